Source: an optimization exercise on an open RTL-to-GDS flow (aim: small area and few clock cycles per item). Production flows keep margins and buffers that such runs may drop. RTL that was checked went through simulation tests only; none was proved equivalent to the original. The runs stand in the order in which they began. Some may have run side by side, so a run need not build on the results above it, and the first need not be the original design. Some runs may be left out. An edit can pass the tests and still lose a function that they never use. Function not checked in runs 4 to 6, 10, 19 and 21: the RTL went through the layout flow alone.

### design/flow/run.sh
#!/bin/bash
# synth_recipe.tcl (not shown) runs the flow's synth.tcl, then flattens the netlist and writes it again
# the make line also repeats each setting of config.mk as NAME=value (left out here)
make -C /OpenROAD-flow-scripts/flow DESIGN_CONFIG=/design/flow/config.mk WORK_HOME=/design/flow/orfs CLKGATE_MAP_FILE= SYNTH_SCRIPT=/design/flow/synth_recipe.tcl finish
### design/flow/config.mk
export PLATFORM = sky130hd
export DESIGN_NAME = mul_op
export DESIGN_NICKNAME = mul_op
export VERILOG_FILES = /design/flow/design.v
export SDC_FILE = /design/flow/constraint.sdc
export NUM_CORES = 4
export LEC_CHECK = 0
export CAP_MARGIN = 20
export CORE_MARGIN = 2
export CORE_UTILIZATION = 40
export SLEW_MARGIN = 20
### design/flow/constraint.sdc
create_clock -name core_clock -period 8.0 [get_ports {clk}]
set_input_delay 1.6000 -clock core_clock [delete_from_list [all_inputs] [get_ports {clk}]]
set_output_delay 1.6000 -clock core_clock [all_outputs]
set_load 0.01 [all_outputs]
### design/flow/design.v
module joinC #(parameter N = 5)(
	input [N - 1 : 0] valid_in,
	output reg  [N - 1 : 0] ready_in,
	output valid_out,
	input ready_out
);
	assign valid_out = &valid_in; 
	reg[N - 1 : 0] singleValid;
	integer i, j;
	always @(*)begin
		for(i = 0; i < N; i = i + 1)begin
			singleValid[i] = 1;
			for(j = 0; j < N; j = j + 1)
				if(i != j)
					singleValid[i] = singleValid[i] & valid_in[j];
		end
		for(i = 0; i < N; i = i + 1)begin
			ready_in[i] = singleValid[i] & ready_out;
		end
	end
endmodule
module OEHB #(parameter INPUTS = 1,
		parameter OUTPUTS = 1,
		parameter DATA_IN_SIZE = 32,
		parameter DATA_OUT_SIZE = 32)
	(
		input clk,
		input rst,
		input [INPUTS * (DATA_IN_SIZE)- 1 : 0]data_in_bus,
		input [INPUTS - 1 : 0]valid_in_bus,
		output [INPUTS - 1 : 0] ready_in_bus,
		output [OUTPUTS * (DATA_OUT_SIZE) - 1 : 0]data_out_bus,
		output reg [OUTPUTS - 1 : 0]valid_out_bus,
		input 	[OUTPUTS - 1 : 0] ready_out_bus
);
	wire reg_en;
	reg [DATA_IN_SIZE - 1 : 0] data_reg;
	always@(posedge clk, posedge rst)
		if(rst)
			valid_out_bus[0] <= 0;
		else
			valid_out_bus[0] <= valid_in_bus[0] | ~ready_in_bus[0];
	always@(posedge clk, posedge rst)
		if(rst)
			data_reg <= 0;
		else if(reg_en)
			data_reg <= data_in_bus[0 * DATA_IN_SIZE +: DATA_IN_SIZE];
	assign data_out_bus[0 * DATA_OUT_SIZE +: DATA_OUT_SIZE] = data_reg;
	assign ready_in_bus[0] = ~valid_out_bus[0] | ready_out_bus[0];
	assign reg_en = ready_in_bus[0] & valid_in_bus[0];
endmodule
module delay_buffer #(parameter SIZE = 32) (
	input clk, rst,
	input valid_in, ready_in,
	output valid_out
);
	reg [SIZE - 1 : 0] shift_reg;
	always @(posedge clk)begin
		if(ready_in | rst)
			shift_reg[0] <= valid_in;
	end
	always @(posedge clk)begin
		if(rst)
			shift_reg[SIZE - 1 : 1] <= 0;
		else if(ready_in)
			shift_reg[SIZE - 1 : 1] <= shift_reg[SIZE - 2 : 0];
	end
	assign valid_out = shift_reg[SIZE - 1];
endmodule
module mul_4_stage (
	input clk, ce,
	input[31 : 0] a,
	input [31 : 0] b,
	output [31 : 0] p
);
	reg [31 : 0] a_reg, b_reg, q0, q1, q2;
	wire [63 : 0] mul_wire;
	assign mul_wire = a_reg * b_reg;
	wire [31 : 0] mul;
	assign mul = mul_wire[31 : 0];
	always @(posedge clk)
		if(ce)begin
			a_reg <= a;
			b_reg <= b;
			q0 <= mul;
			q1 <= q0;
			q2 <= q1;
		end
	assign p = q2;
endmodule
module mul_op #(parameter INPUTS = 2,
		parameter OUTPUTS = 1,
		parameter DATA_IN_SIZE = 32,
		parameter DATA_OUT_SIZE = 32)
		(
		input clk,
		input rst,
		input [INPUTS * (DATA_IN_SIZE)- 1 : 0]data_in_bus,
		input [INPUTS - 1 : 0]valid_in_bus,
		output [INPUTS - 1 : 0] ready_in_bus,
		output [OUTPUTS * (DATA_OUT_SIZE) - 1 : 0]data_out_bus,
		output [OUTPUTS - 1 : 0]valid_out_bus,
		input 	[OUTPUTS - 1 : 0] ready_out_bus
);
	localparam LATENCY = 4;
	wire [2 * DATA_OUT_SIZE - 1 : 0] temp_result;
	wire join_valid;
	wire buff_valid, oehb_valid, oehb_ready;
	wire oehb_dataOut, oehb_datain;
	joinC #(.N(INPUTS)) add_fork(.valid_in(valid_in_bus), .ready_in(ready_in_bus), .valid_out(join_valid), .ready_out(oehb_ready));
	mul_4_stage multiply_unit (.clk(clk), .ce(oehb_ready), .a(data_in_bus[0 * DATA_IN_SIZE +: DATA_IN_SIZE]), .b(data_in_bus[1 * DATA_IN_SIZE +: DATA_IN_SIZE]), .p(data_out_bus[0 * DATA_OUT_SIZE +: DATA_OUT_SIZE]));
	delay_buffer #(.SIZE(LATENCY - 1))delay_buff(.clk(clk), .rst(rst), .valid_in(join_valid), .ready_in(oehb_ready), .valid_out(buff_valid));
	OEHB #(.INPUTS(1), .OUTPUTS(1), .DATA_IN_SIZE(1), .DATA_OUT_SIZE(1)) oehb_buffer (.clk(clk), .rst(rst),
										 .data_in_bus(1'b0), .valid_in_bus(buff_valid), .ready_in_bus(oehb_ready),
										 .data_out_bus(oehb_dataOut), .valid_out_bus(valid_out_bus[0]), .ready_out_bus(ready_out_bus[0]));
endmodule
==> results.toml, run 1 <==
[cts]
cts-root-buf = "clkbuf_16"
cts_buffers = 17
ctsResizeCount = 0
clock-sinks = 164
cts_max_path_buffers = 2
cts_setup_buffers = 0
path_clk_slew_ps = 70
htree_levels = 4
ctsHoldBuffers = 0
clock_latency_ps = 490
cts_tree = "yes"

[yosys]
ys_seq_elements = 164
synth_top_area_cell = "fa_1"
synth_area_leaders = "fa_1 (39%), edfxtp_1 (23%), and2_1 (11%), ha_1 (7.4%), inv_1 (6.6%)"
synth_flop_cell = "edfxtp_1"
syn-cell-area_sq_mm = 0.0208
syn_nets = 2485
synthArstFlopShare = 0.00610
syn_avg_cell_area_sq_um = 11.0
synth.distinct_cells = 48
synth_top_family_by_area = "adder cells"
synth-edff-count = 161
ys_warn_count = 4
synth_adder_area_share = 0.467
synth_cells = 1885
synth_mux_area_frac = 0.000963
synth-simple-area-share = 0.152
seq_area_frac_synth = 0.236
synthXorXnorAreaFrac = 0.0354
synth_top_cell_area_share = 0.393
synth-compound-area-share = 0.0282

[critical_path]
endpoint_kind = "register"
slowest_delay_ps = 1010
cp_max_fo = 24
reg2reg_setup_slack_ps = 590
path_buf_inv = 3
path_delay_family = "adder cells"
worstSetupStartpointType = "register"
path_class = "reg -> reg"
cpMostUsedCell = "fa_1"
crit_required_ps = 8210
crit_chain = "nand2_1 -> fa_1 -> inv_1 -> fa_1 -> fa_1 -> inv_1 -> fa_1 -> inv_1 -> fa_1 -> fa_1 -> fa_1 -> fa_1 -> ha_1 -> a21o_1 -> a21oi_2 -> o21ai_1 -> a221o_1 -> a21oi_2 -> o31ai_4 -> a311oi_2 -> xnor2_1"
worstPathArrival_ps = 7630
cp_slowest_cell = "edfxtp_1"

[global_routing]
gr-usage-met2 = 0.313
grt_max_degree = 73
antenna_found_initial = 0
grt_use_met1 = 0.257
grt_pass1_wl_mm = 77.4
grt_use_met3 = 0.0338
grt_pass1_vias = 13900
gr-total-overflow = 0
top_usage_layer = "met2"
grt.total_usage = 0.191

[sta]
finalSetupViolCount = 0
fin_crit_ps = 7410
hold_viol_final = 0
clock_skew_ps = 13.8
fin_crit_sh = 0.927
rsz0062_at_grt = "false"
maxSlewViolCount = 0
worstMarginPinSlew_ps = 1130
max_freq_ghz = 0.135
setup_tns_ps = 0
slew_headroom = 0.244

[drt]
first_pass_iters = 7
vias = 12600
post_drt_wl_per_cell_microns = 17.9
wirelength_mm = 47.3
vias_per_cell = 4.79
drtAntennaViolNets = 0
drc = 0
drt-initial-drc-count = 621

[die]
start_util = 0.405
die_y_microns = 232
num_io_pins = 104
die_area_sq_mm = 0.0538
coreArea_sq_mm = 0.0514
die_w_microns = 232
rows = 83

[status]
status = "complete, no violations"

[finish]
final_cell_mix = "fa_1 (408), and2_1 (370), inv_1 (366), nand2_1 (163), edfxtp_1 (161)"
multi_input_area_sq_mm = 0.0142
layout_commonest_cell = "fa_1"
drive_gt1_frac = 0.0338
final-seq-area_sq_mm = 0.00490
layout.nets = 2542
fillers = 4740
area_growth_pct = 11.2
diodes = 0

[placement]
numPortBuffers = 103
dp_hpwl_mm = 37.9
gp_congestion = 0.844

[flow_run]
drv_cap = 0

[min_path]
hold_path_class = "reg -> reg"
[cell usage after synthesis (all sizes together), types with 3 or more instances]
cell type	instances
o31ai	4
o21ai	12
o21a	6
nor3	4
inv	366
ha	123
nor2	17
a21o	12
nand2b	5
xor2	20
edfxtp	161
clkbuf	82
and2	370
nand4	3
fa	408
nand3	5
and3	5
o21bai	5
xnor2	64
nand2	163
a21oi	23
[per-stage QoR]
step	util	setup slack, ps	hold slack [ps]	area [sq um]	std cells
CTS	0.449	565	421	23100	2632
floorplan	-	1250	400	20800	1885
global placement	0.437	741	403	22500	2600
global route	0.450	259	422	23100	2635
finish	0.450	585	419	23100	2635
detailed placement	0.437	582	405	22500	2600
[cell type report]
cell class,count,area share
well taps,680,0.0368
multi-input cells,1273,0.615
clock buffers,18,0.0186
inverters,366,0.0594
repair buffers,120,0.0511
flip-flops and latches,164,0.212
clock inverters,14,0.00730
[routing by layer]
layer	part of all wire	vias to the layer above
met5	0	-
met4	0.023	0
met3	0.037	48
met2	0.49	226
met1	0.45	6575
li1	-	5770
[path summary, 6_finish.rpt]
path	from	endpoint	depth (start not counted)
worst max-delay path	multiply_unit.b_reg[8]	multiply_unit.q0[31]	21
worst min-delay path	multiply_unit.q1[9]	multiply_unit.q2[9]	0
worst max register to register	multiply_unit.b_reg[8]	multiply_unit.q0[31]	21
worst min register to register	multiply_unit.q1[9]	multiply_unit.q2[9]	0
max in group asynchronous	rst	oehb_buffer.valid_out_bus	2
min in group asynchronous	rst	oehb_buffer.valid_out_bus	2
[logic make-up after synthesis]
family                     after synthesis
muxes                                    2
DFF                                    164
AOI/OAI and AO/OA                       78
and+or+nand+nor                        578
adders and majority gates              531
buffers and inverters                  448
xor gates and xnor gates                84
Testbench counts, summed over its fixed seeds: cycles 12,032, items 12,000.
Power of run 1 is not shown: default switching activity piles up to over one toggle a cycle in this logic, so the estimate is an artifact.
==> inputs of run 2 (changes only) <==
==> design/flow/design.v (replaced) <==
module joinC #(parameter N = 2)(
	input [N - 1 : 0] valid_in,
	output [N - 1 : 0] ready_in,
	output valid_out,
	input ready_out
);
	assign valid_out = &valid_in;
	genvar i;
	generate
		for (i = 0; i < N; i = i + 1) begin : g_ready
			wire [N - 1 : 0] others = valid_in | ({{(N-1){1'b0}}, 1'b1} << i);
			assign ready_in[i] = (&others) & ready_out;
		end
	endgenerate
endmodule
module OEHB #(parameter INPUTS = 1,
		parameter OUTPUTS = 1,
		parameter DATA_IN_SIZE = 32,
		parameter DATA_OUT_SIZE = 32)
	(
		input clk,
		input rst,
		input [INPUTS * (DATA_IN_SIZE)- 1 : 0]data_in_bus,
		input [INPUTS - 1 : 0]valid_in_bus,
		output [INPUTS - 1 : 0] ready_in_bus,
		output [OUTPUTS * (DATA_OUT_SIZE) - 1 : 0]data_out_bus,
		output reg [OUTPUTS - 1 : 0]valid_out_bus,
		input 	[OUTPUTS - 1 : 0] ready_out_bus
);
	reg [DATA_IN_SIZE - 1 : 0] data_reg;
	always@(posedge clk, posedge rst)
		if(rst)
			valid_out_bus[0] <= 0;
		else if(ready_in_bus[0])
			valid_out_bus[0] <= valid_in_bus[0];
	always@(posedge clk)
		if(ready_in_bus[0])
			data_reg <= data_in_bus[0 * DATA_IN_SIZE +: DATA_IN_SIZE];
	assign data_out_bus[0 * DATA_OUT_SIZE +: DATA_OUT_SIZE] = data_reg;
	assign ready_in_bus[0] = ~valid_out_bus[0] | ready_out_bus[0];
endmodule
module mul_comb (
  input [31:0] a,
  input [31:0] b,
  output [31:0] p
);
  wire [15:0] one, two, neg;
  wire [31:0] x, y;
  wire pp0_0, pn0, pp0_1, pp0_2, pp0_3, pp0_4, pp0_5, pp0_6, pp0_7, pp0_8, pp0_9, pp0_10;
  wire pp0_11, pp0_12, pp0_13, pp0_14, pp0_15, pp0_16, pp0_17, pp0_18, pp0_19, pp0_20, pp0_21, pp0_22;
  wire pp0_23, pp0_24, pp0_25, pp0_26, pp0_27, pp0_28, pp0_29, pp0_30, pp0_31, pp1_0, pn1, pp1_1;
  wire pp1_2, pp1_3, pp1_4, pp1_5, pp1_6, pp1_7, pp1_8, pp1_9, pp1_10, pp1_11, pp1_12, pp1_13;
  wire pp1_14, pp1_15, pp1_16, pp1_17, pp1_18, pp1_19, pp1_20, pp1_21, pp1_22, pp1_23, pp1_24, pp1_25;
  wire pp1_26, pp1_27, pp1_28, pp1_29, pp2_0, pn2, pp2_1, pp2_2, pp2_3, pp2_4, pp2_5, pp2_6;
  wire pp2_7, pp2_8, pp2_9, pp2_10, pp2_11, pp2_12, pp2_13, pp2_14, pp2_15, pp2_16, pp2_17, pp2_18;
  wire pp2_19, pp2_20, pp2_21, pp2_22, pp2_23, pp2_24, pp2_25, pp2_26, pp2_27, pp3_0, pn3, pp3_1;
  wire pp3_2, pp3_3, pp3_4, pp3_5, pp3_6, pp3_7, pp3_8, pp3_9, pp3_10, pp3_11, pp3_12, pp3_13;
  wire pp3_14, pp3_15, pp3_16, pp3_17, pp3_18, pp3_19, pp3_20, pp3_21, pp3_22, pp3_23, pp3_24, pp3_25;
  wire pp4_0, pn4, pp4_1, pp4_2, pp4_3, pp4_4, pp4_5, pp4_6, pp4_7, pp4_8, pp4_9, pp4_10;
  wire pp4_11, pp4_12, pp4_13, pp4_14, pp4_15, pp4_16, pp4_17, pp4_18, pp4_19, pp4_20, pp4_21, pp4_22;
  wire pp4_23, pp5_0, pn5, pp5_1, pp5_2, pp5_3, pp5_4, pp5_5, pp5_6, pp5_7, pp5_8, pp5_9;
  wire pp5_10, pp5_11, pp5_12, pp5_13, pp5_14, pp5_15, pp5_16, pp5_17, pp5_18, pp5_19, pp5_20, pp5_21;
  wire pp6_0, pn6, pp6_1, pp6_2, pp6_3, pp6_4, pp6_5, pp6_6, pp6_7, pp6_8, pp6_9, pp6_10;
  wire pp6_11, pp6_12, pp6_13, pp6_14, pp6_15, pp6_16, pp6_17, pp6_18, pp6_19, pp7_0, pn7, pp7_1;
  wire pp7_2, pp7_3, pp7_4, pp7_5, pp7_6, pp7_7, pp7_8, pp7_9, pp7_10, pp7_11, pp7_12, pp7_13;
  wire pp7_14, pp7_15, pp7_16, pp7_17, pp8_0, pn8, pp8_1, pp8_2, pp8_3, pp8_4, pp8_5, pp8_6;
  wire pp8_7, pp8_8, pp8_9, pp8_10, pp8_11, pp8_12, pp8_13, pp8_14, pp8_15, pp9_0, pn9, pp9_1;
  wire pp9_2, pp9_3, pp9_4, pp9_5, pp9_6, pp9_7, pp9_8, pp9_9, pp9_10, pp9_11, pp9_12, pp9_13;
  wire pp10_0, pn10, pp10_1, pp10_2, pp10_3, pp10_4, pp10_5, pp10_6, pp10_7, pp10_8, pp10_9, pp10_10;
  wire pp10_11, pp11_0, pn11, pp11_1, pp11_2, pp11_3, pp11_4, pp11_5, pp11_6, pp11_7, pp11_8, pp11_9;
  wire pp12_0, pn12, pp12_1, pp12_2, pp12_3, pp12_4, pp12_5, pp12_6, pp12_7, pp13_0, pn13, pp13_1;
  wire pp13_2, pp13_3, pp13_4, pp13_5, pp14_0, pn14, pp14_1, pp14_2, pp14_3, pp15_0, pn15, pp15_1;
  wire s1, c2, s3, c4, s5, c6, s7, c8, s9, c10, s11, c12;
  wire s13, c14, s15, c16, s17, c18, s19, c20, s21, c22, s23, c24;
  wire s25, s26, s27, s28, s29, c30, s31, c32, s33, c34, s35, c36;
  wire s37, c38, s39, c40, s41, c42, s43, c44, s45, c46, s47, c48;
  wire s49, c50, s51, c52, s53, c54, s55, c56, s57, c58, s59, c60;
  wire s61, c62, s63, c64, s65, c66, s67, c68, s69, c70, s71, c72;
  wire s73, c74, s75, c76, s77, c78, s79, c80, s81, c82, s83, c84;
  wire s85, c86, s87, c88, s89, c90, s91, c92, s93, c94, s95, c96;
  wire s97, c98, s99, c100, s101, c102, s103, c104, s105, c106, s107, c108;
  wire s109, c110, s111, c112, s113, c114, s115, c116, s117, s118, s119, s120;
  wire s121, c122, s123, c124, s125, c126, s127, c128, s129, c130, s131, c132;
  wire s133, c134, s135, c136, s137, c138, s139, c140, s141, c142, s143, c144;
  wire s145, c146, s147, c148, s149, c150, s151, c152, s153, c154, s155, c156;
  wire s157, c158, s159, c160, s161, c162, s163, c164, s165, c166, s167, c168;
  wire s169, c170, s171, c172, s173, c174, s175, c176, s177, c178, s179, c180;
  wire s181, c182, s183, c184, s185, c186, s187, c188, s189, c190, s191, c192;
  wire s193, c194, s195, c196, s197, c198, s199, c200, s201, c202, s203, c204;
  wire s205, c206, s207, c208, s209, c210, s211, c212, s213, c214, s215, c216;
  wire s217, c218, s219, c220, s221, c222, s223, c224, s225, c226, s227, c228;
  wire s229, s230, s231, s232, c233, s234, c235, s236, c237, s238, c239, s240;
  wire c241, s242, c243, s244, c245, s246, c247, s248, c249, s250, c251, s252;
  wire c253, s254, c255, s256, c257, s258, c259, s260, c261, s262, c263, s264;
  wire c265, s266, c267, s268, c269, s270, c271, s272, c273, s274, c275, s276;
  wire c277, s278, c279, s280, c281, s282, c283, s284, c285, s286, c287, s288;
  wire c289, s290, c291, s292, c293, s294, c295, s296, c297, s298, c299, s300;
  wire c301, s302, c303, s304, c305, s306, c307, s308, c309, s310, c311, s312;
  wire c313, s314, c315, s316, c317, s318, c319, s320, c321, s322, c323, s324;
  wire s325, s326, c327, s328, c329, s330, c331, s332, c333, s334, c335, s336;
  wire c337, s338, c339, s340, c341, s342, c343, s344, c345, s346, c347, s348;
  wire c349, s350, c351, s352, c353, s354, c355, s356, c357, s358, c359, s360;
  wire c361, s362, c363, s364, c365, s366, c367, s368, c369, s370, c371, s372;
  wire c373, s374, c375, s376, c377, s378, s379, c380, s381, c382, s383, c384;
  wire s385, c386, s387, c388, s389, c390, s391, c392, s393, c394, s395, c396;
  wire s397, c398, s399, c400, s401, c402, s403, c404, s405, c406, s407, c408;
  wire s409, c410, s411, c412, s413, c414, s415, c416, s417, c418, s419, c420;
  wire s421, c422, s423, c424, s425, c426, s427, c428, s429, c430, s431, c432;
  wire s433, c434, s435;
  assign one[0] = b[0] ^ 1'b0;
  assign two[0] = (b[1] & ~b[0] & ~1'b0) | (~b[1] & b[0] & 1'b0);
  assign neg[0] = b[1];
  assign one[1] = b[2] ^ b[1];
  assign two[1] = (b[3] & ~b[2] & ~b[1]) | (~b[3] & b[2] & b[1]);
  assign neg[1] = b[3];
  assign one[2] = b[4] ^ b[3];
  assign two[2] = (b[5] & ~b[4] & ~b[3]) | (~b[5] & b[4] & b[3]);
  assign neg[2] = b[5];
  assign one[3] = b[6] ^ b[5];
  assign two[3] = (b[7] & ~b[6] & ~b[5]) | (~b[7] & b[6] & b[5]);
  assign neg[3] = b[7];
  assign one[4] = b[8] ^ b[7];
  assign two[4] = (b[9] & ~b[8] & ~b[7]) | (~b[9] & b[8] & b[7]);
  assign neg[4] = b[9];
  assign one[5] = b[10] ^ b[9];
  assign two[5] = (b[11] & ~b[10] & ~b[9]) | (~b[11] & b[10] & b[9]);
  assign neg[5] = b[11];
  assign one[6] = b[12] ^ b[11];
  assign two[6] = (b[13] & ~b[12] & ~b[11]) | (~b[13] & b[12] & b[11]);
  assign neg[6] = b[13];
  assign one[7] = b[14] ^ b[13];
  assign two[7] = (b[15] & ~b[14] & ~b[13]) | (~b[15] & b[14] & b[13]);
  assign neg[7] = b[15];
  assign one[8] = b[16] ^ b[15];
  assign two[8] = (b[17] & ~b[16] & ~b[15]) | (~b[17] & b[16] & b[15]);
  assign neg[8] = b[17];
  assign one[9] = b[18] ^ b[17];
  assign two[9] = (b[19] & ~b[18] & ~b[17]) | (~b[19] & b[18] & b[17]);
  assign neg[9] = b[19];
  assign one[10] = b[20] ^ b[19];
  assign two[10] = (b[21] & ~b[20] & ~b[19]) | (~b[21] & b[20] & b[19]);
  assign neg[10] = b[21];
  assign one[11] = b[22] ^ b[21];
  assign two[11] = (b[23] & ~b[22] & ~b[21]) | (~b[23] & b[22] & b[21]);
  assign neg[11] = b[23];
  assign one[12] = b[24] ^ b[23];
  assign two[12] = (b[25] & ~b[24] & ~b[23]) | (~b[25] & b[24] & b[23]);
  assign neg[12] = b[25];
  assign one[13] = b[26] ^ b[25];
  assign two[13] = (b[27] & ~b[26] & ~b[25]) | (~b[27] & b[26] & b[25]);
  assign neg[13] = b[27];
  assign one[14] = b[28] ^ b[27];
  assign two[14] = (b[29] & ~b[28] & ~b[27]) | (~b[29] & b[28] & b[27]);
  assign neg[14] = b[29];
  assign one[15] = b[30] ^ b[29];
  assign two[15] = (b[31] & ~b[30] & ~b[29]) | (~b[31] & b[30] & b[29]);
  assign neg[15] = b[31];
  assign pp0_0 = one[0] & a[0];
  assign pn0 = neg[0] & ~(one[0] & a[0]);
  assign pp0_1 = ((one[0] & a[1]) | (two[0] & a[0])) ^ neg[0];
  assign pp0_2 = ((one[0] & a[2]) | (two[0] & a[1])) ^ neg[0];
  assign pp0_3 = ((one[0] & a[3]) | (two[0] & a[2])) ^ neg[0];
  assign pp0_4 = ((one[0] & a[4]) | (two[0] & a[3])) ^ neg[0];
  assign pp0_5 = ((one[0] & a[5]) | (two[0] & a[4])) ^ neg[0];
  assign pp0_6 = ((one[0] & a[6]) | (two[0] & a[5])) ^ neg[0];
  assign pp0_7 = ((one[0] & a[7]) | (two[0] & a[6])) ^ neg[0];
  assign pp0_8 = ((one[0] & a[8]) | (two[0] & a[7])) ^ neg[0];
  assign pp0_9 = ((one[0] & a[9]) | (two[0] & a[8])) ^ neg[0];
  assign pp0_10 = ((one[0] & a[10]) | (two[0] & a[9])) ^ neg[0];
  assign pp0_11 = ((one[0] & a[11]) | (two[0] & a[10])) ^ neg[0];
  assign pp0_12 = ((one[0] & a[12]) | (two[0] & a[11])) ^ neg[0];
  assign pp0_13 = ((one[0] & a[13]) | (two[0] & a[12])) ^ neg[0];
  assign pp0_14 = ((one[0] & a[14]) | (two[0] & a[13])) ^ neg[0];
  assign pp0_15 = ((one[0] & a[15]) | (two[0] & a[14])) ^ neg[0];
  assign pp0_16 = ((one[0] & a[16]) | (two[0] & a[15])) ^ neg[0];
  assign pp0_17 = ((one[0] & a[17]) | (two[0] & a[16])) ^ neg[0];
  assign pp0_18 = ((one[0] & a[18]) | (two[0] & a[17])) ^ neg[0];
  assign pp0_19 = ((one[0] & a[19]) | (two[0] & a[18])) ^ neg[0];
  assign pp0_20 = ((one[0] & a[20]) | (two[0] & a[19])) ^ neg[0];
  assign pp0_21 = ((one[0] & a[21]) | (two[0] & a[20])) ^ neg[0];
  assign pp0_22 = ((one[0] & a[22]) | (two[0] & a[21])) ^ neg[0];
  assign pp0_23 = ((one[0] & a[23]) | (two[0] & a[22])) ^ neg[0];
  assign pp0_24 = ((one[0] & a[24]) | (two[0] & a[23])) ^ neg[0];
  assign pp0_25 = ((one[0] & a[25]) | (two[0] & a[24])) ^ neg[0];
  assign pp0_26 = ((one[0] & a[26]) | (two[0] & a[25])) ^ neg[0];
  assign pp0_27 = ((one[0] & a[27]) | (two[0] & a[26])) ^ neg[0];
  assign pp0_28 = ((one[0] & a[28]) | (two[0] & a[27])) ^ neg[0];
  assign pp0_29 = ((one[0] & a[29]) | (two[0] & a[28])) ^ neg[0];
  assign pp0_30 = ((one[0] & a[30]) | (two[0] & a[29])) ^ neg[0];
  assign pp0_31 = ((one[0] & a[31]) | (two[0] & a[30])) ^ neg[0];
  assign pp1_0 = one[1] & a[0];
  assign pn1 = neg[1] & ~(one[1] & a[0]);
  assign pp1_1 = ((one[1] & a[1]) | (two[1] & a[0])) ^ neg[1];
  assign pp1_2 = ((one[1] & a[2]) | (two[1] & a[1])) ^ neg[1];
  assign pp1_3 = ((one[1] & a[3]) | (two[1] & a[2])) ^ neg[1];
  assign pp1_4 = ((one[1] & a[4]) | (two[1] & a[3])) ^ neg[1];
  assign pp1_5 = ((one[1] & a[5]) | (two[1] & a[4])) ^ neg[1];
  assign pp1_6 = ((one[1] & a[6]) | (two[1] & a[5])) ^ neg[1];
  assign pp1_7 = ((one[1] & a[7]) | (two[1] & a[6])) ^ neg[1];
  assign pp1_8 = ((one[1] & a[8]) | (two[1] & a[7])) ^ neg[1];
  assign pp1_9 = ((one[1] & a[9]) | (two[1] & a[8])) ^ neg[1];
  assign pp1_10 = ((one[1] & a[10]) | (two[1] & a[9])) ^ neg[1];
  assign pp1_11 = ((one[1] & a[11]) | (two[1] & a[10])) ^ neg[1];
  assign pp1_12 = ((one[1] & a[12]) | (two[1] & a[11])) ^ neg[1];
  assign pp1_13 = ((one[1] & a[13]) | (two[1] & a[12])) ^ neg[1];
  assign pp1_14 = ((one[1] & a[14]) | (two[1] & a[13])) ^ neg[1];
  assign pp1_15 = ((one[1] & a[15]) | (two[1] & a[14])) ^ neg[1];
  assign pp1_16 = ((one[1] & a[16]) | (two[1] & a[15])) ^ neg[1];
  assign pp1_17 = ((one[1] & a[17]) | (two[1] & a[16])) ^ neg[1];
  assign pp1_18 = ((one[1] & a[18]) | (two[1] & a[17])) ^ neg[1];
  assign pp1_19 = ((one[1] & a[19]) | (two[1] & a[18])) ^ neg[1];
  assign pp1_20 = ((one[1] & a[20]) | (two[1] & a[19])) ^ neg[1];
  assign pp1_21 = ((one[1] & a[21]) | (two[1] & a[20])) ^ neg[1];
  assign pp1_22 = ((one[1] & a[22]) | (two[1] & a[21])) ^ neg[1];
  assign pp1_23 = ((one[1] & a[23]) | (two[1] & a[22])) ^ neg[1];
  assign pp1_24 = ((one[1] & a[24]) | (two[1] & a[23])) ^ neg[1];
  assign pp1_25 = ((one[1] & a[25]) | (two[1] & a[24])) ^ neg[1];
  assign pp1_26 = ((one[1] & a[26]) | (two[1] & a[25])) ^ neg[1];
  assign pp1_27 = ((one[1] & a[27]) | (two[1] & a[26])) ^ neg[1];
  assign pp1_28 = ((one[1] & a[28]) | (two[1] & a[27])) ^ neg[1];
  assign pp1_29 = ((one[1] & a[29]) | (two[1] & a[28])) ^ neg[1];
  assign pp2_0 = one[2] & a[0];
  assign pn2 = neg[2] & ~(one[2] & a[0]);
  assign pp2_1 = ((one[2] & a[1]) | (two[2] & a[0])) ^ neg[2];
  assign pp2_2 = ((one[2] & a[2]) | (two[2] & a[1])) ^ neg[2];
  assign pp2_3 = ((one[2] & a[3]) | (two[2] & a[2])) ^ neg[2];
  assign pp2_4 = ((one[2] & a[4]) | (two[2] & a[3])) ^ neg[2];
  assign pp2_5 = ((one[2] & a[5]) | (two[2] & a[4])) ^ neg[2];
  assign pp2_6 = ((one[2] & a[6]) | (two[2] & a[5])) ^ neg[2];
  assign pp2_7 = ((one[2] & a[7]) | (two[2] & a[6])) ^ neg[2];
  assign pp2_8 = ((one[2] & a[8]) | (two[2] & a[7])) ^ neg[2];
  assign pp2_9 = ((one[2] & a[9]) | (two[2] & a[8])) ^ neg[2];
  assign pp2_10 = ((one[2] & a[10]) | (two[2] & a[9])) ^ neg[2];
  assign pp2_11 = ((one[2] & a[11]) | (two[2] & a[10])) ^ neg[2];
  assign pp2_12 = ((one[2] & a[12]) | (two[2] & a[11])) ^ neg[2];
  assign pp2_13 = ((one[2] & a[13]) | (two[2] & a[12])) ^ neg[2];
  assign pp2_14 = ((one[2] & a[14]) | (two[2] & a[13])) ^ neg[2];
  assign pp2_15 = ((one[2] & a[15]) | (two[2] & a[14])) ^ neg[2];
  assign pp2_16 = ((one[2] & a[16]) | (two[2] & a[15])) ^ neg[2];
  assign pp2_17 = ((one[2] & a[17]) | (two[2] & a[16])) ^ neg[2];
  assign pp2_18 = ((one[2] & a[18]) | (two[2] & a[17])) ^ neg[2];
  assign pp2_19 = ((one[2] & a[19]) | (two[2] & a[18])) ^ neg[2];
  assign pp2_20 = ((one[2] & a[20]) | (two[2] & a[19])) ^ neg[2];
  assign pp2_21 = ((one[2] & a[21]) | (two[2] & a[20])) ^ neg[2];
  assign pp2_22 = ((one[2] & a[22]) | (two[2] & a[21])) ^ neg[2];
  assign pp2_23 = ((one[2] & a[23]) | (two[2] & a[22])) ^ neg[2];
  assign pp2_24 = ((one[2] & a[24]) | (two[2] & a[23])) ^ neg[2];
  assign pp2_25 = ((one[2] & a[25]) | (two[2] & a[24])) ^ neg[2];
  assign pp2_26 = ((one[2] & a[26]) | (two[2] & a[25])) ^ neg[2];
  assign pp2_27 = ((one[2] & a[27]) | (two[2] & a[26])) ^ neg[2];
  assign pp3_0 = one[3] & a[0];
  assign pn3 = neg[3] & ~(one[3] & a[0]);
  assign pp3_1 = ((one[3] & a[1]) | (two[3] & a[0])) ^ neg[3];
  assign pp3_2 = ((one[3] & a[2]) | (two[3] & a[1])) ^ neg[3];
  assign pp3_3 = ((one[3] & a[3]) | (two[3] & a[2])) ^ neg[3];
  assign pp3_4 = ((one[3] & a[4]) | (two[3] & a[3])) ^ neg[3];
  assign pp3_5 = ((one[3] & a[5]) | (two[3] & a[4])) ^ neg[3];
  assign pp3_6 = ((one[3] & a[6]) | (two[3] & a[5])) ^ neg[3];
  assign pp3_7 = ((one[3] & a[7]) | (two[3] & a[6])) ^ neg[3];
  assign pp3_8 = ((one[3] & a[8]) | (two[3] & a[7])) ^ neg[3];
  assign pp3_9 = ((one[3] & a[9]) | (two[3] & a[8])) ^ neg[3];
  assign pp3_10 = ((one[3] & a[10]) | (two[3] & a[9])) ^ neg[3];
  assign pp3_11 = ((one[3] & a[11]) | (two[3] & a[10])) ^ neg[3];
  assign pp3_12 = ((one[3] & a[12]) | (two[3] & a[11])) ^ neg[3];
  assign pp3_13 = ((one[3] & a[13]) | (two[3] & a[12])) ^ neg[3];
  assign pp3_14 = ((one[3] & a[14]) | (two[3] & a[13])) ^ neg[3];
  assign pp3_15 = ((one[3] & a[15]) | (two[3] & a[14])) ^ neg[3];
  assign pp3_16 = ((one[3] & a[16]) | (two[3] & a[15])) ^ neg[3];
  assign pp3_17 = ((one[3] & a[17]) | (two[3] & a[16])) ^ neg[3];
  assign pp3_18 = ((one[3] & a[18]) | (two[3] & a[17])) ^ neg[3];
  assign pp3_19 = ((one[3] & a[19]) | (two[3] & a[18])) ^ neg[3];
  assign pp3_20 = ((one[3] & a[20]) | (two[3] & a[19])) ^ neg[3];
  assign pp3_21 = ((one[3] & a[21]) | (two[3] & a[20])) ^ neg[3];
  assign pp3_22 = ((one[3] & a[22]) | (two[3] & a[21])) ^ neg[3];
  assign pp3_23 = ((one[3] & a[23]) | (two[3] & a[22])) ^ neg[3];
  assign pp3_24 = ((one[3] & a[24]) | (two[3] & a[23])) ^ neg[3];
  assign pp3_25 = ((one[3] & a[25]) | (two[3] & a[24])) ^ neg[3];
  assign pp4_0 = one[4] & a[0];
  assign pn4 = neg[4] & ~(one[4] & a[0]);
  assign pp4_1 = ((one[4] & a[1]) | (two[4] & a[0])) ^ neg[4];
  assign pp4_2 = ((one[4] & a[2]) | (two[4] & a[1])) ^ neg[4];
  assign pp4_3 = ((one[4] & a[3]) | (two[4] & a[2])) ^ neg[4];
  assign pp4_4 = ((one[4] & a[4]) | (two[4] & a[3])) ^ neg[4];
  assign pp4_5 = ((one[4] & a[5]) | (two[4] & a[4])) ^ neg[4];
  assign pp4_6 = ((one[4] & a[6]) | (two[4] & a[5])) ^ neg[4];
  assign pp4_7 = ((one[4] & a[7]) | (two[4] & a[6])) ^ neg[4];
  assign pp4_8 = ((one[4] & a[8]) | (two[4] & a[7])) ^ neg[4];
  assign pp4_9 = ((one[4] & a[9]) | (two[4] & a[8])) ^ neg[4];
  assign pp4_10 = ((one[4] & a[10]) | (two[4] & a[9])) ^ neg[4];
  assign pp4_11 = ((one[4] & a[11]) | (two[4] & a[10])) ^ neg[4];
  assign pp4_12 = ((one[4] & a[12]) | (two[4] & a[11])) ^ neg[4];
  assign pp4_13 = ((one[4] & a[13]) | (two[4] & a[12])) ^ neg[4];
  assign pp4_14 = ((one[4] & a[14]) | (two[4] & a[13])) ^ neg[4];
  assign pp4_15 = ((one[4] & a[15]) | (two[4] & a[14])) ^ neg[4];
  assign pp4_16 = ((one[4] & a[16]) | (two[4] & a[15])) ^ neg[4];
  assign pp4_17 = ((one[4] & a[17]) | (two[4] & a[16])) ^ neg[4];
  assign pp4_18 = ((one[4] & a[18]) | (two[4] & a[17])) ^ neg[4];
  assign pp4_19 = ((one[4] & a[19]) | (two[4] & a[18])) ^ neg[4];
  assign pp4_20 = ((one[4] & a[20]) | (two[4] & a[19])) ^ neg[4];
  assign pp4_21 = ((one[4] & a[21]) | (two[4] & a[20])) ^ neg[4];
  assign pp4_22 = ((one[4] & a[22]) | (two[4] & a[21])) ^ neg[4];
  assign pp4_23 = ((one[4] & a[23]) | (two[4] & a[22])) ^ neg[4];
  assign pp5_0 = one[5] & a[0];
  assign pn5 = neg[5] & ~(one[5] & a[0]);
  assign pp5_1 = ((one[5] & a[1]) | (two[5] & a[0])) ^ neg[5];
  assign pp5_2 = ((one[5] & a[2]) | (two[5] & a[1])) ^ neg[5];
  assign pp5_3 = ((one[5] & a[3]) | (two[5] & a[2])) ^ neg[5];
  assign pp5_4 = ((one[5] & a[4]) | (two[5] & a[3])) ^ neg[5];
  assign pp5_5 = ((one[5] & a[5]) | (two[5] & a[4])) ^ neg[5];
  assign pp5_6 = ((one[5] & a[6]) | (two[5] & a[5])) ^ neg[5];
  assign pp5_7 = ((one[5] & a[7]) | (two[5] & a[6])) ^ neg[5];
  assign pp5_8 = ((one[5] & a[8]) | (two[5] & a[7])) ^ neg[5];
  assign pp5_9 = ((one[5] & a[9]) | (two[5] & a[8])) ^ neg[5];
  assign pp5_10 = ((one[5] & a[10]) | (two[5] & a[9])) ^ neg[5];
  assign pp5_11 = ((one[5] & a[11]) | (two[5] & a[10])) ^ neg[5];
  assign pp5_12 = ((one[5] & a[12]) | (two[5] & a[11])) ^ neg[5];
  assign pp5_13 = ((one[5] & a[13]) | (two[5] & a[12])) ^ neg[5];
  assign pp5_14 = ((one[5] & a[14]) | (two[5] & a[13])) ^ neg[5];
  assign pp5_15 = ((one[5] & a[15]) | (two[5] & a[14])) ^ neg[5];
  assign pp5_16 = ((one[5] & a[16]) | (two[5] & a[15])) ^ neg[5];
  assign pp5_17 = ((one[5] & a[17]) | (two[5] & a[16])) ^ neg[5];
  assign pp5_18 = ((one[5] & a[18]) | (two[5] & a[17])) ^ neg[5];
  assign pp5_19 = ((one[5] & a[19]) | (two[5] & a[18])) ^ neg[5];
  assign pp5_20 = ((one[5] & a[20]) | (two[5] & a[19])) ^ neg[5];
  assign pp5_21 = ((one[5] & a[21]) | (two[5] & a[20])) ^ neg[5];
  assign pp6_0 = one[6] & a[0];
  assign pn6 = neg[6] & ~(one[6] & a[0]);
  assign pp6_1 = ((one[6] & a[1]) | (two[6] & a[0])) ^ neg[6];
  assign pp6_2 = ((one[6] & a[2]) | (two[6] & a[1])) ^ neg[6];
  assign pp6_3 = ((one[6] & a[3]) | (two[6] & a[2])) ^ neg[6];
  assign pp6_4 = ((one[6] & a[4]) | (two[6] & a[3])) ^ neg[6];
  assign pp6_5 = ((one[6] & a[5]) | (two[6] & a[4])) ^ neg[6];
  assign pp6_6 = ((one[6] & a[6]) | (two[6] & a[5])) ^ neg[6];
  assign pp6_7 = ((one[6] & a[7]) | (two[6] & a[6])) ^ neg[6];
  assign pp6_8 = ((one[6] & a[8]) | (two[6] & a[7])) ^ neg[6];
  assign pp6_9 = ((one[6] & a[9]) | (two[6] & a[8])) ^ neg[6];
  assign pp6_10 = ((one[6] & a[10]) | (two[6] & a[9])) ^ neg[6];
  assign pp6_11 = ((one[6] & a[11]) | (two[6] & a[10])) ^ neg[6];
  assign pp6_12 = ((one[6] & a[12]) | (two[6] & a[11])) ^ neg[6];
  assign pp6_13 = ((one[6] & a[13]) | (two[6] & a[12])) ^ neg[6];
  assign pp6_14 = ((one[6] & a[14]) | (two[6] & a[13])) ^ neg[6];
  assign pp6_15 = ((one[6] & a[15]) | (two[6] & a[14])) ^ neg[6];
  assign pp6_16 = ((one[6] & a[16]) | (two[6] & a[15])) ^ neg[6];
  assign pp6_17 = ((one[6] & a[17]) | (two[6] & a[16])) ^ neg[6];
  assign pp6_18 = ((one[6] & a[18]) | (two[6] & a[17])) ^ neg[6];
  assign pp6_19 = ((one[6] & a[19]) | (two[6] & a[18])) ^ neg[6];
  assign pp7_0 = one[7] & a[0];
  assign pn7 = neg[7] & ~(one[7] & a[0]);
  assign pp7_1 = ((one[7] & a[1]) | (two[7] & a[0])) ^ neg[7];
  assign pp7_2 = ((one[7] & a[2]) | (two[7] & a[1])) ^ neg[7];
  assign pp7_3 = ((one[7] & a[3]) | (two[7] & a[2])) ^ neg[7];
  assign pp7_4 = ((one[7] & a[4]) | (two[7] & a[3])) ^ neg[7];
  assign pp7_5 = ((one[7] & a[5]) | (two[7] & a[4])) ^ neg[7];
  assign pp7_6 = ((one[7] & a[6]) | (two[7] & a[5])) ^ neg[7];
  assign pp7_7 = ((one[7] & a[7]) | (two[7] & a[6])) ^ neg[7];
  assign pp7_8 = ((one[7] & a[8]) | (two[7] & a[7])) ^ neg[7];
  assign pp7_9 = ((one[7] & a[9]) | (two[7] & a[8])) ^ neg[7];
  assign pp7_10 = ((one[7] & a[10]) | (two[7] & a[9])) ^ neg[7];
  assign pp7_11 = ((one[7] & a[11]) | (two[7] & a[10])) ^ neg[7];
  assign pp7_12 = ((one[7] & a[12]) | (two[7] & a[11])) ^ neg[7];
  assign pp7_13 = ((one[7] & a[13]) | (two[7] & a[12])) ^ neg[7];
  assign pp7_14 = ((one[7] & a[14]) | (two[7] & a[13])) ^ neg[7];
  assign pp7_15 = ((one[7] & a[15]) | (two[7] & a[14])) ^ neg[7];
  assign pp7_16 = ((one[7] & a[16]) | (two[7] & a[15])) ^ neg[7];
  assign pp7_17 = ((one[7] & a[17]) | (two[7] & a[16])) ^ neg[7];
  assign pp8_0 = one[8] & a[0];
  assign pn8 = neg[8] & ~(one[8] & a[0]);
  assign pp8_1 = ((one[8] & a[1]) | (two[8] & a[0])) ^ neg[8];
  assign pp8_2 = ((one[8] & a[2]) | (two[8] & a[1])) ^ neg[8];
  assign pp8_3 = ((one[8] & a[3]) | (two[8] & a[2])) ^ neg[8];
  assign pp8_4 = ((one[8] & a[4]) | (two[8] & a[3])) ^ neg[8];
  assign pp8_5 = ((one[8] & a[5]) | (two[8] & a[4])) ^ neg[8];
  assign pp8_6 = ((one[8] & a[6]) | (two[8] & a[5])) ^ neg[8];
  assign pp8_7 = ((one[8] & a[7]) | (two[8] & a[6])) ^ neg[8];
  assign pp8_8 = ((one[8] & a[8]) | (two[8] & a[7])) ^ neg[8];
  assign pp8_9 = ((one[8] & a[9]) | (two[8] & a[8])) ^ neg[8];
  assign pp8_10 = ((one[8] & a[10]) | (two[8] & a[9])) ^ neg[8];
  assign pp8_11 = ((one[8] & a[11]) | (two[8] & a[10])) ^ neg[8];
  assign pp8_12 = ((one[8] & a[12]) | (two[8] & a[11])) ^ neg[8];
  assign pp8_13 = ((one[8] & a[13]) | (two[8] & a[12])) ^ neg[8];
  assign pp8_14 = ((one[8] & a[14]) | (two[8] & a[13])) ^ neg[8];
  assign pp8_15 = ((one[8] & a[15]) | (two[8] & a[14])) ^ neg[8];
  assign pp9_0 = one[9] & a[0];
  assign pn9 = neg[9] & ~(one[9] & a[0]);
  assign pp9_1 = ((one[9] & a[1]) | (two[9] & a[0])) ^ neg[9];
  assign pp9_2 = ((one[9] & a[2]) | (two[9] & a[1])) ^ neg[9];
  assign pp9_3 = ((one[9] & a[3]) | (two[9] & a[2])) ^ neg[9];
  assign pp9_4 = ((one[9] & a[4]) | (two[9] & a[3])) ^ neg[9];
  assign pp9_5 = ((one[9] & a[5]) | (two[9] & a[4])) ^ neg[9];
  assign pp9_6 = ((one[9] & a[6]) | (two[9] & a[5])) ^ neg[9];
  assign pp9_7 = ((one[9] & a[7]) | (two[9] & a[6])) ^ neg[9];
  assign pp9_8 = ((one[9] & a[8]) | (two[9] & a[7])) ^ neg[9];
  assign pp9_9 = ((one[9] & a[9]) | (two[9] & a[8])) ^ neg[9];
  assign pp9_10 = ((one[9] & a[10]) | (two[9] & a[9])) ^ neg[9];
  assign pp9_11 = ((one[9] & a[11]) | (two[9] & a[10])) ^ neg[9];
  assign pp9_12 = ((one[9] & a[12]) | (two[9] & a[11])) ^ neg[9];
  assign pp9_13 = ((one[9] & a[13]) | (two[9] & a[12])) ^ neg[9];
  assign pp10_0 = one[10] & a[0];
  assign pn10 = neg[10] & ~(one[10] & a[0]);
  assign pp10_1 = ((one[10] & a[1]) | (two[10] & a[0])) ^ neg[10];
  assign pp10_2 = ((one[10] & a[2]) | (two[10] & a[1])) ^ neg[10];
  assign pp10_3 = ((one[10] & a[3]) | (two[10] & a[2])) ^ neg[10];
  assign pp10_4 = ((one[10] & a[4]) | (two[10] & a[3])) ^ neg[10];
  assign pp10_5 = ((one[10] & a[5]) | (two[10] & a[4])) ^ neg[10];
  assign pp10_6 = ((one[10] & a[6]) | (two[10] & a[5])) ^ neg[10];
  assign pp10_7 = ((one[10] & a[7]) | (two[10] & a[6])) ^ neg[10];
  assign pp10_8 = ((one[10] & a[8]) | (two[10] & a[7])) ^ neg[10];
  assign pp10_9 = ((one[10] & a[9]) | (two[10] & a[8])) ^ neg[10];
  assign pp10_10 = ((one[10] & a[10]) | (two[10] & a[9])) ^ neg[10];
  assign pp10_11 = ((one[10] & a[11]) | (two[10] & a[10])) ^ neg[10];
  assign pp11_0 = one[11] & a[0];
  assign pn11 = neg[11] & ~(one[11] & a[0]);
  assign pp11_1 = ((one[11] & a[1]) | (two[11] & a[0])) ^ neg[11];
  assign pp11_2 = ((one[11] & a[2]) | (two[11] & a[1])) ^ neg[11];
  assign pp11_3 = ((one[11] & a[3]) | (two[11] & a[2])) ^ neg[11];
  assign pp11_4 = ((one[11] & a[4]) | (two[11] & a[3])) ^ neg[11];
  assign pp11_5 = ((one[11] & a[5]) | (two[11] & a[4])) ^ neg[11];
  assign pp11_6 = ((one[11] & a[6]) | (two[11] & a[5])) ^ neg[11];
  assign pp11_7 = ((one[11] & a[7]) | (two[11] & a[6])) ^ neg[11];
  assign pp11_8 = ((one[11] & a[8]) | (two[11] & a[7])) ^ neg[11];
  assign pp11_9 = ((one[11] & a[9]) | (two[11] & a[8])) ^ neg[11];
  assign pp12_0 = one[12] & a[0];
  assign pn12 = neg[12] & ~(one[12] & a[0]);
  assign pp12_1 = ((one[12] & a[1]) | (two[12] & a[0])) ^ neg[12];
  assign pp12_2 = ((one[12] & a[2]) | (two[12] & a[1])) ^ neg[12];
  assign pp12_3 = ((one[12] & a[3]) | (two[12] & a[2])) ^ neg[12];
  assign pp12_4 = ((one[12] & a[4]) | (two[12] & a[3])) ^ neg[12];
  assign pp12_5 = ((one[12] & a[5]) | (two[12] & a[4])) ^ neg[12];
  assign pp12_6 = ((one[12] & a[6]) | (two[12] & a[5])) ^ neg[12];
  assign pp12_7 = ((one[12] & a[7]) | (two[12] & a[6])) ^ neg[12];
  assign pp13_0 = one[13] & a[0];
  assign pn13 = neg[13] & ~(one[13] & a[0]);
  assign pp13_1 = ((one[13] & a[1]) | (two[13] & a[0])) ^ neg[13];
  assign pp13_2 = ((one[13] & a[2]) | (two[13] & a[1])) ^ neg[13];
  assign pp13_3 = ((one[13] & a[3]) | (two[13] & a[2])) ^ neg[13];
  assign pp13_4 = ((one[13] & a[4]) | (two[13] & a[3])) ^ neg[13];
  assign pp13_5 = ((one[13] & a[5]) | (two[13] & a[4])) ^ neg[13];
  assign pp14_0 = one[14] & a[0];
  assign pn14 = neg[14] & ~(one[14] & a[0]);
  assign pp14_1 = ((one[14] & a[1]) | (two[14] & a[0])) ^ neg[14];
  assign pp14_2 = ((one[14] & a[2]) | (two[14] & a[1])) ^ neg[14];
  assign pp14_3 = ((one[14] & a[3]) | (two[14] & a[2])) ^ neg[14];
  assign pp15_0 = one[15] & a[0];
  assign pn15 = neg[15] & ~(one[15] & a[0]);
  assign pp15_1 = ((one[15] & a[1]) | (two[15] & a[0])) ^ neg[15];
  assign s1 = pp0_25 ^ pp1_23;
  assign c2 = pp0_25 & pp1_23;
  assign s3 = pp0_26 ^ pp1_24 ^ pp2_22;
  assign c4 = (pp0_26 & pp1_24) | (pp0_26 & pp2_22) | (pp1_24 & pp2_22);
  assign s5 = pp0_27 ^ pp1_25 ^ pp2_23;
  assign c6 = (pp0_27 & pp1_25) | (pp0_27 & pp2_23) | (pp1_25 & pp2_23);
  assign s7 = pp3_21 ^ pp4_19;
  assign c8 = pp3_21 & pp4_19;
  assign s9 = pp0_28 ^ pp1_26 ^ pp2_24;
  assign c10 = (pp0_28 & pp1_26) | (pp0_28 & pp2_24) | (pp1_26 & pp2_24);
  assign s11 = pp3_22 ^ pp4_20 ^ pp5_18;
  assign c12 = (pp3_22 & pp4_20) | (pp3_22 & pp5_18) | (pp4_20 & pp5_18);
  assign s13 = pp0_29 ^ pp1_27 ^ pp2_25;
  assign c14 = (pp0_29 & pp1_27) | (pp0_29 & pp2_25) | (pp1_27 & pp2_25);
  assign s15 = pp3_23 ^ pp4_21 ^ pp5_19;
  assign c16 = (pp3_23 & pp4_21) | (pp3_23 & pp5_19) | (pp4_21 & pp5_19);
  assign s17 = pp6_17 ^ pp7_15;
  assign c18 = pp6_17 & pp7_15;
  assign s19 = pp0_30 ^ pp1_28 ^ pp2_26;
  assign c20 = (pp0_30 & pp1_28) | (pp0_30 & pp2_26) | (pp1_28 & pp2_26);
  assign s21 = pp3_24 ^ pp4_22 ^ pp5_20;
  assign c22 = (pp3_24 & pp4_22) | (pp3_24 & pp5_20) | (pp4_22 & pp5_20);
  assign s23 = pp6_18 ^ pp7_16 ^ pp8_14;
  assign c24 = (pp6_18 & pp7_16) | (pp6_18 & pp8_14) | (pp7_16 & pp8_14);
  assign s25 = pp0_31 ^ pp1_29 ^ pp2_27;
  assign s26 = pp3_25 ^ pp4_23 ^ pp5_21;
  assign s27 = pp6_19 ^ pp7_17 ^ pp8_15;
  assign s28 = pp9_13 ^ pp10_11;
  assign s29 = pp0_17 ^ pp1_15;
  assign c30 = pp0_17 & pp1_15;
  assign s31 = pp0_18 ^ pp1_16 ^ pp2_14;
  assign c32 = (pp0_18 & pp1_16) | (pp0_18 & pp2_14) | (pp1_16 & pp2_14);
  assign s33 = pp0_19 ^ pp1_17 ^ pp2_15;
  assign c34 = (pp0_19 & pp1_17) | (pp0_19 & pp2_15) | (pp1_17 & pp2_15);
  assign s35 = pp3_13 ^ pp4_11;
  assign c36 = pp3_13 & pp4_11;
  assign s37 = pp0_20 ^ pp1_18 ^ pp2_16;
  assign c38 = (pp0_20 & pp1_18) | (pp0_20 & pp2_16) | (pp1_18 & pp2_16);
  assign s39 = pp3_14 ^ pp4_12 ^ pp5_10;
  assign c40 = (pp3_14 & pp4_12) | (pp3_14 & pp5_10) | (pp4_12 & pp5_10);
  assign s41 = pp0_21 ^ pp1_19 ^ pp2_17;
  assign c42 = (pp0_21 & pp1_19) | (pp0_21 & pp2_17) | (pp1_19 & pp2_17);
  assign s43 = pp3_15 ^ pp4_13 ^ pp5_11;
  assign c44 = (pp3_15 & pp4_13) | (pp3_15 & pp5_11) | (pp4_13 & pp5_11);
  assign s45 = pp6_9 ^ pp7_7;
  assign c46 = pp6_9 & pp7_7;
  assign s47 = pp0_22 ^ pp1_20 ^ pp2_18;
  assign c48 = (pp0_22 & pp1_20) | (pp0_22 & pp2_18) | (pp1_20 & pp2_18);
  assign s49 = pp3_16 ^ pp4_14 ^ pp5_12;
  assign c50 = (pp3_16 & pp4_14) | (pp3_16 & pp5_12) | (pp4_14 & pp5_12);
  assign s51 = pp6_10 ^ pp7_8 ^ pp8_6;
  assign c52 = (pp6_10 & pp7_8) | (pp6_10 & pp8_6) | (pp7_8 & pp8_6);
  assign s53 = pp0_23 ^ pp1_21 ^ pp2_19;
  assign c54 = (pp0_23 & pp1_21) | (pp0_23 & pp2_19) | (pp1_21 & pp2_19);
  assign s55 = pp3_17 ^ pp4_15 ^ pp5_13;
  assign c56 = (pp3_17 & pp4_15) | (pp3_17 & pp5_13) | (pp4_15 & pp5_13);
  assign s57 = pp6_11 ^ pp7_9 ^ pp8_7;
  assign c58 = (pp6_11 & pp7_9) | (pp6_11 & pp8_7) | (pp7_9 & pp8_7);
  assign s59 = pp9_5 ^ pp10_3;
  assign c60 = pp9_5 & pp10_3;
  assign s61 = pp0_24 ^ pp1_22 ^ pp2_20;
  assign c62 = (pp0_24 & pp1_22) | (pp0_24 & pp2_20) | (pp1_22 & pp2_20);
  assign s63 = pp3_18 ^ pp4_16 ^ pp5_14;
  assign c64 = (pp3_18 & pp4_16) | (pp3_18 & pp5_14) | (pp4_16 & pp5_14);
  assign s65 = pp6_12 ^ pp7_10 ^ pp8_8;
  assign c66 = (pp6_12 & pp7_10) | (pp6_12 & pp8_8) | (pp7_10 & pp8_8);
  assign s67 = pp9_6 ^ pp10_4 ^ pp11_2;
  assign c68 = (pp9_6 & pp10_4) | (pp9_6 & pp11_2) | (pp10_4 & pp11_2);
  assign s69 = s1 ^ pp2_21 ^ pp3_19;
  assign c70 = (s1 & pp2_21) | (s1 & pp3_19) | (pp2_21 & pp3_19);
  assign s71 = pp4_17 ^ pp5_15 ^ pp6_13;
  assign c72 = (pp4_17 & pp5_15) | (pp4_17 & pp6_13) | (pp5_15 & pp6_13);
  assign s73 = pp7_11 ^ pp8_9 ^ pp9_7;
  assign c74 = (pp7_11 & pp8_9) | (pp7_11 & pp9_7) | (pp8_9 & pp9_7);
  assign s75 = pp10_5 ^ pp11_3 ^ pn12;
  assign c76 = (pp10_5 & pp11_3) | (pp10_5 & pn12) | (pp11_3 & pn12);
  assign s77 = c2 ^ s3 ^ pp3_20;
  assign c78 = (c2 & s3) | (c2 & pp3_20) | (s3 & pp3_20);
  assign s79 = pp4_18 ^ pp5_16 ^ pp6_14;
  assign c80 = (pp4_18 & pp5_16) | (pp4_18 & pp6_14) | (pp5_16 & pp6_14);
  assign s81 = pp7_12 ^ pp8_10 ^ pp9_8;
  assign c82 = (pp7_12 & pp8_10) | (pp7_12 & pp9_8) | (pp8_10 & pp9_8);
  assign s83 = pp10_6 ^ pp11_4 ^ pp12_2;
  assign c84 = (pp10_6 & pp11_4) | (pp10_6 & pp12_2) | (pp11_4 & pp12_2);
  assign s85 = c4 ^ s5 ^ s7;
  assign c86 = (c4 & s5) | (c4 & s7) | (s5 & s7);
  assign s87 = pp5_17 ^ pp6_15 ^ pp7_13;
  assign c88 = (pp5_17 & pp6_15) | (pp5_17 & pp7_13) | (pp6_15 & pp7_13);
  assign s89 = pp8_11 ^ pp9_9 ^ pp10_7;
  assign c90 = (pp8_11 & pp9_9) | (pp8_11 & pp10_7) | (pp9_9 & pp10_7);
  assign s91 = pp11_5 ^ pp12_3 ^ pn13;
  assign c92 = (pp11_5 & pp12_3) | (pp11_5 & pn13) | (pp12_3 & pn13);
  assign s93 = c6 ^ c8 ^ s9;
  assign c94 = (c6 & c8) | (c6 & s9) | (c8 & s9);
  assign s95 = s11 ^ pp6_16 ^ pp7_14;
  assign c96 = (s11 & pp6_16) | (s11 & pp7_14) | (pp6_16 & pp7_14);
  assign s97 = pp8_12 ^ pp9_10 ^ pp10_8;
  assign c98 = (pp8_12 & pp9_10) | (pp8_12 & pp10_8) | (pp9_10 & pp10_8);
  assign s99 = pp11_6 ^ pp12_4 ^ pp13_2;
  assign c100 = (pp11_6 & pp12_4) | (pp11_6 & pp13_2) | (pp12_4 & pp13_2);
  assign s101 = c10 ^ c12 ^ s13;
  assign c102 = (c10 & c12) | (c10 & s13) | (c12 & s13);
  assign s103 = s15 ^ s17 ^ pp8_13;
  assign c104 = (s15 & s17) | (s15 & pp8_13) | (s17 & pp8_13);
  assign s105 = pp9_11 ^ pp10_9 ^ pp11_7;
  assign c106 = (pp9_11 & pp10_9) | (pp9_11 & pp11_7) | (pp10_9 & pp11_7);
  assign s107 = pp12_5 ^ pp13_3 ^ pn14;
  assign c108 = (pp12_5 & pp13_3) | (pp12_5 & pn14) | (pp13_3 & pn14);
  assign s109 = c14 ^ c16 ^ c18;
  assign c110 = (c14 & c16) | (c14 & c18) | (c16 & c18);
  assign s111 = s19 ^ s21 ^ s23;
  assign c112 = (s19 & s21) | (s19 & s23) | (s21 & s23);
  assign s113 = pp9_12 ^ pp10_10 ^ pp11_8;
  assign c114 = (pp9_12 & pp10_10) | (pp9_12 & pp11_8) | (pp10_10 & pp11_8);
  assign s115 = pp12_6 ^ pp13_4 ^ pp14_2;
  assign c116 = (pp12_6 & pp13_4) | (pp12_6 & pp14_2) | (pp13_4 & pp14_2);
  assign s117 = c20 ^ c22 ^ c24;
  assign s118 = s25 ^ s26 ^ s27;
  assign s119 = s28 ^ pp11_9 ^ pp12_7;
  assign s120 = pp13_5 ^ pp14_3 ^ pn15;
  assign s121 = pp0_11 ^ pp1_9;
  assign c122 = pp0_11 & pp1_9;
  assign s123 = pp0_12 ^ pp1_10 ^ pp2_8;
  assign c124 = (pp0_12 & pp1_10) | (pp0_12 & pp2_8) | (pp1_10 & pp2_8);
  assign s125 = pp0_13 ^ pp1_11 ^ pp2_9;
  assign c126 = (pp0_13 & pp1_11) | (pp0_13 & pp2_9) | (pp1_11 & pp2_9);
  assign s127 = pp3_7 ^ pp4_5;
  assign c128 = pp3_7 & pp4_5;
  assign s129 = pp0_14 ^ pp1_12 ^ pp2_10;
  assign c130 = (pp0_14 & pp1_12) | (pp0_14 & pp2_10) | (pp1_12 & pp2_10);
  assign s131 = pp3_8 ^ pp4_6 ^ pp5_4;
  assign c132 = (pp3_8 & pp4_6) | (pp3_8 & pp5_4) | (pp4_6 & pp5_4);
  assign s133 = pp0_15 ^ pp1_13 ^ pp2_11;
  assign c134 = (pp0_15 & pp1_13) | (pp0_15 & pp2_11) | (pp1_13 & pp2_11);
  assign s135 = pp3_9 ^ pp4_7 ^ pp5_5;
  assign c136 = (pp3_9 & pp4_7) | (pp3_9 & pp5_5) | (pp4_7 & pp5_5);
  assign s137 = pp6_3 ^ pn7;
  assign c138 = pp6_3 & pn7;
  assign s139 = pp0_16 ^ pp1_14 ^ pp2_12;
  assign c140 = (pp0_16 & pp1_14) | (pp0_16 & pp2_12) | (pp1_14 & pp2_12);
  assign s141 = pp3_10 ^ pp4_8 ^ pp5_6;
  assign c142 = (pp3_10 & pp4_8) | (pp3_10 & pp5_6) | (pp4_8 & pp5_6);
  assign s143 = pp6_4 ^ pp7_2 ^ pp8_0;
  assign c144 = (pp6_4 & pp7_2) | (pp6_4 & pp8_0) | (pp7_2 & pp8_0);
  assign s145 = s29 ^ pp2_13 ^ pp3_11;
  assign c146 = (s29 & pp2_13) | (s29 & pp3_11) | (pp2_13 & pp3_11);
  assign s147 = pp4_9 ^ pp5_7 ^ pp6_5;
  assign c148 = (pp4_9 & pp5_7) | (pp4_9 & pp6_5) | (pp5_7 & pp6_5);
  assign s149 = pp7_3 ^ pn8 ^ pp8_1;
  assign c150 = (pp7_3 & pn8) | (pp7_3 & pp8_1) | (pn8 & pp8_1);
  assign s151 = c30 ^ s31 ^ pp3_12;
  assign c152 = (c30 & s31) | (c30 & pp3_12) | (s31 & pp3_12);
  assign s153 = pp4_10 ^ pp5_8 ^ pp6_6;
  assign c154 = (pp4_10 & pp5_8) | (pp4_10 & pp6_6) | (pp5_8 & pp6_6);
  assign s155 = pp7_4 ^ pp8_2 ^ pp9_0;
  assign c156 = (pp7_4 & pp8_2) | (pp7_4 & pp9_0) | (pp8_2 & pp9_0);
  assign s157 = c32 ^ s33 ^ s35;
  assign c158 = (c32 & s33) | (c32 & s35) | (s33 & s35);
  assign s159 = pp5_9 ^ pp6_7 ^ pp7_5;
  assign c160 = (pp5_9 & pp6_7) | (pp5_9 & pp7_5) | (pp6_7 & pp7_5);
  assign s161 = pp8_3 ^ pn9 ^ pp9_1;
  assign c162 = (pp8_3 & pn9) | (pp8_3 & pp9_1) | (pn9 & pp9_1);
  assign s163 = c34 ^ c36 ^ s37;
  assign c164 = (c34 & c36) | (c34 & s37) | (c36 & s37);
  assign s165 = s39 ^ pp6_8 ^ pp7_6;
  assign c166 = (s39 & pp6_8) | (s39 & pp7_6) | (pp6_8 & pp7_6);
  assign s167 = pp8_4 ^ pp9_2 ^ pp10_0;
  assign c168 = (pp8_4 & pp9_2) | (pp8_4 & pp10_0) | (pp9_2 & pp10_0);
  assign s169 = c38 ^ c40 ^ s41;
  assign c170 = (c38 & c40) | (c38 & s41) | (c40 & s41);
  assign s171 = s43 ^ s45 ^ pp8_5;
  assign c172 = (s43 & s45) | (s43 & pp8_5) | (s45 & pp8_5);
  assign s173 = pp9_3 ^ pn10 ^ pp10_1;
  assign c174 = (pp9_3 & pn10) | (pp9_3 & pp10_1) | (pn10 & pp10_1);
  assign s175 = c42 ^ c44 ^ c46;
  assign c176 = (c42 & c44) | (c42 & c46) | (c44 & c46);
  assign s177 = s47 ^ s49 ^ s51;
  assign c178 = (s47 & s49) | (s47 & s51) | (s49 & s51);
  assign s179 = pp9_4 ^ pp10_2 ^ pp11_0;
  assign c180 = (pp9_4 & pp10_2) | (pp9_4 & pp11_0) | (pp10_2 & pp11_0);
  assign s181 = c48 ^ c50 ^ c52;
  assign c182 = (c48 & c50) | (c48 & c52) | (c50 & c52);
  assign s183 = s53 ^ s55 ^ s57;
  assign c184 = (s53 & s55) | (s53 & s57) | (s55 & s57);
  assign s185 = s59 ^ pn11 ^ pp11_1;
  assign c186 = (s59 & pn11) | (s59 & pp11_1) | (pn11 & pp11_1);
  assign s187 = c54 ^ c56 ^ c58;
  assign c188 = (c54 & c56) | (c54 & c58) | (c56 & c58);
  assign s189 = c60 ^ s61 ^ s63;
  assign c190 = (c60 & s61) | (c60 & s63) | (s61 & s63);
  assign s191 = s65 ^ s67 ^ pp12_0;
  assign c192 = (s65 & s67) | (s65 & pp12_0) | (s67 & pp12_0);
  assign s193 = c62 ^ c64 ^ c66;
  assign c194 = (c62 & c64) | (c62 & c66) | (c64 & c66);
  assign s195 = c68 ^ s69 ^ s71;
  assign c196 = (c68 & s69) | (c68 & s71) | (s69 & s71);
  assign s197 = s73 ^ s75 ^ pp12_1;
  assign c198 = (s73 & s75) | (s73 & pp12_1) | (s75 & pp12_1);
  assign s199 = c70 ^ c72 ^ c74;
  assign c200 = (c70 & c72) | (c70 & c74) | (c72 & c74);
  assign s201 = c76 ^ s77 ^ s79;
  assign c202 = (c76 & s77) | (c76 & s79) | (s77 & s79);
  assign s203 = s81 ^ s83 ^ pp13_0;
  assign c204 = (s81 & s83) | (s81 & pp13_0) | (s83 & pp13_0);
  assign s205 = c78 ^ c80 ^ c82;
  assign c206 = (c78 & c80) | (c78 & c82) | (c80 & c82);
  assign s207 = c84 ^ s85 ^ s87;
  assign c208 = (c84 & s85) | (c84 & s87) | (s85 & s87);
  assign s209 = s89 ^ s91 ^ pp13_1;
  assign c210 = (s89 & s91) | (s89 & pp13_1) | (s91 & pp13_1);
  assign s211 = c86 ^ c88 ^ c90;
  assign c212 = (c86 & c88) | (c86 & c90) | (c88 & c90);
  assign s213 = c92 ^ s93 ^ s95;
  assign c214 = (c92 & s93) | (c92 & s95) | (s93 & s95);
  assign s215 = s97 ^ s99 ^ pp14_0;
  assign c216 = (s97 & s99) | (s97 & pp14_0) | (s99 & pp14_0);
  assign s217 = c94 ^ c96 ^ c98;
  assign c218 = (c94 & c96) | (c94 & c98) | (c96 & c98);
  assign s219 = c100 ^ s101 ^ s103;
  assign c220 = (c100 & s101) | (c100 & s103) | (s101 & s103);
  assign s221 = s105 ^ s107 ^ pp14_1;
  assign c222 = (s105 & s107) | (s105 & pp14_1) | (s107 & pp14_1);
  assign s223 = c102 ^ c104 ^ c106;
  assign c224 = (c102 & c104) | (c102 & c106) | (c104 & c106);
  assign s225 = c108 ^ s109 ^ s111;
  assign c226 = (c108 & s109) | (c108 & s111) | (s109 & s111);
  assign s227 = s113 ^ s115 ^ pp15_0;
  assign c228 = (s113 & s115) | (s113 & pp15_0) | (s115 & pp15_0);
  assign s229 = c110 ^ c112 ^ c114;
  assign s230 = c116 ^ s117 ^ s118;
  assign s231 = s119 ^ s120 ^ pp15_1;
  assign s232 = pp0_7 ^ pp1_5;
  assign c233 = pp0_7 & pp1_5;
  assign s234 = pp0_8 ^ pp1_6 ^ pp2_4;
  assign c235 = (pp0_8 & pp1_6) | (pp0_8 & pp2_4) | (pp1_6 & pp2_4);
  assign s236 = pp0_9 ^ pp1_7 ^ pp2_5;
  assign c237 = (pp0_9 & pp1_7) | (pp0_9 & pp2_5) | (pp1_7 & pp2_5);
  assign s238 = pp3_3 ^ pn4;
  assign c239 = pp3_3 & pn4;
  assign s240 = pp0_10 ^ pp1_8 ^ pp2_6;
  assign c241 = (pp0_10 & pp1_8) | (pp0_10 & pp2_6) | (pp1_8 & pp2_6);
  assign s242 = pp3_4 ^ pp4_2 ^ pp5_0;
  assign c243 = (pp3_4 & pp4_2) | (pp3_4 & pp5_0) | (pp4_2 & pp5_0);
  assign s244 = s121 ^ pp2_7 ^ pp3_5;
  assign c245 = (s121 & pp2_7) | (s121 & pp3_5) | (pp2_7 & pp3_5);
  assign s246 = pp4_3 ^ pn5 ^ pp5_1;
  assign c247 = (pp4_3 & pn5) | (pp4_3 & pp5_1) | (pn5 & pp5_1);
  assign s248 = c122 ^ s123 ^ pp3_6;
  assign c249 = (c122 & s123) | (c122 & pp3_6) | (s123 & pp3_6);
  assign s250 = pp4_4 ^ pp5_2 ^ pp6_0;
  assign c251 = (pp4_4 & pp5_2) | (pp4_4 & pp6_0) | (pp5_2 & pp6_0);
  assign s252 = c124 ^ s125 ^ s127;
  assign c253 = (c124 & s125) | (c124 & s127) | (s125 & s127);
  assign s254 = pp5_3 ^ pn6 ^ pp6_1;
  assign c255 = (pp5_3 & pn6) | (pp5_3 & pp6_1) | (pn6 & pp6_1);
  assign s256 = c126 ^ c128 ^ s129;
  assign c257 = (c126 & c128) | (c126 & s129) | (c128 & s129);
  assign s258 = s131 ^ pp6_2 ^ pp7_0;
  assign c259 = (s131 & pp6_2) | (s131 & pp7_0) | (pp6_2 & pp7_0);
  assign s260 = c130 ^ c132 ^ s133;
  assign c261 = (c130 & c132) | (c130 & s133) | (c132 & s133);
  assign s262 = s135 ^ s137 ^ pp7_1;
  assign c263 = (s135 & s137) | (s135 & pp7_1) | (s137 & pp7_1);
  assign s264 = c134 ^ c136 ^ c138;
  assign c265 = (c134 & c136) | (c134 & c138) | (c136 & c138);
  assign s266 = s139 ^ s141 ^ s143;
  assign c267 = (s139 & s141) | (s139 & s143) | (s141 & s143);
  assign s268 = c140 ^ c142 ^ c144;
  assign c269 = (c140 & c142) | (c140 & c144) | (c142 & c144);
  assign s270 = s145 ^ s147 ^ s149;
  assign c271 = (s145 & s147) | (s145 & s149) | (s147 & s149);
  assign s272 = c146 ^ c148 ^ c150;
  assign c273 = (c146 & c148) | (c146 & c150) | (c148 & c150);
  assign s274 = s151 ^ s153 ^ s155;
  assign c275 = (s151 & s153) | (s151 & s155) | (s153 & s155);
  assign s276 = c152 ^ c154 ^ c156;
  assign c277 = (c152 & c154) | (c152 & c156) | (c154 & c156);
  assign s278 = s157 ^ s159 ^ s161;
  assign c279 = (s157 & s159) | (s157 & s161) | (s159 & s161);
  assign s280 = c158 ^ c160 ^ c162;
  assign c281 = (c158 & c160) | (c158 & c162) | (c160 & c162);
  assign s282 = s163 ^ s165 ^ s167;
  assign c283 = (s163 & s165) | (s163 & s167) | (s165 & s167);
  assign s284 = c164 ^ c166 ^ c168;
  assign c285 = (c164 & c166) | (c164 & c168) | (c166 & c168);
  assign s286 = s169 ^ s171 ^ s173;
  assign c287 = (s169 & s171) | (s169 & s173) | (s171 & s173);
  assign s288 = c170 ^ c172 ^ c174;
  assign c289 = (c170 & c172) | (c170 & c174) | (c172 & c174);
  assign s290 = s175 ^ s177 ^ s179;
  assign c291 = (s175 & s177) | (s175 & s179) | (s177 & s179);
  assign s292 = c176 ^ c178 ^ c180;
  assign c293 = (c176 & c178) | (c176 & c180) | (c178 & c180);
  assign s294 = s181 ^ s183 ^ s185;
  assign c295 = (s181 & s183) | (s181 & s185) | (s183 & s185);
  assign s296 = c182 ^ c184 ^ c186;
  assign c297 = (c182 & c184) | (c182 & c186) | (c184 & c186);
  assign s298 = s187 ^ s189 ^ s191;
  assign c299 = (s187 & s189) | (s187 & s191) | (s189 & s191);
  assign s300 = c188 ^ c190 ^ c192;
  assign c301 = (c188 & c190) | (c188 & c192) | (c190 & c192);
  assign s302 = s193 ^ s195 ^ s197;
  assign c303 = (s193 & s195) | (s193 & s197) | (s195 & s197);
  assign s304 = c194 ^ c196 ^ c198;
  assign c305 = (c194 & c196) | (c194 & c198) | (c196 & c198);
  assign s306 = s199 ^ s201 ^ s203;
  assign c307 = (s199 & s201) | (s199 & s203) | (s201 & s203);
  assign s308 = c200 ^ c202 ^ c204;
  assign c309 = (c200 & c202) | (c200 & c204) | (c202 & c204);
  assign s310 = s205 ^ s207 ^ s209;
  assign c311 = (s205 & s207) | (s205 & s209) | (s207 & s209);
  assign s312 = c206 ^ c208 ^ c210;
  assign c313 = (c206 & c208) | (c206 & c210) | (c208 & c210);
  assign s314 = s211 ^ s213 ^ s215;
  assign c315 = (s211 & s213) | (s211 & s215) | (s213 & s215);
  assign s316 = c212 ^ c214 ^ c216;
  assign c317 = (c212 & c214) | (c212 & c216) | (c214 & c216);
  assign s318 = s217 ^ s219 ^ s221;
  assign c319 = (s217 & s219) | (s217 & s221) | (s219 & s221);
  assign s320 = c218 ^ c220 ^ c222;
  assign c321 = (c218 & c220) | (c218 & c222) | (c220 & c222);
  assign s322 = s223 ^ s225 ^ s227;
  assign c323 = (s223 & s225) | (s223 & s227) | (s225 & s227);
  assign s324 = c224 ^ c226 ^ c228;
  assign s325 = s229 ^ s230 ^ s231;
  assign s326 = pp0_5 ^ pp1_3;
  assign c327 = pp0_5 & pp1_3;
  assign s328 = pp0_6 ^ pp1_4 ^ pp2_2;
  assign c329 = (pp0_6 & pp1_4) | (pp0_6 & pp2_2) | (pp1_4 & pp2_2);
  assign s330 = s232 ^ pp2_3 ^ pn3;
  assign c331 = (s232 & pp2_3) | (s232 & pn3) | (pp2_3 & pn3);
  assign s332 = c233 ^ s234 ^ pp3_2;
  assign c333 = (c233 & s234) | (c233 & pp3_2) | (s234 & pp3_2);
  assign s334 = c235 ^ s236 ^ s238;
  assign c335 = (c235 & s236) | (c235 & s238) | (s236 & s238);
  assign s336 = c237 ^ c239 ^ s240;
  assign c337 = (c237 & c239) | (c237 & s240) | (c239 & s240);
  assign s338 = c241 ^ c243 ^ s244;
  assign c339 = (c241 & c243) | (c241 & s244) | (c243 & s244);
  assign s340 = c245 ^ c247 ^ s248;
  assign c341 = (c245 & c247) | (c245 & s248) | (c247 & s248);
  assign s342 = c249 ^ c251 ^ s252;
  assign c343 = (c249 & c251) | (c249 & s252) | (c251 & s252);
  assign s344 = c253 ^ c255 ^ s256;
  assign c345 = (c253 & c255) | (c253 & s256) | (c255 & s256);
  assign s346 = c257 ^ c259 ^ s260;
  assign c347 = (c257 & c259) | (c257 & s260) | (c259 & s260);
  assign s348 = c261 ^ c263 ^ s264;
  assign c349 = (c261 & c263) | (c261 & s264) | (c263 & s264);
  assign s350 = c265 ^ c267 ^ s268;
  assign c351 = (c265 & c267) | (c265 & s268) | (c267 & s268);
  assign s352 = c269 ^ c271 ^ s272;
  assign c353 = (c269 & c271) | (c269 & s272) | (c271 & s272);
  assign s354 = c273 ^ c275 ^ s276;
  assign c355 = (c273 & c275) | (c273 & s276) | (c275 & s276);
  assign s356 = c277 ^ c279 ^ s280;
  assign c357 = (c277 & c279) | (c277 & s280) | (c279 & s280);
  assign s358 = c281 ^ c283 ^ s284;
  assign c359 = (c281 & c283) | (c281 & s284) | (c283 & s284);
  assign s360 = c285 ^ c287 ^ s288;
  assign c361 = (c285 & c287) | (c285 & s288) | (c287 & s288);
  assign s362 = c289 ^ c291 ^ s292;
  assign c363 = (c289 & c291) | (c289 & s292) | (c291 & s292);
  assign s364 = c293 ^ c295 ^ s296;
  assign c365 = (c293 & c295) | (c293 & s296) | (c295 & s296);
  assign s366 = c297 ^ c299 ^ s300;
  assign c367 = (c297 & c299) | (c297 & s300) | (c299 & s300);
  assign s368 = c301 ^ c303 ^ s304;
  assign c369 = (c301 & c303) | (c301 & s304) | (c303 & s304);
  assign s370 = c305 ^ c307 ^ s308;
  assign c371 = (c305 & c307) | (c305 & s308) | (c307 & s308);
  assign s372 = c309 ^ c311 ^ s312;
  assign c373 = (c309 & c311) | (c309 & s312) | (c311 & s312);
  assign s374 = c313 ^ c315 ^ s316;
  assign c375 = (c313 & c315) | (c313 & s316) | (c315 & s316);
  assign s376 = c317 ^ c319 ^ s320;
  assign c377 = (c317 & c319) | (c317 & s320) | (c319 & s320);
  assign s378 = c321 ^ c323 ^ s324;
  assign s379 = pp0_3 ^ pn1;
  assign c380 = pp0_3 & pn1;
  assign s381 = pp0_4 ^ pp1_2 ^ pp2_0;
  assign c382 = (pp0_4 & pp1_2) | (pp0_4 & pp2_0) | (pp1_2 & pp2_0);
  assign s383 = s326 ^ pn2 ^ pp2_1;
  assign c384 = (s326 & pn2) | (s326 & pp2_1) | (pn2 & pp2_1);
  assign s385 = c327 ^ s328 ^ pp3_0;
  assign c386 = (c327 & s328) | (c327 & pp3_0) | (s328 & pp3_0);
  assign s387 = c329 ^ s330 ^ pp3_1;
  assign c388 = (c329 & s330) | (c329 & pp3_1) | (s330 & pp3_1);
  assign s389 = c331 ^ s332 ^ pp4_0;
  assign c390 = (c331 & s332) | (c331 & pp4_0) | (s332 & pp4_0);
  assign s391 = c333 ^ s334 ^ pp4_1;
  assign c392 = (c333 & s334) | (c333 & pp4_1) | (s334 & pp4_1);
  assign s393 = c335 ^ s336 ^ s242;
  assign c394 = (c335 & s336) | (c335 & s242) | (s336 & s242);
  assign s395 = c337 ^ s338 ^ s246;
  assign c396 = (c337 & s338) | (c337 & s246) | (s338 & s246);
  assign s397 = c339 ^ s340 ^ s250;
  assign c398 = (c339 & s340) | (c339 & s250) | (s340 & s250);
  assign s399 = c341 ^ s342 ^ s254;
  assign c400 = (c341 & s342) | (c341 & s254) | (s342 & s254);
  assign s401 = c343 ^ s344 ^ s258;
  assign c402 = (c343 & s344) | (c343 & s258) | (s344 & s258);
  assign s403 = c345 ^ s346 ^ s262;
  assign c404 = (c345 & s346) | (c345 & s262) | (s346 & s262);
  assign s405 = c347 ^ s348 ^ s266;
  assign c406 = (c347 & s348) | (c347 & s266) | (s348 & s266);
  assign s407 = c349 ^ s350 ^ s270;
  assign c408 = (c349 & s350) | (c349 & s270) | (s350 & s270);
  assign s409 = c351 ^ s352 ^ s274;
  assign c410 = (c351 & s352) | (c351 & s274) | (s352 & s274);
  assign s411 = c353 ^ s354 ^ s278;
  assign c412 = (c353 & s354) | (c353 & s278) | (s354 & s278);
  assign s413 = c355 ^ s356 ^ s282;
  assign c414 = (c355 & s356) | (c355 & s282) | (s356 & s282);
  assign s415 = c357 ^ s358 ^ s286;
  assign c416 = (c357 & s358) | (c357 & s286) | (s358 & s286);
  assign s417 = c359 ^ s360 ^ s290;
  assign c418 = (c359 & s360) | (c359 & s290) | (s360 & s290);
  assign s419 = c361 ^ s362 ^ s294;
  assign c420 = (c361 & s362) | (c361 & s294) | (s362 & s294);
  assign s421 = c363 ^ s364 ^ s298;
  assign c422 = (c363 & s364) | (c363 & s298) | (s364 & s298);
  assign s423 = c365 ^ s366 ^ s302;
  assign c424 = (c365 & s366) | (c365 & s302) | (s366 & s302);
  assign s425 = c367 ^ s368 ^ s306;
  assign c426 = (c367 & s368) | (c367 & s306) | (s368 & s306);
  assign s427 = c369 ^ s370 ^ s310;
  assign c428 = (c369 & s370) | (c369 & s310) | (s370 & s310);
  assign s429 = c371 ^ s372 ^ s314;
  assign c430 = (c371 & s372) | (c371 & s314) | (s372 & s314);
  assign s431 = c373 ^ s374 ^ s318;
  assign c432 = (c373 & s374) | (c373 & s318) | (s374 & s318);
  assign s433 = c375 ^ s376 ^ s322;
  assign c434 = (c375 & s376) | (c375 & s322) | (s376 & s322);
  assign s435 = c377 ^ s378 ^ s325;
  assign x = {c434, c432, c430, c428, c426, c424, c422, c420, c418, c416, c414, c412, c410, c408, c406, c404, c402, c400, c398, c396, c394, c392, c390, c388, c386, c384, c382, c380, s379, pp0_2, pn0, pp0_0};
  assign y = {s435, s433, s431, s429, s427, s425, s423, s421, s419, s417, s415, s413, s411, s409, s407, s405, s403, s401, s399, s397, s395, s393, s391, s389, s387, s385, s383, s381, pp1_1, pp1_0, pp0_1, 1'b0};
  assign p = x + y;
endmodule
module mul_op #(parameter INPUTS = 2,
		parameter OUTPUTS = 1,
		parameter DATA_IN_SIZE = 32,
		parameter DATA_OUT_SIZE = 32)
		(
		input clk,
		input rst,
		input [INPUTS * (DATA_IN_SIZE)- 1 : 0]data_in_bus,
		input [INPUTS - 1 : 0]valid_in_bus,
		output [INPUTS - 1 : 0] ready_in_bus,
		output [OUTPUTS * (DATA_OUT_SIZE) - 1 : 0]data_out_bus,
		output [OUTPUTS - 1 : 0]valid_out_bus,
		input 	[OUTPUTS - 1 : 0] ready_out_bus
);
	wire join_valid, oehb_ready;
	wire [DATA_OUT_SIZE - 1 : 0] product;
	joinC #(.N(INPUTS)) add_fork(.valid_in(valid_in_bus), .ready_in(ready_in_bus), .valid_out(join_valid), .ready_out(oehb_ready));
	mul_comb multiply_unit (.a(data_in_bus[0 * DATA_IN_SIZE +: DATA_IN_SIZE]), .b(data_in_bus[1 * DATA_IN_SIZE +: DATA_IN_SIZE]), .p(product));
	OEHB #(.INPUTS(1), .OUTPUTS(1), .DATA_IN_SIZE(DATA_OUT_SIZE), .DATA_OUT_SIZE(DATA_OUT_SIZE)) oehb_buffer (.clk(clk), .rst(rst),
										 .data_in_bus(product), .valid_in_bus(join_valid), .ready_in_bus(oehb_ready),
										 .data_out_bus(data_out_bus), .valid_out_bus(valid_out_bus[0]), .ready_out_bus(ready_out_bus[0]));
endmodule
==> run 2 against run 1 <==
Net effect:
- critical path type is now in -> reg
- core utilization is 0.55 points higher
- register-to-register slack better by 6000 ps
- wire length is 28% higher
- clock skew is 7.2 ps lower
- sequential cell count is 131 lower
- highest routed layer unchanged
- synthesized cell count is 19% higher
- area after synthesis is 21% lower
==> results.toml, run 2 <==
[status]
status = "complete, no violations"

[finish]
fillers = 4112
drive_gt1_frac = 0.0929
layout.nets = 2548
layout_commonest_cell = "nor2_1"
final_cell_mix = "nor2_1 (233), inv_1 (221), fa_1 (197), a21oi_1 (177), buf_4 (163)"
largest_register_ff_count = 32
area_growth_pct = 13.1
diodes = 0
fin_area_sq_mm = 0.0185

[placement]
place_ws_ps = 14.0
dp_hpwl_mm = 47.7
dpl_cell_area_sq_mm = 0.0183
numPortBuffers = 103
gp_congestion = 0.963

[critical_path]
worst_r2r_endpoint = "oehb_buffer.data_reg[27]"
reg2reg_setup_slack_ps = 6570
endpoint_kind = "register"
path_class = "in -> reg"
r2r-start = "oehb_buffer.valid_out_bus"
worstSetupStartpointType = "input port"
worstPathArrival_ps = 7660
reg2regPathDepth = 1
cp_max_fo = 5
crit_required_ps = 8040

[yosys]
synth_cells = 2236
ys_warn_count = 1
synth_area_leaders = "fa_1 (24%), edfxtp_1 (5.9%), nor2_1 (5.4%), a21oi_1 (5.4%), a211oi_1 (5.2%)"
synthMostInstantiatedCell = "nor2_1"
synth_flop_cell = "edfxtp_1"
syn-cell-area_sq_mm = 0.0164
synth-edff-count = 32
seq_area_frac_synth = 0.0603
syn_avg_cell_area_sq_um = 7.32
syn_nets = 2546
synthArstFlopShare = 0.0303
ys_seq_elements = 33
synth.distinct_cells = 61
synth_top_area_cell = "fa_1"
synth_top_cell_area_share = 0.241
synth_common_cells = "nor2_1 (237), inv_1 (221), clkbuf_1 (215)"

[sta]
maxSlewViolCount = 0
fin_crit_ps = 7630
rsz0062_at_grt = "false"
clock_skew_ps = 6.59
slew_headroom = 0.402
fin_crit_sh = 0.953
fin_ws_ps = 375
hold_viol_final = 0
finalSetupViolCount = 0
max_freq_ghz = 0.131
worstMarginPinSlew_ps = 898
setup_tns_ps = 0

[global_routing]
top_usage_layer = "met2"
grt_pass1_vias = 15600
grt.total_usage = 0.287
grt_use_met1 = 0.413
antenna_found_initial = 0
grt_use_met3 = 0.0353
gr-usage-met2 = 0.458
grt_pass1_wl_mm = 94.7
gr-total-overflow = 0
grt_max_degree = 46

[cts]
path_clk_slew_ps = 60
clock_latency_ps = 290
htree_levels = 2
clock-sinks = 33
cts_tree = "yes"
cts-root-buf = "clkbuf_16"
cts_max_path_buffers = 2
cts_buffers = 5

[die]
rows = 74
die_area_sq_mm = 0.0425
die_w_microns = 206
coreArea_sq_mm = 0.0406
start_util = 0.403
num_io_pins = 104
die_y_microns = 206

[min_path]
min_to = "oehb_buffer.valid_out_bus"
min_path_cells = 2
worstHoldStart = "oehb_buffer.valid_out_bus"
hold_path_class = "reg -> reg"

[drt]
vias = 16800
post_drt_wl_per_cell_microns = 21.9
wirelength_mm = 60.7
first_pass_iters = 6
drtAntennaViolNets = 0
drt-initial-drc-count = 2006
vias_per_cell = 6.07
drc = 0

[flow_run]
drv_cap = 0
run 2: cell types whose count changed in the layout (fill, tap and decap cells not counted), moves of 100 or more:
cell	previous run	this run
and2_1	370	38
inv_1	366	221
o21ai_0	7	126
edfxtp_1	161	32
a21oi_1	20	177
nor2_1	17	233
a22oi_1	0	100
buf_4	14	163
a211oi_1	1	114
fa_1	408	197
run 2: how the worst max path moves through the flow:
stage                          from                        to  cells after the start
floorplan           data_in_bus[36]  oehb_buffer.data_reg[31]                     24
global placement    data_in_bus[34]  oehb_buffer.data_reg[31]                     21
detailed placement  data_in_bus[34]  oehb_buffer.data_reg[31]                     21
CTS                 data_in_bus[34]  oehb_buffer.data_reg[31]                     22
global route        data_in_bus[35]  oehb_buffer.data_reg[27]                     22
finish              data_in_bus[35]  oehb_buffer.data_reg[31]                     21
run 2: area by class of cell:
| cell class | count | area (sq um) | share of cell area |
|---|---|---|---|
| multi-input cells | 1699 | 13500 | 0.729 |
| repair buffers | 274 | 2360 | 0.128 |
| flip-flops and latches | 33 | 986 | 0.0533 |
| inverters | 225 | 845 | 0.0456 |
| well taps | 532 | 666 | 0.0360 |
| clock buffers | 6 | 129 | 0.00696 |
| clock inverters | 2 | 33.8 | 0.00182 |
run 2: critical path, cell delays in order:
cell             delay [ps]
clkdlybuf4s50_1         570
xor2_1                  250
and2_1                  210
buf_4                   150
a221oi_1                300
fa_1                    540
fa_1                    430
fa_1                    540
inv_1                    60
fa_1                    430
inv_1                    90
fa_1                    440
fa_1                    410
xnor2_1                 190
xnor2_1                 160
xnor2_1                 100
xnor2_1                 160
xnor2_1                 240
xnor2_2                 160
xnor3_1                 450
xnor2_1                 170
run 2: what timing repair did:
| action | in CTS | in global routing |
|---|---|---|
| hold buffers | 0 | 0 |
| resized for setup | 0 | 5 |
| endpoints found under the setup margin | 0 | 3 |
| buffers inserted | 0 | 0 |
run 2: per-layer routing:
metal | vias up | share of wire
met3 | 78 | 0.081
met4 | 0 | 0.026
li1 | 7745 | -
met1 | 8185 | 0.44
met2 | 808 | 0.46
met5 | - | 0
run 2: cells by family (layout without fill, tap and decap cells):
group	after synthesis	count (layout)	share of synthesized area
AO/OA/AOI/OAI	764	764	0.309
AND/OR/NAND/NOR	525	525	0.141
buffers and inverters	504	507	0.118
adder cells (fa/ha/maj)	285	285	0.302
XOR/XNOR	114	114	0.0632
flip-flops	33	33	0.0603
multiplexers	11	11	0.00711
run 2: per-stage QoR:
step / utilization / instances / hold WS, ps
finish: 0.455 / 2771 / 1090
global route: 0.455 / 2771 / 1240
CTS: 0.455 / 2771 / 1140
detailed placement: 0.451 / 2763 / 1120
global placement: 0.451 / 2763 / 1080
floorplan: - / 2236 / 1210
Testbench counts for the RTL of run 2, summed over its fixed seeds: cycles 12,008, items 12,000.
Power of run 2 is not shown: the default activity estimate is doubtful for this run.
==> inputs of run 3 (changes only) <==
--- a/design/flow/config.mk
+++ b/design/flow/config.mk
@@ -5,6 +5,7 @@
 export SDC_FILE = /design/flow/constraint.sdc
 export NUM_CORES = 4
 export LEC_CHECK = 0
+export ABC_AREA = 1
 export CAP_MARGIN = 20
 export CORE_MARGIN = 2
 export CORE_UTILIZATION = 40
==> run 3 against run 2 <==
Net effect:
- non-clock buffer count down 105
- sequential cell count unchanged
- critical path depth up 1
- maximum frequency up 2.9%
- register-to-register slack better by 140 ps
- clock skew down 1.7 ps
==> results.toml, run 3 <==
[status]
status = "complete, no violations"

[finish]
area_growth_pct = 13.3
layout.nets = 2050
diodes = 0
layout_commonest_cell = "inv_1"
fillers = 3229
largest_register_ff_count = 32
finalCoreUtilization = 0.460
drive_gt1_frac = 0.0752
final_cell_mix = "inv_1 (315), xor2_1 (271), o22ai_1 (238), nand2_1 (211), fa_1 (197)"

[yosys]
synthArstFlopShare = 0.0303
synth_top_cell_area_share = 0.299
seq_area_frac_synth = 0.0746
synth_area_leaders = "fa_1 (30%), xor2_1 (18%), o22ai_1 (11%), inv_1 (9.0%), edfxtp_1 (7.3%)"
syn_nets = 1978
syn_avg_cell_area_sq_um = 7.92
synth-edff-count = 32
ys_seq_elements = 33
synth.distinct_cells = 48
synth_cells = 1668
ys_warn_count = 1
synth_flop_cell = "edfxtp_1"
syn-cell-area_sq_mm = 0.0132
synth_common_cells = "inv_1 (315), xor2_1 (271), o22ai_1 (238)"
synth_top_area_cell = "fa_1"
synthMostInstantiatedCell = "inv_1"

[critical_path]
endpoint_kind = "register"
crit_required_ps = 8050
cp_max_fo = 13
worstPathArrival_ps = 7460
worstSetupStartpointType = "input port"
path_class = "in -> reg"

[global_routing]
grt.total_usage = 0.235
grt_pass1_wl_mm = 62.6
gr-total-overflow = 0
grt_pass1_vias = 11300
grt_max_degree = 33
antenna_found_initial = 0

[cts]
clock-sinks = 33
cts-root-buf = "clkbuf_16"
ctsResizeCount = 0
path_clk_slew_ps = 60
cts_buffers = 5
cts_max_path_buffers = 2
htree_levels = 2
ctsHoldBuffers = 0
cts_tree = "yes"
cts_setup_buffers = 0
clock_latency_ps = 290

[sta]
finalSetupViolCount = 0
clock_skew_ps = 4.85
fin_crit_ps = 7410
worstMarginPinSlew_ps = 577
hold_viol_final = 0
setup_tns_ps = 0
max_freq_ghz = 0.135
hold_slack_ps = 655
slew_headroom = 0.615
fin_crit_sh = 0.926
fin_ws_ps = 589
rsz0062_at_grt = "false"
maxSlewViolCount = 0

[placement]
gp_congestion = 0.938
numPortBuffers = 103
place_ws_ps = 326
dp_hpwl_mm = 33.1

[drt]
post_drt_wl_per_cell_microns = 18.3
wirelength_mm = 39.9
drt-initial-drc-count = 827
drc = 0
vias_per_cell = 5.26
drtAntennaViolNets = 0
first_pass_iters = 7
vias = 11500

[die]
die_w_microns = 186
num_io_pins = 104
die_area_sq_mm = 0.0345
coreArea_sq_mm = 0.0325
die_y_microns = 186
start_util = 0.406
rows = 66

[flow_run]
drv_cap = 0

[min_path]
hold_path_class = "reg -> reg"
## run 3: logic make-up (layout without fill, tap and decap cells)
| group | after synthesis | in the layout | synth area share |
|---|---|---|---|
| compound gates | 327 | 327 | 0.154 |
| buf+inv | 453 | 526 | 0.137 |
| fa+ha+maj | 241 | 241 | 0.340 |
| xor+xnor | 282 | 282 | 0.187 |
| flops | 33 | 33 | 0.0746 |
| simple gates | 332 | 332 | 0.107 |
## run 3: path summary, 6_finish.rpt
| check | startpoint | endpoint | slack (ps) | depth (start not counted) |
|---|---|---|---|---|
| setup reg to reg | oehb_buffer.valid_out_bus | oehb_buffer.data_reg[27] | 6710 | 4 |
| max in group asynchronous | rst | oehb_buffer.valid_out_bus | 6470 | 2 |
| min in group asynchronous | rst | oehb_buffer.valid_out_bus | 1440 | 2 |
| hold / removal | oehb_buffer.valid_out_bus | oehb_buffer.valid_out_bus | 660 | 4 |
| setup / recovery | data_in_bus[35] | oehb_buffer.data_reg[31] | 590 | 22 |
| hold reg to reg | oehb_buffer.valid_out_bus | oehb_buffer.valid_out_bus | 660 | 4 |
## run 3: metal layers
metal / vias to the layer above / global-route usage / share of wire
met2: 420 / 0.377 / 0.45
met4: 0 / 0.0573 / 0.022
li1: 5450 / - / -
met3: 52 / 0.0337 / 0.066
met1: 5558 / 0.333 / 0.46
met5: - / 0 / 0
## run 3: layout make-up
class / instances / area, sq um / area share
clock buffer: 6 / 129 / 0.00861
clock inverter: 2 / 33.8 / 0.00226
inverter: 349 / 1330 / 0.0889
multi-input combinational: 1182 / 10400 / 0.695
sequential: 33 / 986 / 0.0659
tap: 442 / 553 / 0.0369
timing repair buffer: 169 / 1530 / 0.102
## run 3: stage by stage
stage | area, sq um | instances
2_1_floorplan | 13200 | 1668
3_3_place_gp | 14800 | 2175
3_5_place_dp | 14800 | 2175
4_1_cts | 15000 | 2183
5_1_grt | 15000 | 2183
6_report | 15000 | 2183
## run 3: worst max-delay path, stage by stage
cell and delay (ps):
clkdlybuf4s50_1 540, or2_1 290, nand2_1 390, o22ai_1 160
xor2_1 170, fa_1 490, inv_1 50, fa_1 550
fa_1 460, fa_1 440, fa_1 520, inv_1 50
fa_1 520, ha_1 370, inv_1 110, o21bai_1 110
a31oi_1 140, o21ai_0 100, a21oi_1 220, inv_1 70
nand2_1 70, nand2_1 40
Power of run 3 is left out: the tool's default activity adds up to more than one toggle a clock period on the data nets, which glitch-free logic cannot reach.
==> inputs of run 4 (changes only) <==
--- a/design/flow/design.v
+++ b/design/flow/design.v
@@ -443,445 +443,243 @@
   assign pp15_0 = one[15] & a[0];
   assign pn15 = neg[15] & ~(one[15] & a[0]);
   assign pp15_1 = ((one[15] & a[1]) | (two[15] & a[0])) ^ neg[15];
-  assign s1 = pp0_25 ^ pp1_23;
-  assign c2 = pp0_25 & pp1_23;
-  assign s3 = pp0_26 ^ pp1_24 ^ pp2_22;
-  assign c4 = (pp0_26 & pp1_24) | (pp0_26 & pp2_22) | (pp1_24 & pp2_22);
-  assign s5 = pp0_27 ^ pp1_25 ^ pp2_23;
-  assign c6 = (pp0_27 & pp1_25) | (pp0_27 & pp2_23) | (pp1_25 & pp2_23);
-  assign s7 = pp3_21 ^ pp4_19;
-  assign c8 = pp3_21 & pp4_19;
-  assign s9 = pp0_28 ^ pp1_26 ^ pp2_24;
-  assign c10 = (pp0_28 & pp1_26) | (pp0_28 & pp2_24) | (pp1_26 & pp2_24);
-  assign s11 = pp3_22 ^ pp4_20 ^ pp5_18;
-  assign c12 = (pp3_22 & pp4_20) | (pp3_22 & pp5_18) | (pp4_20 & pp5_18);
-  assign s13 = pp0_29 ^ pp1_27 ^ pp2_25;
-  assign c14 = (pp0_29 & pp1_27) | (pp0_29 & pp2_25) | (pp1_27 & pp2_25);
-  assign s15 = pp3_23 ^ pp4_21 ^ pp5_19;
-  assign c16 = (pp3_23 & pp4_21) | (pp3_23 & pp5_19) | (pp4_21 & pp5_19);
-  assign s17 = pp6_17 ^ pp7_15;
-  assign c18 = pp6_17 & pp7_15;
-  assign s19 = pp0_30 ^ pp1_28 ^ pp2_26;
-  assign c20 = (pp0_30 & pp1_28) | (pp0_30 & pp2_26) | (pp1_28 & pp2_26);
-  assign s21 = pp3_24 ^ pp4_22 ^ pp5_20;
-  assign c22 = (pp3_24 & pp4_22) | (pp3_24 & pp5_20) | (pp4_22 & pp5_20);
-  assign s23 = pp6_18 ^ pp7_16 ^ pp8_14;
-  assign c24 = (pp6_18 & pp7_16) | (pp6_18 & pp8_14) | (pp7_16 & pp8_14);
+  ha_cell us1 (.a(pp0_25), .b(pp1_23), .s(s1), .co(c2));
+  fa_cell us3 (.a(pp0_26), .b(pp1_24), .ci(pp2_22), .s(s3), .co(c4));
+  fa_cell us5 (.a(pp0_27), .b(pp1_25), .ci(pp2_23), .s(s5), .co(c6));
+  ha_cell us7 (.a(pp3_21), .b(pp4_19), .s(s7), .co(c8));
+  fa_cell us9 (.a(pp0_28), .b(pp1_26), .ci(pp2_24), .s(s9), .co(c10));
+  fa_cell us11 (.a(pp3_22), .b(pp4_20), .ci(pp5_18), .s(s11), .co(c12));
+  fa_cell us13 (.a(pp0_29), .b(pp1_27), .ci(pp2_25), .s(s13), .co(c14));
+  fa_cell us15 (.a(pp3_23), .b(pp4_21), .ci(pp5_19), .s(s15), .co(c16));
+  ha_cell us17 (.a(pp6_17), .b(pp7_15), .s(s17), .co(c18));
+  fa_cell us19 (.a(pp0_30), .b(pp1_28), .ci(pp2_26), .s(s19), .co(c20));
+  fa_cell us21 (.a(pp3_24), .b(pp4_22), .ci(pp5_20), .s(s21), .co(c22));
+  fa_cell us23 (.a(pp6_18), .b(pp7_16), .ci(pp8_14), .s(s23), .co(c24));
   assign s25 = pp0_31 ^ pp1_29 ^ pp2_27;
   assign s26 = pp3_25 ^ pp4_23 ^ pp5_21;
   assign s27 = pp6_19 ^ pp7_17 ^ pp8_15;
   assign s28 = pp9_13 ^ pp10_11;
-  assign s29 = pp0_17 ^ pp1_15;
-  assign c30 = pp0_17 & pp1_15;
-  assign s31 = pp0_18 ^ pp1_16 ^ pp2_14;
-  assign c32 = (pp0_18 & pp1_16) | (pp0_18 & pp2_14) | (pp1_16 & pp2_14);
-  assign s33 = pp0_19 ^ pp1_17 ^ pp2_15;
-  assign c34 = (pp0_19 & pp1_17) | (pp0_19 & pp2_15) | (pp1_17 & pp2_15);
-  assign s35 = pp3_13 ^ pp4_11;
-  assign c36 = pp3_13 & pp4_11;
-  assign s37 = pp0_20 ^ pp1_18 ^ pp2_16;
-  assign c38 = (pp0_20 & pp1_18) | (pp0_20 & pp2_16) | (pp1_18 & pp2_16);
-  assign s39 = pp3_14 ^ pp4_12 ^ pp5_10;
-  assign c40 = (pp3_14 & pp4_12) | (pp3_14 & pp5_10) | (pp4_12 & pp5_10);
-  assign s41 = pp0_21 ^ pp1_19 ^ pp2_17;
-  assign c42 = (pp0_21 & pp1_19) | (pp0_21 & pp2_17) | (pp1_19 & pp2_17);
-  assign s43 = pp3_15 ^ pp4_13 ^ pp5_11;
-  assign c44 = (pp3_15 & pp4_13) | (pp3_15 & pp5_11) | (pp4_13 & pp5_11);
-  assign s45 = pp6_9 ^ pp7_7;
-  assign c46 = pp6_9 & pp7_7;
-  assign s47 = pp0_22 ^ pp1_20 ^ pp2_18;
-  assign c48 = (pp0_22 & pp1_20) | (pp0_22 & pp2_18) | (pp1_20 & pp2_18);
-  assign s49 = pp3_16 ^ pp4_14 ^ pp5_12;
-  assign c50 = (pp3_16 & pp4_14) | (pp3_16 & pp5_12) | (pp4_14 & pp5_12);
-  assign s51 = pp6_10 ^ pp7_8 ^ pp8_6;
-  assign c52 = (pp6_10 & pp7_8) | (pp6_10 & pp8_6) | (pp7_8 & pp8_6);
-  assign s53 = pp0_23 ^ pp1_21 ^ pp2_19;
-  assign c54 = (pp0_23 & pp1_21) | (pp0_23 & pp2_19) | (pp1_21 & pp2_19);
-  assign s55 = pp3_17 ^ pp4_15 ^ pp5_13;
-  assign c56 = (pp3_17 & pp4_15) | (pp3_17 & pp5_13) | (pp4_15 & pp5_13);
-  assign s57 = pp6_11 ^ pp7_9 ^ pp8_7;
-  assign c58 = (pp6_11 & pp7_9) | (pp6_11 & pp8_7) | (pp7_9 & pp8_7);
-  assign s59 = pp9_5 ^ pp10_3;
-  assign c60 = pp9_5 & pp10_3;
-  assign s61 = pp0_24 ^ pp1_22 ^ pp2_20;
-  assign c62 = (pp0_24 & pp1_22) | (pp0_24 & pp2_20) | (pp1_22 & pp2_20);
-  assign s63 = pp3_18 ^ pp4_16 ^ pp5_14;
-  assign c64 = (pp3_18 & pp4_16) | (pp3_18 & pp5_14) | (pp4_16 & pp5_14);
-  assign s65 = pp6_12 ^ pp7_10 ^ pp8_8;
-  assign c66 = (pp6_12 & pp7_10) | (pp6_12 & pp8_8) | (pp7_10 & pp8_8);
-  assign s67 = pp9_6 ^ pp10_4 ^ pp11_2;
-  assign c68 = (pp9_6 & pp10_4) | (pp9_6 & pp11_2) | (pp10_4 & pp11_2);
-  assign s69 = s1 ^ pp2_21 ^ pp3_19;
-  assign c70 = (s1 & pp2_21) | (s1 & pp3_19) | (pp2_21 & pp3_19);
-  assign s71 = pp4_17 ^ pp5_15 ^ pp6_13;
-  assign c72 = (pp4_17 & pp5_15) | (pp4_17 & pp6_13) | (pp5_15 & pp6_13);
-  assign s73 = pp7_11 ^ pp8_9 ^ pp9_7;
-  assign c74 = (pp7_11 & pp8_9) | (pp7_11 & pp9_7) | (pp8_9 & pp9_7);
-  assign s75 = pp10_5 ^ pp11_3 ^ pn12;
-  assign c76 = (pp10_5 & pp11_3) | (pp10_5 & pn12) | (pp11_3 & pn12);
-  assign s77 = c2 ^ s3 ^ pp3_20;
-  assign c78 = (c2 & s3) | (c2 & pp3_20) | (s3 & pp3_20);
-  assign s79 = pp4_18 ^ pp5_16 ^ pp6_14;
-  assign c80 = (pp4_18 & pp5_16) | (pp4_18 & pp6_14) | (pp5_16 & pp6_14);
-  assign s81 = pp7_12 ^ pp8_10 ^ pp9_8;
-  assign c82 = (pp7_12 & pp8_10) | (pp7_12 & pp9_8) | (pp8_10 & pp9_8);
-  assign s83 = pp10_6 ^ pp11_4 ^ pp12_2;
-  assign c84 = (pp10_6 & pp11_4) | (pp10_6 & pp12_2) | (pp11_4 & pp12_2);
-  assign s85 = c4 ^ s5 ^ s7;
-  assign c86 = (c4 & s5) | (c4 & s7) | (s5 & s7);
-  assign s87 = pp5_17 ^ pp6_15 ^ pp7_13;
-  assign c88 = (pp5_17 & pp6_15) | (pp5_17 & pp7_13) | (pp6_15 & pp7_13);
-  assign s89 = pp8_11 ^ pp9_9 ^ pp10_7;
-  assign c90 = (pp8_11 & pp9_9) | (pp8_11 & pp10_7) | (pp9_9 & pp10_7);
-  assign s91 = pp11_5 ^ pp12_3 ^ pn13;
-  assign c92 = (pp11_5 & pp12_3) | (pp11_5 & pn13) | (pp12_3 & pn13);
-  assign s93 = c6 ^ c8 ^ s9;
-  assign c94 = (c6 & c8) | (c6 & s9) | (c8 & s9);
-  assign s95 = s11 ^ pp6_16 ^ pp7_14;
-  assign c96 = (s11 & pp6_16) | (s11 & pp7_14) | (pp6_16 & pp7_14);
-  assign s97 = pp8_12 ^ pp9_10 ^ pp10_8;
-  assign c98 = (pp8_12 & pp9_10) | (pp8_12 & pp10_8) | (pp9_10 & pp10_8);
-  assign s99 = pp11_6 ^ pp12_4 ^ pp13_2;
-  assign c100 = (pp11_6 & pp12_4) | (pp11_6 & pp13_2) | (pp12_4 & pp13_2);
-  assign s101 = c10 ^ c12 ^ s13;
-  assign c102 = (c10 & c12) | (c10 & s13) | (c12 & s13);
-  assign s103 = s15 ^ s17 ^ pp8_13;
-  assign c104 = (s15 & s17) | (s15 & pp8_13) | (s17 & pp8_13);
-  assign s105 = pp9_11 ^ pp10_9 ^ pp11_7;
-  assign c106 = (pp9_11 & pp10_9) | (pp9_11 & pp11_7) | (pp10_9 & pp11_7);
-  assign s107 = pp12_5 ^ pp13_3 ^ pn14;
-  assign c108 = (pp12_5 & pp13_3) | (pp12_5 & pn14) | (pp13_3 & pn14);
-  assign s109 = c14 ^ c16 ^ c18;
-  assign c110 = (c14 & c16) | (c14 & c18) | (c16 & c18);
-  assign s111 = s19 ^ s21 ^ s23;
-  assign c112 = (s19 & s21) | (s19 & s23) | (s21 & s23);
-  assign s113 = pp9_12 ^ pp10_10 ^ pp11_8;
-  assign c114 = (pp9_12 & pp10_10) | (pp9_12 & pp11_8) | (pp10_10 & pp11_8);
-  assign s115 = pp12_6 ^ pp13_4 ^ pp14_2;
-  assign c116 = (pp12_6 & pp13_4) | (pp12_6 & pp14_2) | (pp13_4 & pp14_2);
+  ha_cell us29 (.a(pp0_17), .b(pp1_15), .s(s29), .co(c30));
+  fa_cell us31 (.a(pp0_18), .b(pp1_16), .ci(pp2_14), .s(s31), .co(c32));
+  fa_cell us33 (.a(pp0_19), .b(pp1_17), .ci(pp2_15), .s(s33), .co(c34));
+  ha_cell us35 (.a(pp3_13), .b(pp4_11), .s(s35), .co(c36));
+  fa_cell us37 (.a(pp0_20), .b(pp1_18), .ci(pp2_16), .s(s37), .co(c38));
+  fa_cell us39 (.a(pp3_14), .b(pp4_12), .ci(pp5_10), .s(s39), .co(c40));
+  fa_cell us41 (.a(pp0_21), .b(pp1_19), .ci(pp2_17), .s(s41), .co(c42));
+  fa_cell us43 (.a(pp3_15), .b(pp4_13), .ci(pp5_11), .s(s43), .co(c44));
+  ha_cell us45 (.a(pp6_9), .b(pp7_7), .s(s45), .co(c46));
+  fa_cell us47 (.a(pp0_22), .b(pp1_20), .ci(pp2_18), .s(s47), .co(c48));
+  fa_cell us49 (.a(pp3_16), .b(pp4_14), .ci(pp5_12), .s(s49), .co(c50));
+  fa_cell us51 (.a(pp6_10), .b(pp7_8), .ci(pp8_6), .s(s51), .co(c52));
+  fa_cell us53 (.a(pp0_23), .b(pp1_21), .ci(pp2_19), .s(s53), .co(c54));
+  fa_cell us55 (.a(pp3_17), .b(pp4_15), .ci(pp5_13), .s(s55), .co(c56));
+  fa_cell us57 (.a(pp6_11), .b(pp7_9), .ci(pp8_7), .s(s57), .co(c58));
+  ha_cell us59 (.a(pp9_5), .b(pp10_3), .s(s59), .co(c60));
+  fa_cell us61 (.a(pp0_24), .b(pp1_22), .ci(pp2_20), .s(s61), .co(c62));
+  fa_cell us63 (.a(pp3_18), .b(pp4_16), .ci(pp5_14), .s(s63), .co(c64));
+  fa_cell us65 (.a(pp6_12), .b(pp7_10), .ci(pp8_8), .s(s65), .co(c66));
+  fa_cell us67 (.a(pp9_6), .b(pp10_4), .ci(pp11_2), .s(s67), .co(c68));
+  fa_cell us69 (.a(s1), .b(pp2_21), .ci(pp3_19), .s(s69), .co(c70));
+  fa_cell us71 (.a(pp4_17), .b(pp5_15), .ci(pp6_13), .s(s71), .co(c72));
+  fa_cell us73 (.a(pp7_11), .b(pp8_9), .ci(pp9_7), .s(s73), .co(c74));
+  fa_cell us75 (.a(pp10_5), .b(pp11_3), .ci(pn12), .s(s75), .co(c76));
+  fa_cell us77 (.a(c2), .b(s3), .ci(pp3_20), .s(s77), .co(c78));
+  fa_cell us79 (.a(pp4_18), .b(pp5_16), .ci(pp6_14), .s(s79), .co(c80));
+  fa_cell us81 (.a(pp7_12), .b(pp8_10), .ci(pp9_8), .s(s81), .co(c82));
+  fa_cell us83 (.a(pp10_6), .b(pp11_4), .ci(pp12_2), .s(s83), .co(c84));
+  fa_cell us85 (.a(c4), .b(s5), .ci(s7), .s(s85), .co(c86));
+  fa_cell us87 (.a(pp5_17), .b(pp6_15), .ci(pp7_13), .s(s87), .co(c88));
+  fa_cell us89 (.a(pp8_11), .b(pp9_9), .ci(pp10_7), .s(s89), .co(c90));
+  fa_cell us91 (.a(pp11_5), .b(pp12_3), .ci(pn13), .s(s91), .co(c92));
+  fa_cell us93 (.a(c6), .b(c8), .ci(s9), .s(s93), .co(c94));
+  fa_cell us95 (.a(s11), .b(pp6_16), .ci(pp7_14), .s(s95), .co(c96));
+  fa_cell us97 (.a(pp8_12), .b(pp9_10), .ci(pp10_8), .s(s97), .co(c98));
+  fa_cell us99 (.a(pp11_6), .b(pp12_4), .ci(pp13_2), .s(s99), .co(c100));
+  fa_cell us101 (.a(c10), .b(c12), .ci(s13), .s(s101), .co(c102));
+  fa_cell us103 (.a(s15), .b(s17), .ci(pp8_13), .s(s103), .co(c104));
+  fa_cell us105 (.a(pp9_11), .b(pp10_9), .ci(pp11_7), .s(s105), .co(c106));
+  fa_cell us107 (.a(pp12_5), .b(pp13_3), .ci(pn14), .s(s107), .co(c108));
+  fa_cell us109 (.a(c14), .b(c16), .ci(c18), .s(s109), .co(c110));
+  fa_cell us111 (.a(s19), .b(s21), .ci(s23), .s(s111), .co(c112));
+  fa_cell us113 (.a(pp9_12), .b(pp10_10), .ci(pp11_8), .s(s113), .co(c114));
+  fa_cell us115 (.a(pp12_6), .b(pp13_4), .ci(pp14_2), .s(s115), .co(c116));
   assign s117 = c20 ^ c22 ^ c24;
   assign s118 = s25 ^ s26 ^ s27;
   assign s119 = s28 ^ pp11_9 ^ pp12_7;
   assign s120 = pp13_5 ^ pp14_3 ^ pn15;
-  assign s121 = pp0_11 ^ pp1_9;
-  assign c122 = pp0_11 & pp1_9;
-  assign s123 = pp0_12 ^ pp1_10 ^ pp2_8;
-  assign c124 = (pp0_12 & pp1_10) | (pp0_12 & pp2_8) | (pp1_10 & pp2_8);
-  assign s125 = pp0_13 ^ pp1_11 ^ pp2_9;
-  assign c126 = (pp0_13 & pp1_11) | (pp0_13 & pp2_9) | (pp1_11 & pp2_9);
-  assign s127 = pp3_7 ^ pp4_5;
-  assign c128 = pp3_7 & pp4_5;
-  assign s129 = pp0_14 ^ pp1_12 ^ pp2_10;
-  assign c130 = (pp0_14 & pp1_12) | (pp0_14 & pp2_10) | (pp1_12 & pp2_10);
-  assign s131 = pp3_8 ^ pp4_6 ^ pp5_4;
-  assign c132 = (pp3_8 & pp4_6) | (pp3_8 & pp5_4) | (pp4_6 & pp5_4);
-  assign s133 = pp0_15 ^ pp1_13 ^ pp2_11;
-  assign c134 = (pp0_15 & pp1_13) | (pp0_15 & pp2_11) | (pp1_13 & pp2_11);
-  assign s135 = pp3_9 ^ pp4_7 ^ pp5_5;
-  assign c136 = (pp3_9 & pp4_7) | (pp3_9 & pp5_5) | (pp4_7 & pp5_5);
-  assign s137 = pp6_3 ^ pn7;
-  assign c138 = pp6_3 & pn7;
-  assign s139 = pp0_16 ^ pp1_14 ^ pp2_12;
-  assign c140 = (pp0_16 & pp1_14) | (pp0_16 & pp2_12) | (pp1_14 & pp2_12);
-  assign s141 = pp3_10 ^ pp4_8 ^ pp5_6;
-  assign c142 = (pp3_10 & pp4_8) | (pp3_10 & pp5_6) | (pp4_8 & pp5_6);
-  assign s143 = pp6_4 ^ pp7_2 ^ pp8_0;
-  assign c144 = (pp6_4 & pp7_2) | (pp6_4 & pp8_0) | (pp7_2 & pp8_0);
-  assign s145 = s29 ^ pp2_13 ^ pp3_11;
-  assign c146 = (s29 & pp2_13) | (s29 & pp3_11) | (pp2_13 & pp3_11);
-  assign s147 = pp4_9 ^ pp5_7 ^ pp6_5;
-  assign c148 = (pp4_9 & pp5_7) | (pp4_9 & pp6_5) | (pp5_7 & pp6_5);
-  assign s149 = pp7_3 ^ pn8 ^ pp8_1;
-  assign c150 = (pp7_3 & pn8) | (pp7_3 & pp8_1) | (pn8 & pp8_1);
-  assign s151 = c30 ^ s31 ^ pp3_12;
-  assign c152 = (c30 & s31) | (c30 & pp3_12) | (s31 & pp3_12);
-  assign s153 = pp4_10 ^ pp5_8 ^ pp6_6;
-  assign c154 = (pp4_10 & pp5_8) | (pp4_10 & pp6_6) | (pp5_8 & pp6_6);
-  assign s155 = pp7_4 ^ pp8_2 ^ pp9_0;
-  assign c156 = (pp7_4 & pp8_2) | (pp7_4 & pp9_0) | (pp8_2 & pp9_0);
-  assign s157 = c32 ^ s33 ^ s35;
-  assign c158 = (c32 & s33) | (c32 & s35) | (s33 & s35);
-  assign s159 = pp5_9 ^ pp6_7 ^ pp7_5;
-  assign c160 = (pp5_9 & pp6_7) | (pp5_9 & pp7_5) | (pp6_7 & pp7_5);
-  assign s161 = pp8_3 ^ pn9 ^ pp9_1;
-  assign c162 = (pp8_3 & pn9) | (pp8_3 & pp9_1) | (pn9 & pp9_1);
-  assign s163 = c34 ^ c36 ^ s37;
-  assign c164 = (c34 & c36) | (c34 & s37) | (c36 & s37);
-  assign s165 = s39 ^ pp6_8 ^ pp7_6;
-  assign c166 = (s39 & pp6_8) | (s39 & pp7_6) | (pp6_8 & pp7_6);
-  assign s167 = pp8_4 ^ pp9_2 ^ pp10_0;
-  assign c168 = (pp8_4 & pp9_2) | (pp8_4 & pp10_0) | (pp9_2 & pp10_0);
-  assign s169 = c38 ^ c40 ^ s41;
-  assign c170 = (c38 & c40) | (c38 & s41) | (c40 & s41);
-  assign s171 = s43 ^ s45 ^ pp8_5;
-  assign c172 = (s43 & s45) | (s43 & pp8_5) | (s45 & pp8_5);
-  assign s173 = pp9_3 ^ pn10 ^ pp10_1;
-  assign c174 = (pp9_3 & pn10) | (pp9_3 & pp10_1) | (pn10 & pp10_1);
-  assign s175 = c42 ^ c44 ^ c46;
-  assign c176 = (c42 & c44) | (c42 & c46) | (c44 & c46);
-  assign s177 = s47 ^ s49 ^ s51;
-  assign c178 = (s47 & s49) | (s47 & s51) | (s49 & s51);
-  assign s179 = pp9_4 ^ pp10_2 ^ pp11_0;
-  assign c180 = (pp9_4 & pp10_2) | (pp9_4 & pp11_0) | (pp10_2 & pp11_0);
-  assign s181 = c48 ^ c50 ^ c52;
-  assign c182 = (c48 & c50) | (c48 & c52) | (c50 & c52);
-  assign s183 = s53 ^ s55 ^ s57;
-  assign c184 = (s53 & s55) | (s53 & s57) | (s55 & s57);
-  assign s185 = s59 ^ pn11 ^ pp11_1;
-  assign c186 = (s59 & pn11) | (s59 & pp11_1) | (pn11 & pp11_1);
-  assign s187 = c54 ^ c56 ^ c58;
-  assign c188 = (c54 & c56) | (c54 & c58) | (c56 & c58);
-  assign s189 = c60 ^ s61 ^ s63;
-  assign c190 = (c60 & s61) | (c60 & s63) | (s61 & s63);
-  assign s191 = s65 ^ s67 ^ pp12_0;
-  assign c192 = (s65 & s67) | (s65 & pp12_0) | (s67 & pp12_0);
-  assign s193 = c62 ^ c64 ^ c66;
-  assign c194 = (c62 & c64) | (c62 & c66) | (c64 & c66);
-  assign s195 = c68 ^ s69 ^ s71;
-  assign c196 = (c68 & s69) | (c68 & s71) | (s69 & s71);
-  assign s197 = s73 ^ s75 ^ pp12_1;
-  assign c198 = (s73 & s75) | (s73 & pp12_1) | (s75 & pp12_1);
-  assign s199 = c70 ^ c72 ^ c74;
-  assign c200 = (c70 & c72) | (c70 & c74) | (c72 & c74);
-  assign s201 = c76 ^ s77 ^ s79;
-  assign c202 = (c76 & s77) | (c76 & s79) | (s77 & s79);
-  assign s203 = s81 ^ s83 ^ pp13_0;
-  assign c204 = (s81 & s83) | (s81 & pp13_0) | (s83 & pp13_0);
-  assign s205 = c78 ^ c80 ^ c82;
-  assign c206 = (c78 & c80) | (c78 & c82) | (c80 & c82);
-  assign s207 = c84 ^ s85 ^ s87;
-  assign c208 = (c84 & s85) | (c84 & s87) | (s85 & s87);
-  assign s209 = s89 ^ s91 ^ pp13_1;
-  assign c210 = (s89 & s91) | (s89 & pp13_1) | (s91 & pp13_1);
-  assign s211 = c86 ^ c88 ^ c90;
-  assign c212 = (c86 & c88) | (c86 & c90) | (c88 & c90);
-  assign s213 = c92 ^ s93 ^ s95;
-  assign c214 = (c92 & s93) | (c92 & s95) | (s93 & s95);
-  assign s215 = s97 ^ s99 ^ pp14_0;
-  assign c216 = (s97 & s99) | (s97 & pp14_0) | (s99 & pp14_0);
-  assign s217 = c94 ^ c96 ^ c98;
-  assign c218 = (c94 & c96) | (c94 & c98) | (c96 & c98);
-  assign s219 = c100 ^ s101 ^ s103;
-  assign c220 = (c100 & s101) | (c100 & s103) | (s101 & s103);
-  assign s221 = s105 ^ s107 ^ pp14_1;
-  assign c222 = (s105 & s107) | (s105 & pp14_1) | (s107 & pp14_1);
-  assign s223 = c102 ^ c104 ^ c106;
-  assign c224 = (c102 & c104) | (c102 & c106) | (c104 & c106);
-  assign s225 = c108 ^ s109 ^ s111;
-  assign c226 = (c108 & s109) | (c108 & s111) | (s109 & s111);
-  assign s227 = s113 ^ s115 ^ pp15_0;
-  assign c228 = (s113 & s115) | (s113 & pp15_0) | (s115 & pp15_0);
+  ha_cell us121 (.a(pp0_11), .b(pp1_9), .s(s121), .co(c122));
+  fa_cell us123 (.a(pp0_12), .b(pp1_10), .ci(pp2_8), .s(s123), .co(c124));
+  fa_cell us125 (.a(pp0_13), .b(pp1_11), .ci(pp2_9), .s(s125), .co(c126));
+  ha_cell us127 (.a(pp3_7), .b(pp4_5), .s(s127), .co(c128));
+  fa_cell us129 (.a(pp0_14), .b(pp1_12), .ci(pp2_10), .s(s129), .co(c130));
+  fa_cell us131 (.a(pp3_8), .b(pp4_6), .ci(pp5_4), .s(s131), .co(c132));
+  fa_cell us133 (.a(pp0_15), .b(pp1_13), .ci(pp2_11), .s(s133), .co(c134));
+  fa_cell us135 (.a(pp3_9), .b(pp4_7), .ci(pp5_5), .s(s135), .co(c136));
+  ha_cell us137 (.a(pp6_3), .b(pn7), .s(s137), .co(c138));
+  fa_cell us139 (.a(pp0_16), .b(pp1_14), .ci(pp2_12), .s(s139), .co(c140));
+  fa_cell us141 (.a(pp3_10), .b(pp4_8), .ci(pp5_6), .s(s141), .co(c142));
+  fa_cell us143 (.a(pp6_4), .b(pp7_2), .ci(pp8_0), .s(s143), .co(c144));
+  fa_cell us145 (.a(s29), .b(pp2_13), .ci(pp3_11), .s(s145), .co(c146));
+  fa_cell us147 (.a(pp4_9), .b(pp5_7), .ci(pp6_5), .s(s147), .co(c148));
+  fa_cell us149 (.a(pp7_3), .b(pn8), .ci(pp8_1), .s(s149), .co(c150));
+  fa_cell us151 (.a(c30), .b(s31), .ci(pp3_12), .s(s151), .co(c152));
+  fa_cell us153 (.a(pp4_10), .b(pp5_8), .ci(pp6_6), .s(s153), .co(c154));
+  fa_cell us155 (.a(pp7_4), .b(pp8_2), .ci(pp9_0), .s(s155), .co(c156));
+  fa_cell us157 (.a(c32), .b(s33), .ci(s35), .s(s157), .co(c158));
+  fa_cell us159 (.a(pp5_9), .b(pp6_7), .ci(pp7_5), .s(s159), .co(c160));
+  fa_cell us161 (.a(pp8_3), .b(pn9), .ci(pp9_1), .s(s161), .co(c162));
+  fa_cell us163 (.a(c34), .b(c36), .ci(s37), .s(s163), .co(c164));
+  fa_cell us165 (.a(s39), .b(pp6_8), .ci(pp7_6), .s(s165), .co(c166));
+  fa_cell us167 (.a(pp8_4), .b(pp9_2), .ci(pp10_0), .s(s167), .co(c168));
+  fa_cell us169 (.a(c38), .b(c40), .ci(s41), .s(s169), .co(c170));
+  fa_cell us171 (.a(s43), .b(s45), .ci(pp8_5), .s(s171), .co(c172));
+  fa_cell us173 (.a(pp9_3), .b(pn10), .ci(pp10_1), .s(s173), .co(c174));
+  fa_cell us175 (.a(c42), .b(c44), .ci(c46), .s(s175), .co(c176));
+  fa_cell us177 (.a(s47), .b(s49), .ci(s51), .s(s177), .co(c178));
+  fa_cell us179 (.a(pp9_4), .b(pp10_2), .ci(pp11_0), .s(s179), .co(c180));
+  fa_cell us181 (.a(c48), .b(c50), .ci(c52), .s(s181), .co(c182));
+  fa_cell us183 (.a(s53), .b(s55), .ci(s57), .s(s183), .co(c184));
+  fa_cell us185 (.a(s59), .b(pn11), .ci(pp11_1), .s(s185), .co(c186));
+  fa_cell us187 (.a(c54), .b(c56), .ci(c58), .s(s187), .co(c188));
+  fa_cell us189 (.a(c60), .b(s61), .ci(s63), .s(s189), .co(c190));
+  fa_cell us191 (.a(s65), .b(s67), .ci(pp12_0), .s(s191), .co(c192));
+  fa_cell us193 (.a(c62), .b(c64), .ci(c66), .s(s193), .co(c194));
+  fa_cell us195 (.a(c68), .b(s69), .ci(s71), .s(s195), .co(c196));
+  fa_cell us197 (.a(s73), .b(s75), .ci(pp12_1), .s(s197), .co(c198));
+  fa_cell us199 (.a(c70), .b(c72), .ci(c74), .s(s199), .co(c200));
+  fa_cell us201 (.a(c76), .b(s77), .ci(s79), .s(s201), .co(c202));
+  fa_cell us203 (.a(s81), .b(s83), .ci(pp13_0), .s(s203), .co(c204));
+  fa_cell us205 (.a(c78), .b(c80), .ci(c82), .s(s205), .co(c206));
+  fa_cell us207 (.a(c84), .b(s85), .ci(s87), .s(s207), .co(c208));
+  fa_cell us209 (.a(s89), .b(s91), .ci(pp13_1), .s(s209), .co(c210));
+  fa_cell us211 (.a(c86), .b(c88), .ci(c90), .s(s211), .co(c212));
+  fa_cell us213 (.a(c92), .b(s93), .ci(s95), .s(s213), .co(c214));
+  fa_cell us215 (.a(s97), .b(s99), .ci(pp14_0), .s(s215), .co(c216));
+  fa_cell us217 (.a(c94), .b(c96), .ci(c98), .s(s217), .co(c218));
+  fa_cell us219 (.a(c100), .b(s101), .ci(s103), .s(s219), .co(c220));
+  fa_cell us221 (.a(s105), .b(s107), .ci(pp14_1), .s(s221), .co(c222));
+  fa_cell us223 (.a(c102), .b(c104), .ci(c106), .s(s223), .co(c224));
+  fa_cell us225 (.a(c108), .b(s109), .ci(s111), .s(s225), .co(c226));
+  fa_cell us227 (.a(s113), .b(s115), .ci(pp15_0), .s(s227), .co(c228));
   assign s229 = c110 ^ c112 ^ c114;
   assign s230 = c116 ^ s117 ^ s118;
   assign s231 = s119 ^ s120 ^ pp15_1;
-  assign s232 = pp0_7 ^ pp1_5;
-  assign c233 = pp0_7 & pp1_5;
-  assign s234 = pp0_8 ^ pp1_6 ^ pp2_4;
-  assign c235 = (pp0_8 & pp1_6) | (pp0_8 & pp2_4) | (pp1_6 & pp2_4);
-  assign s236 = pp0_9 ^ pp1_7 ^ pp2_5;
-  assign c237 = (pp0_9 & pp1_7) | (pp0_9 & pp2_5) | (pp1_7 & pp2_5);
-  assign s238 = pp3_3 ^ pn4;
-  assign c239 = pp3_3 & pn4;
-  assign s240 = pp0_10 ^ pp1_8 ^ pp2_6;
-  assign c241 = (pp0_10 & pp1_8) | (pp0_10 & pp2_6) | (pp1_8 & pp2_6);
-  assign s242 = pp3_4 ^ pp4_2 ^ pp5_0;
-  assign c243 = (pp3_4 & pp4_2) | (pp3_4 & pp5_0) | (pp4_2 & pp5_0);
-  assign s244 = s121 ^ pp2_7 ^ pp3_5;
-  assign c245 = (s121 & pp2_7) | (s121 & pp3_5) | (pp2_7 & pp3_5);
-  assign s246 = pp4_3 ^ pn5 ^ pp5_1;
-  assign c247 = (pp4_3 & pn5) | (pp4_3 & pp5_1) | (pn5 & pp5_1);
-  assign s248 = c122 ^ s123 ^ pp3_6;
-  assign c249 = (c122 & s123) | (c122 & pp3_6) | (s123 & pp3_6);
-  assign s250 = pp4_4 ^ pp5_2 ^ pp6_0;
-  assign c251 = (pp4_4 & pp5_2) | (pp4_4 & pp6_0) | (pp5_2 & pp6_0);
-  assign s252 = c124 ^ s125 ^ s127;
-  assign c253 = (c124 & s125) | (c124 & s127) | (s125 & s127);
-  assign s254 = pp5_3 ^ pn6 ^ pp6_1;
-  assign c255 = (pp5_3 & pn6) | (pp5_3 & pp6_1) | (pn6 & pp6_1);
-  assign s256 = c126 ^ c128 ^ s129;
-  assign c257 = (c126 & c128) | (c126 & s129) | (c128 & s129);
-  assign s258 = s131 ^ pp6_2 ^ pp7_0;
-  assign c259 = (s131 & pp6_2) | (s131 & pp7_0) | (pp6_2 & pp7_0);
-  assign s260 = c130 ^ c132 ^ s133;
-  assign c261 = (c130 & c132) | (c130 & s133) | (c132 & s133);
-  assign s262 = s135 ^ s137 ^ pp7_1;
-  assign c263 = (s135 & s137) | (s135 & pp7_1) | (s137 & pp7_1);
-  assign s264 = c134 ^ c136 ^ c138;
-  assign c265 = (c134 & c136) | (c134 & c138) | (c136 & c138);
-  assign s266 = s139 ^ s141 ^ s143;
-  assign c267 = (s139 & s141) | (s139 & s143) | (s141 & s143);
-  assign s268 = c140 ^ c142 ^ c144;
-  assign c269 = (c140 & c142) | (c140 & c144) | (c142 & c144);
-  assign s270 = s145 ^ s147 ^ s149;
-  assign c271 = (s145 & s147) | (s145 & s149) | (s147 & s149);
-  assign s272 = c146 ^ c148 ^ c150;
-  assign c273 = (c146 & c148) | (c146 & c150) | (c148 & c150);
-  assign s274 = s151 ^ s153 ^ s155;
-  assign c275 = (s151 & s153) | (s151 & s155) | (s153 & s155);
-  assign s276 = c152 ^ c154 ^ c156;
-  assign c277 = (c152 & c154) | (c152 & c156) | (c154 & c156);
-  assign s278 = s157 ^ s159 ^ s161;
-  assign c279 = (s157 & s159) | (s157 & s161) | (s159 & s161);
-  assign s280 = c158 ^ c160 ^ c162;
-  assign c281 = (c158 & c160) | (c158 & c162) | (c160 & c162);
-  assign s282 = s163 ^ s165 ^ s167;
-  assign c283 = (s163 & s165) | (s163 & s167) | (s165 & s167);
-  assign s284 = c164 ^ c166 ^ c168;
-  assign c285 = (c164 & c166) | (c164 & c168) | (c166 & c168);
-  assign s286 = s169 ^ s171 ^ s173;
-  assign c287 = (s169 & s171) | (s169 & s173) | (s171 & s173);
-  assign s288 = c170 ^ c172 ^ c174;
-  assign c289 = (c170 & c172) | (c170 & c174) | (c172 & c174);
-  assign s290 = s175 ^ s177 ^ s179;
-  assign c291 = (s175 & s177) | (s175 & s179) | (s177 & s179);
-  assign s292 = c176 ^ c178 ^ c180;
-  assign c293 = (c176 & c178) | (c176 & c180) | (c178 & c180);
-  assign s294 = s181 ^ s183 ^ s185;
-  assign c295 = (s181 & s183) | (s181 & s185) | (s183 & s185);
-  assign s296 = c182 ^ c184 ^ c186;
-  assign c297 = (c182 & c184) | (c182 & c186) | (c184 & c186);
-  assign s298 = s187 ^ s189 ^ s191;
-  assign c299 = (s187 & s189) | (s187 & s191) | (s189 & s191);
-  assign s300 = c188 ^ c190 ^ c192;
-  assign c301 = (c188 & c190) | (c188 & c192) | (c190 & c192);
-  assign s302 = s193 ^ s195 ^ s197;
-  assign c303 = (s193 & s195) | (s193 & s197) | (s195 & s197);
-  assign s304 = c194 ^ c196 ^ c198;
-  assign c305 = (c194 & c196) | (c194 & c198) | (c196 & c198);
-  assign s306 = s199 ^ s201 ^ s203;
-  assign c307 = (s199 & s201) | (s199 & s203) | (s201 & s203);
-  assign s308 = c200 ^ c202 ^ c204;
-  assign c309 = (c200 & c202) | (c200 & c204) | (c202 & c204);
-  assign s310 = s205 ^ s207 ^ s209;
-  assign c311 = (s205 & s207) | (s205 & s209) | (s207 & s209);
-  assign s312 = c206 ^ c208 ^ c210;
-  assign c313 = (c206 & c208) | (c206 & c210) | (c208 & c210);
-  assign s314 = s211 ^ s213 ^ s215;
-  assign c315 = (s211 & s213) | (s211 & s215) | (s213 & s215);
-  assign s316 = c212 ^ c214 ^ c216;
-  assign c317 = (c212 & c214) | (c212 & c216) | (c214 & c216);
-  assign s318 = s217 ^ s219 ^ s221;
-  assign c319 = (s217 & s219) | (s217 & s221) | (s219 & s221);
-  assign s320 = c218 ^ c220 ^ c222;
-  assign c321 = (c218 & c220) | (c218 & c222) | (c220 & c222);
-  assign s322 = s223 ^ s225 ^ s227;
-  assign c323 = (s223 & s225) | (s223 & s227) | (s225 & s227);
+  ha_cell us232 (.a(pp0_7), .b(pp1_5), .s(s232), .co(c233));
+  fa_cell us234 (.a(pp0_8), .b(pp1_6), .ci(pp2_4), .s(s234), .co(c235));
+  fa_cell us236 (.a(pp0_9), .b(pp1_7), .ci(pp2_5), .s(s236), .co(c237));
+  ha_cell us238 (.a(pp3_3), .b(pn4), .s(s238), .co(c239));
+  fa_cell us240 (.a(pp0_10), .b(pp1_8), .ci(pp2_6), .s(s240), .co(c241));
+  fa_cell us242 (.a(pp3_4), .b(pp4_2), .ci(pp5_0), .s(s242), .co(c243));
+  fa_cell us244 (.a(s121), .b(pp2_7), .ci(pp3_5), .s(s244), .co(c245));
+  fa_cell us246 (.a(pp4_3), .b(pn5), .ci(pp5_1), .s(s246), .co(c247));
+  fa_cell us248 (.a(c122), .b(s123), .ci(pp3_6), .s(s248), .co(c249));
+  fa_cell us250 (.a(pp4_4), .b(pp5_2), .ci(pp6_0), .s(s250), .co(c251));
+  fa_cell us252 (.a(c124), .b(s125), .ci(s127), .s(s252), .co(c253));
+  fa_cell us254 (.a(pp5_3), .b(pn6), .ci(pp6_1), .s(s254), .co(c255));
+  fa_cell us256 (.a(c126), .b(c128), .ci(s129), .s(s256), .co(c257));
+  fa_cell us258 (.a(s131), .b(pp6_2), .ci(pp7_0), .s(s258), .co(c259));
+  fa_cell us260 (.a(c130), .b(c132), .ci(s133), .s(s260), .co(c261));
+  fa_cell us262 (.a(s135), .b(s137), .ci(pp7_1), .s(s262), .co(c263));
+  fa_cell us264 (.a(c134), .b(c136), .ci(c138), .s(s264), .co(c265));
+  fa_cell us266 (.a(s139), .b(s141), .ci(s143), .s(s266), .co(c267));
+  fa_cell us268 (.a(c140), .b(c142), .ci(c144), .s(s268), .co(c269));
+  fa_cell us270 (.a(s145), .b(s147), .ci(s149), .s(s270), .co(c271));
+  fa_cell us272 (.a(c146), .b(c148), .ci(c150), .s(s272), .co(c273));
+  fa_cell us274 (.a(s151), .b(s153), .ci(s155), .s(s274), .co(c275));
+  fa_cell us276 (.a(c152), .b(c154), .ci(c156), .s(s276), .co(c277));
+  fa_cell us278 (.a(s157), .b(s159), .ci(s161), .s(s278), .co(c279));
+  fa_cell us280 (.a(c158), .b(c160), .ci(c162), .s(s280), .co(c281));
+  fa_cell us282 (.a(s163), .b(s165), .ci(s167), .s(s282), .co(c283));
+  fa_cell us284 (.a(c164), .b(c166), .ci(c168), .s(s284), .co(c285));
+  fa_cell us286 (.a(s169), .b(s171), .ci(s173), .s(s286), .co(c287));
+  fa_cell us288 (.a(c170), .b(c172), .ci(c174), .s(s288), .co(c289));
+  fa_cell us290 (.a(s175), .b(s177), .ci(s179), .s(s290), .co(c291));
+  fa_cell us292 (.a(c176), .b(c178), .ci(c180), .s(s292), .co(c293));
+  fa_cell us294 (.a(s181), .b(s183), .ci(s185), .s(s294), .co(c295));
+  fa_cell us296 (.a(c182), .b(c184), .ci(c186), .s(s296), .co(c297));
+  fa_cell us298 (.a(s187), .b(s189), .ci(s191), .s(s298), .co(c299));
+  fa_cell us300 (.a(c188), .b(c190), .ci(c192), .s(s300), .co(c301));
+  fa_cell us302 (.a(s193), .b(s195), .ci(s197), .s(s302), .co(c303));
+  fa_cell us304 (.a(c194), .b(c196), .ci(c198), .s(s304), .co(c305));
+  fa_cell us306 (.a(s199), .b(s201), .ci(s203), .s(s306), .co(c307));
+  fa_cell us308 (.a(c200), .b(c202), .ci(c204), .s(s308), .co(c309));
+  fa_cell us310 (.a(s205), .b(s207), .ci(s209), .s(s310), .co(c311));
+  fa_cell us312 (.a(c206), .b(c208), .ci(c210), .s(s312), .co(c313));
+  fa_cell us314 (.a(s211), .b(s213), .ci(s215), .s(s314), .co(c315));
+  fa_cell us316 (.a(c212), .b(c214), .ci(c216), .s(s316), .co(c317));
+  fa_cell us318 (.a(s217), .b(s219), .ci(s221), .s(s318), .co(c319));
+  fa_cell us320 (.a(c218), .b(c220), .ci(c222), .s(s320), .co(c321));
+  fa_cell us322 (.a(s223), .b(s225), .ci(s227), .s(s322), .co(c323));
   assign s324 = c224 ^ c226 ^ c228;
   assign s325 = s229 ^ s230 ^ s231;
-  assign s326 = pp0_5 ^ pp1_3;
-  assign c327 = pp0_5 & pp1_3;
-  assign s328 = pp0_6 ^ pp1_4 ^ pp2_2;
-  assign c329 = (pp0_6 & pp1_4) | (pp0_6 & pp2_2) | (pp1_4 & pp2_2);
-  assign s330 = s232 ^ pp2_3 ^ pn3;
-  assign c331 = (s232 & pp2_3) | (s232 & pn3) | (pp2_3 & pn3);
-  assign s332 = c233 ^ s234 ^ pp3_2;
-  assign c333 = (c233 & s234) | (c233 & pp3_2) | (s234 & pp3_2);
-  assign s334 = c235 ^ s236 ^ s238;
-  assign c335 = (c235 & s236) | (c235 & s238) | (s236 & s238);
-  assign s336 = c237 ^ c239 ^ s240;
-  assign c337 = (c237 & c239) | (c237 & s240) | (c239 & s240);
-  assign s338 = c241 ^ c243 ^ s244;
-  assign c339 = (c241 & c243) | (c241 & s244) | (c243 & s244);
-  assign s340 = c245 ^ c247 ^ s248;
-  assign c341 = (c245 & c247) | (c245 & s248) | (c247 & s248);
-  assign s342 = c249 ^ c251 ^ s252;
-  assign c343 = (c249 & c251) | (c249 & s252) | (c251 & s252);
-  assign s344 = c253 ^ c255 ^ s256;
-  assign c345 = (c253 & c255) | (c253 & s256) | (c255 & s256);
-  assign s346 = c257 ^ c259 ^ s260;
-  assign c347 = (c257 & c259) | (c257 & s260) | (c259 & s260);
-  assign s348 = c261 ^ c263 ^ s264;
-  assign c349 = (c261 & c263) | (c261 & s264) | (c263 & s264);
-  assign s350 = c265 ^ c267 ^ s268;
-  assign c351 = (c265 & c267) | (c265 & s268) | (c267 & s268);
-  assign s352 = c269 ^ c271 ^ s272;
-  assign c353 = (c269 & c271) | (c269 & s272) | (c271 & s272);
-  assign s354 = c273 ^ c275 ^ s276;
-  assign c355 = (c273 & c275) | (c273 & s276) | (c275 & s276);
-  assign s356 = c277 ^ c279 ^ s280;
-  assign c357 = (c277 & c279) | (c277 & s280) | (c279 & s280);
-  assign s358 = c281 ^ c283 ^ s284;
-  assign c359 = (c281 & c283) | (c281 & s284) | (c283 & s284);
-  assign s360 = c285 ^ c287 ^ s288;
-  assign c361 = (c285 & c287) | (c285 & s288) | (c287 & s288);
-  assign s362 = c289 ^ c291 ^ s292;
-  assign c363 = (c289 & c291) | (c289 & s292) | (c291 & s292);
-  assign s364 = c293 ^ c295 ^ s296;
-  assign c365 = (c293 & c295) | (c293 & s296) | (c295 & s296);
-  assign s366 = c297 ^ c299 ^ s300;
-  assign c367 = (c297 & c299) | (c297 & s300) | (c299 & s300);
-  assign s368 = c301 ^ c303 ^ s304;
-  assign c369 = (c301 & c303) | (c301 & s304) | (c303 & s304);
-  assign s370 = c305 ^ c307 ^ s308;
-  assign c371 = (c305 & c307) | (c305 & s308) | (c307 & s308);
-  assign s372 = c309 ^ c311 ^ s312;
-  assign c373 = (c309 & c311) | (c309 & s312) | (c311 & s312);
-  assign s374 = c313 ^ c315 ^ s316;
-  assign c375 = (c313 & c315) | (c313 & s316) | (c315 & s316);
-  assign s376 = c317 ^ c319 ^ s320;
-  assign c377 = (c317 & c319) | (c317 & s320) | (c319 & s320);
+  ha_cell us326 (.a(pp0_5), .b(pp1_3), .s(s326), .co(c327));
+  fa_cell us328 (.a(pp0_6), .b(pp1_4), .ci(pp2_2), .s(s328), .co(c329));
+  fa_cell us330 (.a(s232), .b(pp2_3), .ci(pn3), .s(s330), .co(c331));
+  fa_cell us332 (.a(c233), .b(s234), .ci(pp3_2), .s(s332), .co(c333));
+  fa_cell us334 (.a(c235), .b(s236), .ci(s238), .s(s334), .co(c335));
+  fa_cell us336 (.a(c237), .b(c239), .ci(s240), .s(s336), .co(c337));
+  fa_cell us338 (.a(c241), .b(c243), .ci(s244), .s(s338), .co(c339));
+  fa_cell us340 (.a(c245), .b(c247), .ci(s248), .s(s340), .co(c341));
+  fa_cell us342 (.a(c249), .b(c251), .ci(s252), .s(s342), .co(c343));
+  fa_cell us344 (.a(c253), .b(c255), .ci(s256), .s(s344), .co(c345));
+  fa_cell us346 (.a(c257), .b(c259), .ci(s260), .s(s346), .co(c347));
+  fa_cell us348 (.a(c261), .b(c263), .ci(s264), .s(s348), .co(c349));
+  fa_cell us350 (.a(c265), .b(c267), .ci(s268), .s(s350), .co(c351));
+  fa_cell us352 (.a(c269), .b(c271), .ci(s272), .s(s352), .co(c353));
+  fa_cell us354 (.a(c273), .b(c275), .ci(s276), .s(s354), .co(c355));
+  fa_cell us356 (.a(c277), .b(c279), .ci(s280), .s(s356), .co(c357));
+  fa_cell us358 (.a(c281), .b(c283), .ci(s284), .s(s358), .co(c359));
+  fa_cell us360 (.a(c285), .b(c287), .ci(s288), .s(s360), .co(c361));
+  fa_cell us362 (.a(c289), .b(c291), .ci(s292), .s(s362), .co(c363));
+  fa_cell us364 (.a(c293), .b(c295), .ci(s296), .s(s364), .co(c365));
+  fa_cell us366 (.a(c297), .b(c299), .ci(s300), .s(s366), .co(c367));
+  fa_cell us368 (.a(c301), .b(c303), .ci(s304), .s(s368), .co(c369));
+  fa_cell us370 (.a(c305), .b(c307), .ci(s308), .s(s370), .co(c371));
+  fa_cell us372 (.a(c309), .b(c311), .ci(s312), .s(s372), .co(c373));
+  fa_cell us374 (.a(c313), .b(c315), .ci(s316), .s(s374), .co(c375));
+  fa_cell us376 (.a(c317), .b(c319), .ci(s320), .s(s376), .co(c377));
   assign s378 = c321 ^ c323 ^ s324;
-  assign s379 = pp0_3 ^ pn1;
-  assign c380 = pp0_3 & pn1;
-  assign s381 = pp0_4 ^ pp1_2 ^ pp2_0;
-  assign c382 = (pp0_4 & pp1_2) | (pp0_4 & pp2_0) | (pp1_2 & pp2_0);
-  assign s383 = s326 ^ pn2 ^ pp2_1;
-  assign c384 = (s326 & pn2) | (s326 & pp2_1) | (pn2 & pp2_1);
-  assign s385 = c327 ^ s328 ^ pp3_0;
-  assign c386 = (c327 & s328) | (c327 & pp3_0) | (s328 & pp3_0);
-  assign s387 = c329 ^ s330 ^ pp3_1;
-  assign c388 = (c329 & s330) | (c329 & pp3_1) | (s330 & pp3_1);
-  assign s389 = c331 ^ s332 ^ pp4_0;
-  assign c390 = (c331 & s332) | (c331 & pp4_0) | (s332 & pp4_0);
-  assign s391 = c333 ^ s334 ^ pp4_1;
-  assign c392 = (c333 & s334) | (c333 & pp4_1) | (s334 & pp4_1);
-  assign s393 = c335 ^ s336 ^ s242;
-  assign c394 = (c335 & s336) | (c335 & s242) | (s336 & s242);
-  assign s395 = c337 ^ s338 ^ s246;
-  assign c396 = (c337 & s338) | (c337 & s246) | (s338 & s246);
-  assign s397 = c339 ^ s340 ^ s250;
-  assign c398 = (c339 & s340) | (c339 & s250) | (s340 & s250);
-  assign s399 = c341 ^ s342 ^ s254;
-  assign c400 = (c341 & s342) | (c341 & s254) | (s342 & s254);
-  assign s401 = c343 ^ s344 ^ s258;
-  assign c402 = (c343 & s344) | (c343 & s258) | (s344 & s258);
-  assign s403 = c345 ^ s346 ^ s262;
-  assign c404 = (c345 & s346) | (c345 & s262) | (s346 & s262);
-  assign s405 = c347 ^ s348 ^ s266;
-  assign c406 = (c347 & s348) | (c347 & s266) | (s348 & s266);
-  assign s407 = c349 ^ s350 ^ s270;
-  assign c408 = (c349 & s350) | (c349 & s270) | (s350 & s270);
-  assign s409 = c351 ^ s352 ^ s274;
-  assign c410 = (c351 & s352) | (c351 & s274) | (s352 & s274);
-  assign s411 = c353 ^ s354 ^ s278;
-  assign c412 = (c353 & s354) | (c353 & s278) | (s354 & s278);
-  assign s413 = c355 ^ s356 ^ s282;
-  assign c414 = (c355 & s356) | (c355 & s282) | (s356 & s282);
-  assign s415 = c357 ^ s358 ^ s286;
-  assign c416 = (c357 & s358) | (c357 & s286) | (s358 & s286);
-  assign s417 = c359 ^ s360 ^ s290;
-  assign c418 = (c359 & s360) | (c359 & s290) | (s360 & s290);
-  assign s419 = c361 ^ s362 ^ s294;
-  assign c420 = (c361 & s362) | (c361 & s294) | (s362 & s294);
-  assign s421 = c363 ^ s364 ^ s298;
-  assign c422 = (c363 & s364) | (c363 & s298) | (s364 & s298);
-  assign s423 = c365 ^ s366 ^ s302;
-  assign c424 = (c365 & s366) | (c365 & s302) | (s366 & s302);
-  assign s425 = c367 ^ s368 ^ s306;
-  assign c426 = (c367 & s368) | (c367 & s306) | (s368 & s306);
-  assign s427 = c369 ^ s370 ^ s310;
-  assign c428 = (c369 & s370) | (c369 & s310) | (s370 & s310);
-  assign s429 = c371 ^ s372 ^ s314;
-  assign c430 = (c371 & s372) | (c371 & s314) | (s372 & s314);
-  assign s431 = c373 ^ s374 ^ s318;
-  assign c432 = (c373 & s374) | (c373 & s318) | (s374 & s318);
-  assign s433 = c375 ^ s376 ^ s322;
-  assign c434 = (c375 & s376) | (c375 & s322) | (s376 & s322);
+  ha_cell us379 (.a(pp0_3), .b(pn1), .s(s379), .co(c380));
+  fa_cell us381 (.a(pp0_4), .b(pp1_2), .ci(pp2_0), .s(s381), .co(c382));
+  fa_cell us383 (.a(s326), .b(pn2), .ci(pp2_1), .s(s383), .co(c384));
+  fa_cell us385 (.a(c327), .b(s328), .ci(pp3_0), .s(s385), .co(c386));
+  fa_cell us387 (.a(c329), .b(s330), .ci(pp3_1), .s(s387), .co(c388));
+  fa_cell us389 (.a(c331), .b(s332), .ci(pp4_0), .s(s389), .co(c390));
+  fa_cell us391 (.a(c333), .b(s334), .ci(pp4_1), .s(s391), .co(c392));
+  fa_cell us393 (.a(c335), .b(s336), .ci(s242), .s(s393), .co(c394));
+  fa_cell us395 (.a(c337), .b(s338), .ci(s246), .s(s395), .co(c396));
+  fa_cell us397 (.a(c339), .b(s340), .ci(s250), .s(s397), .co(c398));
+  fa_cell us399 (.a(c341), .b(s342), .ci(s254), .s(s399), .co(c400));
+  fa_cell us401 (.a(c343), .b(s344), .ci(s258), .s(s401), .co(c402));
+  fa_cell us403 (.a(c345), .b(s346), .ci(s262), .s(s403), .co(c404));
+  fa_cell us405 (.a(c347), .b(s348), .ci(s266), .s(s405), .co(c406));
+  fa_cell us407 (.a(c349), .b(s350), .ci(s270), .s(s407), .co(c408));
+  fa_cell us409 (.a(c351), .b(s352), .ci(s274), .s(s409), .co(c410));
+  fa_cell us411 (.a(c353), .b(s354), .ci(s278), .s(s411), .co(c412));
+  fa_cell us413 (.a(c355), .b(s356), .ci(s282), .s(s413), .co(c414));
+  fa_cell us415 (.a(c357), .b(s358), .ci(s286), .s(s415), .co(c416));
+  fa_cell us417 (.a(c359), .b(s360), .ci(s290), .s(s417), .co(c418));
+  fa_cell us419 (.a(c361), .b(s362), .ci(s294), .s(s419), .co(c420));
+  fa_cell us421 (.a(c363), .b(s364), .ci(s298), .s(s421), .co(c422));
+  fa_cell us423 (.a(c365), .b(s366), .ci(s302), .s(s423), .co(c424));
+  fa_cell us425 (.a(c367), .b(s368), .ci(s306), .s(s425), .co(c426));
+  fa_cell us427 (.a(c369), .b(s370), .ci(s310), .s(s427), .co(c428));
+  fa_cell us429 (.a(c371), .b(s372), .ci(s314), .s(s429), .co(c430));
+  fa_cell us431 (.a(c373), .b(s374), .ci(s318), .s(s431), .co(c432));
+  fa_cell us433 (.a(c375), .b(s376), .ci(s322), .s(s433), .co(c434));
   assign s435 = c377 ^ s378 ^ s325;
   assign x = {c434, c432, c430, c428, c426, c424, c422, c420, c418, c416, c414, c412, c410, c408, c406, c404, c402, c400, c398, c396, c394, c392, c390, c388, c386, c384, c382, c380, s379, pp0_2, pn0, pp0_0};
   assign y = {s435, s433, s431, s429, s427, s425, s423, s421, s419, s417, s415, s413, s411, s409, s407, s405, s403, s401, s399, s397, s395, s393, s391, s389, s387, s385, s383, s381, pp1_1, pp1_0, pp0_1, 1'b0};
   assign p = x + y;
 endmodule
+module fa_cell (input a, input b, input ci, output s, output co);
+  assign s = a ^ b ^ ci;
+  assign co = (a & b) | (a & ci) | (b & ci);
+endmodule
+module ha_cell (input a, input b, output s, output co);
+  assign s = a ^ b;
+  assign co = a & b;
+endmodule
 module mul_op #(parameter INPUTS = 2,
 		parameter OUTPUTS = 1,
 		parameter DATA_IN_SIZE = 32,
--- a/design/flow/config.mk
+++ b/design/flow/config.mk
@@ -10,3 +10,4 @@
 export CORE_MARGIN = 2
 export CORE_UTILIZATION = 40
 export SLEW_MARGIN = 20
+export SYNTH_HIERARCHICAL = 1
==> run 4 against run 3 <==
Net effect:
- first-iteration DRC count is 15% higher
- area after synthesis down 5.2%
- register-to-register slack got worse by 70 ps
- critical path depth stayed put
- wire length decreased by 2.0%
- clock skew shrank 0.84 ps
- still clean on timing, DRC and antenna
- critical path type unchanged
- largest cell class unchanged
- critical endpoint is now oehb_buffer.data_reg[31]
==> results.toml, run 4 <==
[critical_path]
path_class = "in -> reg"
endpoint_kind = "register"
worstSetupStartpointType = "input port"
r2r-start = "oehb_buffer.valid_out_bus"
slowest_delay_ps = 620
crit_required_ps = 8030
cp_max_fo = 15
path_buf_inv = 5
worst_r2r_endpoint = "oehb_buffer.data_reg[17]"
reg2regPathDepth = 1
worstPathArrival_ps = 7400
cpMostUsedCell = "fa_1"
reg2reg_setup_slack_ps = 6640
crit_chain = "clkdlybuf4s50_1 -> nor2_1 -> nor2_1 -> inv_1 -> o22ai_1 -> xor2_1 -> fa_1 -> fa_1 -> fa_1 -> fa_1 -> fa_1 -> fa_1 -> ha_1 -> inv_1 -> nor3_1 -> nand2_1 -> inv_1 -> nand4_1 -> nand2_1 -> inv_1 -> nand3_1 -> nand2_1"
path_delay_family = "adder cells"
cp_slowest_cell = "clkdlybuf4s50_1"

[placement]
dp_hpwl_mm = 31.9
place_ws_ps = 405
gp_congestion = 0.929
numPortBuffers = 103

[finish]
drive_gt1_frac = 0.0629
final_cell_mix = "xor2_1 (266), o22ai_1 (239), nand2_1 (214), fa_1 (197), inv_1 (136)"
multi_input_area_sq_mm = 0.0104
fillers = 3066
area_growth_pct = 13.0
diodes = 0
layout_commonest_cell = "xor2_1"
largest_register_ff_count = 32
final-seq-area_sq_um = 986
layout.nets = 1883

[yosys]
ys_seq_elements = 33
syn_avg_cell_area_sq_um = 8.29
ys_warn_count = 7
synth_mux_area_frac = 0
synthMostInstantiatedCell = "xor2_1"
synth_area_leaders = "fa_1 (31%), xor2_1 (19%), o22ai_1 (12%), edfxtp_1 (7.7%), nand2_1 (6.4%)"
synth_adder_area_share = 0.359
synth_common_cells = "xor2_1 (266), o22ai_1 (239), nand2_1 (214)"
synth_cells = 1512
synth_top_area_cell = "fa_1"
synthArstFlopShare = 0.0303
synth-simple-area-share = 0.115
synth-compound-area-share = 0.162
syn-cell-area_sq_mm = 0.0125
synth.distinct_cells = 41
synth_top_family_by_area = "adder cells"
seq_area_frac_synth = 0.0787
syn_nets = 1822
synth-edff-count = 32
synth_flop_cell = "edfxtp_1"
synth_top_cell_area_share = 0.315
synthXorXnorAreaFrac = 0.198

[sta]
worstMarginPinSlew_ps = 792
clock_skew_ps = 4.01
max_freq_ghz = 0.136
maxSlewViolCount = 0
rsz0062_at_grt = "false"
fin_ws_ps = 628
hold_viol_final = 0
fin_crit_ps = 7370
fin_crit_sh = 0.922
slew_headroom = 0.470
finalSetupViolCount = 0
setup_tns_ps = 0

[min_path]
min_to = "oehb_buffer.valid_out_bus"
hold_path_class = "reg -> reg"
worstHoldStart = "oehb_buffer.valid_out_bus"
min_path_cells = 2

[global_routing]
grt_pass1_vias = 11200
gr-total-overflow = 0
grt.total_usage = 0.235
grt_pass1_wl_mm = 61.3
antenna_found_initial = 0
grt_max_degree = 36

[drt]
vias_per_cell = 5.72
wirelength_mm = 39.0
drtAntennaViolNets = 0
post_drt_wl_per_cell_microns = 19.8
drt-initial-drc-count = 950
vias = 11300
drc = 0
first_pass_iters = 9

[die]
die_area_sq_mm = 0.0328
die_y_microns = 181
num_io_pins = 104
die_w_microns = 181
rows = 64
coreArea_sq_mm = 0.0307
start_util = 0.407

[cts]
clock_latency_ps = 280
path_clk_slew_ps = 50
cts_max_path_buffers = 2
htree_levels = 2
cts_buffers = 5
clock-sinks = 33
ctsHoldBuffers = 0
cts_setup_buffers = 0
ctsResizeCount = 0
cts-root-buf = "clkbuf_16"
cts_tree = "yes"

[flow_run]
drv_cap = 0

[status]
status = "complete, no violations"
## run 4: changes by cell type in the layout (fill, tap and decap cells not counted), moves of 4 or more
cell,change
buf_4,-5
inv_1,-179
nand2_2,-9
nand3_1,+14
nor2_1,+13
o21ai_1,+6
o22ai_2,-4
xnor2_1,+6
xor2_1,-5
## run 4: worst min-delay path: stages (launching register included)
cell and delay [ps]:
dfrtp_1 350, nand2_2 450, nand2_2 170
## run 4: cell type report
cell class | instances | share of cell area
well taps | 396 | 0.0350
multi-input cells | 1206 | 0.738
repair buffers | 164 | 0.104
clock buffers | 8 | 0.0103
inverters | 163 | 0.0432
flip-flops and latches | 33 | 0.0696
## run 4: how the worst max path moves through the flow
stage                                from                        to  slack, ps  cells past startpoint
after floorplan           data_in_bus[33]  oehb_buffer.data_reg[28]       1300                     24
after global placement    data_in_bus[39]  oehb_buffer.data_reg[31]        470                     22
after detailed placement  data_in_bus[39]  oehb_buffer.data_reg[31]        410                     22
after CTS                 data_in_bus[39]  oehb_buffer.data_reg[31]        680                     22
after global routing      data_in_bus[39]  oehb_buffer.data_reg[31]        330                     22
final                     data_in_bus[39]  oehb_buffer.data_reg[31]        630                     22
## run 4: cell families after synthesis
family | after synthesis
buffers and inverters | 273
xor gates and xnor gates | 283
AOI/OAI and AO/OA | 333
adders and majority gates | 241
DFF | 33
and+or+nand+nor | 349
## run 4: routing by layer
metal	up-vias	global-route usage	wire, microns
li1	5166	-	-
met2	589	0.376	17700
met5	-	0	0
met4	0	0.0611	872
met1	5465	0.332	16900
met3	58	0.0349	3540
## run 4: modules after synthesis, one instance, submodules excluded, a selection
module	flops+latches	cell area (sq um)	cells inside
mul_comb	0	7400	1258
fa_cell	0	20.0	1
ha_cell	0	12.5	1
## run 4: metrics by stage
stage	instance area [sq um]	hold slack [ps]	instances	util
2_1_floorplan	12500	922	1512	-
3_3_place_gp	14000	1010	1962	0.456
3_5_place_dp	14000	1050	1962	0.456
4_1_cts	14200	1060	1970	0.460
5_1_grt	14200	1160	1970	0.460
6_report	14200	1010	1970	0.460
Power of run 4 is left out for the same reason.
==> inputs of run 5 (changes only) <==
--- a/design/flow/config.mk
+++ b/design/flow/config.mk
@@ -6,8 +6,8 @@
 export NUM_CORES = 4
 export LEC_CHECK = 0
 export ABC_AREA = 1
-export CAP_MARGIN = 20
+export CAP_MARGIN = 0
 export CORE_MARGIN = 2
-export CORE_UTILIZATION = 40
-export SLEW_MARGIN = 20
+export CORE_UTILIZATION = 65
+export SLEW_MARGIN = 0
 export SYNTH_HIERARCHICAL = 1
==> run 5 against run 4 <==
Net effect:
- critical path type unchanged
- sequential share of layout area is 0.052 points higher
- worst hold slack better by 3.0 ps
- register-to-register slack about the same
==> results.toml, run 5 <==
[finish]
multi_input_area_sq_mm = 0.0104
layout_commonest_cell = "xor2_1"
final_cell_mix = "xor2_1 (266), o22ai_1 (239), nand2_1 (214), fa_1 (197), inv_1 (136)"
fillers = 1509
drive_gt1_frac = 0.0671
area_growth_pct = 12.2
diodes = 0
layout.nets = 1889
final-seq-area_sq_um = 986
largest_register_ff_count = 32

[die]
die_w_microns = 143
num_io_pins = 104
die_y_microns = 143
die_area_sq_mm = 0.0204
start_util = 0.665
rows = 50
coreArea_sq_mm = 0.0188

[sta]
finalSetupViolCount = 0
clock_skew_ps = 5.05
worstMarginPinSlew_ps = 842
maxSlewViolCount = 0
slew_headroom = 0.435
max_freq_ghz = 0.135
rsz0062_at_grt = "false"
fin_crit_sh = 0.925
hold_viol_final = 0
setup_tns_ps = 0
fin_crit_ps = 7400

[yosys]
syn_avg_cell_area_sq_um = 8.29
synth_common_cells = "xor2_1 (266), o22ai_1 (239), nand2_1 (214)"
synth.distinct_cells = 41
synth_area_leaders = "fa_1 (31%), xor2_1 (19%), o22ai_1 (12%), edfxtp_1 (7.7%), nand2_1 (6.4%)"
synth_flop_cell = "edfxtp_1"
ys_warn_count = 7
synth_top_cell_area_share = 0.315
synth-edff-count = 32
synth_top_area_cell = "fa_1"
ys_seq_elements = 33
syn-cell-area_sq_mm = 0.0125
synth_cells = 1512
syn_nets = 1822
seq_area_frac_synth = 0.0787
synthMostInstantiatedCell = "xor2_1"
synthArstFlopShare = 0.0303

[drt]
drc = 0
vias = 11800
drt-initial-drc-count = 1313
post_drt_wl_per_cell_microns = 20.7
drtAntennaViolNets = 0
vias_per_cell = 6.43
first_pass_iters = 6
wirelength_mm = 38.2

[cts]
htree_levels = 2
clock_latency_ps = 280
cts-root-buf = "clkbuf_16"
ctsResizeCount = 0
clock-sinks = 33
cts_max_path_buffers = 2
cts_setup_buffers = 0
cts_buffers = 5
cts_tree = "yes"
ctsHoldBuffers = 0
path_clk_slew_ps = 50

[min_path]
worstHoldStart = "oehb_buffer.valid_out_bus"
hold_path_class = "reg -> reg"

[critical_path]
crit_required_ps = 8040
endpoint_kind = "register"
worstSetupStartpointType = "input port"
cp-startpoint = "data_in_bus[43]"
path_class = "in -> reg"
worstPathArrival_ps = 7440
cp_max_fo = 12
r2r-start = "oehb_buffer.valid_out_bus"

[placement]
dp_hpwl_mm = 30.7
gp_congestion = 1.01
numPortBuffers = 103

[status]
status = "complete, no violations"

[global_routing]
grt.total_usage = 0.382
grt_pass1_vias = 11500
gr-total-overflow = 0
grt_max_degree = 36
antenna_found_initial = 0
grt_pass1_wl_mm = 60.4

[flow_run]
drv_cap = 0
[run 5: cell count changes in the layout (fill, tap and decap cells not counted), sizes merged]
cell      before  now
buf           64   70
clkbuf         8    5
bufinv         0    1
clkinv        12   13
clkinvlp       0    1
[run 5: cells by family (layout without fill, tap and decap cells)]
family,count (synthesis),in the layout,share of synthesized area
AOI/OAI and AO/OA,333,333,0.162
buffers and inverters,273,341,0.0876
xor gates and xnor gates,283,283,0.198
DFF,33,33,0.0787
and+or+nand+nor,349,349,0.115
adders and majority gates,241,241,0.359
[run 5: final cells by class]
| type | instances | share of cell area |
|---|---|---|
| multi-input combinational | 1206 | 0.743 |
| clock buffer | 5 | 0.00890 |
| sequential | 33 | 0.0702 |
| inverter | 163 | 0.0435 |
| tap | 260 | 0.0231 |
| clock inverter | 3 | 0.00294 |
| timing repair buffer | 170 | 0.108 |
[run 5: worst paths after layout]
check / cells after the start / slack, ps / end
setup / recovery: 22 / 600 / oehb_buffer.data_reg[31]
hold / removal: 2 / 1020 / oehb_buffer.valid_out_bus
setup reg to reg: 1 / 6640 / oehb_buffer.data_reg[12]
hold reg to reg: 2 / 1020 / oehb_buffer.valid_out_bus
max in group asynchronous: 2 / 6450 / oehb_buffer.valid_out_bus
min in group asynchronous: 2 / 1460 / oehb_buffer.valid_out_bus
[run 5: stage by stage]
step	cell area (sq um)	setup slack, ps	hold WS, ps	util	instances
after floorplan	12500	1300	922	-	1512
after global routing	14100	340	1100	0.746	1840
after global placement	13900	580	979	0.737	1832
after detailed placement	13900	407	1020	0.737	1832
after CTS	14100	718	1030	0.746	1840
final	14100	598	1020	0.746	1840
[run 5: modules after synthesis (local to each module, per instance), excerpt]
module | area (sq um) | cells inside
fa_cell | 20.0 | 1
ha_cell | 12.5 | 1
mul_comb | 7400 | 1258
[run 5: worst max-delay path, cell delays in order]
cell and delay (ps):
clkdlybuf4s50_1 690, inv_2 100, nand2_1 100, nand2_1 280
o22ai_1 250, xor2_1 230, fa_1 490, fa_1 580
fa_1 450, fa_1 430, fa_1 560, fa_1 420
ha_1 330, inv_1 90, nor3_1 270, nand2_1 100
inv_1 80, nand4_1 90, nand2_1 100, inv_1 50
nand3_1 80, nand2_1 50
[run 5: layer usage]
metal,vias up,track usage,routed length (microns)
met5,-,0,0
li1,5171,-,-
met1,5649,0.517,14500
met3,148,0.0701,4620
met4,0,0.161,1610
met2,858,0.608,17400
Power of run 5 is left out for the same reason.
==> inputs of run 6 (changes only) <==
--- a/design/flow/design.v
+++ b/design/flow/design.v
@@ -670,7 +670,145 @@
   assign s435 = c377 ^ s378 ^ s325;
   assign x = {c434, c432, c430, c428, c426, c424, c422, c420, c418, c416, c414, c412, c410, c408, c406, c404, c402, c400, c398, c396, c394, c392, c390, c388, c386, c384, c382, c380, s379, pp0_2, pn0, pp0_0};
   assign y = {s435, s433, s431, s429, s427, s425, s423, s421, s419, s417, s415, s413, s411, s409, s407, s405, s403, s401, s399, s397, s395, s393, s391, s389, s387, s385, s383, s381, pp1_1, pp1_0, pp0_1, 1'b0};
-  assign p = x + y;
+  wire [31:0] g, t, cg, cp;
+  assign g = x & y;
+  assign t = x ^ y;
+  wire pg1 = g[1] | (t[1] & g[0]);
+  wire pp1 = t[1] & t[0];
+  wire pg2 = g[3] | (t[3] & g[2]);
+  wire pp2 = t[3] & t[2];
+  wire pg3 = g[5] | (t[5] & g[4]);
+  wire pp3 = t[5] & t[4];
+  wire pg4 = g[7] | (t[7] & g[6]);
+  wire pp4 = t[7] & t[6];
+  wire pg5 = g[9] | (t[9] & g[8]);
+  wire pp5 = t[9] & t[8];
+  wire pg6 = g[11] | (t[11] & g[10]);
+  wire pp6 = t[11] & t[10];
+  wire pg7 = g[13] | (t[13] & g[12]);
+  wire pp7 = t[13] & t[12];
+  wire pg8 = g[15] | (t[15] & g[14]);
+  wire pp8 = t[15] & t[14];
+  wire pg9 = g[17] | (t[17] & g[16]);
+  wire pp9 = t[17] & t[16];
+  wire pg10 = g[19] | (t[19] & g[18]);
+  wire pp10 = t[19] & t[18];
+  wire pg11 = g[21] | (t[21] & g[20]);
+  wire pp11 = t[21] & t[20];
+  wire pg12 = g[23] | (t[23] & g[22]);
+  wire pp12 = t[23] & t[22];
+  wire pg13 = g[25] | (t[25] & g[24]);
+  wire pp13 = t[25] & t[24];
+  wire pg14 = g[27] | (t[27] & g[26]);
+  wire pp14 = t[27] & t[26];
+  wire pg15 = g[29] | (t[29] & g[28]);
+  wire pp15 = t[29] & t[28];
+  wire pg16 = pg2 | (pp2 & pg1);
+  wire pp16 = pp2 & pp1;
+  wire pg17 = pg4 | (pp4 & pg3);
+  wire pp17 = pp4 & pp3;
+  wire pg18 = pg6 | (pp6 & pg5);
+  wire pp18 = pp6 & pp5;
+  wire pg19 = pg8 | (pp8 & pg7);
+  wire pp19 = pp8 & pp7;
+  wire pg20 = pg10 | (pp10 & pg9);
+  wire pp20 = pp10 & pp9;
+  wire pg21 = pg12 | (pp12 & pg11);
+  wire pp21 = pp12 & pp11;
+  wire pg22 = pg14 | (pp14 & pg13);
+  wire pp22 = pp14 & pp13;
+  wire pg23 = pg17 | (pp17 & pg16);
+  wire pp23 = pp17 & pp16;
+  wire pg24 = pg19 | (pp19 & pg18);
+  wire pp24 = pp19 & pp18;
+  wire pg25 = pg21 | (pp21 & pg20);
+  wire pp25 = pp21 & pp20;
+  wire pg26 = pg24 | (pp24 & pg23);
+  wire pp26 = pp24 & pp23;
+  wire pg27 = pg25 | (pp25 & pg26);
+  wire pp27 = pp25 & pp26;
+  wire pg28 = pg18 | (pp18 & pg23);
+  wire pp28 = pp18 & pp23;
+  wire pg29 = pg20 | (pp20 & pg26);
+  wire pp29 = pp20 & pp26;
+  wire pg30 = pg22 | (pp22 & pg27);
+  wire pp30 = pp22 & pp27;
+  wire pg31 = pg3 | (pp3 & pg16);
+  wire pp31 = pp3 & pp16;
+  wire pg32 = pg5 | (pp5 & pg23);
+  wire pp32 = pp5 & pp23;
+  wire pg33 = pg7 | (pp7 & pg28);
+  wire pp33 = pp7 & pp28;
+  wire pg34 = pg9 | (pp9 & pg26);
+  wire pp34 = pp9 & pp26;
+  wire pg35 = pg11 | (pp11 & pg29);
+  wire pp35 = pp11 & pp29;
+  wire pg36 = pg13 | (pp13 & pg27);
+  wire pp36 = pp13 & pp27;
+  wire pg37 = pg15 | (pp15 & pg30);
+  wire pp37 = pp15 & pp30;
+  wire pg38 = g[2] | (t[2] & pg1);
+  wire pp38 = t[2] & pp1;
+  wire pg39 = g[4] | (t[4] & pg16);
+  wire pp39 = t[4] & pp16;
+  wire pg40 = g[6] | (t[6] & pg31);
+  wire pp40 = t[6] & pp31;
+  wire pg41 = g[8] | (t[8] & pg23);
+  wire pp41 = t[8] & pp23;
+  wire pg42 = g[10] | (t[10] & pg32);
+  wire pp42 = t[10] & pp32;
+  wire pg43 = g[12] | (t[12] & pg28);
+  wire pp43 = t[12] & pp28;
+  wire pg44 = g[14] | (t[14] & pg33);
+  wire pp44 = t[14] & pp33;
+  wire pg45 = g[16] | (t[16] & pg26);
+  wire pp45 = t[16] & pp26;
+  wire pg46 = g[18] | (t[18] & pg34);
+  wire pp46 = t[18] & pp34;
+  wire pg47 = g[20] | (t[20] & pg29);
+  wire pp47 = t[20] & pp29;
+  wire pg48 = g[22] | (t[22] & pg35);
+  wire pp48 = t[22] & pp35;
+  wire pg49 = g[24] | (t[24] & pg27);
+  wire pp49 = t[24] & pp27;
+  wire pg50 = g[26] | (t[26] & pg36);
+  wire pp50 = t[26] & pp36;
+  wire pg51 = g[28] | (t[28] & pg30);
+  wire pp51 = t[28] & pp30;
+  wire pg52 = g[30] | (t[30] & pg37);
+  wire pp52 = t[30] & pp37;
+  assign p[0] = t[0];
+  assign p[1] = t[1] ^ g[0];
+  assign p[2] = t[2] ^ pg1;
+  assign p[3] = t[3] ^ pg38;
+  assign p[4] = t[4] ^ pg16;
+  assign p[5] = t[5] ^ pg39;
+  assign p[6] = t[6] ^ pg31;
+  assign p[7] = t[7] ^ pg40;
+  assign p[8] = t[8] ^ pg23;
+  assign p[9] = t[9] ^ pg41;
+  assign p[10] = t[10] ^ pg32;
+  assign p[11] = t[11] ^ pg42;
+  assign p[12] = t[12] ^ pg28;
+  assign p[13] = t[13] ^ pg43;
+  assign p[14] = t[14] ^ pg33;
+  assign p[15] = t[15] ^ pg44;
+  assign p[16] = t[16] ^ pg26;
+  assign p[17] = t[17] ^ pg45;
+  assign p[18] = t[18] ^ pg34;
+  assign p[19] = t[19] ^ pg46;
+  assign p[20] = t[20] ^ pg29;
+  assign p[21] = t[21] ^ pg47;
+  assign p[22] = t[22] ^ pg35;
+  assign p[23] = t[23] ^ pg48;
+  assign p[24] = t[24] ^ pg27;
+  assign p[25] = t[25] ^ pg49;
+  assign p[26] = t[26] ^ pg36;
+  assign p[27] = t[27] ^ pg50;
+  assign p[28] = t[28] ^ pg30;
+  assign p[29] = t[29] ^ pg51;
+  assign p[30] = t[30] ^ pg37;
+  assign p[31] = t[31] ^ pg52;
 endmodule
 module fa_cell (input a, input b, input ci, output s, output co);
   assign s = a ^ b ^ ci;
--- a/design/flow/config.mk
+++ b/design/flow/config.mk
@@ -6,8 +6,8 @@
 export NUM_CORES = 4
 export LEC_CHECK = 0
 export ABC_AREA = 1
-export CAP_MARGIN = 0
+export CAP_MARGIN = 20
 export CORE_MARGIN = 2
-export CORE_UTILIZATION = 65
-export SLEW_MARGIN = 0
+export CORE_UTILIZATION = 40
+export SLEW_MARGIN = 20
 export SYNTH_HIERARCHICAL = 1
==> run 6 against run 5 <==
Net effect:
- sequential cell count stayed put
- design area rose by 9.5%
- synthesized cell count down 9.4%
- core utilization down 23 points
- wire length is 1.3% higher
- clock-buffer cell count stayed put
- register-to-register slack worse by 160 ps
- first-iteration DRC count decreased by 41%
- sequential share of layout area fell by 0.61 points
- global-route usage decreased by 13 points
- die area up 55%
- critical path type unchanged
- critical endpoint unchanged
- largest cell class unchanged
- highest routed layer unchanged
==> results.toml, run 6 <==
[yosys]
synth-edff-count = 32
synth_adder_area_share = 0.395
ys_seq_elements = 33
synth_top_cell_area_share = 0.350
seq_area_frac_synth = 0.0817
synthMostInstantiatedCell = "xor2_1"
synth_area_leaders = "fa_1 (35%), xor2_1 (19%), o22ai_1 (12%), edfxtp_1 (8.0%), nand2_1 (5.3%)"
synthXorXnorAreaFrac = 0.194
synth_flop_cell = "edfxtp_1"
syn_avg_cell_area_sq_um = 8.81
synth_top_area_cell = "fa_1"
ys_warn_count = 7
synth_top_family_by_area = "adder cells"
synthArstFlopShare = 0.0303
synth.distinct_cells = 38
synth_mux_area_frac = 0
synth-compound-area-share = 0.147
syn_nets = 1693
synth_common_cells = "xor2_1 (258), o22ai_1 (238), fa_1 (211)"
synth-simple-area-share = 0.0995
syn-cell-area_sq_mm = 0.0121
synth_cells = 1370

[sta]
hold_viol_final = 0
maxSlewViolCount = 0
clock_skew_ps = 14.1
fin_crit_sh = 0.961
rsz0062_at_grt = "false"
slew_headroom = 0.327
worstMarginPinSlew_ps = 1010
hold_slack_ps = 1140
max_freq_ghz = 0.130
finalSetupViolCount = 0
setup_tns_ps = 0
fin_ws_ps = 312
fin_crit_ps = 7690

[cts]
clock_latency_ps = 300
cts_max_path_buffers = 2
cts_tree = "yes"
cts-root-buf = "clkbuf_16"
clock-sinks = 33
path_clk_slew_ps = 70
ctsHoldBuffers = 0
htree_levels = 2
cts_buffers = 5

[placement]
numPortBuffers = 103
dpl_cell_area_sq_mm = 0.0149
gp_congestion = 0.974
place_ws_ps = -456
dp_hpwl_mm = 32.5

[status]
status = "complete, no violations"

[drt]
drtAntennaViolNets = 0
drt-initial-drc-count = 778
vias_per_cell = 5.45
post_drt_wl_per_cell_microns = 19.3
first_pass_iters = 6
wirelength_mm = 38.6
vias = 10900
drc = 0

[critical_path]
slowest_delay_ps = 600
cp_slowest_cell = "fa_1"
r2r-start = "oehb_buffer.valid_out_bus"
worstPathArrival_ps = 7760
crit_required_ps = 8070
path_class = "in -> reg"
cp_max_fo = 12
cpMostUsedCell = "nand2_1"
endpoint_kind = "register"
cp-startpoint = "data_in_bus[32]"
worstSetupStartpointType = "input port"

[global_routing]
grt_pass1_wl_mm = 60.8
antenna_found_initial = 0
grt_max_degree = 36
grt.total_usage = 0.251
gr-total-overflow = 0
grt_pass1_vias = 11300

[die]
start_util = 0.407
die_w_microns = 178
die_y_microns = 178
rows = 63
num_io_pins = 104
coreArea_sq_mm = 0.0296
die_area_sq_mm = 0.0316

[finish]
largest_register_ff_count = 32
layout.nets = 1931
diodes = 0
drive_gt1_frac = 0.206
area_growth_pct = 27.6
fin_area_sq_mm = 0.0154
layout_commonest_cell = "xor2_1"
final_cell_mix = "xor2_1 (252), buf_4 (226), o22ai_1 (222), fa_1 (199), nand2_1 (164)"
fillers = 2805

[flow_run]
drv_cap = 0

[min_path]
hold_path_class = "reg -> reg"
worstHoldStart = "oehb_buffer.valid_out_bus"
==> run 6: cell count changes after synthesis, sizes merged, moves of 6 or more <==
cell,before,now
nand2,220,182
buf,50,42
o21ai,38,27
a21oi,37,12
inv,151,128
xnor2,17,8
fa,197,211
clkbuf,60,66
nand3,55,49
xor2,266,259
nor2,61,37
==> run 6: logic make-up after synthesis <==
family	count (synthesis)
AO/OA/AOI/OAI	287
AND/OR/NAND/NOR	283
XOR/XNOR	267
adder cells (fa/ha/maj)	254
buffers and inverters	246
flip-flops	33
==> run 6: path summary, 6_finish.rpt <==
path | end | slack, ps | cells after the start
worst max-delay path | oehb_buffer.data_reg[31] | 310 | 32
worst min-delay path | oehb_buffer.valid_out_bus | 1140 | 2
worst max register to register | oehb_buffer.data_reg[7] | 6480 | 1
worst min register to register | oehb_buffer.valid_out_bus | 1140 | 2
max in group asynchronous | oehb_buffer.valid_out_bus | 6470 | 2
min in group asynchronous | oehb_buffer.valid_out_bus | 1440 | 2
==> run 6: timing repair <==
item,CTS,global route
setup endpoints to repair,1,1
setup buffers,1,1
pin swaps,3,34
resized for setup,4,70
gates cloned,0,0
==> run 6: routing by layer <==
| layer | share of wire | global-route usage | vias to the layer above |
|---|---|---|---|
| li1 | - | - | 5044 |
| met1 | 0.41 | 0.318 | 5338 |
| met2 | 0.49 | 0.429 | 437 |
| met3 | 0.053 | 0.0285 | 77 |
| met4 | 0.049 | 0.119 | 0 |
| met5 | 0 | 0 | - |
==> run 6: worst max-delay path, delay by kind of cell <==
kind	cells	cell delay [ps]
fa+ha+maj	8	3540
xor+xnor	2	370
compound gates	2	440
simple gates	12	820
buf+inv	8	990
==> run 6: layout make-up <==
| class | instances | area (sq um) | area share |
|---|---|---|---|
| flip-flops and latches | 33 | 986 | 0.0640 |
| well taps | 390 | 488 | 0.0317 |
| repair buffers | 339 | 2890 | 0.187 |
| multi-input cells | 1091 | 10400 | 0.674 |
| clock buffers | 5 | 125 | 0.00813 |
| clock inverters | 3 | 12.5 | 0.000813 |
| inverters | 138 | 518 | 0.0336 |
==> run 6: modules after synthesis (local to each module, per instance), excerpt <==
| module | cell area [sq um] | times used |
|---|---|---|
| ha_cell | 12.5 | 14 |
| mul_comb | 6940 | 1 |
| fa_cell | 20.0 | 196 |
==> run 6: metrics by stage <==
step | cells | utilization
2_1_floorplan | 1370 | -
3_3_place_gp | 1989 | 0.503
3_5_place_dp | 1989 | 0.503
4_1_cts | 1998 | 0.508
5_1_grt | 1999 | 0.519
6_report | 1999 | 0.519
Power of run 6 is left out for the same reason.
==> inputs of run 7 (changes only) <==
--- a/design/flow/design.v
+++ b/design/flow/design.v
@@ -675,140 +675,132 @@
   assign t = x ^ y;
   wire pg1 = g[1] | (t[1] & g[0]);
   wire pp1 = t[1] & t[0];
-  wire pg2 = g[3] | (t[3] & g[2]);
-  wire pp2 = t[3] & t[2];
-  wire pg3 = g[5] | (t[5] & g[4]);
-  wire pp3 = t[5] & t[4];
-  wire pg4 = g[7] | (t[7] & g[6]);
-  wire pp4 = t[7] & t[6];
-  wire pg5 = g[9] | (t[9] & g[8]);
-  wire pp5 = t[9] & t[8];
-  wire pg6 = g[11] | (t[11] & g[10]);
-  wire pp6 = t[11] & t[10];
-  wire pg7 = g[13] | (t[13] & g[12]);
-  wire pp7 = t[13] & t[12];
-  wire pg8 = g[15] | (t[15] & g[14]);
-  wire pp8 = t[15] & t[14];
-  wire pg9 = g[17] | (t[17] & g[16]);
-  wire pp9 = t[17] & t[16];
-  wire pg10 = g[19] | (t[19] & g[18]);
-  wire pp10 = t[19] & t[18];
-  wire pg11 = g[21] | (t[21] & g[20]);
-  wire pp11 = t[21] & t[20];
-  wire pg12 = g[23] | (t[23] & g[22]);
-  wire pp12 = t[23] & t[22];
-  wire pg13 = g[25] | (t[25] & g[24]);
-  wire pp13 = t[25] & t[24];
-  wire pg14 = g[27] | (t[27] & g[26]);
-  wire pp14 = t[27] & t[26];
-  wire pg15 = g[29] | (t[29] & g[28]);
-  wire pp15 = t[29] & t[28];
-  wire pg16 = pg2 | (pp2 & pg1);
-  wire pp16 = pp2 & pp1;
-  wire pg17 = pg4 | (pp4 & pg3);
-  wire pp17 = pp4 & pp3;
-  wire pg18 = pg6 | (pp6 & pg5);
-  wire pp18 = pp6 & pp5;
-  wire pg19 = pg8 | (pp8 & pg7);
-  wire pp19 = pp8 & pp7;
-  wire pg20 = pg10 | (pp10 & pg9);
-  wire pp20 = pp10 & pp9;
-  wire pg21 = pg12 | (pp12 & pg11);
-  wire pp21 = pp12 & pp11;
-  wire pg22 = pg14 | (pp14 & pg13);
-  wire pp22 = pp14 & pp13;
-  wire pg23 = pg17 | (pp17 & pg16);
-  wire pp23 = pp17 & pp16;
-  wire pg24 = pg19 | (pp19 & pg18);
-  wire pp24 = pp19 & pp18;
-  wire pg25 = pg21 | (pp21 & pg20);
-  wire pp25 = pp21 & pp20;
-  wire pg26 = pg24 | (pp24 & pg23);
-  wire pp26 = pp24 & pp23;
-  wire pg27 = pg25 | (pp25 & pg26);
-  wire pp27 = pp25 & pp26;
-  wire pg28 = pg18 | (pp18 & pg23);
-  wire pp28 = pp18 & pp23;
-  wire pg29 = pg20 | (pp20 & pg26);
-  wire pp29 = pp20 & pp26;
-  wire pg30 = pg22 | (pp22 & pg27);
-  wire pp30 = pp22 & pp27;
-  wire pg31 = pg3 | (pp3 & pg16);
-  wire pp31 = pp3 & pp16;
-  wire pg32 = pg5 | (pp5 & pg23);
-  wire pp32 = pp5 & pp23;
-  wire pg33 = pg7 | (pp7 & pg28);
-  wire pp33 = pp7 & pp28;
-  wire pg34 = pg9 | (pp9 & pg26);
-  wire pp34 = pp9 & pp26;
-  wire pg35 = pg11 | (pp11 & pg29);
-  wire pp35 = pp11 & pp29;
-  wire pg36 = pg13 | (pp13 & pg27);
-  wire pp36 = pp13 & pp27;
-  wire pg37 = pg15 | (pp15 & pg30);
-  wire pp37 = pp15 & pp30;
-  wire pg38 = g[2] | (t[2] & pg1);
-  wire pp38 = t[2] & pp1;
-  wire pg39 = g[4] | (t[4] & pg16);
-  wire pp39 = t[4] & pp16;
-  wire pg40 = g[6] | (t[6] & pg31);
-  wire pp40 = t[6] & pp31;
-  wire pg41 = g[8] | (t[8] & pg23);
-  wire pp41 = t[8] & pp23;
-  wire pg42 = g[10] | (t[10] & pg32);
-  wire pp42 = t[10] & pp32;
-  wire pg43 = g[12] | (t[12] & pg28);
-  wire pp43 = t[12] & pp28;
-  wire pg44 = g[14] | (t[14] & pg33);
-  wire pp44 = t[14] & pp33;
-  wire pg45 = g[16] | (t[16] & pg26);
-  wire pp45 = t[16] & pp26;
-  wire pg46 = g[18] | (t[18] & pg34);
-  wire pp46 = t[18] & pp34;
-  wire pg47 = g[20] | (t[20] & pg29);
-  wire pp47 = t[20] & pp29;
-  wire pg48 = g[22] | (t[22] & pg35);
-  wire pp48 = t[22] & pp35;
-  wire pg49 = g[24] | (t[24] & pg27);
-  wire pp49 = t[24] & pp27;
-  wire pg50 = g[26] | (t[26] & pg36);
-  wire pp50 = t[26] & pp36;
-  wire pg51 = g[28] | (t[28] & pg30);
-  wire pp51 = t[28] & pp30;
-  wire pg52 = g[30] | (t[30] & pg37);
-  wire pp52 = t[30] & pp37;
+  wire pg2 = g[2] | (t[2] & pg1);
+  wire pp2 = t[2] & pp1;
+  wire pg3 = g[3] | (t[3] & pg2);
+  wire pp3 = t[3] & pp2;
+  wire pg4 = g[4] | (t[4] & pg3);
+  wire pp4 = t[4] & pp3;
+  wire pg5 = g[5] | (t[5] & pg4);
+  wire pp5 = t[5] & pp4;
+  wire pg6 = g[6] | (t[6] & pg5);
+  wire pp6 = t[6] & pp5;
+  wire pg7 = g[7] | (t[7] & pg6);
+  wire pp7 = t[7] & pp6;
+  wire pg8 = g[8] | (t[8] & pg7);
+  wire pp8 = t[8] & pp7;
+  wire pg9 = g[10] | (t[10] & g[9]);
+  wire pp9 = t[10] & t[9];
+  wire pg10 = g[12] | (t[12] & g[11]);
+  wire pp10 = t[12] & t[11];
+  wire pg11 = g[14] | (t[14] & g[13]);
+  wire pp11 = t[14] & t[13];
+  wire pg12 = g[16] | (t[16] & g[15]);
+  wire pp12 = t[16] & t[15];
+  wire pg13 = g[18] | (t[18] & g[17]);
+  wire pp13 = t[18] & t[17];
+  wire pg14 = g[20] | (t[20] & g[19]);
+  wire pp14 = t[20] & t[19];
+  wire pg15 = g[22] | (t[22] & g[21]);
+  wire pp15 = t[22] & t[21];
+  wire pg16 = g[24] | (t[24] & g[23]);
+  wire pp16 = t[24] & t[23];
+  wire pg17 = g[26] | (t[26] & g[25]);
+  wire pp17 = t[26] & t[25];
+  wire pg18 = g[28] | (t[28] & g[27]);
+  wire pp18 = t[28] & t[27];
+  wire pg19 = g[30] | (t[30] & g[29]);
+  wire pp19 = t[30] & t[29];
+  wire pg20 = pg9 | (pp9 & pg8);
+  wire pp20 = pp9 & pp8;
+  wire pg21 = pg11 | (pp11 & pg10);
+  wire pp21 = pp11 & pp10;
+  wire pg22 = pg13 | (pp13 & pg12);
+  wire pp22 = pp13 & pp12;
+  wire pg23 = pg15 | (pp15 & pg14);
+  wire pp23 = pp15 & pp14;
+  wire pg24 = pg17 | (pp17 & pg16);
+  wire pp24 = pp17 & pp16;
+  wire pg25 = pg19 | (pp19 & pg18);
+  wire pp25 = pp19 & pp18;
+  wire pg26 = pg21 | (pp21 & pg20);
+  wire pp26 = pp21 & pp20;
+  wire pg27 = pg23 | (pp23 & pg22);
+  wire pp27 = pp23 & pp22;
+  wire pg28 = pg25 | (pp25 & pg24);
+  wire pp28 = pp25 & pp24;
+  wire pg29 = pg27 | (pp27 & pg26);
+  wire pp29 = pp27 & pp26;
+  wire pg30 = pg28 | (pp28 & pg29);
+  wire pp30 = pp28 & pp29;
+  wire pg31 = pg22 | (pp22 & pg26);
+  wire pp31 = pp22 & pp26;
+  wire pg32 = pg24 | (pp24 & pg29);
+  wire pp32 = pp24 & pp29;
+  wire pg33 = pg10 | (pp10 & pg20);
+  wire pp33 = pp10 & pp20;
+  wire pg34 = pg12 | (pp12 & pg26);
+  wire pp34 = pp12 & pp26;
+  wire pg35 = pg14 | (pp14 & pg31);
+  wire pp35 = pp14 & pp31;
+  wire pg36 = pg16 | (pp16 & pg29);
+  wire pp36 = pp16 & pp29;
+  wire pg37 = pg18 | (pp18 & pg32);
+  wire pp37 = pp18 & pp32;
+  wire pg38 = g[9] | (t[9] & pg8);
+  wire pp38 = t[9] & pp8;
+  wire pg39 = g[11] | (t[11] & pg20);
+  wire pp39 = t[11] & pp20;
+  wire pg40 = g[13] | (t[13] & pg33);
+  wire pp40 = t[13] & pp33;
+  wire pg41 = g[15] | (t[15] & pg26);
+  wire pp41 = t[15] & pp26;
+  wire pg42 = g[17] | (t[17] & pg34);
+  wire pp42 = t[17] & pp34;
+  wire pg43 = g[19] | (t[19] & pg31);
+  wire pp43 = t[19] & pp31;
+  wire pg44 = g[21] | (t[21] & pg35);
+  wire pp44 = t[21] & pp35;
+  wire pg45 = g[23] | (t[23] & pg29);
+  wire pp45 = t[23] & pp29;
+  wire pg46 = g[25] | (t[25] & pg36);
+  wire pp46 = t[25] & pp36;
+  wire pg47 = g[27] | (t[27] & pg32);
+  wire pp47 = t[27] & pp32;
+  wire pg48 = g[29] | (t[29] & pg37);
+  wire pp48 = t[29] & pp37;
   assign p[0] = t[0];
   assign p[1] = t[1] ^ g[0];
   assign p[2] = t[2] ^ pg1;
-  assign p[3] = t[3] ^ pg38;
-  assign p[4] = t[4] ^ pg16;
-  assign p[5] = t[5] ^ pg39;
-  assign p[6] = t[6] ^ pg31;
-  assign p[7] = t[7] ^ pg40;
-  assign p[8] = t[8] ^ pg23;
-  assign p[9] = t[9] ^ pg41;
-  assign p[10] = t[10] ^ pg32;
-  assign p[11] = t[11] ^ pg42;
-  assign p[12] = t[12] ^ pg28;
-  assign p[13] = t[13] ^ pg43;
-  assign p[14] = t[14] ^ pg33;
-  assign p[15] = t[15] ^ pg44;
-  assign p[16] = t[16] ^ pg26;
-  assign p[17] = t[17] ^ pg45;
-  assign p[18] = t[18] ^ pg34;
-  assign p[19] = t[19] ^ pg46;
-  assign p[20] = t[20] ^ pg29;
-  assign p[21] = t[21] ^ pg47;
-  assign p[22] = t[22] ^ pg35;
-  assign p[23] = t[23] ^ pg48;
-  assign p[24] = t[24] ^ pg27;
-  assign p[25] = t[25] ^ pg49;
-  assign p[26] = t[26] ^ pg36;
-  assign p[27] = t[27] ^ pg50;
-  assign p[28] = t[28] ^ pg30;
-  assign p[29] = t[29] ^ pg51;
-  assign p[30] = t[30] ^ pg37;
-  assign p[31] = t[31] ^ pg52;
+  assign p[3] = t[3] ^ pg2;
+  assign p[4] = t[4] ^ pg3;
+  assign p[5] = t[5] ^ pg4;
+  assign p[6] = t[6] ^ pg5;
+  assign p[7] = t[7] ^ pg6;
+  assign p[8] = t[8] ^ pg7;
+  assign p[9] = t[9] ^ pg8;
+  assign p[10] = t[10] ^ pg38;
+  assign p[11] = t[11] ^ pg20;
+  assign p[12] = t[12] ^ pg39;
+  assign p[13] = t[13] ^ pg33;
+  assign p[14] = t[14] ^ pg40;
+  assign p[15] = t[15] ^ pg26;
+  assign p[16] = t[16] ^ pg41;
+  assign p[17] = t[17] ^ pg34;
+  assign p[18] = t[18] ^ pg42;
+  assign p[19] = t[19] ^ pg31;
+  assign p[20] = t[20] ^ pg43;
+  assign p[21] = t[21] ^ pg35;
+  assign p[22] = t[22] ^ pg44;
+  assign p[23] = t[23] ^ pg29;
+  assign p[24] = t[24] ^ pg45;
+  assign p[25] = t[25] ^ pg36;
+  assign p[26] = t[26] ^ pg46;
+  assign p[27] = t[27] ^ pg32;
+  assign p[28] = t[28] ^ pg47;
+  assign p[29] = t[29] ^ pg37;
+  assign p[30] = t[30] ^ pg48;
+  assign p[31] = t[31] ^ pg30;
 endmodule
 module fa_cell (input a, input b, input ci, output s, output co);
   assign s = a ^ b ^ ci;
==> run 7 against run 6 <==
Net effect:
- maximum frequency rose by 1.6%
- core utilization fell by 5.3 points
- clock-buffer cell count rose by 3
- sequential share of layout area rose by 0.73 points
- synthesized cell count rose by 0.29%
- worst hold slack got worse by 84 ps
- worst setup slack improved by 120 ps
- sequential cell count did not move
- clock skew fell by 5.3 ps
- non-clock buffer count fell by 157
- design area fell by 10%
- wire length fell by 6.0%
==> results.toml, run 7 <==
[yosys]
synth_common_cells = "xor2_1 (252), o22ai_1 (239), fa_1 (214)"
synth.distinct_cells = 37
synth-edff-count = 32
synth_flop_cell = "edfxtp_1"
syn_nets = 1694
ys_seq_elements = 33
synth_top_cell_area_share = 0.355
synthMostInstantiatedCell = "xor2_1"
ys_warn_count = 7
synthArstFlopShare = 0.0303
syn_avg_cell_area_sq_um = 8.77
synth_cells = 1374
synth_area_leaders = "fa_1 (36%), xor2_1 (18%), o22ai_1 (12%), edfxtp_1 (8.0%), nand2_1 (5.4%)"
synth_top_area_cell = "fa_1"
seq_area_frac_synth = 0.0818
syn-cell-area_sq_mm = 0.0121

[die]
rows = 63
die_y_microns = 178
die_area_sq_mm = 0.0315
coreArea_sq_mm = 0.0296
die_w_microns = 178
start_util = 0.407
num_io_pins = 104

[finish]
final_cell_mix = "xor2_1 (252), o22ai_1 (239), fa_1 (214), nand2_1 (174), inv_1 (126)"
diodes = 0
fillers = 2940
layout.nets = 1771
layout_commonest_cell = "xor2_1"
area_growth_pct = 14.6
largest_register_ff_count = 32
drive_gt1_frac = 0.0792

[critical_path]
r2r-start = "oehb_buffer.valid_out_bus"
path_delay_family = "adder cells"
cpMostUsedCell = "fa_1"
slowest_delay_ps = 700
cp_slowest_cell = "clkdlybuf4s50_1"
path_buf_inv = 2
endpoint_kind = "register"
cp_max_fo = 10
path_class = "in -> reg"
worstPathArrival_ps = 7590
crit_chain = "clkdlybuf4s50_1 -> inv_1 -> nand2_1 -> nand2_1 -> o22ai_1 -> xor2_1 -> fa_1 -> fa_1 -> fa_1 -> fa_1 -> fa_1 -> ha_1 -> a21oi_1 -> nor2_1 -> a211oi_1 -> o21ai_0 -> nand3_1 -> nand2_1 -> fa_1 -> xor2_1"
crit_required_ps = 8030
cp-startpoint = "data_in_bus[49]"
worstSetupStartpointType = "input port"

[min_path]
worstHoldStart = "oehb_buffer.valid_out_bus"
hold_path_class = "reg -> reg"

[flow_run]
drv_cap = 0

[global_routing]
gr-total-overflow = 0
grt.total_usage = 0.231
grt_max_degree = 36
antenna_found_initial = 0
grt_pass1_wl_mm = 56.4
grt_pass1_vias = 10400

[sta]
fin_crit_ps = 7570
slew_headroom = 0.427
hold_slack_ps = 1060
maxSlewViolCount = 0
hold_viol_final = 0
finalSetupViolCount = 0
setup_tns_ps = 0
worstMarginPinSlew_ps = 857
fin_crit_sh = 0.946
rsz0062_at_grt = "false"
clock_skew_ps = 8.75
max_freq_ghz = 0.132

[cts]
clock-sinks = 33
ctsHoldBuffers = 0
clock_latency_ps = 280
cts-root-buf = "clkbuf_16"
cts_max_path_buffers = 2
htree_levels = 2
cts_setup_buffers = 0
path_clk_slew_ps = 50
cts_tree = "yes"
ctsResizeCount = 0
cts_buffers = 5

[drt]
vias_per_cell = 5.67
wirelength_mm = 36.3
drc = 0
post_drt_wl_per_cell_microns = 19.7
vias = 10400
drt-initial-drc-count = 839
drtAntennaViolNets = 0
first_pass_iters = 5

[placement]
dp_hpwl_mm = 30.1
numPortBuffers = 103
gp_congestion = 0.937

[status]
status = "complete, no violations"
[run 7: area by class of cell]
type | instances | area (sq um) | area share
multi-input combinational | 1081 | 10000 | 0.725
timing repair buffer | 182 | 1630 | 0.118
sequential | 33 | 986 | 0.0714
inverter | 148 | 556 | 0.0402
tap | 390 | 488 | 0.0353
clock buffer | 8 | 136 | 0.00987
[run 7: cell families after synthesis]
family                     after synthesis  synth area share
adders and majority gates              251             0.394
AOI/OAI and AO/OA                      289             0.148
DFF                                     33            0.0818
buffers and inverters                  260            0.0875
and+or+nand+nor                        276            0.0957
xor gates and xnor gates               265             0.193
[run 7: worst paths after layout]
path | to | slack [ps] | depth (start not counted)
max | oehb_buffer.data_reg[30] | 430 | 20
min | oehb_buffer.valid_out_bus | 1060 | 2
max reg2reg | oehb_buffer.data_reg[6] | 6580 | 1
min reg2reg | oehb_buffer.valid_out_bus | 1060 | 2
max in group asynchronous | oehb_buffer.valid_out_bus | 6450 | 2
min in group asynchronous | oehb_buffer.valid_out_bus | 1460 | 2
[run 7: modules after synthesis, one instance, submodules excluded, a selection]
module    cells  flops+latches
fa_cell       1              0
ha_cell       1              0
mul_comb   1120              0
[run 7: metrics by stage]
step / cell area (sq um) / util / std cells / worst slack, ps
floorplan: 12100 / - / 1374 / 1050
global placement: 13700 / 0.462 / 1834 / 261
detailed placement: 13700 / 0.462 / 1834 / 184
CTS: 13800 / 0.466 / 1842 / 471
global route: 13800 / 0.466 / 1842 / 115
finish: 13800 / 0.466 / 1842 / 435
[run 7: layer usage]
metal	GRT usage	up-vias	wire length [microns]
met5	0	-	0
met4	0.0598	0	703
met3	0.0358	53	2950
met2	0.370	468	17100
met1	0.325	5219	15600
li1	-	4708	-
[run 7: tightest hold or removal path, delay by kind of cell, from the launching register on]
| kind | cells | cell delay [ps] |
|---|---|---|
| DFF | 1 | 360 |
| and+or+nand+nor | 2 | 660 |
Testbench counts for the RTL of run 7, summed over its fixed seeds: cycles 12,008, items 12,000.
Power of run 7 is left out for the same reason.
==> inputs of run 8 (changes only) <==
--- a/design/flow/config.mk
+++ b/design/flow/config.mk
@@ -9,5 +9,6 @@
 export CAP_MARGIN = 20
 export CORE_MARGIN = 2
 export CORE_UTILIZATION = 40
+export GPL_TIMING_DRIVEN = 0
 export SLEW_MARGIN = 20
 export SYNTH_HIERARCHICAL = 1
==> run 8 against run 7 <==
Net effect:
- clock skew fell by 1.5 ps
- sequential share of layout area rose by 0.074 points
- die area did not move
- critical path depth rose by 1
- wire length rose by 8.2%
- design area fell by 1.0%
- synthesized cell count did not move
- worst setup slack got worse by 130 ps
- worst hold slack got worse by 8.0 ps
- via count rose by 1.3%
- critical endpoint is now oehb_buffer.data_reg[29]
==> results.toml, run 8 <==
[status]
status = "complete, no violations"

[finish]
final_cell_mix = "xor2_1 (252), o22ai_1 (239), fa_1 (214), nand2_1 (171), inv_1 (126)"
largest_register_ff_count = 32
layout_commonest_cell = "xor2_1"
drive_gt1_frac = 0.0543
diodes = 0
fin_area_sq_mm = 0.0137
layout.nets = 1794
area_growth_pct = 13.4

[critical_path]
worstPathArrival_ps = 7710
endpoint_kind = "register"
path_class = "in -> reg"
worstSetupStartpointType = "input port"
cp_max_fo = 10
crit_required_ps = 8020

[min_path]
hold_path_class = "reg -> reg"

[global_routing]
antenna_found_initial = 0
grt.total_usage = 0.251
gr-total-overflow = 0
grt_pass1_vias = 10700
grt_max_degree = 36
grt_pass1_wl_mm = 60.0

[die]
die_area_sq_mm = 0.0315
coreArea_sq_mm = 0.0296
die_y_microns = 178
die_w_microns = 178
start_util = 0.407
num_io_pins = 104
rows = 63

[cts]
htree_levels = 2
clock-sinks = 33
cts_tree = "yes"
cts-root-buf = "clkbuf_16"
ctsHoldBuffers = 0
cts_buffers = 5
path_clk_slew_ps = 50
cts_max_path_buffers = 2
clock_latency_ps = 290

[sta]
hold_slack_ps = 1050
maxSlewViolCount = 0
clock_skew_ps = 7.27
slew_headroom = 0.430
hold_viol_final = 0
rsz0062_at_grt = "false"
fin_ws_ps = 308
fin_crit_ps = 7690
max_freq_ghz = 0.130
fin_crit_sh = 0.962
worstMarginPinSlew_ps = 851
finalSetupViolCount = 0

[drt]
vias_per_cell = 5.68
drc = 0
post_drt_wl_per_cell_microns = 21.1
wirelength_mm = 39.3
vias = 10600
first_pass_iters = 7
drt-initial-drc-count = 1042
drtAntennaViolNets = 0

[yosys]
ys_warn_count = 7
synth_common_cells = "xor2_1 (252), o22ai_1 (239), fa_1 (214)"
synth_top_cell_area_share = 0.355
synthArstFlopShare = 0.0303
synth_area_leaders = "fa_1 (36%), xor2_1 (18%), o22ai_1 (12%), edfxtp_1 (8.0%), nand2_1 (5.4%)"
syn_avg_cell_area_sq_um = 8.77
ys_seq_elements = 33
syn_nets = 1694
synth_flop_cell = "edfxtp_1"
synth-edff-count = 32
synth_top_area_cell = "fa_1"
syn-cell-area_sq_mm = 0.0121
synth_cells = 1374
synthMostInstantiatedCell = "xor2_1"
synth.distinct_cells = 37
seq_area_frac_synth = 0.0818

[placement]
dpl_cell_area_sq_mm = 0.0135
place_ws_ps = -678
numPortBuffers = 95
gp_congestion = 0.927
dp_hpwl_mm = 32.3

[flow_run]
drv_cap = 0
[run 8: cell counts after synthesis]
No cell type changed its count.
[run 8: cell type report]
class | count | area [sq um]
clock inverter | 1 | 3.75
multi-input combinational | 1081 | 10000
fill | 2916 | 16000
tap | 390 | 488
clock buffer | 6 | 129
buffer | 110 | 524
inverter | 148 | 566
sequential | 33 | 986
timing repair buffer | 95 | 953
[run 8: worst max-delay path, stage by stage]
cell and delay, ps:
clkdlybuf4s50_1 530, buf_6 190, o21ai_1 130, nand2_2 190
clkbuf_2 290, o22ai_1 140, xor2_1 200, fa_1 570
fa_1 540, fa_1 430, fa_1 580, fa_1 480
ha_1 320, nand4_1 140, o221a_2 290, nand2_2 160
inv_1 100, o21ai_1 200, nand3_1 100, nand2_1 90
fa_1 420
[run 8: per-stage QoR]
step / TNS (ps) / util / std cells
3_3_place_gp: -4570 / 0.455 / 1859
4_1_cts: 0 / 0.460 / 1865
6_report: 0 / 0.461 / 1864
2_1_floorplan: 0 / - / 1374
3_5_place_dp: -4350 / 0.455 / 1859
5_1_grt: 0 / 0.461 / 1864
[run 8: modules after synthesis, one instance, submodules excluded, a selection]
module	flops+latches	cells	cell area, sq um	times used
mul_comb	0	1120	6930	1
fa_cell	0	1	20.0	196
ha_cell	0	1	12.5	14
[run 8: final timing paths]
check | startpoint | to | slack (ps) | cells after the start
worst max-delay path | data_in_bus[39] | oehb_buffer.data_reg[29] | 310 | 21
worst max register to register | oehb_buffer.valid_out_bus | oehb_buffer.data_reg[16] | 6600 | 1
worst min-delay path | oehb_buffer.valid_out_bus | oehb_buffer.valid_out_bus | 1050 | 2
min in group asynchronous | rst | oehb_buffer.valid_out_bus | 1440 | 2
worst min register to register | oehb_buffer.valid_out_bus | oehb_buffer.valid_out_bus | 1050 | 2
max in group asynchronous | rst | oehb_buffer.valid_out_bus | 6470 | 2
[run 8: metal layers]
layer / track usage / up-vias / part of all wire
li1: - / 4766 / -
met1: 0.356 / 5234 / 0.43
met2: 0.394 / 516 / 0.46
met3: 0.0416 / 70 / 0.087
met4: 0.0748 / 0 / 0.025
met5: 0 / - / 0
[run 8: repair_timing]
action                     in CTS  in global routing
gates resized for setup        14                 30
setup buffers                   0                  0
setup endpoints to repair       6                  5
[run 8: cell families after synthesis]
group           share of synthesized area
buf+inv                            0.0875
flops                              0.0818
xor+xnor                            0.193
simple gates                       0.0957
compound gates                      0.148
fa+ha+maj                           0.394
Power of run 8 is left out for the same reason.
==> inputs of run 9 (changes only) <==
==> design/flow/flow/run.sh (new file) <==
#!/bin/bash
set -euo pipefail
cd "$(dirname "$0")/.."
bash standard.sh 'BUFFER_PORTS_ARGS=-buffer_cell sky130_fd_sc_hd__buf_1' finish > standard_sh.log 2>&1 || { tail -50 standard_sh.log; exit 1; }
tail -5 standard_sh.log
ls -l out/final.def
==> design/flow/standard.sh (new file) <==
#!/bin/bash
# synth_recipe.tcl (not shown) runs the flow's synth.tcl, then flattens the netlist and writes it again
# the make line also repeats each setting of config.mk as NAME=value (left out here)
make -C /OpenROAD-flow-scripts/flow DESIGN_CONFIG=/design/flow/config.mk WORK_HOME=/design/flow/orfs CLKGATE_MAP_FILE= SYNTH_SCRIPT=/design/flow/synth_recipe.tcl "${@:-finish}"
--- a/design/flow/config.mk
+++ b/design/flow/config.mk
@@ -9,6 +9,5 @@
 export CAP_MARGIN = 20
 export CORE_MARGIN = 2
 export CORE_UTILIZATION = 40
-export GPL_TIMING_DRIVEN = 0
 export SLEW_MARGIN = 20
 export SYNTH_HIERARCHICAL = 1
removed: design/flow/run.sh
==> run 9 against run 8 <==
Net effect:
- non-clock buffer count down 32
- critical path depth up 7
- final cell count down 1.7%
- clock skew down 0.51 ps
- core utilization down 1.9 points
- critical path type unchanged
- highest routed layer unchanged
==> results.toml, run 9 <==
[critical_path]
endpoint_kind = "register"
reg2regPathDepth = 1
path_class = "in -> reg"
cp_slowest_cell = "nand2_1"
path_buf_inv = 9
worst_r2r_endpoint = "oehb_buffer.data_reg[20]"
slowest_delay_ps = 490
crit_required_ps = 8030
reg2reg_setup_slack_ps = 6610
cp_max_fo = 13
path_delay_family = "adder cells"
worstPathArrival_ps = 7420
cpMostUsedCell = "fa_1"
r2r-start = "oehb_buffer.valid_out_bus"
worstSetupStartpointType = "input port"

[drt]
wirelength_mm = 36.1
met1_length_mm = 15.9
drt-initial-drc-count = 877
met2_length_mm = 16.6
vias_per_cell = 5.61
post_drt_wl_per_cell_microns = 19.7
first_pass_iters = 7
highest_layer = "met4"
met3_length_mm = 2.99
drtAntennaViolNets = 0
drc = 0
vias = 10300

[placement]
numPortBuffers = 103
placedCellCount = 1825
gp_congestion = 0.942
dp_hpwl_mm = 29.7

[finish]
drive_gt1_frac = 0.0769
fillers = 3001
diodes = 0
final_cell_mix = "xor2_1 (252), o22ai_1 (239), fa_1 (214), nand2_1 (174), inv_1 (126)"
area_growth_pct = 8.83
layoutNonFillerInstCount = 1833
multi_input_area_sq_mm = 0.0100
final-seq-area_sq_um = 986
layout_commonest_cell = "xor2_1"
layout.nets = 1762
largest_register_ff_count = 32

[min_path]
min_path_cells = 2
hold_path_class = "reg -> reg"
worstHoldStart = "oehb_buffer.valid_out_bus"
min_to = "oehb_buffer.valid_out_bus"

[die]
start_util = 0.407
die_w_microns = 178
die_area_sq_mm = 0.0315
rows = 63
die_y_microns = 178
num_io_pins = 104
coreArea_sq_mm = 0.0296

[yosys]
synthMostInstantiatedCell = "xor2_1"
synthXorXnorAreaFrac = 0.193
synth_adder_area_share = 0.394
seq_area_frac_synth = 0.0818
synth_flop_cell = "edfxtp_1"
syn-cell-area_sq_mm = 0.0121
synth-edff-count = 32
synthArstFlopShare = 0.0303
synth.distinct_cells = 37
ys_seq_elements = 33
syn_nets = 1694
synth-simple-area-share = 0.0957
ys_warn_count = 7
synth_mux_area_frac = 0
synth_common_cells = "xor2_1 (252), o22ai_1 (239), fa_1 (214)"
synth_top_family_by_area = "adder cells"
synth-compound-area-share = 0.148
synth_area_leaders = "fa_1 (36%), xor2_1 (18%), o22ai_1 (12%), edfxtp_1 (8.0%), nand2_1 (5.4%)"
synth_top_area_cell = "fa_1"
syn_avg_cell_area_sq_um = 8.77
synth_top_cell_area_share = 0.355
synth_cells = 1374

[cts]
cts_max_path_buffers = 2
htree_levels = 2
ctsHoldBuffers = 0
clock-sinks = 33
cts_setup_buffers = 0
ctsResizeCount = 0
cts_buffers = 5
path_clk_slew_ps = 60
cts-root-buf = "clkbuf_16"
clock_latency_ps = 280
cts_tree = "yes"

[global_routing]
antenna_found_initial = 0
gr-total-overflow = 0
grt.total_usage = 0.229
grt_pass1_wl_mm = 56.2
grt_pass1_vias = 10300
grt_max_degree = 44

[sta]
worstMarginPinSlew_ps = 862
fin_crit_sh = 0.924
rsz0062_at_grt = "false"
max_freq_ghz = 0.135
hold_viol_final = 0
clock_skew_ps = 6.76
finalSetupViolCount = 0
maxSlewViolCount = 0
slew_headroom = 0.421
setup_tns_ps = 0
fin_crit_ps = 7390

[status]
status = "complete, no violations"

[flow_run]
drv_cap = 0
==> run 9: cell count changes in the layout (fill, tap and decap cells not counted), moves of 2 or more <==
cell and change:
buf_1 +88, buf_2 -11, buf_4 +62, buf_6 -6
clkbuf_1 -60, clkbuf_2 -10, clkbuf_8 +2, clkdlybuf4s50_1 -94
clkinv_1 +2, clkinvlp_4 -2, nand2_1 +3, nand2_2 -3
==> run 9: area by class of cell <==
class / count / area share
multi-input cells: 1081 / 0.763
repair buffers: 173 / 0.0700
well taps: 390 / 0.0372
clock inverters: 1 / 0.000381
clock buffers: 7 / 0.0116
inverters: 148 / 0.0423
flip-flops and latches: 33 / 0.0751
==> run 9: worst min-delay path, stage by stage (launching register included) <==
cell	delay [ps]
dfrtp_1	350
nand2_2	470
nand2_2	170
==> run 9: worst max-delay path by stage <==
stage	startpoint	endpoint	slack (ps)	depth (start not counted)
floorplan	data_in_bus[33]	oehb_buffer.data_reg[29]	1050	22
global placement	data_in_bus[32]	oehb_buffer.data_reg[30]	390	28
detailed placement	data_in_bus[32]	oehb_buffer.data_reg[30]	310	28
CTS	data_in_bus[32]	oehb_buffer.data_reg[30]	620	28
global route	data_in_bus[32]	oehb_buffer.data_reg[30]	200	28
finish	data_in_bus[33]	oehb_buffer.data_reg[30]	610	28
==> run 9: stage by stage <==
step	area [sq um]	setup WS [ps]	hold WS, ps	utilization
5_1_grt	13100	198	1120	0.443
3_3_place_gp	13000	387	1070	0.437
4_1_cts	13100	615	1100	0.443
2_1_floorplan	12100	1050	922	-
3_5_place_dp	13000	311	1090	0.437
6_report	13100	609	1040	0.443
==> run 9: layer usage <==
layer,GRT usage,vias up
met5,0,-
met4,0.0543,0
met3,0.0338,51
met2,0.366,484
met1,0.328,5044
li1,-,4704
==> run 9: logic make-up after synthesis <==
| group | after synthesis |
|---|---|
| compound gates | 289 |
| fa+ha+maj | 251 |
| xor+xnor | 265 |
| simple gates | 276 |
| flops | 33 |
| buf+inv | 260 |
==> run 9: per-module statistics from Yosys, one instance, submodules excluded, a selection <==
| module | cells inside | area [sq um] | copies in the design |
|---|---|---|---|
| mul_comb | 1120 | 6930 | 1 |
| fa_cell | 1 | 20.0 | 196 |
| ha_cell | 1 | 12.5 | 14 |
Power of run 9 is left out for the same reason.
==> inputs of run 10 (changes only) <==
--- a/design/flow/design.v
+++ b/design/flow/design.v
@@ -689,36 +689,36 @@
   wire pp7 = t[7] & pp6;
   wire pg8 = g[8] | (t[8] & pg7);
   wire pp8 = t[8] & pp7;
-  wire pg9 = g[10] | (t[10] & g[9]);
-  wire pp9 = t[10] & t[9];
-  wire pg10 = g[12] | (t[12] & g[11]);
-  wire pp10 = t[12] & t[11];
-  wire pg11 = g[14] | (t[14] & g[13]);
-  wire pp11 = t[14] & t[13];
-  wire pg12 = g[16] | (t[16] & g[15]);
-  wire pp12 = t[16] & t[15];
-  wire pg13 = g[18] | (t[18] & g[17]);
-  wire pp13 = t[18] & t[17];
-  wire pg14 = g[20] | (t[20] & g[19]);
-  wire pp14 = t[20] & t[19];
-  wire pg15 = g[22] | (t[22] & g[21]);
-  wire pp15 = t[22] & t[21];
-  wire pg16 = g[24] | (t[24] & g[23]);
-  wire pp16 = t[24] & t[23];
-  wire pg17 = g[26] | (t[26] & g[25]);
-  wire pp17 = t[26] & t[25];
-  wire pg18 = g[28] | (t[28] & g[27]);
-  wire pp18 = t[28] & t[27];
-  wire pg19 = g[30] | (t[30] & g[29]);
-  wire pp19 = t[30] & t[29];
-  wire pg20 = pg9 | (pp9 & pg8);
-  wire pp20 = pp9 & pp8;
-  wire pg21 = pg11 | (pp11 & pg10);
-  wire pp21 = pp11 & pp10;
-  wire pg22 = pg13 | (pp13 & pg12);
-  wire pp22 = pp13 & pp12;
-  wire pg23 = pg15 | (pp15 & pg14);
-  wire pp23 = pp15 & pp14;
+  wire pg9 = g[9] | (t[9] & pg8);
+  wire pp9 = t[9] & pp8;
+  wire pg10 = g[10] | (t[10] & pg9);
+  wire pp10 = t[10] & pp9;
+  wire pg11 = g[11] | (t[11] & pg10);
+  wire pp11 = t[11] & pp10;
+  wire pg12 = g[12] | (t[12] & pg11);
+  wire pp12 = t[12] & pp11;
+  wire pg13 = g[13] | (t[13] & pg12);
+  wire pp13 = t[13] & pp12;
+  wire pg14 = g[14] | (t[14] & pg13);
+  wire pp14 = t[14] & pp13;
+  wire pg15 = g[15] | (t[15] & pg14);
+  wire pp15 = t[15] & pp14;
+  wire pg16 = g[16] | (t[16] & pg15);
+  wire pp16 = t[16] & pp15;
+  wire pg17 = g[18] | (t[18] & g[17]);
+  wire pp17 = t[18] & t[17];
+  wire pg18 = g[20] | (t[20] & g[19]);
+  wire pp18 = t[20] & t[19];
+  wire pg19 = g[22] | (t[22] & g[21]);
+  wire pp19 = t[22] & t[21];
+  wire pg20 = g[24] | (t[24] & g[23]);
+  wire pp20 = t[24] & t[23];
+  wire pg21 = g[26] | (t[26] & g[25]);
+  wire pp21 = t[26] & t[25];
+  wire pg22 = g[28] | (t[28] & g[27]);
+  wire pp22 = t[28] & t[27];
+  wire pg23 = g[30] | (t[30] & g[29]);
+  wire pp23 = t[30] & t[29];
   wire pg24 = pg17 | (pp17 & pg16);
   wire pp24 = pp17 & pp16;
   wire pg25 = pg19 | (pp19 & pg18);
@@ -731,44 +731,30 @@
   wire pp28 = pp25 & pp24;
   wire pg29 = pg27 | (pp27 & pg26);
   wire pp29 = pp27 & pp26;
-  wire pg30 = pg28 | (pp28 & pg29);
-  wire pp30 = pp28 & pp29;
-  wire pg31 = pg22 | (pp22 & pg26);
-  wire pp31 = pp22 & pp26;
-  wire pg32 = pg24 | (pp24 & pg29);
-  wire pp32 = pp24 & pp29;
-  wire pg33 = pg10 | (pp10 & pg20);
-  wire pp33 = pp10 & pp20;
-  wire pg34 = pg12 | (pp12 & pg26);
-  wire pp34 = pp12 & pp26;
-  wire pg35 = pg14 | (pp14 & pg31);
-  wire pp35 = pp14 & pp31;
-  wire pg36 = pg16 | (pp16 & pg29);
-  wire pp36 = pp16 & pp29;
-  wire pg37 = pg18 | (pp18 & pg32);
-  wire pp37 = pp18 & pp32;
-  wire pg38 = g[9] | (t[9] & pg8);
-  wire pp38 = t[9] & pp8;
-  wire pg39 = g[11] | (t[11] & pg20);
-  wire pp39 = t[11] & pp20;
-  wire pg40 = g[13] | (t[13] & pg33);
-  wire pp40 = t[13] & pp33;
-  wire pg41 = g[15] | (t[15] & pg26);
-  wire pp41 = t[15] & pp26;
-  wire pg42 = g[17] | (t[17] & pg34);
-  wire pp42 = t[17] & pp34;
-  wire pg43 = g[19] | (t[19] & pg31);
-  wire pp43 = t[19] & pp31;
-  wire pg44 = g[21] | (t[21] & pg35);
-  wire pp44 = t[21] & pp35;
-  wire pg45 = g[23] | (t[23] & pg29);
-  wire pp45 = t[23] & pp29;
-  wire pg46 = g[25] | (t[25] & pg36);
-  wire pp46 = t[25] & pp36;
-  wire pg47 = g[27] | (t[27] & pg32);
-  wire pp47 = t[27] & pp32;
-  wire pg48 = g[29] | (t[29] & pg37);
-  wire pp48 = t[29] & pp37;
+  wire pg30 = pg29 | (pp29 & pg28);
+  wire pp30 = pp29 & pp28;
+  wire pg31 = pg26 | (pp26 & pg28);
+  wire pp31 = pp26 & pp28;
+  wire pg32 = pg18 | (pp18 & pg24);
+  wire pp32 = pp18 & pp24;
+  wire pg33 = pg20 | (pp20 & pg28);
+  wire pp33 = pp20 & pp28;
+  wire pg34 = pg22 | (pp22 & pg31);
+  wire pp34 = pp22 & pp31;
+  wire pg35 = g[17] | (t[17] & pg16);
+  wire pp35 = t[17] & pp16;
+  wire pg36 = g[19] | (t[19] & pg24);
+  wire pp36 = t[19] & pp24;
+  wire pg37 = g[21] | (t[21] & pg32);
+  wire pp37 = t[21] & pp32;
+  wire pg38 = g[23] | (t[23] & pg28);
+  wire pp38 = t[23] & pp28;
+  wire pg39 = g[25] | (t[25] & pg33);
+  wire pp39 = t[25] & pp33;
+  wire pg40 = g[27] | (t[27] & pg31);
+  wire pp40 = t[27] & pp31;
+  wire pg41 = g[29] | (t[29] & pg34);
+  wire pp41 = t[29] & pp34;
   assign p[0] = t[0];
   assign p[1] = t[1] ^ g[0];
   assign p[2] = t[2] ^ pg1;
@@ -779,27 +765,27 @@
   assign p[7] = t[7] ^ pg6;
   assign p[8] = t[8] ^ pg7;
   assign p[9] = t[9] ^ pg8;
-  assign p[10] = t[10] ^ pg38;
-  assign p[11] = t[11] ^ pg20;
-  assign p[12] = t[12] ^ pg39;
-  assign p[13] = t[13] ^ pg33;
-  assign p[14] = t[14] ^ pg40;
-  assign p[15] = t[15] ^ pg26;
-  assign p[16] = t[16] ^ pg41;
-  assign p[17] = t[17] ^ pg34;
-  assign p[18] = t[18] ^ pg42;
-  assign p[19] = t[19] ^ pg31;
-  assign p[20] = t[20] ^ pg43;
-  assign p[21] = t[21] ^ pg35;
-  assign p[22] = t[22] ^ pg44;
-  assign p[23] = t[23] ^ pg29;
-  assign p[24] = t[24] ^ pg45;
-  assign p[25] = t[25] ^ pg36;
-  assign p[26] = t[26] ^ pg46;
-  assign p[27] = t[27] ^ pg32;
-  assign p[28] = t[28] ^ pg47;
-  assign p[29] = t[29] ^ pg37;
-  assign p[30] = t[30] ^ pg48;
+  assign p[10] = t[10] ^ pg9;
+  assign p[11] = t[11] ^ pg10;
+  assign p[12] = t[12] ^ pg11;
+  assign p[13] = t[13] ^ pg12;
+  assign p[14] = t[14] ^ pg13;
+  assign p[15] = t[15] ^ pg14;
+  assign p[16] = t[16] ^ pg15;
+  assign p[17] = t[17] ^ pg16;
+  assign p[18] = t[18] ^ pg35;
+  assign p[19] = t[19] ^ pg24;
+  assign p[20] = t[20] ^ pg36;
+  assign p[21] = t[21] ^ pg32;
+  assign p[22] = t[22] ^ pg37;
+  assign p[23] = t[23] ^ pg28;
+  assign p[24] = t[24] ^ pg38;
+  assign p[25] = t[25] ^ pg33;
+  assign p[26] = t[26] ^ pg39;
+  assign p[27] = t[27] ^ pg31;
+  assign p[28] = t[28] ^ pg40;
+  assign p[29] = t[29] ^ pg34;
+  assign p[30] = t[30] ^ pg41;
   assign p[31] = t[31] ^ pg30;
 endmodule
 module fa_cell (input a, input b, input ci, output s, output co);
==> run 10 against run 9 <==
Net effect:
- now fails the layout checks on negative setup slack
- sequential cell count stayed put
- die area is 1.4% lower
- design area is 3.9% higher
- sequential share of layout area is 0.28 points lower
- wire length is 2.4% higher
- critical path depth is 7 higher
- clock skew is 1.5 ps higher
- critical endpoint unchanged
- register-to-register slack hardly changed
- synthesized cell count is 2.3% lower
- largest cell class unchanged
- non-clock buffer count is 47 higher
==> results.toml, run 10 <==
[global_routing]
grt_max_degree = 36
gr-total-overflow = 0
gr-usage-met2 = 0.389
grt_use_met1 = 0.334
grt_use_met3 = 0.0528
top_usage_layer = "met2"
grt_pass1_wl_mm = 58.0
antenna_found_initial = 0
grt_pass1_vias = 10500
grt.total_usage = 0.240

[yosys]
synth.distinct_cells = 37
syn-cell-area_sq_mm = 0.0119
synth_common_cells = "xor2_1 (251), o22ai_1 (237), fa_1 (218)"
synth_top_area_cell = "fa_1"
synth_cells = 1343
ys_seq_elements = 33
synth-edff-count = 32
synth_area_leaders = "fa_1 (37%), xor2_1 (18%), o22ai_1 (12%), edfxtp_1 (8.1%), nand2_1 (5.6%)"
synth_flop_cell = "edfxtp_1"
synthArstFlopShare = 0.0303
syn_nets = 1659
seq_area_frac_synth = 0.0829
syn_avg_cell_area_sq_um = 8.85
ys_warn_count = 7
synthMostInstantiatedCell = "xor2_1"
synth_top_cell_area_share = 0.367

[sta]
fin_crit_ps = 8760
fin_crit_sh = 1.10
maxSlewViolCount = 0
rsz0062_at_grt = "true"
worstMarginPinSlew_ps = 833
max_freq_ghz = 0.114
clock_skew_ps = 8.27
finalSetupViolCount = 13
hold_viol_final = 0
slew_headroom = 0.443
fin_ws_ps = -761

[finish]
final-seq-area_sq_um = 986
drive_gt1_frac = 0.145
diodes = 0
largest_register_ff_count = 32
layout.nets = 1778
multi_input_area_sq_mm = 0.0101
layoutNonFillerInstCount = 1853
area_growth_pct = 14.6
final_cell_mix = "xor2_1 (250), o22ai_1 (232), fa_1 (198), nand2_1 (171), buf_4 (111)"
fillers = 2907
layout_commonest_cell = "xor2_1"

[drt]
vias_per_cell = 5.53
drt-initial-drc-count = 868
drtAntennaViolNets = 0
vias = 10300
first_pass_iters = 5
drc = 0
post_drt_wl_per_cell_microns = 19.9
wirelength_mm = 36.9

[critical_path]
worst_r2r_endpoint = "oehb_buffer.data_reg[21]"
r2r-start = "oehb_buffer.valid_out_bus"
path_class = "in -> reg"
worstSetupStartpointType = "input port"
cp_slowest_cell = "fa_2"
cp_max_fo = 7
worstPathArrival_ps = 8800
cpMostUsedCell = "fa_2"
path_delay_family = "adder cells"
reg2reg_setup_slack_ps = 6600
path_buf_inv = 8
crit_required_ps = 8040
slowest_delay_ps = 360
reg2regPathDepth = 1
endpoint_kind = "register"

[cts]
path_clk_slew_ps = 60
cts_tree = "yes"
ctsHoldBuffers = 0
htree_levels = 2
cts_buffers = 5
clock_latency_ps = 290
cts-root-buf = "clkbuf_16"
clock-sinks = 33
cts_max_path_buffers = 2

[die]
rows = 63
die_y_microns = 176
num_io_pins = 104
start_util = 0.403
die_area_sq_mm = 0.0311
coreArea_sq_mm = 0.0295
die_w_microns = 176

[status]
status = "complete, but fails checks"
so_faults = "negative setup slack"

[placement]
numPortBuffers = 103
dp_hpwl_mm = 30.5
gp_congestion = 0.924
placedCellCount = 1840

[min_path]
worstHoldStart = "oehb_buffer.valid_out_bus"
min_path_cells = 2
min_to = "oehb_buffer.valid_out_bus"
hold_path_class = "reg -> reg"

[flow_run]
drv_cap = 0
==> run 10: cell count changes in the layout (fill, tap and decap cells not counted), moves of 10 or more <==
| cell | change |
|---|---|
| buf_4 | +41 |
| fa_2 | +20 |
| inv_1 | -17 |
| fa_1 | -16 |
| inv_2 | +10 |
==> run 10: metal layers <==
layer | wire length [microns] | vias to the layer above
li1 | - | 4693
met1 | 15900 | 5024
met2 | 17100 | 491
met3 | 3490 | 44
met4 | 513 | 0
met5 | 0 | -
==> run 10: timing repair <==
item                                    4_1_cts  5_1_grt
pin swaps                                     7        5
resized for setup                            30       19
setup buffers                                 3        2
cloned                                        0        0
endpoints found under the setup margin       13       13
==> run 10: per-stage QoR <==
stage                     instance area (sq um)   util  worst slack, ps  setup TNS, ps  hold WS [ps]
after floorplan                           12000      -            -1020          -8160           922
after global placement                    13200  0.449            -1260         -12140          1040
after detailed placement                  13200  0.449            -1340         -12930          1100
after CTS                                 13500  0.459             -839          -7330          1110
after global routing                      13600  0.462             -991          -9320          1120
final                                     13600  0.462             -761          -6610          1050
==> run 10: how the worst max path moves through the flow <==
stage	start	endpoint	slack, ps	cells past startpoint
finish	data_in_bus[33]	oehb_buffer.data_reg[30]	-760	35
global route	data_in_bus[33]	oehb_buffer.data_reg[30]	-990	33
CTS	data_in_bus[33]	oehb_buffer.data_reg[30]	-840	35
detailed placement	data_in_bus[32]	oehb_buffer.data_reg[30]	-1340	36
global placement	data_in_bus[32]	oehb_buffer.data_reg[30]	-1260	36
floorplan	data_in_bus[33]	oehb_buffer.data_reg[30]	-1020	34
==> run 10: per-module statistics from Yosys (local to each module, per instance), excerpt <==
module | times used | cell area [sq um]
fa_cell | 196 | 20.0
mul_comb | 1 | 6760
ha_cell | 14 | 12.5
==> run 10: final cells by class <==
type,count,area share
flip-flops and latches,33,0.0724
repair buffers,220,0.0990
well taps,390,0.0358
clock inverters,3,0.00477
inverters,142,0.0395
multi-input cells,1060,0.739
clock buffers,5,0.00918
==> run 10: kinds of logic after synthesis <==
logic type	synth area share
compound gates	0.145
xor+xnor	0.192
fa+ha+maj	0.398
buf+inv	0.0844
flops	0.0829
simple gates	0.0986
Power of run 10 is left out for the same reason.
==> inputs of run 11 (changes only) <==
==> design/flow/design.v: back to that of run 7 <==
--- a/design/flow/config.mk
+++ b/design/flow/config.mk
@@ -9,5 +9,6 @@
 export CAP_MARGIN = 20
 export CORE_MARGIN = 2
 export CORE_UTILIZATION = 40
+export GPL_TIMING_DRIVEN = 0
 export SLEW_MARGIN = 20
 export SYNTH_HIERARCHICAL = 1
==> run 11 against run 10 <==
Net effect:
- now clean on timing, DRC and antenna
- critical path depth decreased by 14
- clock-buffer cell count increased by 2
- highest routed layer unchanged
- via count up 3.8%
- critical path type unchanged
- register-to-register slack barely moved
- final cell count is 0.59% higher
==> results.toml, run 11 <==
[yosys]
ys_seq_elements = 33
synth_cells = 1374
syn_nets = 1694
syn_avg_cell_area_sq_um = 8.77
synth_common_cells = "xor2_1 (252), o22ai_1 (239), fa_1 (214)"
syn-cell-area_sq_mm = 0.0121
seq_area_frac_synth = 0.0818
synth.distinct_cells = 37
synth_top_area_cell = "fa_1"
synth_area_leaders = "fa_1 (36%), xor2_1 (18%), o22ai_1 (12%), edfxtp_1 (8.0%), nand2_1 (5.4%)"
synthArstFlopShare = 0.0303
synth_top_cell_area_share = 0.355
synthMostInstantiatedCell = "xor2_1"
synth_flop_cell = "edfxtp_1"
ys_warn_count = 7
synth-edff-count = 32

[cts]
cts_max_path_buffers = 2
clock-sinks = 33
htree_levels = 2
path_clk_slew_ps = 50
cts_buffers = 5
cts-root-buf = "clkbuf_16"
clock_latency_ps = 290
cts_tree = "yes"

[finish]
multi_input_area_sq_mm = 0.0100
final-seq-area_sq_um = 986
largest_register_ff_count = 32
layout.nets = 1793
fillers = 3021
final_cell_mix = "xor2_1 (252), o22ai_1 (239), fa_1 (214), nand2_1 (174), inv_1 (126)"
finalCoreUtilization = 0.440
area_growth_pct = 8.17
layout_commonest_cell = "xor2_1"
drive_gt1_frac = 0.0421
diodes = 0

[die]
coreArea_sq_mm = 0.0296
start_util = 0.407
die_w_microns = 178
die_area_sq_mm = 0.0315
num_io_pins = 104
die_y_microns = 178
rows = 63

[critical_path]
slowest_delay_ps = 600
worstPathArrival_ps = 7770
cpMostUsedCell = "fa_1"
cp_max_fo = 10
worstSetupStartpointType = "input port"
path_delay_family = "adder cells"
path_class = "in -> reg"
cp_slowest_cell = "fa_1"
crit_required_ps = 8030
endpoint_kind = "register"
path_buf_inv = 4
crit_chain = "buf_1 -> buf_6 -> o21ai_1 -> nand2_1 -> clkbuf_1 -> o22ai_1 -> xor2_1 -> fa_1 -> fa_1 -> fa_1 -> fa_1 -> fa_1 -> ha_1 -> nand4_1 -> o221a_2 -> nand2_1 -> inv_1 -> o21ai_0 -> nand3_1 -> nand2_1 -> fa_1"

[drt]
vias_per_cell = 5.71
vias = 10600
drtAntennaViolNets = 0
wirelength_mm = 38.3
drt-initial-drc-count = 1072
first_pass_iters = 7
drc = 0
post_drt_wl_per_cell_microns = 20.5

[placement]
numPortBuffers = 95
dp_hpwl_mm = 31.9
gp_congestion = 0.959

[min_path]
hold_path_class = "reg -> reg"

[sta]
max_freq_ghz = 0.129
clock_skew_ps = 5.04
fin_crit_sh = 0.967
hold_viol_final = 0
fin_crit_ps = 7740
worstMarginPinSlew_ps = 879
maxSlewViolCount = 0
finalSetupViolCount = 0
rsz0062_at_grt = "false"
slew_headroom = 0.414

[global_routing]
antenna_found_initial = 0
grt_max_degree = 36
grt_pass1_wl_mm = 59.2
gr-total-overflow = 0
grt_pass1_vias = 10500
grt.total_usage = 0.245

[status]
status = "complete, no violations"

[flow_run]
drv_cap = 0
[run 11: changes by cell type after synthesis, sizes merged, moves of 4 or more]
cell / previous run / this run
nor2: 28 / 37
nand2: 190 / 184
inv: 131 / 136
buf: 40 / 35
clkbuf: 68 / 77
ha: 29 / 37
o21ai: 23 / 29
fa: 218 / 214
[run 11: per-layer routing]
| layer | track usage | part of all wire |
|---|---|---|
| met1 | 0.354 | 0.43 |
| met2 | 0.386 | 0.45 |
| met3 | 0.0266 | 0.089 |
| met4 | 0.0768 | 0.027 |
| met5 | 0 | 0 |
[run 11: worst paths after layout]
| kind | startpoint | depth (start not counted) | slack [ps] | endpoint |
|---|---|---|---|---|
| max | data_in_bus[39] | 21 | 260 | oehb_buffer.data_reg[29] |
| min | oehb_buffer.valid_out_bus | 2 | 1050 | oehb_buffer.valid_out_bus |
| max reg2reg | oehb_buffer.valid_out_bus | 1 | 6590 | oehb_buffer.data_reg[13] |
| min reg2reg | oehb_buffer.valid_out_bus | 2 | 1050 | oehb_buffer.valid_out_bus |
| max in group asynchronous | rst | 2 | 6800 | oehb_buffer.valid_out_bus |
| min in group asynchronous | rst | 2 | 1110 | oehb_buffer.valid_out_bus |
[run 11: per-stage QoR]
step | worst slack, ps | area [sq um] | TNS, ps | std cells | hold WS (ps)
after global placement | -336 | 12900 | -849 | 1859 | 1060
final | 262 | 13000 | 0 | 1864 | 1050
after floorplan | 1050 | 12100 | 0 | 1374 | 922
after CTS | 32.4 | 13000 | 0 | 1866 | 1100
after global routing | 3.78 | 13000 | 0 | 1864 | 1120
after detailed placement | -307 | 12900 | -729 | 1859 | 1090
[run 11: timing repair]
item,in CTS,in global routing
endpoints found under the setup margin,1,6
buffers inserted,0,0
pin swaps,0,0
hold buffers,0,0
resized for setup,0,16
[run 11: tightest hold or removal path, cell delays in order (launching register included)]
cell and delay (ps):
dfrtp_1 360, nand2_2 480, nand2_2 170
[run 11: cell families after synthesis]
group                    share of synthesized area
adder cells (fa/ha/maj)                      0.394
AND/OR/NAND/NOR                             0.0957
AO/OA/AOI/OAI                                0.148
flip-flops                                  0.0818
buffers and inverters                       0.0875
XOR/XNOR                                     0.193
[run 11: modules after synthesis, one instance, submodules excluded, a selection]
| module | copies in the design | cells |
|---|---|---|
| ha_cell | 14 | 1 |
| mul_comb | 1 | 1120 |
| fa_cell | 196 | 1 |
[run 11: layout make-up]
class,count,area share
plain buffers,109,0.0382
clock buffers,7,0.0102
clock inverters,1,0.000384
inverters,148,0.0429
multi-input cells,1081,0.768
flip-flops and latches,33,0.0756
well taps,390,0.0374
repair buffers,95,0.0273
Testbench counts for the RTL of run 11, summed over its fixed seeds: cycles 12,008, items 12,000.
Power of run 11 is left out for the same reason.
==> inputs of run 12 (changes only) <==
==> design/flow/flow/run.sh (replaced) <==
#!/bin/bash
# The standard layout (standard.sh) with two changes to how it is made:
#  - ABC's area script for the synthesis's technology mapping is flow/abc_area.script
#    (run from a copy of ORFS's scripts folder that differs only in that file);
#  - the port buffers are made from the smallest buffer cell, buf_1.
# The synthesis is otherwise the standard one (synth_recipe.tcl), so the registers
# and their names are the standard synthesis's.
set -euo pipefail
cd "$(dirname "$0")/.."
W=$PWD
rm -rf "$W/scripts_abc"
cp -r "$FLOW_HOME/scripts" "$W/scripts_abc"
cp "$W/flow/abc_area.script" "$W/scripts_abc/abc_area.script"
diff -r "$FLOW_HOME/scripts" "$W/scripts_abc" > scripts_diff.log 2>&1 || true
bash standard.sh "SCRIPTS_DIR=$W/scripts_abc" 'BUFFER_PORTS_ARGS=-buffer_cell sky130_fd_sc_hd__buf_1' finish > standard_sh.log 2>&1 || { tail -50 standard_sh.log; exit 1; }
tail -5 standard_sh.log
ls -l out/final.def
==> design/flow/flow/abc_area.script (new file) <==
strash
dch
amap
topo
--- a/design/flow/config.mk
+++ b/design/flow/config.mk
@@ -9,6 +9,5 @@
 export CAP_MARGIN = 20
 export CORE_MARGIN = 2
 export CORE_UTILIZATION = 40
-export GPL_TIMING_DRIVEN = 0
 export SLEW_MARGIN = 20
 export SYNTH_HIERARCHICAL = 1
==> run 12 against run 11 <==
Net effect:
- worst setup slack better by 170 ps
- final cell count is 1.4% higher
- critical endpoint is now oehb_buffer.data_reg[30]
- area after synthesis is 9.4% lower
- critical path type unchanged
- critical path depth is 8 higher
- sequential cell count stayed put
- first-iteration DRC count is 19% lower
- register-to-register slack better by 70 ps
- die area is 9.2% lower
==> results.toml, run 12 <==
[global_routing]
grt_max_degree = 53
gr-total-overflow = 0
grt_pass1_vias = 10500
grt_pass1_wl_mm = 57.2
grt.total_usage = 0.255
antenna_found_initial = 0

[cts]
cts_tree = "yes"
clock_latency_ps = 300
cts_max_path_buffers = 2
path_clk_slew_ps = 60
htree_levels = 2
cts_buffers = 5
cts-root-buf = "clkbuf_16"
clock-sinks = 33

[die]
start_util = 0.406
coreArea_sq_mm = 0.0269
die_y_microns = 169
rows = 60
die_w_microns = 169
die_area_sq_mm = 0.0286
num_io_pins = 104

[drt]
drt-initial-drc-count = 863
wirelength_mm = 35.6
vias_per_cell = 5.76
drc = 0
vias = 10900
drtAntennaViolNets = 0
first_pass_iters = 7
post_drt_wl_per_cell_microns = 18.9

[yosys]
syn-cell-area_sq_mm = 0.0109
synthMostInstantiatedCell = "nor2_1"
synth_area_leaders = "fa_1 (39%), o22ai_1 (15%), a21oi_1 (12%), nor2_1 (10%), edfxtp_1 (8.8%)"
synth_top_area_cell = "fa_1"
synth_common_cells = "nor2_1 (298), o22ai_1 (270), a21oi_1 (251)"
synthArstFlopShare = 0.0303
ys_seq_elements = 33
synth_top_cell_area_share = 0.392
ys_warn_count = 7
synth_flop_cell = "edfxtp_1"
synth_cells = 1334
seq_area_frac_synth = 0.0903
synth.distinct_cells = 24
synth-edff-count = 32
syn_avg_cell_area_sq_um = 8.19
syn_nets = 1654

[critical_path]
reg2reg_setup_slack_ps = 6660
cpMostUsedCell = "buf_4"
cp_slowest_cell = "fa_1"
cp_max_fo = 11
path_class = "in -> reg"
worstSetupStartpointType = "input port"
endpoint_kind = "register"
worstPathArrival_ps = 7620
slowest_delay_ps = 540
crit_required_ps = 8050

[finish]
area_growth_pct = 18.4
final-seq-area_sq_um = 986
drive_gt1_frac = 0.102
multi_input_area_sq_mm = 0.00983
fillers = 2666
largest_register_ff_count = 32
layout.nets = 1868
diodes = 0
fin_area_sq_mm = 0.0129
layout_commonest_cell = "nor2_1"
finalCoreUtilization = 0.481
final_cell_mix = "nor2_1 (295), o22ai_1 (258), a21oi_1 (243), fa_1 (210), buf_4 (101)"

[placement]
gp_congestion = 0.884
dpl_cell_area_sq_mm = 0.0126
dp_hpwl_mm = 28.5
numPortBuffers = 103

[sta]
worstMarginPinSlew_ps = 893
finalSetupViolCount = 0
maxSlewViolCount = 0
max_freq_ghz = 0.132
fin_crit_sh = 0.946
hold_slack_ps = 669
clock_skew_ps = 4.37
slew_headroom = 0.405
hold_viol_final = 0
fin_crit_ps = 7570

[status]
status = "complete, no violations"

[min_path]
hold_path_class = "reg -> reg"

[flow_run]
drv_cap = 0
-- run 12: metal layers --
layer / track usage / share of wire
met5: 0 / 0
met4: 0.0821 / 0.031
met3: 0.0299 / 0.055
met2: 0.412 / 0.46
met1: 0.358 / 0.45
-- run 12: modules after synthesis, one instance, submodules excluded, excerpt --
module | flops+latches | cells inside | cell area [sq um] | copies in the design
mul_comb | 0 | 1081 | 5790 | 1
fa_cell | 0 | 1 | 20.0 | 196
ha_cell | 0 | 1 | 12.5 | 14
-- run 12: repair_timing --
action,4_1_cts,5_1_grt
pin swaps,0,19
gates resized for setup,3,35
hold buffers,0,0
setup endpoints to repair,6,7
setup buffers,0,1
-- run 12: worst paths after layout --
check / startpoint / to / cells after the start
worst min register to register: oehb_buffer.valid_out_bus / oehb_buffer.valid_out_bus / 2
worst max-delay path: data_in_bus[33] / oehb_buffer.data_reg[30] / 29
max in group asynchronous: rst / oehb_buffer.valid_out_bus / 2
min in group asynchronous: rst / oehb_buffer.valid_out_bus / 2
worst max register to register: oehb_buffer.valid_out_bus / oehb_buffer.data_reg[0] / 3
worst min-delay path: oehb_buffer.valid_out_bus / oehb_buffer.valid_out_bus / 2
-- run 12: layout make-up --
| type | count | area share |
|---|---|---|
| Timing Repair Buffer | 208 | 0.0950 |
| Multi-Input combinational cell | 1225 | 0.761 |
| Sequential cell | 33 | 0.0763 |
| Inverter | 75 | 0.0225 |
| Tap cell | 341 | 0.0330 |
| Clock buffer | 6 | 0.00997 |
| Clock inverter | 2 | 0.00261 |
-- run 12: critical path: cells and delay by family --
| family | cells | cell delay [ps] |
|---|---|---|
| adders and majority gates | 7 | 2950 |
| AOI/OAI and AO/OA | 6 | 1200 |
| and+or+nand+nor | 10 | 990 |
| buffers and inverters | 6 | 860 |
-- run 12: metrics by stage --
stage	worst slack, ps	instances	setup TNS, ps
after floorplan	5.62	1334	0
after global routing	-15.5	1890	-15.5
after CTS	49.6	1888	0
after detailed placement	-509	1880	-2530
after global placement	-380	1880	-1490
final	431	1890	0
-- run 12: cell families after synthesis --
family                     after synthesis  share of synthesized area
AOI/OAI and AO/OA                      579                      0.301
xor gates and xnor gates                 7                    0.00561
adders and majority gates              251                      0.435
buffers and inverters                   76                     0.0265
DFF                                     33                     0.0903
and+or+nand+nor                        388                      0.142
Power of run 12 is not shown: the default activity estimate is doubtful for this run.
==> inputs of run 13 (changes only) <==
==> design/flow/flow/abc_area.script (replaced) <==
strash
dch
map -a
topo
==> run 13 against run 12 <==
Net effect:
- global-route usage shrank 1.0 points
- worst setup slack better by 28 ps
- area after synthesis grew 0.73%
- register-to-register slack worse by 140 ps
- clock-buffer cell count unchanged
- critical path depth decreased by 7
- wire length down 4.9%
- clock skew is 0.55 ps higher
==> results.toml, run 13 <==
[die]
num_io_pins = 104
coreArea_sq_mm = 0.0270
die_y_microns = 170
die_area_sq_mm = 0.0288
rows = 60
start_util = 0.408
die_w_microns = 170

[sta]
hold_viol_final = 0
maxSlewViolCount = 0
slew_headroom = 0.351
rsz0062_at_grt = "false"
fin_crit_sh = 0.943
clock_skew_ps = 4.92
finalSetupViolCount = 0
max_freq_ghz = 0.133
worstMarginPinSlew_ps = 966
fin_crit_ps = 7540

[yosys]
synth-simple-area-share = 0.0392
ys_warn_count = 7
synthArstFlopShare = 0.0303
synth_adder_area_share = 0.432
syn_nets = 1419
syn_avg_cell_area_sq_um = 10.0
syn-cell-area_sq_mm = 0.0110
synth_top_family_by_area = "adder cells"
synth_common_cells = "xor2_1 (269), o22ai_1 (253), fa_1 (214)"
synth-edff-count = 32
synth_top_area_cell = "fa_1"
synth-compound-area-share = 0.167
synth.distinct_cells = 19
synth_cells = 1099
seq_area_frac_synth = 0.0896
ys_seq_elements = 33
synth_mux_area_frac = 0
synth_area_leaders = "fa_1 (39%), xor2_1 (21%), o22ai_1 (14%), edfxtp_1 (8.7%), ha_1 (4.2%)"
synthMostInstantiatedCell = "xor2_1"
synthXorXnorAreaFrac = 0.236
synth_flop_cell = "edfxtp_1"
synth_top_cell_area_share = 0.389

[critical_path]
cp_max_fo = 12
path_class = "in -> reg"
endpoint_kind = "register"
crit_required_ps = 8060
worstSetupStartpointType = "input port"
worstPathArrival_ps = 7600

[cts]
clock-sinks = 33
ctsHoldBuffers = 0
cts_setup_buffers = 0
clock_latency_ps = 310
cts_buffers = 5
path_clk_slew_ps = 70
cts_max_path_buffers = 2
cts_tree = "yes"
cts-root-buf = "clkbuf_16"
htree_levels = 2
ctsResizeCount = 0

[drt]
drt-initial-drc-count = 724
wirelength_mm = 33.9
drc = 0
vias_per_cell = 5.74
drtAntennaViolNets = 0
met2_length_mm = 16.1
met3_length_mm = 2.22
first_pass_iters = 5
met1_length_mm = 14.4
post_drt_wl_per_cell_microns = 20.6
vias = 9457
highest_layer = "met4"

[finish]
layout.nets = 1626
final_cell_mix = "xor2_1 (269), o22ai_1 (253), fa_1 (214), clkinv_1 (107), buf_1 (99)"
fin_area_sq_mm = 0.0127
diodes = 0
drive_gt1_frac = 0.0865
area_growth_pct = 15.8
layout_commonest_cell = "xor2_1"
largest_register_ff_count = 32

[min_path]
hold_path_class = "in -> async"

[flow_run]
drv_cap = 0

[status]
status = "complete, no violations"

[global_routing]
antenna_found_initial = 0
grt_max_degree = 35
gr-total-overflow = 0
grt_pass1_wl_mm = 54.5
grt_pass1_vias = 9894
grt.total_usage = 0.244

[placement]
dpl_cell_area_sq_mm = 0.0126
numPortBuffers = 103
gp_congestion = 0.941
dp_hpwl_mm = 26.6
-- run 13: cell count changes in the layout (fill, tap and decap cells not counted), moves of 10 or more --
cell	previous run	this run
nand2_1	48	15
or2_0	13	0
a21oi_1	243	13
nor2_1	295	86
xnor2_1	0	27
nor2b_1	15	0
xor2_1	7	269
o21ai_0	41	20
o22ai_2	10	0
clkinv_1	72	107
-- run 13: area by class of cell --
class / instances / area (sq um)
clock buffers: 6 / 129
well taps: 341 / 427
repair buffers: 201 / 1140
fillers: 2589 / 14200
clock inverters: 2 / 33.8
inverters: 106 / 398
flip-flops and latches: 33 / 986
multi-input cells: 959 / 9620
-- run 13: per-layer routing --
metal | up-vias | global-route usage
li1 | 4286 | -
met1 | 4702 | 0.330
met2 | 393 | 0.405
met3 | 76 | 0.0307
met4 | 0 | 0.0866
met5 | - | 0
-- run 13: cell families (layout without fill, tap and decap cells) --
kind of cell	count (synthesis)	in the layout
xor gates and xnor gates	296	296
AOI/OAI and AO/OA	300	300
and+or+nand+nor	112	112
adders and majority gates	251	251
buffers and inverters	107	315
DFF	33	33
-- run 13: Yosys stat by module (local to each module, per instance), a selection --
module / cell area [sq um] / cells inside / copies in the design
fa_cell: 20.0 / 1 / 196
ha_cell: 12.5 / 1 / 14
mul_comb: 5870 / 845 / 1
-- run 13: worst paths after layout --
kind | start | endpoint | slack [ps] | depth (start not counted)
worst max-delay path | data_in_bus[43] | oehb_buffer.data_reg[28] | 460 | 22
worst min-delay path | rst | oehb_buffer.valid_out_bus | 1090 | 2
worst max register to register | oehb_buffer.valid_out_bus | oehb_buffer.data_reg[26] | 6520 | 1
worst min register to register | oehb_buffer.valid_out_bus | oehb_buffer.valid_out_bus | 1140 | 2
max in group asynchronous | rst | oehb_buffer.valid_out_bus | 6830 | 2
min in group core_clock | oehb_buffer.valid_out_bus | oehb_buffer.valid_out_bus | 1140 | 2
-- run 13: metrics by stage --
stage / util / hold WS (ps) / instances / worst slack (ps) / TNS, ps
3_3_place_gp: 0.466 / 1160 / 1640 / -71.5 / -88.6
3_5_place_dp: 0.466 / 1180 / 1640 / -163 / -300
2_1_floorplan: - / 1200 / 1099 / 46.2 / 0
4_1_cts: 0.472 / 1090 / 1648 / 177 / 0
5_1_grt: 0.473 / 1100 / 1648 / 72.6 / 0
6_report: 0.473 / 1090 / 1648 / 459 / 0
-- run 13: worst max-delay path, stage by stage --
cell and delay [ps]:
buf_1 110, clkinv_1 180, o21ai_1 810, buf_4 330
o22ai_1 100, xor2_1 170, fa_1 490, fa_1 530
fa_1 430, fa_1 460, fa_1 520, ha_1 340
nand2_1 90, nor2_1 50, a211oi_1 180, o21ai_1 170
nand3_1 120, o21ai_0 80, buf_4 160, buf_4 130
fa_1 380, xor2_1 160
Power of run 13 is not shown: default switching activity piles up to over one toggle a cycle in this logic, so the estimate is an artifact.
==> inputs of run 14 (changes only) <==
--- a/design/flow/config.mk
+++ b/design/flow/config.mk
@@ -9,5 +9,7 @@
 export CAP_MARGIN = 20
 export CORE_MARGIN = 2
 export CORE_UTILIZATION = 40
+export CTS_BUF_LIST = sky130_fd_sc_hd__clkbuf_8
+export GPL_TIMING_DRIVEN = 0
 export SLEW_MARGIN = 20
 export SYNTH_HIERARCHICAL = 1
==> run 14 against run 13 <==
Net effect:
- clock skew up 8.3 ps
- maximum frequency down 1.9%
- still clean on timing, DRC and antenna
- sequential cell count stayed put
- design area fell by 1.8%
==> results.toml, run 14 <==
[status]
status = "complete, no violations"

[yosys]
syn-cell-area_sq_mm = 0.0110
synth.distinct_cells = 19
ys_warn_count = 7
synth_area_leaders = "fa_1 (39%), xor2_1 (21%), o22ai_1 (14%), edfxtp_1 (8.7%), ha_1 (4.2%)"
synthMostInstantiatedCell = "xor2_1"
synth-edff-count = 32
seq_area_frac_synth = 0.0896
synthArstFlopShare = 0.0303
synth_common_cells = "xor2_1 (269), o22ai_1 (253), fa_1 (214)"
synth_top_area_cell = "fa_1"
synth_top_cell_area_share = 0.389
synth_flop_cell = "edfxtp_1"
ys_seq_elements = 33
syn_nets = 1419
syn_avg_cell_area_sq_um = 10.0
synth_cells = 1099

[die]
die_y_microns = 170
die_area_sq_mm = 0.0288
coreArea_sq_mm = 0.0270
rows = 60
start_util = 0.408
die_w_microns = 170
num_io_pins = 104

[cts]
htree_levels = 2
cts_buffers = 5
ctsHoldBuffers = 0
cts-root-buf = "clkbuf_8"
path_clk_slew_ps = 90
clock_latency_ps = 330
cts_max_path_buffers = 2
cts_tree = "yes"
clock-sinks = 33

[flow_run]
drv_cap = 0

[placement]
gp_congestion = 0.853
dp_hpwl_mm = 24.9
dpl_cell_area_sq_mm = 0.0122
numPortBuffers = 103

[global_routing]
gr-total-overflow = 0
grt.total_usage = 0.240
grt_pass1_wl_mm = 53.8
grt_max_degree = 33
grt_pass1_vias = 9623
antenna_found_initial = 0

[critical_path]
endpoint_kind = "register"
cp_max_fo = 14
slowest_delay_ps = 550
cpMostUsedCell = "fa_1"
reg2reg_setup_slack_ps = 6620
worstSetupStartpointType = "input port"
worstPathArrival_ps = 7760
path_class = "in -> reg"
cp_slowest_cell = "fa_1"
crit_required_ps = 8070

[sta]
rsz0062_at_grt = "false"
fin_crit_sh = 0.961
fin_crit_ps = 7690
slew_headroom = 0.442
finalSetupViolCount = 0
hold_slack_ps = 890
worstMarginPinSlew_ps = 837
maxSlewViolCount = 0
clock_skew_ps = 13.2
hold_viol_final = 0
max_freq_ghz = 0.130

[finish]
drive_gt1_frac = 0.0635
finalCoreUtilization = 0.464
layout_commonest_cell = "xor2_1"
diodes = 0
fin_area_sq_mm = 0.0125
final_cell_mix = "xor2_1 (269), o22ai_1 (253), fa_1 (214), buf_1 (92), clkinv_1 (88)"
largest_register_ff_count = 32
layout.nets = 1548
area_growth_pct = 13.7

[drt]
post_drt_wl_per_cell_microns = 21.6
drc = 0
wirelength_mm = 33.9
first_pass_iters = 5
vias_per_cell = 5.97
vias = 9374
drtAntennaViolNets = 0
drt-initial-drc-count = 871

[min_path]
hold_path_class = "reg -> reg"
==> run 14: cell counts after synthesis <==
No cell type changed its count.
==> run 14: per-module statistics from Yosys, one instance, submodules excluded, a selection <==
module | area [sq um] | flip-flops and latches | cells inside
fa_cell | 20.0 | 0 | 1
mul_comb | 5870 | 0 | 845
ha_cell | 12.5 | 0 | 1
==> run 14: kinds of logic after synthesis <==
logic type / after synthesis / share of synthesized area
simple gates: 112 / 0.0392
flops: 33 / 0.0896
buf+inv: 107 / 0.0369
xor+xnor: 296 / 0.236
fa+ha+maj: 251 / 0.432
compound gates: 300 / 0.167
==> run 14: per-layer routing <==
| layer | GRT usage | vias to the layer above | wire length (microns) |
|---|---|---|---|
| li1 | - | 4131 | - |
| met1 | 0.331 | 4711 | 14300 |
| met2 | 0.396 | 478 | 16200 |
| met3 | 0.0312 | 54 | 2450 |
| met4 | 0.0762 | 0 | 913 |
| met5 | 0 | - | 0 |
==> run 14: final timing paths <==
| kind | startpoint | to | cells after the start |
|---|---|---|---|
| setup / recovery | data_in_bus[41] | oehb_buffer.data_reg[30] | 25 |
| hold / removal | oehb_buffer.valid_out_bus | oehb_buffer.valid_out_bus | 2 |
| setup reg to reg | oehb_buffer.valid_out_bus | oehb_buffer.data_reg[30] | 2 |
| hold reg to reg | oehb_buffer.valid_out_bus | oehb_buffer.valid_out_bus | 2 |
| max in group asynchronous | rst | oehb_buffer.valid_out_bus | 2 |
| min in group asynchronous | rst | oehb_buffer.valid_out_bus | 2 |
==> run 14: final cells by class <==
class	count	area, sq um
fill	2543	14400
timing repair buffer	121	763
timing repair inverter	1	7.51
buffer	1	7.51
tap	341	427
sequential	33	986
clock buffer	5	68.8
clock inverter	3	41.3
inverter	106	460
multi-input combinational	959	9740
==> run 14: repair_timing <==
item | CTS | global route
cloned | 0 | 1
setup buffers | 0 | 2
pin swaps | 0 | 1
resized for setup | 23 | 30
endpoints found under the setup margin | 17 | 7
==> run 14: critical path: cells and delay by family <==
kind	cells	cell delay (ps)
xor+xnor	2	410
simple gates	7	1010
buf+inv	5	980
compound gates	4	610
fa+ha+maj	7	3130
==> run 14: through the flow <==
stage / worst slack, ps / TNS [ps] / cells
final: 314 / 0 / 1570
after global routing: 18.1 / 0 / 1570
after CTS: 3.41 / 0 / 1567
after detailed placement: -1870 / -20260 / 1559
after global placement: -4100 / -65350 / 1543
after floorplan: 46.2 / 0 / 1099
Power of run 14 is left out for the same reason.
==> inputs of run 15 (changes only) <==
==> design/flow/flow/run.sh (replaced) <==
#!/bin/bash
# The standard layout (standard.sh) with two changes to how it is made:
#  - ABC's area script for the synthesis's technology mapping is flow/abc_area.script
#    (run from a copy of ORFS's scripts folder that differs only in that file);
#  - the port buffers are made from the smallest buffer cell, buf_1;
#  - clock tree synthesis uses clkbuf_8 for its root and tree buffers and adds no dummy loads.
# The synthesis is otherwise the standard one (synth_recipe.tcl), so the registers
# and their names are the standard synthesis's.
set -euo pipefail
cd "$(dirname "$0")/.."
W=$PWD
rm -rf "$W/scripts_abc"
cp -r "$FLOW_HOME/scripts" "$W/scripts_abc"
cp "$W/flow/abc_area.script" "$W/scripts_abc/abc_area.script"
diff -r "$FLOW_HOME/scripts" "$W/scripts_abc" > scripts_diff.log 2>&1 || true
bash standard.sh "SCRIPTS_DIR=$W/scripts_abc" 'BUFFER_PORTS_ARGS=-buffer_cell sky130_fd_sc_hd__buf_1' \
  'CTS_ARGS=-sink_clustering_enable -repair_clock_nets -root_buf sky130_fd_sc_hd__clkbuf_8 -buf_list sky130_fd_sc_hd__clkbuf_8 -dont_use_dummy_load' finish > standard_sh.log 2>&1 || { tail -50 standard_sh.log; exit 1; }
tail -5 standard_sh.log
ls -l out/final.def
==> run 15 against run 14 <==
Net effect:
- still clean
- clock-buffer cell count unchanged
- register-to-register slack is essentially flat
- worst hold slack worse by 1.4 ps
- critical endpoint unchanged
- largest cell class unchanged
==> results.toml, run 15 <==
[sta]
rsz0062_at_grt = "false"
maxSlewViolCount = 0
worstMarginPinSlew_ps = 803
setup_tns_ps = 0
fin_ws_ps = 346
slew_headroom = 0.465
hold_viol_final = 0
fin_crit_ps = 7650
finalSetupViolCount = 0
fin_crit_sh = 0.957
clock_skew_ps = 19.8
max_freq_ghz = 0.131

[cts]
cts_max_path_buffers = 2
clock-sinks = 33
clock_latency_ps = 330
cts_buffers = 5
cts_tree = "yes"
htree_levels = 2
path_clk_slew_ps = 90
cts-root-buf = "clkbuf_8"
cts_setup_buffers = 0
ctsHoldBuffers = 0

[yosys]
synthMostInstantiatedCell = "xor2_1"
synth_top_cell_area_share = 0.389
synth_top_area_cell = "fa_1"
synth_flop_cell = "edfxtp_1"
ys_seq_elements = 33
synth.distinct_cells = 19
seq_area_frac_synth = 0.0896
synth_common_cells = "xor2_1 (269), o22ai_1 (253), fa_1 (214)"
syn_nets = 1419
syn_avg_cell_area_sq_um = 10.0
synthArstFlopShare = 0.0303
ys_warn_count = 7
synth-edff-count = 32
syn-cell-area_sq_mm = 0.0110
synth_cells = 1099
synth_area_leaders = "fa_1 (39%), xor2_1 (21%), o22ai_1 (14%), edfxtp_1 (8.7%), ha_1 (4.2%)"

[critical_path]
slowest_delay_ps = 420
cp_slowest_cell = "fa_1"
worstSetupStartpointType = "input port"
cpMostUsedCell = "fa_1"
worstPathArrival_ps = 7710
endpoint_kind = "register"
path_class = "in -> reg"
reg2reg_setup_slack_ps = 6620
crit_required_ps = 8060
cp_max_fo = 29

[finish]
layoutNonFillerInstCount = 1564
layout.nets = 1545
diodes = 0
layout_commonest_cell = "xor2_1"
drive_gt1_frac = 0.0597
largest_register_ff_count = 32
final_cell_mix = "xor2_1 (269), o22ai_1 (253), fa_1 (214), buf_1 (92), clkinv_1 (87)"
area_growth_pct = 13.1
fillers = 2548

[drt]
drc = 0
drtAntennaViolNets = 0
vias = 9302
drt-initial-drc-count = 854
first_pass_iters = 5
wirelength_mm = 33.5
post_drt_wl_per_cell_microns = 21.4
vias_per_cell = 5.95

[placement]
dp_hpwl_mm = 24.9
numPortBuffers = 103
place_ws_ps = -1870
gp_congestion = 0.853
placedCellCount = 1559

[global_routing]
gr-total-overflow = 0
grt_max_degree = 33
grt_pass1_vias = 9602
grt.total_usage = 0.240
antenna_found_initial = 0
grt_pass1_wl_mm = 53.6

[die]
die_area_sq_mm = 0.0288
coreArea_sq_mm = 0.0270
die_w_microns = 170
die_y_microns = 170
start_util = 0.408
rows = 60
num_io_pins = 104

[min_path]
hold_path_class = "reg -> reg"

[flow_run]
drv_cap = 0

[status]
status = "complete, no violations"
run 15: cell count changes in the layout (fill, tap and decap cells not counted):
cell | before | now
bufinv_16 | 1 | 0
buf_4 | 4 | 2
clkinv_1 | 88 | 87
clkinvlp_4 | 12 | 10
run 15: cell families after synthesis:
family / after synthesis / share of synthesized area
flip-flops: 33 / 0.0896
AND/OR/NAND/NOR: 112 / 0.0392
AO/OA/AOI/OAI: 300 / 0.167
XOR/XNOR: 296 / 0.236
buffers and inverters: 107 / 0.0369
adder cells (fa/ha/maj): 251 / 0.432
run 15: final cells by class:
| type | instances | area [sq um] | area share |
|---|---|---|---|
| plain buffers | 1 | 7.51 | 0.000603 |
| clock buffers | 5 | 68.8 | 0.00553 |
| inverters | 106 | 460 | 0.0370 |
| multi-input cells | 959 | 9740 | 0.783 |
| flip-flops and latches | 33 | 986 | 0.0792 |
| well taps | 341 | 427 | 0.0343 |
| repair buffers | 119 | 748 | 0.0601 |
run 15: layer usage:
metal,routed length [microns],track usage,vias up
li1,-,-,4135
met1,14300,0.330,4698
met2,16000,0.394,424
met3,2300,0.0314,45
met4,896,0.0758,0
met5,0,0,-
run 15: what timing repair did:
action	in CTS	in global routing
pin swaps	0	1
setup endpoints to repair	17	8
resized for setup	23	29
run 15: per-stage QoR:
| step | hold slack, ps | util | area [sq um] |
|---|---|---|---|
| floorplan | 1200 | - | 11000 |
| global placement | 1410 | 0.438 | 11800 |
| detailed placement | 911 | 0.453 | 12200 |
| CTS | 926 | 0.458 | 12300 |
| global route | 985 | 0.462 | 12400 |
| finish | 888 | 0.462 | 12400 |
run 15: worst max-delay path: cells and delay by family:
| kind | cells | cell delay (ps) |
|---|---|---|
| and+or+nand+nor | 7 | 780 |
| xor gates and xnor gates | 2 | 270 |
| AOI/OAI and AO/OA | 8 | 1250 |
| adders and majority gates | 9 | 3020 |
| buffers and inverters | 6 | 760 |
run 15: final timing paths:
path	end	depth (start not counted)	from
max	oehb_buffer.data_reg[30]	32	data_in_bus[33]
min	oehb_buffer.valid_out_bus	2	oehb_buffer.valid_out_bus
max reg2reg	oehb_buffer.data_reg[30]	2	oehb_buffer.valid_out_bus
min reg2reg	oehb_buffer.valid_out_bus	2	oehb_buffer.valid_out_bus
max in group asynchronous	oehb_buffer.valid_out_bus	2	rst
min in group asynchronous	oehb_buffer.valid_out_bus	2	rst
run 15: Yosys stat by module, one instance, submodules excluded, excerpt:
module	copies in the design	flops+latches
ha_cell	14	0
mul_comb	1	0
fa_cell	196	0
Power of run 15 is left out for the same reason.
==> inputs of run 16 (changes only) <==
==> design/flow/flow/run.sh (replaced) <==
#!/bin/bash
# The standard layout (standard.sh) with two changes to how it is made:
#  - ABC's area script for the synthesis's technology mapping is flow/abc_area.script
#    (run from a copy of ORFS's scripts folder that differs only in that file);
#  - the port buffers are made from the smallest buffer cell, buf_1.
# The synthesis is otherwise the standard one (synth_recipe.tcl), so the registers
# and their names are the standard synthesis's.
set -euo pipefail
cd "$(dirname "$0")/.."
W=$PWD
rm -rf "$W/scripts_abc"
cp -r "$FLOW_HOME/scripts" "$W/scripts_abc"
cp "$W/flow/abc_area.script" "$W/scripts_abc/abc_area.script"
diff -r "$FLOW_HOME/scripts" "$W/scripts_abc" > scripts_diff.log 2>&1 || true
bash standard.sh "SCRIPTS_DIR=$W/scripts_abc" 'BUFFER_PORTS_ARGS=-buffer_cell sky130_fd_sc_hd__buf_1' finish > standard_sh.log 2>&1 || { tail -50 standard_sh.log; exit 1; }
tail -5 standard_sh.log
ls -l out/final.def
--- a/design/flow/config.mk
+++ b/design/flow/config.mk
@@ -8,8 +8,9 @@
 export ABC_AREA = 1
 export CAP_MARGIN = 20
 export CORE_MARGIN = 2
-export CORE_UTILIZATION = 40
+export CORE_UTILIZATION = 60
 export CTS_BUF_LIST = sky130_fd_sc_hd__clkbuf_8
 export GPL_TIMING_DRIVEN = 0
+export PLACE_DENSITY = 0.75
 export SLEW_MARGIN = 20
 export SYNTH_HIERARCHICAL = 1
==> run 16 against run 15 <==
Net effect:
- synthesized cell count is the same
- clock-buffer cell count is the same
- critical path depth shrank 5
- critical endpoint is now oehb_buffer.data_reg[29]
- highest routed layer unchanged
==> results.toml, run 16 <==
[status]
status = "complete, no violations"

[yosys]
synth_flop_cell = "edfxtp_1"
synth_common_cells = "xor2_1 (269), o22ai_1 (253), fa_1 (214)"
synth_top_area_cell = "fa_1"
synth_top_cell_area_share = 0.389
syn_avg_cell_area_sq_um = 10.0
synthArstFlopShare = 0.0303
syn_nets = 1419
synth-edff-count = 32
ys_seq_elements = 33
synth.distinct_cells = 19
synthMostInstantiatedCell = "xor2_1"
syn-cell-area_sq_mm = 0.0110
synth_area_leaders = "fa_1 (39%), xor2_1 (21%), o22ai_1 (14%), edfxtp_1 (8.7%), ha_1 (4.2%)"
ys_warn_count = 7
seq_area_frac_synth = 0.0896
synth_cells = 1099

[die]
die_w_microns = 139
die_y_microns = 139
start_util = 0.612
num_io_pins = 104
rows = 49
coreArea_sq_mm = 0.0180
die_area_sq_mm = 0.0194

[global_routing]
top_usage_layer = "met2"
gr-total-overflow = 0
grt_max_degree = 33
antenna_found_initial = 0
gr-usage-met2 = 0.532
grt_pass1_vias = 9411
grt_pass1_wl_mm = 50.5
grt.total_usage = 0.328
grt_use_met3 = 0.0623
grt_use_met1 = 0.450

[finish]
fillers = 1457
drive_gt1_frac = 0.0612
largest_register_ff_count = 32
final_cell_mix = "xor2_1 (269), o22ai_1 (253), fa_1 (214), buf_1 (92), clkinv_1 (90)"
area_growth_pct = 11.8
final-seq-area_sq_um = 986
multi_input_area_sq_mm = 0.00977
layout_commonest_cell = "xor2_1"
diodes = 0
layout.nets = 1545

[critical_path]
cp_max_fo = 19
reg2regPathDepth = 2
path_class = "in -> reg"
endpoint_kind = "register"
worstSetupStartpointType = "input port"
reg2reg_setup_slack_ps = 6670
worstPathArrival_ps = 7770
crit_required_ps = 8060

[sta]
maxSlewViolCount = 0
worstMarginPinSlew_ps = 804
fin_ws_ps = 297
clock_skew_ps = 7.93
fin_crit_sh = 0.963
slew_headroom = 0.461
hold_viol_final = 0
setup_tns_ps = 0
max_freq_ghz = 0.130
finalSetupViolCount = 0
rsz0062_at_grt = "false"
fin_crit_ps = 7700

[drt]
post_drt_wl_per_cell_microns = 21.4
drtAntennaViolNets = 0
drt-initial-drc-count = 1193
vias_per_cell = 6.53
first_pass_iters = 5
drc = 0
vias = 9496
wirelength_mm = 31.2

[placement]
dp_hpwl_mm = 22.6
gp_congestion = 0.892
place_ws_ps = -1660
numPortBuffers = 103

[min_path]
min_path_cells = 2
hold_path_class = "reg -> reg"

[cts]
htree_levels = 2
clock-sinks = 33
cts-root-buf = "clkbuf_8"
cts_buffers = 5
cts_tree = "yes"
clock_latency_ps = 320
ctsHoldBuffers = 0
cts_max_path_buffers = 2
path_clk_slew_ps = 90

[flow_run]
drv_cap = 0
run 16: cell counts after synthesis:
Identical to the previous run, type by type.
run 16: what timing repair did:
action	in CTS	in global routing
gates resized for setup	27	34
setup buffers	0	4
pin swaps	1	3
gates cloned	1	0
hold endpoints to repair	0	0
setup endpoints to repair	15	8
run 16: critical path: stages:
cell and delay (ps):
buf_6 240, clkinvlp_4 200, o21ai_4 250, o21ai_4 190
o22ai_1 240, xor2_1 270, fa_1 480, fa_1 500
fa_1 550, clkinv_1 100, fa_1 460, nor2_1 180
a211oi_2 60, buf_4 150, o31ai_4 210, a21o_2 180
a21oi_2 70, nor2_1 90, clkinv_1 90, o21ai_2 210
nand3_1 180, o21ai_2 280, nand3_2 140, o21ai_4 220
nand3_1 90, nand2_1 90, fa_1 410
run 16: logic make-up (layout without fill, tap and decap cells):
| family | after synthesis | in the layout | share of synthesized area |
|---|---|---|---|
| AOI/OAI and AO/OA | 300 | 301 | 0.167 |
| xor gates and xnor gates | 296 | 296 | 0.236 |
| adders and majority gates | 251 | 251 | 0.432 |
| and+or+nand+nor | 112 | 112 | 0.0392 |
| buffers and inverters | 107 | 233 | 0.0369 |
| DFF | 33 | 33 | 0.0896 |
run 16: routing by layer:
| metal | vias to the layer above | part of all wire |
|---|---|---|
| li1 | 4131 | - |
| met1 | 4677 | 0.39 |
| met2 | 592 | 0.48 |
| met3 | 96 | 0.096 |
| met4 | 0 | 0.037 |
| met5 | - | 0 |
run 16: metrics by stage:
step	hold WS, ps	cell area (sq um)	util	cells
floorplan	1200	11000	-	1099
global placement	1410	11700	0.650	1431
detailed placement	843	11900	0.664	1442
CTS	872	12100	0.675	1451
global route	962	12300	0.684	1455
finish	850	12300	0.684	1455
run 16: Yosys stat by module, one instance, submodules excluded, a selection:
module    flip-flops and latches  copies in the design  cells inside  area, sq um
mul_comb                       0                     1           845         5870
ha_cell                        0                    14             1         12.5
fa_cell                        0                   196             1         20.0
run 16: path summary, 6_finish.rpt:
path | endpoint | start
max | oehb_buffer.data_reg[29] | data_in_bus[33]
max in group asynchronous | oehb_buffer.valid_out_bus | rst
min reg2reg | oehb_buffer.valid_out_bus | oehb_buffer.valid_out_bus
min in group asynchronous | oehb_buffer.valid_out_bus | rst
min | oehb_buffer.valid_out_bus | oehb_buffer.valid_out_bus
max reg2reg | oehb_buffer.data_reg[30] | oehb_buffer.valid_out_bus
run 16: final cells by class:
| cell class | count | share of cell area |
|---|---|---|
| inverters | 106 | 0.0390 |
| plain buffers | 1 | 0.000611 |
| repair buffers | 118 | 0.0535 |
| clock inverters | 3 | 0.00336 |
| clock buffers | 5 | 0.00560 |
| flip-flops and latches | 33 | 0.0802 |
| well taps | 229 | 0.0233 |
| multi-input cells | 960 | 0.794 |
Power of run 16 is left out for the same reason.
==> inputs of run 17 (changes only) <==
==> design/flow/flow/run.sh (replaced) <==
#!/bin/bash
# The standard layout (standard.sh) with three changes to how it is made:
#  - ABC's area script for the synthesis's technology mapping is flow/abc_area.script
#    (run from a copy of ORFS's scripts folder that differs only in that file);
#  - the port buffers are made from the smallest buffer cell, buf_1;
#  - clock tree synthesis uses clkbuf_8 for its root and tree buffers and adds no dummy loads; its sink clusters may hold up to 50 registers.
# The synthesis is otherwise the standard one (synth_recipe.tcl), so the registers
# and their names are the standard synthesis's.
set -euo pipefail
cd "$(dirname "$0")/.."
W=$PWD
rm -rf "$W/scripts_abc"
cp -r "$FLOW_HOME/scripts" "$W/scripts_abc"
cp "$W/flow/abc_area.script" "$W/scripts_abc/abc_area.script"
diff -r "$FLOW_HOME/scripts" "$W/scripts_abc" > scripts_diff.log 2>&1 || true
bash standard.sh "SCRIPTS_DIR=$W/scripts_abc" 'BUFFER_PORTS_ARGS=-buffer_cell sky130_fd_sc_hd__buf_1' \
  'CTS_ARGS=-sink_clustering_enable -repair_clock_nets -root_buf sky130_fd_sc_hd__clkbuf_8 -buf_list sky130_fd_sc_hd__clkbuf_8 -dont_use_dummy_load -sink_clustering_size 50 -sink_clustering_max_diameter 500' finish > standard_sh.log 2>&1 || { tail -50 standard_sh.log; exit 1; }
tail -5 standard_sh.log
ls -l out/final.def
==> run 17 against run 16 <==
Net effect:
- still clean
- first-iteration DRC count is 7.8% lower
- final cell count fell by 0.21%
- sequential share of layout area hardly changed
- critical path depth down 2
- clock skew increased by 8.6 ps
==> results.toml, run 17 <==
[status]
status = "complete, no violations"

[cts]
clock_latency_ps = 320
cts_max_path_buffers = 2
cts-root-buf = "clkbuf_8"
htree_levels = 2
cts_buffers = 5
clock-sinks = 33
cts_tree = "yes"
path_clk_slew_ps = 80
ctsHoldBuffers = 0

[yosys]
syn-cell-area_sq_mm = 0.0110
syn_nets = 1419
synth_area_leaders = "fa_1 (39%), xor2_1 (21%), o22ai_1 (14%), edfxtp_1 (8.7%), ha_1 (4.2%)"
ys_warn_count = 7
synth_common_cells = "xor2_1 (269), o22ai_1 (253), fa_1 (214)"
synthMostInstantiatedCell = "xor2_1"
synth_top_area_cell = "fa_1"
synth_cells = 1099
seq_area_frac_synth = 0.0896
synth.distinct_cells = 19
synth_flop_cell = "edfxtp_1"
syn_avg_cell_area_sq_um = 10.0
synth_top_cell_area_share = 0.389
synthArstFlopShare = 0.0303
ys_seq_elements = 33
synth-edff-count = 32

[finish]
largest_register_ff_count = 32
fin_area_sq_mm = 0.0123
layout.nets = 1545
diodes = 0
area_growth_pct = 11.4
layout_commonest_cell = "xor2_1"
finalCoreUtilization = 0.682
drive_gt1_frac = 0.0605
final_cell_mix = "xor2_1 (269), o22ai_1 (253), fa_1 (214), buf_1 (92), clkinv_1 (88)"

[critical_path]
crit_required_ps = 8050
endpoint_kind = "register"
worstPathArrival_ps = 7720
cp_slowest_cell = "clkinv_1"
cp_max_fo = 24
slowest_delay_ps = 640
path_class = "in -> reg"
cpMostUsedCell = "fa_1"
worstSetupStartpointType = "input port"
reg2regPathDepth = 2

[drt]
drt-initial-drc-count = 1100
highest_layer = "met4"
met1_length_mm = 12.1
first_pass_iters = 5
vias = 9454
met2_length_mm = 14.9
post_drt_wl_per_cell_microns = 21.5
wirelength_mm = 31.2
vias_per_cell = 6.51
drc = 0
met3_length_mm = 3.05
drtAntennaViolNets = 0

[sta]
fin_crit_ps = 7670
max_freq_ghz = 0.130
worstMarginPinSlew_ps = 806
fin_crit_sh = 0.959
maxSlewViolCount = 0
finalSetupViolCount = 0
hold_viol_final = 0
clock_skew_ps = 16.5
slew_headroom = 0.460

[min_path]
min_path_cells = 2
hold_path_class = "reg -> reg"

[die]
die_y_microns = 139
die_area_sq_mm = 0.0194
start_util = 0.612
coreArea_sq_mm = 0.0180
rows = 49
die_w_microns = 139
num_io_pins = 104

[placement]
gp_congestion = 0.892
dp_hpwl_mm = 22.6
numPortBuffers = 103
dpl_cell_area_sq_mm = 0.0119

[flow_run]
drv_cap = 0

[global_routing]
grt_pass1_vias = 9369
antenna_found_initial = 0
grt.total_usage = 0.329
grt_pass1_wl_mm = 50.5
grt_max_degree = 33
gr-total-overflow = 0
## run 17: cell counts after synthesis
No cell type changed its count.
## run 17: final timing paths
kind                                                start                         to  slack (ps)
worst max-delay path                       data_in_bus[8]   oehb_buffer.data_reg[29]         330
worst min-delay path            oehb_buffer.valid_out_bus  oehb_buffer.valid_out_bus         850
worst max register to register  oehb_buffer.valid_out_bus   oehb_buffer.data_reg[30]        6650
worst min register to register  oehb_buffer.valid_out_bus  oehb_buffer.valid_out_bus         850
max in group asynchronous                             rst  oehb_buffer.valid_out_bus        6860
min in group asynchronous                             rst  oehb_buffer.valid_out_bus        1060
## run 17: cell type report
cell class              instances  area, sq um
inverters                     106          483
repair buffers                118          658
fillers                      1463         5710
plain buffers                   1         7.51
clock buffers                   5         68.8
multi-input cells             960         9770
flip-flops and latches         33          986
well taps                     229          287
## run 17: timing repair
| action | in CTS | in global routing |
|---|---|---|
| resized for setup | 27 | 36 |
| pin swaps | 1 | 3 |
| cloned | 1 | 0 |
| setup buffers | 0 | 4 |
| setup endpoints to repair | 15 | 8 |
## run 17: kinds of logic after synthesis
family | Yosys count | synth area share
AO/OA/AOI/OAI | 300 | 0.167
XOR/XNOR | 296 | 0.236
adder cells (fa/ha/maj) | 251 | 0.432
buffers and inverters | 107 | 0.0369
flip-flops | 33 | 0.0896
AND/OR/NAND/NOR | 112 | 0.0392
## run 17: stage by stage
step | setup TNS [ps] | hold slack [ps] | worst slack [ps] | std cells
finish | 0 | 853 | 327 | 1452
global route | -20.8 | 955 | -12.5 | 1452
CTS | 0 | 870 | 23.5 | 1448
detailed placement | -16560 | 843 | -1660 | 1442
global placement | -59730 | 1410 | -3830 | 1431
floorplan | 0 | 1200 | 46.2 | 1099
## run 17: worst max-delay path: cells and delay by family
family / cells / cell delay, ps
adders and majority gates: 5 / 2370
AOI/OAI and AO/OA: 8 / 1670
buffers and inverters: 5 / 1080
and+or+nand+nor: 6 / 760
xor gates and xnor gates: 1 / 240
## run 17: per-module statistics from Yosys, one instance, submodules excluded, a selection
| module | cell area [sq um] | flip-flops and latches | copies in the design | cells |
|---|---|---|---|---|
| fa_cell | 20.0 | 0 | 196 | 1 |
| mul_comb | 5870 | 0 | 1 | 845 |
| ha_cell | 12.5 | 0 | 14 | 1 |
## run 17: layer usage
layer | GRT usage | vias up
met4 | 0.107 | 0
li1 | - | 4120
met3 | 0.0606 | 99
met2 | 0.532 | 598
met1 | 0.453 | 4637
met5 | 0 | -
Power of run 17 is left out for the same reason.
==> inputs of run 18 (changes only) <==
==> design/flow/flow/run.sh (replaced) <==
#!/bin/bash
# The standard layout (standard.sh) with three changes to how it is made:
#  - ABC's area script for the synthesis's technology mapping is flow/abc_area.script
#    (run from a copy of ORFS's scripts folder that differs only in that file);
#  - the port buffers are made from the smallest buffer cell, buf_1;
#  - clock tree synthesis uses clkbuf_8 for its root and tree buffers and adds no dummy loads.
# The synthesis is otherwise the standard one (synth_recipe.tcl), so the registers
# and their names are the standard synthesis's.
set -euo pipefail
cd "$(dirname "$0")/.."
W=$PWD
rm -rf "$W/scripts_abc"
cp -r "$FLOW_HOME/scripts" "$W/scripts_abc"
cp "$W/flow/abc_area.script" "$W/scripts_abc/abc_area.script"
diff -r "$FLOW_HOME/scripts" "$W/scripts_abc" > scripts_diff.log 2>&1 || true
bash standard.sh "SCRIPTS_DIR=$W/scripts_abc" 'BUFFER_PORTS_ARGS=-buffer_cell sky130_fd_sc_hd__buf_1' \
  'CTS_ARGS=-sink_clustering_enable -repair_clock_nets -root_buf sky130_fd_sc_hd__clkbuf_8 -buf_list sky130_fd_sc_hd__clkbuf_8 -dont_use_dummy_load' finish > standard_sh.log 2>&1 || { tail -50 standard_sh.log; exit 1; }
tail -5 standard_sh.log
ls -l out/final.def
==> run 18 against run 17 <==
Net effect:
- sequential share of layout area stayed put
- via count stayed put
- register-to-register slack hardly changed
- die area stayed put
- design area stayed put
- maximum frequency stayed put
- non-clock buffer count stayed put
==> results.toml, run 18 <==
[status]
status = "complete, no violations"

[drt]
vias_per_cell = 6.51
drtAntennaViolNets = 0
vias = 9454
post_drt_wl_per_cell_microns = 21.5
first_pass_iters = 5
drt-initial-drc-count = 1100
wirelength_mm = 31.2
drc = 0

[yosys]
synth_top_area_cell = "fa_1"
synth.distinct_cells = 19
synthArstFlopShare = 0.0303
synth-edff-count = 32
synth_cells = 1099
synth_area_leaders = "fa_1 (39%), xor2_1 (21%), o22ai_1 (14%), edfxtp_1 (8.7%), ha_1 (4.2%)"
seq_area_frac_synth = 0.0896
synthMostInstantiatedCell = "xor2_1"
ys_warn_count = 7
synth_top_cell_area_share = 0.389
synth_common_cells = "xor2_1 (269), o22ai_1 (253), fa_1 (214)"
synth_flop_cell = "edfxtp_1"
syn_avg_cell_area_sq_um = 10.0
ys_seq_elements = 33
syn_nets = 1419
syn-cell-area_sq_mm = 0.0110

[cts]
cts_max_path_buffers = 2
cts_tree = "yes"
clock-sinks = 33
path_clk_slew_ps = 80
htree_levels = 2
ctsHoldBuffers = 0
clock_latency_ps = 320
cts-root-buf = "clkbuf_8"
cts_buffers = 5

[die]
die_area_sq_mm = 0.0194
start_util = 0.612
die_w_microns = 139
coreArea_sq_mm = 0.0180
num_io_pins = 104
die_y_microns = 139
rows = 49

[critical_path]
r2r-start = "oehb_buffer.valid_out_bus"
worstPathArrival_ps = 7720
reg2regPathDepth = 2
worstSetupStartpointType = "input port"
reg2reg_setup_slack_ps = 6650
path_class = "in -> reg"
cp-endpoint = "oehb_buffer.data_reg[29]"
crit_required_ps = 8050
worst_r2r_endpoint = "oehb_buffer.data_reg[30]"
cp_max_fo = 24
endpoint_kind = "register"
cp-startpoint = "data_in_bus[8]"

[finish]
largest_register_ff_count = 32
layoutNonFillerInstCount = 1452
layout.nets = 1545
final_cell_mix = "xor2_1 (269), o22ai_1 (253), fa_1 (214), buf_1 (92), clkinv_1 (88)"
layout_commonest_cell = "xor2_1"
fillers = 1463
fin_area_sq_mm = 0.0123
diodes = 0
drive_gt1_frac = 0.0605
area_growth_pct = 11.4

[global_routing]
grt_pass1_vias = 9369
grt_max_degree = 33
gr-total-overflow = 0
antenna_found_initial = 0
grt.total_usage = 0.329
grt_pass1_wl_mm = 50.5

[min_path]
worstHoldStart = "oehb_buffer.valid_out_bus"
hold_path_class = "reg -> reg"

[sta]
fin_crit_sh = 0.959
fin_crit_ps = 7670
hold_slack_ps = 853
clock_skew_ps = 16.5
finalSetupViolCount = 0
max_freq_ghz = 0.130
maxSlewViolCount = 0
worstMarginPinSlew_ps = 806
slew_headroom = 0.460
hold_viol_final = 0

[placement]
numPortBuffers = 103
gp_congestion = 0.892
dp_hpwl_mm = 22.6
placedCellCount = 1442
dpl_cell_area_sq_mm = 0.0119

[flow_run]
drv_cap = 0
-- run 18: kinds of logic (layout without fill, tap and decap cells) --
| kind of cell | count (synthesis) | count (layout) | share of synthesized area |
|---|---|---|---|
| compound gates | 300 | 301 | 0.167 |
| xor+xnor | 296 | 296 | 0.236 |
| fa+ha+maj | 251 | 251 | 0.432 |
| buf+inv | 107 | 230 | 0.0369 |
| flops | 33 | 33 | 0.0896 |
| simple gates | 112 | 112 | 0.0392 |
-- run 18: critical path, cell delays in order --
cell and delay [ps]:
buf_1 100, clkinv_1 640, o22ai_1 460, xor2_1 240, fa_1 450, fa_1 500
fa_1 550, clkinv_1 100, fa_1 460, nor2_1 170, a211oi_2 60, buf_4 150
o31ai_4 210, a21o_2 180, a21oi_2 70, nor2_1 90, clkinv_1 90, o21ai_2 200
nand3_1 180, o21ai_2 270, nand3_2 140, o21ai_4 220, nand3_1 90, nand2_1 90
fa_1 410
-- run 18: worst min path at each step --
| stage | end | depth (start not counted) |
|---|---|---|
| detailed placement | oehb_buffer.valid_out_bus | 2 |
| floorplan | oehb_buffer.valid_out_bus | 2 |
| global route | oehb_buffer.valid_out_bus | 2 |
| global placement | oehb_buffer.valid_out_bus | 2 |
| CTS | oehb_buffer.valid_out_bus | 2 |
| finish | oehb_buffer.valid_out_bus | 2 |
-- run 18: routing by layer --
layer  up-vias  routed length (microns)  share of wire  global-route usage
li1       4120                        -              -                   -
met1      4637                    12100           0.39               0.453
met2       598                    14900           0.48               0.532
met3        99                     3050          0.098              0.0606
met4         0                     1160          0.037               0.107
met5         -                        0              0                   0
-- run 18: metrics by stage --
stage          setup slack [ps]  TNS (ps)  utilization
6_report                    327         0        0.682
5_1_grt                   -12.5     -20.8        0.682
4_1_cts                    23.5         0        0.672
3_5_place_dp              -1660    -16560        0.664
3_3_place_gp              -3830    -59730        0.650
2_1_floorplan              46.2         0            -
-- run 18: what timing repair did --
item,CTS,global route
gates cloned,1,0
resized for setup,27,36
buffers inserted,0,4
pin swaps,1,3
endpoints found under the setup margin,15,8
-- run 18: layout make-up --
class / count / area (sq um) / share of cell area
Buffer: 1 / 7.51 / 0.000612
Clock buffer: 5 / 68.8 / 0.00561
Inverter: 106 / 483 / 0.0394
Multi-Input combinational cell: 960 / 9770 / 0.797
Sequential cell: 33 / 986 / 0.0804
Tap cell: 229 / 287 / 0.0234
Timing Repair Buffer: 118 / 658 / 0.0537
-- run 18: modules after synthesis, one instance, submodules excluded, excerpt --
module,flops+latches,copies in the design
fa_cell,0,196
ha_cell,0,14
mul_comb,0,1
Power of run 18 is left out for the same reason.
==> inputs of run 19 (changes only) <==
--- a/design/flow/design.v
+++ b/design/flow/design.v
@@ -689,32 +689,32 @@
   wire pp7 = t[7] & pp6;
   wire pg8 = g[8] | (t[8] & pg7);
   wire pp8 = t[8] & pp7;
-  wire pg9 = g[10] | (t[10] & g[9]);
-  wire pp9 = t[10] & t[9];
-  wire pg10 = g[12] | (t[12] & g[11]);
-  wire pp10 = t[12] & t[11];
-  wire pg11 = g[14] | (t[14] & g[13]);
-  wire pp11 = t[14] & t[13];
-  wire pg12 = g[16] | (t[16] & g[15]);
-  wire pp12 = t[16] & t[15];
-  wire pg13 = g[18] | (t[18] & g[17]);
-  wire pp13 = t[18] & t[17];
-  wire pg14 = g[20] | (t[20] & g[19]);
-  wire pp14 = t[20] & t[19];
-  wire pg15 = g[22] | (t[22] & g[21]);
-  wire pp15 = t[22] & t[21];
-  wire pg16 = g[24] | (t[24] & g[23]);
-  wire pp16 = t[24] & t[23];
-  wire pg17 = g[26] | (t[26] & g[25]);
-  wire pp17 = t[26] & t[25];
-  wire pg18 = g[28] | (t[28] & g[27]);
-  wire pp18 = t[28] & t[27];
-  wire pg19 = g[30] | (t[30] & g[29]);
-  wire pp19 = t[30] & t[29];
-  wire pg20 = pg9 | (pp9 & pg8);
-  wire pp20 = pp9 & pp8;
-  wire pg21 = pg11 | (pp11 & pg10);
-  wire pp21 = pp11 & pp10;
+  wire pg9 = g[9] | (t[9] & pg8);
+  wire pp9 = t[9] & pp8;
+  wire pg10 = g[10] | (t[10] & pg9);
+  wire pp10 = t[10] & pp9;
+  wire pg11 = g[11] | (t[11] & pg10);
+  wire pp11 = t[11] & pp10;
+  wire pg12 = g[12] | (t[12] & pg11);
+  wire pp12 = t[12] & pp11;
+  wire pg13 = g[14] | (t[14] & g[13]);
+  wire pp13 = t[14] & t[13];
+  wire pg14 = g[16] | (t[16] & g[15]);
+  wire pp14 = t[16] & t[15];
+  wire pg15 = g[18] | (t[18] & g[17]);
+  wire pp15 = t[18] & t[17];
+  wire pg16 = g[20] | (t[20] & g[19]);
+  wire pp16 = t[20] & t[19];
+  wire pg17 = g[22] | (t[22] & g[21]);
+  wire pp17 = t[22] & t[21];
+  wire pg18 = g[24] | (t[24] & g[23]);
+  wire pp18 = t[24] & t[23];
+  wire pg19 = g[26] | (t[26] & g[25]);
+  wire pp19 = t[26] & t[25];
+  wire pg20 = g[28] | (t[28] & g[27]);
+  wire pp20 = t[28] & t[27];
+  wire pg21 = g[30] | (t[30] & g[29]);
+  wire pp21 = t[30] & t[29];
   wire pg22 = pg13 | (pp13 & pg12);
   wire pp22 = pp13 & pp12;
   wire pg23 = pg15 | (pp15 & pg14);
@@ -729,46 +729,38 @@
   wire pp27 = pp23 & pp22;
   wire pg28 = pg25 | (pp25 & pg24);
   wire pp28 = pp25 & pp24;
-  wire pg29 = pg27 | (pp27 & pg26);
-  wire pp29 = pp27 & pp26;
-  wire pg30 = pg28 | (pp28 & pg29);
-  wire pp30 = pp28 & pp29;
-  wire pg31 = pg22 | (pp22 & pg26);
-  wire pp31 = pp22 & pp26;
-  wire pg32 = pg24 | (pp24 & pg29);
-  wire pp32 = pp24 & pp29;
-  wire pg33 = pg10 | (pp10 & pg20);
-  wire pp33 = pp10 & pp20;
-  wire pg34 = pg12 | (pp12 & pg26);
-  wire pp34 = pp12 & pp26;
-  wire pg35 = pg14 | (pp14 & pg31);
-  wire pp35 = pp14 & pp31;
-  wire pg36 = pg16 | (pp16 & pg29);
-  wire pp36 = pp16 & pp29;
-  wire pg37 = pg18 | (pp18 & pg32);
-  wire pp37 = pp18 & pp32;
-  wire pg38 = g[9] | (t[9] & pg8);
-  wire pp38 = t[9] & pp8;
-  wire pg39 = g[11] | (t[11] & pg20);
-  wire pp39 = t[11] & pp20;
-  wire pg40 = g[13] | (t[13] & pg33);
-  wire pp40 = t[13] & pp33;
-  wire pg41 = g[15] | (t[15] & pg26);
-  wire pp41 = t[15] & pp26;
-  wire pg42 = g[17] | (t[17] & pg34);
-  wire pp42 = t[17] & pp34;
-  wire pg43 = g[19] | (t[19] & pg31);
-  wire pp43 = t[19] & pp31;
-  wire pg44 = g[21] | (t[21] & pg35);
-  wire pp44 = t[21] & pp35;
-  wire pg45 = g[23] | (t[23] & pg29);
-  wire pp45 = t[23] & pp29;
-  wire pg46 = g[25] | (t[25] & pg36);
-  wire pp46 = t[25] & pp36;
-  wire pg47 = g[27] | (t[27] & pg32);
-  wire pp47 = t[27] & pp32;
-  wire pg48 = g[29] | (t[29] & pg37);
-  wire pp48 = t[29] & pp37;
+  wire pg29 = pg28 | (pp28 & pg27);
+  wire pp29 = pp28 & pp27;
+  wire pg30 = pg24 | (pp24 & pg27);
+  wire pp30 = pp24 & pp27;
+  wire pg31 = pg26 | (pp26 & pg29);
+  wire pp31 = pp26 & pp29;
+  wire pg32 = pg14 | (pp14 & pg22);
+  wire pp32 = pp14 & pp22;
+  wire pg33 = pg16 | (pp16 & pg27);
+  wire pp33 = pp16 & pp27;
+  wire pg34 = pg18 | (pp18 & pg30);
+  wire pp34 = pp18 & pp30;
+  wire pg35 = pg20 | (pp20 & pg29);
+  wire pp35 = pp20 & pp29;
+  wire pg36 = g[13] | (t[13] & pg12);
+  wire pp36 = t[13] & pp12;
+  wire pg37 = g[15] | (t[15] & pg22);
+  wire pp37 = t[15] & pp22;
+  wire pg38 = g[17] | (t[17] & pg32);
+  wire pp38 = t[17] & pp32;
+  wire pg39 = g[19] | (t[19] & pg27);
+  wire pp39 = t[19] & pp27;
+  wire pg40 = g[21] | (t[21] & pg33);
+  wire pp40 = t[21] & pp33;
+  wire pg41 = g[23] | (t[23] & pg30);
+  wire pp41 = t[23] & pp30;
+  wire pg42 = g[25] | (t[25] & pg34);
+  wire pp42 = t[25] & pp34;
+  wire pg43 = g[27] | (t[27] & pg29);
+  wire pp43 = t[27] & pp29;
+  wire pg44 = g[29] | (t[29] & pg35);
+  wire pp44 = t[29] & pp35;
   assign p[0] = t[0];
   assign p[1] = t[1] ^ g[0];
   assign p[2] = t[2] ^ pg1;
@@ -779,28 +771,28 @@
   assign p[7] = t[7] ^ pg6;
   assign p[8] = t[8] ^ pg7;
   assign p[9] = t[9] ^ pg8;
-  assign p[10] = t[10] ^ pg38;
-  assign p[11] = t[11] ^ pg20;
-  assign p[12] = t[12] ^ pg39;
-  assign p[13] = t[13] ^ pg33;
-  assign p[14] = t[14] ^ pg40;
-  assign p[15] = t[15] ^ pg26;
-  assign p[16] = t[16] ^ pg41;
-  assign p[17] = t[17] ^ pg34;
-  assign p[18] = t[18] ^ pg42;
-  assign p[19] = t[19] ^ pg31;
-  assign p[20] = t[20] ^ pg43;
-  assign p[21] = t[21] ^ pg35;
-  assign p[22] = t[22] ^ pg44;
-  assign p[23] = t[23] ^ pg29;
-  assign p[24] = t[24] ^ pg45;
-  assign p[25] = t[25] ^ pg36;
-  assign p[26] = t[26] ^ pg46;
-  assign p[27] = t[27] ^ pg32;
-  assign p[28] = t[28] ^ pg47;
-  assign p[29] = t[29] ^ pg37;
-  assign p[30] = t[30] ^ pg48;
-  assign p[31] = t[31] ^ pg30;
+  assign p[10] = t[10] ^ pg9;
+  assign p[11] = t[11] ^ pg10;
+  assign p[12] = t[12] ^ pg11;
+  assign p[13] = t[13] ^ pg12;
+  assign p[14] = t[14] ^ pg36;
+  assign p[15] = t[15] ^ pg22;
+  assign p[16] = t[16] ^ pg37;
+  assign p[17] = t[17] ^ pg32;
+  assign p[18] = t[18] ^ pg38;
+  assign p[19] = t[19] ^ pg27;
+  assign p[20] = t[20] ^ pg39;
+  assign p[21] = t[21] ^ pg33;
+  assign p[22] = t[22] ^ pg40;
+  assign p[23] = t[23] ^ pg30;
+  assign p[24] = t[24] ^ pg41;
+  assign p[25] = t[25] ^ pg34;
+  assign p[26] = t[26] ^ pg42;
+  assign p[27] = t[27] ^ pg29;
+  assign p[28] = t[28] ^ pg43;
+  assign p[29] = t[29] ^ pg35;
+  assign p[30] = t[30] ^ pg44;
+  assign p[31] = t[31] ^ pg31;
 endmodule
 module fa_cell (input a, input b, input ci, output s, output co);
   assign s = a ^ b ^ ci;
==> run 19 against run 18 <==
Net effect:
- the layout now fails its checks (negative setup slack)
- synthesized cell count down 1.4%
- wire length increased by 4.3%
- final cell count rose by 1.7%
- worst hold slack better by 6.8 ps
- global-route usage increased by 1.6 points
- clock-buffer cell count stayed put
- area after synthesis decreased by 0.84%
- sequential cell count is the same
- clock skew shrank 3.8 ps
- largest cell class unchanged
- sequential share of layout area down 0.32 points
- design area increased by 4.1%
==> results.toml, run 19 <==
[critical_path]
reg2reg_setup_slack_ps = 6650
worstSetupStartpointType = "input port"
r2r-start = "oehb_buffer.valid_out_bus"
cpMostUsedCell = "fa_2"
reg2regPathDepth = 2
worstPathArrival_ps = 8180
endpoint_kind = "register"
cp-startpoint = "data_in_bus[2]"
cp_max_fo = 15
path_class = "in -> reg"
cp_slowest_cell = "fa_2"
slowest_delay_ps = 380
crit_required_ps = 8050
worst_r2r_endpoint = "oehb_buffer.data_reg[30]"

[die]
die_area_sq_mm = 0.0193
die_y_microns = 139
die_w_microns = 139
coreArea_sq_mm = 0.0179
start_util = 0.609
num_io_pins = 104
rows = 49

[sta]
maxSlewViolCount = 0
rsz0062_at_grt = "true"
fin_crit_sh = 1.02
fin_crit_ps = 8130
hold_slack_ps = 860
max_freq_ghz = 0.123
finalSetupViolCount = 4
hold_viol_final = 0
fin_ws_ps = -129
slew_headroom = 0.226
clock_skew_ps = 12.7
worstMarginPinSlew_ps = 1160

[min_path]
min_path_cells = 2
worstHoldStart = "oehb_buffer.valid_out_bus"
hold_path_class = "reg -> reg"
min_to = "oehb_buffer.valid_out_bus"

[yosys]
ys_seq_elements = 33
synth_area_leaders = "fa_1 (40%), xor2_1 (22%), o22ai_1 (15%), edfxtp_1 (8.8%), ha_1 (3.8%)"
synthMostInstantiatedCell = "xor2_1"
seq_area_frac_synth = 0.0904
synth_top_cell_area_share = 0.396
syn-cell-area_sq_mm = 0.0109
syn_avg_cell_area_sq_um = 10.1
synth-edff-count = 32
synth_flop_cell = "edfxtp_1"
synth_top_area_cell = "fa_1"
synth_cells = 1084
synth_common_cells = "xor2_1 (269), o22ai_1 (254), fa_1 (216)"
synth.distinct_cells = 20
ys_warn_count = 7
synthArstFlopShare = 0.0303
syn_nets = 1402

[cts]
cts_tree = "yes"
cts-root-buf = "clkbuf_8"
cts_buffers = 5
cts_max_path_buffers = 2
clock_latency_ps = 310
path_clk_slew_ps = 70
clock-sinks = 33
htree_levels = 2

[finish]
drive_gt1_frac = 0.121
area_growth_pct = 17.0
layout_commonest_cell = "xor2_1"
largest_register_ff_count = 32
layout.nets = 1567
diodes = 0
fillers = 1348
finalCoreUtilization = 0.713
final_cell_mix = "xor2_1 (269), o22ai_1 (247), fa_1 (203), buf_1 (90), clkinv_1 (83)"

[status]
so_faults = "negative setup slack"
status = "complete, but fails checks"

[placement]
numPortBuffers = 103
gp_congestion = 0.903
dp_hpwl_mm = 21.7

[global_routing]
grt_pass1_vias = 10100
grt_max_degree = 30
grt.total_usage = 0.345
antenna_found_initial = 0
grt_pass1_wl_mm = 53.0
gr-total-overflow = 0

[drt]
vias = 9761
drc = 0
wirelength_mm = 32.5
drtAntennaViolNets = 0
drt-initial-drc-count = 1182
first_pass_iters = 6
post_drt_wl_per_cell_microns = 22.0
vias_per_cell = 6.61

[flow_run]
drv_cap = 0
[run 19: changes by cell type after synthesis, moves of 2 or more]
cell / delta
a211oi_1: -2
a21oi_1: -4
fa_1: +2
ha_1: -4
nand2_1: +24
nand3_1: -2
nor2_1: -15
nor3_1: -3
o21ai_0: -12
xnor2_1: -2
[run 19: modules after synthesis, one instance, submodules excluded, excerpt]
module | cells inside | flops+latches
fa_cell | 1 | 0
ha_cell | 1 | 0
mul_comb | 830 | 0
[run 19: worst max-delay path by stage]
stage / slack (ps) / cells after the start / endpoint
CTS: -40 / 32 / oehb_buffer.data_reg[30]
finish: -130 / 32 / oehb_buffer.data_reg[30]
floorplan: -260 / 29 / oehb_buffer.data_reg[30]
global route: -370 / 32 / oehb_buffer.data_reg[30]
detailed placement: -1540 / 34 / oehb_buffer.data_reg[30]
global placement: -3050 / 33 / oehb_buffer.data_reg[30]
[run 19: cell families (layout without fill, tap and decap cells)]
logic type / count (synthesis) / in the layout / synth area share
flip-flops: 33 / 33 / 0.0904
adder cells (fa/ha/maj): 249 / 249 / 0.434
buffers and inverters: 107 / 267 / 0.0372
XOR/XNOR: 294 / 294 / 0.236
AND/OR/NAND/NOR: 116 / 117 / 0.0404
AO/OA/AOI/OAI: 285 / 287 / 0.162
[run 19: what timing repair did]
action                                  4_1_cts  5_1_grt
endpoints found under the hold margin         0        0
pin swaps                                    13        3
gates resized for setup                      55       20
hold buffers                                  0        0
cloned                                       12        0
buffers inserted                             27        6
endpoints found under the setup margin       11        7
[run 19: metal layers]
layer / part of all wire / wire length (microns) / global-route usage / up-vias
met4: 0.050 / 1610 / 0.159 / 0
li1: - / - / - / 4150
met1: 0.36 / 11900 / 0.454 / 4830
met2: 0.48 / 15600 / 0.562 / 653
met5: 0 / 0 / 0 / -
met3: 0.10 / 3400 / 0.0611 / 128
[run 19: worst max-delay path: cells and delay by family]
| kind | cells | cell delay, ps |
|---|---|---|
| AOI/OAI and AO/OA | 8 | 1430 |
| xor gates and xnor gates | 2 | 260 |
| adders and majority gates | 12 | 4000 |
| buffers and inverters | 6 | 610 |
| and+or+nand+nor | 4 | 270 |
[run 19: per-stage QoR]
stage	setup TNS, ps	cell area (sq um)	worst slack, ps	cells
4_1_cts	-41.0	12600	-41.0	1470
3_5_place_dp	-11200	12000	-1540	1426
6_report	-292	12800	-129	1476
2_1_floorplan	-502	11100	-258	1084
5_1_grt	-1380	12800	-373	1476
3_3_place_gp	-38160	11800	-3050	1416
[run 19: layout make-up]
type | count | area [sq um] | area share
Sequential cell | 33 | 986 | 0.0773
Tap cell | 229 | 287 | 0.0225
Timing Repair inverter | 6 | 41.3 | 0.00324
Inverter | 106 | 527 | 0.0413
Timing Repair Buffer | 149 | 1000 | 0.0786
Buffer | 1 | 7.51 | 0.000588
Multi-Input combinational cell | 947 | 9840 | 0.771
Clock buffer | 5 | 68.8 | 0.00539
Power of run 19 is left out for the same reason.
==> inputs of run 20 (changes only) <==
==> design/flow/design.v: back to that of run 7 <==
--- a/design/flow/config.mk
+++ b/design/flow/config.mk
@@ -8,9 +8,8 @@
 export ABC_AREA = 1
 export CAP_MARGIN = 20
 export CORE_MARGIN = 2
-export CORE_UTILIZATION = 60
-export CTS_BUF_LIST = sky130_fd_sc_hd__clkbuf_8
+export CORE_UTILIZATION = 75
 export GPL_TIMING_DRIVEN = 0
-export PLACE_DENSITY = 0.75
+export PLACE_DENSITY = 0.85
 export SLEW_MARGIN = 20
 export SYNTH_HIERARCHICAL = 1
==> run 20 against run 19 <==
Net effect:
- wire length increased by 2.0%
- synthesized cell count increased by 1.4%
- global-route usage increased by 7.5 points
- sequential share of layout area increased by 0.35 points
- first-iteration DRC count increased by 17%
- maximum frequency increased by 4.1%
- via count increased by 3.9%
- the run now finishes clean
- final cell count decreased by 4.5%
- core utilization increased by 13 points
- worst hold slack improved by 46 ps
- worst setup slack improved by 320 ps
==> results.toml, run 20 <==
[critical_path]
reg2regPathDepth = 2
slowest_delay_ps = 540
cpMostUsedCell = "fa_1"
worst_r2r_endpoint = "oehb_buffer.data_reg[28]"
worstSetupStartpointType = "input port"
cp_slowest_cell = "fa_1"
worstPathArrival_ps = 7880
path_class = "in -> reg"
reg2reg_setup_slack_ps = 6620
crit_required_ps = 8070
cp_max_fo = 25
r2r-start = "oehb_buffer.valid_out_bus"
endpoint_kind = "register"
cp-startpoint = "data_in_bus[41]"
crit_chain = "clkbuf_4 -> clkinv_1 -> o21ai_0 -> o21ai_4 -> buf_6 -> o22ai_1 -> xor2_1 -> fa_1 -> fa_1 -> fa_1 -> fa_1 -> fa_1 -> ha_1 -> a21oi_1 -> nor2_1 -> a211oi_1 -> o21ai_4 -> nand3_1 -> nand2_1 -> fa_1 -> xor2_1"

[min_path]
hold_path_class = "reg -> reg"
min_to = "oehb_buffer.valid_out_bus"
min_path_cells = 2
worstHoldStart = "oehb_buffer.valid_out_bus"

[drt]
drtAntennaViolNets = 0
drt-initial-drc-count = 1388
first_pass_iters = 8
vias_per_cell = 7.20
post_drt_wl_per_cell_microns = 23.5
drc = 0
wirelength_mm = 33.2
vias = 10100

[yosys]
synthArstFlopShare = 0.0303
syn_nets = 1419
ys_warn_count = 7
synth-edff-count = 32
ys_seq_elements = 33
synth_flop_cell = "edfxtp_1"
seq_area_frac_synth = 0.0896
synth_top_area_cell = "fa_1"
synthMostInstantiatedCell = "xor2_1"
synth_cells = 1099
synth.distinct_cells = 19
synth_area_leaders = "fa_1 (39%), xor2_1 (21%), o22ai_1 (14%), edfxtp_1 (8.7%), ha_1 (4.2%)"
syn_avg_cell_area_sq_um = 10.0
synth_top_cell_area_share = 0.389
syn-cell-area_sq_mm = 0.0110
synth_common_cells = "xor2_1 (269), o22ai_1 (253), fa_1 (214)"

[die]
start_util = 0.763
rows = 44
die_y_microns = 125
num_io_pins = 104
coreArea_sq_mm = 0.0144
die_area_sq_mm = 0.0157
die_w_microns = 125

[cts]
cts_tree = "yes"
path_clk_slew_ps = 80
cts-root-buf = "clkbuf_8"
cts_max_path_buffers = 2
htree_levels = 2
clock_latency_ps = 330
cts_buffers = 5
clock-sinks = 33

[global_routing]
antenna_found_initial = 0
grt.total_usage = 0.420
grt_pass1_vias = 10200
grt_pass1_wl_mm = 52.1
grt_max_degree = 33
gr-total-overflow = 0

[sta]
maxSlewViolCount = 0
clock_skew_ps = 11.6
fin_ws_ps = 189
fin_crit_sh = 0.976
worstMarginPinSlew_ps = 962
slew_headroom = 0.355
fin_crit_ps = 7810
setup_tns_ps = 0
finalSetupViolCount = 0
hold_viol_final = 0
max_freq_ghz = 0.128

[flow_run]
drv_cap = 0

[placement]
dp_hpwl_mm = 22.9
gp_congestion = 0.897
dpl_cell_area_sq_mm = 0.0119
numPortBuffers = 103
place_ws_ps = -1720

[finish]
layout.nets = 1547
drive_gt1_frac = 0.0604
finalCoreUtilization = 0.846
diodes = 0
layout_commonest_cell = "xor2_1"
area_growth_pct = 10.9
fin_area_sq_mm = 0.0122
final_cell_mix = "xor2_1 (268), o22ai_1 (252), fa_1 (214), clkinv_1 (92), buf_1 (92)"
largest_register_ff_count = 32

[status]
status = "complete, no violations"
## run 20: what timing repair did
action | in CTS | in global routing
resized for setup | 23 | 35
buffers inserted | 0 | 3
pin swaps | 1 | 3
hold buffers | 0 | 0
endpoints found under the setup margin | 16 | 9
gates cloned | 1 | 1
## run 20: layout make-up
cell class / count / area (sq um)
Buffer: 1 / 7.51
Sequential cell: 33 / 986
Timing Repair inverter: 1 / 5.00
Clock buffer: 5 / 68.8
Tap cell: 184 / 230
Timing Repair Buffer: 119 / 659
Fill cell: 821 / 2220
Multi-Input combinational cell: 960 / 9780
Inverter: 106 / 458
## run 20: kinds of logic (layout without fill, tap and decap cells)
kind of cell / count (synthesis) / in the layout / share of synthesized area
xor gates and xnor gates: 296 / 296 / 0.236
AOI/OAI and AO/OA: 300 / 301 / 0.167
DFF: 33 / 33 / 0.0896
adders and majority gates: 251 / 251 / 0.432
buffers and inverters: 107 / 232 / 0.0369
and+or+nand+nor: 112 / 112 / 0.0392
## run 20: worst max path at each step
stage / end / cells past startpoint
floorplan: oehb_buffer.data_reg[29] / 23
global placement: oehb_buffer.data_reg[29] / 24
detailed placement: oehb_buffer.data_reg[30] / 32
CTS: oehb_buffer.data_reg[29] / 25
global route: oehb_buffer.data_reg[29] / 28
finish: oehb_buffer.data_reg[30] / 21
## run 20: per-stage QoR
stage,std cells,hold slack [ps]
finish,1409,906
floorplan,1099,1200
global route,1409,947
CTS,1404,903
global placement,1386,1410
detailed placement,1398,879
## run 20: per-module statistics from Yosys, one instance, submodules excluded, a selection
module,times used,cells inside,flops+latches
ha_cell,14,1,0
fa_cell,196,1,0
mul_comb,1,845,0
## run 20: worst max-delay path: cells and delay by family
family / cells / cell delay [ps]
buffers and inverters: 3 / 990
AND/OR/NAND/NOR: 3 / 220
XOR/XNOR: 2 / 390
adder cells (fa/ha/maj): 7 / 3120
AO/OA/AOI/OAI: 6 / 1510
## run 20: metal layers
layer,global-route usage,part of all wire,vias up
met2,0.667,0.47,904
met1,0.556,0.35,4921
met5,0,0,-
li1,-,-,4127
met4,0.218,0.054,0
met3,0.0800,0.12,190
Testbench counts for the RTL of run 20, summed over its fixed seeds: cycles 12,008, items 12,000.
Power of run 20 is left out for the same reason.
==> inputs of run 21 (changes only) <==
--- a/design/flow/design.v
+++ b/design/flow/design.v
@@ -673,134 +673,122 @@
   wire [31:0] g, t, cg, cp;
   assign g = x & y;
   assign t = x ^ y;
-  wire pg1 = g[1] | (t[1] & g[0]);
-  wire pp1 = t[1] & t[0];
-  wire pg2 = g[2] | (t[2] & pg1);
-  wire pp2 = t[2] & pp1;
-  wire pg3 = g[3] | (t[3] & pg2);
-  wire pp3 = t[3] & pp2;
-  wire pg4 = g[4] | (t[4] & pg3);
-  wire pp4 = t[4] & pp3;
-  wire pg5 = g[5] | (t[5] & pg4);
-  wire pp5 = t[5] & pp4;
-  wire pg6 = g[6] | (t[6] & pg5);
-  wire pp6 = t[6] & pp5;
-  wire pg7 = g[7] | (t[7] & pg6);
-  wire pp7 = t[7] & pp6;
-  wire pg8 = g[8] | (t[8] & pg7);
-  wire pp8 = t[8] & pp7;
-  wire pg9 = g[10] | (t[10] & g[9]);
-  wire pp9 = t[10] & t[9];
-  wire pg10 = g[12] | (t[12] & g[11]);
-  wire pp10 = t[12] & t[11];
-  wire pg11 = g[14] | (t[14] & g[13]);
-  wire pp11 = t[14] & t[13];
-  wire pg12 = g[16] | (t[16] & g[15]);
-  wire pp12 = t[16] & t[15];
-  wire pg13 = g[18] | (t[18] & g[17]);
-  wire pp13 = t[18] & t[17];
-  wire pg14 = g[20] | (t[20] & g[19]);
-  wire pp14 = t[20] & t[19];
-  wire pg15 = g[22] | (t[22] & g[21]);
-  wire pp15 = t[22] & t[21];
-  wire pg16 = g[24] | (t[24] & g[23]);
-  wire pp16 = t[24] & t[23];
-  wire pg17 = g[26] | (t[26] & g[25]);
-  wire pp17 = t[26] & t[25];
-  wire pg18 = g[28] | (t[28] & g[27]);
-  wire pp18 = t[28] & t[27];
-  wire pg19 = g[30] | (t[30] & g[29]);
-  wire pp19 = t[30] & t[29];
-  wire pg20 = pg9 | (pp9 & pg8);
-  wire pp20 = pp9 & pp8;
-  wire pg21 = pg11 | (pp11 & pg10);
-  wire pp21 = pp11 & pp10;
-  wire pg22 = pg13 | (pp13 & pg12);
-  wire pp22 = pp13 & pp12;
-  wire pg23 = pg15 | (pp15 & pg14);
-  wire pp23 = pp15 & pp14;
-  wire pg24 = pg17 | (pp17 & pg16);
-  wire pp24 = pp17 & pp16;
-  wire pg25 = pg19 | (pp19 & pg18);
-  wire pp25 = pp19 & pp18;
-  wire pg26 = pg21 | (pp21 & pg20);
-  wire pp26 = pp21 & pp20;
-  wire pg27 = pg23 | (pp23 & pg22);
-  wire pp27 = pp23 & pp22;
-  wire pg28 = pg25 | (pp25 & pg24);
-  wire pp28 = pp25 & pp24;
-  wire pg29 = pg27 | (pp27 & pg26);
-  wire pp29 = pp27 & pp26;
-  wire pg30 = pg28 | (pp28 & pg29);
-  wire pp30 = pp28 & pp29;
-  wire pg31 = pg22 | (pp22 & pg26);
-  wire pp31 = pp22 & pp26;
-  wire pg32 = pg24 | (pp24 & pg29);
-  wire pp32 = pp24 & pp29;
-  wire pg33 = pg10 | (pp10 & pg20);
-  wire pp33 = pp10 & pp20;
-  wire pg34 = pg12 | (pp12 & pg26);
-  wire pp34 = pp12 & pp26;
-  wire pg35 = pg14 | (pp14 & pg31);
-  wire pp35 = pp14 & pp31;
-  wire pg36 = pg16 | (pp16 & pg29);
-  wire pp36 = pp16 & pp29;
-  wire pg37 = pg18 | (pp18 & pg32);
-  wire pp37 = pp18 & pp32;
-  wire pg38 = g[9] | (t[9] & pg8);
-  wire pp38 = t[9] & pp8;
-  wire pg39 = g[11] | (t[11] & pg20);
-  wire pp39 = t[11] & pp20;
-  wire pg40 = g[13] | (t[13] & pg33);
-  wire pp40 = t[13] & pp33;
-  wire pg41 = g[15] | (t[15] & pg26);
-  wire pp41 = t[15] & pp26;
-  wire pg42 = g[17] | (t[17] & pg34);
-  wire pp42 = t[17] & pp34;
-  wire pg43 = g[19] | (t[19] & pg31);
-  wire pp43 = t[19] & pp31;
-  wire pg44 = g[21] | (t[21] & pg35);
-  wire pp44 = t[21] & pp35;
-  wire pg45 = g[23] | (t[23] & pg29);
-  wire pp45 = t[23] & pp29;
-  wire pg46 = g[25] | (t[25] & pg36);
-  wire pp46 = t[25] & pp36;
-  wire pg47 = g[27] | (t[27] & pg32);
-  wire pp47 = t[27] & pp32;
-  wire pg48 = g[29] | (t[29] & pg37);
-  wire pp48 = t[29] & pp37;
+  wire [7:0] rc;
+  assign rc[0] = 1'b0;
+  ha_cell ur1 (.a(x[1]), .b(y[1]), .s(p[1]), .co(rc[1]));
+  fa_cell ur2 (.a(x[2]), .b(y[2]), .ci(rc[1]), .s(p[2]), .co(rc[2]));
+  fa_cell ur3 (.a(x[3]), .b(y[3]), .ci(rc[2]), .s(p[3]), .co(rc[3]));
+  fa_cell ur4 (.a(x[4]), .b(y[4]), .ci(rc[3]), .s(p[4]), .co(rc[4]));
+  fa_cell ur5 (.a(x[5]), .b(y[5]), .ci(rc[4]), .s(p[5]), .co(rc[5]));
+  fa_cell ur6 (.a(x[6]), .b(y[6]), .ci(rc[5]), .s(p[6]), .co(rc[6]));
+  fa_cell ur7 (.a(x[7]), .b(y[7]), .ci(rc[6]), .s(p[7]), .co(rc[7]));
+  wire pg1 = g[8] | (t[8] & rc[7]);
+  wire pp1 = t[8] & 1'b0;
+  wire pg2 = g[10] | (t[10] & g[9]);
+  wire pp2 = t[10] & t[9];
+  wire pg3 = g[12] | (t[12] & g[11]);
+  wire pp3 = t[12] & t[11];
+  wire pg4 = g[14] | (t[14] & g[13]);
+  wire pp4 = t[14] & t[13];
+  wire pg5 = g[16] | (t[16] & g[15]);
+  wire pp5 = t[16] & t[15];
+  wire pg6 = g[18] | (t[18] & g[17]);
+  wire pp6 = t[18] & t[17];
+  wire pg7 = g[20] | (t[20] & g[19]);
+  wire pp7 = t[20] & t[19];
+  wire pg8 = g[22] | (t[22] & g[21]);
+  wire pp8 = t[22] & t[21];
+  wire pg9 = g[24] | (t[24] & g[23]);
+  wire pp9 = t[24] & t[23];
+  wire pg10 = g[26] | (t[26] & g[25]);
+  wire pp10 = t[26] & t[25];
+  wire pg11 = g[28] | (t[28] & g[27]);
+  wire pp11 = t[28] & t[27];
+  wire pg12 = g[30] | (t[30] & g[29]);
+  wire pp12 = t[30] & t[29];
+  wire pg13 = pg2 | (pp2 & pg1);
+  wire pp13 = pp2 & pp1;
+  wire pg14 = pg4 | (pp4 & pg3);
+  wire pp14 = pp4 & pp3;
+  wire pg15 = pg6 | (pp6 & pg5);
+  wire pp15 = pp6 & pp5;
+  wire pg16 = pg8 | (pp8 & pg7);
+  wire pp16 = pp8 & pp7;
+  wire pg17 = pg10 | (pp10 & pg9);
+  wire pp17 = pp10 & pp9;
+  wire pg18 = pg12 | (pp12 & pg11);
+  wire pp18 = pp12 & pp11;
+  wire pg19 = pg14 | (pp14 & pg13);
+  wire pp19 = pp14 & pp13;
+  wire pg20 = pg16 | (pp16 & pg15);
+  wire pp20 = pp16 & pp15;
+  wire pg21 = pg18 | (pp18 & pg17);
+  wire pp21 = pp18 & pp17;
+  wire pg22 = pg20 | (pp20 & pg19);
+  wire pp22 = pp20 & pp19;
+  wire pg23 = pg21 | (pp21 & pg22);
+  wire pp23 = pp21 & pp22;
+  wire pg24 = pg15 | (pp15 & pg19);
+  wire pp24 = pp15 & pp19;
+  wire pg25 = pg17 | (pp17 & pg22);
+  wire pp25 = pp17 & pp22;
+  wire pg26 = pg3 | (pp3 & pg13);
+  wire pp26 = pp3 & pp13;
+  wire pg27 = pg5 | (pp5 & pg19);
+  wire pp27 = pp5 & pp19;
+  wire pg28 = pg7 | (pp7 & pg24);
+  wire pp28 = pp7 & pp24;
+  wire pg29 = pg9 | (pp9 & pg22);
+  wire pp29 = pp9 & pp22;
+  wire pg30 = pg11 | (pp11 & pg25);
+  wire pp30 = pp11 & pp25;
+  wire pg31 = g[9] | (t[9] & pg1);
+  wire pp31 = t[9] & pp1;
+  wire pg32 = g[11] | (t[11] & pg13);
+  wire pp32 = t[11] & pp13;
+  wire pg33 = g[13] | (t[13] & pg26);
+  wire pp33 = t[13] & pp26;
+  wire pg34 = g[15] | (t[15] & pg19);
+  wire pp34 = t[15] & pp19;
+  wire pg35 = g[17] | (t[17] & pg27);
+  wire pp35 = t[17] & pp27;
+  wire pg36 = g[19] | (t[19] & pg24);
+  wire pp36 = t[19] & pp24;
+  wire pg37 = g[21] | (t[21] & pg28);
+  wire pp37 = t[21] & pp28;
+  wire pg38 = g[23] | (t[23] & pg22);
+  wire pp38 = t[23] & pp22;
+  wire pg39 = g[25] | (t[25] & pg29);
+  wire pp39 = t[25] & pp29;
+  wire pg40 = g[27] | (t[27] & pg25);
+  wire pp40 = t[27] & pp25;
+  wire pg41 = g[29] | (t[29] & pg30);
+  wire pp41 = t[29] & pp30;
   assign p[0] = t[0];
-  assign p[1] = t[1] ^ g[0];
-  assign p[2] = t[2] ^ pg1;
-  assign p[3] = t[3] ^ pg2;
-  assign p[4] = t[4] ^ pg3;
-  assign p[5] = t[5] ^ pg4;
-  assign p[6] = t[6] ^ pg5;
-  assign p[7] = t[7] ^ pg6;
-  assign p[8] = t[8] ^ pg7;
-  assign p[9] = t[9] ^ pg8;
-  assign p[10] = t[10] ^ pg38;
-  assign p[11] = t[11] ^ pg20;
-  assign p[12] = t[12] ^ pg39;
-  assign p[13] = t[13] ^ pg33;
-  assign p[14] = t[14] ^ pg40;
-  assign p[15] = t[15] ^ pg26;
-  assign p[16] = t[16] ^ pg41;
-  assign p[17] = t[17] ^ pg34;
-  assign p[18] = t[18] ^ pg42;
-  assign p[19] = t[19] ^ pg31;
-  assign p[20] = t[20] ^ pg43;
-  assign p[21] = t[21] ^ pg35;
-  assign p[22] = t[22] ^ pg44;
-  assign p[23] = t[23] ^ pg29;
-  assign p[24] = t[24] ^ pg45;
-  assign p[25] = t[25] ^ pg36;
-  assign p[26] = t[26] ^ pg46;
-  assign p[27] = t[27] ^ pg32;
-  assign p[28] = t[28] ^ pg47;
-  assign p[29] = t[29] ^ pg37;
-  assign p[30] = t[30] ^ pg48;
-  assign p[31] = t[31] ^ pg30;
+  assign p[8] = t[8] ^ rc[7];
+  assign p[9] = t[9] ^ pg1;
+  assign p[10] = t[10] ^ pg31;
+  assign p[11] = t[11] ^ pg13;
+  assign p[12] = t[12] ^ pg32;
+  assign p[13] = t[13] ^ pg26;
+  assign p[14] = t[14] ^ pg33;
+  assign p[15] = t[15] ^ pg19;
+  assign p[16] = t[16] ^ pg34;
+  assign p[17] = t[17] ^ pg27;
+  assign p[18] = t[18] ^ pg35;
+  assign p[19] = t[19] ^ pg24;
+  assign p[20] = t[20] ^ pg36;
+  assign p[21] = t[21] ^ pg28;
+  assign p[22] = t[22] ^ pg37;
+  assign p[23] = t[23] ^ pg22;
+  assign p[24] = t[24] ^ pg38;
+  assign p[25] = t[25] ^ pg29;
+  assign p[26] = t[26] ^ pg39;
+  assign p[27] = t[27] ^ pg25;
+  assign p[28] = t[28] ^ pg40;
+  assign p[29] = t[29] ^ pg30;
+  assign p[30] = t[30] ^ pg41;
+  assign p[31] = t[31] ^ pg23;
 endmodule
 module fa_cell (input a, input b, input ci, output s, output co);
   assign s = a ^ b ^ ci;
--- a/design/flow/config.mk
+++ b/design/flow/config.mk
@@ -8,8 +8,9 @@
 export ABC_AREA = 1
 export CAP_MARGIN = 20
 export CORE_MARGIN = 2
-export CORE_UTILIZATION = 75
+export CORE_UTILIZATION = 60
+export CTS_BUF_LIST = sky130_fd_sc_hd__clkbuf_8
 export GPL_TIMING_DRIVEN = 0
-export PLACE_DENSITY = 0.85
+export PLACE_DENSITY = 0.75
 export SLEW_MARGIN = 20
 export SYNTH_HIERARCHICAL = 1
==> run 21 against run 20 <==
Net effect:
- largest cell class unchanged
- worst hold slack worse by 80 ps
- still clean
- design area is 1.2% higher
- critical endpoint unchanged
- clock-buffer cell count stayed put
- sequential share of layout area is 0.099 points lower
==> results.toml, run 21 <==
[drt]
met3_length_mm = 3.03
post_drt_wl_per_cell_microns = 21.7
highest_layer = "met4"
vias = 9531
drt-initial-drc-count = 1130
drc = 0
wirelength_mm = 31.8
met1_length_mm = 11.9
met2_length_mm = 15.2
drtAntennaViolNets = 0
vias_per_cell = 6.50
first_pass_iters = 5

[sta]
worstMarginPinSlew_ps = 1160
maxSlewViolCount = 0
max_freq_ghz = 0.129
fin_crit_ps = 7730
fin_crit_sh = 0.966
hold_viol_final = 0
clock_skew_ps = 16.7
finalSetupViolCount = 0
slew_headroom = 0.223

[critical_path]
endpoint_kind = "register"
r2r-start = "oehb_buffer.valid_out_bus"
worstPathArrival_ps = 7790
cp-startpoint = "data_in_bus[51]"
reg2regPathDepth = 2
worstSetupStartpointType = "input port"
cp_max_fo = 16
crit_required_ps = 8060
path_class = "in -> reg"
reg2reg_setup_slack_ps = 6680

[die]
num_io_pins = 104
coreArea_sq_mm = 0.0180
die_area_sq_mm = 0.0194
die_y_microns = 139
die_w_microns = 139
start_util = 0.610
rows = 49

[placement]
numPortBuffers = 103
gp_congestion = 0.890
dpl_cell_area_sq_mm = 0.0119
dp_hpwl_mm = 22.2

[finish]
largest_register_ff_count = 32
diodes = 0
final_cell_mix = "xor2_1 (274), o22ai_1 (254), fa_1 (213), buf_1 (91), clkinv_1 (85)"
layout_commonest_cell = "xor2_1"
area_growth_pct = 12.7
layout.nets = 1559
drive_gt1_frac = 0.0784
fin_area_sq_mm = 0.0124

[yosys]
synth-edff-count = 32
syn_avg_cell_area_sq_um = 10.0
syn_nets = 1411
synth.distinct_cells = 19
synth_common_cells = "xor2_1 (274), o22ai_1 (255), fa_1 (214)"
synthArstFlopShare = 0.0303
synthMostInstantiatedCell = "xor2_1"
synth_top_cell_area_share = 0.391
synth_flop_cell = "edfxtp_1"
ys_seq_elements = 33
seq_area_frac_synth = 0.0900
ys_warn_count = 7
synth_top_area_cell = "fa_1"
synth_area_leaders = "fa_1 (39%), xor2_1 (22%), o22ai_1 (15%), edfxtp_1 (8.8%), ha_1 (4.2%)"
synth_cells = 1091
syn-cell-area_sq_mm = 0.0110

[min_path]
min_path_cells = 2
hold_path_class = "reg -> reg"
worstHoldStart = "oehb_buffer.valid_out_bus"

[cts]
clock_latency_ps = 340
cts_tree = "yes"
path_clk_slew_ps = 80
htree_levels = 2
clock-sinks = 33
cts_max_path_buffers = 2
cts_buffers = 5
cts-root-buf = "clkbuf_8"

[global_routing]
grt_pass1_vias = 9681
gr-total-overflow = 0
grt_max_degree = 31
grt_pass1_wl_mm = 50.8
grt.total_usage = 0.334
antenna_found_initial = 0

[status]
status = "complete, no violations"

[flow_run]
drv_cap = 0
-- run 21: worst paths after layout --
kind	endpoint
worst max register to register	oehb_buffer.data_reg[30]
worst min register to register	oehb_buffer.valid_out_bus
worst max-delay path	oehb_buffer.data_reg[30]
min in group asynchronous	oehb_buffer.valid_out_bus
max in group asynchronous	oehb_buffer.valid_out_bus
worst min-delay path	oehb_buffer.valid_out_bus
-- run 21: layout make-up --
cell class / count / area, sq um
well taps: 229 / 287
inverters: 103 / 442
clock buffers: 5 / 68.8
multi-input cells: 956 / 9720
fillers: 1379 / 5610
flip-flops and latches: 33 / 986
repair buffers: 135 / 816
repair inverters: 4 / 20.0
plain buffers: 1 / 7.51
-- run 21: stage by stage --
step | instances | hold slack, ps | TNS [ps] | setup slack [ps] | util
finish | 1466 | 826 | 0 | 271 | 0.688
floorplan | 1091 | 1200 | 0 | 149 | -
global route | 1466 | 884 | -1.98 | -1.98 | 0.688
detailed placement | 1436 | 808 | -11560 | -1310 | 0.664
global placement | 1423 | 1410 | -48900 | -3110 | 0.648
CTS | 1464 | 828 | 0 | 40.7 | 0.683
-- run 21: Yosys stat by module, one instance, submodules excluded, excerpt --
module    times used  cells inside  area (sq um)
ha_cell           15             1          12.5
mul_comb           1           830          5700
fa_cell          202             1          20.0
-- run 21: timing repair --
action / CTS / global route
gates cloned: 7 / 1
buffers inserted: 16 / 1
pin swaps: 5 / 3
endpoints found under the setup margin: 13 / 7
hold buffers: 0 / 0
gates resized for setup: 32 / 15
-- run 21: logic make-up after synthesis --
kind of cell | after synthesis | synth area share
flip-flops | 33 | 0.0900
buffers and inverters | 104 | 0.0360
adder cells (fa/ha/maj) | 251 | 0.433
AND/OR/NAND/NOR | 114 | 0.0395
AO/OA/AOI/OAI | 292 | 0.164
XOR/XNOR | 297 | 0.237
-- run 21: per-layer routing --
metal / global-route usage / vias up
li1: - / 4129
met1: 0.437 / 4652
met2: 0.543 / 626
met3: 0.0577 / 124
met4: 0.163 / 0
met5: 0 / -
-- run 21: worst max-delay path, stage by stage --
cell     delay (ps)
buf_1           830
nor2_1          160
a21oi_1         860
o22ai_1         210
xor2_1          210
fa_1            580
fa_1            430
fa_1            400
fa_1            540
fa_1            430
ha_1            330
a21oi_1         180
o21ai_0         140
nor2_2          230
o21ai_1         110
fa_1            380
xor2_1          170
Power of run 21 is left out for the same reason.
==> inputs of run 22 (changes only) <==
==> design/flow/design.v: back to that of run 7 <==
==> design/flow/config.mk (replaced) <==
export PLATFORM = sky130hd
export DESIGN_NAME = mul_op
export DESIGN_NICKNAME = mul_op
export VERILOG_FILES = /design/flow/design.v
export SDC_FILE = /design/flow/constraint.sdc
export NUM_CORES = 4
export LEC_CHECK = 0
export ABC_AREA = 1
export CAP_MARGIN = 10
export CORE_MARGIN = 2
export CORE_UTILIZATION = 60
export GPL_TIMING_DRIVEN = 0
export PLACE_DENSITY = 0.75
export SLEW_MARGIN = 10
export SYNTH_HIERARCHICAL = 1
==> run 22 against run 21 <==
Net effect:
- core utilization is 0.65 points lower
- maximum frequency rose by 0.43%
- area after synthesis grew 0.41%
- clock-buffer cell count did not move
- non-clock buffer count down 14
- die area grew 0.40%
- final cell count decreased by 0.82%
- critical path depth up 3
- worst hold slack better by 27 ps
- global-route usage down 0.94 points
- largest cell class unchanged
- highest routed layer unchanged
==> results.toml, run 22 <==
[drt]
vias_per_cell = 6.51
drc = 0
drtAntennaViolNets = 0
post_drt_wl_per_cell_microns = 21.4
drt-initial-drc-count = 1196
first_pass_iters = 7
vias = 9460
wirelength_mm = 31.1

[yosys]
ys_seq_elements = 33
syn-cell-area_sq_mm = 0.0110
synth_common_cells = "xor2_1 (269), o22ai_1 (253), fa_1 (214)"
synth_area_leaders = "fa_1 (39%), xor2_1 (21%), o22ai_1 (14%), edfxtp_1 (8.7%), ha_1 (4.2%)"
synth-edff-count = 32
syn_avg_cell_area_sq_um = 10.0
synth_cells = 1099
seq_area_frac_synth = 0.0896
synthArstFlopShare = 0.0303
ys_warn_count = 7
synth_top_cell_area_share = 0.389
synthMostInstantiatedCell = "xor2_1"
synth_top_area_cell = "fa_1"
syn_nets = 1419
synth_flop_cell = "edfxtp_1"
synth.distinct_cells = 19

[critical_path]
worstPathArrival_ps = 7760
endpoint_kind = "register"
cp_slowest_cell = "buf_2"
cp_max_fo = 19
worstSetupStartpointType = "input port"
crit_chain = "buf_2 -> clkinv_1 -> o21ai_0 -> o21ai_4 -> o22ai_1 -> xor2_1 -> fa_1 -> fa_1 -> fa_1 -> fa_1 -> fa_1 -> ha_1 -> a21oi_1 -> nor2_1 -> a211oi_1 -> o21ai_4 -> nand3_1 -> nand2_1 -> fa_1 -> xor2_1"
path_class = "in -> reg"
cpMostUsedCell = "fa_1"
crit_required_ps = 8060
slowest_delay_ps = 500

[die]
die_area_sq_mm = 0.0194
coreArea_sq_mm = 0.0180
die_y_microns = 139
rows = 49
die_w_microns = 139
start_util = 0.612
num_io_pins = 104

[cts]
path_clk_slew_ps = 80
cts_tree = "yes"
cts_max_path_buffers = 2
cts_buffers = 5
clock-sinks = 33
htree_levels = 2
cts-root-buf = "clkbuf_8"
clock_latency_ps = 320

[sta]
fin_crit_ps = 7700
slew_headroom = 0.458
finalSetupViolCount = 0
fin_crit_sh = 0.962
setup_tns_ps = 0
max_freq_ghz = 0.130
clock_skew_ps = 14.5
worstMarginPinSlew_ps = 812
hold_viol_final = 0
maxSlewViolCount = 0

[finish]
drive_gt1_frac = 0.0612
finalCoreUtilization = 0.681
fillers = 1446
final_cell_mix = "xor2_1 (269), o22ai_1 (253), fa_1 (214), buf_1 (93), clkinv_1 (88)"
layoutNonFillerInstCount = 1454
area_growth_pct = 11.2
largest_register_ff_count = 32
diodes = 0
layout.nets = 1547
layout_commonest_cell = "xor2_1"

[global_routing]
grt.total_usage = 0.325
grt_max_degree = 33
grt_pass1_wl_mm = 50.3
antenna_found_initial = 0
grt_pass1_vias = 9544
gr-total-overflow = 0

[flow_run]
drv_cap = 0

[placement]
numPortBuffers = 103
placedCellCount = 1441
dp_hpwl_mm = 22.5
gp_congestion = 0.892

[status]
status = "complete, no violations"

[min_path]
hold_path_class = "reg -> reg"
## run 22: path summary, 6_finish.rpt
kind                                      startpoint                        end  slack (ps)  cells past startpoint
min in group asynchronous                        rst  oehb_buffer.valid_out_bus        1060                      2
hold reg to reg            oehb_buffer.valid_out_bus  oehb_buffer.valid_out_bus         850                      2
hold / removal             oehb_buffer.valid_out_bus  oehb_buffer.valid_out_bus         850                      2
max in group asynchronous                        rst  oehb_buffer.valid_out_bus        6860                      2
setup reg to reg           oehb_buffer.valid_out_bus   oehb_buffer.data_reg[30]        6650                      2
setup / recovery                     data_in_bus[47]   oehb_buffer.data_reg[30]         300                     20
## run 22: cell type report
type                    instances  area, sq um  share of cell area
clock buffers                   5         68.8             0.00562
well taps                     229          287              0.0234
plain buffers                   1         7.51            0.000614
inverters                     106          474              0.0388
multi-input cells             959         9770               0.798
flip-flops and latches         33          986              0.0806
repair buffers                121          643              0.0526
## run 22: Yosys stat by module, one instance, submodules excluded, a selection
| module | times used | cells | cell area (sq um) | flops+latches |
|---|---|---|---|---|
| ha_cell | 14 | 1 | 12.5 | 0 |
| mul_comb | 1 | 845 | 5870 | 0 |
| fa_cell | 196 | 1 | 20.0 | 0 |
## run 22: cells by family after synthesis
family | Yosys count | share of synthesized area
adder cells (fa/ha/maj) | 251 | 0.432
flip-flops | 33 | 0.0896
XOR/XNOR | 296 | 0.236
AO/OA/AOI/OAI | 300 | 0.167
AND/OR/NAND/NOR | 112 | 0.0392
buffers and inverters | 107 | 0.0369
## run 22: timing repair
| item | CTS | global route |
|---|---|---|
| hold buffers | 0 | 0 |
| setup buffers | 0 | 8 |
| pin swaps | 0 | 6 |
| setup endpoints to repair | 15 | 8 |
| cloned | 0 | 0 |
| gates resized for setup | 27 | 38 |
## run 22: metal layers
metal | part of all wire | global-route usage | vias to the layer above
met1 | 0.40 | 0.450 | 4690
met3 | 0.084 | 0.0509 | 78
met2 | 0.48 | 0.531 | 564
met4 | 0.029 | 0.101 | 0
met5 | 0 | 0 | -
li1 | - | - | 4128
## run 22: worst max-delay path: cells and delay by family
family,cells,cell delay (ps)
AOI/OAI and AO/OA,6,1620
xor gates and xnor gates,2,410
adders and majority gates,7,3030
buffers and inverters,2,870
and+or+nand+nor,3,220
## run 22: through the flow
stage | worst slack (ps) | hold slack (ps) | area, sq um
6_report | 304 | 852 | 12200
5_1_grt | -50.3 | 948 | 12200
4_1_cts | 7.55 | 868 | 12000
3_5_place_dp | -1680 | 843 | 11900
3_3_place_gp | -3830 | 1410 | 11700
2_1_floorplan | 46.2 | 1200 | 11000
Testbench counts for the RTL of run 22, summed over its fixed seeds: cycles 12,008, items 12,000.
Power of run 22 is left out for the same reason.
==> inputs of run 23 (changes only) <==
--- a/design/flow/config.mk
+++ b/design/flow/config.mk
@@ -6,10 +6,10 @@
 export NUM_CORES = 4
 export LEC_CHECK = 0
 export ABC_AREA = 1
-export CAP_MARGIN = 10
+export CAP_MARGIN = 0
 export CORE_MARGIN = 2
 export CORE_UTILIZATION = 60
 export GPL_TIMING_DRIVEN = 0
 export PLACE_DENSITY = 0.75
-export SLEW_MARGIN = 10
+export SLEW_MARGIN = 0
 export SYNTH_HIERARCHICAL = 1
==> run 23 against run 22 <==
Net effect:
- via count grew 0.16%
- design area is essentially flat
- sequential share of layout area is essentially flat
- maximum frequency grew 0.23%
- still clean on timing, DRC and antenna
- worst hold slack gained 210 ps
- worst setup slack gained 18 ps
==> results.toml, run 23 <==
[critical_path]
crit_required_ps = 8060
worstSetupStartpointType = "input port"
cp_max_fo = 17
path_class = "in -> reg"
endpoint_kind = "register"
r2r-start = "oehb_buffer.valid_out_bus"
reg2reg_setup_slack_ps = 6530
cp-startpoint = "data_in_bus[49]"
worstPathArrival_ps = 7730

[finish]
layout_commonest_cell = "xor2_1"
layoutNonFillerInstCount = 1456
area_growth_pct = 11.3
drive_gt1_frac = 0.0628
fin_area_sq_mm = 0.0122
final_cell_mix = "xor2_1 (269), o22ai_1 (253), fa_1 (214), buf_1 (92), clkinv_1 (87)"
largest_register_ff_count = 32
diodes = 0
finalCoreUtilization = 0.681
layout.nets = 1549

[drt]
first_pass_iters = 6
wirelength_mm = 31.5
drt-initial-drc-count = 1300
vias = 9475
drc = 0
drtAntennaViolNets = 0
vias_per_cell = 6.51
post_drt_wl_per_cell_microns = 21.6

[die]
die_y_microns = 139
start_util = 0.612
rows = 49
die_w_microns = 139
coreArea_sq_mm = 0.0180
num_io_pins = 104
die_area_sq_mm = 0.0194

[yosys]
synthMostInstantiatedCell = "xor2_1"
synth_area_leaders = "fa_1 (39%), xor2_1 (21%), o22ai_1 (14%), edfxtp_1 (8.7%), ha_1 (4.2%)"
synth-edff-count = 32
syn_avg_cell_area_sq_um = 10.0
ys_warn_count = 7
seq_area_frac_synth = 0.0896
synth_common_cells = "xor2_1 (269), o22ai_1 (253), fa_1 (214)"
synthArstFlopShare = 0.0303
synth_top_cell_area_share = 0.389
ys_seq_elements = 33
synth_flop_cell = "edfxtp_1"
synth.distinct_cells = 19
synth_cells = 1099
synth_top_area_cell = "fa_1"
syn-cell-area_sq_mm = 0.0110
syn_nets = 1419

[sta]
finalSetupViolCount = 0
fin_crit_ps = 7680
slew_headroom = 0.386
max_freq_ghz = 0.130
worstMarginPinSlew_ps = 917
hold_viol_final = 0
maxSlewViolCount = 0
fin_crit_sh = 0.960
clock_skew_ps = 17.1
fin_ws_ps = 322

[min_path]
hold_path_class = "in -> async"

[placement]
dpl_cell_area_sq_mm = 0.0118
placedCellCount = 1438
dp_hpwl_mm = 22.3
numPortBuffers = 103
gp_congestion = 0.892
place_ws_ps = -1930

[cts]
clock_latency_ps = 320
htree_levels = 2
path_clk_slew_ps = 80
ctsHoldBuffers = 0
cts-root-buf = "clkbuf_8"
cts_tree = "yes"
cts_buffers = 5
clock-sinks = 33
cts_max_path_buffers = 2

[global_routing]
grt_pass1_vias = 9509
grt_pass1_wl_mm = 50.1
grt.total_usage = 0.325
gr-total-overflow = 0
grt_max_degree = 36
antenna_found_initial = 0

[status]
status = "complete, no violations"

[flow_run]
drv_cap = 0
run 23: cell counts after synthesis:
No cell type changed its count.
run 23: final timing paths:
kind | depth (start not counted) | endpoint
max | 20 | oehb_buffer.data_reg[30]
min | 2 | oehb_buffer.valid_out_bus
max reg2reg | 1 | oehb_buffer.data_reg[30]
min reg2reg | 2 | oehb_buffer.valid_out_bus
max in group asynchronous | 2 | oehb_buffer.valid_out_bus
min in group core_clock | 2 | oehb_buffer.valid_out_bus
run 23: layout make-up:
class                   instances  area, sq um
fillers                      1485         5720
inverters                     106          488
repair inverters                3         17.5
multi-input cells             960         9770
clock buffers                   5         68.8
repair buffers                119          618
plain buffers                   1         7.51
flip-flops and latches         33          986
well taps                     229          287
run 23: timing repair:
item,CTS,global route
pin swaps,0,4
cloned,0,4
resized for setup,37,51
setup endpoints to repair,15,9
buffers inserted,0,9
run 23: logic make-up (layout without fill, tap and decap cells):
kind of cell             count (synthesis)  in the layout  share of synthesized area
AO/OA/AOI/OAI                          300            300                      0.167
XOR/XNOR                               296            296                      0.236
adder cells (fa/ha/maj)                251            251                      0.432
AND/OR/NAND/NOR                        112            113                     0.0392
buffers and inverters                  107            234                     0.0369
flip-flops                              33             33                     0.0896
run 23: Yosys stat by module, one instance, submodules excluded, excerpt:
module / area, sq um / flip-flops and latches / times used / cells inside
mul_comb: 5870 / 0 / 1 / 845
ha_cell: 12.5 / 0 / 14 / 1
fa_cell: 20.0 / 0 / 196 / 1
run 23: worst max-delay path: stages:
cell and delay, ps:
buf_2 440, clkinv_1 330, o21ai_1 600, buf_6 250
o22ai_1 100, xor2_1 180, fa_1 520, fa_1 450
fa_1 430, fa_1 550, fa_1 440, ha_1 330
a21oi_1 220, nor2_1 60, a211oi_1 340, o21ai_4 140
nand3_1 90, nand2_1 70, fa_1 390, xor2_1 170
run 23: through the flow:
stage                     hold WS (ps)  setup TNS (ps)
final                             1060               0
after global routing              1060           -21.3
after CTS                         1060               0
after detailed placement          1130          -18830
after global placement            1410          -59730
after floorplan                   1200               0
run 23: routing by layer:
metal | up-vias | track usage | wire, microns
met5 | - | 0 | 0
met4 | 0 | 0.123 | 1300
met3 | 105 | 0.0609 | 3100
met2 | 600 | 0.520 | 14900
met1 | 4629 | 0.444 | 12200
li1 | 4141 | - | -
Power of run 23 is left out for the same reason.
==> inputs of run 24 (changes only) <==
==> design/flow/flow/run.sh (replaced) <==
#!/bin/bash
# The standard layout (standard.sh) with three changes to how it is made:
#  - ABC's area script for the synthesis's technology mapping is flow/abc_area.script
#    (run from a copy of ORFS's scripts folder that differs only in that file);
#  - the port buffers are made from the smallest buffer cell, buf_1;
#  - clock tree synthesis uses clkbuf_8 for its root and tree buffers and adds no dummy loads or sink clusters.
# The synthesis is otherwise the standard one (synth_recipe.tcl), so the registers
# and their names are the standard synthesis's.
set -euo pipefail
cd "$(dirname "$0")/.."
W=$PWD
rm -rf "$W/scripts_abc"
cp -r "$FLOW_HOME/scripts" "$W/scripts_abc"
cp "$W/flow/abc_area.script" "$W/scripts_abc/abc_area.script"
diff -r "$FLOW_HOME/scripts" "$W/scripts_abc" > scripts_diff.log 2>&1 || true
bash standard.sh "SCRIPTS_DIR=$W/scripts_abc" 'BUFFER_PORTS_ARGS=-buffer_cell sky130_fd_sc_hd__buf_1' \
  'CTS_ARGS=-repair_clock_nets -root_buf sky130_fd_sc_hd__clkbuf_8 -buf_list sky130_fd_sc_hd__clkbuf_8 -dont_use_dummy_load' finish > standard_sh.log 2>&1 || { tail -50 standard_sh.log; exit 1; }
tail -5 standard_sh.log
ls -l out/final.def
--- a/design/flow/config.mk
+++ b/design/flow/config.mk
@@ -6,10 +6,10 @@
 export NUM_CORES = 4
 export LEC_CHECK = 0
 export ABC_AREA = 1
-export CAP_MARGIN = 0
+export CAP_MARGIN = 10
 export CORE_MARGIN = 2
 export CORE_UTILIZATION = 60
 export GPL_TIMING_DRIVEN = 0
 export PLACE_DENSITY = 0.75
-export SLEW_MARGIN = 0
+export SLEW_MARGIN = 10
 export SYNTH_HIERARCHICAL = 1
==> run 24 against run 23 <==
Net effect:
- clock-buffer cell count unchanged
- clock skew decreased by 2.6 ps
- wire length is 1.4% lower
- critical path type unchanged
- design area barely moved
- worst setup slack got worse by 18 ps
- final cell count is 0.14% lower
- largest cell class unchanged
==> results.toml, run 24 <==
[min_path]
worstHoldStart = "oehb_buffer.valid_out_bus"
hold_path_class = "reg -> reg"

[sta]
fin_crit_sh = 0.962
fin_ws_ps = 304
maxSlewViolCount = 0
slew_headroom = 0.458
clock_skew_ps = 14.5
finalSetupViolCount = 0
worstMarginPinSlew_ps = 812
hold_slack_ps = 852
hold_viol_final = 0
fin_crit_ps = 7700
setup_tns_ps = 0
max_freq_ghz = 0.130

[finish]
final-seq-area_sq_um = 986
layout_commonest_cell = "xor2_1"
drive_gt1_frac = 0.0612
multi_input_area_sq_mm = 0.00977
largest_register_ff_count = 32
layout.nets = 1547
area_growth_pct = 11.2
fillers = 1446
finalCoreUtilization = 0.681
final_cell_mix = "xor2_1 (269), o22ai_1 (253), fa_1 (214), buf_1 (93), clkinv_1 (88)"
diodes = 0

[drt]
drc = 0
first_pass_iters = 7
wirelength_mm = 31.1
vias = 9460
drt-initial-drc-count = 1196
post_drt_wl_per_cell_microns = 21.4
drtAntennaViolNets = 0
vias_per_cell = 6.51

[cts]
cts_tree = "yes"
cts-root-buf = "clkbuf_8"
cts_max_path_buffers = 2
clock_latency_ps = 320
htree_levels = 2
path_clk_slew_ps = 80
clock-sinks = 33
cts_buffers = 5

[critical_path]
cp-startpoint = "data_in_bus[47]"
endpoint_kind = "register"
path_class = "in -> reg"
r2r-start = "oehb_buffer.valid_out_bus"
crit_required_ps = 8060
worstPathArrival_ps = 7760
cp_max_fo = 19
worstSetupStartpointType = "input port"

[yosys]
ys_seq_elements = 33
synth_cells = 1099
synth_top_area_cell = "fa_1"
syn_avg_cell_area_sq_um = 10.0
synth_area_leaders = "fa_1 (39%), xor2_1 (21%), o22ai_1 (14%), edfxtp_1 (8.7%), ha_1 (4.2%)"
ys_warn_count = 7
synth_top_cell_area_share = 0.389
synth.distinct_cells = 19
synth_common_cells = "xor2_1 (269), o22ai_1 (253), fa_1 (214)"
synthMostInstantiatedCell = "xor2_1"
syn_nets = 1419
seq_area_frac_synth = 0.0896
synthArstFlopShare = 0.0303
syn-cell-area_sq_mm = 0.0110
synth-edff-count = 32
synth_flop_cell = "edfxtp_1"

[die]
die_y_microns = 139
start_util = 0.612
coreArea_sq_mm = 0.0180
die_w_microns = 139
num_io_pins = 104
die_area_sq_mm = 0.0194
rows = 49

[global_routing]
gr-total-overflow = 0
grt.total_usage = 0.325
grt_pass1_wl_mm = 50.3
grt_pass1_vias = 9544
antenna_found_initial = 0
grt_max_degree = 33

[placement]
gp_congestion = 0.892
dp_hpwl_mm = 22.5
place_ws_ps = -1680
numPortBuffers = 103

[flow_run]
drv_cap = 0

[status]
status = "complete, no violations"
[run 24: cell count changes in the layout (fill, tap and decap cells not counted), moves of 2 or more]
cell	change
buf_12	-2
buf_4	-2
buf_6	+3
clkinv_2	-2
clkinvlp_4	-2
inv_4	+2
o21ai_1	-2
o21ai_2	+2
[run 24: cells by family after synthesis]
family | count (synthesis) | synth area share
xor gates and xnor gates | 296 | 0.236
buffers and inverters | 107 | 0.0369
adders and majority gates | 251 | 0.432
and+or+nand+nor | 112 | 0.0392
DFF | 33 | 0.0896
AOI/OAI and AO/OA | 300 | 0.167
[run 24: layer usage]
| metal | wire (microns) | track usage | up-vias |
|---|---|---|---|
| li1 | - | - | 4128 |
| met1 | 12500 | 0.450 | 4690 |
| met2 | 15100 | 0.531 | 564 |
| met3 | 2620 | 0.0509 | 78 |
| met4 | 903 | 0.101 | 0 |
| met5 | 0 | 0 | - |
[run 24: worst paths after layout]
path	end	slack, ps	cells after the start
max reg2reg	oehb_buffer.data_reg[30]	6650	2
max in group asynchronous	oehb_buffer.valid_out_bus	6860	2
min	oehb_buffer.valid_out_bus	850	2
min in group asynchronous	oehb_buffer.valid_out_bus	1060	2
min reg2reg	oehb_buffer.valid_out_bus	850	2
max	oehb_buffer.data_reg[30]	300	20
[run 24: final cells by class]
cell class / count / area share
plain buffers: 1 / 0.000614
clock buffers: 5 / 0.00562
inverters: 106 / 0.0388
multi-input cells: 959 / 0.798
flip-flops and latches: 33 / 0.0806
well taps: 229 / 0.0234
repair buffers: 121 / 0.0526
[run 24: what timing repair did]
item                       in CTS  in global routing
pin swaps                       0                  6
setup buffers                   0                  8
hold buffers                    0                  0
setup endpoints to repair      15                  8
gates resized for setup        27                 38
[run 24: Yosys stat by module (local to each module, per instance), a selection]
module / copies in the design / cells inside / flip-flops and latches
mul_comb: 1 / 845 / 0
fa_cell: 196 / 1 / 0
ha_cell: 14 / 1 / 0
[run 24: per-stage QoR]
stage	instances	instance area (sq um)
floorplan	1099	11000
global placement	1431	11700
detailed placement	1441	11900
CTS	1446	12000
global route	1454	12200
finish	1454	12200
[run 24: critical path: stages]
cell and delay, ps:
buf_2 500, clkinv_1 370, o21ai_0 390, o21ai_4 250
o22ai_1 290, xor2_1 240, fa_1 460, fa_1 460
fa_1 460, fa_1 440, fa_1 480, ha_1 340
a21oi_1 220, nor2_1 60, a211oi_1 340, o21ai_4 130
nand3_1 90, nand2_1 70, fa_1 390, xor2_1 170
Power of run 24 is left out for the same reason.
==> inputs of run 25 (changes only) <==
--- a/design/flow/design.v
+++ b/design/flow/design.v
@@ -72,14 +72,14 @@
   wire pp13_2, pp13_3, pp13_4, pp13_5, pp14_0, pn14, pp14_1, pp14_2, pp14_3, pp15_0, pn15, pp15_1;
   wire s1, c2, s3, c4, s5, c6, s7, c8, s9, c10, s11, c12;
   wire s13, c14, s15, c16, s17, c18, s19, c20, s21, c22, s23, c24;
-  wire s25, s26, s27, s28, s29, c30, s31, c32, s33, c34, s35, c36;
+  wire s25, c26, s27, c28, s29, c30, s31, c32, s33, c34, s35, c36;
   wire s37, c38, s39, c40, s41, c42, s43, c44, s45, c46, s47, c48;
   wire s49, c50, s51, c52, s53, c54, s55, c56, s57, c58, s59, c60;
   wire s61, c62, s63, c64, s65, c66, s67, c68, s69, c70, s71, c72;
   wire s73, c74, s75, c76, s77, c78, s79, c80, s81, c82, s83, c84;
   wire s85, c86, s87, c88, s89, c90, s91, c92, s93, c94, s95, c96;
   wire s97, c98, s99, c100, s101, c102, s103, c104, s105, c106, s107, c108;
-  wire s109, c110, s111, c112, s113, c114, s115, c116, s117, s118, s119, s120;
+  wire s109, c110, s111, c112, s113, c114, s115, c116, s117, c118, s119, c120;
   wire s121, c122, s123, c124, s125, c126, s127, c128, s129, c130, s131, c132;
   wire s133, c134, s135, c136, s137, c138, s139, c140, s141, c142, s143, c144;
   wire s145, c146, s147, c148, s149, c150, s151, c152, s153, c154, s155, c156;
@@ -89,24 +89,24 @@
   wire s193, c194, s195, c196, s197, c198, s199, c200, s201, c202, s203, c204;
   wire s205, c206, s207, c208, s209, c210, s211, c212, s213, c214, s215, c216;
   wire s217, c218, s219, c220, s221, c222, s223, c224, s225, c226, s227, c228;
-  wire s229, s230, s231, s232, c233, s234, c235, s236, c237, s238, c239, s240;
-  wire c241, s242, c243, s244, c245, s246, c247, s248, c249, s250, c251, s252;
-  wire c253, s254, c255, s256, c257, s258, c259, s260, c261, s262, c263, s264;
-  wire c265, s266, c267, s268, c269, s270, c271, s272, c273, s274, c275, s276;
-  wire c277, s278, c279, s280, c281, s282, c283, s284, c285, s286, c287, s288;
-  wire c289, s290, c291, s292, c293, s294, c295, s296, c297, s298, c299, s300;
-  wire c301, s302, c303, s304, c305, s306, c307, s308, c309, s310, c311, s312;
-  wire c313, s314, c315, s316, c317, s318, c319, s320, c321, s322, c323, s324;
-  wire s325, s326, c327, s328, c329, s330, c331, s332, c333, s334, c335, s336;
-  wire c337, s338, c339, s340, c341, s342, c343, s344, c345, s346, c347, s348;
-  wire c349, s350, c351, s352, c353, s354, c355, s356, c357, s358, c359, s360;
-  wire c361, s362, c363, s364, c365, s366, c367, s368, c369, s370, c371, s372;
-  wire c373, s374, c375, s376, c377, s378, s379, c380, s381, c382, s383, c384;
+  wire s229, c230, s231, c232, s233, c234, s235, c236, s237, c238, s239, c240;
+  wire s241, c242, s243, c244, s245, c246, s247, c248, s249, c250, s251, c252;
+  wire s253, c254, s255, c256, s257, c258, s259, c260, s261, c262, s263, c264;
+  wire s265, c266, s267, c268, s269, c270, s271, c272, s273, c274, s275, c276;
+  wire s277, c278, s279, c280, s281, c282, s283, c284, s285, c286, s287, c288;
+  wire s289, c290, s291, c292, s293, c294, s295, c296, s297, c298, s299, c300;
+  wire s301, c302, s303, c304, s305, c306, s307, c308, s309, c310, s311, c312;
+  wire s313, c314, s315, c316, s317, c318, s319, c320, s321, c322, s323, c324;
+  wire s325, c326, s327, c328, s329, c330, s331, c332, s333, c334, s335, c336;
+  wire s337, c338, s339, c340, s341, c342, s343, c344, s345, c346, s347, c348;
+  wire s349, c350, s351, c352, s353, c354, s355, c356, s357, c358, s359, c360;
+  wire s361, c362, s363, c364, s365, c366, s367, c368, s369, c370, s371, c372;
+  wire s373, c374, s375, c376, s377, c378, s379, c380, s381, c382, s383, c384;
   wire s385, c386, s387, c388, s389, c390, s391, c392, s393, c394, s395, c396;
   wire s397, c398, s399, c400, s401, c402, s403, c404, s405, c406, s407, c408;
   wire s409, c410, s411, c412, s413, c414, s415, c416, s417, c418, s419, c420;
-  wire s421, c422, s423, c424, s425, c426, s427, c428, s429, c430, s431, c432;
-  wire s433, c434, s435;
+  wire s421, s422, s423, s424, s425, s426, s427, s428, s429, s430, s431, s432;
+  wire s433, s434, s435;
   assign one[0] = b[0] ^ 1'b0;
   assign two[0] = (b[1] & ~b[0] & ~1'b0) | (~b[1] & b[0] & 1'b0);
   assign neg[0] = b[1];
@@ -443,364 +443,352 @@
   assign pp15_0 = one[15] & a[0];
   assign pn15 = neg[15] & ~(one[15] & a[0]);
   assign pp15_1 = ((one[15] & a[1]) | (two[15] & a[0])) ^ neg[15];
-  ha_cell us1 (.a(pp0_25), .b(pp1_23), .s(s1), .co(c2));
-  fa_cell us3 (.a(pp0_26), .b(pp1_24), .ci(pp2_22), .s(s3), .co(c4));
-  fa_cell us5 (.a(pp0_27), .b(pp1_25), .ci(pp2_23), .s(s5), .co(c6));
-  ha_cell us7 (.a(pp3_21), .b(pp4_19), .s(s7), .co(c8));
-  fa_cell us9 (.a(pp0_28), .b(pp1_26), .ci(pp2_24), .s(s9), .co(c10));
-  fa_cell us11 (.a(pp3_22), .b(pp4_20), .ci(pp5_18), .s(s11), .co(c12));
-  fa_cell us13 (.a(pp0_29), .b(pp1_27), .ci(pp2_25), .s(s13), .co(c14));
-  fa_cell us15 (.a(pp3_23), .b(pp4_21), .ci(pp5_19), .s(s15), .co(c16));
-  ha_cell us17 (.a(pp6_17), .b(pp7_15), .s(s17), .co(c18));
-  fa_cell us19 (.a(pp0_30), .b(pp1_28), .ci(pp2_26), .s(s19), .co(c20));
-  fa_cell us21 (.a(pp3_24), .b(pp4_22), .ci(pp5_20), .s(s21), .co(c22));
-  fa_cell us23 (.a(pp6_18), .b(pp7_16), .ci(pp8_14), .s(s23), .co(c24));
-  assign s25 = pp0_31 ^ pp1_29 ^ pp2_27;
-  assign s26 = pp3_25 ^ pp4_23 ^ pp5_21;
-  assign s27 = pp6_19 ^ pp7_17 ^ pp8_15;
-  assign s28 = pp9_13 ^ pp10_11;
-  ha_cell us29 (.a(pp0_17), .b(pp1_15), .s(s29), .co(c30));
-  fa_cell us31 (.a(pp0_18), .b(pp1_16), .ci(pp2_14), .s(s31), .co(c32));
-  fa_cell us33 (.a(pp0_19), .b(pp1_17), .ci(pp2_15), .s(s33), .co(c34));
-  ha_cell us35 (.a(pp3_13), .b(pp4_11), .s(s35), .co(c36));
-  fa_cell us37 (.a(pp0_20), .b(pp1_18), .ci(pp2_16), .s(s37), .co(c38));
-  fa_cell us39 (.a(pp3_14), .b(pp4_12), .ci(pp5_10), .s(s39), .co(c40));
-  fa_cell us41 (.a(pp0_21), .b(pp1_19), .ci(pp2_17), .s(s41), .co(c42));
-  fa_cell us43 (.a(pp3_15), .b(pp4_13), .ci(pp5_11), .s(s43), .co(c44));
-  ha_cell us45 (.a(pp6_9), .b(pp7_7), .s(s45), .co(c46));
-  fa_cell us47 (.a(pp0_22), .b(pp1_20), .ci(pp2_18), .s(s47), .co(c48));
-  fa_cell us49 (.a(pp3_16), .b(pp4_14), .ci(pp5_12), .s(s49), .co(c50));
-  fa_cell us51 (.a(pp6_10), .b(pp7_8), .ci(pp8_6), .s(s51), .co(c52));
-  fa_cell us53 (.a(pp0_23), .b(pp1_21), .ci(pp2_19), .s(s53), .co(c54));
-  fa_cell us55 (.a(pp3_17), .b(pp4_15), .ci(pp5_13), .s(s55), .co(c56));
-  fa_cell us57 (.a(pp6_11), .b(pp7_9), .ci(pp8_7), .s(s57), .co(c58));
-  ha_cell us59 (.a(pp9_5), .b(pp10_3), .s(s59), .co(c60));
-  fa_cell us61 (.a(pp0_24), .b(pp1_22), .ci(pp2_20), .s(s61), .co(c62));
-  fa_cell us63 (.a(pp3_18), .b(pp4_16), .ci(pp5_14), .s(s63), .co(c64));
-  fa_cell us65 (.a(pp6_12), .b(pp7_10), .ci(pp8_8), .s(s65), .co(c66));
-  fa_cell us67 (.a(pp9_6), .b(pp10_4), .ci(pp11_2), .s(s67), .co(c68));
-  fa_cell us69 (.a(s1), .b(pp2_21), .ci(pp3_19), .s(s69), .co(c70));
-  fa_cell us71 (.a(pp4_17), .b(pp5_15), .ci(pp6_13), .s(s71), .co(c72));
-  fa_cell us73 (.a(pp7_11), .b(pp8_9), .ci(pp9_7), .s(s73), .co(c74));
-  fa_cell us75 (.a(pp10_5), .b(pp11_3), .ci(pn12), .s(s75), .co(c76));
-  fa_cell us77 (.a(c2), .b(s3), .ci(pp3_20), .s(s77), .co(c78));
-  fa_cell us79 (.a(pp4_18), .b(pp5_16), .ci(pp6_14), .s(s79), .co(c80));
-  fa_cell us81 (.a(pp7_12), .b(pp8_10), .ci(pp9_8), .s(s81), .co(c82));
-  fa_cell us83 (.a(pp10_6), .b(pp11_4), .ci(pp12_2), .s(s83), .co(c84));
-  fa_cell us85 (.a(c4), .b(s5), .ci(s7), .s(s85), .co(c86));
-  fa_cell us87 (.a(pp5_17), .b(pp6_15), .ci(pp7_13), .s(s87), .co(c88));
-  fa_cell us89 (.a(pp8_11), .b(pp9_9), .ci(pp10_7), .s(s89), .co(c90));
-  fa_cell us91 (.a(pp11_5), .b(pp12_3), .ci(pn13), .s(s91), .co(c92));
-  fa_cell us93 (.a(c6), .b(c8), .ci(s9), .s(s93), .co(c94));
-  fa_cell us95 (.a(s11), .b(pp6_16), .ci(pp7_14), .s(s95), .co(c96));
-  fa_cell us97 (.a(pp8_12), .b(pp9_10), .ci(pp10_8), .s(s97), .co(c98));
-  fa_cell us99 (.a(pp11_6), .b(pp12_4), .ci(pp13_2), .s(s99), .co(c100));
-  fa_cell us101 (.a(c10), .b(c12), .ci(s13), .s(s101), .co(c102));
-  fa_cell us103 (.a(s15), .b(s17), .ci(pp8_13), .s(s103), .co(c104));
-  fa_cell us105 (.a(pp9_11), .b(pp10_9), .ci(pp11_7), .s(s105), .co(c106));
-  fa_cell us107 (.a(pp12_5), .b(pp13_3), .ci(pn14), .s(s107), .co(c108));
-  fa_cell us109 (.a(c14), .b(c16), .ci(c18), .s(s109), .co(c110));
-  fa_cell us111 (.a(s19), .b(s21), .ci(s23), .s(s111), .co(c112));
-  fa_cell us113 (.a(pp9_12), .b(pp10_10), .ci(pp11_8), .s(s113), .co(c114));
-  fa_cell us115 (.a(pp12_6), .b(pp13_4), .ci(pp14_2), .s(s115), .co(c116));
-  assign s117 = c20 ^ c22 ^ c24;
-  assign s118 = s25 ^ s26 ^ s27;
-  assign s119 = s28 ^ pp11_9 ^ pp12_7;
-  assign s120 = pp13_5 ^ pp14_3 ^ pn15;
-  ha_cell us121 (.a(pp0_11), .b(pp1_9), .s(s121), .co(c122));
-  fa_cell us123 (.a(pp0_12), .b(pp1_10), .ci(pp2_8), .s(s123), .co(c124));
-  fa_cell us125 (.a(pp0_13), .b(pp1_11), .ci(pp2_9), .s(s125), .co(c126));
-  ha_cell us127 (.a(pp3_7), .b(pp4_5), .s(s127), .co(c128));
-  fa_cell us129 (.a(pp0_14), .b(pp1_12), .ci(pp2_10), .s(s129), .co(c130));
-  fa_cell us131 (.a(pp3_8), .b(pp4_6), .ci(pp5_4), .s(s131), .co(c132));
-  fa_cell us133 (.a(pp0_15), .b(pp1_13), .ci(pp2_11), .s(s133), .co(c134));
-  fa_cell us135 (.a(pp3_9), .b(pp4_7), .ci(pp5_5), .s(s135), .co(c136));
-  ha_cell us137 (.a(pp6_3), .b(pn7), .s(s137), .co(c138));
-  fa_cell us139 (.a(pp0_16), .b(pp1_14), .ci(pp2_12), .s(s139), .co(c140));
-  fa_cell us141 (.a(pp3_10), .b(pp4_8), .ci(pp5_6), .s(s141), .co(c142));
-  fa_cell us143 (.a(pp6_4), .b(pp7_2), .ci(pp8_0), .s(s143), .co(c144));
-  fa_cell us145 (.a(s29), .b(pp2_13), .ci(pp3_11), .s(s145), .co(c146));
-  fa_cell us147 (.a(pp4_9), .b(pp5_7), .ci(pp6_5), .s(s147), .co(c148));
-  fa_cell us149 (.a(pp7_3), .b(pn8), .ci(pp8_1), .s(s149), .co(c150));
-  fa_cell us151 (.a(c30), .b(s31), .ci(pp3_12), .s(s151), .co(c152));
-  fa_cell us153 (.a(pp4_10), .b(pp5_8), .ci(pp6_6), .s(s153), .co(c154));
-  fa_cell us155 (.a(pp7_4), .b(pp8_2), .ci(pp9_0), .s(s155), .co(c156));
-  fa_cell us157 (.a(c32), .b(s33), .ci(s35), .s(s157), .co(c158));
-  fa_cell us159 (.a(pp5_9), .b(pp6_7), .ci(pp7_5), .s(s159), .co(c160));
-  fa_cell us161 (.a(pp8_3), .b(pn9), .ci(pp9_1), .s(s161), .co(c162));
-  fa_cell us163 (.a(c34), .b(c36), .ci(s37), .s(s163), .co(c164));
-  fa_cell us165 (.a(s39), .b(pp6_8), .ci(pp7_6), .s(s165), .co(c166));
-  fa_cell us167 (.a(pp8_4), .b(pp9_2), .ci(pp10_0), .s(s167), .co(c168));
-  fa_cell us169 (.a(c38), .b(c40), .ci(s41), .s(s169), .co(c170));
-  fa_cell us171 (.a(s43), .b(s45), .ci(pp8_5), .s(s171), .co(c172));
-  fa_cell us173 (.a(pp9_3), .b(pn10), .ci(pp10_1), .s(s173), .co(c174));
-  fa_cell us175 (.a(c42), .b(c44), .ci(c46), .s(s175), .co(c176));
-  fa_cell us177 (.a(s47), .b(s49), .ci(s51), .s(s177), .co(c178));
-  fa_cell us179 (.a(pp9_4), .b(pp10_2), .ci(pp11_0), .s(s179), .co(c180));
-  fa_cell us181 (.a(c48), .b(c50), .ci(c52), .s(s181), .co(c182));
-  fa_cell us183 (.a(s53), .b(s55), .ci(s57), .s(s183), .co(c184));
-  fa_cell us185 (.a(s59), .b(pn11), .ci(pp11_1), .s(s185), .co(c186));
-  fa_cell us187 (.a(c54), .b(c56), .ci(c58), .s(s187), .co(c188));
-  fa_cell us189 (.a(c60), .b(s61), .ci(s63), .s(s189), .co(c190));
-  fa_cell us191 (.a(s65), .b(s67), .ci(pp12_0), .s(s191), .co(c192));
-  fa_cell us193 (.a(c62), .b(c64), .ci(c66), .s(s193), .co(c194));
-  fa_cell us195 (.a(c68), .b(s69), .ci(s71), .s(s195), .co(c196));
-  fa_cell us197 (.a(s73), .b(s75), .ci(pp12_1), .s(s197), .co(c198));
-  fa_cell us199 (.a(c70), .b(c72), .ci(c74), .s(s199), .co(c200));
-  fa_cell us201 (.a(c76), .b(s77), .ci(s79), .s(s201), .co(c202));
-  fa_cell us203 (.a(s81), .b(s83), .ci(pp13_0), .s(s203), .co(c204));
-  fa_cell us205 (.a(c78), .b(c80), .ci(c82), .s(s205), .co(c206));
-  fa_cell us207 (.a(c84), .b(s85), .ci(s87), .s(s207), .co(c208));
-  fa_cell us209 (.a(s89), .b(s91), .ci(pp13_1), .s(s209), .co(c210));
-  fa_cell us211 (.a(c86), .b(c88), .ci(c90), .s(s211), .co(c212));
-  fa_cell us213 (.a(c92), .b(s93), .ci(s95), .s(s213), .co(c214));
-  fa_cell us215 (.a(s97), .b(s99), .ci(pp14_0), .s(s215), .co(c216));
-  fa_cell us217 (.a(c94), .b(c96), .ci(c98), .s(s217), .co(c218));
-  fa_cell us219 (.a(c100), .b(s101), .ci(s103), .s(s219), .co(c220));
-  fa_cell us221 (.a(s105), .b(s107), .ci(pp14_1), .s(s221), .co(c222));
-  fa_cell us223 (.a(c102), .b(c104), .ci(c106), .s(s223), .co(c224));
-  fa_cell us225 (.a(c108), .b(s109), .ci(s111), .s(s225), .co(c226));
-  fa_cell us227 (.a(s113), .b(s115), .ci(pp15_0), .s(s227), .co(c228));
-  assign s229 = c110 ^ c112 ^ c114;
-  assign s230 = c116 ^ s117 ^ s118;
-  assign s231 = s119 ^ s120 ^ pp15_1;
-  ha_cell us232 (.a(pp0_7), .b(pp1_5), .s(s232), .co(c233));
-  fa_cell us234 (.a(pp0_8), .b(pp1_6), .ci(pp2_4), .s(s234), .co(c235));
-  fa_cell us236 (.a(pp0_9), .b(pp1_7), .ci(pp2_5), .s(s236), .co(c237));
-  ha_cell us238 (.a(pp3_3), .b(pn4), .s(s238), .co(c239));
-  fa_cell us240 (.a(pp0_10), .b(pp1_8), .ci(pp2_6), .s(s240), .co(c241));
-  fa_cell us242 (.a(pp3_4), .b(pp4_2), .ci(pp5_0), .s(s242), .co(c243));
-  fa_cell us244 (.a(s121), .b(pp2_7), .ci(pp3_5), .s(s244), .co(c245));
-  fa_cell us246 (.a(pp4_3), .b(pn5), .ci(pp5_1), .s(s246), .co(c247));
-  fa_cell us248 (.a(c122), .b(s123), .ci(pp3_6), .s(s248), .co(c249));
-  fa_cell us250 (.a(pp4_4), .b(pp5_2), .ci(pp6_0), .s(s250), .co(c251));
-  fa_cell us252 (.a(c124), .b(s125), .ci(s127), .s(s252), .co(c253));
-  fa_cell us254 (.a(pp5_3), .b(pn6), .ci(pp6_1), .s(s254), .co(c255));
-  fa_cell us256 (.a(c126), .b(c128), .ci(s129), .s(s256), .co(c257));
-  fa_cell us258 (.a(s131), .b(pp6_2), .ci(pp7_0), .s(s258), .co(c259));
-  fa_cell us260 (.a(c130), .b(c132), .ci(s133), .s(s260), .co(c261));
-  fa_cell us262 (.a(s135), .b(s137), .ci(pp7_1), .s(s262), .co(c263));
-  fa_cell us264 (.a(c134), .b(c136), .ci(c138), .s(s264), .co(c265));
-  fa_cell us266 (.a(s139), .b(s141), .ci(s143), .s(s266), .co(c267));
-  fa_cell us268 (.a(c140), .b(c142), .ci(c144), .s(s268), .co(c269));
-  fa_cell us270 (.a(s145), .b(s147), .ci(s149), .s(s270), .co(c271));
-  fa_cell us272 (.a(c146), .b(c148), .ci(c150), .s(s272), .co(c273));
-  fa_cell us274 (.a(s151), .b(s153), .ci(s155), .s(s274), .co(c275));
-  fa_cell us276 (.a(c152), .b(c154), .ci(c156), .s(s276), .co(c277));
-  fa_cell us278 (.a(s157), .b(s159), .ci(s161), .s(s278), .co(c279));
-  fa_cell us280 (.a(c158), .b(c160), .ci(c162), .s(s280), .co(c281));
-  fa_cell us282 (.a(s163), .b(s165), .ci(s167), .s(s282), .co(c283));
-  fa_cell us284 (.a(c164), .b(c166), .ci(c168), .s(s284), .co(c285));
-  fa_cell us286 (.a(s169), .b(s171), .ci(s173), .s(s286), .co(c287));
-  fa_cell us288 (.a(c170), .b(c172), .ci(c174), .s(s288), .co(c289));
-  fa_cell us290 (.a(s175), .b(s177), .ci(s179), .s(s290), .co(c291));
-  fa_cell us292 (.a(c176), .b(c178), .ci(c180), .s(s292), .co(c293));
-  fa_cell us294 (.a(s181), .b(s183), .ci(s185), .s(s294), .co(c295));
-  fa_cell us296 (.a(c182), .b(c184), .ci(c186), .s(s296), .co(c297));
-  fa_cell us298 (.a(s187), .b(s189), .ci(s191), .s(s298), .co(c299));
-  fa_cell us300 (.a(c188), .b(c190), .ci(c192), .s(s300), .co(c301));
-  fa_cell us302 (.a(s193), .b(s195), .ci(s197), .s(s302), .co(c303));
-  fa_cell us304 (.a(c194), .b(c196), .ci(c198), .s(s304), .co(c305));
-  fa_cell us306 (.a(s199), .b(s201), .ci(s203), .s(s306), .co(c307));
-  fa_cell us308 (.a(c200), .b(c202), .ci(c204), .s(s308), .co(c309));
-  fa_cell us310 (.a(s205), .b(s207), .ci(s209), .s(s310), .co(c311));
-  fa_cell us312 (.a(c206), .b(c208), .ci(c210), .s(s312), .co(c313));
-  fa_cell us314 (.a(s211), .b(s213), .ci(s215), .s(s314), .co(c315));
-  fa_cell us316 (.a(c212), .b(c214), .ci(c216), .s(s316), .co(c317));
-  fa_cell us318 (.a(s217), .b(s219), .ci(s221), .s(s318), .co(c319));
-  fa_cell us320 (.a(c218), .b(c220), .ci(c222), .s(s320), .co(c321));
-  fa_cell us322 (.a(s223), .b(s225), .ci(s227), .s(s322), .co(c323));
-  assign s324 = c224 ^ c226 ^ c228;
-  assign s325 = s229 ^ s230 ^ s231;
-  ha_cell us326 (.a(pp0_5), .b(pp1_3), .s(s326), .co(c327));
-  fa_cell us328 (.a(pp0_6), .b(pp1_4), .ci(pp2_2), .s(s328), .co(c329));
-  fa_cell us330 (.a(s232), .b(pp2_3), .ci(pn3), .s(s330), .co(c331));
-  fa_cell us332 (.a(c233), .b(s234), .ci(pp3_2), .s(s332), .co(c333));
-  fa_cell us334 (.a(c235), .b(s236), .ci(s238), .s(s334), .co(c335));
-  fa_cell us336 (.a(c237), .b(c239), .ci(s240), .s(s336), .co(c337));
-  fa_cell us338 (.a(c241), .b(c243), .ci(s244), .s(s338), .co(c339));
-  fa_cell us340 (.a(c245), .b(c247), .ci(s248), .s(s340), .co(c341));
-  fa_cell us342 (.a(c249), .b(c251), .ci(s252), .s(s342), .co(c343));
-  fa_cell us344 (.a(c253), .b(c255), .ci(s256), .s(s344), .co(c345));
-  fa_cell us346 (.a(c257), .b(c259), .ci(s260), .s(s346), .co(c347));
-  fa_cell us348 (.a(c261), .b(c263), .ci(s264), .s(s348), .co(c349));
-  fa_cell us350 (.a(c265), .b(c267), .ci(s268), .s(s350), .co(c351));
-  fa_cell us352 (.a(c269), .b(c271), .ci(s272), .s(s352), .co(c353));
-  fa_cell us354 (.a(c273), .b(c275), .ci(s276), .s(s354), .co(c355));
-  fa_cell us356 (.a(c277), .b(c279), .ci(s280), .s(s356), .co(c357));
-  fa_cell us358 (.a(c281), .b(c283), .ci(s284), .s(s358), .co(c359));
-  fa_cell us360 (.a(c285), .b(c287), .ci(s288), .s(s360), .co(c361));
-  fa_cell us362 (.a(c289), .b(c291), .ci(s292), .s(s362), .co(c363));
-  fa_cell us364 (.a(c293), .b(c295), .ci(s296), .s(s364), .co(c365));
-  fa_cell us366 (.a(c297), .b(c299), .ci(s300), .s(s366), .co(c367));
-  fa_cell us368 (.a(c301), .b(c303), .ci(s304), .s(s368), .co(c369));
-  fa_cell us370 (.a(c305), .b(c307), .ci(s308), .s(s370), .co(c371));
-  fa_cell us372 (.a(c309), .b(c311), .ci(s312), .s(s372), .co(c373));
-  fa_cell us374 (.a(c313), .b(c315), .ci(s316), .s(s374), .co(c375));
-  fa_cell us376 (.a(c317), .b(c319), .ci(s320), .s(s376), .co(c377));
-  assign s378 = c321 ^ c323 ^ s324;
-  ha_cell us379 (.a(pp0_3), .b(pn1), .s(s379), .co(c380));
-  fa_cell us381 (.a(pp0_4), .b(pp1_2), .ci(pp2_0), .s(s381), .co(c382));
-  fa_cell us383 (.a(s326), .b(pn2), .ci(pp2_1), .s(s383), .co(c384));
-  fa_cell us385 (.a(c327), .b(s328), .ci(pp3_0), .s(s385), .co(c386));
-  fa_cell us387 (.a(c329), .b(s330), .ci(pp3_1), .s(s387), .co(c388));
-  fa_cell us389 (.a(c331), .b(s332), .ci(pp4_0), .s(s389), .co(c390));
-  fa_cell us391 (.a(c333), .b(s334), .ci(pp4_1), .s(s391), .co(c392));
-  fa_cell us393 (.a(c335), .b(s336), .ci(s242), .s(s393), .co(c394));
-  fa_cell us395 (.a(c337), .b(s338), .ci(s246), .s(s395), .co(c396));
-  fa_cell us397 (.a(c339), .b(s340), .ci(s250), .s(s397), .co(c398));
-  fa_cell us399 (.a(c341), .b(s342), .ci(s254), .s(s399), .co(c400));
-  fa_cell us401 (.a(c343), .b(s344), .ci(s258), .s(s401), .co(c402));
-  fa_cell us403 (.a(c345), .b(s346), .ci(s262), .s(s403), .co(c404));
-  fa_cell us405 (.a(c347), .b(s348), .ci(s266), .s(s405), .co(c406));
-  fa_cell us407 (.a(c349), .b(s350), .ci(s270), .s(s407), .co(c408));
-  fa_cell us409 (.a(c351), .b(s352), .ci(s274), .s(s409), .co(c410));
-  fa_cell us411 (.a(c353), .b(s354), .ci(s278), .s(s411), .co(c412));
-  fa_cell us413 (.a(c355), .b(s356), .ci(s282), .s(s413), .co(c414));
-  fa_cell us415 (.a(c357), .b(s358), .ci(s286), .s(s415), .co(c416));
-  fa_cell us417 (.a(c359), .b(s360), .ci(s290), .s(s417), .co(c418));
-  fa_cell us419 (.a(c361), .b(s362), .ci(s294), .s(s419), .co(c420));
-  fa_cell us421 (.a(c363), .b(s364), .ci(s298), .s(s421), .co(c422));
-  fa_cell us423 (.a(c365), .b(s366), .ci(s302), .s(s423), .co(c424));
-  fa_cell us425 (.a(c367), .b(s368), .ci(s306), .s(s425), .co(c426));
-  fa_cell us427 (.a(c369), .b(s370), .ci(s310), .s(s427), .co(c428));
-  fa_cell us429 (.a(c371), .b(s372), .ci(s314), .s(s429), .co(c430));
-  fa_cell us431 (.a(c373), .b(s374), .ci(s318), .s(s431), .co(c432));
-  fa_cell us433 (.a(c375), .b(s376), .ci(s322), .s(s433), .co(c434));
-  assign s435 = c377 ^ s378 ^ s325;
-  assign x = {c434, c432, c430, c428, c426, c424, c422, c420, c418, c416, c414, c412, c410, c408, c406, c404, c402, c400, c398, c396, c394, c392, c390, c388, c386, c384, c382, c380, s379, pp0_2, pn0, pp0_0};
-  assign y = {s435, s433, s431, s429, s427, s425, s423, s421, s419, s417, s415, s413, s411, s409, s407, s405, s403, s401, s399, s397, s395, s393, s391, s389, s387, s385, s383, s381, pp1_1, pp1_0, pp0_1, 1'b0};
+  fa_cell us1 (.a(pp0_3), .b(pn1), .ci(pp1_1), .s(s1), .co(c2));
+  fa_cell us3 (.a(pp0_4), .b(pp1_2), .ci(pp2_0), .s(s3), .co(c4));
+  fa_cell us5 (.a(pp0_5), .b(pp1_3), .ci(pn2), .s(s5), .co(c6));
+  fa_cell us7 (.a(pp2_1), .b(c4), .ci(s5), .s(s7), .co(c8));
+  fa_cell us9 (.a(pp0_6), .b(pp1_4), .ci(pp2_2), .s(s9), .co(c10));
+  fa_cell us11 (.a(pp3_0), .b(c6), .ci(s9), .s(s11), .co(c12));
+  fa_cell us13 (.a(pp0_7), .b(pp1_5), .ci(pp2_3), .s(s13), .co(c14));
+  fa_cell us15 (.a(pn3), .b(pp3_1), .ci(c10), .s(s15), .co(c16));
+  fa_cell us17 (.a(s13), .b(c12), .ci(s15), .s(s17), .co(c18));
+  fa_cell us19 (.a(pp0_8), .b(pp1_6), .ci(pp2_4), .s(s19), .co(c20));
+  fa_cell us21 (.a(pp3_2), .b(pp4_0), .ci(c14), .s(s21), .co(c22));
+  fa_cell us23 (.a(s19), .b(c16), .ci(s21), .s(s23), .co(c24));
+  fa_cell us25 (.a(pp0_9), .b(pp1_7), .ci(pp2_5), .s(s25), .co(c26));
+  fa_cell us27 (.a(pp3_3), .b(pn4), .ci(pp4_1), .s(s27), .co(c28));
+  fa_cell us29 (.a(c20), .b(s25), .ci(s27), .s(s29), .co(c30));
+  fa_cell us31 (.a(c22), .b(s29), .ci(c24), .s(s31), .co(c32));
+  fa_cell us33 (.a(pp0_10), .b(pp1_8), .ci(pp2_6), .s(s33), .co(c34));
+  fa_cell us35 (.a(pp3_4), .b(pp4_2), .ci(pp5_0), .s(s35), .co(c36));
+  fa_cell us37 (.a(c26), .b(c28), .ci(s33), .s(s37), .co(c38));
+  fa_cell us39 (.a(s35), .b(c30), .ci(s37), .s(s39), .co(c40));
+  fa_cell us41 (.a(pp0_11), .b(pp1_9), .ci(pp2_7), .s(s41), .co(c42));
+  fa_cell us43 (.a(pp3_5), .b(pp4_3), .ci(pn5), .s(s43), .co(c44));
+  fa_cell us45 (.a(pp5_1), .b(c34), .ci(c36), .s(s45), .co(c46));
+  fa_cell us47 (.a(s41), .b(s43), .ci(c38), .s(s47), .co(c48));
+  fa_cell us49 (.a(s45), .b(c40), .ci(s47), .s(s49), .co(c50));
+  fa_cell us51 (.a(pp0_12), .b(pp1_10), .ci(pp2_8), .s(s51), .co(c52));
+  fa_cell us53 (.a(pp3_6), .b(pp4_4), .ci(pp5_2), .s(s53), .co(c54));
+  fa_cell us55 (.a(pp6_0), .b(c42), .ci(c44), .s(s55), .co(c56));
+  fa_cell us57 (.a(s51), .b(s53), .ci(c46), .s(s57), .co(c58));
+  fa_cell us59 (.a(s55), .b(c48), .ci(s57), .s(s59), .co(c60));
+  fa_cell us61 (.a(pp0_13), .b(pp1_11), .ci(pp2_9), .s(s61), .co(c62));
+  fa_cell us63 (.a(pp3_7), .b(pp4_5), .ci(pp5_3), .s(s63), .co(c64));
+  fa_cell us65 (.a(pn6), .b(pp6_1), .ci(c52), .s(s65), .co(c66));
+  fa_cell us67 (.a(c54), .b(s61), .ci(s63), .s(s67), .co(c68));
+  fa_cell us69 (.a(c56), .b(s65), .ci(s67), .s(s69), .co(c70));
+  fa_cell us71 (.a(c58), .b(s69), .ci(c60), .s(s71), .co(c72));
+  fa_cell us73 (.a(pp0_14), .b(pp1_12), .ci(pp2_10), .s(s73), .co(c74));
+  fa_cell us75 (.a(pp3_8), .b(pp4_6), .ci(pp5_4), .s(s75), .co(c76));
+  fa_cell us77 (.a(pp6_2), .b(pp7_0), .ci(c62), .s(s77), .co(c78));
+  fa_cell us79 (.a(c64), .b(s73), .ci(s75), .s(s79), .co(c80));
+  fa_cell us81 (.a(c66), .b(c68), .ci(s77), .s(s81), .co(c82));
+  fa_cell us83 (.a(s79), .b(c70), .ci(s81), .s(s83), .co(c84));
+  fa_cell us85 (.a(pp0_15), .b(pp1_13), .ci(pp2_11), .s(s85), .co(c86));
+  fa_cell us87 (.a(pp3_9), .b(pp4_7), .ci(pp5_5), .s(s87), .co(c88));
+  fa_cell us89 (.a(pp6_3), .b(pn7), .ci(pp7_1), .s(s89), .co(c90));
+  fa_cell us91 (.a(c74), .b(c76), .ci(s85), .s(s91), .co(c92));
+  fa_cell us93 (.a(s87), .b(s89), .ci(c78), .s(s93), .co(c94));
+  fa_cell us95 (.a(c80), .b(s91), .ci(c82), .s(s95), .co(c96));
+  fa_cell us97 (.a(s93), .b(c84), .ci(s95), .s(s97), .co(c98));
+  fa_cell us99 (.a(pp0_16), .b(pp1_14), .ci(pp2_12), .s(s99), .co(c100));
+  fa_cell us101 (.a(pp3_10), .b(pp4_8), .ci(pp5_6), .s(s101), .co(c102));
+  fa_cell us103 (.a(pp6_4), .b(pp7_2), .ci(pp8_0), .s(s103), .co(c104));
+  fa_cell us105 (.a(c86), .b(c88), .ci(c90), .s(s105), .co(c106));
+  fa_cell us107 (.a(s99), .b(s101), .ci(s103), .s(s107), .co(c108));
+  fa_cell us109 (.a(c92), .b(s105), .ci(s107), .s(s109), .co(c110));
+  fa_cell us111 (.a(c94), .b(s109), .ci(c96), .s(s111), .co(c112));
+  fa_cell us113 (.a(pp0_17), .b(pp1_15), .ci(pp2_13), .s(s113), .co(c114));
+  fa_cell us115 (.a(pp3_11), .b(pp4_9), .ci(pp5_7), .s(s115), .co(c116));
+  fa_cell us117 (.a(pp6_5), .b(pp7_3), .ci(pn8), .s(s117), .co(c118));
+  fa_cell us119 (.a(pp8_1), .b(c100), .ci(c102), .s(s119), .co(c120));
+  fa_cell us121 (.a(c104), .b(s113), .ci(s115), .s(s121), .co(c122));
+  fa_cell us123 (.a(s117), .b(c106), .ci(c108), .s(s123), .co(c124));
+  fa_cell us125 (.a(s119), .b(s121), .ci(c110), .s(s125), .co(c126));
+  fa_cell us127 (.a(s123), .b(s125), .ci(c112), .s(s127), .co(c128));
+  fa_cell us129 (.a(pp0_18), .b(pp1_16), .ci(pp2_14), .s(s129), .co(c130));
+  fa_cell us131 (.a(pp3_12), .b(pp4_10), .ci(pp5_8), .s(s131), .co(c132));
+  fa_cell us133 (.a(pp6_6), .b(pp7_4), .ci(pp8_2), .s(s133), .co(c134));
+  fa_cell us135 (.a(pp9_0), .b(c114), .ci(c116), .s(s135), .co(c136));
+  fa_cell us137 (.a(c118), .b(s129), .ci(s131), .s(s137), .co(c138));
+  fa_cell us139 (.a(s133), .b(c120), .ci(c122), .s(s139), .co(c140));
+  fa_cell us141 (.a(s135), .b(s137), .ci(c124), .s(s141), .co(c142));
+  fa_cell us143 (.a(s139), .b(c126), .ci(s141), .s(s143), .co(c144));
+  fa_cell us145 (.a(pp0_19), .b(pp1_17), .ci(pp2_15), .s(s145), .co(c146));
+  fa_cell us147 (.a(pp3_13), .b(pp4_11), .ci(pp5_9), .s(s147), .co(c148));
+  fa_cell us149 (.a(pp6_7), .b(pp7_5), .ci(pp8_3), .s(s149), .co(c150));
+  fa_cell us151 (.a(pn9), .b(pp9_1), .ci(c130), .s(s151), .co(c152));
+  fa_cell us153 (.a(c132), .b(c134), .ci(s145), .s(s153), .co(c154));
+  fa_cell us155 (.a(s147), .b(s149), .ci(c136), .s(s155), .co(c156));
+  fa_cell us157 (.a(c138), .b(s151), .ci(s153), .s(s157), .co(c158));
+  fa_cell us159 (.a(c140), .b(s155), .ci(s157), .s(s159), .co(c160));
+  fa_cell us161 (.a(c142), .b(s159), .ci(c144), .s(s161), .co(c162));
+  fa_cell us163 (.a(pp0_20), .b(pp1_18), .ci(pp2_16), .s(s163), .co(c164));
+  fa_cell us165 (.a(pp3_14), .b(pp4_12), .ci(pp5_10), .s(s165), .co(c166));
+  fa_cell us167 (.a(pp6_8), .b(pp7_6), .ci(pp8_4), .s(s167), .co(c168));
+  fa_cell us169 (.a(pp9_2), .b(pp10_0), .ci(c146), .s(s169), .co(c170));
+  fa_cell us171 (.a(c148), .b(c150), .ci(s163), .s(s171), .co(c172));
+  fa_cell us173 (.a(s165), .b(s167), .ci(c152), .s(s173), .co(c174));
+  fa_cell us175 (.a(c154), .b(s169), .ci(s171), .s(s175), .co(c176));
+  fa_cell us177 (.a(c156), .b(s173), .ci(c158), .s(s177), .co(c178));
+  fa_cell us179 (.a(s175), .b(c160), .ci(s177), .s(s179), .co(c180));
+  fa_cell us181 (.a(pp0_21), .b(pp1_19), .ci(pp2_17), .s(s181), .co(c182));
+  fa_cell us183 (.a(pp3_15), .b(pp4_13), .ci(pp5_11), .s(s183), .co(c184));
+  fa_cell us185 (.a(pp6_9), .b(pp7_7), .ci(pp8_5), .s(s185), .co(c186));
+  fa_cell us187 (.a(pp9_3), .b(pn10), .ci(pp10_1), .s(s187), .co(c188));
+  fa_cell us189 (.a(c164), .b(c166), .ci(c168), .s(s189), .co(c190));
+  fa_cell us191 (.a(s181), .b(s183), .ci(s185), .s(s191), .co(c192));
+  fa_cell us193 (.a(s187), .b(c170), .ci(c172), .s(s193), .co(c194));
+  fa_cell us195 (.a(s189), .b(s191), .ci(c174), .s(s195), .co(c196));
+  fa_cell us197 (.a(c176), .b(s193), .ci(s195), .s(s197), .co(c198));
+  fa_cell us199 (.a(c178), .b(s197), .ci(c180), .s(s199), .co(c200));
+  fa_cell us201 (.a(pp0_22), .b(pp1_20), .ci(pp2_18), .s(s201), .co(c202));
+  fa_cell us203 (.a(pp3_16), .b(pp4_14), .ci(pp5_12), .s(s203), .co(c204));
+  fa_cell us205 (.a(pp6_10), .b(pp7_8), .ci(pp8_6), .s(s205), .co(c206));
+  fa_cell us207 (.a(pp9_4), .b(pp10_2), .ci(pp11_0), .s(s207), .co(c208));
+  fa_cell us209 (.a(c182), .b(c184), .ci(c186), .s(s209), .co(c210));
+  fa_cell us211 (.a(c188), .b(s201), .ci(s203), .s(s211), .co(c212));
+  fa_cell us213 (.a(s205), .b(s207), .ci(c190), .s(s213), .co(c214));
+  fa_cell us215 (.a(c192), .b(s209), .ci(s211), .s(s215), .co(c216));
+  fa_cell us217 (.a(c194), .b(s213), .ci(s215), .s(s217), .co(c218));
+  fa_cell us219 (.a(c196), .b(s217), .ci(c198), .s(s219), .co(c220));
+  fa_cell us221 (.a(pp0_23), .b(pp1_21), .ci(pp2_19), .s(s221), .co(c222));
+  fa_cell us223 (.a(pp3_17), .b(pp4_15), .ci(pp5_13), .s(s223), .co(c224));
+  fa_cell us225 (.a(pp6_11), .b(pp7_9), .ci(pp8_7), .s(s225), .co(c226));
+  fa_cell us227 (.a(pp9_5), .b(pp10_3), .ci(pn11), .s(s227), .co(c228));
+  fa_cell us229 (.a(pp11_1), .b(c202), .ci(c204), .s(s229), .co(c230));
+  fa_cell us231 (.a(c206), .b(c208), .ci(s221), .s(s231), .co(c232));
+  fa_cell us233 (.a(s223), .b(s225), .ci(s227), .s(s233), .co(c234));
+  fa_cell us235 (.a(c210), .b(c212), .ci(s229), .s(s235), .co(c236));
+  fa_cell us237 (.a(s231), .b(s233), .ci(c214), .s(s237), .co(c238));
+  fa_cell us239 (.a(c216), .b(s235), .ci(s237), .s(s239), .co(c240));
+  fa_cell us241 (.a(c218), .b(s239), .ci(c220), .s(s241), .co(c242));
+  fa_cell us243 (.a(pp0_24), .b(pp1_22), .ci(pp2_20), .s(s243), .co(c244));
+  fa_cell us245 (.a(pp3_18), .b(pp4_16), .ci(pp5_14), .s(s245), .co(c246));
+  fa_cell us247 (.a(pp6_12), .b(pp7_10), .ci(pp8_8), .s(s247), .co(c248));
+  fa_cell us249 (.a(pp9_6), .b(pp10_4), .ci(pp11_2), .s(s249), .co(c250));
+  fa_cell us251 (.a(pp12_0), .b(c222), .ci(c224), .s(s251), .co(c252));
+  fa_cell us253 (.a(c226), .b(c228), .ci(s243), .s(s253), .co(c254));
+  fa_cell us255 (.a(s245), .b(s247), .ci(s249), .s(s255), .co(c256));
+  fa_cell us257 (.a(c230), .b(c232), .ci(c234), .s(s257), .co(c258));
+  fa_cell us259 (.a(s251), .b(s253), .ci(s255), .s(s259), .co(c260));
+  fa_cell us261 (.a(c236), .b(s257), .ci(s259), .s(s261), .co(c262));
+  fa_cell us263 (.a(c238), .b(s261), .ci(c240), .s(s263), .co(c264));
+  fa_cell us265 (.a(pp0_25), .b(pp1_23), .ci(pp2_21), .s(s265), .co(c266));
+  fa_cell us267 (.a(pp3_19), .b(pp4_17), .ci(pp5_15), .s(s267), .co(c268));
+  fa_cell us269 (.a(pp6_13), .b(pp7_11), .ci(pp8_9), .s(s269), .co(c270));
+  fa_cell us271 (.a(pp9_7), .b(pp10_5), .ci(pp11_3), .s(s271), .co(c272));
+  fa_cell us273 (.a(pn12), .b(pp12_1), .ci(c244), .s(s273), .co(c274));
+  fa_cell us275 (.a(c246), .b(c248), .ci(c250), .s(s275), .co(c276));
+  fa_cell us277 (.a(s265), .b(s267), .ci(s269), .s(s277), .co(c278));
+  fa_cell us279 (.a(s271), .b(c252), .ci(c254), .s(s279), .co(c280));
+  fa_cell us281 (.a(c256), .b(s273), .ci(s275), .s(s281), .co(c282));
+  fa_cell us283 (.a(s277), .b(c258), .ci(c260), .s(s283), .co(c284));
+  fa_cell us285 (.a(s279), .b(s281), .ci(c262), .s(s285), .co(c286));
+  fa_cell us287 (.a(s283), .b(s285), .ci(c264), .s(s287), .co(c288));
+  fa_cell us289 (.a(pp0_26), .b(pp1_24), .ci(pp2_22), .s(s289), .co(c290));
+  fa_cell us291 (.a(pp3_20), .b(pp4_18), .ci(pp5_16), .s(s291), .co(c292));
+  fa_cell us293 (.a(pp6_14), .b(pp7_12), .ci(pp8_10), .s(s293), .co(c294));
+  fa_cell us295 (.a(pp9_8), .b(pp10_6), .ci(pp11_4), .s(s295), .co(c296));
+  fa_cell us297 (.a(pp12_2), .b(pp13_0), .ci(c266), .s(s297), .co(c298));
+  fa_cell us299 (.a(c268), .b(c270), .ci(c272), .s(s299), .co(c300));
+  fa_cell us301 (.a(s289), .b(s291), .ci(s293), .s(s301), .co(c302));
+  fa_cell us303 (.a(s295), .b(c274), .ci(c276), .s(s303), .co(c304));
+  fa_cell us305 (.a(c278), .b(s297), .ci(s299), .s(s305), .co(c306));
+  fa_cell us307 (.a(s301), .b(c280), .ci(c282), .s(s307), .co(c308));
+  fa_cell us309 (.a(s303), .b(s305), .ci(c284), .s(s309), .co(c310));
+  fa_cell us311 (.a(s307), .b(c286), .ci(s309), .s(s311), .co(c312));
+  fa_cell us313 (.a(pp0_27), .b(pp1_25), .ci(pp2_23), .s(s313), .co(c314));
+  fa_cell us315 (.a(pp3_21), .b(pp4_19), .ci(pp5_17), .s(s315), .co(c316));
+  fa_cell us317 (.a(pp6_15), .b(pp7_13), .ci(pp8_11), .s(s317), .co(c318));
+  fa_cell us319 (.a(pp9_9), .b(pp10_7), .ci(pp11_5), .s(s319), .co(c320));
+  fa_cell us321 (.a(pp12_3), .b(pn13), .ci(pp13_1), .s(s321), .co(c322));
+  fa_cell us323 (.a(c290), .b(c292), .ci(c294), .s(s323), .co(c324));
+  fa_cell us325 (.a(c296), .b(s313), .ci(s315), .s(s325), .co(c326));
+  fa_cell us327 (.a(s317), .b(s319), .ci(s321), .s(s327), .co(c328));
+  fa_cell us329 (.a(c298), .b(c300), .ci(c302), .s(s329), .co(c330));
+  fa_cell us331 (.a(s323), .b(s325), .ci(s327), .s(s331), .co(c332));
+  fa_cell us333 (.a(c304), .b(c306), .ci(s329), .s(s333), .co(c334));
+  fa_cell us335 (.a(s331), .b(c308), .ci(s333), .s(s335), .co(c336));
+  fa_cell us337 (.a(c310), .b(s335), .ci(c312), .s(s337), .co(c338));
+  fa_cell us339 (.a(pp0_28), .b(pp1_26), .ci(pp2_24), .s(s339), .co(c340));
+  fa_cell us341 (.a(pp3_22), .b(pp4_20), .ci(pp5_18), .s(s341), .co(c342));
+  fa_cell us343 (.a(pp6_16), .b(pp7_14), .ci(pp8_12), .s(s343), .co(c344));
+  fa_cell us345 (.a(pp9_10), .b(pp10_8), .ci(pp11_6), .s(s345), .co(c346));
+  fa_cell us347 (.a(pp12_4), .b(pp13_2), .ci(pp14_0), .s(s347), .co(c348));
+  fa_cell us349 (.a(c314), .b(c316), .ci(c318), .s(s349), .co(c350));
+  fa_cell us351 (.a(c320), .b(c322), .ci(s339), .s(s351), .co(c352));
+  fa_cell us353 (.a(s341), .b(s343), .ci(s345), .s(s353), .co(c354));
+  fa_cell us355 (.a(s347), .b(c324), .ci(c326), .s(s355), .co(c356));
+  fa_cell us357 (.a(c328), .b(s349), .ci(s351), .s(s357), .co(c358));
+  fa_cell us359 (.a(s353), .b(c330), .ci(c332), .s(s359), .co(c360));
+  fa_cell us361 (.a(s355), .b(s357), .ci(c334), .s(s361), .co(c362));
+  fa_cell us363 (.a(s359), .b(c336), .ci(s361), .s(s363), .co(c364));
+  fa_cell us365 (.a(pp0_29), .b(pp1_27), .ci(pp2_25), .s(s365), .co(c366));
+  fa_cell us367 (.a(pp3_23), .b(pp4_21), .ci(pp5_19), .s(s367), .co(c368));
+  fa_cell us369 (.a(pp6_17), .b(pp7_15), .ci(pp8_13), .s(s369), .co(c370));
+  fa_cell us371 (.a(pp9_11), .b(pp10_9), .ci(pp11_7), .s(s371), .co(c372));
+  fa_cell us373 (.a(pp12_5), .b(pp13_3), .ci(pn14), .s(s373), .co(c374));
+  fa_cell us375 (.a(pp14_1), .b(c340), .ci(c342), .s(s375), .co(c376));
+  fa_cell us377 (.a(c344), .b(c346), .ci(c348), .s(s377), .co(c378));
+  fa_cell us379 (.a(s365), .b(s367), .ci(s369), .s(s379), .co(c380));
+  fa_cell us381 (.a(s371), .b(s373), .ci(c350), .s(s381), .co(c382));
+  fa_cell us383 (.a(c352), .b(c354), .ci(s375), .s(s383), .co(c384));
+  fa_cell us385 (.a(s377), .b(s379), .ci(c356), .s(s385), .co(c386));
+  fa_cell us387 (.a(s381), .b(c358), .ci(s383), .s(s387), .co(c388));
+  fa_cell us389 (.a(c360), .b(s385), .ci(s387), .s(s389), .co(c390));
+  fa_cell us391 (.a(c362), .b(s389), .ci(c364), .s(s391), .co(c392));
+  fa_cell us393 (.a(pp0_30), .b(pp1_28), .ci(pp2_26), .s(s393), .co(c394));
+  fa_cell us395 (.a(pp3_24), .b(pp4_22), .ci(pp5_20), .s(s395), .co(c396));
+  fa_cell us397 (.a(pp6_18), .b(pp7_16), .ci(pp8_14), .s(s397), .co(c398));
+  fa_cell us399 (.a(pp9_12), .b(pp10_10), .ci(pp11_8), .s(s399), .co(c400));
+  fa_cell us401 (.a(pp12_6), .b(pp13_4), .ci(pp14_2), .s(s401), .co(c402));
+  fa_cell us403 (.a(pp15_0), .b(c366), .ci(c368), .s(s403), .co(c404));
+  fa_cell us405 (.a(c370), .b(c372), .ci(c374), .s(s405), .co(c406));
+  fa_cell us407 (.a(s393), .b(s395), .ci(s397), .s(s407), .co(c408));
+  fa_cell us409 (.a(s399), .b(s401), .ci(c376), .s(s409), .co(c410));
+  fa_cell us411 (.a(c378), .b(c380), .ci(s403), .s(s411), .co(c412));
+  fa_cell us413 (.a(s405), .b(s407), .ci(c382), .s(s413), .co(c414));
+  fa_cell us415 (.a(c384), .b(s409), .ci(s411), .s(s415), .co(c416));
+  fa_cell us417 (.a(c386), .b(s413), .ci(c388), .s(s417), .co(c418));
+  fa_cell us419 (.a(s415), .b(c390), .ci(s417), .s(s419), .co(c420));
+  assign s421 = pp0_31 ^ pp1_29 ^ pp2_27;
+  assign s422 = pp3_25 ^ pp4_23 ^ pp5_21;
+  assign s423 = pp6_19 ^ pp7_17 ^ pp8_15;
+  assign s424 = pp9_13 ^ pp10_11 ^ pp11_9;
+  assign s425 = pp12_7 ^ pp13_5 ^ pp14_3;
+  assign s426 = pn15 ^ pp15_1 ^ c394;
+  assign s427 = c396 ^ c398 ^ c400;
+  assign s428 = c402 ^ s421 ^ s422;
+  assign s429 = s423 ^ s424 ^ s425;
+  assign s430 = c404 ^ c406 ^ c408;
+  assign s431 = s426 ^ s427 ^ s428;
+  assign s432 = s429 ^ c410 ^ c412;
+  assign s433 = s430 ^ s431 ^ c414;
+  assign s434 = c416 ^ s432 ^ s433;
+  assign s435 = c418 ^ s434 ^ c420;
+  assign x = {s435, c392, s391, c338, s337, c288, s287, c242, s241, c200, s199, c162, s161, c128, s127, c98, s97, c72, s71, c50, s49, c32, s31, c18, s17, c8, s7, c2, s1, pp0_2, pn0, pp0_0};
+  assign y = {1'b0, s419, 1'b0, s363, 1'b0, s311, 1'b0, s263, 1'b0, s219, 1'b0, s179, 1'b0, s143, 1'b0, s111, 1'b0, s83, 1'b0, s59, 1'b0, s39, 1'b0, s23, 1'b0, s11, 1'b0, s3, 1'b0, pp1_0, pp0_1, 1'b0};
   wire [31:0] g, t, cg, cp;
   assign g = x & y;
   assign t = x ^ y;
-  wire pg1 = g[1] | (t[1] & g[0]);
-  wire pp1 = t[1] & t[0];
-  wire pg2 = g[2] | (t[2] & pg1);
-  wire pp2 = t[2] & pp1;
-  wire pg3 = g[3] | (t[3] & pg2);
-  wire pp3 = t[3] & pp2;
-  wire pg4 = g[4] | (t[4] & pg3);
-  wire pp4 = t[4] & pp3;
-  wire pg5 = g[5] | (t[5] & pg4);
-  wire pp5 = t[5] & pp4;
-  wire pg6 = g[6] | (t[6] & pg5);
-  wire pp6 = t[6] & pp5;
-  wire pg7 = g[7] | (t[7] & pg6);
-  wire pp7 = t[7] & pp6;
-  wire pg8 = g[8] | (t[8] & pg7);
-  wire pp8 = t[8] & pp7;
-  wire pg9 = g[10] | (t[10] & g[9]);
-  wire pp9 = t[10] & t[9];
-  wire pg10 = g[12] | (t[12] & g[11]);
-  wire pp10 = t[12] & t[11];
-  wire pg11 = g[14] | (t[14] & g[13]);
-  wire pp11 = t[14] & t[13];
-  wire pg12 = g[16] | (t[16] & g[15]);
-  wire pp12 = t[16] & t[15];
-  wire pg13 = g[18] | (t[18] & g[17]);
-  wire pp13 = t[18] & t[17];
-  wire pg14 = g[20] | (t[20] & g[19]);
-  wire pp14 = t[20] & t[19];
-  wire pg15 = g[22] | (t[22] & g[21]);
-  wire pp15 = t[22] & t[21];
-  wire pg16 = g[24] | (t[24] & g[23]);
-  wire pp16 = t[24] & t[23];
-  wire pg17 = g[26] | (t[26] & g[25]);
-  wire pp17 = t[26] & t[25];
-  wire pg18 = g[28] | (t[28] & g[27]);
-  wire pp18 = t[28] & t[27];
-  wire pg19 = g[30] | (t[30] & g[29]);
-  wire pp19 = t[30] & t[29];
-  wire pg20 = pg9 | (pp9 & pg8);
-  wire pp20 = pp9 & pp8;
-  wire pg21 = pg11 | (pp11 & pg10);
-  wire pp21 = pp11 & pp10;
-  wire pg22 = pg13 | (pp13 & pg12);
-  wire pp22 = pp13 & pp12;
-  wire pg23 = pg15 | (pp15 & pg14);
-  wire pp23 = pp15 & pp14;
-  wire pg24 = pg17 | (pp17 & pg16);
-  wire pp24 = pp17 & pp16;
-  wire pg25 = pg19 | (pp19 & pg18);
-  wire pp25 = pp19 & pp18;
-  wire pg26 = pg21 | (pp21 & pg20);
-  wire pp26 = pp21 & pp20;
-  wire pg27 = pg23 | (pp23 & pg22);
-  wire pp27 = pp23 & pp22;
-  wire pg28 = pg25 | (pp25 & pg24);
-  wire pp28 = pp25 & pp24;
-  wire pg29 = pg27 | (pp27 & pg26);
-  wire pp29 = pp27 & pp26;
-  wire pg30 = pg28 | (pp28 & pg29);
-  wire pp30 = pp28 & pp29;
-  wire pg31 = pg22 | (pp22 & pg26);
-  wire pp31 = pp22 & pp26;
-  wire pg32 = pg24 | (pp24 & pg29);
-  wire pp32 = pp24 & pp29;
-  wire pg33 = pg10 | (pp10 & pg20);
-  wire pp33 = pp10 & pp20;
-  wire pg34 = pg12 | (pp12 & pg26);
-  wire pp34 = pp12 & pp26;
-  wire pg35 = pg14 | (pp14 & pg31);
-  wire pp35 = pp14 & pp31;
-  wire pg36 = pg16 | (pp16 & pg29);
-  wire pp36 = pp16 & pp29;
-  wire pg37 = pg18 | (pp18 & pg32);
-  wire pp37 = pp18 & pp32;
-  wire pg38 = g[9] | (t[9] & pg8);
-  wire pp38 = t[9] & pp8;
-  wire pg39 = g[11] | (t[11] & pg20);
-  wire pp39 = t[11] & pp20;
-  wire pg40 = g[13] | (t[13] & pg33);
-  wire pp40 = t[13] & pp33;
-  wire pg41 = g[15] | (t[15] & pg26);
-  wire pp41 = t[15] & pp26;
-  wire pg42 = g[17] | (t[17] & pg34);
-  wire pp42 = t[17] & pp34;
-  wire pg43 = g[19] | (t[19] & pg31);
-  wire pp43 = t[19] & pp31;
-  wire pg44 = g[21] | (t[21] & pg35);
-  wire pp44 = t[21] & pp35;
-  wire pg45 = g[23] | (t[23] & pg29);
-  wire pp45 = t[23] & pp29;
-  wire pg46 = g[25] | (t[25] & pg36);
-  wire pp46 = t[25] & pp36;
-  wire pg47 = g[27] | (t[27] & pg32);
-  wire pp47 = t[27] & pp32;
-  wire pg48 = g[29] | (t[29] & pg37);
-  wire pp48 = t[29] & pp37;
+  wire [7:0] rc;
+  assign rc[0] = 1'b0;
+  ha_cell ur1 (.a(x[1]), .b(y[1]), .s(p[1]), .co(rc[1]));
+  fa_cell ur2 (.a(x[2]), .b(y[2]), .ci(rc[1]), .s(p[2]), .co(rc[2]));
+  ha_cell ur3 (.a(x[3]), .b(rc[2]), .s(p[3]), .co(rc[3]));
+  fa_cell ur4 (.a(x[4]), .b(y[4]), .ci(rc[3]), .s(p[4]), .co(rc[4]));
+  ha_cell ur5 (.a(x[5]), .b(rc[4]), .s(p[5]), .co(rc[5]));
+  fa_cell ur6 (.a(x[6]), .b(y[6]), .ci(rc[5]), .s(p[6]), .co(rc[6]));
+  ha_cell ur7 (.a(x[7]), .b(rc[6]), .s(p[7]), .co(rc[7]));
+  wire pg1 = g[8] | (t[8] & rc[7]);
+  wire pp1 = t[8] & 1'b0;
+  wire pg2 = g[10] | (t[10] & g[9]);
+  wire pp2 = t[10] & t[9];
+  wire pg3 = g[12] | (t[12] & g[11]);
+  wire pp3 = t[12] & t[11];
+  wire pg4 = g[14] | (t[14] & g[13]);
+  wire pp4 = t[14] & t[13];
+  wire pg5 = g[16] | (t[16] & g[15]);
+  wire pp5 = t[16] & t[15];
+  wire pg6 = g[18] | (t[18] & g[17]);
+  wire pp6 = t[18] & t[17];
+  wire pg7 = g[20] | (t[20] & g[19]);
+  wire pp7 = t[20] & t[19];
+  wire pg8 = g[22] | (t[22] & g[21]);
+  wire pp8 = t[22] & t[21];
+  wire pg9 = g[24] | (t[24] & g[23]);
+  wire pp9 = t[24] & t[23];
+  wire pg10 = g[26] | (t[26] & g[25]);
+  wire pp10 = t[26] & t[25];
+  wire pg11 = g[28] | (t[28] & g[27]);
+  wire pp11 = t[28] & t[27];
+  wire pg12 = g[30] | (t[30] & g[29]);
+  wire pp12 = t[30] & t[29];
+  wire pg13 = pg2 | (pp2 & pg1);
+  wire pp13 = pp2 & pp1;
+  wire pg14 = pg4 | (pp4 & pg3);
+  wire pp14 = pp4 & pp3;
+  wire pg15 = pg6 | (pp6 & pg5);
+  wire pp15 = pp6 & pp5;
+  wire pg16 = pg8 | (pp8 & pg7);
+  wire pp16 = pp8 & pp7;
+  wire pg17 = pg10 | (pp10 & pg9);
+  wire pp17 = pp10 & pp9;
+  wire pg18 = pg12 | (pp12 & pg11);
+  wire pp18 = pp12 & pp11;
+  wire pg19 = pg14 | (pp14 & pg13);
+  wire pp19 = pp14 & pp13;
+  wire pg20 = pg16 | (pp16 & pg15);
+  wire pp20 = pp16 & pp15;
+  wire pg21 = pg18 | (pp18 & pg17);
+  wire pp21 = pp18 & pp17;
+  wire pg22 = pg20 | (pp20 & pg19);
+  wire pp22 = pp20 & pp19;
+  wire pg23 = pg21 | (pp21 & pg22);
+  wire pp23 = pp21 & pp22;
+  wire pg24 = pg15 | (pp15 & pg19);
+  wire pp24 = pp15 & pp19;
+  wire pg25 = pg17 | (pp17 & pg22);
+  wire pp25 = pp17 & pp22;
+  wire pg26 = pg3 | (pp3 & pg13);
+  wire pp26 = pp3 & pp13;
+  wire pg27 = pg5 | (pp5 & pg19);
+  wire pp27 = pp5 & pp19;
+  wire pg28 = pg7 | (pp7 & pg24);
+  wire pp28 = pp7 & pp24;
+  wire pg29 = pg9 | (pp9 & pg22);
+  wire pp29 = pp9 & pp22;
+  wire pg30 = pg11 | (pp11 & pg25);
+  wire pp30 = pp11 & pp25;
+  wire pg31 = g[9] | (t[9] & pg1);
+  wire pp31 = t[9] & pp1;
+  wire pg32 = g[11] | (t[11] & pg13);
+  wire pp32 = t[11] & pp13;
+  wire pg33 = g[13] | (t[13] & pg26);
+  wire pp33 = t[13] & pp26;
+  wire pg34 = g[15] | (t[15] & pg19);
+  wire pp34 = t[15] & pp19;
+  wire pg35 = g[17] | (t[17] & pg27);
+  wire pp35 = t[17] & pp27;
+  wire pg36 = g[19] | (t[19] & pg24);
+  wire pp36 = t[19] & pp24;
+  wire pg37 = g[21] | (t[21] & pg28);
+  wire pp37 = t[21] & pp28;
+  wire pg38 = g[23] | (t[23] & pg22);
+  wire pp38 = t[23] & pp22;
+  wire pg39 = g[25] | (t[25] & pg29);
+  wire pp39 = t[25] & pp29;
+  wire pg40 = g[27] | (t[27] & pg25);
+  wire pp40 = t[27] & pp25;
+  wire pg41 = g[29] | (t[29] & pg30);
+  wire pp41 = t[29] & pp30;
   assign p[0] = t[0];
-  assign p[1] = t[1] ^ g[0];
-  assign p[2] = t[2] ^ pg1;
-  assign p[3] = t[3] ^ pg2;
-  assign p[4] = t[4] ^ pg3;
-  assign p[5] = t[5] ^ pg4;
-  assign p[6] = t[6] ^ pg5;
-  assign p[7] = t[7] ^ pg6;
-  assign p[8] = t[8] ^ pg7;
-  assign p[9] = t[9] ^ pg8;
-  assign p[10] = t[10] ^ pg38;
-  assign p[11] = t[11] ^ pg20;
-  assign p[12] = t[12] ^ pg39;
-  assign p[13] = t[13] ^ pg33;
-  assign p[14] = t[14] ^ pg40;
-  assign p[15] = t[15] ^ pg26;
-  assign p[16] = t[16] ^ pg41;
-  assign p[17] = t[17] ^ pg34;
-  assign p[18] = t[18] ^ pg42;
-  assign p[19] = t[19] ^ pg31;
-  assign p[20] = t[20] ^ pg43;
-  assign p[21] = t[21] ^ pg35;
-  assign p[22] = t[22] ^ pg44;
-  assign p[23] = t[23] ^ pg29;
-  assign p[24] = t[24] ^ pg45;
-  assign p[25] = t[25] ^ pg36;
-  assign p[26] = t[26] ^ pg46;
-  assign p[27] = t[27] ^ pg32;
-  assign p[28] = t[28] ^ pg47;
-  assign p[29] = t[29] ^ pg37;
-  assign p[30] = t[30] ^ pg48;
-  assign p[31] = t[31] ^ pg30;
+  assign p[8] = t[8] ^ rc[7];
+  assign p[9] = t[9] ^ pg1;
+  assign p[10] = t[10] ^ pg31;
+  assign p[11] = t[11] ^ pg13;
+  assign p[12] = t[12] ^ pg32;
+  assign p[13] = t[13] ^ pg26;
+  assign p[14] = t[14] ^ pg33;
+  assign p[15] = t[15] ^ pg19;
+  assign p[16] = t[16] ^ pg34;
+  assign p[17] = t[17] ^ pg27;
+  assign p[18] = t[18] ^ pg35;
+  assign p[19] = t[19] ^ pg24;
+  assign p[20] = t[20] ^ pg36;
+  assign p[21] = t[21] ^ pg28;
+  assign p[22] = t[22] ^ pg37;
+  assign p[23] = t[23] ^ pg22;
+  assign p[24] = t[24] ^ pg38;
+  assign p[25] = t[25] ^ pg29;
+  assign p[26] = t[26] ^ pg39;
+  assign p[27] = t[27] ^ pg25;
+  assign p[28] = t[28] ^ pg40;
+  assign p[29] = t[29] ^ pg30;
+  assign p[30] = t[30] ^ pg41;
+  assign p[31] = t[31] ^ pg23;
 endmodule
 module fa_cell (input a, input b, input ci, output s, output co);
   assign s = a ^ b ^ ci;
==> design/flow/flow/run.sh (replaced) <==
#!/bin/bash
# The standard layout (standard.sh) with three changes to how it is made:
#  - ABC's area script for the synthesis's technology mapping is flow/abc_area.script
#    (run from a copy of ORFS's scripts folder that differs only in that file);
#  - the port buffers are made from the smallest buffer cell, buf_1;
#  - clock tree synthesis uses clkbuf_8 for its root and tree buffers and adds no dummy loads.
# The synthesis is otherwise the standard one (synth_recipe.tcl), so the registers
# and their names are the standard synthesis's.
set -euo pipefail
cd "$(dirname "$0")/.."
W=$PWD
rm -rf "$W/scripts_abc"
cp -r "$FLOW_HOME/scripts" "$W/scripts_abc"
cp "$W/flow/abc_area.script" "$W/scripts_abc/abc_area.script"
diff -r "$FLOW_HOME/scripts" "$W/scripts_abc" > scripts_diff.log 2>&1 || true
bash standard.sh "SCRIPTS_DIR=$W/scripts_abc" 'BUFFER_PORTS_ARGS=-buffer_cell sky130_fd_sc_hd__buf_1' \
  'CTS_ARGS=-sink_clustering_enable -repair_clock_nets -root_buf sky130_fd_sc_hd__clkbuf_8 -buf_list sky130_fd_sc_hd__clkbuf_8 -dont_use_dummy_load' finish > standard_sh.log 2>&1 || { tail -50 standard_sh.log; exit 1; }
tail -5 standard_sh.log
ls -l out/final.def
==> run 25 against run 24 <==
Net effect:
- non-clock buffer count increased by 4
- maximum frequency decreased by 1.3%
- largest cell class unchanged
- critical endpoint unchanged
- die area decreased by 2.7%
- still clean
- first-iteration DRC count decreased by 8.4%
- synthesized cell count decreased by 5.2%
- global-route usage increased by 2.8 points
==> results.toml, run 25 <==
[global_routing]
grt.total_usage = 0.352
antenna_found_initial = 0
grt_pass1_wl_mm = 50.8
grt_pass1_vias = 9598
gr-total-overflow = 0
grt_max_degree = 33

[yosys]
ys_seq_elements = 33
synth_common_cells = "xor2_1 (275), o22ai_1 (254), fa_1 (214)"
synth.distinct_cells = 22
synth_top_area_cell = "fa_1"
synth-edff-count = 32
syn_nets = 1351
synth_area_leaders = "fa_1 (40%), xor2_1 (23%), o22ai_1 (15%), edfxtp_1 (9.0%), clkinv_1 (3.1%)"
ys_warn_count = 7
synthMostInstantiatedCell = "xor2_1"
synth_top_cell_area_share = 0.400
synth_flop_cell = "edfxtp_1"
synthArstFlopShare = 0.0303
syn-cell-area_sq_mm = 0.0107
synth_cells = 1042
syn_avg_cell_area_sq_um = 10.3
seq_area_frac_synth = 0.0922

[placement]
dp_hpwl_mm = 22.6
place_ws_ps = -1610
dpl_cell_area_sq_mm = 0.0116
gp_congestion = 0.926
numPortBuffers = 103

[sta]
hold_viol_final = 0
fin_crit_ps = 7800
hold_slack_ps = 874
maxSlewViolCount = 0
finalSetupViolCount = 0
fin_ws_ps = 203
clock_skew_ps = 15.3
fin_crit_sh = 0.975
worstMarginPinSlew_ps = 907
slew_headroom = 0.396
max_freq_ghz = 0.128

[flow_run]
drv_cap = 0

[cts]
clock-sinks = 33
htree_levels = 2
cts_buffers = 5
cts-root-buf = "clkbuf_8"
cts_tree = "yes"
cts_max_path_buffers = 2
path_clk_slew_ps = 80
clock_latency_ps = 320

[finish]
fin_area_sq_mm = 0.0121
layout.nets = 1485
diodes = 0
largest_register_ff_count = 32
drive_gt1_frac = 0.0792
finalCoreUtilization = 0.696
final_cell_mix = "xor2_1 (275), o22ai_1 (254), fa_1 (212), buf_1 (92), nor2_1 (72)"
area_growth_pct = 12.9
layout_commonest_cell = "xor2_1"

[drt]
wirelength_mm = 32.6
post_drt_wl_per_cell_microns = 23.3
drtAntennaViolNets = 0
drc = 0
vias = 9491
drt-initial-drc-count = 1095
vias_per_cell = 6.78
first_pass_iters = 6

[status]
status = "complete, no violations"

[die]
die_area_sq_mm = 0.0189
coreArea_sq_mm = 0.0174
num_io_pins = 104
die_w_microns = 138
start_util = 0.616
rows = 48
die_y_microns = 138

[critical_path]
cpMostUsedCell = "a31o_2"
worstSetupStartpointType = "input port"
slowest_delay_ps = 480
path_class = "in -> reg"
cp_max_fo = 15
cp_slowest_cell = "fa_1"
worstPathArrival_ps = 7860
path_buf_inv = 7
crit_required_ps = 8060
path_delay_family = "adder cells"
endpoint_kind = "register"

[min_path]
hold_path_class = "reg -> reg"
==> run 25: per-module statistics from Yosys (local to each module, per instance), excerpt <==
module	flops+latches	times used	area [sq um]	cells inside
mul_comb	0	1	5360	781
fa_cell	0	213	20.0	1
ha_cell	0	4	12.5	1
==> run 25: final timing paths <==
check,start,endpoint,slack (ps),depth (start not counted)
hold / removal,oehb_buffer.valid_out_bus,oehb_buffer.valid_out_bus,870,2
setup / recovery,data_in_bus[35],oehb_buffer.data_reg[30],200,29
max in group asynchronous,rst,oehb_buffer.valid_out_bus,6850,2
min in group asynchronous,rst,oehb_buffer.valid_out_bus,1070,2
setup reg to reg,oehb_buffer.valid_out_bus,oehb_buffer.data_reg[31],6630,2
hold reg to reg,oehb_buffer.valid_out_bus,oehb_buffer.valid_out_bus,870,2
==> run 25: layer usage <==
metal / track usage / wire length, microns / vias to the layer above
met5: 0 / 0 / -
met4: 0.136 / 1620 / 0
met3: 0.0666 / 3610 / 152
met2: 0.578 / 15500 / 721
met1: 0.465 / 11900 / 4639
li1: - / - / 3979
==> run 25: logic make-up (layout without fill, tap and decap cells) <==
logic type,Yosys count,in the layout,share of synthesized area
compound gates,296,296,0.171
xor+xnor,296,296,0.242
fa+ha+maj,240,240,0.431
simple gates,89,89,0.0319
buf+inv,88,220,0.0312
flops,33,33,0.0922
==> run 25: repair_timing <==
action,CTS,global route
hold buffers,0,0
pin swaps,4,4
setup buffers,7,3
endpoints found under the setup margin,11,5
resized for setup,46,51
gates cloned,1,2
==> run 25: final cells by class <==
type	instances	area, sq um
Multi-Input combinational cell	921	9520
Timing Repair inverter	2	10.0
Tap cell	225	282
Inverter	87	449
Clock buffer	5	68.8
Fill cell	1312	5270
Buffer	1	7.51
Timing Repair Buffer	125	756
Sequential cell	33	986
==> run 25: worst register-to-register path, cell delays in order (launching register included) <==
cell and delay, ps:
dfrtp_1 390, nand2_2 430, buf_16 230
==> run 25: metrics by stage <==
| stage | setup TNS [ps] | instances |
|---|---|---|
| after floorplan | 0 | 1042 |
| after global placement | -49730 | 1370 |
| after detailed placement | -12560 | 1380 |
| after CTS | 0 | 1393 |
| after global routing | -3.61 | 1399 |
| final | 0 | 1399 |
Testbench counts for the RTL of run 25, summed over its fixed seeds: cycles 12,008, items 12,000.
Power of run 25 is not shown: the default activity estimate is doubtful for this run.
==> inputs of run 26 (changes only) <==
==> design/flow/flow/abc_area.script (replaced) <==
strash
dch
amap
topo
==> run 26 against run 25 <==
Net effect:
- wire length up 5.9%
- critical path depth down 6
- core utilization up 0.36 points
- global-route usage up 2.1 points
- worst hold slack worse by 200 ps
- maximum frequency down 0.43%
- area after synthesis down 0.96%
- die area down 0.93%
- critical endpoint is now oehb_buffer.data_reg[31]
- still clean on timing, DRC and antenna
- sequential share of layout area about the same
- via count up 15%
- clock skew down 6.4 ps
- final cell count up 17%
==> results.toml, run 26 <==
[flow_run]
drv_cap = 0

[critical_path]
path_delay_family = "compound AO/OA/AOI/OAI gates"
reg2regPathDepth = 3
worst-path-stages = 23
worstSetupStartpointType = "input port"
path_buf_inv = 2
path_class = "in -> reg"
crit_chain = "buf_1 -> clkinv_2 -> o21ai_0 -> o22ai_1 -> fa_1 -> fa_1 -> ha_1 -> fa_1 -> ha_1 -> fa_1 -> a31o_1 -> a31o_1 -> a31o_1 -> a31o_1 -> a31o_1 -> a31o_1 -> a31o_1 -> a31o_1 -> a31o_1 -> a31o_1 -> a31oi_2 -> nor2_1 -> nand2b_1"
cp_max_fo = 27
endpoint_kind = "register"
slowest_delay_ps = 580
crit_required_ps = 8070
cpMostUsedCell = "a31o_1"
cp_slowest_cell = "fa_1"
worstPathArrival_ps = 7900

[die]
die_w_microns = 137
rows = 48
start_util = 0.613
num_io_pins = 104
die_y_microns = 137
coreArea_sq_mm = 0.0173
die_area_sq_mm = 0.0187

[global_routing]
grt_max_degree = 53
grt_pass1_vias = 10200
grt_pass1_wl_mm = 53.5
gr-usage-met2 = 0.591
antenna_found_initial = 0
gr-total-overflow = 0
grt.total_usage = 0.373
grt_use_met3 = 0.0689
top_usage_layer = "met2"
grt_use_met1 = 0.509

[drt]
drc = 0
drtAntennaViolNets = 0
first_pass_iters = 6
drt-initial-drc-count = 1438
post_drt_wl_per_cell_microns = 21.0
vias = 10900
wirelength_mm = 34.5
vias_per_cell = 6.67

[yosys]
synth-compound-area-share = 0.308
synth_top_cell_area_share = 0.404
seq_area_frac_synth = 0.0931
synth-edff-count = 32
synth_area_leaders = "fa_1 (40%), o22ai_1 (16%), a21oi_1 (12%), nor2_1 (11%), edfxtp_1 (9.1%)"
synthMostInstantiatedCell = "nor2_1"
synth-simple-area-share = 0.140
synth_mux_area_frac = 0
synth_cells = 1277
syn_nets = 1586
synth_flop_cell = "edfxtp_1"
ys_warn_count = 7
syn_avg_cell_area_sq_um = 8.30
synth_adder_area_share = 0.435
synth_common_cells = "nor2_1 (302), o22ai_1 (269), a21oi_1 (248)"
ys_seq_elements = 33
synth_top_family_by_area = "adder cells"
synthArstFlopShare = 0.0303
synth.distinct_cells = 23
synth_top_area_cell = "fa_1"
syn-cell-area_sq_mm = 0.0106
synthXorXnorAreaFrac = 0.00496

[finish]
drive_gt1_frac = 0.0664
area_growth_pct = 14.2
diodes = 0
layoutNonFillerInstCount = 1640
fin_area_sq_mm = 0.0121
final_cell_mix = "nor2_1 (301), o22ai_1 (259), a21oi_1 (248), fa_1 (214), buf_1 (91)"
layout_commonest_cell = "nor2_1"
layout.nets = 1726
largest_register_ff_count = 32

[min_path]
min_path_cells = 2
hold_path_class = "reg -> reg"

[cts]
clock_latency_ps = 320
cts_buffers = 5
htree_levels = 2
path_clk_slew_ps = 70
clock-sinks = 33
cts_tree = "yes"
cts_max_path_buffers = 2
cts-root-buf = "clkbuf_8"

[sta]
fin_crit_ps = 7830
hold_viol_final = 0
finalSetupViolCount = 0
fin_crit_sh = 0.979
slew_headroom = 0.404
clock_skew_ps = 8.85
maxSlewViolCount = 0
worstMarginPinSlew_ps = 894
max_freq_ghz = 0.128

[placement]
placedCellCount = 1618
numPortBuffers = 103
dpl_cell_area_sq_mm = 0.0116
gp_congestion = 0.892
dp_hpwl_mm = 24.1

[status]
status = "complete, no violations"
-- run 26: layout make-up --
cell class	count	area [sq um]
flip-flops and latches	33	986
fillers	1410	5190
clock buffers	5	68.8
repair buffers	128	833
inverters	51	274
plain buffers	1	7.51
multi-input cells	1196	9650
repair inverters	1	5.00
well taps	225	282
-- run 26: Yosys stat by module (local to each module, per instance), excerpt --
module	cells	cell area, sq um	flops+latches
ha_cell	1	12.5	0
mul_comb	1017	5250	0
fa_cell	1	20.0	0
-- run 26: worst paths after layout --
check / from / endpoint / slack [ps]
min: oehb_buffer.valid_out_bus / oehb_buffer.valid_out_bus / 680
max: data_in_bus[4] / oehb_buffer.data_reg[31] / 170
max in group asynchronous: rst / oehb_buffer.valid_out_bus / 6850
min reg2reg: oehb_buffer.valid_out_bus / oehb_buffer.valid_out_bus / 680
min in group asynchronous: rst / oehb_buffer.valid_out_bus / 1070
max reg2reg: oehb_buffer.valid_out_bus / oehb_buffer.data_reg[10] / 6300
-- run 26: through the flow --
stage / hold WS, ps / setup slack [ps] / util / setup TNS (ps)
after floorplan: 676 / 82.1 / - / 0
after global placement: 637 / -3420 / 0.652 / -48410
after detailed placement: 667 / -1540 / 0.668 / -10930
after CTS: 691 / 2.15 / 0.680 / 0
after global routing: 723 / -19.3 / 0.700 / -19.3
final: 676 / 169 / 0.700 / 0
-- run 26: what timing repair did --
action                     in CTS  in global routing
gates cloned                    2                  4
pin swaps                       2                  5
hold buffers                    0                  0
resized for setup              36                 55
setup buffers                   4                  7
setup endpoints to repair      11                  5
-- run 26: cells by family (layout without fill, tap and decap cells) --
| family | count (synthesis) | after routing |
|---|---|---|
| AO/OA/AOI/OAI | 572 | 574 |
| buffers and inverters | 52 | 186 |
| adder cells (fa/ha/maj) | 240 | 240 |
| flip-flops | 33 | 33 |
| AND/OR/NAND/NOR | 374 | 376 |
| XOR/XNOR | 6 | 6 |
-- run 26: worst reg2reg max path: cells and delay by family (launching register included) --
kind / cells / cell delay, ps
buf+inv: 2 / 900
flops: 1 / 340
simple gates: 1 / 180
-- run 26: routing by layer --
metal | share of wire | wire, microns | vias to the layer above
met5 | 0 | 0 | -
met4 | 0.044 | 1520 | 0
met3 | 0.12 | 4010 | 116
met2 | 0.46 | 15800 | 757
met1 | 0.38 | 13100 | 5002
li1 | - | - | 5071
Power of run 26 is not shown: the default activity estimate is doubtful for this run.

## afterwards: timing with drivers on the ports
The flow's constraints put no driver on any port. The routed layouts listed below were extracted and timed again, unchanged, in two steps.
Step 1 (the two cells are an assumption about what drives the block):
set clk [get_ports {clk}]
set_driving_cell -lib_cell sky130_fd_sc_hd__clkbuf_16 $clk
set_driving_cell -lib_cell sky130_fd_sc_hd__buf_2 [delete_from_list [all_inputs] $clk]
Step 2 moves the port delays by t, midway between the first and last clock arrival at a register: inputs arrive t later, outputs are due t later. That takes back most of the time a late clock gives input paths.
Slacks: no drivers / after step 1 / after step 2; pairs: no drivers / after step 1.
| run | shift t [ns] | setup WS [ns] | slew at the worst register clock pin (ns) |
|---|---|---|---|
| run 1 | 0.537 | 0.585 / 0.585 / 0.585 | 0.08 / 0.08 |
| run 2 | 0.341 | 0.375 / 0.399 / 0.059 | 0.06 / 0.06 |
| run 3 | 0.339 | 0.589 / 0.618 / 0.280 | 0.06 / 0.06 |
| run 4 | 0.313 | 0.628 / 0.641 / 0.328 | 0.05 / 0.05 |
| run 5 | 0.309 | 0.598 / 0.609 / 0.300 | 0.05 / 0.05 |
| run 6 | 0.348 | 0.312 / 0.339 / -0.008 | 0.07 / 0.07 |
| run 7 | 0.320 | 0.435 / 0.451 / 0.131 | 0.06 / 0.06 |
| run 8 | 0.336 | 0.308 / 0.332 / -0.004 | 0.05 / 0.05 |
| run 9 | 0.325 | 0.609 / 0.630 / 0.306 | 0.06 / 0.06 |
| run 10 | 0.327 | -0.761 / -0.775 / -1.101 | 0.06 / 0.06 |
| run 11 | 0.330 | 0.262 / 0.282 / -0.048 | 0.05 / 0.05 |
| run 12 | 0.344 | 0.431 / 0.456 / 0.113 | 0.06 / 0.06 |
| run 13 | 0.351 | 0.459 / 0.485 / 0.134 | 0.07 / 0.07 |
| run 14 | 0.374 | 0.314 / 0.343 / -0.032 | 0.10 / 0.10 |
| run 15 | 0.370 | 0.346 / 0.371 / 0.000 | 0.10 / 0.10 |
| run 16 | 0.367 | 0.297 / 0.302 / -0.065 | 0.10 / 0.10 |
| run 17 | 0.363 | 0.327 / 0.344 / -0.019 | 0.10 / 0.10 |
| run 18 | 0.363 | 0.327 / 0.344 / -0.019 | 0.10 / 0.10 |
| run 19 | 0.349 | -0.129 / -0.138 / -0.487 | 0.08 / 0.08 |
| run 20 | 0.364 | 0.189 / 0.199 / -0.165 | 0.09 / 0.09 |
| run 21 | 0.362 | 0.271 / 0.280 / -0.082 | 0.10 / 0.10 |
| run 22 | 0.363 | 0.304 / 0.322 / -0.042 | 0.09 / 0.09 |
| run 23 | 0.363 | 0.322 / 0.343 / -0.020 | 0.10 / 0.10 |
| run 24 | 0.363 | 0.304 / 0.322 / -0.042 | 0.09 / 0.09 |
| run 25 | 0.357 | 0.203 / 0.212 / -0.145 | 0.09 / 0.09 |
| run 26 | 0.354 | 0.169 / 0.080 / -0.275 | 0.08 / 0.08 |
With both steps, setup timing fails in 14 of these runs, where it was met with ideal ports. The setup slack of run 26, which loses most, moves by -0.089 ns with the drivers and by -0.444 ns with both steps.
